From an optimization exercise on the open Yosys and OpenROAD flow, aimed at a short achievable clock period; shortcuts taken in it are not production practice.
Where RTL was checked, it was by simulation tests only, not by an equivalence proof against the original.
Order is by start time. A run may have started before the one above it ended, and the first run may already hold edits.
The series may have gaps, and a smaller design here may also do less where the tests do not look.
No functional check of the RTL was part of run 1.
Power and IR drop assume default switching activity.

[run.sh]
#!/bin/bash
# synth_recipe.tcl (not shown) runs the flow's synth.tcl, then flattens the netlist and writes it again
# the make line also repeats each setting of config.mk as NAME=value (left out here)
make -C /OpenROAD-flow-scripts/flow DESIGN_CONFIG=/design/flow/config.mk WORK_HOME=/design/flow/orfs CLKGATE_MAP_FILE= SYNTH_SCRIPT=/design/flow/synth_recipe.tcl finish
[config.mk]
export PLATFORM = sky130hd
export DESIGN_NAME = riscv_core
export DESIGN_NICKNAME = riscv_core
export VERILOG_FILES = /design/flow/design.v
export SDC_FILE = /design/flow/constraint.sdc
export NUM_CORES = 8
export LEC_CHECK = 0
export CAP_MARGIN = 20
export CORE_MARGIN = 2
export CORE_UTILIZATION = 32
export SLEW_MARGIN = 20
[constraint.sdc]
create_clock -name core_clock -period 12.5 [get_ports {clock}]
set_input_delay 2.5000 -clock core_clock [delete_from_list [all_inputs] [get_ports {clock}]]
set_output_delay 2.5000 -clock core_clock [all_outputs]
set_load 0.01 [all_outputs]
[design.v]
module signExtend(	input [24:0] instr,
					output [31:0] imm_i,
					output [31:0] imm_s,
					output [31:0] imm_b,
					output [31:0] imm_u,
					output [31:0] imm_j,
					output [31:0] imm_z
					);
assign imm_i = { {20{{instr[24]}}}, instr[24:13]};
assign imm_s = { {20{instr[24]}}, instr[24:18], instr[4:0]};
assign imm_b = { {20{instr[24]}}, instr[0], instr[23:18], instr[4:1], 1'b0};
assign imm_u = { instr[24:5], {12{1'b0}}};
assign imm_j = { {12{instr[24]}}, instr[12:5], instr[13], instr[23:18], instr[17:14], 1'b0};
assign imm_z = { {27{1'b0}}, instr[19:15] };  
endmodule
module SignExtendSelector(	output reg [31:0] out,
							input [31:0] imm_i,
							input [31:0] imm_s,
							input [31:0] imm_b,
							input [31:0] imm_u,
							input [31:0] imm_j,
							input [31:0] imm_z,
							input [6:0] opcode);
always @(*)
begin
	case (opcode)
		7'b0010011:	out = imm_i;
		7'b0000011:	out = imm_i;
		7'b1100111:	out = imm_i;
		7'b1110011:  out = imm_z;
		7'b0100011:		out = imm_s;
		7'b1100011:		out = imm_b;
		7'b1101111:		out = imm_j;
		7'b0010111,
		7'b0110111:	out = imm_u;
		default:		out = 32'b0;
	endcase
end
endmodule
module RegFile (input clock, reset,
				input [4:0] raA, raB, wa,
				input wen,
				input [31:0] wd,
				output [31:0] rdA, rdB);
integer i;
reg [31:0] data[31:0];
always @(posedge clock or negedge reset)
begin
	if (reset == 1'b0) begin
		for (i = 0; i < 32; i = i+1)
			data[i] <= 0;
            data[2] <= 256;
    end
	else begin
		if (wen == 1'b1 && wa != 5'b0)
			data[wa] <=  wd;
	end
end
assign rdA = (wen == 1'b1 && wa == raA && wa != 5'b0) ? wd : data[raA];
assign rdB = (wen == 1'b1 && wa == raB && wa != 5'b0) ? wd : data[raB];
endmodule
module CSRFile (input clock, 
                input reset,
                input [11:0] csrAddr,
                input [11:0] csrWAddr,
                input ren,
                input wen,
                input [31:0] wd,
                output reg [31:0] rd,
                input write_pc,
                input [31:0] PC,
                input [31:0] IDEX_PC,
                input timer_interrupt,
                input software_interrupt,
                input external_interrupt,
                input syscall,
                output reg int_taken,
                output reg trap_in_ID,
                output reg flushPipeline,
                output reg [31:0] trap_vector
);
parameter FLUSH_COUNT = 4'd13;
integer i;
reg [31:0] mstatus;  
reg [31:0] mstatush;  
reg [31:0] misa;     
reg [31:0] mie;      
reg [31:0] mtvec;    
reg [31:0] mscratch; 
reg [31:0] mepc;     
reg [31:0] mcause;   
reg [31:0] mtval;    
wire [31:0] mip;      
assign mip = {16'b0,4'b0,external_interrupt,3'b0,timer_interrupt,3'b0,software_interrupt,3'b0}; 
reg [2:0] enableInterrupts;
reg [3:0] pipeline_flush_count;
always @(posedge clock or negedge reset)
begin
    if(reset == 1'b0)
    begin
        mstatus <= 32'b0;
        mstatush <= 32'b0;
        misa <= 32'h40000100;
        mie <= 32'b0;
        mtvec <= 32'b0;
        mscratch <= 32'b0;
        mepc <= 32'b0;
        mcause <= 32'b0;
        mtval <= 32'b0;
        int_taken <= 1'b0;
        trap_vector <= 32'b0;
        enableInterrupts <= 3'b111;
        flushPipeline <= 1'b0;
        pipeline_flush_count <= FLUSH_COUNT;
        rd <= 32'b0;
        trap_in_ID <= 1'b0;
    end
    else
    begin
        begin  
            if(wen == 1'b1)
            begin
                case(csrWAddr)
                    12'h300: mstatus <= wd;
                    12'h304: mie <= wd;
                    12'h305: mtvec <= {wd[31:2],2'b0};
                    12'h301: mstatush <= wd;
                    12'h340: mscratch <= wd;
                    12'h341: mepc <= wd;
                    12'h342: mcause <= wd;
                    12'h343: mtval <= wd;
                endcase 
            end
            if(csrAddr==csrWAddr)
            begin
                rd <= wd;
            end
            else begin
                if(write_pc)begin
                    case(csrAddr)
                        12'h300: rd <= mstatus;
                        12'h301: rd <= misa;
                        12'h304: rd <= mie;
                        12'h305: rd <= mtvec;
                        12'h301: rd <= mstatush;
                        12'h340: rd <= mscratch;
                        12'h341: rd <= mepc;
                        12'h342: rd <= mcause;
                        12'h343: rd <= mtval;
                        12'h344: rd <= mip;
                        default: rd <= 32'b0;
                    endcase 
                end
            end
        end
        begin  
            if(enableInterrupts <= 3'b110)
            begin
                enableInterrupts <= enableInterrupts + 1;
                if(enableInterrupts == 3'b110)
                begin
                    mstatus[3] <= mstatus[7];
                end
            end
            if(flushPipeline == 1'b1)
            begin
                if(write_pc == 1'b1)
                    pipeline_flush_count <= pipeline_flush_count + 1;
                if(pipeline_flush_count == FLUSH_COUNT)
                begin
                    flushPipeline <= 1'b0;
                    mepc <= IDEX_PC;
                    int_taken <= 1;
                end
            end
            else if(write_pc == 1'b1)
            begin
                int_taken <= 1'b0;
                trap_in_ID <= 1'b0;
                if(syscall == 1'b1) begin
                    if(csrAddr==0)begin
                        mepc <= IDEX_PC;
                        trap_in_ID <= 1'b1;
                        trap_vector <= {mtvec[31:2],2'b0};
                        mcause <= {1'b1,31'd11};
                        mstatus[7] <= mstatus[3];
                        mstatus[3] <= 1'b0;
                    end
                    else if(csrAddr==1)begin
                        mepc <= IDEX_PC;
                        trap_in_ID <= 1'b1;
                        trap_vector <= {mtvec[31:2],2'b0};
                        mcause <= {1'b1,31'd3};
                        mstatus[7] <= mstatus[3];
                        mstatus[3] <= 1'b0;
                    end
                    else if(csrAddr=='h302)begin
                        trap_in_ID <= 1'b1;
                        trap_vector <= mepc;
                        enableInterrupts <= 0;
                    end
                end
                else if(mstatus[3] == 1'b1) begin
                    if(external_interrupt & mie[11]==1'b1 & mip[11] == 1'b1) begin
                        trap_vector <= {mtvec[31:2],2'b0};
                        mcause <= {1'b1,31'd11};
                        mstatus[7] <= mstatus[3];
                        mstatus[3] <= 1'b0;
                        flushPipeline <= 1'b1;
                        pipeline_flush_count <= 0;
                    end
                    else if(timer_interrupt & mie[7]==1'b1 & mip[7] == 1'b1) begin
                        trap_vector <= {mtvec[31:2],2'b0};
                        mcause <= {1'b1,31'd7};
                        mstatus[7] <= mstatus[3];
                        mstatus[3] <= 1'b0;
                        flushPipeline <= 1'b1;
                        pipeline_flush_count <= 0;
                    end
                    else if(software_interrupt & mie[3]==1'b1 & mip[3] == 1'b1) begin
                        trap_vector <= {mtvec[31:2],2'b0};
                        mcause <= {1'b1,31'd3};
                        mstatus[7] <= mstatus[3];
                        mstatus[3] <= 1'b0;
                        flushPipeline <= 1'b1;
                        pipeline_flush_count <= 0;
                    end
                end
            end
        end
    end
end
endmodule
module ALUCPU #(parameter N = 32) (output [N-1:0] out,
								output zero,
								output overflow,
								input signed [N-1:0] inA, inB,
								input [3:0] op);
wire 	[N-1:0] 	out_val;
/*verilator lint_off UNUSED*/
wire 	[N:0]		unsigned_sub;
/*verilator lint_on UNUSED*/
assign unsigned_sub = {({1'b0, inA} - {1'b0, inB})};
assign {overflow, out_val} = (op == 4'b0000) ? (inA + inB) : 
	(op == 4'b0001) 	? 	(inA - inB) :  
	(op == 4'b0010) 	? 	{1'b0, (inA ^ inB)} :
	(op == 4'b0011)  	? 	{1'b0, (inA | inB)} :
	(op == 4'b0100) 	? 	{1'b0, (inA & inB)} :
	(op == 4'b1110) 	? 	{1'b0, ((!inA) & inB)} :
	(op == 4'b0101) 	? 	{1'b0, (inA << inB[4:0])} :
	(op == 4'b0110) 	? 	{1'b0, (inA >> inB[4:0])} :
	(op == 4'b0111) 	? 	{1'b0, {inA >>> inB[4:0]}} :
	(op == 4'b1000) 	? 	{1'b0, ( (inA < inB) ? 32'b1 : 32'b0 )} :
	(op == 4'b1001)	? 	{1'b0, ( ($unsigned(inA) < $unsigned(inB)) ? 32'b1 : 32'b0)} :
	(op == 4'b1010)  	? 	{1'b0, unsigned_sub[32:1]} :  
	(op == 4'b1011)   	? 	{1'b0, inB[31:12], 12'b0}:
	(op == 4'b1100) 	? 	(inA + {inB[31:12], 12'b0}) : 33'b0;
assign zero = (out == 0);
assign out 	= {{(N-32){out_val[31]}}, out_val[31:0]};
endmodule
module control_alu(	output reg [3:0] ALUOp,
					output reg csr_immidiate,
					input [2:0] ALUcntrl,
					input [2:0] funct3,
					input [6:0] funct7);
always @(ALUcntrl or funct3 or funct7)
begin
	csr_immidiate = 0;
	case (ALUcntrl)
		3'b000: begin
			case (funct3)
				3'b000:	ALUOp = (funct7 == 7'h00) ? 4'b0000 : 4'b0001;
				3'b100:		ALUOp = 4'b0010;
				3'b110:			ALUOp = 4'b0011;
				3'b111:		ALUOp = 4'b0100;
				3'b001:		ALUOp = 4'b0101;
				3'b101:		ALUOp = (funct7 == 7'h00) ? 4'b0110 : 4'b0111;
				3'b010:		ALUOp = 4'b1000;
				3'b011:		ALUOp = 4'b1001;
				default:			ALUOp = 4'b0000;
			endcase
		end
		3'b001: begin
			ALUOp  = 4'b0000;
		end
		3'b010: begin
			case (funct3)
				3'b000, 3'b001, 3'b100, 3'b101:	ALUOp = 4'b0001;
				3'b110, 3'b111:							ALUOp = 4'b1010;
				default:											ALUOp = 4'b0001;
			endcase
		end
		3'b011: begin
			ALUOp = 4'b1011;
		end
		3'b100: begin
			ALUOp = 4'b1100;
		end
		3'b101: begin
			case (funct3)
				3'b000:	ALUOp = 4'b0000;
				3'b100:	ALUOp = 4'b0010;
				3'b110:	ALUOp = 4'b0011;
				3'b111:	ALUOp = 4'b0100;
				3'b001:	ALUOp = 4'b0101;
				3'b101:	ALUOp = (funct7 == 7'h00) ? 4'b0110 : 4'b0111;
				3'b010:	ALUOp = 4'b1000;
				3'b011:	ALUOp = 4'b1001;
				default:		ALUOp = 4'b0000;
			endcase
		end
		3'b110: begin
			ALUOp = 4'b0000;
		end
		3'b111:begin
			case (funct3)
				3'b001:
				begin
					csr_immidiate = 0;
					ALUOp = 4'b0000;
				end
				3'b010:
				begin
					csr_immidiate = 0;
					ALUOp = 4'b0011;
				end
				3'b011:
				begin
					csr_immidiate = 0;
					ALUOp = 4'b1110;
				end
				3'b101:
				begin
					csr_immidiate = 1;
					ALUOp = 4'b0000;
				end
				3'b110:
				begin
					csr_immidiate = 1;
					ALUOp = 4'b0011;
				end
				3'b111:
				begin
					csr_immidiate = 1;
					ALUOp = 4'b1110;
				end
				default:
				begin
					csr_immidiate = 0;
					ALUOp = 4'b0000;
				end
			endcase
		end
		default: begin
			ALUOp = 4'b0000;
		end
	endcase
end
endmodule
module control_branch(	output reg branch_taken,
						input [2:0] funct3,
						input Branch,
						input zero,
						input sign);
always @(*)
begin
	if (Branch) begin
		case (funct3)
			3'b000:	branch_taken = zero;
			3'b001:	branch_taken = ~zero;
			3'b100,
			3'b110:	branch_taken = sign;
			3'b101,
			3'b111:	branch_taken = ~sign;
			default:		branch_taken = 1'b0;
		endcase
	end
	else begin
		branch_taken = 1'b0;
	end
end
endmodule
module control_bypass_ex(
    output reg [31:0] bypassOutA,      
    output reg [31:0] bypassOutB,      
    input [4:0] idex_rs1,              
    input [4:0] idex_rs2,              
    input [4:0] idex_rd,               
    input [1:0] idex_reg_type,         
	input [1:0] exmem_reg_type,              
	input [1:0] memwb_reg_type,              
    input [31:0] idex_rdA,             
    input [31:0] idex_rdB,             
    input [31:0] wRegData,             
    input [31:0] EXMEM_ALUOut,         
    input [31:0] csr_data,             
    input [31:0] WB_csr_data,             
    input [31:0] idex_csr_addr,             
    input [31:0] exmem_csr_addr,             
    input [31:0] memwb_csr_addr,             
    input csr_immidiate,               
	input exmem_csr_write_allowed,
	input memwb_csr_write_allowed,
    input [4:0] exmem_rd,              
    input [4:0] memwb_rd,              
    input exmem_regwrite,              
    input memwb_regwrite               
);
reg [1:0] bypassA;  
reg [1:0] bypassB;  
always @(*) begin
	if (exmem_regwrite == 1'b1 && exmem_rd != 5'b0 && exmem_rd == idex_rs1) begin
		bypassA = 2'b10;  
	end
	else if (memwb_regwrite == 1'b1 && memwb_rd != 5'b0 && memwb_rd == idex_rs1) begin
		bypassA = 2'b01;  
	end
	else begin
		bypassA = 2'b00;  
	end
end
always @(*) begin
	case(idex_reg_type)
	2'b00:begin
		if (exmem_regwrite == 1'b1 && exmem_rd == idex_rs2) begin
			bypassB = 2'b10;  
		end
		else if (memwb_regwrite == 1'b1 && memwb_rd == idex_rs2) begin
			bypassB = 2'b01;  
		end
		else begin
			bypassB = 2'b00;  
		end
	end
	2'b01:begin
		if (exmem_regwrite == 1'b1 && exmem_rd != 5'b0 && exmem_csr_addr == idex_csr_addr) begin
			bypassB = 2'b10;  
		end
		else if (memwb_regwrite == 1'b1 && memwb_rd != 5'b0 && memwb_csr_addr == idex_csr_addr) begin
			bypassB = 2'b01;  
		end
		else begin
			bypassB = 2'b00;  
		end
	end
	default:begin
		bypassB = 2'b00;  
	end
	endcase
end
always @(*) begin
	if(csr_immidiate == 1'b1) begin
		bypassOutA = idex_rs1;
	end
	else begin
		case (bypassA)
			2'b00: bypassOutA = idex_rdA;			 
			2'b01: bypassOutA = (idex_reg_type == 2'b01) ?WB_csr_data:wRegData; 
			default: bypassOutA = EXMEM_ALUOut;		 
		endcase
	end
end
always @(*) begin
    case (bypassB)
        2'b00: bypassOutB = (idex_reg_type == 2'b01) ? csr_data : idex_rdB; 	 
        2'b01: bypassOutB = (idex_reg_type == 2'b01) ? WB_csr_data : wRegData; 	 
        default: bypassOutB = EXMEM_ALUOut;                                		 
    endcase
end
endmodule
module control_main(output reg RegDst,
					output reg Branch,
					output reg MemRead,
					output reg MemWrite,
					output reg MemToReg,
					output reg ALUSrc,
					output reg RegWrite,
					output reg Jump,
					output reg JumpJALR,
					output reg inA_is_PC,
					output reg [1:0] reg_type,
					output reg [2:0] ALUcntrl,
					input [6:0] opcode);
always @(*)
begin
	reg_type = 0;  
	case (opcode)
		7'b0110011: begin 
			RegDst		= 1'b1;
			MemRead		= 1'b0;
			MemWrite	= 1'b0;
			MemToReg	= 1'b0;
			ALUSrc		= 1'b0;
			RegWrite	= 1'b1;
			Branch		= 1'b0;
			Jump		= 0;
			JumpJALR	= 0;
			inA_is_PC	= 1'b0;
			ALUcntrl	= 3'b000;
		end
		7'b0010011: begin
			RegDst 		= 1'b1;
			MemRead 	= 1'b0;
			MemWrite 	= 1'b0;
			MemToReg 	= 1'b0;
			ALUSrc 		= 1'b1;
			RegWrite 	= 1'b1;
			Branch 		= 1'b0;
			Jump 		= 0;
			JumpJALR 	= 0;
			inA_is_PC 	= 1'b0;
			ALUcntrl 	= 3'b101;
		end
		7'b0000011: begin 
			RegDst		= 1'b1;
			MemRead		= 1'b1;
			MemWrite	= 1'b0;
			MemToReg	= 1'b1;
			ALUSrc		= 1'b1;
			RegWrite	= 1'b1;
			Branch		= 1'b0;
			Jump		= 0;
			JumpJALR	= 0;
			inA_is_PC	= 1'b0;
			ALUcntrl	= 3'b001;
		end
		7'b1110011: 	begin
			reg_type 	= 2'b01;  
			RegDst		= 1'b1;
			MemRead		= 1'b0;
			MemWrite	= 1'b0;
			MemToReg	= 1'b0;
			ALUSrc		= 1'b0;
			RegWrite	= 1'b1;
			Branch		= 1'b0;
			Jump		= 0;
			JumpJALR	= 0;
			inA_is_PC	= 1'b0;
			ALUcntrl	= 3'b111;
		end
		7'b1100111: begin
			RegDst		= 1'b1;
			MemRead		= 1'b0;
			MemWrite	= 1'b0;
			MemToReg	= 1'b0;
			ALUSrc		= 1'b0;
			RegWrite	= 1'b1;
			Branch		= 1'b0;
			Jump		= 0;
			JumpJALR	= 1;
			inA_is_PC	= 1'b1;
			ALUcntrl	= 3'b110;
		end
		7'b0100011: begin 
			RegDst		= 1'b0;
			MemRead		= 1'b0;
			MemWrite	= 1'b1;
			MemToReg	= 1'b0;
			ALUSrc		= 1'b1;
			RegWrite	= 1'b0;
			Branch		= 1'b0;
			Jump		= 0;
			JumpJALR	= 0;
			inA_is_PC	= 1'b0;
			ALUcntrl	= 3'b001;
		end
		7'b1100011: begin 
			RegDst		= 1'b0;
			MemRead		= 1'b0;
			MemWrite	= 1'b0;
			MemToReg	= 1'b0;
			ALUSrc		= 1'b0;
			RegWrite	= 1'b0;
			Branch		= 1'b1;
			Jump		= 0;
			JumpJALR	= 0;
			inA_is_PC	= 1'b0;
			ALUcntrl	= 3'b010;
		end
		7'b1101111: begin
			RegDst		= 1'b1;
			MemRead		= 1'b0;
			MemWrite	= 1'b0;
			MemToReg	= 1'b0;
			ALUSrc		= 1'b0;
			RegWrite	= 1'b1;
			Branch		= 1'b0;
			Jump		= 1;
			JumpJALR	= 0;
			inA_is_PC	= 1'b1;
			ALUcntrl	= 3'b110;
		end
		7'b0110111: begin
			RegDst		= 1'b1;
			MemRead		= 1'b0;
			MemWrite	= 1'b0;
			MemToReg	= 1'b0;
			ALUSrc		= 1'b1;
			RegWrite	= 1'b1;
			Branch		= 1'b0;
			Jump		= 1'b0;
			JumpJALR	= 0;
			inA_is_PC	= 1'b0;
			ALUcntrl	= 3'b011;
		end
		7'b0010111: begin
			RegDst		= 1'b1;
			MemRead		= 1'b0;
			MemWrite	= 1'b0;
			MemToReg	= 1'b0;
			ALUSrc		= 1'b1;
			RegWrite	= 1'b1;
			Branch		= 1'b0;
			Jump		= 1'b0;
			JumpJALR	= 0;
			inA_is_PC	= 1'b1;
			ALUcntrl	= 3'b100;
		end
		default: begin
			RegDst		= 1'b0;
			MemRead		= 1'b0;
			MemWrite	= 1'b0;
			MemToReg	= 1'b0;
			ALUSrc		= 1'b0;
			RegWrite	= 1'b0;
			Branch		= 0;
			Jump		= 0;
			JumpJALR	= 0;
			inA_is_PC	= 1'b0;
			ALUcntrl	= 3'b000;
		end
	endcase
end  
endmodule
module  control_stall_id(	
	output reg bubble_ifid,
	output reg bubble_idex,
	output reg bubble_exmem,
	output reg bubble_memwb,
	output reg write_ifid,
	output reg write_idex,
	output reg write_exmem,
	output reg write_memwb,
	output reg write_pc,
	output reg instr_en,
	output reg trap_waiting,
	input [4:0] ifid_rs,
	input [4:0] ifid_rt,
	input [4:0] idex_rd,
	input memRead,
	input idex_memWrite,
	input idex_memread,
	input memReady,
	input Jump,
	input IDEX_Branch,
	input EXMEM_Branch,
	input syscall,
	input int_trap,
	input trap_in_ID,
	input flushPipeline,
	input PCSrc);
reg memStalled;
reg suppressTrap;
reg [3:0] state;
always @(*)
begin
	state = 4'b0000;
	bubble_ifid		= 1'b0;
	bubble_idex		= 1'b0;
	bubble_exmem	= 1'b0;
	bubble_memwb	= 1'b0;
	write_pc		= 1'b1;
	write_ifid		= 1'b1;
	write_idex		= 1'b1;
	write_exmem		= 1'b1;
	write_memwb		= 1'b1;
	memStalled		= 1'b0;
	suppressTrap	= 1'b0;
	trap_waiting   	= syscall;
	instr_en 		= 1'b1;
	if(memReady == 1'b0) begin  
		state = 4'd1;
		memStalled		= 1'b1;
		if(memStalled == 1'b0) begin
			write_exmem		= 1'b0;
			write_idex		= 1'b0;
			write_ifid		= 1'b1;
			write_pc		= 1'b0;
		end
		else begin
			write_memwb		= 1'b0;
			write_exmem		= 1'b0;
			write_idex		= 1'b0;
			write_ifid		= 1'b0;
			write_pc		= 1'b0;
			trap_waiting	= 1'b0;
		end
	end
	else if((IDEX_Branch|EXMEM_Branch) && (syscall))begin
		state = 4'd2;
		suppressTrap=1;
		bubble_idex	= 1'b1;
		write_ifid	= 1'b0;
		trap_waiting= 1'b0;
	end
	else if(memRead==1'b1 && idex_memWrite == 1'b1)begin
		state = 4'd3;
		bubble_idex	= 1'b1;
		write_ifid	= 1'b0;
		write_pc	= 1'b0;
		instr_en	= 1'b0;
		trap_waiting= 1'b0;
	end
	else if ((idex_memread == 1'b1) && ((idex_rd==ifid_rs) || (idex_rd==ifid_rt))) begin  
		state = 4'd4;
		bubble_idex	= 1'b1;
		write_ifid	= 1'b0;
		write_pc	= 1'b0;
		instr_en 	= 1'b0;
		trap_waiting= 1'b0;
	end
	else if (Jump == 1'b1||trap_in_ID == 1'b1) begin  
		state = 4'd5;
		bubble_ifid	= 1'b1;
	end
	if(int_trap == 1'b1) begin  
		state = 4'd6;
		bubble_ifid		= 1'b1;
		bubble_idex		= 1'b1;
		bubble_exmem	= 1'b1;
		bubble_memwb	= 1'b1;
		write_pc	= 1'b1;
	end
	else if (PCSrc == 1'b1) begin  
		state = 4'd7;
		bubble_ifid		= 1'b1;
		bubble_idex		= 1'b1;
		bubble_exmem	= 1'b1;
		write_pc	= 1'b1;  
		instr_en = 1'b0;
	end
	if(flushPipeline == 1'b1) begin
		state = 4'd8;
		bubble_ifid		= 1'b1;
	end
end
endmodule
module mem_read_selector(	input [2:0] mem_select,
							input [31:0] DMemOut,
							input [1:0] byte_index,
							output reg [31:0] out);
wire [7:0] byte_sel;
wire [15:0] half;
assign byte_sel = (byte_index == 2'b00) ? DMemOut[7:0] :
				(byte_index == 2'b01) ? DMemOut[15:8] :
				(byte_index == 2'b10) ? DMemOut[23:16] : DMemOut[31:24];
assign half = (byte_index[1] == 1'b0) ? DMemOut[15:0] : DMemOut[31:16];
always @(*)
begin
	case (mem_select)
		3'b000:		out = {{24{byte_sel[7]}}, byte_sel};
		3'b001:		out = {{16{half[15]}}, half};
		3'b100:	out = {{24{1'b0}}, byte_sel};
		3'b101:	out = {{16{1'b0}}, half};
		default:		out = DMemOut;
	endcase
end
endmodule
module mem_write_selector(	input [2:0] mem_select,
							input [31:0] ALUin,
							input [1:0] offset,
							output reg [3:0] byte_select_vector,
							output reg [31:0] out);
always @(*)
begin
	case (mem_select)
		3'b000  : byte_select_vector = 4'b0001 << offset; 
		3'b001  : byte_select_vector = (offset[1] == 1'b1) ? 4'b1100 : 4'b0011;
		default: byte_select_vector = 4'b1111;
	endcase
end
always @(*)
begin
	if (mem_select == 3'b000)
		case (offset)
			2'b00: out = ALUin;
			2'b01: out = ALUin << 8;
			2'b10: out = ALUin << 16;
			2'b11: out = ALUin << 24;
		endcase
	else if (mem_select == 3'b001)
		case (offset)
			2'b00:		out = ALUin;
			2'b10:		out = ALUin << 16;
			default:	out = 32'b0;
		endcase
	else
		out = ALUin;
end
endmodule
module cpu(	input clock,
			input reset,
			output overflow,
			output 	[31:0] PC_out,
			input  	[31:0] instr_in,
			output 	[31:0] data_addr,
			output ren,
			output wen,
			output instr_en,
			output 	[31:0] data_out,
			input 	[31:0] data_in,
			output 	[3:0]  byte_select,
			input software_interrupt,
			input timer_interrupt,
			input external_interrupt,
			output write_pc_out,
			input memReady
			);
reg		[31:0]	IFID_instr;
reg 	[31:0]  PC_IF2;
reg		[31:0]	PC, PC_OLD, IFID_PC, IDEX_PC, EXMEM_PC, MEMWB_PC;
wire	[31:0]	PCplus4, JumpAddress;
reg 	[31:0] PC_new;
wire	[31:0]	instr;
reg		[31:0]	IF2_instr;
reg	[31:0]	IDEX_instr;
reg	[31:0]	EXMEM_instr;
reg	[31:0]	MEMWB_instr;
reg     [31:0]  delayed_instr;
wire			inA_is_PC, branch_taken;
wire	[31:0]	BranchInA;
reg		[31:0]	IDEX_signExtend;
wire	[31:0]	signExtend;
wire	[31:0]	rdA, rdB;
reg		[31:0]	IDEX_rdA, IDEX_rdB;
reg		[2:0]	IDEX_funct3;
reg		[6:0]	IDEX_funct7;
reg		[4:0]	IDEX_instr_rs2, IDEX_instr_rs1, IDEX_instr_rd;
reg				IDEX_RegDst, IDEX_ALUSrc, IDEX_inA_is_PC, IDEX_Jump, IDEX_JumpJALR;
reg 	[1:0] 	IDEX_reg_type;
reg		[2:0]	IDEX_ALUcntrl;
reg				IDEX_MemRead, IDEX_MemWrite;
reg				IDEX_MemToReg, IDEX_RegWrite;
reg 	[2:0]	EXMEM_funct3, MEMWB_funct3;
reg 	[4:0]	EXMEM_RegWriteAddr;
reg 	[31:0]	EXMEM_ALUOut;
reg 	[31:0]	EXMEM_BranchALUOut;
reg 	[1:0] 	EXMEM_reg_type;
reg				EXMEM_Zero, EXMEM_JumpJALR;
wire		[3:0]	byte_select_vector;
reg		[31:0]	EXMEM_MemWriteData;
wire	[31:0]	MemWriteData;
reg				EXMEM_MemRead, EXMEM_MemWrite, EXMEM_RegWrite, EXMEM_MemToReg;
reg		[31:0]	MEMWB_DMemOut;
reg		[4:0]	MEMWB_RegWriteAddr;
reg		[31:0]	MEMWB_ALUOut;
reg				MEMWB_MemToReg, MEMWB_RegWrite;
reg 	[1:0] 	MEMWB_reg_type;
reg 	[31:0] 	ALUInA, ALUInB;
wire 	[31:0] 	bypassOutA, bypassOutB;
wire	[31:0]	ALUOut, BranchALUOut, DMemOut, MemOut;
reg     [31:0]  wRegData;
reg     [31:0]  WB_csr_data;
wire			Zero, RegDst, MemRead, MemWrite, MemToReg, ALUSrc, PCSrc, RegWrite, Jump, JumpJALR;
wire 	[1:0] 	reg_type;  
wire			Branch;
reg				IDEX_Branch, EXMEM_Branch;
wire			bubble_ifid, bubble_idex, bubble_exmem;    
wire			bubble_memwb = 1'b0;  
wire			write_ifid, write_idex, write_exmem, write_memwb, write_pc;   
wire	[6:0]	opcode;
wire	[2:0]	funct3, ALUcntrl; 
wire 	[31:0] 	csr_data;
reg 	[31:0] 	EXMEM_csr_data;
reg 	[31:0] 	MEMWB_csr_data;
wire 	[11:0]	csr_addr;
reg 	[11:0]	IDEX_csr_addr;
reg 	[11:0]	EXMEM_csr_addr;
reg 	[11:0]	MEMWB_csr_addr;
reg 			csr_write_allowed;
reg 			IDEX_csr_write_allowed;
reg 			EXMEM_csr_write_allowed;
reg 			MEMWB_csr_write_allowed;
wire       		csr_immidiate;
reg      		IDEX_csr_immidiate;
reg      		EXMEM_csr_immidiate;
reg      		MEMWB_csr_immidiate;
wire	[6:0]	funct7;
wire	[4:0]	instr_rs1, instr_rs2, instr_rd, RegWriteAddr;
wire	[3:0]	ALUOp;
wire	[1:0]	bypassA, bypassB;
wire	[31:0]	imm_i, imm_s, imm_b, imm_u, imm_j, imm_z;
reg keepDelayInstr;
wire flushPipeline;
wire int_taken;
wire [31:0] trap_vector;
wire syscall, trap_waiting;
wire trap_in_ID;
assign PC_out = PC;
assign instr = instr_in;
assign write_pc_out = write_pc;
assign data_addr = (ren==1'b1)?ALUOut:EXMEM_ALUOut;
assign ren = IDEX_MemRead&(~branch_taken);
assign wen = EXMEM_MemWrite;
assign data_out = MemWriteData;
assign DMemOut = data_in;
assign byte_select = byte_select_vector;
always @(posedge clock or negedge reset)
begin 
	if (reset == 1'b0)
	begin
		PC <= 32'h00000000; 
	end
	else if (write_pc == 1'b1)
	begin
		PC <= PC_new;
	end
	else
	begin
	end
end
reg write_pc_delayed;
reg bubble_ifid_delayed;
always @(posedge clock or negedge reset)
begin
	if(reset == 1'b0)begin
		PC_IF2 <= 32'b0;
		write_pc_delayed <= 1'b0;
		bubble_ifid_delayed <= 1'b0;
		delayed_instr <= 32'b0;
		keepDelayInstr <= 1'b0;
	end
	else begin
		write_pc_delayed <= write_pc;
		if(write_ifid == 1'b1)begin
			if(bubble_ifid == 1'b1)begin
				PC_IF2 <= 32'hffffffff;
			end
			else begin
				PC_IF2 <= PC;
			end
			bubble_ifid_delayed <= bubble_ifid;
			delayed_instr <= 0;
			keepDelayInstr <= 0;
		end
		else begin
			if(bubble_ifid == 1'b1||bubble_ifid_delayed == 1'b1)begin
				PC_IF2 <= 32'hffffffff;
			end
			if(keepDelayInstr ==1'b0) begin
				keepDelayInstr <= 1;
				delayed_instr <= (PCSrc)?32'hffffffff: instr;
			end
		end
	end
end
always@(*)
begin
	if(delayed_instr == 0) begin
		IF2_instr = instr;
	end
	else begin
		if(bubble_ifid_delayed == 1'b1) begin
			IF2_instr = 32'b0;
		end
		else begin
			IF2_instr = delayed_instr;
		end
	end
end
reg [31:0] PCPrevious;
always @(*) begin
	if(int_taken||trap_in_ID)
	begin
		PC_new = trap_vector;
	end
	else if (PCSrc == 1'b0) begin
		if (Jump == 1'b0) begin
			PC_new = PC + ((flushPipeline == 1'b1) ? 32'd0 : 32'd4);
		end
		else begin
			PC_new = JumpAddress;
		end
	end
	else begin
		PC_new = EXMEM_BranchALUOut;
	end
end
assign JumpAddress = IFID_PC + signExtend;
always @(posedge clock or negedge reset)
begin 
	if((reset == 1'b0))
	begin
		IFID_PC			<= 32'b0;
		IFID_instr		<= 32'b0;
	end
	else begin
		if ((bubble_ifid_delayed||bubble_ifid == 1'b1)) begin
			IFID_instr		<= 32'b0;
			IFID_PC			<= 32'hffffffff;
		end 
		else if (write_ifid == 1'b1) begin
			IFID_PC			<= PC_IF2;
			IFID_instr		<= IF2_instr;
		end
	end
end
assign opcode		= IFID_instr[6:0];
assign funct3		= IFID_instr[14:12];
assign funct7		= IFID_instr[31:25];
assign instr_rs1	= IFID_instr[19:15];
assign csr_addr		= IFID_instr[31:20];
assign instr_rs2	= IFID_instr[24:20];
assign instr_rd		= IFID_instr[11:7];
assign syscall		= (IDEX_Jump==1'b0 & 
						IDEX_JumpJALR==1'b0&opcode == 7'b1110011 & funct3==0) ? 1'b1 : 1'b0;
always @(*) begin
	if(reg_type == 2'b01) begin
		if(funct3[1:0] == 2'b00) begin
			csr_write_allowed = 1'b0;
		end
		else if(funct3[1:0] == 2'b01) begin
			csr_write_allowed = 1'b1;
		end
		else begin
			if(instr_rs1 == 32'b0) begin
				csr_write_allowed = 1'b0;
			end
			else begin
				csr_write_allowed = 1'b1;
			end
		end
	end
	else begin
		csr_write_allowed = 1'b0;
	end
end
signExtend signExtendUnit (
	.instr(IFID_instr[31:7]),
	.imm_i(imm_i),
	.imm_s(imm_s),
	.imm_b(imm_b),
	.imm_u(imm_u),
	.imm_j(imm_j),
	.imm_z(imm_z)
);
RegFile cpu_regs (
	.clock(clock),
	.reset(reset),
	.raA(instr_rs1),
	.raB(instr_rs2),
	.wa(MEMWB_RegWriteAddr),
	.wen(MEMWB_RegWrite),
	.wd(wRegData),
	.rdA(rdA),
	.rdB(rdB)
);
SignExtendSelector SignExtendSelector (
	.out(signExtend),
	.imm_i(imm_i),
	.imm_s(imm_s),
	.imm_b(imm_b),
	.imm_u(imm_u),
	.imm_j(imm_j),
	.imm_z(imm_z),
	.opcode(opcode)
);
always @(posedge clock or negedge reset)
begin 
	if ((reset == 1'b0)) begin
		IDEX_inA_is_PC	<= 1'b0;
		IDEX_Jump		<= 1'b0;
		IDEX_JumpJALR	<= 1'b0;
		IDEX_signExtend	<= 32'b0;
		IDEX_instr_rd	<= 5'b0;
		IDEX_instr_rs1	<= 5'b0;
		IDEX_instr_rs2	<= 5'b0;
		IDEX_RegDst		<= 1'b0;
		IDEX_ALUcntrl	<= 3'b0;
		IDEX_ALUSrc		<= 1'b0;
		IDEX_Branch		<= 1'b0;
		IDEX_MemRead	<= 1'b0;
		IDEX_MemWrite	<= 1'b0;
		IDEX_MemToReg	<= 1'b0;
		IDEX_RegWrite	<= 1'b0;
		IDEX_funct3		<= 3'b0;
		IDEX_funct7		<= 7'b0;
		IDEX_PC			<= 32'b0;
		IDEX_rdA		<= 32'b0;
		IDEX_rdB		<= 32'b0;
		IDEX_reg_type	<= 3'b0;
		IDEX_instr		<= 32'b0;
		IDEX_csr_addr	<= 12'b0;
		IDEX_csr_write_allowed <= 1'b0;
	end
	else
	begin
		if ((bubble_idex == 1'b1)) begin
			IDEX_inA_is_PC	<= 1'b0;
			IDEX_Jump		<= 1'b0;
			IDEX_JumpJALR	<= 1'b0;
			IDEX_signExtend	<= 32'b0;
			IDEX_instr_rd	<= 5'b0;
			IDEX_instr_rs1	<= 5'b0;
			IDEX_instr_rs2	<= 5'b0;
			IDEX_RegDst		<= 1'b0;
			IDEX_ALUcntrl	<= 3'b0;
			IDEX_ALUSrc		<= 1'b0;
			IDEX_Branch		<= 1'b0;
			IDEX_MemRead	<= 1'b0;
			IDEX_MemWrite	<= 1'b0;
			IDEX_MemToReg	<= 1'b0;
			IDEX_RegWrite	<= 1'b0;
			IDEX_funct3		<= 3'b0;
			IDEX_funct7		<= 7'b0;
			IDEX_rdA		<= 32'b0;
			IDEX_rdB		<= 32'b0;
			IDEX_reg_type	<= 3'b0;
			IDEX_instr		<= 32'b0;
			IDEX_csr_addr	<= 12'b0;
			IDEX_csr_write_allowed <= 1'b0;
			IDEX_PC			<= 32'hffffffff;
		end
		else if (write_idex == 1'b1) begin
			IDEX_inA_is_PC	<= inA_is_PC;
			IDEX_Jump		<= Jump;
			IDEX_JumpJALR	<= JumpJALR;
			IDEX_signExtend	<= signExtend;
			IDEX_instr_rd	<= instr_rd;
			IDEX_instr_rs1	<= instr_rs1;
			IDEX_instr_rs2	<= instr_rs2;
			IDEX_RegDst		<= RegDst;
			IDEX_ALUcntrl	<= ALUcntrl;
			IDEX_ALUSrc		<= ALUSrc;
			IDEX_Branch		<= Branch;
			IDEX_MemRead	<= MemRead;
			IDEX_MemWrite	<= MemWrite;
			IDEX_MemToReg	<= MemToReg;
			IDEX_RegWrite	<= RegWrite;
			IDEX_funct3		<= funct3;
			IDEX_funct7		<= funct7;
			IDEX_PC			<= IFID_PC;
			IDEX_rdA		<= rdA;
			IDEX_rdB		<= rdB;
			IDEX_reg_type	<= reg_type;
			IDEX_instr		<= IFID_instr;
			IDEX_csr_addr	<= csr_addr;
			IDEX_csr_write_allowed <= csr_write_allowed;
		end
	end
end
reg [31:0] newmepc;
localparam MEPC_IDLE = 32'h0;
localparam MEPC_WAITINGJUMP = 32'h1;
reg mepc_state;
always@(posedge clock or negedge reset)begin
	if(reset==1'b0)begin
		newmepc <= 32'h0;
		mepc_state <= MEPC_IDLE;
	end
	else
	begin
		case(mepc_state)
			MEPC_IDLE:begin
				if(flushPipeline)
				begin
					if(branch_taken||Jump||EXMEM_JumpJALR)
					begin
						newmepc <= PC_new;
					end
					else if(write_pc==1'b0&&IFID_PC!=32'hffffffff)
					begin
						newmepc <= IFID_PC;
					end
					else if(PC_IF2!=32'hffffffff)
					begin
						newmepc <= PC_IF2;
					end
					else
					begin
						newmepc <= PC;
					end
					mepc_state <= MEPC_WAITINGJUMP;
				end
			end
			MEPC_WAITINGJUMP:begin
				if(branch_taken||Jump||EXMEM_JumpJALR)
				begin
					newmepc <= PC_new;
				end
				if(flushPipeline==1'b0)
				begin
					mepc_state <= MEPC_IDLE;
				end
			end
		endcase
	end
end
CSRFile csrFile(
	.clock(clock),
	.reset(reset),
	.wen(MEMWB_csr_write_allowed),
	.ren(reg_type==2'b01),
	.csrAddr(csr_addr),
	.csrWAddr(MEMWB_csr_addr),
	.wd(WB_csr_data),
	.rd(csr_data),
	.write_pc(write_pc),
	.PC(PC),
	.IDEX_PC(newmepc),
	.software_interrupt(software_interrupt),
	.timer_interrupt(timer_interrupt),
	.external_interrupt(external_interrupt),
	.syscall(trap_waiting),
	.int_taken(int_taken),
	.trap_in_ID(trap_in_ID),
	.flushPipeline(flushPipeline),
	.trap_vector(trap_vector)
);
control_main control_main (
	.RegDst(RegDst),
	.reg_type(reg_type),
	.Branch(Branch),
	.MemRead(MemRead),
	.MemWrite(MemWrite),
	.MemToReg(MemToReg),
	.ALUSrc(ALUSrc),
	.RegWrite(RegWrite),
	.Jump(Jump),
	.JumpJALR(JumpJALR),
	.inA_is_PC(inA_is_PC),
	.ALUcntrl(ALUcntrl),
	.opcode(opcode)
);
control_stall_id control_stall_id (
	.bubble_ifid	(bubble_ifid),
	.bubble_idex	(bubble_idex),
	.bubble_exmem	(bubble_exmem),
	.write_ifid		(write_ifid),
	.write_idex		(write_idex),
	.write_exmem	(write_exmem),
	.write_memwb	(write_memwb),
	.write_pc		(write_pc),
	.instr_en		(instr_en),
	.trap_waiting	(trap_waiting),
	.ifid_rs		(instr_rs1),
	.ifid_rt		(instr_rs2),
	.idex_rd		(IDEX_instr_rd),
	.memRead		(MemRead),
	.idex_memWrite	(IDEX_MemWrite),
	.idex_memread	(IDEX_MemRead),
	.Jump			(Jump),
	.IDEX_Branch	(IDEX_Branch),
	.EXMEM_Branch	(EXMEM_Branch),
	.syscall		(syscall),
	.trap_in_ID		(trap_in_ID),
	.int_trap		(int_taken),
	.flushPipeline	(flushPipeline),
	.memReady		(memReady),
	.PCSrc			(PCSrc));
always @(*) begin
    if (IDEX_inA_is_PC == 1'b1) begin
        ALUInA = IDEX_PC;
    end else begin
        ALUInA = bypassOutA;
    end
end
always @(*) begin
    if (IDEX_Jump == 1'b1 || IDEX_JumpJALR == 1'b1) begin
        ALUInB = 32'd4;
    end else if (IDEX_ALUSrc == 1'b0) begin
        ALUInB = bypassOutB;
    end else begin
        ALUInB = IDEX_signExtend;
    end
end
assign BranchInA = (IDEX_JumpJALR == 1'b1) ? bypassOutA : IDEX_PC;
assign BranchALUOut = BranchInA + IDEX_signExtend;
ALUCPU cpu_alu(.out(ALUOut),
			.zero(Zero),	
			.overflow(overflow),
			.inA(ALUInA),
			.inB(ALUInB),
			.op(ALUOp));
assign RegWriteAddr = (IDEX_RegDst==1'b0) ? IDEX_instr_rs2 : IDEX_instr_rd;
always @(posedge clock or negedge reset)
begin
	if ((reset == 1'b0)) begin
		EXMEM_ALUOut		<= 32'b0;
		EXMEM_JumpJALR 		<= 1'b0;
		EXMEM_BranchALUOut	<= 32'b0;
		EXMEM_RegWriteAddr	<= 5'b0;
		EXMEM_MemWriteData	<= 32'b0;
		EXMEM_Zero			<= 1'b0;
		EXMEM_Branch		<= 1'b0;
		EXMEM_MemRead		<= 1'b0;
		EXMEM_MemWrite		<= 1'b0;
		EXMEM_MemToReg		<= 1'b0;
		EXMEM_RegWrite		<= 1'b0;
		EXMEM_funct3		<= 3'b0;
		EXMEM_csr_data		<= 32'b0;
		EXMEM_reg_type		<= 2'b00;
		EXMEM_csr_addr		<= 12'b0;
		EXMEM_csr_write_allowed <= 1'b0;
		EXMEM_PC			<= 32'hffffffff;
		EXMEM_instr			<= 32'b0;
	end 
	else
	begin
		if ((bubble_exmem == 1'b1)) begin
			EXMEM_ALUOut		<= 32'b0;
			EXMEM_JumpJALR 		<= 1'b0;
			EXMEM_BranchALUOut	<= 32'b0;
			EXMEM_RegWriteAddr	<= 5'b0;
			EXMEM_MemWriteData	<= 32'b0;
			EXMEM_Zero			<= 1'b0;
			EXMEM_Branch		<= 1'b0;
			EXMEM_MemRead		<= 1'b0;
			EXMEM_MemWrite		<= 1'b0;
			EXMEM_MemToReg		<= 1'b0;
			EXMEM_RegWrite		<= 1'b0;
			EXMEM_funct3		<= 3'b0;
			EXMEM_csr_data		<= 32'b0;
			EXMEM_reg_type		<= 2'b00;
			EXMEM_csr_addr		<= 12'b0;
			EXMEM_csr_write_allowed <= 1'b0;
			EXMEM_PC			<= 32'hffffffff;
			EXMEM_instr			<= 32'b0;
		end 
		else if (write_exmem == 1'b1) begin
			EXMEM_ALUOut		<= ALUOut;
			EXMEM_JumpJALR		<= IDEX_JumpJALR;
			EXMEM_BranchALUOut	<= BranchALUOut;
			EXMEM_RegWriteAddr	<= RegWriteAddr;
			EXMEM_MemWriteData	<= bypassOutB;
			EXMEM_Zero			<= Zero;
			EXMEM_Branch		<= IDEX_Branch;
			EXMEM_MemRead		<= IDEX_MemRead;
			EXMEM_MemWrite		<= IDEX_MemWrite;
			EXMEM_MemToReg		<= IDEX_MemToReg;
			EXMEM_RegWrite		<= IDEX_RegWrite;
			EXMEM_funct3		<= IDEX_funct3;
			EXMEM_csr_data		<= csr_data;
			EXMEM_reg_type		<= IDEX_reg_type;
			EXMEM_csr_addr		<= IDEX_csr_addr;
			EXMEM_csr_write_allowed <= IDEX_csr_write_allowed;
			EXMEM_PC			<= IDEX_PC;
			EXMEM_instr			<= IDEX_instr;
		end
	end
end
control_alu control_alu(
	.ALUOp(ALUOp), 
	.ALUcntrl(IDEX_ALUcntrl), 
	.csr_immidiate(csr_immidiate),
	.funct3(IDEX_funct3), 
	.funct7(IDEX_funct7)
);
control_bypass_ex control_bypass_ex(
	.bypassOutA(bypassOutA),
	.bypassOutB(bypassOutB),
	.idex_rs1(IDEX_instr_rs1), 
	.idex_rs2(IDEX_instr_rs2),
	.idex_rd(IDEX_instr_rd),
	.idex_reg_type(IDEX_reg_type),
	.exmem_reg_type(EXMEM_reg_type),
	.memwb_reg_type(MEMWB_reg_type),
	.idex_rdA(IDEX_rdA),
	.idex_rdB(IDEX_rdB),
	.wRegData(wRegData),
	.EXMEM_ALUOut(EXMEM_ALUOut),
	.idex_csr_addr(IDEX_csr_addr),
	.exmem_csr_addr(EXMEM_csr_addr),
	.memwb_csr_addr(MEMWB_csr_addr),
	.csr_data(csr_data),
	.WB_csr_data(WB_csr_data),
	.csr_immidiate(csr_immidiate),
	.exmem_csr_write_allowed(EXMEM_csr_write_allowed),
	.memwb_csr_write_allowed(MEMWB_csr_write_allowed),
	.exmem_rd(EXMEM_RegWriteAddr), 
	.memwb_rd(MEMWB_RegWriteAddr),
	.exmem_regwrite(EXMEM_RegWrite), 
	.memwb_regwrite(MEMWB_RegWrite)
);
mem_write_selector mem_write_selector(
	.mem_select(EXMEM_funct3),
	.ALUin(EXMEM_MemWriteData),
	.offset(EXMEM_ALUOut[1:0]),
	.byte_select_vector(byte_select_vector),
	.out(MemWriteData)
);
always @(posedge clock or negedge reset)
begin 
	if (reset == 1'b0) begin
		MEMWB_DMemOut		<= 32'b0;
		MEMWB_ALUOut		<= 32'b0;
		MEMWB_RegWriteAddr	<= 5'b0;
		MEMWB_MemToReg		<= 1'b0;
		MEMWB_RegWrite		<= 1'b0;
		MEMWB_funct3		<= 3'b0;
		MEMWB_csr_data		<= 32'b0;
		MEMWB_reg_type		<= 2'b00;
		MEMWB_csr_addr		<= 12'b0;
		MEMWB_csr_write_allowed <= 1'b0;
		MEMWB_PC			<= 32'b0;
		MEMWB_instr			<= 32'b0;
	end 
	else 
	begin
		if(bubble_memwb == 1'b1) begin
			MEMWB_DMemOut		<= 32'b0;
			MEMWB_ALUOut		<= 32'b0;
			MEMWB_RegWriteAddr	<= 5'b0;
			MEMWB_MemToReg		<= 1'b0;
			MEMWB_RegWrite		<= 1'b0;
			MEMWB_funct3		<= 3'b0;
			MEMWB_csr_data		<= 32'b0;
			MEMWB_reg_type		<= 2'b00;
			MEMWB_csr_addr		<= 12'b0;
			MEMWB_csr_write_allowed <= 1'b0;
			MEMWB_PC			<= 32'hffffffff;
			MEMWB_instr			<= 32'b0;
		end 
		else if (write_memwb == 1'b1) begin
			MEMWB_DMemOut		<= DMemOut;
			MEMWB_ALUOut		<= EXMEM_ALUOut;
			MEMWB_RegWriteAddr	<= EXMEM_RegWriteAddr;
			MEMWB_MemToReg		<= EXMEM_MemToReg;
			MEMWB_RegWrite		<= EXMEM_RegWrite;
			MEMWB_funct3		<= EXMEM_funct3;
			MEMWB_csr_data		<= EXMEM_csr_data;
			MEMWB_reg_type		<= EXMEM_reg_type;
			MEMWB_csr_addr		<= EXMEM_csr_addr;
			MEMWB_csr_write_allowed <= EXMEM_csr_write_allowed;
			MEMWB_PC			<= EXMEM_PC;
			MEMWB_instr			<= EXMEM_instr;
		end
	end
end
control_branch control_branch (
	.branch_taken(branch_taken),
	.funct3(EXMEM_funct3),
	.Branch(EXMEM_Branch),
	.zero(EXMEM_Zero),
	.sign(EXMEM_ALUOut[31])
);
assign PCSrc = (EXMEM_JumpJALR) ? 1'b1 : branch_taken;
mem_read_selector mem_read_selector(
	.mem_select(MEMWB_funct3),
	.DMemOut(MEMWB_DMemOut),
	.byte_index(MEMWB_ALUOut[1:0]),
	.out(MemOut)
);
always @(*) begin
	if (MEMWB_reg_type == 0) begin
		if (MEMWB_MemToReg == 1'b0) begin
			wRegData = MEMWB_ALUOut;
		end else begin
			wRegData = MemOut;
		end
	end else begin
		wRegData = MEMWB_csr_data;
	end
end
always @(*)
begin 
	if (write_memwb == 1'b1) begin
		if (MEMWB_MemToReg == 1'b0) begin
			WB_csr_data = MEMWB_ALUOut;
		end else begin
			WB_csr_data = MemOut;
		end
	end
	else
	begin
		WB_csr_data = 0;
	end
end
endmodule
module riscv_core (
	input         clock,
	input         reset,
	output [31:0] PC_out,
	input  [31:0] instr_in,
	output        instr_en,
	output [31:0] data_addr,
	output        ren,
	output        wen,
	output [31:0] data_out,
	input  [31:0] data_in,
	output [3:0]  byte_select,
	input         memReady,
	input         software_interrupt,
	input         timer_interrupt,
	input         external_interrupt
);
	wire overflow_unused;
	wire write_pc_unused;
	cpu cpu1 (
		.clock(clock),
		.reset(reset),
		.overflow(overflow_unused),
		.PC_out(PC_out),
		.instr_in(instr_in),
		.data_addr(data_addr),
		.ren(ren),
		.wen(wen),
		.instr_en(instr_en),
		.data_out(data_out),
		.data_in(data_in),
		.byte_select(byte_select),
		.software_interrupt(software_interrupt),
		.timer_interrupt(timer_interrupt),
		.external_interrupt(external_interrupt),
		.write_pc_out(write_pc_unused),
		.memReady(memReady)
	);
endmodule
==> results of run 1 <==
==> placed cells by master (no fill, tap or decap), types with 33 or more instances in the layout <==
cell type / instances
dfrtp_1: 1940
nand2_1: 1560
o21ai_0: 1464
nor2_1: 1169
a21oi_1: 816
a22oi_1: 544
buf_4: 450
mux2i_1: 303
a22o_1: 249
nand3_1: 243
nand4_1: 237
a221oi_1: 224
clkbuf_16: 220
mux2_2: 195
clkdlybuf4s50_1: 170
nor3_1: 169
inv_1: 164
ha_1: 164
a211oi_1: 142
xnor2_1: 138
o211ai_1: 123
a222oi_1: 107
xor2_1: 74
o221ai_1: 67
nor2_4: 67
nand2b_1: 66
nor2b_1: 61
a31oi_1: 60
a21o_1: 56
o22ai_1: 55
and3_1: 51
clkbuf_8: 49
clkbuf_1: 46
o21a_1: 44
or3_1: 39
diode_2: 36
o31ai_1: 35
o21ai_1: 33
==> final cells by class <==
cell class / count / area share [%]
antenna: 36 / 0.0721
clock buffer: 315 / 5.08
clock inverter: 84 / 1.02
inverter: 178 / 0.538
multi-input combinational: 9215 / 45.2
sequential: 1957 / 39.2
tap: 4536 / 4.54
timing repair buffer: 638 / 4.37
==> critical path, stage by stage (launching register included) <==
cell and delay (ns):
dfrtp_1 0.65, nand2b_1 0.41, a22oi_1 0.61, a31oi_4 0.14, buf_4 0.28, o2bb2ai_1 0.33, a21oi_2 0.08, a2111oi_2 0.86
o21ai_4 0.13, ha_1 0.35, nor2b_1 0.19, o2111ai_1 0.15, and3_1 0.23, o31a_1 0.35, o21ai_0 0.32, buf_4 0.19
nand2_1 0.06, nor2_1 0.30, a211oi_1 0.22, o41ai_4 0.54, a21oi_1 0.22, a31oi_1 0.40, buf_4 0.21, xnor2_1 0.10
a2111oi_4 0.52, buf_4 0.20, mux2_2 0.14, clkdlybuf4s50_1 0.54
==> report_power, final <==
group / switching [mW] / total [mW] / internal (mW)
clock network: 2.94 / 7.02 / 4.07
registers: 1.53 / 8.72 / 7.20
logic: 8.83 / 12.6 / 3.78
==> layer usage <==
metal | track usage [%] | routed length, um | vias to the layer above
met4 | 24.6 | 55800 | 38
met1 | 42.1 | 223000 | 53817
met2 | 48.5 | 249000 | 8731
li1 | - | - | 45171
met5 | 0.274 | 347 | -
met3 | 11.9 | 80300 | 2629
==> cell usage after synthesis, types with 165 or more instances <==
cell | instances | area share, %
a22oi_1 | 544 | 3.7
a22o_1 | 249 | 2.0
a21oi_1 | 841 | 3.9
clkbuf_1 | 976 | 3.4
nand4_1 | 237 | 1.4
dfrtp_1 | 1950 | 45
nand2_1 | 1584 | 5.5
inv_1 | 165 | 0.57
a221oi_1 | 225 | 1.8
nand3_1 | 253 | 1.2
o21ai_0 | 1467 | 6.7
mux2_2 | 195 | 2.0
nor3_1 | 181 | 0.83
mux2i_1 | 304 | 2.8
nor2_1 | 1258 | 4.3
==> what timing repair did <==
item	in CTS	in global routing
setup endpoints to repair	1	5
endpoints found under the hold margin	0	0
gates resized for setup	3	7
==> worst paths after layout <==
path	start	end	cells after the start
min in group asynchronous	reset	cpu1.cpu_regs.data[23][22]	1
max in group asynchronous	reset	cpu1.EXMEM_MemWriteData[6]	4
setup / recovery	cpu1.MEMWB_ALUOut[0]	data_addr[30]	27
setup reg to reg	cpu1.MEMWB_ALUOut[0]	cpu1.EXMEM_Zero	28
hold reg to reg	cpu1.cpu_regs.data[0][29]	cpu1.cpu_regs.data[0][29]	0
hold / removal	cpu1.cpu_regs.data[0][29]	cpu1.cpu_regs.data[0][29]	0
==> cell families (layout without fill, tap and decap cells) <==
kind of cell / Yosys count / count (layout) / synth area share, %
adders and majority gates: 169 / 169 / 1.97
xor gates and xnor gates: 212 / 212 / 1.70
muxes: 505 / 505 / 4.93
other: 0 / 36 / 0
DFF: 1957 / 1957 / 44.9
and+or+nand+nor: 3924 / 3924 / 15.7
AOI/OAI and AO/OA: 4405 / 4405 / 26.3
buffers and inverters: 1285 / 1215 / 4.54
==> metrics by stage <==
step                setup slack, ns  area [um^2]  hold WS, ns
detailed placement           -0.182       117000        0.389
global placement             -0.546       117000        0.387
floorplan                      1.92       109000        0.352
global route                  0.116       125000        0.410
CTS                          0.0296       125000        0.403
finish                        0.307       125000        0.404
==> key figures, run 1 <==
Outcome
  • Status: no timing/DRC/antenna violations

Routing
  • DRC: 0
  • DR WL/cell: 35.9 um
  • Vias: 110,386
  • Final antenna-violating net count: 0
  • Vias/cell: between 6 and 7
  • Routed WL: slightly above 600 mm
  • DR iter-0 viols: 17,848
  • DRT Pass-1 Iters: 10

Floorplan
  • Row count: about 210
  • Core Area: roughly 0.34 mm^2
  • Die H: roughly 590 um
  • Initial core utilization: 32.1%
  • Die X-Extent: just under 600 um
  • Top Ports: 173
  • Die area: 0.346 mm^2

Yosys
  • Post-synth EDFFs: 0
  • Main synth FF type: dfrtp_1
  • Post-Syn Area per Cell: 8.76 um^2
  • Post-synth ARST share: between 90% and 100%
  • Synth cell types: 107
  • Yosys warns: 15
  • #FFs+latches synth: between 1,500 and 2,000
  • Cells after synthesis: 12,457
  • Seq/Total Area, Yosys: 44.9%
  • Syn Nets: 12,696
  • Synthesized cell area: 0.109 mm^2

STA
  • Max-slew violation count: 0
  • Fin crit share: 97.5%
  • Clk_skew: 0.103 ns
  • Count of final setup violators: 0
  • Fmax: 0.0820 GHz
  • Sum Neg Setup Slack: 0 ns
  • Final hold violations: 0
  • RSZ-0062 raised after global routing: no
  • Relative slew slack: 11.8%
  • Period minus WS final: 12.19 ns
  • Worst-Margin Slew: 1.32 ns

Clock network
  • Clock Tree Buf Depth: 4
  • H-tree levels: 4
  • Clock Sinks: 1,957
  • Post-CTS Hold Fix Bufs: 0
  • CTS tree: done
  • Clock latency at the later pin of the worst-skew pair: 0.97 ns
  • Setup Fix Bufs, Post-CTS: 0
  • Clk root buf: clkbuf_16
  • Clk slew on worst S/H paths: around 0.070 ns
  • CTS Buf Count: 218

GRT
  • Total track usage: about 34%
  • Initial antenna violation count: 52
  • GRT overflow: 0
  • Largest net degree at the start of global routing: 170
  • Vias in the first global route: ~100k
  • First-pass GRT wire length: 837 mm

Power
  • Overall power: 28.4 mW
  • Worst vdd ir: 0.147 mV
  • Power Density: approximately 230 mW/mm^2
  • Pleak: between 50 and 60 nW

Cells and area
  • Utilization after layout: around 37%
  • Footprint of the multi-input gates: 0.0564 mm^2
  • Area grow syn2layout: 14.5%
  • Fillers: ~35,000
  • FF+latch area: 0.0490 mm^2
  • Number of flip-flops under the largest register name: 1,024
  • Largest Register: cpu1.cpu_regs.data
  • Final net count: 12,447
  • Share of layout cells above drive strength 1: between 10% and 20%
  • Non-filler instance count after layout: 16,959

Worst setup path
  • Crit end category: output port
  • CP required: 10.00 ns
  • Internal reg-to-reg setup slack: 3.19 ns
  • CP arrival: 9.69 ns
  • Crit path max fanout: 34
  • Critical Path Start Type: register
  • Setup Crit Path Kind: reg2out

Hold path
  • Worst Hold Class: reg2reg

Placed design
  • Detailed Place HPWL: 410 mm
  • Port Buf Inserts: 172
  • Final Wtd Congestion: between 1 and 1.5
  • Dpl cells: 16,521

Flow run
  • MaxCap Viol Count: 0
==> inputs of run 2 (changes only) <==
--- a/design.v
+++ b/design.v
@@ -75,6 +75,7 @@
                 input external_interrupt,
                 input syscall,
                 output reg int_taken,
+                output int_taken_nx,
                 output reg trap_in_ID,
                 output reg flushPipeline,
                 output reg [31:0] trap_vector
@@ -94,6 +95,8 @@
 assign mip = {16'b0,4'b0,external_interrupt,3'b0,timer_interrupt,3'b0,software_interrupt,3'b0}; 
 reg [2:0] enableInterrupts;
 reg [3:0] pipeline_flush_count;
+assign int_taken_nx = flushPipeline ? ((pipeline_flush_count == FLUSH_COUNT) ? 1'b1 : int_taken)
+                                    : (write_pc ? 1'b0 : int_taken);
 always @(posedge clock or negedge reset)
 begin
     if(reset == 1'b0)
@@ -800,7 +803,6 @@
 endmodule
 module cpu(	input clock,
 			input reset,
-			output overflow,
 			output 	[31:0] PC_out,
 			input  	[31:0] instr_in,
 			output 	[31:0] data_addr,
@@ -813,66 +815,46 @@
 			input software_interrupt,
 			input timer_interrupt,
 			input external_interrupt,
-			output write_pc_out,
 			input memReady
 			);
+wire mr = memReady;
 reg		[31:0]	IFID_instr;
 reg 	[31:0]  PC_IF2;
-reg		[31:0]	PC, PC_OLD, IFID_PC, IDEX_PC, EXMEM_PC, MEMWB_PC;
-wire	[31:0]	PCplus4, JumpAddress;
-reg 	[31:0] PC_new;
+reg		[31:0]	PC, IFID_PC, IDEX_PC;
+wire	[31:0]	JumpAddress;
+reg 	[31:0]  PC_new;
 wire	[31:0]	instr;
 reg		[31:0]	IF2_instr;
-reg	[31:0]	IDEX_instr;
-reg	[31:0]	EXMEM_instr;
-reg	[31:0]	MEMWB_instr;
 reg     [31:0]  delayed_instr;
-wire			inA_is_PC, branch_taken;
-wire	[31:0]	BranchInA;
+wire			inA_is_PC;
 reg		[31:0]	IDEX_signExtend;
 wire	[31:0]	signExtend;
 wire	[31:0]	rdA, rdB;
 reg		[31:0]	IDEX_rdA, IDEX_rdB;
 reg		[2:0]	IDEX_funct3;
-reg		[6:0]	IDEX_funct7;
 reg		[4:0]	IDEX_instr_rs2, IDEX_instr_rs1, IDEX_instr_rd;
 reg				IDEX_RegDst, IDEX_ALUSrc, IDEX_inA_is_PC, IDEX_Jump, IDEX_JumpJALR;
 reg 	[1:0] 	IDEX_reg_type;
-reg		[2:0]	IDEX_ALUcntrl;
 reg				IDEX_MemRead, IDEX_MemWrite;
 reg				IDEX_MemToReg, IDEX_RegWrite;
-reg 	[2:0]	EXMEM_funct3, MEMWB_funct3;
+reg				IDEX_csr_imm;
+reg 	[2:0]	EXMEM_funct3;
 reg 	[4:0]	EXMEM_RegWriteAddr;
 reg 	[31:0]	EXMEM_ALUOut;
 reg 	[31:0]	EXMEM_BranchALUOut;
 reg 	[1:0] 	EXMEM_reg_type;
-reg				EXMEM_Zero, EXMEM_JumpJALR;
-wire		[3:0]	byte_select_vector;
-reg		[31:0]	EXMEM_MemWriteData;
-wire	[31:0]	MemWriteData;
+reg				EXMEM_JumpJALR;
 reg				EXMEM_MemRead, EXMEM_MemWrite, EXMEM_RegWrite, EXMEM_MemToReg;
-reg		[31:0]	MEMWB_DMemOut;
 reg		[4:0]	MEMWB_RegWriteAddr;
-reg		[31:0]	MEMWB_ALUOut;
-reg				MEMWB_MemToReg, MEMWB_RegWrite;
-reg 	[1:0] 	MEMWB_reg_type;
-reg 	[31:0] 	ALUInA, ALUInB;
-wire 	[31:0] 	bypassOutA, bypassOutB;
-wire	[31:0]	ALUOut, BranchALUOut, DMemOut, MemOut;
-reg     [31:0]  wRegData;
-reg     [31:0]  WB_csr_data;
-wire			Zero, RegDst, MemRead, MemWrite, MemToReg, ALUSrc, PCSrc, RegWrite, Jump, JumpJALR;
-wire 	[1:0] 	reg_type;  
+reg				MEMWB_RegWrite;
+wire			RegDst, MemRead, MemWrite, MemToReg, ALUSrc, RegWrite, Jump, JumpJALR;
+wire 	[1:0] 	reg_type;
 wire			Branch;
 reg				IDEX_Branch, EXMEM_Branch;
-wire			bubble_ifid, bubble_idex, bubble_exmem;    
-wire			bubble_memwb = 1'b0;  
-wire			write_ifid, write_idex, write_exmem, write_memwb, write_pc;   
 wire	[6:0]	opcode;
-wire	[2:0]	funct3, ALUcntrl; 
+wire	[2:0]	funct3, ALUcntrl;
 wire 	[31:0] 	csr_data;
 reg 	[31:0] 	EXMEM_csr_data;
-reg 	[31:0] 	MEMWB_csr_data;
 wire 	[11:0]	csr_addr;
 reg 	[11:0]	IDEX_csr_addr;
 reg 	[11:0]	EXMEM_csr_addr;
@@ -881,72 +863,67 @@
 reg 			IDEX_csr_write_allowed;
 reg 			EXMEM_csr_write_allowed;
 reg 			MEMWB_csr_write_allowed;
-wire       		csr_immidiate;
-reg      		IDEX_csr_immidiate;
-reg      		EXMEM_csr_immidiate;
-reg      		MEMWB_csr_immidiate;
 wire	[6:0]	funct7;
 wire	[4:0]	instr_rs1, instr_rs2, instr_rd, RegWriteAddr;
-wire	[3:0]	ALUOp;
-wire	[1:0]	bypassA, bypassB;
 wire	[31:0]	imm_i, imm_s, imm_b, imm_u, imm_j, imm_z;
 reg keepDelayInstr;
 wire flushPipeline;
-wire int_taken;
+wire int_taken, int_taken_nx;
 wire [31:0] trap_vector;
 wire syscall, trap_waiting;
 wire trap_in_ID;
+reg		[31:0]	MEMWB_wRegData;		 
+reg		[31:0]	MEMWB_wbData;		 
+wire	[31:0]	WB_csr_data = mr ? MEMWB_wbData : 32'b0;
+reg		s2_q;		 
+reg		s34_q;		 
+reg		X_q;		 
+reg		brtaken_q;	 
+wire PCSrc = EXMEM_JumpJALR | brtaken_q;
+wire int_trap = int_taken;
+wire stallY = ~s2_q & s34_q;
+wire write_pc		= int_trap | PCSrc | (mr & ~stallY);
+wire write_ifid		= mr & ~s2_q & ~s34_q;
+wire write_idex		= mr;
+wire write_exmem	= mr;
+wire write_memwb	= mr;
+wire bubble_idex	= int_trap | PCSrc | (mr & (s2_q | s34_q));
+wire bubble_exmem	= int_trap | PCSrc;
+wire bubble_ifid	= int_trap | PCSrc | flushPipeline | (mr & ~s2_q & ~s34_q & (Jump | trap_in_ID));
+assign trap_waiting	= mr & syscall & ~s2_q & ~s34_q;
+assign instr_en		= ~(X_q | (mr & stallY));
 assign PC_out = PC;
 assign instr = instr_in;
-assign write_pc_out = write_pc;
-assign data_addr = (ren==1'b1)?ALUOut:EXMEM_ALUOut;
-assign ren = IDEX_MemRead&(~branch_taken);
 assign wen = EXMEM_MemWrite;
-assign data_out = MemWriteData;
-assign DMemOut = data_in;
-assign byte_select = byte_select_vector;
 always @(posedge clock or negedge reset)
-begin 
+begin
 	if (reset == 1'b0)
-	begin
-		PC <= 32'h00000000; 
-	end
+		PC <= 32'h00000000;
 	else if (write_pc == 1'b1)
-	begin
 		PC <= PC_new;
-	end
-	else
-	begin
-	end
 end
-reg write_pc_delayed;
 reg bubble_ifid_delayed;
 always @(posedge clock or negedge reset)
 begin
 	if(reset == 1'b0)begin
 		PC_IF2 <= 32'b0;
-		write_pc_delayed <= 1'b0;
 		bubble_ifid_delayed <= 1'b0;
 		delayed_instr <= 32'b0;
 		keepDelayInstr <= 1'b0;
 	end
 	else begin
-		write_pc_delayed <= write_pc;
 		if(write_ifid == 1'b1)begin
-			if(bubble_ifid == 1'b1)begin
+			if(bubble_ifid == 1'b1)
 				PC_IF2 <= 32'hffffffff;
-			end
-			else begin
+			else
 				PC_IF2 <= PC;
-			end
 			bubble_ifid_delayed <= bubble_ifid;
 			delayed_instr <= 0;
 			keepDelayInstr <= 0;
 		end
 		else begin
-			if(bubble_ifid == 1'b1||bubble_ifid_delayed == 1'b1)begin
+			if(bubble_ifid == 1'b1||bubble_ifid_delayed == 1'b1)
 				PC_IF2 <= 32'hffffffff;
-			end
 			if(keepDelayInstr ==1'b0) begin
 				keepDelayInstr <= 1;
 				delayed_instr <= (PCSrc)?32'hffffffff: instr;
@@ -956,53 +933,41 @@
 end
 always@(*)
 begin
-	if(delayed_instr == 0) begin
+	if(delayed_instr == 0)
 		IF2_instr = instr;
-	end
-	else begin
-		if(bubble_ifid_delayed == 1'b1) begin
-			IF2_instr = 32'b0;
-		end
-		else begin
-			IF2_instr = delayed_instr;
-		end
-	end
+	else if(bubble_ifid_delayed == 1'b1)
+		IF2_instr = 32'b0;
+	else
+		IF2_instr = delayed_instr;
 end
-reg [31:0] PCPrevious;
 always @(*) begin
 	if(int_taken||trap_in_ID)
-	begin
 		PC_new = trap_vector;
-	end
 	else if (PCSrc == 1'b0) begin
-		if (Jump == 1'b0) begin
+		if (Jump == 1'b0)
 			PC_new = PC + ((flushPipeline == 1'b1) ? 32'd0 : 32'd4);
-		end
-		else begin
+		else
 			PC_new = JumpAddress;
-		end
 	end
-	else begin
+	else
 		PC_new = EXMEM_BranchALUOut;
-	end
 end
 assign JumpAddress = IFID_PC + signExtend;
+wire ifid_clear = bubble_ifid_delayed | bubble_ifid;
+wire [31:0] IFID_instr_d = ifid_clear ? 32'b0 : (write_ifid ? IF2_instr : IFID_instr);
 always @(posedge clock or negedge reset)
-begin 
+begin
 	if((reset == 1'b0))
 	begin
 		IFID_PC			<= 32'b0;
 		IFID_instr		<= 32'b0;
 	end
 	else begin
-		if ((bubble_ifid_delayed||bubble_ifid == 1'b1)) begin
-			IFID_instr		<= 32'b0;
+		IFID_instr <= IFID_instr_d;
+		if (ifid_clear)
 			IFID_PC			<= 32'hffffffff;
-		end 
-		else if (write_ifid == 1'b1) begin
+		else if (write_ifid == 1'b1)
 			IFID_PC			<= PC_IF2;
-			IFID_instr		<= IF2_instr;
-		end
 	end
 end
 assign opcode		= IFID_instr[6:0];
@@ -1012,28 +977,19 @@
 assign csr_addr		= IFID_instr[31:20];
 assign instr_rs2	= IFID_instr[24:20];
 assign instr_rd		= IFID_instr[11:7];
-assign syscall		= (IDEX_Jump==1'b0 & 
+assign syscall		= (IDEX_Jump==1'b0 &
 						IDEX_JumpJALR==1'b0&opcode == 7'b1110011 & funct3==0) ? 1'b1 : 1'b0;
 always @(*) begin
 	if(reg_type == 2'b01) begin
-		if(funct3[1:0] == 2'b00) begin
+		if(funct3[1:0] == 2'b00)
 			csr_write_allowed = 1'b0;
-		end
-		else if(funct3[1:0] == 2'b01) begin
+		else if(funct3[1:0] == 2'b01)
 			csr_write_allowed = 1'b1;
-		end
-		else begin
-			if(instr_rs1 == 32'b0) begin
-				csr_write_allowed = 1'b0;
-			end
-			else begin
-				csr_write_allowed = 1'b1;
-			end
-		end
+		else
+			csr_write_allowed = (instr_rs1 != 5'b0);
 	end
-	else begin
+	else
 		csr_write_allowed = 1'b0;
-	end
 end
 signExtend signExtendUnit (
 	.instr(IFID_instr[31:7]),
@@ -1051,7 +1007,7 @@
 	.raB(instr_rs2),
 	.wa(MEMWB_RegWriteAddr),
 	.wen(MEMWB_RegWrite),
-	.wd(wRegData),
+	.wd(MEMWB_wRegData),
 	.rdA(rdA),
 	.rdB(rdB)
 );
@@ -1065,8 +1021,42 @@
 	.imm_z(imm_z),
 	.opcode(opcode)
 );
+localparam NOPS = 13;
+localparam O_ADD = 0, O_SUB = 1, O_XOR = 2, O_OR = 3, O_AND = 4, O_SLL = 5, O_SRL = 6,
+           O_SRA = 7, O_SLT = 8, O_SLTU = 9, O_SUBU = 10, O_LUI = 11, O_CLEAR = 12;
+wire [3:0] ALUOp_id;
+wire csr_imm_id;
+control_alu control_alu(
+	.ALUOp(ALUOp_id),
+	.ALUcntrl(ALUcntrl),
+	.csr_immidiate(csr_imm_id),
+	.funct3(funct3),
+	.funct7(funct7)
+);
+reg [NOPS-1:0] op_id;
+always @(*) begin
+	op_id = 0;
+	case (ALUOp_id)
+		4'b0000:   op_id[O_ADD] = 1'b1;
+		4'b1100: op_id[O_ADD] = 1'b1;
+		4'b0001:   op_id[O_SUB] = 1'b1;
+		4'b0010:   op_id[O_XOR] = 1'b1;
+		4'b0011:    op_id[O_OR] = 1'b1;
+		4'b0100:   op_id[O_AND] = 1'b1;
+		4'b0101:   op_id[O_SLL] = 1'b1;
+		4'b0110:   op_id[O_SRL] = 1'b1;
+		4'b0111:   op_id[O_SRA] = 1'b1;
+		4'b1000:   op_id[O_SLT] = 1'b1;
+		4'b1001:  op_id[O_SLTU] = 1'b1;
+		4'b1010:  op_id[O_SUBU] = 1'b1;
+		4'b1011:   op_id[O_LUI] = 1'b1;
+		4'b1110: op_id[O_CLEAR] = 1'b1;
+		default: op_id = 0;
+	endcase
+end
+reg [NOPS-1:0] IDEX_op;
 always @(posedge clock or negedge reset)
-begin 
+begin
 	if ((reset == 1'b0)) begin
 		IDEX_inA_is_PC	<= 1'b0;
 		IDEX_Jump		<= 1'b0;
@@ -1076,7 +1066,6 @@
 		IDEX_instr_rs1	<= 5'b0;
 		IDEX_instr_rs2	<= 5'b0;
 		IDEX_RegDst		<= 1'b0;
-		IDEX_ALUcntrl	<= 3'b0;
 		IDEX_ALUSrc		<= 1'b0;
 		IDEX_Branch		<= 1'b0;
 		IDEX_MemRead	<= 1'b0;
@@ -1084,14 +1073,14 @@
 		IDEX_MemToReg	<= 1'b0;
 		IDEX_RegWrite	<= 1'b0;
 		IDEX_funct3		<= 3'b0;
-		IDEX_funct7		<= 7'b0;
 		IDEX_PC			<= 32'b0;
 		IDEX_rdA		<= 32'b0;
 		IDEX_rdB		<= 32'b0;
-		IDEX_reg_type	<= 3'b0;
-		IDEX_instr		<= 32'b0;
+		IDEX_reg_type	<= 2'b0;
 		IDEX_csr_addr	<= 12'b0;
 		IDEX_csr_write_allowed <= 1'b0;
+		IDEX_csr_imm	<= 1'b0;
+		IDEX_op			<= 1 << O_ADD;
 	end
 	else
 	begin
@@ -1104,7 +1093,6 @@
 			IDEX_instr_rs1	<= 5'b0;
 			IDEX_instr_rs2	<= 5'b0;
 			IDEX_RegDst		<= 1'b0;
-			IDEX_ALUcntrl	<= 3'b0;
 			IDEX_ALUSrc		<= 1'b0;
 			IDEX_Branch		<= 1'b0;
 			IDEX_MemRead	<= 1'b0;
@@ -1112,13 +1100,13 @@
 			IDEX_MemToReg	<= 1'b0;
 			IDEX_RegWrite	<= 1'b0;
 			IDEX_funct3		<= 3'b0;
-			IDEX_funct7		<= 7'b0;
 			IDEX_rdA		<= 32'b0;
 			IDEX_rdB		<= 32'b0;
-			IDEX_reg_type	<= 3'b0;
-			IDEX_instr		<= 32'b0;
+			IDEX_reg_type	<= 2'b0;
 			IDEX_csr_addr	<= 12'b0;
 			IDEX_csr_write_allowed <= 1'b0;
+			IDEX_csr_imm	<= 1'b0;
+			IDEX_op			<= 1 << O_ADD;
 			IDEX_PC			<= 32'hffffffff;
 		end
 		else if (write_idex == 1'b1) begin
@@ -1130,7 +1118,6 @@
 			IDEX_instr_rs1	<= instr_rs1;
 			IDEX_instr_rs2	<= instr_rs2;
 			IDEX_RegDst		<= RegDst;
-			IDEX_ALUcntrl	<= ALUcntrl;
 			IDEX_ALUSrc		<= ALUSrc;
 			IDEX_Branch		<= Branch;
 			IDEX_MemRead	<= MemRead;
@@ -1138,20 +1125,20 @@
 			IDEX_MemToReg	<= MemToReg;
 			IDEX_RegWrite	<= RegWrite;
 			IDEX_funct3		<= funct3;
-			IDEX_funct7		<= funct7;
 			IDEX_PC			<= IFID_PC;
 			IDEX_rdA		<= rdA;
 			IDEX_rdB		<= rdB;
 			IDEX_reg_type	<= reg_type;
-			IDEX_instr		<= IFID_instr;
 			IDEX_csr_addr	<= csr_addr;
 			IDEX_csr_write_allowed <= csr_write_allowed;
+			IDEX_csr_imm	<= csr_imm_id;
+			IDEX_op			<= op_id;
 		end
 	end
 end
 reg [31:0] newmepc;
-localparam MEPC_IDLE = 32'h0;
-localparam MEPC_WAITINGJUMP = 32'h1;
+localparam MEPC_IDLE = 1'b0;
+localparam MEPC_WAITINGJUMP = 1'b1;
 reg mepc_state;
 always@(posedge clock or negedge reset)begin
 	if(reset==1'b0)begin
@@ -1164,34 +1151,22 @@
 			MEPC_IDLE:begin
 				if(flushPipeline)
 				begin
-					if(branch_taken||Jump||EXMEM_JumpJALR)
-					begin
+					if(brtaken_q||Jump||EXMEM_JumpJALR)
 						newmepc <= PC_new;
-					end
 					else if(write_pc==1'b0&&IFID_PC!=32'hffffffff)
-					begin
 						newmepc <= IFID_PC;
-					end
 					else if(PC_IF2!=32'hffffffff)
-					begin
 						newmepc <= PC_IF2;
-					end
 					else
-					begin
 						newmepc <= PC;
-					end
 					mepc_state <= MEPC_WAITINGJUMP;
 				end
 			end
 			MEPC_WAITINGJUMP:begin
-				if(branch_taken||Jump||EXMEM_JumpJALR)
-				begin
+				if(brtaken_q||Jump||EXMEM_JumpJALR)
 					newmepc <= PC_new;
-				end
 				if(flushPipeline==1'b0)
-				begin
 					mepc_state <= MEPC_IDLE;
-				end
 			end
 		endcase
 	end
@@ -1213,6 +1188,7 @@
 	.external_interrupt(external_interrupt),
 	.syscall(trap_waiting),
 	.int_taken(int_taken),
+	.int_taken_nx(int_taken_nx),
 	.trap_in_ID(trap_in_ID),
 	.flushPipeline(flushPipeline),
 	.trap_vector(trap_vector)
@@ -1232,56 +1208,52 @@
 	.ALUcntrl(ALUcntrl),
 	.opcode(opcode)
 );
-control_stall_id control_stall_id (
-	.bubble_ifid	(bubble_ifid),
-	.bubble_idex	(bubble_idex),
-	.bubble_exmem	(bubble_exmem),
-	.write_ifid		(write_ifid),
-	.write_idex		(write_idex),
-	.write_exmem	(write_exmem),
-	.write_memwb	(write_memwb),
-	.write_pc		(write_pc),
-	.instr_en		(instr_en),
-	.trap_waiting	(trap_waiting),
-	.ifid_rs		(instr_rs1),
-	.ifid_rt		(instr_rs2),
-	.idex_rd		(IDEX_instr_rd),
-	.memRead		(MemRead),
-	.idex_memWrite	(IDEX_MemWrite),
-	.idex_memread	(IDEX_MemRead),
-	.Jump			(Jump),
-	.IDEX_Branch	(IDEX_Branch),
-	.EXMEM_Branch	(EXMEM_Branch),
-	.syscall		(syscall),
-	.trap_in_ID		(trap_in_ID),
-	.int_trap		(int_taken),
-	.flushPipeline	(flushPipeline),
-	.memReady		(memReady),
-	.PCSrc			(PCSrc));
+reg fA_ex, fA_wb;		 
+reg fB_ex, fB_wb;		 
+wire [31:0] wbA = (IDEX_reg_type == 2'b01) ? MEMWB_wbData : MEMWB_wRegData;
+wire [31:0] bypassOutA = IDEX_csr_imm ? {27'b0, IDEX_instr_rs1} :
+                         fA_ex ? EXMEM_ALUOut : fA_wb ? wbA : IDEX_rdA;
+wire [31:0] bypassOutB = fB_ex ? EXMEM_ALUOut : fB_wb ? wbA :
+                         ((IDEX_reg_type == 2'b01) ? csr_data : IDEX_rdB);
+wire [31:0] ALUInA = IDEX_inA_is_PC ? IDEX_PC : bypassOutA;
+wire [31:0] ALUInB = (IDEX_Jump | IDEX_JumpJALR) ? 32'd4 :
+                     (IDEX_ALUSrc == 1'b0) ? bypassOutB : IDEX_signExtend;
+wire [31:0] BranchInA = (IDEX_JumpJALR == 1'b1) ? bypassOutA : IDEX_PC;
+wire [31:0] BranchALUOut = BranchInA + IDEX_signExtend;
+wire [31:0] alu_add = ALUInA + ALUInB;
+wire [31:0] alu_sub = ALUInA - ALUInB;
+wire [32:0] alu_usub = {1'b0, ALUInA} - {1'b0, ALUInB};
+wire signed [31:0] sALUInA = ALUInA;
+wire signed [31:0] sALUInB = ALUInB;
+wire        alu_lt  = sALUInA < sALUInB;
+wire        alu_ltu = ALUInA < ALUInB;
+wire [31:0] alu_sra = sALUInA >>> ALUInB[4:0];
+wire [31:0] ALUOut =
+	({32{IDEX_op[O_ADD]}}   & alu_add) |
+	({32{IDEX_op[O_SUB]}}   & alu_sub) |
+	({32{IDEX_op[O_XOR]}}   & (ALUInA ^ ALUInB)) |
+	({32{IDEX_op[O_OR]}}    & (ALUInA | ALUInB)) |
+	({32{IDEX_op[O_AND]}}   & (ALUInA & ALUInB)) |
+	({32{IDEX_op[O_SLL]}}   & (ALUInA << ALUInB[4:0])) |
+	({32{IDEX_op[O_SRL]}}   & (ALUInA >> ALUInB[4:0])) |
+	({32{IDEX_op[O_SRA]}}   & alu_sra) |
+	({32{IDEX_op[O_SLT]}}   & {31'b0, alu_lt}) |
+	({32{IDEX_op[O_SLTU]}}  & {31'b0, alu_ltu}) |
+	({32{IDEX_op[O_SUBU]}}  & alu_usub[32:1]) |
+	({32{IDEX_op[O_LUI]}}   & {ALUInB[31:12], 12'b0}) |
+	({32{IDEX_op[O_CLEAR]}} & {31'b0, (ALUInA == 32'b0) & ALUInB[0]});
+reg brcond;
 always @(*) begin
-    if (IDEX_inA_is_PC == 1'b1) begin
-        ALUInA = IDEX_PC;
-    end else begin
-        ALUInA = bypassOutA;
-    end
-end
-always @(*) begin
-    if (IDEX_Jump == 1'b1 || IDEX_JumpJALR == 1'b1) begin
-        ALUInB = 32'd4;
-    end else if (IDEX_ALUSrc == 1'b0) begin
-        ALUInB = bypassOutB;
-    end else begin
-        ALUInB = IDEX_signExtend;
-    end
+	case (IDEX_funct3)
+		3'b000:	brcond = (ALUInA == ALUInB);
+		3'b001:	brcond = (ALUInA != ALUInB);
+		3'b100:	brcond = alu_sub[31];
+		3'b101:	brcond = ~alu_sub[31];
+		3'b110:	brcond = alu_usub[32];
+		3'b111:	brcond = ~alu_usub[32];
+		default:		brcond = 1'b0;
+	endcase
 end
-assign BranchInA = (IDEX_JumpJALR == 1'b1) ? bypassOutA : IDEX_PC;
-assign BranchALUOut = BranchInA + IDEX_signExtend;
-ALUCPU cpu_alu(.out(ALUOut),
-			.zero(Zero),	
-			.overflow(overflow),
-			.inA(ALUInA),
-			.inB(ALUInB),
-			.op(ALUOp));
 assign RegWriteAddr = (IDEX_RegDst==1'b0) ? IDEX_instr_rs2 : IDEX_instr_rd;
 always @(posedge clock or negedge reset)
 begin
@@ -1290,8 +1262,6 @@
 		EXMEM_JumpJALR 		<= 1'b0;
 		EXMEM_BranchALUOut	<= 32'b0;
 		EXMEM_RegWriteAddr	<= 5'b0;
-		EXMEM_MemWriteData	<= 32'b0;
-		EXMEM_Zero			<= 1'b0;
 		EXMEM_Branch		<= 1'b0;
 		EXMEM_MemRead		<= 1'b0;
 		EXMEM_MemWrite		<= 1'b0;
@@ -1302,9 +1272,8 @@
 		EXMEM_reg_type		<= 2'b00;
 		EXMEM_csr_addr		<= 12'b0;
 		EXMEM_csr_write_allowed <= 1'b0;
-		EXMEM_PC			<= 32'hffffffff;
-		EXMEM_instr			<= 32'b0;
-	end 
+		brtaken_q			<= 1'b0;
+	end
 	else
 	begin
 		if ((bubble_exmem == 1'b1)) begin
@@ -1312,8 +1281,6 @@
 			EXMEM_JumpJALR 		<= 1'b0;
 			EXMEM_BranchALUOut	<= 32'b0;
 			EXMEM_RegWriteAddr	<= 5'b0;
-			EXMEM_MemWriteData	<= 32'b0;
-			EXMEM_Zero			<= 1'b0;
 			EXMEM_Branch		<= 1'b0;
 			EXMEM_MemRead		<= 1'b0;
 			EXMEM_MemWrite		<= 1'b0;
@@ -1324,16 +1291,13 @@
 			EXMEM_reg_type		<= 2'b00;
 			EXMEM_csr_addr		<= 12'b0;
 			EXMEM_csr_write_allowed <= 1'b0;
-			EXMEM_PC			<= 32'hffffffff;
-			EXMEM_instr			<= 32'b0;
-		end 
+			brtaken_q			<= 1'b0;
+		end
 		else if (write_exmem == 1'b1) begin
 			EXMEM_ALUOut		<= ALUOut;
 			EXMEM_JumpJALR		<= IDEX_JumpJALR;
 			EXMEM_BranchALUOut	<= BranchALUOut;
 			EXMEM_RegWriteAddr	<= RegWriteAddr;
-			EXMEM_MemWriteData	<= bypassOutB;
-			EXMEM_Zero			<= Zero;
 			EXMEM_Branch		<= IDEX_Branch;
 			EXMEM_MemRead		<= IDEX_MemRead;
 			EXMEM_MemWrite		<= IDEX_MemWrite;
@@ -1344,138 +1308,129 @@
 			EXMEM_reg_type		<= IDEX_reg_type;
 			EXMEM_csr_addr		<= IDEX_csr_addr;
 			EXMEM_csr_write_allowed <= IDEX_csr_write_allowed;
-			EXMEM_PC			<= IDEX_PC;
-			EXMEM_instr			<= IDEX_instr;
+			brtaken_q			<= IDEX_Branch & brcond;
 		end
 	end
 end
-control_alu control_alu(
-	.ALUOp(ALUOp), 
-	.ALUcntrl(IDEX_ALUcntrl), 
-	.csr_immidiate(csr_immidiate),
-	.funct3(IDEX_funct3), 
-	.funct7(IDEX_funct7)
-);
-control_bypass_ex control_bypass_ex(
-	.bypassOutA(bypassOutA),
-	.bypassOutB(bypassOutB),
-	.idex_rs1(IDEX_instr_rs1), 
-	.idex_rs2(IDEX_instr_rs2),
-	.idex_rd(IDEX_instr_rd),
-	.idex_reg_type(IDEX_reg_type),
-	.exmem_reg_type(EXMEM_reg_type),
-	.memwb_reg_type(MEMWB_reg_type),
-	.idex_rdA(IDEX_rdA),
-	.idex_rdB(IDEX_rdB),
-	.wRegData(wRegData),
-	.EXMEM_ALUOut(EXMEM_ALUOut),
-	.idex_csr_addr(IDEX_csr_addr),
-	.exmem_csr_addr(EXMEM_csr_addr),
-	.memwb_csr_addr(MEMWB_csr_addr),
-	.csr_data(csr_data),
-	.WB_csr_data(WB_csr_data),
-	.csr_immidiate(csr_immidiate),
-	.exmem_csr_write_allowed(EXMEM_csr_write_allowed),
-	.memwb_csr_write_allowed(MEMWB_csr_write_allowed),
-	.exmem_rd(EXMEM_RegWriteAddr), 
-	.memwb_rd(MEMWB_RegWriteAddr),
-	.exmem_regwrite(EXMEM_RegWrite), 
-	.memwb_regwrite(MEMWB_RegWrite)
-);
+wire [31:0] staddr = bypassOutA + IDEX_signExtend;
+wire [3:0]  bsel_ex;
+wire [31:0] wdata_ex;
 mem_write_selector mem_write_selector(
+	.mem_select(IDEX_funct3),
+	.ALUin(bypassOutB),
+	.offset(staddr[1:0]),
+	.byte_select_vector(bsel_ex),
+	.out(wdata_ex)
+);
+reg [3:0]  bsel_q;
+reg [31:0] wdata_q;
+always @(posedge clock or negedge reset)
+begin
+	if (reset == 1'b0) begin
+		bsel_q  <= 4'b0;
+		wdata_q <= 32'b0;
+	end
+	else if (mr == 1'b1) begin
+		bsel_q  <= bsel_ex;
+		wdata_q <= wdata_ex;
+	end
+end
+assign byte_select = bsel_q;
+assign data_out = wdata_q;
+wire [31:0] MemOut_mem;
+mem_read_selector mem_read_selector(
 	.mem_select(EXMEM_funct3),
-	.ALUin(EXMEM_MemWriteData),
-	.offset(EXMEM_ALUOut[1:0]),
-	.byte_select_vector(byte_select_vector),
-	.out(MemWriteData)
+	.DMemOut(data_in),
+	.byte_index(EXMEM_ALUOut[1:0]),
+	.out(MemOut_mem)
 );
+wire [31:0] wbData_nx = (EXMEM_MemToReg == 1'b0) ? EXMEM_ALUOut : MemOut_mem;
+wire [31:0] wRegData_nx = (EXMEM_reg_type == 2'b00) ? wbData_nx : EXMEM_csr_data;
 always @(posedge clock or negedge reset)
-begin 
+begin
 	if (reset == 1'b0) begin
-		MEMWB_DMemOut		<= 32'b0;
-		MEMWB_ALUOut		<= 32'b0;
 		MEMWB_RegWriteAddr	<= 5'b0;
-		MEMWB_MemToReg		<= 1'b0;
 		MEMWB_RegWrite		<= 1'b0;
-		MEMWB_funct3		<= 3'b0;
-		MEMWB_csr_data		<= 32'b0;
-		MEMWB_reg_type		<= 2'b00;
 		MEMWB_csr_addr		<= 12'b0;
 		MEMWB_csr_write_allowed <= 1'b0;
-		MEMWB_PC			<= 32'b0;
-		MEMWB_instr			<= 32'b0;
-	end 
-	else 
-	begin
-		if(bubble_memwb == 1'b1) begin
-			MEMWB_DMemOut		<= 32'b0;
-			MEMWB_ALUOut		<= 32'b0;
-			MEMWB_RegWriteAddr	<= 5'b0;
-			MEMWB_MemToReg		<= 1'b0;
-			MEMWB_RegWrite		<= 1'b0;
-			MEMWB_funct3		<= 3'b0;
-			MEMWB_csr_data		<= 32'b0;
-			MEMWB_reg_type		<= 2'b00;
-			MEMWB_csr_addr		<= 12'b0;
-			MEMWB_csr_write_allowed <= 1'b0;
-			MEMWB_PC			<= 32'hffffffff;
-			MEMWB_instr			<= 32'b0;
-		end 
-		else if (write_memwb == 1'b1) begin
-			MEMWB_DMemOut		<= DMemOut;
-			MEMWB_ALUOut		<= EXMEM_ALUOut;
-			MEMWB_RegWriteAddr	<= EXMEM_RegWriteAddr;
-			MEMWB_MemToReg		<= EXMEM_MemToReg;
-			MEMWB_RegWrite		<= EXMEM_RegWrite;
-			MEMWB_funct3		<= EXMEM_funct3;
-			MEMWB_csr_data		<= EXMEM_csr_data;
-			MEMWB_reg_type		<= EXMEM_reg_type;
-			MEMWB_csr_addr		<= EXMEM_csr_addr;
-			MEMWB_csr_write_allowed <= EXMEM_csr_write_allowed;
-			MEMWB_PC			<= EXMEM_PC;
-			MEMWB_instr			<= EXMEM_instr;
-		end
+		MEMWB_wRegData		<= 32'b0;
+		MEMWB_wbData		<= 32'b0;
 	end
-end
-control_branch control_branch (
-	.branch_taken(branch_taken),
-	.funct3(EXMEM_funct3),
-	.Branch(EXMEM_Branch),
-	.zero(EXMEM_Zero),
-	.sign(EXMEM_ALUOut[31])
-);
-assign PCSrc = (EXMEM_JumpJALR) ? 1'b1 : branch_taken;
-mem_read_selector mem_read_selector(
-	.mem_select(MEMWB_funct3),
-	.DMemOut(MEMWB_DMemOut),
-	.byte_index(MEMWB_ALUOut[1:0]),
-	.out(MemOut)
-);
-always @(*) begin
-	if (MEMWB_reg_type == 0) begin
-		if (MEMWB_MemToReg == 1'b0) begin
-			wRegData = MEMWB_ALUOut;
-		end else begin
-			wRegData = MemOut;
-		end
-	end else begin
-		wRegData = MEMWB_csr_data;
-	end
-end
-always @(*)
-begin 
-	if (write_memwb == 1'b1) begin
-		if (MEMWB_MemToReg == 1'b0) begin
-			WB_csr_data = MEMWB_ALUOut;
-		end else begin
-			WB_csr_data = MemOut;
-		end
+	else if (write_memwb == 1'b1) begin
+		MEMWB_RegWriteAddr	<= EXMEM_RegWriteAddr;
+		MEMWB_RegWrite		<= EXMEM_RegWrite;
+		MEMWB_csr_addr		<= EXMEM_csr_addr;
+		MEMWB_csr_write_allowed <= EXMEM_csr_write_allowed;
+		MEMWB_wRegData		<= wRegData_nx;
+		MEMWB_wbData		<= wbData_nx;
+	end
+end
+wire [4:0]  IDEX_rs1_d   = bubble_idex ? 5'b0 : (write_idex ? instr_rs1 : IDEX_instr_rs1);
+wire [4:0]  IDEX_rs2_d   = bubble_idex ? 5'b0 : (write_idex ? instr_rs2 : IDEX_instr_rs2);
+wire [4:0]  IDEX_rd_d    = bubble_idex ? 5'b0 : (write_idex ? instr_rd : IDEX_instr_rd);
+wire [11:0] IDEX_csra_d  = bubble_idex ? 12'b0 : (write_idex ? csr_addr : IDEX_csr_addr);
+wire [1:0]  IDEX_rt_d    = bubble_idex ? 2'b0 : (write_idex ? reg_type : IDEX_reg_type);
+wire        IDEX_MemRead_d  = bubble_idex ? 1'b0 : (write_idex ? MemRead : IDEX_MemRead);
+wire        IDEX_MemWrite_d = bubble_idex ? 1'b0 : (write_idex ? MemWrite : IDEX_MemWrite);
+wire        IDEX_Branch_d   = bubble_idex ? 1'b0 : (write_idex ? Branch : IDEX_Branch);
+wire        IDEX_Jump_d     = bubble_idex ? 1'b0 : (write_idex ? Jump : IDEX_Jump);
+wire        IDEX_JumpJALR_d = bubble_idex ? 1'b0 : (write_idex ? JumpJALR : IDEX_JumpJALR);
+wire [4:0]  EXMEM_rd_d   = bubble_exmem ? 5'b0 : (write_exmem ? RegWriteAddr : EXMEM_RegWriteAddr);
+wire        EXMEM_rw_d   = bubble_exmem ? 1'b0 : (write_exmem ? IDEX_RegWrite : EXMEM_RegWrite);
+wire [11:0] EXMEM_csra_d = bubble_exmem ? 12'b0 : (write_exmem ? IDEX_csr_addr : EXMEM_csr_addr);
+wire        EXMEM_Branch_d = bubble_exmem ? 1'b0 : (write_exmem ? IDEX_Branch : EXMEM_Branch);
+wire        EXMEM_JumpJALR_d = bubble_exmem ? 1'b0 : (write_exmem ? IDEX_JumpJALR : EXMEM_JumpJALR);
+wire        brtaken_d    = bubble_exmem ? 1'b0 : (write_exmem ? (IDEX_Branch & brcond) : brtaken_q);
+wire [4:0]  MEMWB_rd_d   = write_memwb ? EXMEM_RegWriteAddr : MEMWB_RegWriteAddr;
+wire        MEMWB_rw_d   = write_memwb ? EXMEM_RegWrite : MEMWB_RegWrite;
+wire [11:0] MEMWB_csra_d = write_memwb ? EXMEM_csr_addr : MEMWB_csr_addr;
+wire fA_ex_d = EXMEM_rw_d & (EXMEM_rd_d != 5'b0) & (EXMEM_rd_d == IDEX_rs1_d);
+wire fA_wb_d = ~fA_ex_d & MEMWB_rw_d & (MEMWB_rd_d != 5'b0) & (MEMWB_rd_d == IDEX_rs1_d);
+wire fB_ex_d = (IDEX_rt_d == 2'b00) ? (EXMEM_rw_d & (EXMEM_rd_d == IDEX_rs2_d)) :
+               (IDEX_rt_d == 2'b01) ? (EXMEM_rw_d & (EXMEM_rd_d != 5'b0) & (EXMEM_csra_d == IDEX_csra_d)) : 1'b0;
+wire fB_wb_d = ~fB_ex_d & ((IDEX_rt_d == 2'b00) ? (MEMWB_rw_d & (MEMWB_rd_d == IDEX_rs2_d)) :
+               (IDEX_rt_d == 2'b01) ? (MEMWB_rw_d & (MEMWB_rd_d != 5'b0) & (MEMWB_csra_d == IDEX_csra_d)) : 1'b0);
+wire [31:0] ifid_nx = IFID_instr_d;
+wire        sys_nx  = ~IDEX_Jump_d & ~IDEX_JumpJALR_d & (ifid_nx[6:0] == 7'b1110011) & (ifid_nx[14:12] == 3'b000);
+wire        s2_d    = (IDEX_Branch_d | EXMEM_Branch_d) & sys_nx;
+wire        s34_d   = ((ifid_nx[6:0] == 7'b0000011) & IDEX_MemWrite_d) |
+                      (IDEX_MemRead_d & ((IDEX_rd_d == ifid_nx[19:15]) | (IDEX_rd_d == ifid_nx[24:20])));
+wire        X_d     = ~int_taken_nx & (EXMEM_JumpJALR_d | brtaken_d);
+wire ldf_ex = IDEX_RegWrite & (RegWriteAddr != 5'b0) & (RegWriteAddr == instr_rs1);
+wire ldf_wb = EXMEM_RegWrite & (EXMEM_RegWriteAddr != 5'b0) & (EXMEM_RegWriteAddr == instr_rs1);
+wire [31:0] ldbase = ldf_ex ? ALUOut : ldf_wb ? wRegData_nx : rdA;
+wire [31:0] ldaddr = ldbase + signExtend;
+wire        ld_enter = MemRead & ~bubble_idex;
+reg [31:0] da_q;
+reg        ren_q;
+always @(posedge clock or negedge reset)
+begin
+	if (reset == 1'b0) begin
+		fA_ex <= 1'b0;
+		fA_wb <= 1'b0;
+		fB_ex <= 1'b0;
+		fB_wb <= 1'b0;
+		s2_q  <= 1'b0;
+		s34_q <= 1'b0;
+		X_q   <= 1'b0;
+		ren_q <= 1'b0;
+		da_q  <= 32'b0;
 	end
-	else
-	begin
-		WB_csr_data = 0;
+	else begin
+		fA_ex <= fA_ex_d;
+		fA_wb <= fA_wb_d;
+		fB_ex <= fB_ex_d;
+		fB_wb <= fB_wb_d;
+		s2_q  <= s2_d;
+		s34_q <= s34_d;
+		X_q   <= X_d;
+		ren_q <= IDEX_MemRead_d & ~brtaken_d;
+		if (mr == 1'b1)
+			da_q <= ld_enter ? ldaddr : staddr;
 	end
 end
+assign ren = ren_q;
+assign data_addr = da_q;
 endmodule
 module riscv_core (
 	input         clock,
@@ -1494,12 +1449,9 @@
 	input         timer_interrupt,
 	input         external_interrupt
 );
-	wire overflow_unused;
-	wire write_pc_unused;
 	cpu cpu1 (
 		.clock(clock),
 		.reset(reset),
-		.overflow(overflow_unused),
 		.PC_out(PC_out),
 		.instr_in(instr_in),
 		.data_addr(data_addr),
@@ -1512,7 +1464,6 @@
 		.software_interrupt(software_interrupt),
 		.timer_interrupt(timer_interrupt),
 		.external_interrupt(external_interrupt),
-		.write_pc_out(write_pc_unused),
 		.memReady(memReady)
 	);
 endmodule
==> run 2 against run 1 <==
Clock power rose by 2%. Register-to-register slack worse by 0.40 ns. Sequential power shrank 4.9%. Still clean. Non-clock buffer count decreased by 74. Final area rose by 3.4%. Cell count fell by 2.6%. Utilization down 0.23 points. Largest cell class unchanged. Hold slack better by 0.00062 ns.
==> key figures, run 2 <==
Cells and area
  • Most common cell after layout, fill and taps aside: dfrtp_1
  • Footprint of the multi-input gates: 0.0600 mm^2
  • Commonest non-fill, non-tap cells in the layout: dfrtp_1 (1,968), mux2_2 (1,050), nor2_1 (952)
  • Final net count: around 12,000
  • Number of flip-flops under the largest register name: 1,024
  • FF+latch area: about 0.050 mm^2
  • Share of layout cells above drive strength 1: between 10% and 20%
  • Area grow syn2layout: 13.5%
  • Largest Register: cpu1.cpu_regs.data
  • Fillers: around 36,000

GRT
  • First-pass GRT wire length: 814 mm
  • Largest net degree at the start of global routing: approximately 180
  • Vias in the first global route: ~100k
  • Total track usage: a little under a third
  • Initial antenna violation count: 37
  • GRT overflow: 0

Yosys
  • Main synth FF type: dfrtp_1
  • #FFs+latches synth: 1,983
  • Synthesized cell area: 0.114 mm^2
  • Share of the synthesized area in the top cell type: 43.4%
  • Synth cell types: 105
  • Most numerous cell in the Yosys netlist: dfrtp_1
  • Post-Syn Area per Cell: 9.59 um^2
  • Cells after synthesis: roughly 12,000
  • Top cell type by total area after synthesis: dfrtp_1
  • Seq/Total Area, Yosys: 43.6%
  • Area contributors post-synth: dfrtp_1 (43%), mux2_2 (10%), a21oi_1 (4.2%), a22oi_1 (3.8%), nor2_1 (3.4%)
  • Yosys warns: 9
  • Syn Nets: 12,168
  • Post-synth ARST share: between 90% and 100%
  • Post-synth EDFFs: 0
  • Top cells by count, synth: dfrtp_1 (1,975), mux2_2 (1,050), nor2_1 (1,030)

STA
  • RSZ-0062 raised after global routing: no
  • Count of final setup violators: 0
  • Max-slew violation count: 0
  • WHS: 0.404 ns
  • Sum Neg Setup Slack: 0 ns
  • Fmax: 0.103 GHz
  • Period minus WS final: 9.71 ns
  • Final hold violations: 0
  • Relative slew slack: 12.5%
  • Clk_skew: 0.170 ns
  • Fin crit share: 77.7%
  • Worst-Margin Slew: ~1.3 ns

Power
  • Sw Share: 44.6%
  • Pleak: around 57 nW
  • Worst vdd ir: 0.133 mV
  • Internal: ~15 mW
  • Clock power frac: between 20% and 30%
  • Comb power frac: 41.1%
  • Power Density: roughly 200 mW/mm^2
  • Sequential share of power: between 30% and 40%
  • Psw: 11.7 mW

Routing
  • DRT Pass-1 Iters: 7
  • Vias/cell: 6.50
  • Vias: 107,451
  • DR WL/cell: 35.7 um
  • Routed WL: between 500 and 600 mm
  • Final antenna-violating net count: 0
  • DR iter-0 viols: around 17,000
  • DRC: 0

Hold path
  • Hold path start: cpu1.cpu_regs.data[0][12]
  • Worst Hold Class: reg2reg

Worst setup path
  • CP required: around 13 ns
  • Setup Crit Path Kind: reg2reg
  • Worst reg2reg path startpoint: cpu1.IDEX_reg_type[1]
  • Most used cell, CP: nor2_1
  • Max incr delay on CP: 0.83 ns
  • R2R depth: 35
  • Crit-path slowest cell: nor2b_4
  • Critical Path Start Type: register
  • Crit. Startpoint: cpu1.IDEX_reg_type[1]
  • Setup crit end: cpu1.da_q[30]
  • Internal reg-to-reg setup slack: around 2.8 ns
  • CP arrival: 10.46 ns
  • Crit path max fanout: 29
  • Crit end category: register
  • RR Endpoint: cpu1.da_q[30]

Placed design
  • Final Wtd Congestion: between 1 and 1.5
  • Detailed Place HPWL: 393 mm
  • Port Buf Inserts: 172

Clock network
  • Setup Fix Bufs, Post-CTS: 0
  • CTS Buf Count: 221
  • Clock latency at the later pin of the worst-skew pair: 1.07 ns
  • Post-CTS sizing: 0
  • H-tree levels: 4
  • Clock Tree Buf Depth: 4
  • Clk slew on worst S/H paths: 0.06 ns
  • Clk root buf: clkbuf_16
  • Post-CTS Hold Fix Bufs: 0
  • Clock Sinks: 1,983
  • CTS tree: done

Floorplan
  • Core Area: 0.353 mm^2
  • Die H: 600 um
  • Top Ports: 173
  • Initial core utilization: 32.2%
  • Row count: ~220
  • Die area: 0.360 mm^2
  • Die X-Extent: 600 um

Outcome
  • Status: no timing/DRC/antenna violations

Flow run
  • MaxCap Viol Count: 0
[run 2: changes by cell type after synthesis, sizes merged, moves of 87 or more]
cell	previous run	this run
o21ai	1506	701
mux2	195	1050
nand2	1585	963
a21oi	846	953
nor2	1259	1030
clkbuf	977	890
[run 2: cell type report]
cell class | count | share of cell area [%]
multi-input combinational | 8578 | 46.5
sequential | 1983 | 38.4
clock buffer | 308 | 4.89
tap | 4730 | 4.58
timing repair buffer | 564 | 3.75
clock inverter | 96 | 1.14
inverter | 243 | 0.707
antenna | 22 | 0.0426
[run 2: layer usage]
layer	up-vias	wire, um	track usage [%]
li1	43413	-	-
met1	53544	218000	39.5
met2	8076	242000	45.4
met3	2388	76300	11.1
met4	30	53400	22.9
met5	-	221	0.147
[run 2: worst min-delay path by stage]
stage	end	slack, ns	cells past startpoint
3_3_place_gp	cpu1.cpu_regs.data[0][18]	0.39	0
4_1_cts	cpu1.cpu_regs.data[0][9]	0.41	0
3_5_place_dp	cpu1.cpu_regs.data[0][9]	0.39	0
6_report	cpu1.cpu_regs.data[0][12]	0.40	0
5_1_grt	cpu1.cpu_regs.data[0][21]	0.42	0
2_1_floorplan	cpu1.mepc_state	0.35	0
[run 2: logic make-up (layout without fill, tap and decap cells)]
family / Yosys count / after routing / share of synthesized area (%)
buffers and inverters: 1305 / 1211 / 4.43
adder cells (fa/ha/maj): 232 / 232 / 2.59
other: 0 / 22 / 0
XOR/XNOR: 268 / 268 / 2.08
AND/OR/NAND/NOR: 3060 / 3060 / 12.2
flip-flops: 1983 / 1983 / 43.6
AO/OA/AOI/OAI: 3699 / 3699 / 21.9
multiplexers: 1319 / 1319 / 13.1
[run 2: worst max-delay path, delay by kind of cell (launching register included)]
kind / cells / cell delay, ns
flip-flops: 1 / 0.40
multiplexers: 2 / 0.90
buffers and inverters: 3 / 0.71
adder cells (fa/ha/maj): 3 / 1.07
AO/OA/AOI/OAI: 14 / 2.97
XOR/XNOR: 2 / 0.35
AND/OR/NAND/NOR: 11 / 3.10
[run 2: power groups by stage]
stage	clock (mW)	sequential [mW]	combinational, mW
2_1_floorplan	0	7.71	6.12
3_3_place_gp	0	8.34	10.3
3_5_place_dp	0	8.34	10.2
4_1_cts	7.14	8.23	10.3
5_1_grt	7.40	8.31	11.2
6_report	7.15	8.29	10.8
[run 2: stage by stage]
stage	utilization [%]	total power [mW]	setup slack, ns	area, um^2	cells
after floorplan	-	13.8	4.71	114000	11866
after global placement	34.3	18.6	3.06	121000	16095
after detailed placement	34.3	18.6	3.02	121000	16095
after CTS	36.5	25.7	2.98	129000	16499
after global routing	36.6	26.9	2.22	129000	16503
final	36.6	26.2	2.79	129000	16524
==> inputs of run 3 (changes only) <==
--- a/design.v
+++ b/design.v
@@ -879,6 +879,7 @@
 reg		s34_q;		 
 reg		X_q;		 
 reg		brtaken_q;	 
+reg		Y_q;		 
 wire PCSrc = EXMEM_JumpJALR | brtaken_q;
 wire int_trap = int_taken;
 wire stallY = ~s2_q & s34_q;
@@ -891,7 +892,7 @@
 wire bubble_exmem	= int_trap | PCSrc;
 wire bubble_ifid	= int_trap | PCSrc | flushPipeline | (mr & ~s2_q & ~s34_q & (Jump | trap_in_ID));
 assign trap_waiting	= mr & syscall & ~s2_q & ~s34_q;
-assign instr_en		= ~(X_q | (mr & stallY));
+assign instr_en		= ~(X_q | (mr & Y_q));
 assign PC_out = PC;
 assign instr = instr_in;
 assign wen = EXMEM_MemWrite;
@@ -1210,14 +1211,23 @@
 );
 reg fA_ex, fA_wb;		 
 reg fB_ex, fB_wb;		 
-wire [31:0] wbA = (IDEX_reg_type == 2'b01) ? MEMWB_wbData : MEMWB_wRegData;
-wire [31:0] bypassOutA = IDEX_csr_imm ? {27'b0, IDEX_instr_rs1} :
-                         fA_ex ? EXMEM_ALUOut : fA_wb ? wbA : IDEX_rdA;
-wire [31:0] bypassOutB = fB_ex ? EXMEM_ALUOut : fB_wb ? wbA :
-                         ((IDEX_reg_type == 2'b01) ? csr_data : IDEX_rdB);
-wire [31:0] ALUInA = IDEX_inA_is_PC ? IDEX_PC : bypassOutA;
-wire [31:0] ALUInB = (IDEX_Jump | IDEX_JumpJALR) ? 32'd4 :
-                     (IDEX_ALUSrc == 1'b0) ? bypassOutB : IDEX_signExtend;
+reg bA_imm, bA_ex, bA_wbc, bA_wbr, bA_rf;			 
+reg aA_pc, aA_imm, aA_ex, aA_wbc, aA_wbr, aA_rf;	 
+reg bB_ex, bB_wbc, bB_wbr, bB_csr, bB_rf;			 
+reg aB_4, aB_imm, aB_ex, aB_wbc, aB_wbr, aB_csr, aB_rf;	 
+wire [31:0] bypassOutA = ({32{bA_imm}} & {27'b0, IDEX_instr_rs1}) | ({32{bA_ex}} & EXMEM_ALUOut) |
+                         ({32{bA_wbc}} & MEMWB_wbData) | ({32{bA_wbr}} & MEMWB_wRegData) |
+                         ({32{bA_rf}} & IDEX_rdA);
+wire [31:0] bypassOutB = ({32{bB_ex}} & EXMEM_ALUOut) | ({32{bB_wbc}} & MEMWB_wbData) |
+                         ({32{bB_wbr}} & MEMWB_wRegData) | ({32{bB_csr}} & csr_data) |
+                         ({32{bB_rf}} & IDEX_rdB);
+wire [31:0] ALUInA = ({32{aA_pc}} & IDEX_PC) | ({32{aA_imm}} & {27'b0, IDEX_instr_rs1}) |
+                     ({32{aA_ex}} & EXMEM_ALUOut) | ({32{aA_wbc}} & MEMWB_wbData) |
+                     ({32{aA_wbr}} & MEMWB_wRegData) | ({32{aA_rf}} & IDEX_rdA);
+wire [31:0] ALUInB = ({32{aB_4}} & 32'd4) | ({32{aB_imm}} & IDEX_signExtend) |
+                     ({32{aB_ex}} & EXMEM_ALUOut) | ({32{aB_wbc}} & MEMWB_wbData) |
+                     ({32{aB_wbr}} & MEMWB_wRegData) | ({32{aB_csr}} & csr_data) |
+                     ({32{aB_rf}} & IDEX_rdB);
 wire [31:0] BranchInA = (IDEX_JumpJALR == 1'b1) ? bypassOutA : IDEX_PC;
 wire [31:0] BranchALUOut = BranchInA + IDEX_signExtend;
 wire [31:0] alu_add = ALUInA + ALUInB;
@@ -1228,20 +1238,25 @@
 wire        alu_lt  = sALUInA < sALUInB;
 wire        alu_ltu = ALUInA < ALUInB;
 wire [31:0] alu_sra = sALUInA >>> ALUInB[4:0];
-wire [31:0] ALUOut =
-	({32{IDEX_op[O_ADD]}}   & alu_add) |
-	({32{IDEX_op[O_SUB]}}   & alu_sub) |
+wire [31:0] alu_log =
 	({32{IDEX_op[O_XOR]}}   & (ALUInA ^ ALUInB)) |
 	({32{IDEX_op[O_OR]}}    & (ALUInA | ALUInB)) |
 	({32{IDEX_op[O_AND]}}   & (ALUInA & ALUInB)) |
-	({32{IDEX_op[O_SLL]}}   & (ALUInA << ALUInB[4:0])) |
-	({32{IDEX_op[O_SRL]}}   & (ALUInA >> ALUInB[4:0])) |
-	({32{IDEX_op[O_SRA]}}   & alu_sra) |
-	({32{IDEX_op[O_SLT]}}   & {31'b0, alu_lt}) |
-	({32{IDEX_op[O_SLTU]}}  & {31'b0, alu_ltu}) |
-	({32{IDEX_op[O_SUBU]}}  & alu_usub[32:1]) |
 	({32{IDEX_op[O_LUI]}}   & {ALUInB[31:12], 12'b0}) |
 	({32{IDEX_op[O_CLEAR]}} & {31'b0, (ALUInA == 32'b0) & ALUInB[0]});
+wire [31:0] alu_sh =
+	({32{IDEX_op[O_SLL]}}   & (ALUInA << ALUInB[4:0])) |
+	({32{IDEX_op[O_SRL]}}   & (ALUInA >> ALUInB[4:0])) |
+	({32{IDEX_op[O_SRA]}}   & alu_sra);
+wire        alu_ltx = (IDEX_op[O_SLT] & alu_lt) | (IDEX_op[O_SLTU] & alu_ltu);
+wire        op_log = IDEX_op[O_XOR] | IDEX_op[O_OR] | IDEX_op[O_AND] | IDEX_op[O_LUI] | IDEX_op[O_CLEAR];
+wire        op_sh  = IDEX_op[O_SLL] | IDEX_op[O_SRL] | IDEX_op[O_SRA];
+wire        op_lt  = IDEX_op[O_SLT] | IDEX_op[O_SLTU];
+wire [31:0] ALUOut =
+	({32{IDEX_op[O_ADD]}}   & alu_add) |
+	({32{IDEX_op[O_SUB]}}   & alu_sub) |
+	alu_log | alu_sh | {31'b0, alu_ltx} |
+	({32{IDEX_op[O_SUBU]}}  & alu_usub[32:1]);
 reg brcond;
 always @(*) begin
 	case (IDEX_funct3)
@@ -1390,6 +1405,22 @@
                (IDEX_rt_d == 2'b01) ? (EXMEM_rw_d & (EXMEM_rd_d != 5'b0) & (EXMEM_csra_d == IDEX_csra_d)) : 1'b0;
 wire fB_wb_d = ~fB_ex_d & ((IDEX_rt_d == 2'b00) ? (MEMWB_rw_d & (MEMWB_rd_d == IDEX_rs2_d)) :
                (IDEX_rt_d == 2'b01) ? (MEMWB_rw_d & (MEMWB_rd_d != 5'b0) & (MEMWB_csra_d == IDEX_csra_d)) : 1'b0);
+wire csrimm_d = bubble_idex ? 1'b0 : (write_idex ? csr_imm_id : IDEX_csr_imm);
+wire inApc_d  = bubble_idex ? 1'b0 : (write_idex ? inA_is_PC : IDEX_inA_is_PC);
+wire alusrc_d = bubble_idex ? 1'b0 : (write_idex ? ALUSrc : IDEX_ALUSrc);
+wire jmp_d    = IDEX_Jump_d | IDEX_JumpJALR_d;
+wire rt01_d   = (IDEX_rt_d == 2'b01);
+wire bA_imm_d = csrimm_d;
+wire bA_ex_d  = ~csrimm_d & fA_ex_d;
+wire bA_wbc_d = ~csrimm_d & fA_wb_d & rt01_d;
+wire bA_wbr_d = ~csrimm_d & fA_wb_d & ~rt01_d;
+wire bA_rf_d  = ~csrimm_d & ~fA_ex_d & ~fA_wb_d;
+wire bB_ex_d  = fB_ex_d;
+wire bB_wbc_d = fB_wb_d & rt01_d;
+wire bB_wbr_d = fB_wb_d & ~rt01_d;
+wire bB_csr_d = ~fB_ex_d & ~fB_wb_d & rt01_d;
+wire bB_rf_d  = ~fB_ex_d & ~fB_wb_d & ~rt01_d;
+wire bBsel_d  = ~jmp_d & ~alusrc_d;
 wire [31:0] ifid_nx = IFID_instr_d;
 wire        sys_nx  = ~IDEX_Jump_d & ~IDEX_JumpJALR_d & (ifid_nx[6:0] == 7'b1110011) & (ifid_nx[14:12] == 3'b000);
 wire        s2_d    = (IDEX_Branch_d | EXMEM_Branch_d) & sys_nx;
@@ -1398,8 +1429,21 @@
 wire        X_d     = ~int_taken_nx & (EXMEM_JumpJALR_d | brtaken_d);
 wire ldf_ex = IDEX_RegWrite & (RegWriteAddr != 5'b0) & (RegWriteAddr == instr_rs1);
 wire ldf_wb = EXMEM_RegWrite & (EXMEM_RegWriteAddr != 5'b0) & (EXMEM_RegWriteAddr == instr_rs1);
-wire [31:0] ldbase = ldf_ex ? ALUOut : ldf_wb ? wRegData_nx : rdA;
-wire [31:0] ldaddr = ldbase + signExtend;
+wire [31:0] ld_csa_s  = ALUInA ^ ALUInB ^ signExtend;
+wire [31:0] ld_csa_c  = (ALUInA & ALUInB) | (ALUInA & signExtend) | (ALUInB & signExtend);
+wire [31:0] ld_csu_s  = ALUInA ^ ~ALUInB ^ signExtend;
+wire [31:0] ld_csu_c  = (ALUInA & ~ALUInB) | (ALUInA & signExtend) | (~ALUInB & signExtend);
+wire [31:0] ld_add    = ld_csa_s + {ld_csa_c[30:0], 1'b0};
+wire [31:0] ld_sub    = ld_csu_s + {ld_csu_c[30:0], 1'b1};
+wire [31:0] ld_log    = alu_log + signExtend;
+wire [31:0] ld_sh     = alu_sh + signExtend;
+wire [31:0] imm_p1    = signExtend + 32'd1;
+wire [31:0] ld_lt     = alu_ltx ? imm_p1 : signExtend;
+wire [31:0] ld_fwd    = ({32{IDEX_op[O_ADD]}} & ld_add) | ({32{IDEX_op[O_SUB]}} & ld_sub) |
+                        ({32{op_log}} & ld_log) | ({32{op_sh}} & ld_sh) | ({32{op_lt}} & ld_lt);
+wire [31:0] ld_wb     = wRegData_nx + signExtend;
+wire [31:0] ld_rf     = rdA + signExtend;
+wire [31:0] ldaddr    = ldf_ex ? ld_fwd : ldf_wb ? ld_wb : ld_rf;
 wire        ld_enter = MemRead & ~bubble_idex;
 reg [31:0] da_q;
 reg        ren_q;
@@ -1410,9 +1454,14 @@
 		fA_wb <= 1'b0;
 		fB_ex <= 1'b0;
 		fB_wb <= 1'b0;
+		bA_imm <= 1'b0; bA_ex <= 1'b0; bA_wbc <= 1'b0; bA_wbr <= 1'b0; bA_rf <= 1'b1;
+		aA_pc <= 1'b0; aA_imm <= 1'b0; aA_ex <= 1'b0; aA_wbc <= 1'b0; aA_wbr <= 1'b0; aA_rf <= 1'b1;
+		bB_ex <= 1'b0; bB_wbc <= 1'b0; bB_wbr <= 1'b0; bB_csr <= 1'b0; bB_rf <= 1'b1;
+		aB_4 <= 1'b0; aB_imm <= 1'b0; aB_ex <= 1'b0; aB_wbc <= 1'b0; aB_wbr <= 1'b0; aB_csr <= 1'b0; aB_rf <= 1'b1;
 		s2_q  <= 1'b0;
 		s34_q <= 1'b0;
 		X_q   <= 1'b0;
+		Y_q   <= 1'b0;
 		ren_q <= 1'b0;
 		da_q  <= 32'b0;
 	end
@@ -1421,9 +1470,19 @@
 		fA_wb <= fA_wb_d;
 		fB_ex <= fB_ex_d;
 		fB_wb <= fB_wb_d;
+		bA_imm <= bA_imm_d; bA_ex <= bA_ex_d; bA_wbc <= bA_wbc_d; bA_wbr <= bA_wbr_d; bA_rf <= bA_rf_d;
+		aA_pc  <= inApc_d;
+		aA_imm <= ~inApc_d & bA_imm_d; aA_ex <= ~inApc_d & bA_ex_d; aA_wbc <= ~inApc_d & bA_wbc_d;
+		aA_wbr <= ~inApc_d & bA_wbr_d; aA_rf <= ~inApc_d & bA_rf_d;
+		bB_ex <= bB_ex_d; bB_wbc <= bB_wbc_d; bB_wbr <= bB_wbr_d; bB_csr <= bB_csr_d; bB_rf <= bB_rf_d;
+		aB_4   <= jmp_d;
+		aB_imm <= ~jmp_d & alusrc_d;
+		aB_ex <= bBsel_d & bB_ex_d; aB_wbc <= bBsel_d & bB_wbc_d; aB_wbr <= bBsel_d & bB_wbr_d;
+		aB_csr <= bBsel_d & bB_csr_d; aB_rf <= bBsel_d & bB_rf_d;
 		s2_q  <= s2_d;
 		s34_q <= s34_d;
 		X_q   <= X_d;
+		Y_q   <= ~s2_d & s34_d;
 		ren_q <= IDEX_MemRead_d & ~brtaken_d;
 		if (mr == 1'b1)
 			da_q <= ld_enter ? ldaddr : staddr;
--- a/config.mk
+++ b/config.mk
@@ -8,4 +8,5 @@
 export CAP_MARGIN = 20
 export CORE_MARGIN = 2
 export CORE_UTILIZATION = 32
+export SETUP_SLACK_MARGIN = 5
 export SLEW_MARGIN = 20
==> run 3 against run 2 <==
Still clean. Setup slack better by 2.2 ns. Via count grew 11%. Flip-flop and latch count rose by 18. Critical path depth decreased by 13. First-iteration DRC count is 10% higher. Hold slack worse by 0.00078 ns. Largest power group unchanged.
==> key figures, run 3 <==
Power
  • Internal: 15.0 mW
  • Pleak: just over 60 nW
  • Psw: 12.9 mW
  • Sequential share of power: 31.4%
  • Comb power frac: a little over two fifths
  • Power Density: 201 mW/mm^2
  • Clock power frac: 25.8%
  • Sw Share: approximately 46%
  • Worst vdd ir: 0.172 mV

STA
  • Clk_skew: 0.144 ns
  • Count of final setup violators: 0
  • Period minus WS final: roughly 7.5 ns
  • Sum Neg Setup Slack: 0 ns
  • Final hold violations: 0
  • RSZ-0062 raised after global routing: yes
  • Max-slew violation count: 0
  • Fmax: 0.133 GHz
  • Final WS setup: 5.00 ns
  • Fin crit share: 60.0%
  • Worst-Margin Slew: 1.39 ns
  • Relative slew slack: 7.19%

Yosys
  • Seq/Total Area, Yosys: between 40% and 50%
  • #FFs+latches synth: 2,001
  • Top cells by count, synth: dfrtp_1 (1,989), nand2_1 (1,235), nor2_1 (1,084)
  • Post-Synth XOR/XNOR Area: 2.73%
  • Compound-Gate Fraction of Synth Area: 22.9%
  • Largest family of logic cells by synthesized area: compound AO/OA/AOI/OAI gates
  • Yosys warns: 9
  • Cells after synthesis: 13,093
  • Main synth FF type: dfrtp_1
  • Post-Syn Area per Cell: 9.37 um^2
  • Area contributors post-synth: dfrtp_1 (41%), mux2_2 (9.8%), nand2_1 (3.8%), o21ai_0 (3.5%), ha_1 (3.5%)
  • Syn Nets: 13,571
  • Share of the synthesized area in the top cell type: 40.6%
  • Most numerous cell in the Yosys netlist: dfrtp_1
  • Post-synth EDFFs: 0
  • Synthesized cell area: 0.123 mm^2
  • Post-synthesis mux area share: 11.6%
  • Adder-cell share of the synthesized area: 4.58%
  • Post-synth ARST share: 100%
  • Synth Area in Simple Gates: 12.7%
  • Synth cell types: roughly 120
  • Top cell type by total area after synthesis: dfrtp_1

Hold path
  • Hold Crit Depth: 0
  • Worst Hold Class: reg2reg
  • Hold path start: cpu1.cpu_regs.data[0][24]

Worst setup path
  • Crit. Startpoint: cpu1.IFID_instr[18]
  • Critical Path Start Type: register
  • R2R depth: 22
  • Internal reg-to-reg setup slack: 5.00 ns
  • Worst reg2reg path startpoint: cpu1.IFID_instr[18]
  • Crit path max fanout: 26
  • CP arrival: 8.33 ns
  • Setup Crit Path Kind: reg2reg
  • Crit end category: register
  • RR Endpoint: cpu1.da_q[25]
  • Setup crit end: cpu1.da_q[25]
  • CP required: 13.33 ns

Placed design
  • Placed cell areas: 0.131 mm^2
  • Port Buf Inserts: 172
  • Pre-CTS WS: 4.04 ns
  • Detailed Place HPWL: approximately 450 mm
  • Final Wtd Congestion: 1.05
  • Dpl cells: about 18,000

Clock network
  • Clk root buf: clkbuf_16
  • Post-CTS Hold Fix Bufs: 0
  • Clock latency at the later pin of the worst-skew pair: 0.98 ns
  • H-tree levels: 4
  • Clk slew on worst S/H paths: roughly 0.070 ns
  • CTS Buf Count: between 200 and 250
  • Clock Tree Buf Depth: 4
  • CTS tree: done
  • Clock Sinks: 2,001

Floorplan
  • Die H: 623 um
  • Die area: between 0.3 and 0.4 mm^2
  • Core Area: 0.382 mm^2
  • Row count: about 230
  • Die X-Extent: 623 um
  • Top Ports: 173
  • Initial core utilization: 32.1%

Routing
  • DR WL/cell: 36.4 um
  • Vias/cell: 6.57
  • Routed WL: roughly 660 mm
  • DR iter-0 viols: between 15,000 and 20,000
  • Vias: between 100k and 150k
  • DRC: 0
  • DRT Pass-1 Iters: 11
  • Final antenna-violating net count: 0

GRT
  • Met1 Use GR: roughly two fifths
  • Layer with the highest usage: met2
  • Initial antenna violation count: 53
  • Largest net degree at the start of global routing: 168
  • Grt met2 use: 46.3%
  • GRT overflow: 0
  • Met3 Usage GRT: 10.6%
  • First-pass GRT wire length: between 900 and 1000 mm
  • Total track usage: 32.6%
  • Vias in the first global route: between 100k and 150k

Cells and area
  • Most common cell after layout, fill and taps aside: dfrtp_1
  • Non-filler instance count after layout: 18,105
  • Commonest non-fill, non-tap cells in the layout: dfrtp_1 (1,982), nand2_1 (1,219), mux2_2 (1,067)
  • Utilization after layout: a little over a third
  • Largest Register: cpu1.cpu_regs.data
  • Area grow syn2layout: 13.3%
  • Share of layout cells above drive strength 1: approximately 17%
  • Final net count: 13,334
  • Design area: ~0.14 mm^2
  • Number of flip-flops under the largest register name: ~1,000

Outcome
  • Status: no timing/DRC/antenna violations

Flow run
  • MaxCap Viol Count: 0
[run 3: final cells by class]
cell class,instances,area (um^2)
clock buffers,317,6430
repair buffers,637,5390
diodes,32,80.1
flip-flops and latches,2001,50100
clock inverters,88,1370
fillers,38722,243000
inverters,383,1450
multi-input cells,9609,67900
well taps,5038,6300
[run 3: layer usage]
layer	wire length (um)	vias to the layer above	share of wire, %
li1	-	48101	-
met1	239000	59000	36
met2	265000	9015	40
met3	82500	2889	13
met4	73100	32	11
met5	473	-	0.072
[run 3: what timing repair did]
action,4_1_cts,5_1_grt
pin swaps,2,3
setup endpoints to repair,29,26
setup buffers,3,10
resized for setup,16,26
[run 3: metrics by stage]
step           total power, mW  hold slack, ns
2_1_floorplan             14.6           0.352
3_3_place_gp              20.1           0.388
3_5_place_dp              20.0           0.388
4_1_cts                   27.2           0.405
5_1_grt                   28.6           0.412
6_report                  27.9           0.404
[run 3: power by group through the flow]
stage                     Combinational [mW]  Clock (mW)  Sequential (mW)
after floorplan                         6.55           0             8.02
after global placement                  11.3           0             8.77
after detailed placement                11.3           0             8.77
after CTS                               11.3        7.20             8.66
after global routing                    12.4        7.46             8.75
final                                   11.9        7.19             8.75
[run 3: how the worst min path moves through the flow]
stage | to
after global routing | cpu1.cpu_regs.data[0][12]
after global placement | cpu1.cpu_regs.data[0][0]
after CTS | cpu1.cpu_regs.data[0][30]
after detailed placement | cpu1.cpu_regs.data[0][30]
after floorplan | cpu1.mepc_state
final | cpu1.cpu_regs.data[0][24]
[run 3: logic make-up after synthesis]
logic type / Yosys count
compound gates: 4048
xor+xnor: 381
fa+ha+maj: 411
buf+inv: 1483
flops: 2001
mux: 1282
simple gates: 3487
[run 3: critical path: stages (launching register included)]
cell and delay (ns):
dfrtp_1 0.38, buf_4 0.38, nand2b_1 0.69, nor2_4 0.29
buf_4 0.41, a221oi_1 0.37, nand3_1 0.15, o32ai_2 0.68
nor2_1 0.09, a21oi_1 0.84, a21oi_1 0.27, ha_1 0.42
a21o_1 0.19, a21oi_1 0.25, inv_1 0.08, a21oi_1 0.22
a21oi_1 0.14, nor4_1 0.43, o31a_1 0.33, o21ai_0 0.18
a31oi_1 0.23, xor2_1 0.11, a311oi_1 0.28
==> inputs of run 4 (changes only) <==
--- a/config.mk
+++ b/config.mk
@@ -7,6 +7,7 @@
 export LEC_CHECK = 0
 export CAP_MARGIN = 20
 export CORE_MARGIN = 2
-export CORE_UTILIZATION = 32
+export CORE_UTILIZATION = 45
+export PLACE_DENSITY = 0.65
 export SETUP_SLACK_MARGIN = 5
 export SLEW_MARGIN = 20
==> run 4 against run 3 <==
Hold slack lost 0.0012 ns. Still clean. Synthesized area unchanged. Highest routed layer unchanged. Routed wire length up 0.72%. Critical endpoint is now cpu1.da_q[30]. Synthesized cell count did not move. Count of clock-buffer cells in the layout up 2. Clock skew fell by 0.039 ns. Combinational power hardly changed. Fmax decreased by 1.7%. Global-route usage grew 14 points.
==> key figures, run 4 <==
Floorplan
  • Row count: 191
  • Die area: 0.277 mm^2
  • Core Area: 0.271 mm^2
  • Die H: 526 um
  • Initial core utilization: a little under half
  • Die X-Extent: roughly 530 um
  • Top Ports: 173

Clock network
  • Clock latency at the later pin of the worst-skew pair: 0.98 ns
  • Clk slew on worst S/H paths: around 0.07 ns
  • Clock Tree Buf Depth: 4
  • CTS Buf Count: approximately 220
  • Clock Sinks: 2,001
  • Clk root buf: clkbuf_16
  • CTS tree: done
  • H-tree levels: 4

Cells and area
  • Number of flip-flops under the largest register name: 1,024
  • Final net count: 13,321
  • Most common cell after layout, fill and taps aside: dfrtp_1
  • Fillers: 24,817
  • Commonest non-fill, non-tap cells in the layout: dfrtp_1 (1,980), nand2_1 (1,220), mux2_2 (1,067)
  • Largest Register: cpu1.cpu_regs.data
  • Share of layout cells above drive strength 1: 16.8%
  • Area grow syn2layout: 11.7%

Yosys
  • Post-synth EDFFs: 0
  • Main synth FF type: dfrtp_1
  • Post-synthesis mux area share: 11.6%
  • Synthesized cell area: 0.123 mm^2
  • Most numerous cell in the Yosys netlist: dfrtp_1
  • Top cells by count, synth: dfrtp_1 (1,989), nand2_1 (1,235), nor2_1 (1,084)
  • Post-Syn Area per Cell: roughly 9.4 um^2
  • Post-Synth XOR/XNOR Area: 2.73%
  • Post-synth ARST share: 100%
  • #FFs+latches synth: 2,001
  • Synth cell types: 118
  • Compound-Gate Fraction of Synth Area: a little under a quarter
  • Adder-cell share of the synthesized area: 4.58%
  • Top cell type by total area after synthesis: dfrtp_1
  • Cells after synthesis: 13,093
  • Share of the synthesized area in the top cell type: 40.6%
  • Largest family of logic cells by synthesized area: compound AO/OA/AOI/OAI gates
  • Syn Nets: 13,571
  • Area contributors post-synth: dfrtp_1 (41%), mux2_2 (9.8%), nand2_1 (3.8%), o21ai_0 (3.5%), ha_1 (3.5%)
  • Yosys warns: 9
  • Synth Area in Simple Gates: 12.7%
  • Seq/Total Area, Yosys: 40.8%

Power
  • Power Density: 202 mW/mm^2
  • Clock power frac: 25.4%
  • Sw Share: a little under half
  • Worst vdd ir: 0.152 mV
  • Sequential share of power: 31.4%
  • Internal: ~15 mW
  • Psw: 12.9 mW
  • Pleak: 61.8 nW
  • Comb power frac: 43.2%

Routing
  • DRT Pass-1 Iters: 12
  • Vias/cell: approximately 7.3
  • DRC: 0
  • DR iter-0 viols: around 21,000
  • Final antenna-violating net count: 0
  • DR WL/cell: 39.9 um
  • Vias: about 120k
  • Routed WL: 664 mm

STA
  • Sum Neg Setup Slack: 0 ns
  • Final hold violations: 0
  • RSZ-0062 raised after global routing: yes
  • Final WS setup: 4.87 ns
  • Count of final setup violators: 0
  • Clk_skew: 0.105 ns
  • Relative slew slack: 14.1%
  • Max-slew violation count: 0
  • Fin crit share: between 60% and 70%
  • Worst-Margin Slew: approximately 1.3 ns
  • Period minus WS final: around 7.6 ns
  • Fmax: 0.131 GHz

GRT
  • Largest net degree at the start of global routing: 176
  • Initial antenna violation count: 58
  • Total track usage: a little under half
  • Vias in the first global route: between 100k and 150k
  • First-pass GRT wire length: 914 mm
  • GRT overflow: 0

Worst setup path
  • Internal reg-to-reg setup slack: around 5 ns
  • CP arrival: about 8.5 ns
  • CP required: 13.32 ns
  • Critical Path Start Type: register
  • Crit end category: register
  • Setup Crit Path Kind: reg2reg
  • Crit path max fanout: 16

Placed design
  • Port Buf Inserts: between 150 and 200
  • Final Wtd Congestion: ~1.1
  • Pre-CTS WS: 3.80 ns
  • Detailed Place HPWL: about 450 mm

Hold path
  • Worst Hold Class: reg2reg

Flow run
  • MaxCap Viol Count: 0

Outcome
  • Status: no timing/DRC/antenna violations
[run 4: cells by family after synthesis]
logic type	Yosys count
DFF	2001
adders and majority gates	411
muxes	1282
buffers and inverters	1483
xor gates and xnor gates	381
and+or+nand+nor	3487
AOI/OAI and AO/OA	4048
[run 4: layout make-up]
type                    instances  area, um^2  area share [%]
multi-input cells            9609       67900            49.6
flip-flops and latches       2001       50100            36.6
clock buffers                 319        6470            4.72
repair buffers                626        5300            3.87
well taps                    3570        4470            3.26
inverters                     383        1460            1.07
clock inverters                92        1200           0.874
diodes                         37        92.6          0.0676
[run 4: final timing paths]
path,depth (start not counted),end,from
worst max-delay path,23,cpu1.da_q[30],cpu1.IFID_instr[15]
worst min-delay path,0,cpu1.cpu_regs.data[0][29],cpu1.cpu_regs.data[0][29]
worst max register to register,23,cpu1.da_q[30],cpu1.IFID_instr[15]
worst min register to register,0,cpu1.cpu_regs.data[0][29],cpu1.cpu_regs.data[0][29]
max in group asynchronous,4,cpu1.csrFile.enableInterrupts[0],reset
min in group asynchronous,1,cpu1.IFID_PC[24],reset
[run 4: power groups by stage]
stage | Sequential (mW) | Clock (mW) | Combinational [mW]
3_3_place_gp | 8.69 | 0 | 11.2
4_1_cts | 8.60 | 7.02 | 11.3
6_report | 8.71 | 7.03 | 12.0
3_5_place_dp | 8.71 | 0 | 11.2
5_1_grt | 8.70 | 7.29 | 12.4
2_1_floorplan | 8.02 | 0 | 6.55
[run 4: critical path: stages (launching register included)]
cell,delay (ns)
dfrtp_4,0.61
inv_1,0.69
nor4_2,0.31
buf_4,0.33
a22o_1,0.21
a221oi_1,0.27
nand4_1,0.20
o32ai_2,0.53
nor2_1,0.17
a21oi_2,0.42
a21oi_1,0.23
ha_1,0.41
a41oi_1,0.19
o21ai_1,0.13
a221oi_2,0.30
a21boi_2,0.29
o211ai_2,0.18
a311o_1,0.43
and2_4,0.21
a311oi_4,0.48
a211oi_1,0.19
or3_1,0.37
o211ai_1,0.14
o221ai_1,0.17
[run 4: metrics by stage]
stage / util, % / cells / power, mW / area (um^2) / hold slack (ns)
4_1_cts: 50.4 / 16581 / 26.9 / 137000 / 0.401
3_5_place_dp: 47.5 / 16167 / 19.9 / 129000 / 0.385
2_1_floorplan: - / 13093 / 14.6 / 123000 / 0.352
3_3_place_gp: 47.5 / 16163 / 19.8 / 129000 / 0.385
6_report: 50.6 / 16637 / 27.7 / 137000 / 0.402
5_1_grt: 50.5 / 16605 / 28.4 / 137000 / 0.411
[run 4: what timing repair did]
item / CTS / global route
hold buffers: 0 / 0
buffers inserted: 3 / 15
gates resized for setup: 26 / 32
setup endpoints to repair: 24 / 27
pin swaps: 1 / 5
[run 4: layer usage]
metal | GRT usage, % | up-vias | part of all wire [%]
met2 | 64.0 | 10763 | 39
met1 | 57.2 | 59891 | 35
met5 | 0.485 | - | 0.081
li1 | - | 48071 | -
met4 | 39.8 | 54 | 11
met3 | 16.7 | 3415 | 14
==> inputs of run 5 (changes only) <==
--- a/design.v
+++ b/design.v
@@ -954,6 +954,28 @@
 		PC_new = EXMEM_BranchALUOut;
 end
 assign JumpAddress = IFID_PC + signExtend;
+signExtend signExtendUnit (
+	.instr(IF2_instr[31:7]),
+	.imm_i(imm_i),
+	.imm_s(imm_s),
+	.imm_b(imm_b),
+	.imm_u(imm_u),
+	.imm_j(imm_j),
+	.imm_z(imm_z)
+);
+wire [31:0] signExtend_if2;
+SignExtendSelector SignExtendSelector (
+	.out(signExtend_if2),
+	.imm_i(imm_i),
+	.imm_s(imm_s),
+	.imm_b(imm_b),
+	.imm_u(imm_u),
+	.imm_j(imm_j),
+	.imm_z(imm_z),
+	.opcode(IF2_instr[6:0])
+);
+reg [31:0] IFID_imm;
+assign signExtend = IFID_imm;
 wire ifid_clear = bubble_ifid_delayed | bubble_ifid;
 wire [31:0] IFID_instr_d = ifid_clear ? 32'b0 : (write_ifid ? IF2_instr : IFID_instr);
 always @(posedge clock or negedge reset)
@@ -962,13 +984,18 @@
 	begin
 		IFID_PC			<= 32'b0;
 		IFID_instr		<= 32'b0;
+		IFID_imm		<= 32'b0;
 	end
 	else begin
 		IFID_instr <= IFID_instr_d;
-		if (ifid_clear)
+		if (ifid_clear) begin
 			IFID_PC			<= 32'hffffffff;
-		else if (write_ifid == 1'b1)
+			IFID_imm		<= 32'b0;
+		end
+		else if (write_ifid == 1'b1) begin
 			IFID_PC			<= PC_IF2;
+			IFID_imm		<= signExtend_if2;
+		end
 	end
 end
 assign opcode		= IFID_instr[6:0];
@@ -992,15 +1019,6 @@
 	else
 		csr_write_allowed = 1'b0;
 end
-signExtend signExtendUnit (
-	.instr(IFID_instr[31:7]),
-	.imm_i(imm_i),
-	.imm_s(imm_s),
-	.imm_b(imm_b),
-	.imm_u(imm_u),
-	.imm_j(imm_j),
-	.imm_z(imm_z)
-);
 RegFile cpu_regs (
 	.clock(clock),
 	.reset(reset),
@@ -1012,16 +1030,6 @@
 	.rdA(rdA),
 	.rdB(rdB)
 );
-SignExtendSelector SignExtendSelector (
-	.out(signExtend),
-	.imm_i(imm_i),
-	.imm_s(imm_s),
-	.imm_b(imm_b),
-	.imm_u(imm_u),
-	.imm_j(imm_j),
-	.imm_z(imm_z),
-	.opcode(opcode)
-);
 localparam NOPS = 13;
 localparam O_ADD = 0, O_SUB = 1, O_XOR = 2, O_OR = 3, O_AND = 4, O_SLL = 5, O_SRL = 6,
            O_SRA = 7, O_SLT = 8, O_SLTU = 9, O_SUBU = 10, O_LUI = 11, O_CLEAR = 12;
==> flow/run.sh (new file) <==
#!/bin/bash
# Layout flow: the standard flow (standard.sh, unchanged synthesis, floorplan,
# placement, CTS and routing) with two changes to how the layout is optimised:
#  - the setup repair steps aim for a larger slack margin, so that repair_timing
#    keeps improving paths that already meet the 12.5 ns clock;
#  - memReady and instr_en, the only input-to-output path, get adjacent pins.
set -euo pipefail
here=$(pwd)
bash standard.sh SETUP_SLACK_MARGIN=7 IO_CONSTRAINTS=$here/flow/io.tcl finish > $here/standard.log 2>&1
==> flow/io.tcl (new file) <==
set_io_pin_constraint -group -order -pin_names {memReady instr_en}
==> standard.sh (new file) <==
#!/bin/bash
# synth_recipe.tcl (not shown) runs the flow's synth.tcl, then flattens the netlist and writes it again
# the make line also repeats each setting of config.mk as NAME=value (left out here)
make -C /OpenROAD-flow-scripts/flow DESIGN_CONFIG=/design/flow/config.mk WORK_HOME=/design/flow/orfs CLKGATE_MAP_FILE= SYNTH_SCRIPT=/design/flow/synth_recipe.tcl "${@:-finish}"
--- a/config.mk
+++ b/config.mk
@@ -7,7 +7,5 @@
 export LEC_CHECK = 0
 export CAP_MARGIN = 20
 export CORE_MARGIN = 2
-export CORE_UTILIZATION = 45
-export PLACE_DENSITY = 0.65
-export SETUP_SLACK_MARGIN = 5
+export CORE_UTILIZATION = 32
 export SLEW_MARGIN = 20
removed: run.sh
==> run 5 against run 4 <==
Via count is 0.20% higher. Hold slack improved by 0.0050 ns. Synthesized area is 0.40% higher. Highest routed layer unchanged. Global-route usage is 13 points lower. Cell count grew 10%. Clock power grew 1%. First-iteration DRC count down 3.3%. Setup slack better by 1.3 ns. Routed wire length up 3.6%.
==> key figures, run 5 <==
Cells and area
  • Final net count: 13,583
  • FF+latch area: between 0.05 and 0.06 mm^2
  • Commonest non-fill, non-tap cells in the layout: dfrtp_1 (1,996), nand2_1 (1,161), mux2_2 (1,048)
  • Area grow syn2layout: 18.0%
  • Fillers: 38,238
  • Number of flip-flops under the largest register name: slightly above 1,000
  • Footprint of the multi-input gates: 0.0698 mm^2
  • Most common cell after layout, fill and taps aside: dfrtp_1
  • Share of layout cells above drive strength 1: 21.1%
  • Largest Register: cpu1.cpu_regs.data

STA
  • Max-slew violation count: 0
  • WHS: between 0.4 and 0.5 ns
  • Relative slew slack: 8.72%
  • RSZ-0062 raised after global routing: yes
  • Fin crit share: 50.4%
  • Period minus WS final: 6.30 ns
  • Final hold violations: 0
  • Count of final setup violators: 0
  • Worst-Margin Slew: approximately 1.4 ns
  • Sum Neg Setup Slack: 0 ns
  • Clk_skew: 0.141 ns
  • Fmax: 0.159 GHz

Worst setup path
  • Crit. Startpoint: cpu1.IFID_instr[16]
  • RR Endpoint: cpu1.da_q[30]
  • Sum of buffers and inverters on the critical path: 3
  • Crit-path leading delay family: compound AO/OA/AOI/OAI gates
  • Critical Path Start Type: register
  • Instance count on the critical path: 26
  • Crit end category: register
  • Worst reg2reg path startpoint: cpu1.IFID_instr[16]
  • Max incr delay on CP: 0.49 ns
  • Internal reg-to-reg setup slack: 6.20 ns
  • R2R depth: 26
  • CP required: 13.37 ns
  • Setup crit end: cpu1.da_q[30]
  • Setup Crit Path Kind: reg2reg
  • Crit path max fanout: 13
  • CP arrival: roughly 7.2 ns
  • Crit-path slowest cell: dfrtp_2

Yosys
  • Main synth FF type: dfrtp_1
  • Cells after synthesis: 12,960
  • Post-synth ARST share: 100%
  • #FFs+latches synth: ~2,000
  • Most numerous cell in the Yosys netlist: dfrtp_1
  • Post-synth EDFFs: 0
  • Share of the synthesized area in the top cell type: 41.0%
  • Top cell type by total area after synthesis: dfrtp_1
  • Post-Syn Area per Cell: 9.51 um^2
  • Synthesized cell area: 0.123 mm^2
  • Syn Nets: 13,459
  • Synth cell types: ~100
  • Seq/Total Area, Yosys: 41.3%
  • Area contributors post-synth: dfrtp_1 (41%), mux2_2 (9.6%), a22oi_1 (3.7%), nand2_1 (3.6%), o21ai_0 (3.6%)
  • Yosys warns: 9
  • Top cells by count, synth: dfrtp_1 (2,021), nand2_1 (1,198), mux2_2 (1,049)

GRT
  • Grt met2 use: 47.2%
  • Initial antenna violation count: 59
  • Met1 Use GR: 40.3%
  • First-pass GRT wire length: 936 mm
  • Met3 Usage GRT: 13.6%
  • Largest net degree at the start of global routing: 167
  • Vias in the first global route: 114,909
  • GRT overflow: 0
  • Total track usage: between 30% and 40%
  • Layer with the highest usage: met2

Floorplan
  • Core Area: 0.383 mm^2
  • Die H: approximately 620 um
  • Die area: 0.390 mm^2
  • Die X-Extent: 624 um
  • Row count: 227
  • Initial core utilization: 32.2%
  • Top Ports: between 150 and 200

Clock network
  • Clock Sinks: 2,033
  • Clock Tree Buf Depth: 4
  • H-tree levels: 4
  • Clock latency at the later pin of the worst-skew pair: 0.99 ns
  • Clk slew on worst S/H paths: 0.07 ns
  • CTS tree: done
  • CTS Buf Count: 224
  • Clk root buf: clkbuf_16

Hold path
  • Hold path start: cpu1.cpu_regs.data[0][25]
  • Hold Crit Depth: 0
  • Worst Hold Class: reg2reg

Routing
  • Routed WL: 689 mm
  • DR iter-0 viols: 20,562
  • DR WL/cell: 37.5 um
  • Vias/cell: about 6.7
  • DRT Pass-1 Iters: 17
  • Vias: 122,437
  • Final antenna-violating net count: 0
  • DRC: 0

Placed design
  • Port Buf Inserts: roughly 170
  • Detailed Place HPWL: around 460 mm
  • Final Wtd Congestion: around 1.0

Power
  • Pleak: 63.9 nW
  • Worst vdd ir: 0.136 mV
  • Power Density: between 150 and 200 mW/mm^2

Flow run
  • MaxCap Viol Count: 0

Outcome
  • Status: no timing/DRC/antenna violations
run 5: cell families after synthesis:
family / share of synthesized area, %
adders and majority gates: 4.80
muxes: 11.8
DFF: 41.3
AOI/OAI and AO/OA: 23.3
and+or+nand+nor: 11.5
xor gates and xnor gates: 2.82
buffers and inverters: 4.48
run 5: where the power goes:
| part | total [mW] | switching, mW | internal, mW |
|---|---|---|---|
| clock | 7.12 | 3.08 | 4.04 |
| combinational | 7.37 | 4.98 | 2.39 |
| sequential | 8.17 | 1.03 | 7.14 |
run 5: repair_timing:
action / in CTS / in global routing
pin swaps: 123 / 68
gates resized for setup: 484 / 246
hold buffers: 0 / 0
setup endpoints to repair: 98 / 42
cloned: 13 / 7
buffers inserted: 242 / 76
run 5: worst min-delay path by stage:
stage / endpoint / slack, ns
floorplan: cpu1.mepc_state / 0.35
global placement: cpu1.cpu_regs.data[0][28] / 0.39
detailed placement: cpu1.cpu_regs.data[0][28] / 0.39
CTS: cpu1.cpu_regs.data[0][28] / 0.40
global route: cpu1.cpu_regs.data[0][25] / 0.42
finish: cpu1.cpu_regs.data[0][25] / 0.41
run 5: layer usage:
metal / routed length [um] / up-vias
met5: 865 / -
li1: - / 48667
met2: 272000 / 10060
met4: 75500 / 61
met3: 96600 / 3366
met1: 244000 / 60283
run 5: final cells by class:
cell class / instances / area share (%)
clock inverter: 109 / 0.920
sequential: 2033 / 35.0
inverter: 388 / 1.04
timing repair buffer: 959 / 6.21
tap: 5038 / 4.34
multi-input combinational: 9478 / 48.0
clock buffer: 305 / 4.39
antenna: 40 / 0.0688
run 5: per-stage QoR:
step | instances | area [um^2] | worst slack (ns) | total power [mW] | util, %
floorplan | 12960 | 123000 | 6.11 | 11.4 | -
global placement | 17551 | 132000 | 4.35 | 14.5 | 34.4
detailed placement | 17554 | 132000 | 4.46 | 14.5 | 34.4
CTS | 18223 | 143000 | 6.38 | 22.0 | 37.5
global route | 18319 | 145000 | 6.09 | 23.2 | 38.0
finish | 18350 | 145000 | 6.20 | 22.7 | 38.0
run 5: worst register-to-register path, delay by kind of cell, from the launching register on:
family,cells,cell delay (ns)
simple gates,7,1.24
mux,2,0.50
xor+xnor,1,0.14
compound gates,12,2.75
buf+inv,3,0.85
flops,1,0.49
fa+ha+maj,1,0.30
==> inputs of run 6 (changes only) <==
--- a/design.v
+++ b/design.v
@@ -39,9 +39,12 @@
 endmodule
 module RegFile (input clock, reset,
 				input [4:0] raA, raB, wa,
+				input [31:0] raA_oh, raB_oh,	 
 				input wen,
 				input [31:0] wd,
-				output [31:0] rdA, rdB);
+				output [31:0] rdA, rdB,
+				output [31:0] rdA_nb,	 
+				output byA);			 
 integer i;
 reg [31:0] data[31:0];
 always @(posedge clock or negedge reset)
@@ -56,8 +59,20 @@
 			data[wa] <=  wd;
 	end
 end
-assign rdA = (wen == 1'b1 && wa == raA && wa != 5'b0) ? wd : data[raA];
-assign rdB = (wen == 1'b1 && wa == raB && wa != 5'b0) ? wd : data[raB];
+reg [31:0] rdA_rf, rdB_rf;
+integer j;
+always @(*) begin
+	rdA_rf = 32'b0;
+	rdB_rf = 32'b0;
+	for (j = 0; j < 32; j = j+1) begin
+		rdA_rf = rdA_rf | ({32{raA_oh[j]}} & data[j]);
+		rdB_rf = rdB_rf | ({32{raB_oh[j]}} & data[j]);
+	end
+end
+assign byA = (wen == 1'b1 && wa == raA && wa != 5'b0);
+assign rdA_nb = rdA_rf;
+assign rdA = byA ? wd : rdA_rf;
+assign rdB = (wen == 1'b1 && wa == raB && wa != 5'b0) ? wd : rdB_rf;
 endmodule
 module CSRFile (input clock, 
                 input reset,
@@ -801,6 +816,15 @@
 		out = ALUin;
 end
 endmodule
+module add_sx12(input [31:0] base, input [31:0] imm, output [31:0] sum);
+	wire [12:0] lo = {1'b0, base[11:0]} + {1'b0, imm[11:0]};
+	wire [19:0] hi_inc = base[31:12] + 20'd1;
+	wire [19:0] hi_dec = base[31:12] - 20'd1;
+	wire up = lo[12] & ~imm[11];
+	wire dn = ~lo[12] & imm[11];
+	assign sum[11:0] = lo[11:0];
+	assign sum[31:12] = up ? hi_inc : dn ? hi_dec : base[31:12];
+endmodule
 module cpu(	input clock,
 			input reset,
 			output 	[31:0] PC_out,
@@ -829,7 +853,8 @@
 wire			inA_is_PC;
 reg		[31:0]	IDEX_signExtend;
 wire	[31:0]	signExtend;
-wire	[31:0]	rdA, rdB;
+wire	[31:0]	rdA, rdB, rdA_nb;
+wire			rf_byA;
 reg		[31:0]	IDEX_rdA, IDEX_rdB;
 reg		[2:0]	IDEX_funct3;
 reg		[4:0]	IDEX_instr_rs2, IDEX_instr_rs1, IDEX_instr_rd;
@@ -976,6 +1001,9 @@
 );
 reg [31:0] IFID_imm;
 assign signExtend = IFID_imm;
+reg [31:0] IFID_rs1_oh, IFID_rs2_oh;
+wire [31:0] rs1_oh_if2 = 32'b1 << IF2_instr[19:15];
+wire [31:0] rs2_oh_if2 = 32'b1 << IF2_instr[24:20];
 wire ifid_clear = bubble_ifid_delayed | bubble_ifid;
 wire [31:0] IFID_instr_d = ifid_clear ? 32'b0 : (write_ifid ? IF2_instr : IFID_instr);
 always @(posedge clock or negedge reset)
@@ -985,16 +1013,22 @@
 		IFID_PC			<= 32'b0;
 		IFID_instr		<= 32'b0;
 		IFID_imm		<= 32'b0;
+		IFID_rs1_oh		<= 32'b1;
+		IFID_rs2_oh		<= 32'b1;
 	end
 	else begin
 		IFID_instr <= IFID_instr_d;
 		if (ifid_clear) begin
 			IFID_PC			<= 32'hffffffff;
 			IFID_imm		<= 32'b0;
+			IFID_rs1_oh		<= 32'b1;
+			IFID_rs2_oh		<= 32'b1;
 		end
 		else if (write_ifid == 1'b1) begin
 			IFID_PC			<= PC_IF2;
 			IFID_imm		<= signExtend_if2;
+			IFID_rs1_oh		<= rs1_oh_if2;
+			IFID_rs2_oh		<= rs2_oh_if2;
 		end
 	end
 end
@@ -1024,11 +1058,15 @@
 	.reset(reset),
 	.raA(instr_rs1),
 	.raB(instr_rs2),
+	.raA_oh(IFID_rs1_oh),
+	.raB_oh(IFID_rs2_oh),
 	.wa(MEMWB_RegWriteAddr),
 	.wen(MEMWB_RegWrite),
 	.wd(MEMWB_wRegData),
 	.rdA(rdA),
-	.rdB(rdB)
+	.rdB(rdB),
+	.rdA_nb(rdA_nb),
+	.byA(rf_byA)
 );
 localparam NOPS = 13;
 localparam O_ADD = 0, O_SUB = 1, O_XOR = 2, O_OR = 3, O_AND = 4, O_SLL = 5, O_SRL = 6,
@@ -1250,16 +1288,16 @@
 	({32{IDEX_op[O_XOR]}}   & (ALUInA ^ ALUInB)) |
 	({32{IDEX_op[O_OR]}}    & (ALUInA | ALUInB)) |
 	({32{IDEX_op[O_AND]}}   & (ALUInA & ALUInB)) |
-	({32{IDEX_op[O_LUI]}}   & {ALUInB[31:12], 12'b0}) |
-	({32{IDEX_op[O_CLEAR]}} & {31'b0, (ALUInA == 32'b0) & ALUInB[0]});
+	({32{IDEX_op[O_LUI]}}   & {ALUInB[31:12], 12'b0});
+wire        alu_clr = (ALUInA == 32'b0) & ALUInB[0];
 wire [31:0] alu_sh =
 	({32{IDEX_op[O_SLL]}}   & (ALUInA << ALUInB[4:0])) |
 	({32{IDEX_op[O_SRL]}}   & (ALUInA >> ALUInB[4:0])) |
 	({32{IDEX_op[O_SRA]}}   & alu_sra);
-wire        alu_ltx = (IDEX_op[O_SLT] & alu_lt) | (IDEX_op[O_SLTU] & alu_ltu);
-wire        op_log = IDEX_op[O_XOR] | IDEX_op[O_OR] | IDEX_op[O_AND] | IDEX_op[O_LUI] | IDEX_op[O_CLEAR];
+wire        alu_ltx = (IDEX_op[O_SLT] & alu_lt) | (IDEX_op[O_SLTU] & alu_ltu) | (IDEX_op[O_CLEAR] & alu_clr);
+wire        op_log = IDEX_op[O_XOR] | IDEX_op[O_OR] | IDEX_op[O_AND] | IDEX_op[O_LUI];
 wire        op_sh  = IDEX_op[O_SLL] | IDEX_op[O_SRL] | IDEX_op[O_SRA];
-wire        op_lt  = IDEX_op[O_SLT] | IDEX_op[O_SLTU];
+wire        op_lt  = IDEX_op[O_SLT] | IDEX_op[O_SLTU] | IDEX_op[O_CLEAR];
 wire [31:0] ALUOut =
 	({32{IDEX_op[O_ADD]}}   & alu_add) |
 	({32{IDEX_op[O_SUB]}}   & alu_sub) |
@@ -1335,7 +1373,8 @@
 		end
 	end
 end
-wire [31:0] staddr = bypassOutA + IDEX_signExtend;
+wire [31:0] staddr;
+add_sx12 add_staddr(.base(bypassOutA), .imm(IDEX_signExtend), .sum(staddr));
 wire [3:0]  bsel_ex;
 wire [31:0] wdata_ex;
 mem_write_selector mem_write_selector(
@@ -1360,15 +1399,56 @@
 end
 assign byte_select = bsel_q;
 assign data_out = wdata_q;
+reg [3:0] mf_b0;		 
+reg       mf_b1lo, mf_b1hi, mf_b1sg;	 
+reg       mf_hw, mf_hsg;	 
+reg [3:0] mf_sg;		 
+reg       wb_m, wb_a, wb_c;	 
+wire ld_lb  = (IDEX_funct3 == 3'b000);
+wire ld_lh  = (IDEX_funct3 == 3'b001);
+wire ld_lbu = (IDEX_funct3 == 3'b100);
+wire ld_lhu = (IDEX_funct3 == 3'b101);
+wire ld_w   = ~(ld_lb | ld_lh | ld_lbu | ld_lhu);
+wire [1:0] ld_off = da_q[1:0];
+always @(posedge clock or negedge reset)
+begin
+	if (reset == 1'b0) begin
+		mf_b0 <= 4'b0; mf_b1lo <= 1'b0; mf_b1hi <= 1'b0; mf_b1sg <= 1'b0;
+		mf_hw <= 1'b0; mf_hsg <= 1'b0; mf_sg <= 4'b0;
+		wb_m <= 1'b0; wb_a <= 1'b1; wb_c <= 1'b0;
+	end
+	else if (bubble_exmem == 1'b1) begin
+		mf_b0 <= 4'b0; mf_b1lo <= 1'b0; mf_b1hi <= 1'b0; mf_b1sg <= 1'b0;
+		mf_hw <= 1'b0; mf_hsg <= 1'b0; mf_sg <= 4'b0;
+		wb_m <= 1'b0; wb_a <= 1'b1; wb_c <= 1'b0;
+	end
+	else if (write_exmem == 1'b1) begin
+		mf_b0[0] <= ld_w | ((ld_lb | ld_lbu) & (ld_off == 2'd0)) | ((ld_lh | ld_lhu) & ~ld_off[1]);
+		mf_b0[1] <= (ld_lb | ld_lbu) & (ld_off == 2'd1);
+		mf_b0[2] <= ((ld_lb | ld_lbu) & (ld_off == 2'd2)) | ((ld_lh | ld_lhu) & ld_off[1]);
+		mf_b0[3] <= (ld_lb | ld_lbu) & (ld_off == 2'd3);
+		mf_b1lo  <= ld_w | ((ld_lh | ld_lhu) & ~ld_off[1]);
+		mf_b1hi  <= (ld_lh | ld_lhu) & ld_off[1];
+		mf_b1sg  <= ld_lb;
+		mf_hw    <= ld_w;
+		mf_hsg   <= ld_lb | ld_lh;
+		mf_sg[0] <= ld_lb & (ld_off == 2'd0);
+		mf_sg[1] <= (ld_lb & (ld_off == 2'd1)) | (ld_lh & ~ld_off[1]);
+		mf_sg[2] <= ld_lb & (ld_off == 2'd2);
+		mf_sg[3] <= (ld_lb & (ld_off == 2'd3)) | (ld_lh & ld_off[1]);
+		wb_m <= (IDEX_reg_type == 2'b00) & IDEX_MemToReg;
+		wb_a <= (IDEX_reg_type == 2'b00) & ~IDEX_MemToReg;
+		wb_c <= (IDEX_reg_type != 2'b00);
+	end
+end
+wire ld_sgn = (mf_sg[0] & data_in[7]) | (mf_sg[1] & data_in[15]) | (mf_sg[2] & data_in[23]) | (mf_sg[3] & data_in[31]);
 wire [31:0] MemOut_mem;
-mem_read_selector mem_read_selector(
-	.mem_select(EXMEM_funct3),
-	.DMemOut(data_in),
-	.byte_index(EXMEM_ALUOut[1:0]),
-	.out(MemOut_mem)
-);
+assign MemOut_mem[7:0] = ({8{mf_b0[0]}} & data_in[7:0]) | ({8{mf_b0[1]}} & data_in[15:8]) |
+                         ({8{mf_b0[2]}} & data_in[23:16]) | ({8{mf_b0[3]}} & data_in[31:24]);
+assign MemOut_mem[15:8] = ({8{mf_b1lo}} & data_in[15:8]) | ({8{mf_b1hi}} & data_in[31:24]) | {8{mf_b1sg & ld_sgn}};
+assign MemOut_mem[31:16] = ({16{mf_hw}} & data_in[31:16]) | {16{mf_hsg & ld_sgn}};
 wire [31:0] wbData_nx = (EXMEM_MemToReg == 1'b0) ? EXMEM_ALUOut : MemOut_mem;
-wire [31:0] wRegData_nx = (EXMEM_reg_type == 2'b00) ? wbData_nx : EXMEM_csr_data;
+wire [31:0] wRegData_nx = ({32{wb_m}} & MemOut_mem) | ({32{wb_a}} & EXMEM_ALUOut) | ({32{wb_c}} & EXMEM_csr_data);
 always @(posedge clock or negedge reset)
 begin
 	if (reset == 1'b0) begin
@@ -1443,16 +1523,26 @@
 wire [31:0] ld_csu_c  = (ALUInA & ~ALUInB) | (ALUInA & signExtend) | (~ALUInB & signExtend);
 wire [31:0] ld_add    = ld_csa_s + {ld_csa_c[30:0], 1'b0};
 wire [31:0] ld_sub    = ld_csu_s + {ld_csu_c[30:0], 1'b1};
-wire [31:0] ld_log    = alu_log + signExtend;
-wire [31:0] ld_sh     = alu_sh + signExtend;
+wire [31:0] ld_log, ld_sh;
+add_sx12 add_ld_log(.base(alu_log), .imm(signExtend), .sum(ld_log));
+add_sx12 add_ld_sh(.base(alu_sh), .imm(signExtend), .sum(ld_sh));
 wire [31:0] imm_p1    = signExtend + 32'd1;
 wire [31:0] ld_lt     = alu_ltx ? imm_p1 : signExtend;
-wire [31:0] ld_fwd    = ({32{IDEX_op[O_ADD]}} & ld_add) | ({32{IDEX_op[O_SUB]}} & ld_sub) |
-                        ({32{op_log}} & ld_log) | ({32{op_sh}} & ld_sh) | ({32{op_lt}} & ld_lt);
-wire [31:0] ld_wb     = wRegData_nx + signExtend;
-wire [31:0] ld_rf     = rdA + signExtend;
-wire [31:0] ldaddr    = ldf_ex ? ld_fwd : ldf_wb ? ld_wb : ld_rf;
-wire        ld_enter = MemRead & ~bubble_idex;
+wire [31:0] ld_wbm, ld_wbr, ld_rfw, ld_rfr;
+add_sx12 add_ld_wbm(.base(MemOut_mem), .imm(signExtend), .sum(ld_wbm));
+add_sx12 add_ld_wbr(.base(({32{wb_a}} & EXMEM_ALUOut) | ({32{wb_c}} & EXMEM_csr_data)), .imm(signExtend), .sum(ld_wbr));
+add_sx12 add_ld_rfw(.base(MEMWB_wRegData), .imm(signExtend), .sum(ld_rfw));
+add_sx12 add_ld_rfr(.base(rdA_nb), .imm(signExtend), .sum(ld_rfr));
+wire        ld_enter  = MemRead & ~(int_trap | PCSrc | s2_q | s34_q);
+wire        ldsel_x   = ld_enter & ldf_ex;
+wire        ldsel_w   = ld_enter & ~ldf_ex & ldf_wb;
+wire        ldsel_r   = ld_enter & ~ldf_ex & ~ldf_wb;
+wire [31:0] da_d =
+	({32{ldsel_x & IDEX_op[O_ADD]}} & ld_add) | ({32{ldsel_x & IDEX_op[O_SUB]}} & ld_sub) |
+	({32{ldsel_x & op_log}} & ld_log) | ({32{ldsel_x & op_sh}} & ld_sh) | ({32{ldsel_x & op_lt}} & ld_lt) |
+	({32{ldsel_w & wb_m}} & ld_wbm) | ({32{ldsel_w & ~wb_m}} & ld_wbr) |
+	({32{ldsel_r & rf_byA}} & ld_rfw) | ({32{ldsel_r & ~rf_byA}} & ld_rfr) |
+	({32{~ld_enter}} & staddr);
 reg [31:0] da_q;
 reg        ren_q;
 always @(posedge clock or negedge reset)
@@ -1493,7 +1583,7 @@
 		Y_q   <= ~s2_d & s34_d;
 		ren_q <= IDEX_MemRead_d & ~brtaken_d;
 		if (mr == 1'b1)
-			da_q <= ld_enter ? ldaddr : staddr;
+			da_q <= da_d;
 	end
 end
 assign ren = ren_q;
==> flow/run.sh (replaced) <==
#!/bin/bash
# Layout flow: the standard flow (standard.sh) with these changes to how the
# layout is optimised; synthesis is the standard one, run first on its own.
#  - the setup repair steps aim for a larger slack margin, so that repair_timing
#    keeps improving paths that already meet the 12.5 ns clock;
#  - memReady and instr_en, the only input-to-output path, get adjacent pins;
#  - ports are buffered with buf_4 and the delay cells are not used, so that
#    the resizer does not put slow delay buffers on the port paths.
set -euo pipefail
here=$(pwd)
bash standard.sh synth > "$here/synth.log" 2>&1
export DONT_USE_CELLS="sky130_fd_sc_hd__dlygate4sd1_1 sky130_fd_sc_hd__dlygate4sd2_1 sky130_fd_sc_hd__dlygate4sd3_1 sky130_fd_sc_hd__clkdlybuf4s15_1 sky130_fd_sc_hd__clkdlybuf4s15_2 sky130_fd_sc_hd__clkdlybuf4s18_1 sky130_fd_sc_hd__clkdlybuf4s18_2 sky130_fd_sc_hd__clkdlybuf4s25_1 sky130_fd_sc_hd__clkdlybuf4s25_2 sky130_fd_sc_hd__clkdlybuf4s50_1 sky130_fd_sc_hd__clkdlybuf4s50_2 sky130_fd_sc_hd__dlymetal6s2s_1 sky130_fd_sc_hd__dlymetal6s4s_1 sky130_fd_sc_hd__dlymetal6s6s_1"
bash standard.sh SETUP_SLACK_MARGIN=7.3 IO_CONSTRAINTS="$here/flow/io.tcl" \
  "BUFFER_PORTS_ARGS=-buffer_cell sky130_fd_sc_hd__buf_4" finish > "$here/layout.log" 2>&1
==> run 6 against run 5 <==
Still clean. Register-to-register slack improved by 0.32 ns. Via count grew 4.6%. Synthesized cell count increased by 4.3%. Fmax up 5.4%. Global-route usage grew 0.79 points. Clock skew fell by 0.053 ns. Clock power increased by 8.6%. Routed wire length grew 5.9%. Synthesized area grew 3.7%. Critical path type unchanged. Critical endpoint is now cpu1.da_q[28]. Largest cell class unchanged.
==> key figures, run 6 <==
Routing
  • DRC: 0
  • DRT Pass-1 Iters: 14
  • Final antenna-violating net count: 0
  • DR WL/cell: 37.9 um
  • DR iter-0 viols: roughly 21,000
  • Vias/cell: 6.67
  • Vias: 128,103
  • Routed WL: roughly 730 mm

Floorplan
  • Top Ports: 173
  • Row count: 232
  • Die H: 636 um
  • Initial core utilization: 32.1%
  • Die X-Extent: 636 um
  • Die area: between 0.4 and 0.5 mm^2
  • Core Area: between 0.3 and 0.4 mm^2

Cells and area
  • Share of layout cells above drive strength 1: 23.4%
  • Most common cell after layout, fill and taps aside: dfrtp_1
  • Commonest non-fill, non-tap cells in the layout: dfrtp_1 (2,009), nand2_1 (1,137), mux2_2 (1,029)
  • Final net count: 14,190
  • Largest Register: cpu1.cpu_regs.data
  • Fillers: 39,761
  • Number of flip-flops under the largest register name: 1,024
  • Utilization after layout: 38.3%
  • Area grow syn2layout: 19.5%

Yosys
  • #FFs+latches synth: between 2,000 and 2,500
  • Main synth FF type: dfrtp_1
  • Synth cell types: 102
  • Compound-Gate Fraction of Synth Area: between 20% and 30%
  • Top cell type by total area after synthesis: dfrtp_1
  • Synthesized cell area: roughly 0.13 mm^2
  • Area contributors post-synth: dfrtp_1 (41%), mux2_2 (9.1%), a22oi_1 (6.0%), o21ai_0 (3.5%), nand2_1 (3.5%)
  • Synth Area in Simple Gates: 12.2%
  • Largest family of logic cells by synthesized area: compound AO/OA/AOI/OAI gates
  • Post-synth EDFFs: 0
  • Post-Syn Area per Cell: ~9.5 um^2
  • Post-Synth XOR/XNOR Area: 3.31%
  • Top cells by count, synth: dfrtp_1 (2,093), nand2_1 (1,181), mux2_2 (1,032)
  • Syn Nets: 13,988
  • Yosys warns: 8
  • Adder-cell share of the synthesized area: 4.35%
  • Post-synth ARST share: 100%
  • Most numerous cell in the Yosys netlist: dfrtp_1
  • Cells after synthesis: 13,519
  • Post-synthesis mux area share: between 10% and 20%
  • Share of the synthesized area in the top cell type: 41.0%
  • Seq/Total Area, Yosys: between 40% and 50%

GRT
  • GRT overflow: 0
  • Vias in the first global route: between 100k and 150k
  • Total track usage: 34.6%
  • Largest net degree at the start of global routing: 169
  • Initial antenna violation count: 43
  • First-pass GRT wire length: 992 mm

Placed design
  • Final Wtd Congestion: 1.08
  • Port Buf Inserts: 172
  • Pre-CTS WS: roughly 4.6 ns
  • Detailed Place HPWL: 485 mm

Outcome
  • Status: no timing/DRC/antenna violations

Clock network
  • Clk root buf: clkbuf_16
  • Post-CTS Hold Fix Bufs: 0
  • Clock latency at the later pin of the worst-skew pair: between 1 and 1.5 ns
  • H-tree levels: 4
  • Clock Sinks: 2,108
  • CTS tree: done
  • Clk slew on worst S/H paths: roughly 0.060 ns
  • CTS Buf Count: 240
  • Clock Tree Buf Depth: 4

Power
  • Power Density: 129 mW/mm^2
  • Worst vdd ir: 0.129 mV
  • Pleak: roughly 66 nW
  • Overall power: 19.8 mW

STA
  • Period minus WS final: 5.98 ns
  • Fmax: 0.167 GHz
  • Sum Neg Setup Slack: 0 ns
  • Fin crit share: 47.8%
  • Count of final setup violators: 0
  • WHS: 0.404 ns
  • Final WS setup: 6.52 ns
  • Worst-Margin Slew: 1.30 ns
  • Max-slew violation count: 0
  • Relative slew slack: 13.0%
  • RSZ-0062 raised after global routing: yes
  • Clk_skew: between 0.08 and 0.09 ns
  • Final hold violations: 0

Worst setup path
  • Crit path max fanout: 23
  • Critical Path Start Type: register
  • Crit end category: register
  • CP required: 13.34 ns
  • CP arrival: 6.82 ns
  • Setup Crit Path Kind: reg2reg

Hold path
  • Worst Hold Class: reg2reg

Flow run
  • MaxCap Viol Count: 0
run 6: cell types whose count changed in the layout (fill, tap and decap cells not counted), moves of 46 or more:
cell | before | now
a222oi_1 | 194 | 71
a221oi_1 | 333 | 273
o21ai_1 | 85 | 35
a22oi_1 | 597 | 987
buf_4 | 633 | 863
xnor2_1 | 262 | 308
nor3_1 | 102 | 197
clkdlybuf4s50_1 | 149 | 0
nand4_1 | 232 | 279
a21o_1 | 129 | 83
ha_1 | 336 | 274
run 6: worst paths after layout:
path	depth (start not counted)	endpoint	slack [ns]	start
setup / recovery	18	cpu1.da_q[28]	6.52	cpu1.wb_a
hold / removal	0	cpu1.cpu_regs.data[0][15]	0.40	cpu1.cpu_regs.data[0][15]
setup reg to reg	18	cpu1.da_q[28]	6.52	cpu1.wb_a
hold reg to reg	0	cpu1.cpu_regs.data[0][15]	0.40	cpu1.cpu_regs.data[0][15]
max in group asynchronous	4	cpu1.cpu_regs.data[8][4]	8.07	reset
min in group asynchronous	1	cpu1.IDEX_op[2]	1.39	reset
run 6: cell families after synthesis:
family | count (synthesis)
muxes | 1317
buffers and inverters | 1516
xor gates and xnor gates | 483
AOI/OAI and AO/OA | 4276
adders and majority gates | 399
and+or+nand+nor | 3420
DFF | 2108
run 6: layout make-up:
type | count | area [um^2] | share of cell area (%)
Antenna cell | 31 | 77.6 | 0.0508
Timing Repair inverter | 3 | 53.8 | 0.0352
Timing Repair Buffer | 1044 | 9690 | 6.34
Clock inverter | 100 | 1360 | 0.890
Inverter | 425 | 1700 | 1.11
Tap cell | 5265 | 6590 | 4.31
Clock buffer | 343 | 7040 | 4.61
Multi-Input combinational cell | 9899 | 73300 | 48.0
Sequential cell | 2108 | 52900 | 34.7
run 6: timing repair:
action	4_1_cts	5_1_grt
resized for setup	759	191
cloned	23	2
endpoints found under the setup margin	164	116
pin swaps	209	75
buffers inserted	329	60
run 6: critical path, stage by stage, from the launching register on:
cell and delay (ns):
dfstp_4 0.69, buf_12 0.23, a22o_1 0.26, ha_1 0.23, inv_1 0.07, fa_1 0.40, nand2b_1 0.23, a21oi_4 0.22
o31ai_1 0.13, a21oi_1 0.27, o21a_2 0.19, nand2_1 0.15, or2_2 0.42, o32ai_2 0.30, xnor2_1 0.19, a222oi_1 0.68
o211ai_1 0.43, a2111o_1 0.39, o32a_1 0.29
run 6: metrics by stage:
| step | cell area [um^2] | cells |
|---|---|---|
| final | 153000 | 19218 |
| after global routing | 153000 | 19197 |
| after CTS | 151000 | 19120 |
| after detailed placement | 136000 | 18325 |
| after global placement | 136000 | 18324 |
| after floorplan | 128000 | 13519 |
run 6: layer usage:
layer	track usage [%]	vias to the layer above	part of all wire [%]
li1	-	50772	-
met1	41.1	63260	35
met2	48.4	10580	40
met3	12.9	3463	14
met4	31.2	28	12
met5	0.343	-	0.037
run 6: power breakdown:
| part | leakage (nW) | total [mW] | internal, mW | switching, mW |
|---|---|---|---|---|
| sequential | 27.1 | 8.17 | 7.31 | 0.854 |
| combinational | 34.7 | 3.88 | 1.11 | 2.77 |
| clock | 4.15 | 7.73 | 4.47 | 3.26 |
| total | 66.0 | 19.8 | 12.9 | 6.89 |
==> inputs of run 7 (changes only) <==
--- a/design.v
+++ b/design.v
@@ -40,6 +40,8 @@
 module RegFile (input clock, reset,
 				input [4:0] raA, raB, wa,
 				input [31:0] raA_oh, raB_oh,	 
+				input [31:0] raC_oh,			 
+				output [31:0] rdC,
 				input wen,
 				input [31:0] wd,
 				output [31:0] rdA, rdB,
@@ -59,18 +61,21 @@
 			data[wa] <=  wd;
 	end
 end
-reg [31:0] rdA_rf, rdB_rf;
+reg [31:0] rdA_rf, rdB_rf, rdC_rf;
 integer j;
 always @(*) begin
 	rdA_rf = 32'b0;
 	rdB_rf = 32'b0;
+	rdC_rf = 32'b0;
 	for (j = 0; j < 32; j = j+1) begin
 		rdA_rf = rdA_rf | ({32{raA_oh[j]}} & data[j]);
 		rdB_rf = rdB_rf | ({32{raB_oh[j]}} & data[j]);
+		rdC_rf = rdC_rf | ({32{raC_oh[j]}} & data[j]);
 	end
 end
 assign byA = (wen == 1'b1 && wa == raA && wa != 5'b0);
 assign rdA_nb = rdA_rf;
+assign rdC = rdC_rf;
 assign rdA = byA ? wd : rdA_rf;
 assign rdB = (wen == 1'b1 && wa == raB && wa != 5'b0) ? wd : rdB_rf;
 endmodule
@@ -1002,6 +1007,11 @@
 reg [31:0] IFID_imm;
 assign signExtend = IFID_imm;
 reg [31:0] IFID_rs1_oh, IFID_rs2_oh;
+reg [31:0] IFID_rs1val;
+wire [31:0] rs1v_rf_if2;
+wire rf_wr_if2 = MEMWB_RegWrite & (MEMWB_RegWriteAddr != 5'b0) & (MEMWB_RegWriteAddr == IF2_instr[19:15]);
+wire [31:0] rs1v_if2 = rf_wr_if2 ? MEMWB_wRegData : rs1v_rf_if2;
+wire [31:0] rdA_f = rf_byA ? MEMWB_wRegData : IFID_rs1val;	 
 wire [31:0] rs1_oh_if2 = 32'b1 << IF2_instr[19:15];
 wire [31:0] rs2_oh_if2 = 32'b1 << IF2_instr[24:20];
 wire ifid_clear = bubble_ifid_delayed | bubble_ifid;
@@ -1013,23 +1023,28 @@
 		IFID_PC			<= 32'b0;
 		IFID_instr		<= 32'b0;
 		IFID_imm		<= 32'b0;
-		IFID_rs1_oh		<= 32'b1;
-		IFID_rs2_oh		<= 32'b1;
+		IFID_rs1_oh		<= 32'b0;
+		IFID_rs2_oh		<= 32'b0;
+		IFID_rs1val		<= 32'b0;
 	end
 	else begin
 		IFID_instr <= IFID_instr_d;
 		if (ifid_clear) begin
 			IFID_PC			<= 32'hffffffff;
 			IFID_imm		<= 32'b0;
-			IFID_rs1_oh		<= 32'b1;
-			IFID_rs2_oh		<= 32'b1;
+			IFID_rs1_oh		<= 32'b0;
+			IFID_rs2_oh		<= 32'b0;
+			IFID_rs1val		<= 32'b0;
 		end
 		else if (write_ifid == 1'b1) begin
 			IFID_PC			<= PC_IF2;
 			IFID_imm		<= signExtend_if2;
 			IFID_rs1_oh		<= rs1_oh_if2;
 			IFID_rs2_oh		<= rs2_oh_if2;
+			IFID_rs1val		<= rs1v_if2;
 		end
+		else if (rf_byA)
+			IFID_rs1val		<= MEMWB_wRegData;
 	end
 end
 assign opcode		= IFID_instr[6:0];
@@ -1060,6 +1075,8 @@
 	.raB(instr_rs2),
 	.raA_oh(IFID_rs1_oh),
 	.raB_oh(IFID_rs2_oh),
+	.raC_oh(rs1_oh_if2),
+	.rdC(rs1v_rf_if2),
 	.wa(MEMWB_RegWriteAddr),
 	.wen(MEMWB_RegWrite),
 	.wd(MEMWB_wRegData),
@@ -1128,6 +1145,9 @@
 		IDEX_csr_write_allowed <= 1'b0;
 		IDEX_csr_imm	<= 1'b0;
 		IDEX_op			<= 1 << O_ADD;
+		IDEX_opA		<= 32'b0;
+		IDEX_opA2		<= 32'b0;
+		IDEX_opB		<= 32'b0;
 	end
 	else
 	begin
@@ -1154,6 +1174,9 @@
 			IDEX_csr_write_allowed <= 1'b0;
 			IDEX_csr_imm	<= 1'b0;
 			IDEX_op			<= 1 << O_ADD;
+			IDEX_opA		<= 32'b0;
+			IDEX_opA2		<= 32'b0;
+			IDEX_opB		<= 32'b0;
 			IDEX_PC			<= 32'hffffffff;
 		end
 		else if (write_idex == 1'b1) begin
@@ -1173,13 +1196,16 @@
 			IDEX_RegWrite	<= RegWrite;
 			IDEX_funct3		<= funct3;
 			IDEX_PC			<= IFID_PC;
-			IDEX_rdA		<= rdA;
+			IDEX_rdA		<= rdA_f;
 			IDEX_rdB		<= rdB;
 			IDEX_reg_type	<= reg_type;
 			IDEX_csr_addr	<= csr_addr;
 			IDEX_csr_write_allowed <= csr_write_allowed;
 			IDEX_csr_imm	<= csr_imm_id;
 			IDEX_op			<= op_id;
+			IDEX_opA		<= inA_is_PC ? IFID_PC : csr_imm_id ? {27'b0, instr_rs1} : rdA_f;
+			IDEX_opA2		<= csr_imm_id ? {27'b0, instr_rs1} : rdA_f;
+			IDEX_opB		<= (Jump | JumpJALR) ? 32'd4 : ALUSrc ? signExtend : rdB;
 		end
 	end
 end
@@ -1257,23 +1283,20 @@
 );
 reg fA_ex, fA_wb;		 
 reg fB_ex, fB_wb;		 
-reg bA_imm, bA_ex, bA_wbc, bA_wbr, bA_rf;			 
-reg aA_pc, aA_imm, aA_ex, aA_wbc, aA_wbr, aA_rf;	 
-reg bB_ex, bB_wbc, bB_wbr, bB_csr, bB_rf;			 
-reg aB_4, aB_imm, aB_ex, aB_wbc, aB_wbr, aB_csr, aB_rf;	 
-wire [31:0] bypassOutA = ({32{bA_imm}} & {27'b0, IDEX_instr_rs1}) | ({32{bA_ex}} & EXMEM_ALUOut) |
-                         ({32{bA_wbc}} & MEMWB_wbData) | ({32{bA_wbr}} & MEMWB_wRegData) |
-                         ({32{bA_rf}} & IDEX_rdA);
-wire [31:0] bypassOutB = ({32{bB_ex}} & EXMEM_ALUOut) | ({32{bB_wbc}} & MEMWB_wbData) |
-                         ({32{bB_wbr}} & MEMWB_wRegData) | ({32{bB_csr}} & csr_data) |
-                         ({32{bB_rf}} & IDEX_rdB);
-wire [31:0] ALUInA = ({32{aA_pc}} & IDEX_PC) | ({32{aA_imm}} & {27'b0, IDEX_instr_rs1}) |
-                     ({32{aA_ex}} & EXMEM_ALUOut) | ({32{aA_wbc}} & MEMWB_wbData) |
-                     ({32{aA_wbr}} & MEMWB_wRegData) | ({32{aA_rf}} & IDEX_rdA);
-wire [31:0] ALUInB = ({32{aB_4}} & 32'd4) | ({32{aB_imm}} & IDEX_signExtend) |
-                     ({32{aB_ex}} & EXMEM_ALUOut) | ({32{aB_wbc}} & MEMWB_wbData) |
-                     ({32{aB_wbr}} & MEMWB_wRegData) | ({32{aB_csr}} & csr_data) |
-                     ({32{aB_rf}} & IDEX_rdB);
+reg bA_op, bA_ex, bA_wb;				 
+reg aA_op, aA_ex, aA_wb;				 
+reg bB_rf, bB_ex, bB_wb, bB_csr;		 
+reg aB_op, aB_ex, aB_wb, aB_csr;		 
+reg [31:0] IDEX_opA;	 
+reg [31:0] IDEX_opA2;	 
+reg [31:0] IDEX_opB;	 
+reg [31:0] wbX;			 
+wire [31:0] bypassOutA = ({32{bA_op}} & IDEX_opA2) | ({32{bA_ex}} & EXMEM_ALUOut) | ({32{bA_wb}} & wbX);
+wire [31:0] bypassOutB = ({32{bB_rf}} & IDEX_rdB) | ({32{bB_ex}} & EXMEM_ALUOut) | ({32{bB_wb}} & wbX) |
+                         ({32{bB_csr}} & csr_data);
+wire [31:0] ALUInA = ({32{aA_op}} & IDEX_opA) | ({32{aA_ex}} & EXMEM_ALUOut) | ({32{aA_wb}} & wbX);
+wire [31:0] ALUInB = ({32{aB_op}} & IDEX_opB) | ({32{aB_ex}} & EXMEM_ALUOut) | ({32{aB_wb}} & wbX) |
+                     ({32{aB_csr}} & csr_data);
 wire [31:0] BranchInA = (IDEX_JumpJALR == 1'b1) ? bypassOutA : IDEX_PC;
 wire [31:0] BranchALUOut = BranchInA + IDEX_signExtend;
 wire [31:0] alu_add = ALUInA + ALUInB;
@@ -1498,14 +1521,11 @@
 wire alusrc_d = bubble_idex ? 1'b0 : (write_idex ? ALUSrc : IDEX_ALUSrc);
 wire jmp_d    = IDEX_Jump_d | IDEX_JumpJALR_d;
 wire rt01_d   = (IDEX_rt_d == 2'b01);
-wire bA_imm_d = csrimm_d;
+wire bA_op_d  = csrimm_d | (~fA_ex_d & ~fA_wb_d);
 wire bA_ex_d  = ~csrimm_d & fA_ex_d;
-wire bA_wbc_d = ~csrimm_d & fA_wb_d & rt01_d;
-wire bA_wbr_d = ~csrimm_d & fA_wb_d & ~rt01_d;
-wire bA_rf_d  = ~csrimm_d & ~fA_ex_d & ~fA_wb_d;
+wire bA_wb_d  = ~csrimm_d & fA_wb_d;
 wire bB_ex_d  = fB_ex_d;
-wire bB_wbc_d = fB_wb_d & rt01_d;
-wire bB_wbr_d = fB_wb_d & ~rt01_d;
+wire bB_wb_d  = fB_wb_d;
 wire bB_csr_d = ~fB_ex_d & ~fB_wb_d & rt01_d;
 wire bB_rf_d  = ~fB_ex_d & ~fB_wb_d & ~rt01_d;
 wire bBsel_d  = ~jmp_d & ~alusrc_d;
@@ -1532,19 +1552,22 @@
 add_sx12 add_ld_wbm(.base(MemOut_mem), .imm(signExtend), .sum(ld_wbm));
 add_sx12 add_ld_wbr(.base(({32{wb_a}} & EXMEM_ALUOut) | ({32{wb_c}} & EXMEM_csr_data)), .imm(signExtend), .sum(ld_wbr));
 add_sx12 add_ld_rfw(.base(MEMWB_wRegData), .imm(signExtend), .sum(ld_rfw));
-add_sx12 add_ld_rfr(.base(rdA_nb), .imm(signExtend), .sum(ld_rfr));
+add_sx12 add_ld_rfr(.base(IFID_rs1val), .imm(signExtend), .sum(ld_rfr));
 wire        ld_enter  = MemRead & ~(int_trap | PCSrc | s2_q | s34_q);
 wire        ldsel_x   = ld_enter & ldf_ex;
 wire        ldsel_w   = ld_enter & ~ldf_ex & ldf_wb;
 wire        ldsel_r   = ld_enter & ~ldf_ex & ~ldf_wb;
-wire [31:0] da_d =
-	({32{ldsel_x & IDEX_op[O_ADD]}} & ld_add) | ({32{ldsel_x & IDEX_op[O_SUB]}} & ld_sub) |
-	({32{ldsel_x & op_log}} & ld_log) | ({32{ldsel_x & op_sh}} & ld_sh) | ({32{ldsel_x & op_lt}} & ld_lt) |
+wire [31:0] da_add_d = {32{ldsel_x & IDEX_op[O_ADD]}} & ld_add;
+wire [31:0] da_sub_d = {32{ldsel_x & IDEX_op[O_SUB]}} & ld_sub;
+wire [31:0] da_log_d = {32{ldsel_x & op_log}} & ld_log;
+wire [31:0] da_sh_d  = {32{ldsel_x & op_sh}} & ld_sh;
+wire [31:0] da_oth_d =
+	({32{ldsel_x & op_lt}} & ld_lt) |
 	({32{ldsel_w & wb_m}} & ld_wbm) | ({32{ldsel_w & ~wb_m}} & ld_wbr) |
 	({32{ldsel_r & rf_byA}} & ld_rfw) | ({32{ldsel_r & ~rf_byA}} & ld_rfr) |
 	({32{~ld_enter}} & staddr);
-reg [31:0] da_q;
-reg        ren_q;
+reg [31:0] da_add_q, da_sub_q, da_log_q, da_sh_q, da_oth_q;
+wire [31:0] da_q = da_add_q | da_sub_q | da_log_q | da_sh_q | da_oth_q;
 always @(posedge clock or negedge reset)
 begin
 	if (reset == 1'b0) begin
@@ -1552,41 +1575,46 @@
 		fA_wb <= 1'b0;
 		fB_ex <= 1'b0;
 		fB_wb <= 1'b0;
-		bA_imm <= 1'b0; bA_ex <= 1'b0; bA_wbc <= 1'b0; bA_wbr <= 1'b0; bA_rf <= 1'b1;
-		aA_pc <= 1'b0; aA_imm <= 1'b0; aA_ex <= 1'b0; aA_wbc <= 1'b0; aA_wbr <= 1'b0; aA_rf <= 1'b1;
-		bB_ex <= 1'b0; bB_wbc <= 1'b0; bB_wbr <= 1'b0; bB_csr <= 1'b0; bB_rf <= 1'b1;
-		aB_4 <= 1'b0; aB_imm <= 1'b0; aB_ex <= 1'b0; aB_wbc <= 1'b0; aB_wbr <= 1'b0; aB_csr <= 1'b0; aB_rf <= 1'b1;
+		bA_op <= 1'b0; bA_ex <= 1'b0; bA_wb <= 1'b0;
+		aA_op <= 1'b0; aA_ex <= 1'b0; aA_wb <= 1'b0;
+		bB_rf <= 1'b0; bB_ex <= 1'b0; bB_wb <= 1'b0; bB_csr <= 1'b0;
+		aB_op <= 1'b0; aB_ex <= 1'b0; aB_wb <= 1'b0; aB_csr <= 1'b0;
+		wbX <= 32'b0;
 		s2_q  <= 1'b0;
 		s34_q <= 1'b0;
 		X_q   <= 1'b0;
 		Y_q   <= 1'b0;
-		ren_q <= 1'b0;
-		da_q  <= 32'b0;
+		da_add_q <= 32'b0;
+		da_sub_q <= 32'b0;
+		da_log_q <= 32'b0;
+		da_sh_q  <= 32'b0;
+		da_oth_q <= 32'b0;
 	end
 	else begin
 		fA_ex <= fA_ex_d;
 		fA_wb <= fA_wb_d;
 		fB_ex <= fB_ex_d;
 		fB_wb <= fB_wb_d;
-		bA_imm <= bA_imm_d; bA_ex <= bA_ex_d; bA_wbc <= bA_wbc_d; bA_wbr <= bA_wbr_d; bA_rf <= bA_rf_d;
-		aA_pc  <= inApc_d;
-		aA_imm <= ~inApc_d & bA_imm_d; aA_ex <= ~inApc_d & bA_ex_d; aA_wbc <= ~inApc_d & bA_wbc_d;
-		aA_wbr <= ~inApc_d & bA_wbr_d; aA_rf <= ~inApc_d & bA_rf_d;
-		bB_ex <= bB_ex_d; bB_wbc <= bB_wbc_d; bB_wbr <= bB_wbr_d; bB_csr <= bB_csr_d; bB_rf <= bB_rf_d;
-		aB_4   <= jmp_d;
-		aB_imm <= ~jmp_d & alusrc_d;
-		aB_ex <= bBsel_d & bB_ex_d; aB_wbc <= bBsel_d & bB_wbc_d; aB_wbr <= bBsel_d & bB_wbr_d;
-		aB_csr <= bBsel_d & bB_csr_d; aB_rf <= bBsel_d & bB_rf_d;
+		bA_op <= bA_op_d; bA_ex <= bA_ex_d; bA_wb <= bA_wb_d;
+		aA_op <= inApc_d | bA_op_d; aA_ex <= ~inApc_d & bA_ex_d; aA_wb <= ~inApc_d & bA_wb_d;
+		bB_rf <= bB_rf_d; bB_ex <= bB_ex_d; bB_wb <= bB_wb_d; bB_csr <= bB_csr_d;
+		aB_op <= ~bBsel_d | bB_rf_d; aB_ex <= bBsel_d & bB_ex_d; aB_wb <= bBsel_d & bB_wb_d;
+		aB_csr <= bBsel_d & bB_csr_d;
+		wbX <= rt01_d ? (write_memwb ? wbData_nx : MEMWB_wbData) : (write_memwb ? wRegData_nx : MEMWB_wRegData);
 		s2_q  <= s2_d;
 		s34_q <= s34_d;
 		X_q   <= X_d;
 		Y_q   <= ~s2_d & s34_d;
-		ren_q <= IDEX_MemRead_d & ~brtaken_d;
-		if (mr == 1'b1)
-			da_q <= da_d;
+		if (mr == 1'b1) begin
+			da_add_q <= da_add_d;
+			da_sub_q <= da_sub_d;
+			da_log_q <= da_log_d;
+			da_sh_q  <= da_sh_d;
+			da_oth_q <= da_oth_d;
+		end
 	end
 end
-assign ren = ren_q;
+assign ren = IDEX_MemRead & ~brtaken_q;
 assign data_addr = da_q;
 endmodule
 module riscv_core (
==> run 7 against run 6 <==
Highest routed layer unchanged. Die area is 6.0% higher. Setup slack better by 0.073 ns. Largest power group unchanged. Fmax is 1.2% higher. Count of clock-buffer cells in the layout is 41 higher. Register-to-register slack better by 0.07 ns. Largest cell class unchanged. Synthesized area is 6.1% higher. Via count is 4.1% higher. Synthesized cell count is 4.9% higher. Combinational power is 100% higher. Non-clock buffer count is 108 lower. Still clean. Cell count is 5.0% higher.
==> key figures, run 7 <==
Outcome
  • Status: no timing/DRC/antenna violations

Clock network
  • Clk root buf: clkbuf_16
  • H-tree levels: 5
  • CTS Buf Count: approximately 280
  • Clock latency at the later pin of the worst-skew pair: 1.02 ns
  • CTS tree: done
  • Clk slew on worst S/H paths: 0.06 ns
  • Post-CTS Hold Fix Bufs: 0
  • Clock Sinks: 2,324
  • Clock Tree Buf Depth: 4

Yosys
  • Most numerous cell in the Yosys netlist: dfrtp_1
  • Synth cell types: 97
  • Top cell type by total area after synthesis: dfrtp_1
  • Syn Nets: 14,649
  • Cells after synthesis: 14,180
  • Post-synth EDFFs: 0
  • Main synth FF type: dfrtp_1
  • Area contributors post-synth: dfrtp_1 (43%), mux2_2 (8.3%), a22oi_1 (3.7%), o21ai_0 (3.4%), nand2_1 (3.4%)
  • Yosys warns: 8
  • Post-Syn Area per Cell: roughly 9.6 um^2
  • Synthesized cell area: between 0.1 and 0.15 mm^2
  • Post-synth ARST share: 100%
  • #FFs+latches synth: 2,324
  • Seq/Total Area, Yosys: 42.9%
  • Share of the synthesized area in the top cell type: 42.7%
  • Top cells by count, synth: dfrtp_1 (2,315), nand2_1 (1,224), nor2_1 (1,134)

Power
  • Pleak: 69.5 nW
  • Power Density: between 150 and 200 mW/mm^2
  • Comb power frac: about 30%
  • Clock power frac: approximately a third
  • Internal: 15.6 mW
  • Psw: 10.6 mW
  • Worst vdd ir: 0.165 mV
  • Sw Share: 40.5%
  • Sequential share of power: between 30% and 40%

STA
  • Worst-Margin Slew: 1.35 ns
  • Sum Neg Setup Slack: 0 ns
  • Period minus WS final: between 5 and 6 ns
  • Fmax: 0.169 GHz
  • Relative slew slack: roughly a tenth
  • Final WS setup: 6.59 ns
  • Fin crit share: 47.3%
  • Max-slew violation count: 0
  • Clk_skew: 0.0778 ns
  • RSZ-0062 raised after global routing: yes
  • Count of final setup violators: 0
  • Final hold violations: 0

Routing
  • Vias: 133,357
  • Routed WL: 744 mm
  • DRC: 0
  • Metal2 WL: 301 mm
  • Vias/cell: 6.61
  • Max layer used: met5
  • DR WL/cell: 36.9 um
  • DR iter-0 viols: 21,289
  • DRT Pass-1 Iters: 10
  • Wire length on met1: around 260 mm
  • Met3 wire length: 104 mm
  • Final antenna-violating net count: 0

Cells and area
  • Largest Register: cpu1.cpu_regs.data
  • Footprint of the multi-input gates: 0.0743 mm^2
  • FF+latch area: between 0.05 and 0.06 mm^2
  • Most common cell after layout, fill and taps aside: dfrtp_1
  • Commonest non-fill, non-tap cells in the layout: dfrtp_1 (2,263), nand2_1 (1,185), nor2_1 (1,068)
  • Non-filler instance count after layout: 20,172
  • Final net count: roughly 15,000
  • Area grow syn2layout: 17.2%
  • Number of flip-flops under the largest register name: 1,024
  • Share of layout cells above drive strength 1: between 20% and 30%
  • Fillers: 42,532
  • Utilization after layout: 37.6%

Worst setup path
  • R2R depth: 22
  • Worst reg2reg path startpoint: cpu1.aA_ex
  • RR Endpoint: cpu1.da_sh_q[30]
  • CP arrival: approximately 6.8 ns
  • CP required: 13.37 ns
  • Internal reg-to-reg setup slack: 6.59 ns
  • Crit end category: register
  • Critical Path Start Type: register
  • Crit path max fanout: 8
  • Setup Crit Path Kind: reg2reg

GRT
  • Total track usage: 33.4%
  • Initial antenna violation count: 65
  • GRT overflow: 0
  • Largest net degree at the start of global routing: 181
  • First-pass GRT wire length: between 1000 and 1500 mm
  • Vias in the first global route: 124,742

Floorplan
  • Row count: 239
  • Die H: around 650 um
  • Top Ports: ~170
  • Die X-Extent: 655 um
  • Die area: 0.429 mm^2
  • Core Area: approximately 0.42 mm^2
  • Initial core utilization: approximately 32%

Flow run
  • MaxCap Viol Count: 0

Hold path
  • Hold path start: cpu1.cpu_regs.data[0][16]
  • Worst Hold Class: reg2reg
  • Min-Delay Endpoint: cpu1.cpu_regs.data[0][16]
  • Hold Crit Depth: 0

Placed design
  • Dpl cells: about 19,000
  • Detailed Place HPWL: ~490 mm
  • Final Wtd Congestion: 1.10
  • Port Buf Inserts: between 150 and 200
  • Pre-CTS WS: 5.64 ns
==> run 7: changes by cell type after synthesis, sizes merged, moves of 101 or more <==
cell    before   now
clkbuf     924  1025
a21oi      715   826
dfrtp     2093  2315
a222oi      71   182
nor2       970  1134
a22o       259   416
a22oi     1031   667
==> run 7: cell type report <==
| class | instances | share of cell area (%) |
|---|---|---|
| clock buffers | 384 | 5.00 |
| well taps | 5663 | 4.46 |
| clock inverters | 110 | 0.888 |
| multi-input cells | 10286 | 46.7 |
| repair buffers | 936 | 5.17 |
| flip-flops and latches | 2324 | 36.7 |
| inverters | 418 | 1.01 |
| diodes | 51 | 0.0803 |
==> run 7: worst max-delay path, stage by stage, from the launching register on <==
cell and delay [ns]:
dfrtp_2 0.47, buf_6 0.15, buf_16 0.14, a222oi_1 0.49
buf_4 0.32, o21ai_4 0.09, and2_4 0.17, a222oi_1 0.49
o22ai_1 0.21, o21bai_4 0.22, o22a_4 0.26, ha_4 0.29
nor2b_1 0.13, o21a_1 0.17, o21ai_2 0.08, a21o_1 0.24
o211a_4 0.31, or3_4 0.39, or3_1 0.32, o31a_1 0.36
a2111oi_4 0.23, xnor2_1 0.16, o2bb2ai_1 0.08
==> run 7: stage by stage <==
step	cell area, um^2	hold slack (ns)	power, mW
final	159000	0.404	26.2
after CTS	157000	0.404	25.6
after global placement	144000	0.387	16.7
after global routing	159000	0.413	26.7
after floorplan	136000	0.389	13.0
after detailed placement	145000	0.390	16.7
==> run 7: metal layers <==
metal  global-route usage, %  vias up
met5                   0.464        -
met4                    27.9       40
met3                    13.4     3495
met2                    47.4    10688
met1                    39.4    66125
li1                        -    53009
==> run 7: power groups by stage <==
stage	sequential (mW)	clock (mW)	combinational (mW)
6_report	9.79	8.65	7.77
5_1_grt	9.75	8.95	8.00
4_1_cts	9.65	8.65	7.26
3_5_place_dp	9.77	0	6.95
3_3_place_gp	9.77	0	6.91
2_1_floorplan	8.91	0	4.05
==> run 7: how the worst max path moves through the flow <==
stage                     slack [ns]  cells after the start               end        from
after floorplan                 6.21                      9          instr_en    memReady
after global placement          5.53                     20  cpu1.da_sh_q[29]  cpu1.aB_wb
after detailed placement        5.64                     25  cpu1.da_sh_q[30]  cpu1.aB_wb
after CTS                       6.86                     26  cpu1.da_sh_q[30]  cpu1.aA_ex
after global routing            6.62                     23  cpu1.da_sh_q[30]  cpu1.aA_ex
final                           6.59                     22  cpu1.da_sh_q[30]  cpu1.aA_ex
==> run 7: what timing repair did <==
action / 4_1_cts / 5_1_grt
gates resized for setup: 325 / 188
endpoints found under the hold margin: 0 / 0
cloned: 25 / 1
pin swaps: 97 / 143
endpoints found under the setup margin: 269 / 108
buffers inserted: 160 / 72
==> run 7: kinds of logic after synthesis <==
kind of cell,count (synthesis),share of synthesized area (%)
AO/OA/AOI/OAI,4462,22.8
AND/OR/NAND/NOR,3720,12.5
flip-flops,2324,42.9
buffers and inverters,1574,4.40
multiplexers,1228,10.3
XOR/XNOR,473,3.06
adder cells (fa/ha/maj),399,4.10
==> inputs of run 8 (changes only) <==
--- a/design.v
+++ b/design.v
@@ -87,6 +87,7 @@
                 input wen,
                 input [31:0] wd,
                 output reg [31:0] rd,
+                output reg [31:0] rd_nx,	 
                 input write_pc,
                 input [31:0] PC,
                 input [31:0] IDEX_PC,
@@ -117,6 +118,26 @@
 reg [3:0] pipeline_flush_count;
 assign int_taken_nx = flushPipeline ? ((pipeline_flush_count == FLUSH_COUNT) ? 1'b1 : int_taken)
                                     : (write_pc ? 1'b0 : int_taken);
+always @(*)
+begin
+    if(csrAddr==csrWAddr)
+        rd_nx = wd;
+    else if(write_pc)
+        case(csrAddr)
+            12'h300: rd_nx = mstatus;
+            12'h301: rd_nx = misa;
+            12'h304: rd_nx = mie;
+            12'h305: rd_nx = mtvec;
+            12'h340: rd_nx = mscratch;
+            12'h341: rd_nx = mepc;
+            12'h342: rd_nx = mcause;
+            12'h343: rd_nx = mtval;
+            12'h344: rd_nx = mip;
+            default: rd_nx = 32'b0;
+        endcase
+    else
+        rd_nx = rd;
+end
 always @(posedge clock or negedge reset)
 begin
     if(reset == 1'b0)
@@ -821,15 +842,6 @@
 		out = ALUin;
 end
 endmodule
-module add_sx12(input [31:0] base, input [31:0] imm, output [31:0] sum);
-	wire [12:0] lo = {1'b0, base[11:0]} + {1'b0, imm[11:0]};
-	wire [19:0] hi_inc = base[31:12] + 20'd1;
-	wire [19:0] hi_dec = base[31:12] - 20'd1;
-	wire up = lo[12] & ~imm[11];
-	wire dn = ~lo[12] & imm[11];
-	assign sum[11:0] = lo[11:0];
-	assign sum[31:12] = up ? hi_inc : dn ? hi_dec : base[31:12];
-endmodule
 module cpu(	input clock,
 			input reset,
 			output 	[31:0] PC_out,
@@ -860,7 +872,7 @@
 wire	[31:0]	signExtend;
 wire	[31:0]	rdA, rdB, rdA_nb;
 wire			rf_byA;
-reg		[31:0]	IDEX_rdA, IDEX_rdB;
+reg		[31:0]	IDEX_rdB;
 reg		[2:0]	IDEX_funct3;
 reg		[4:0]	IDEX_instr_rs2, IDEX_instr_rs1, IDEX_instr_rd;
 reg				IDEX_RegDst, IDEX_ALUSrc, IDEX_inA_is_PC, IDEX_Jump, IDEX_JumpJALR;
@@ -883,7 +895,7 @@
 reg				IDEX_Branch, EXMEM_Branch;
 wire	[6:0]	opcode;
 wire	[2:0]	funct3, ALUcntrl;
-wire 	[31:0] 	csr_data;
+wire 	[31:0] 	csr_data, csr_data_nx;
 reg 	[31:0] 	EXMEM_csr_data;
 wire 	[11:0]	csr_addr;
 reg 	[11:0]	IDEX_csr_addr;
@@ -1138,7 +1150,6 @@
 		IDEX_RegWrite	<= 1'b0;
 		IDEX_funct3		<= 3'b0;
 		IDEX_PC			<= 32'b0;
-		IDEX_rdA		<= 32'b0;
 		IDEX_rdB		<= 32'b0;
 		IDEX_reg_type	<= 2'b0;
 		IDEX_csr_addr	<= 12'b0;
@@ -1167,7 +1178,6 @@
 			IDEX_MemToReg	<= 1'b0;
 			IDEX_RegWrite	<= 1'b0;
 			IDEX_funct3		<= 3'b0;
-			IDEX_rdA		<= 32'b0;
 			IDEX_rdB		<= 32'b0;
 			IDEX_reg_type	<= 2'b0;
 			IDEX_csr_addr	<= 12'b0;
@@ -1196,16 +1206,15 @@
 			IDEX_RegWrite	<= RegWrite;
 			IDEX_funct3		<= funct3;
 			IDEX_PC			<= IFID_PC;
-			IDEX_rdA		<= rdA_f;
 			IDEX_rdB		<= rdB;
 			IDEX_reg_type	<= reg_type;
 			IDEX_csr_addr	<= csr_addr;
 			IDEX_csr_write_allowed <= csr_write_allowed;
 			IDEX_csr_imm	<= csr_imm_id;
 			IDEX_op			<= op_id;
-			IDEX_opA		<= inA_is_PC ? IFID_PC : csr_imm_id ? {27'b0, instr_rs1} : rdA_f;
-			IDEX_opA2		<= csr_imm_id ? {27'b0, instr_rs1} : rdA_f;
-			IDEX_opB		<= (Jump | JumpJALR) ? 32'd4 : ALUSrc ? signExtend : rdB;
+			IDEX_opA		<= opA_new;
+			IDEX_opA2		<= opA2_new;
+			IDEX_opB		<= opB_new;
 		end
 	end
 end
@@ -1253,6 +1262,7 @@
 	.csrWAddr(MEMWB_csr_addr),
 	.wd(WB_csr_data),
 	.rd(csr_data),
+	.rd_nx(csr_data_nx),
 	.write_pc(write_pc),
 	.PC(PC),
 	.IDEX_PC(newmepc),
@@ -1281,22 +1291,11 @@
 	.ALUcntrl(ALUcntrl),
 	.opcode(opcode)
 );
-reg fA_ex, fA_wb;		 
-reg fB_ex, fB_wb;		 
-reg bA_op, bA_ex, bA_wb;				 
-reg aA_op, aA_ex, aA_wb;				 
-reg bB_rf, bB_ex, bB_wb, bB_csr;		 
-reg aB_op, aB_ex, aB_wb, aB_csr;		 
 reg [31:0] IDEX_opA;	 
 reg [31:0] IDEX_opA2;	 
 reg [31:0] IDEX_opB;	 
 reg [31:0] wbX;			 
-wire [31:0] bypassOutA = ({32{bA_op}} & IDEX_opA2) | ({32{bA_ex}} & EXMEM_ALUOut) | ({32{bA_wb}} & wbX);
-wire [31:0] bypassOutB = ({32{bB_rf}} & IDEX_rdB) | ({32{bB_ex}} & EXMEM_ALUOut) | ({32{bB_wb}} & wbX) |
-                         ({32{bB_csr}} & csr_data);
-wire [31:0] ALUInA = ({32{aA_op}} & IDEX_opA) | ({32{aA_ex}} & EXMEM_ALUOut) | ({32{aA_wb}} & wbX);
-wire [31:0] ALUInB = ({32{aB_op}} & IDEX_opB) | ({32{aB_ex}} & EXMEM_ALUOut) | ({32{aB_wb}} & wbX) |
-                     ({32{aB_csr}} & csr_data);
+reg [31:0] bypassOutA, bypassOutB, ALUInA, ALUInB;
 wire [31:0] BranchInA = (IDEX_JumpJALR == 1'b1) ? bypassOutA : IDEX_PC;
 wire [31:0] BranchALUOut = BranchInA + IDEX_signExtend;
 wire [31:0] alu_add = ALUInA + ALUInB;
@@ -1397,7 +1396,7 @@
 	end
 end
 wire [31:0] staddr;
-add_sx12 add_staddr(.base(bypassOutA), .imm(IDEX_signExtend), .sum(staddr));
+assign staddr = bypassOutA + IDEX_signExtend;
 wire [3:0]  bsel_ex;
 wire [31:0] wdata_ex;
 mem_write_selector mem_write_selector(
@@ -1529,6 +1528,22 @@
 wire bB_csr_d = ~fB_ex_d & ~fB_wb_d & rt01_d;
 wire bB_rf_d  = ~fB_ex_d & ~fB_wb_d & ~rt01_d;
 wire bBsel_d  = ~jmp_d & ~alusrc_d;
+wire aA_op_d  = inApc_d | bA_op_d;
+wire aA_ex_d  = ~inApc_d & bA_ex_d;
+wire aA_wb_d  = ~inApc_d & bA_wb_d;
+wire aB_op_d  = ~bBsel_d | bB_rf_d;
+wire aB_ex_d  = bBsel_d & bB_ex_d;
+wire aB_wb_d  = bBsel_d & bB_wb_d;
+wire aB_csr_d = bBsel_d & bB_csr_d;
+wire [31:0] opA_new  = inA_is_PC ? IFID_PC : csr_imm_id ? {27'b0, instr_rs1} : rdA_f;
+wire [31:0] opA2_new = csr_imm_id ? {27'b0, instr_rs1} : rdA_f;
+wire [31:0] opB_new  = (Jump | JumpJALR) ? 32'd4 : ALUSrc ? signExtend : rdB;
+wire [31:0] IDEX_opA_d  = bubble_idex ? 32'b0 : (write_idex ? opA_new : IDEX_opA);
+wire [31:0] IDEX_opA2_d = bubble_idex ? 32'b0 : (write_idex ? opA2_new : IDEX_opA2);
+wire [31:0] IDEX_opB_d  = bubble_idex ? 32'b0 : (write_idex ? opB_new : IDEX_opB);
+wire [31:0] IDEX_rdB_d  = bubble_idex ? 32'b0 : (write_idex ? rdB : IDEX_rdB);
+wire [31:0] EXMEM_ALUOut_d = bubble_exmem ? 32'b0 : (write_exmem ? ALUOut : EXMEM_ALUOut);
+wire [31:0] wbX_d = rt01_d ? (write_memwb ? wbData_nx : MEMWB_wbData) : (write_memwb ? wRegData_nx : MEMWB_wRegData);
 wire [31:0] ifid_nx = IFID_instr_d;
 wire        sys_nx  = ~IDEX_Jump_d & ~IDEX_JumpJALR_d & (ifid_nx[6:0] == 7'b1110011) & (ifid_nx[14:12] == 3'b000);
 wire        s2_d    = (IDEX_Branch_d | EXMEM_Branch_d) & sys_nx;
@@ -1544,15 +1559,15 @@
 wire [31:0] ld_add    = ld_csa_s + {ld_csa_c[30:0], 1'b0};
 wire [31:0] ld_sub    = ld_csu_s + {ld_csu_c[30:0], 1'b1};
 wire [31:0] ld_log, ld_sh;
-add_sx12 add_ld_log(.base(alu_log), .imm(signExtend), .sum(ld_log));
-add_sx12 add_ld_sh(.base(alu_sh), .imm(signExtend), .sum(ld_sh));
+assign ld_log = alu_log + signExtend;
+assign ld_sh = alu_sh + signExtend;
 wire [31:0] imm_p1    = signExtend + 32'd1;
 wire [31:0] ld_lt     = alu_ltx ? imm_p1 : signExtend;
 wire [31:0] ld_wbm, ld_wbr, ld_rfw, ld_rfr;
-add_sx12 add_ld_wbm(.base(MemOut_mem), .imm(signExtend), .sum(ld_wbm));
-add_sx12 add_ld_wbr(.base(({32{wb_a}} & EXMEM_ALUOut) | ({32{wb_c}} & EXMEM_csr_data)), .imm(signExtend), .sum(ld_wbr));
-add_sx12 add_ld_rfw(.base(MEMWB_wRegData), .imm(signExtend), .sum(ld_rfw));
-add_sx12 add_ld_rfr(.base(IFID_rs1val), .imm(signExtend), .sum(ld_rfr));
+assign ld_wbm = MemOut_mem + signExtend;
+assign ld_wbr = (({32{wb_a}} & EXMEM_ALUOut) | ({32{wb_c}} & EXMEM_csr_data)) + signExtend;
+assign ld_rfw = MEMWB_wRegData + signExtend;
+assign ld_rfr = IFID_rs1val + signExtend;
 wire        ld_enter  = MemRead & ~(int_trap | PCSrc | s2_q | s34_q);
 wire        ldsel_x   = ld_enter & ldf_ex;
 wire        ldsel_w   = ld_enter & ~ldf_ex & ldf_wb;
@@ -1571,14 +1586,10 @@
 always @(posedge clock or negedge reset)
 begin
 	if (reset == 1'b0) begin
-		fA_ex <= 1'b0;
-		fA_wb <= 1'b0;
-		fB_ex <= 1'b0;
-		fB_wb <= 1'b0;
-		bA_op <= 1'b0; bA_ex <= 1'b0; bA_wb <= 1'b0;
-		aA_op <= 1'b0; aA_ex <= 1'b0; aA_wb <= 1'b0;
-		bB_rf <= 1'b0; bB_ex <= 1'b0; bB_wb <= 1'b0; bB_csr <= 1'b0;
-		aB_op <= 1'b0; aB_ex <= 1'b0; aB_wb <= 1'b0; aB_csr <= 1'b0;
+		bypassOutA <= 32'b0;
+		bypassOutB <= 32'b0;
+		ALUInA <= 32'b0;
+		ALUInB <= 32'b0;
 		wbX <= 32'b0;
 		s2_q  <= 1'b0;
 		s34_q <= 1'b0;
@@ -1591,16 +1602,13 @@
 		da_oth_q <= 32'b0;
 	end
 	else begin
-		fA_ex <= fA_ex_d;
-		fA_wb <= fA_wb_d;
-		fB_ex <= fB_ex_d;
-		fB_wb <= fB_wb_d;
-		bA_op <= bA_op_d; bA_ex <= bA_ex_d; bA_wb <= bA_wb_d;
-		aA_op <= inApc_d | bA_op_d; aA_ex <= ~inApc_d & bA_ex_d; aA_wb <= ~inApc_d & bA_wb_d;
-		bB_rf <= bB_rf_d; bB_ex <= bB_ex_d; bB_wb <= bB_wb_d; bB_csr <= bB_csr_d;
-		aB_op <= ~bBsel_d | bB_rf_d; aB_ex <= bBsel_d & bB_ex_d; aB_wb <= bBsel_d & bB_wb_d;
-		aB_csr <= bBsel_d & bB_csr_d;
-		wbX <= rt01_d ? (write_memwb ? wbData_nx : MEMWB_wbData) : (write_memwb ? wRegData_nx : MEMWB_wRegData);
+		bypassOutA <= ({32{bA_op_d}} & IDEX_opA2_d) | ({32{bA_ex_d}} & EXMEM_ALUOut_d) | ({32{bA_wb_d}} & wbX_d);
+		bypassOutB <= ({32{bB_rf_d}} & IDEX_rdB_d) | ({32{bB_ex_d}} & EXMEM_ALUOut_d) | ({32{bB_wb_d}} & wbX_d) |
+		              ({32{bB_csr_d}} & csr_data_nx);
+		ALUInA <= ({32{aA_op_d}} & IDEX_opA_d) | ({32{aA_ex_d}} & EXMEM_ALUOut_d) | ({32{aA_wb_d}} & wbX_d);
+		ALUInB <= ({32{aB_op_d}} & IDEX_opB_d) | ({32{aB_ex_d}} & EXMEM_ALUOut_d) | ({32{aB_wb_d}} & wbX_d) |
+		          ({32{aB_csr_d}} & csr_data_nx);
+		wbX <= wbX_d;
 		s2_q  <= s2_d;
 		s34_q <= s34_d;
 		X_q   <= X_d;
--- a/flow/run.sh
+++ b/flow/run.sh
@@ -5,10 +5,14 @@
 #    keeps improving paths that already meet the 12.5 ns clock;
 #  - memReady and instr_en, the only input-to-output path, get adjacent pins;
 #  - ports are buffered with buf_4 and the delay cells are not used, so that
-#    the resizer does not put slow delay buffers on the port paths.
+#    the resizer does not put slow delay buffers on the port paths;
+#  - after global routing, the gate that drives instr_en's output buffer gets
+#    its own memReady input buffer, placed with it next to the two pins
+#    (flow/post_grt.tcl, flow/eco_io.tcl).
 set -euo pipefail
 here=$(pwd)
 bash standard.sh synth > "$here/synth.log" 2>&1
 export DONT_USE_CELLS="sky130_fd_sc_hd__dlygate4sd1_1 sky130_fd_sc_hd__dlygate4sd2_1 sky130_fd_sc_hd__dlygate4sd3_1 sky130_fd_sc_hd__clkdlybuf4s15_1 sky130_fd_sc_hd__clkdlybuf4s15_2 sky130_fd_sc_hd__clkdlybuf4s18_1 sky130_fd_sc_hd__clkdlybuf4s18_2 sky130_fd_sc_hd__clkdlybuf4s25_1 sky130_fd_sc_hd__clkdlybuf4s25_2 sky130_fd_sc_hd__clkdlybuf4s50_1 sky130_fd_sc_hd__clkdlybuf4s50_2 sky130_fd_sc_hd__dlymetal6s2s_1 sky130_fd_sc_hd__dlymetal6s4s_1 sky130_fd_sc_hd__dlymetal6s6s_1"
 bash standard.sh SETUP_SLACK_MARGIN=7.3 IO_CONSTRAINTS="$here/flow/io.tcl" \
-  "BUFFER_PORTS_ARGS=-buffer_cell sky130_fd_sc_hd__buf_4" finish > "$here/layout.log" 2>&1
+  "BUFFER_PORTS_ARGS=-buffer_cell sky130_fd_sc_hd__buf_4" \
+  POST_GLOBAL_ROUTE_TCL="$here/flow/post_grt.tcl" finish > "$here/layout.log" 2>&1
==> flow/eco_io.tcl (new file) <==
# ECO on the only input-to-output path, memReady -> instr_en: give the gate
# that drives instr_en's output buffer its own memReady buffer, next to the
# pins, so that the path is port, buffer, gate, buffer, port.
proc eco_io_driver_iterm {net} {
  foreach it [$net getITerms] {
    if {[$it isOutputSignal]} { return $it }
  }
  return ""
}
proc eco_io_from_port {net port} {
  # follows buffers back from net; 1 if they lead to the input port
  for {set i 0} {$i < 20} {incr i} {
    foreach bt [$net getBTerms] { if {[$bt getName] eq $port} { return 1 } }
    set drv [eco_io_driver_iterm $net]
    if {$drv eq ""} { return 0 }
    set inst [$drv getInst]
    set master [[$inst getMaster] getName]
    if {![regexp {__(buf|bufbuf|clkbuf)_} $master]} { return 0 }
    set nxt ""
    foreach it [$inst getITerms] {
      if {[$it isInputSignal] && [$it getNet] ne "NULL"} { set nxt [$it getNet] }
    }
    if {$nxt eq ""} { return 0 }
    set net $nxt
  }
  return 0
}
proc eco_io {in_port out_port {inbuf sky130_fd_sc_hd__buf_4} {gsize 2} {outbuf sky130_fd_sc_hd__buf_4}} {
  set block [ord::get_db_block]
  set onet [[$block findBTerm $out_port] getNet]
  set obuf [[eco_io_driver_iterm $onet] getInst]
  set obuf_in ""
  foreach it [$obuf getITerms] { if {[$it isInputSignal]} { set obuf_in $it } }
  set gnet [$obuf_in getNet]
  set gate [[eco_io_driver_iterm $gnet] getInst]
  set gpin ""
  foreach it [$gate getITerms] {
    if {[$it isInputSignal] && [$it getNet] ne "NULL" && [eco_io_from_port [$it getNet] $in_port]} { set gpin $it }
  }
  if {$gpin eq ""} { puts "ECO-IO: no path found"; return }
  puts "ECO-IO: output buffer [$obuf getName] ([[$obuf getMaster] getName]), gate [$gate getName] ([[$gate getMaster] getName]) pin [[$gpin getMTerm] getName]"
  set pnet [[$block findBTerm $in_port] getNet]
  # new buffer on the port net driving only the gate's pin
  set bufm [[ord::get_db] findMaster $inbuf]
  set newbuf [odb::dbInst_create $block $bufm eco_io_inbuf]
  set newnet [odb::dbNet_create $block eco_io_net]
  $gpin disconnect
  $gpin connect $newnet
  foreach it [$newbuf getITerms] {
    set mt [[$it getMTerm] getName]
    if {$mt eq "A"} { $it connect $pnet }
    if {$mt eq "X"} { $it connect $newnet }
  }
  # sizes
  set gm [[$gate getMaster] getName]
  regsub {_[0-9]+$} $gm "_$gsize" gm2
  set m2 [[ord::get_db] findMaster $gm2]
  if {$m2 ne "NULL"} { $gate swapMaster $m2 }
  set om [[ord::get_db] findMaster $outbuf]
  $obuf swapMaster $om
  # place next to the pins, inside the core
  set pb [[lindex [[$block findBTerm $in_port] getBPins] 0] getBBox]
  set ob [[lindex [[$block findBTerm $out_port] getBPins] 0] getBBox]
  set core [$block getCoreArea]
  set px [expr {([$pb xMin] + [$ob xMin]) / 2}]
  set py [expr {([$pb yMin] + [$ob yMin]) / 2}]
  set x [expr {max([$core xMin], min([$core xMax] - 20000, $px))}]
  set y [expr {max([$core yMin], min([$core yMax] - 20000, $py))}]
  foreach inst [list $newbuf $gate $obuf] {
    $inst setLocation $x $y
    $inst setPlacementStatus PLACED
  }
  puts "ECO-IO: placed near ($x, $y)"
}
==> flow/post_grt.tcl (new file) <==
# POST_GLOBAL_ROUTE hook: ECO on the memReady -> instr_en path, then the
# changed nets are routed again and the route guides rewritten.
source [file join [file dirname [info script]] eco_io.tcl]
global_route -start_incremental
eco_io memReady instr_en sky130_fd_sc_hd__buf_2 2 sky130_fd_sc_hd__buf_4
detailed_placement
check_placement -verbose
global_route -end_incremental
estimate_parasitics -global_routing
report_checks -to instr_en -fields {fanout cap slew}
write_guides $::env(RESULTS_DIR)/route.guide
==> run 8 against run 7 <==
Still clean. Sequential power down 2.8%. Sequential share of layout area up 0.48 points. Clock power down 2%. Fmax up 9.4%. Register-to-register slack better by 0.51 ns.
==> key figures, run 8 <==
Outcome
  • Status: no timing/DRC/antenna violations

Yosys
  • Cells after synthesis: 14,496
  • Seq/Total Area, Yosys: 42.5%
  • Syn Nets: 15,084
  • Area contributors post-synth: dfrtp_1 (42%), mux2_2 (8.7%), ha_1 (3.9%), nand2_1 (3.2%), a21oi_1 (3.2%)
  • Top cell type by total area after synthesis: dfrtp_1
  • Adder-cell share of the synthesized area: 4.97%
  • Main synth FF type: dfrtp_1
  • Largest family of logic cells by synthesized area: compound AO/OA/AOI/OAI gates
  • Top cells by count, synth: dfrtp_1 (2,397), nand2_1 (1,224), nor2_1 (1,112)
  • Post-synthesis mux area share: 11.7%
  • Post-Syn Area per Cell: 9.77 um^2
  • Synth Area in Simple Gates: a little under an eighth
  • Post-Synth XOR/XNOR Area: 2.90%
  • Synthesized cell area: between 0.1 and 0.15 mm^2
  • Share of the synthesized area in the top cell type: 42.4%
  • #FFs+latches synth: 2,406
  • Most numerous cell in the Yosys netlist: dfrtp_1
  • Yosys warns: 8
  • Post-synth EDFFs: 0
  • Post-synth ARST share: 100%
  • Compound-Gate Fraction of Synth Area: a little over a fifth
  • Synth cell types: 114

Worst setup path
  • Setup Crit Path Kind: reg2reg
  • Crit end category: register
  • Worst reg2reg path startpoint: cpu1.ALUInB[0]
  • CP arrival: 6.30 ns
  • Internal reg-to-reg setup slack: a little over 7 ns
  • CP required: 13.40 ns
  • Critical Path Start Type: register
  • R2R depth: 25
  • Crit path max fanout: 8
  • RR Endpoint: cpu1.da_sh_q[29]

Routing
  • Vias/cell: 6.55
  • Vias: 134,827
  • DRC: 0
  • Routed WL: about 750 mm
  • Final antenna-violating net count: 0
  • DR WL/cell: 36.6 um
  • DRT Pass-1 Iters: 11
  • DR iter-0 viols: 21,885

GRT
  • Initial antenna violation count: 73
  • Total track usage: 32.3%
  • Largest net degree at the start of global routing: 169
  • GRT overflow: 0
  • First-pass GRT wire length: 1020 mm
  • Vias in the first global route: approximately 120k

Clock network
  • Clock latency at the later pin of the worst-skew pair: slightly above 1 ns
  • Post-CTS sizing: ~190
  • H-tree levels: 5
  • Clk root buf: clkbuf_16
  • Clk slew on worst S/H paths: 0.06 ns
  • CTS tree: done
  • Setup Fix Bufs, Post-CTS: 68
  • CTS Buf Count: 277
  • Clock Sinks: 2,406
  • Post-CTS Hold Fix Bufs: 0
  • Clock Tree Buf Depth: 4

Floorplan
  • Die area: 0.448 mm^2
  • Row count: 244
  • Top Ports: around 170
  • Die H: 669 um
  • Core Area: 0.441 mm^2
  • Die X-Extent: 669 um
  • Initial core utilization: about 32%

STA
  • Clk_skew: 0.0942 ns
  • Fmax: 0.185 GHz
  • Final hold violations: 0
  • Sum Neg Setup Slack: 0 ns
  • Count of final setup violators: 0
  • Period minus WS final: about 5.4 ns
  • Fin crit share: between 40% and 50%
  • Worst-Margin Slew: 1.40 ns
  • Final WS setup: 7.10 ns
  • Relative slew slack: roughly 6%
  • Max-slew violation count: 0

Cells and area
  • Largest Register: cpu1.cpu_regs.data
  • Number of flip-flops under the largest register name: 1,024
  • Final net count: 14,989
  • Area grow syn2layout: 14.7%
  • Most common cell after layout, fill and taps aside: dfrtp_1
  • Fillers: 44,384
  • FF+latch area: 0.0603 mm^2
  • Share of layout cells above drive strength 1: 19.3%
  • Footprint of the multi-input gates: 0.0773 mm^2
  • Commonest non-fill, non-tap cells in the layout: dfrtp_1 (2,341), nand2_1 (1,196), mux2_2 (1,088)

Placed design
  • Pre-CTS WS: 4.29 ns
  • Final Wtd Congestion: 1.05
  • Port Buf Inserts: between 150 and 200
  • Detailed Place HPWL: 506 mm

Hold path
  • Worst Hold Class: reg2reg
  • Min-Delay Endpoint: cpu1.cpu_regs.data[0][26]
  • Hold Crit Depth: 0
  • Hold path start: cpu1.cpu_regs.data[0][26]

Power
  • Power Density: roughly 150 mW/mm^2
  • Pleak: just over 70 nW
  • Worst vdd ir: around 0.13 mV

Flow run
  • MaxCap Viol Count: 0
## run 8: cell types whose count changed after synthesis, sizes merged, moves of 72 or more
cell | previous run | this run
buf | 130 | 281
a221o | 12 | 89
dfrtp | 2315 | 2397
a222oi | 182 | 103
mux2 | 1005 | 1090
a21o | 111 | 189
mux2i | 194 | 307
nand3 | 257 | 185
a21oi | 826 | 913
ha | 324 | 443
clkbuf | 1025 | 837
## run 8: worst max-delay path, stage by stage, from the launching register on
cell and delay (ns):
dfrtp_4 0.56, buf_12 0.16, buf_16 0.14, buf_6 0.13, mux4_2 0.42, mux2_4 0.29, nand2_1 0.07, nand2_1 0.06
o21ai_1 0.18, a21oi_1 0.10, a21oi_2 0.13, buf_6 0.15, inv_2 0.05, ha_4 0.22, a211oi_4 0.31, nor2_4 0.09
o2111ai_4 0.32, a2bb2oi_4 0.29, o211ai_1 0.13, buf_4 0.17, a2111oi_4 0.38, nor3_2 0.11, or3_1 0.38, a21oi_2 0.17
xnor2_1 0.08, a22o_1 0.18
## run 8: kinds of logic after synthesis
| logic type | after synthesis |
|---|---|
| multiplexers | 1454 |
| adder cells (fa/ha/maj) | 518 |
| flip-flops | 2406 |
| AO/OA/AOI/OAI | 4479 |
| XOR/XNOR | 468 |
| AND/OR/NAND/NOR | 3596 |
| buffers and inverters | 1575 |
## run 8: stage by stage
step	total power [mW]	instance area, um^2	cells	util (%)	hold WS (ns)
6_report	25.1	162000	20573	36.8	0.403
4_1_cts	24.6	161000	20468	36.5	0.405
3_5_place_dp	16.2	150000	19898	34.1	0.392
3_3_place_gp	16.2	150000	19897	34.1	0.388
2_1_floorplan	12.9	142000	14496	-	0.352
## run 8: layout make-up
class	instances	area share (%)
tap	5904	4.55
inverter	457	1.08
antenna	57	0.0878
sequential	2406	37.1
timing repair buffer	738	3.96
clock buffer	394	4.95
multi-input combinational	10520	47.6
buffer	1	0.00308
clock inverter	96	0.658
## run 8: worst max path at each step
| stage | slack [ns] | depth (start not counted) | end | start |
|---|---|---|---|---|
| 2_1_floorplan | 5.77 | 13 | instr_en | memReady |
| 3_3_place_gp | 4.38 | 16 | cpu1.ALUInB[18] | memReady |
| 3_5_place_dp | 4.29 | 15 | cpu1.ALUInB[24] | memReady |
| 4_1_cts | 7.06 | 3 | instr_en | memReady |
| 6_report | 7.10 | 25 | cpu1.da_sh_q[29] | cpu1.ALUInB[0] |
## run 8: per-layer routing
| layer | GRT usage, % | vias up | wire length, um |
|---|---|---|---|
| li1 | - | 53772 | - |
| met1 | 39.9 | 67227 | 274000 |
| met2 | 44.9 | 10634 | 300000 |
| met3 | 12.8 | 3146 | 106000 |
| met4 | 24.2 | 48 | 72200 |
| met5 | 0.0859 | - | 768 |
## run 8: report_power, final
group	internal [mW]	switching, mW	total [mW]	leakage (nW)
combinational	2.06	5.00	7.06	36.7
clock	4.83	3.67	8.50	4.50
sequential	8.43	1.09	9.52	31.3
total	15.3	9.76	25.1	72.5
==> inputs of run 9 (changes only) <==
--- a/config.mk
+++ b/config.mk
@@ -5,7 +5,7 @@
 export SDC_FILE = /design/flow/constraint.sdc
 export NUM_CORES = 8
 export LEC_CHECK = 0
-export CAP_MARGIN = 20
+export CAP_MARGIN = 30
 export CORE_MARGIN = 2
 export CORE_UTILIZATION = 32
-export SLEW_MARGIN = 20
+export SLEW_MARGIN = 30
==> run 9 against run 8 <==
Largest power group unchanged. Critical path type unchanged. Clock power grew 2%. Largest cell class unchanged. Register-to-register slack better by 0.02 ns. Final area grew 0.50%.
==> key figures, run 9 <==
Worst setup path
  • Worst reg2reg path startpoint: cpu1.ALUInB[0]
  • Max incr delay on CP: 0.53 ns
  • Internal reg-to-reg setup slack: 7.12 ns
  • Crit-path slowest cell: a22oi_1
  • Crit. Startpoint: cpu1.ALUInB[0]
  • Setup crit end: cpu1.da_sh_q[30]
  • CP arrival: approximately 6.3 ns
  • Crit path max fanout: 6
  • Critical path, cell by cell: buf_12, buf_16, buf_4, mux4_2, nor2_1, a21oi_1, a211o_1, nand2_1, a22oi_1, ha_1, a21oi_1, a31oi_1, nor2_1, a311oi_4, buf_6, o41ai_4, o21ai_2, or4_4, a31oi_4, xnor2_1, a22o_1
  • CP required: 13.39 ns
  • Critical Path Start Type: register
  • R2R depth: 21
  • Setup Crit Path Kind: reg2reg
  • RR Endpoint: cpu1.da_sh_q[30]
  • Crit end category: register

Routing
  • Max layer used: met5
  • Routed WL: 754 mm
  • DR iter-0 viols: 21,761
  • Vias/cell: approximately 6.5
  • Metal2 WL: 299 mm
  • Wire length on met1: between 200 and 300 mm
  • DR WL/cell: between 30 and 40 um
  • Met3 wire length: 106 mm
  • Final antenna-violating net count: 0
  • DRT Pass-1 Iters: 11
  • Vias: 134,770
  • DRC: 0

Cells and area
  • Fillers: about 44,000
  • Number of flip-flops under the largest register name: approximately 1,000
  • FF+latch area: approximately 0.06 mm^2
  • Most common cell after layout, fill and taps aside: dfrtp_1
  • Non-filler instance count after layout: just over 20,000
  • Final net count: about 15,000
  • Share of layout cells above drive strength 1: between 10% and 20%
  • Area grow syn2layout: 15.3%
  • Commonest non-fill, non-tap cells in the layout: dfrtp_1 (2,340), nand2_1 (1,194), mux2_2 (1,088)
  • Largest Register: cpu1.cpu_regs.data
  • Footprint of the multi-input gates: 0.0775 mm^2

Yosys
  • Area contributors post-synth: dfrtp_1 (42%), mux2_2 (8.7%), ha_1 (3.9%), nand2_1 (3.2%), a21oi_1 (3.2%)
  • Post-Syn Area per Cell: slightly below 10 um^2
  • Post-synth ARST share: 100%
  • Post-synth EDFFs: 0
  • Top cell type by total area after synthesis: dfrtp_1
  • Syn Nets: 15,084
  • Top cells by count, synth: dfrtp_1 (2,397), nand2_1 (1,224), nor2_1 (1,112)
  • #FFs+latches synth: about 2,400
  • Synth cell types: 114
  • Most numerous cell in the Yosys netlist: dfrtp_1
  • Yosys warns: 8
  • Seq/Total Area, Yosys: 42.5%
  • Cells after synthesis: roughly 14,000
  • Synthesized cell area: 0.142 mm^2
  • Main synth FF type: dfrtp_1
  • Share of the synthesized area in the top cell type: 42.4%

Floorplan
  • Die H: 669 um
  • Die X-Extent: 669 um
  • Row count: roughly 240
  • Die area: between 0.4 and 0.5 mm^2
  • Top Ports: 173
  • Core Area: 0.441 mm^2
  • Initial core utilization: 32.1%

Clock network
  • Clock latency at the later pin of the worst-skew pair: between 1 and 1.5 ns
  • Post-CTS sizing: ~140
  • Clk root buf: clkbuf_16
  • Setup Fix Bufs, Post-CTS: 44
  • CTS tree: done
  • Clk slew on worst S/H paths: 0.06 ns
  • Post-CTS Hold Fix Bufs: 0
  • CTS Buf Count: between 200 and 300
  • Clock Sinks: about 2,400
  • H-tree levels: 5
  • Clock Tree Buf Depth: 4

Placed design
  • Pre-CTS WS: 4.32 ns
  • Port Buf Inserts: 172
  • Dpl cells: ~20,000
  • Final Wtd Congestion: 1.05
  • Detailed Place HPWL: 507 mm

STA
  • Max-slew violation count: 0
  • Fmax: 0.186 GHz
  • Period minus WS final: approximately 5.4 ns
  • Clk_skew: 0.0791 ns
  • Sum Neg Setup Slack: 0 ns
  • Count of final setup violators: 0
  • Fin crit share: 43.0%
  • Final hold violations: 0
  • Worst-Margin Slew: 1.26 ns
  • Relative slew slack: about 15%
  • Final WS setup: about 7.1 ns

Flow run
  • MaxCap Viol Count: 0

GRT
  • Total track usage: 32.3%
  • Largest net degree at the start of global routing: about 170
  • GRT overflow: 0
  • Vias in the first global route: 124,135
  • Initial antenna violation count: 77
  • First-pass GRT wire length: about 1000 mm

Power
  • Worst vdd ir: 0.115 mV
  • Pleak: 72.8 nW
  • Comb power frac: 28.1%
  • Clock power frac: 34.2%
  • Psw: 9.78 mW
  • Internal: 15.5 mW
  • Sequential share of power: 37.7%
  • Power Density: 155 mW/mm^2
  • Sw Share: 38.7%

Outcome
  • Status: no timing/DRC/antenna violations

Hold path
  • Worst Hold Class: reg2reg
## run 9: worst min-delay path by stage
stage | cells after the start | endpoint | slack, ns | from
6_report | 0 | cpu1.cpu_regs.data[0][30] | 0.40 | cpu1.cpu_regs.data[0][30]
2_1_floorplan | 0 | cpu1.mepc_state | 0.35 | cpu1.csrFile.flushPipeline
3_5_place_dp | 0 | cpu1.cpu_regs.data[0][30] | 0.39 | cpu1.cpu_regs.data[0][30]
3_3_place_gp | 0 | cpu1.cpu_regs.data[0][15] | 0.39 | cpu1.cpu_regs.data[0][15]
4_1_cts | 0 | cpu1.cpu_regs.data[0][26] | 0.40 | cpu1.cpu_regs.data[0][26]
## run 9: area by class of cell
type,count,area share (%)
multi-input combinational,10522,47.5
sequential,2406,36.9
clock buffer,400,5.05
tap,5904,4.53
timing repair buffer,765,4.17
inverter,457,1.07
clock inverter,83,0.670
antenna,53,0.0813
buffer,1,0.00307
## run 9: per-layer routing
| layer | global-route usage [%] | vias up |
|---|---|---|
| met4 | 25.1 | 48 |
| met3 | 12.4 | 3059 |
| met5 | 0.247 | - |
| li1 | - | 53858 |
| met1 | 40.1 | 67134 |
| met2 | 44.5 | 10671 |
## run 9: power by group through the flow
stage	logic (mW)	registers [mW]	clock network, mW
final	7.09	9.53	8.63
after CTS	6.69	9.46	8.63
after detailed placement	6.60	9.58	0
after global placement	6.58	9.59	0
after floorplan	3.94	8.97	0
## run 9: cell families (layout without fill, tap and decap cells)
family | after synthesis | count (layout) | synth area share [%]
AO/OA/AOI/OAI | 4479 | 4479 | 21.9
XOR/XNOR | 468 | 468 | 2.90
adder cells (fa/ha/maj) | 518 | 518 | 4.97
buffers and inverters | 1575 | 1706 | 4.37
flip-flops | 2406 | 2406 | 42.5
multiplexers | 1454 | 1454 | 11.7
other | 0 | 53 | 0
AND/OR/NAND/NOR | 3596 | 3603 | 11.6
## run 9: stage by stage
step / hold WS [ns] / util [%] / cell area [um^2] / power [mW]
finish: 0.403 / 37.0 / 163000 / 25.3
CTS: 0.404 / 36.5 / 161000 / 24.8
detailed placement: 0.391 / 34.1 / 151000 / 16.2
global placement: 0.388 / 34.1 / 150000 / 16.2
floorplan: 0.352 / - / 142000 / 12.9
## run 9: worst max-delay path: cells and delay by family (launching register included)
kind,cells,cell delay [ns]
buf+inv,4,0.61
flops,1,0.49
compound gates,10,2.43
xor+xnor,1,0.08
mux,1,0.41
simple gates,4,0.77
fa+ha+maj,1,0.43
==> inputs of run 10 (changes only) <==
--- a/design.v
+++ b/design.v
@@ -42,6 +42,8 @@
 				input [31:0] raA_oh, raB_oh,	 
 				input [31:0] raC_oh,			 
 				output [31:0] rdC,
+				input [31:0] raD_oh,			 
+				output [31:0] rdD,
 				input wen,
 				input [31:0] wd,
 				output [31:0] rdA, rdB,
@@ -61,21 +63,24 @@
 			data[wa] <=  wd;
 	end
 end
-reg [31:0] rdA_rf, rdB_rf, rdC_rf;
+reg [31:0] rdA_rf, rdB_rf, rdC_rf, rdD_rf;
 integer j;
 always @(*) begin
 	rdA_rf = 32'b0;
 	rdB_rf = 32'b0;
 	rdC_rf = 32'b0;
+	rdD_rf = 32'b0;
 	for (j = 0; j < 32; j = j+1) begin
 		rdA_rf = rdA_rf | ({32{raA_oh[j]}} & data[j]);
 		rdB_rf = rdB_rf | ({32{raB_oh[j]}} & data[j]);
 		rdC_rf = rdC_rf | ({32{raC_oh[j]}} & data[j]);
+		rdD_rf = rdD_rf | ({32{raD_oh[j]}} & data[j]);
 	end
 end
 assign byA = (wen == 1'b1 && wa == raA && wa != 5'b0);
 assign rdA_nb = rdA_rf;
 assign rdC = rdC_rf;
+assign rdD = rdD_rf;
 assign rdA = byA ? wd : rdA_rf;
 assign rdB = (wen == 1'b1 && wa == raB && wa != 5'b0) ? wd : rdB_rf;
 endmodule
@@ -1020,9 +1025,15 @@
 assign signExtend = IFID_imm;
 reg [31:0] IFID_rs1_oh, IFID_rs2_oh;
 reg [31:0] IFID_rs1val;
-wire [31:0] rs1v_rf_if2;
-wire rf_wr_if2 = MEMWB_RegWrite & (MEMWB_RegWriteAddr != 5'b0) & (MEMWB_RegWriteAddr == IF2_instr[19:15]);
-wire [31:0] rs1v_if2 = rf_wr_if2 ? MEMWB_wRegData : rs1v_rf_if2;
+wire        if2_sel_in = (delayed_instr == 32'b0);
+wire [4:0]  rs1_in = instr[19:15];
+wire [4:0]  rs1_dl = bubble_ifid_delayed ? 5'b0 : delayed_instr[19:15];
+wire [31:0] rs1v_rf_in, rs1v_rf_dl;
+wire        rf_wr_in = MEMWB_RegWrite & (MEMWB_RegWriteAddr != 5'b0) & (MEMWB_RegWriteAddr == rs1_in);
+wire        rf_wr_dl = MEMWB_RegWrite & (MEMWB_RegWriteAddr != 5'b0) & (MEMWB_RegWriteAddr == rs1_dl);
+wire [31:0] rs1v_in = rf_wr_in ? MEMWB_wRegData : rs1v_rf_in;
+wire [31:0] rs1v_dl = rf_wr_dl ? MEMWB_wRegData : rs1v_rf_dl;
+wire [31:0] rs1v_if2 = if2_sel_in ? rs1v_in : rs1v_dl;
 wire [31:0] rdA_f = rf_byA ? MEMWB_wRegData : IFID_rs1val;	 
 wire [31:0] rs1_oh_if2 = 32'b1 << IF2_instr[19:15];
 wire [31:0] rs2_oh_if2 = 32'b1 << IF2_instr[24:20];
@@ -1087,8 +1098,10 @@
 	.raB(instr_rs2),
 	.raA_oh(IFID_rs1_oh),
 	.raB_oh(IFID_rs2_oh),
-	.raC_oh(rs1_oh_if2),
-	.rdC(rs1v_rf_if2),
+	.raC_oh(32'b1 << rs1_in),
+	.rdC(rs1v_rf_in),
+	.raD_oh(32'b1 << rs1_dl),
+	.rdD(rs1v_rf_dl),
 	.wa(MEMWB_RegWriteAddr),
 	.wen(MEMWB_RegWrite),
 	.wd(MEMWB_wRegData),
@@ -1305,7 +1318,10 @@
 wire signed [31:0] sALUInB = ALUInB;
 wire        alu_lt  = sALUInA < sALUInB;
 wire        alu_ltu = ALUInA < ALUInB;
-wire [31:0] alu_sra = sALUInA >>> ALUInB[4:0];
+reg  [31:0] shA;
+reg  [4:0]  shamt;
+wire signed [31:0] sshA = shA;
+wire [31:0] alu_sra = sshA >>> shamt;
 wire [31:0] alu_log =
 	({32{IDEX_op[O_XOR]}}   & (ALUInA ^ ALUInB)) |
 	({32{IDEX_op[O_OR]}}    & (ALUInA | ALUInB)) |
@@ -1313,8 +1329,8 @@
 	({32{IDEX_op[O_LUI]}}   & {ALUInB[31:12], 12'b0});
 wire        alu_clr = (ALUInA == 32'b0) & ALUInB[0];
 wire [31:0] alu_sh =
-	({32{IDEX_op[O_SLL]}}   & (ALUInA << ALUInB[4:0])) |
-	({32{IDEX_op[O_SRL]}}   & (ALUInA >> ALUInB[4:0])) |
+	({32{IDEX_op[O_SLL]}}   & (shA << shamt)) |
+	({32{IDEX_op[O_SRL]}}   & (shA >> shamt)) |
 	({32{IDEX_op[O_SRA]}}   & alu_sra);
 wire        alu_ltx = (IDEX_op[O_SLT] & alu_lt) | (IDEX_op[O_SLTU] & alu_ltu) | (IDEX_op[O_CLEAR] & alu_clr);
 wire        op_log = IDEX_op[O_XOR] | IDEX_op[O_OR] | IDEX_op[O_AND] | IDEX_op[O_LUI];
@@ -1325,15 +1341,17 @@
 	({32{IDEX_op[O_SUB]}}   & alu_sub) |
 	alu_log | alu_sh | {31'b0, alu_ltx} |
 	({32{IDEX_op[O_SUBU]}}  & alu_usub[32:1]);
+wire [31:0] br_sub  = bypassOutA - bypassOutB;
+wire [32:0] br_usub = {1'b0, bypassOutA} - {1'b0, bypassOutB};
 reg brcond;
 always @(*) begin
 	case (IDEX_funct3)
-		3'b000:	brcond = (ALUInA == ALUInB);
-		3'b001:	brcond = (ALUInA != ALUInB);
-		3'b100:	brcond = alu_sub[31];
-		3'b101:	brcond = ~alu_sub[31];
-		3'b110:	brcond = alu_usub[32];
-		3'b111:	brcond = ~alu_usub[32];
+		3'b000:	brcond = (bypassOutA == bypassOutB);
+		3'b001:	brcond = (bypassOutA != bypassOutB);
+		3'b100:	brcond = br_sub[31];
+		3'b101:	brcond = ~br_sub[31];
+		3'b110:	brcond = br_usub[32];
+		3'b111:	brcond = ~br_usub[32];
 		default:		brcond = 1'b0;
 	endcase
 end
@@ -1543,7 +1561,12 @@
 wire [31:0] IDEX_opB_d  = bubble_idex ? 32'b0 : (write_idex ? opB_new : IDEX_opB);
 wire [31:0] IDEX_rdB_d  = bubble_idex ? 32'b0 : (write_idex ? rdB : IDEX_rdB);
 wire [31:0] EXMEM_ALUOut_d = bubble_exmem ? 32'b0 : (write_exmem ? ALUOut : EXMEM_ALUOut);
+wire [NOPS-1:0] IDEX_op_d = bubble_idex ? (1 << O_ADD) : (write_idex ? op_id : IDEX_op);
+wire        op_sh_d = IDEX_op_d[O_SLL] | IDEX_op_d[O_SRL] | IDEX_op_d[O_SRA];
 wire [31:0] wbX_d = rt01_d ? (write_memwb ? wbData_nx : MEMWB_wbData) : (write_memwb ? wRegData_nx : MEMWB_wRegData);
+wire [31:0] ALUInA_d = ({32{aA_op_d}} & IDEX_opA_d) | ({32{aA_ex_d}} & EXMEM_ALUOut_d) | ({32{aA_wb_d}} & wbX_d);
+wire [31:0] ALUInB_d = ({32{aB_op_d}} & IDEX_opB_d) | ({32{aB_ex_d}} & EXMEM_ALUOut_d) | ({32{aB_wb_d}} & wbX_d) |
+                       ({32{aB_csr_d}} & csr_data_nx);
 wire [31:0] ifid_nx = IFID_instr_d;
 wire        sys_nx  = ~IDEX_Jump_d & ~IDEX_JumpJALR_d & (ifid_nx[6:0] == 7'b1110011) & (ifid_nx[14:12] == 3'b000);
 wire        s2_d    = (IDEX_Branch_d | EXMEM_Branch_d) & sys_nx;
@@ -1572,17 +1595,15 @@
 wire        ldsel_x   = ld_enter & ldf_ex;
 wire        ldsel_w   = ld_enter & ~ldf_ex & ldf_wb;
 wire        ldsel_r   = ld_enter & ~ldf_ex & ~ldf_wb;
-wire [31:0] da_add_d = {32{ldsel_x & IDEX_op[O_ADD]}} & ld_add;
-wire [31:0] da_sub_d = {32{ldsel_x & IDEX_op[O_SUB]}} & ld_sub;
-wire [31:0] da_log_d = {32{ldsel_x & op_log}} & ld_log;
 wire [31:0] da_sh_d  = {32{ldsel_x & op_sh}} & ld_sh;
 wire [31:0] da_oth_d =
-	({32{ldsel_x & op_lt}} & ld_lt) |
+	({32{ldsel_x & IDEX_op[O_ADD]}} & ld_add) | ({32{ldsel_x & IDEX_op[O_SUB]}} & ld_sub) |
+	({32{ldsel_x & op_log}} & ld_log) | ({32{ldsel_x & op_lt}} & ld_lt) |
 	({32{ldsel_w & wb_m}} & ld_wbm) | ({32{ldsel_w & ~wb_m}} & ld_wbr) |
 	({32{ldsel_r & rf_byA}} & ld_rfw) | ({32{ldsel_r & ~rf_byA}} & ld_rfr) |
 	({32{~ld_enter}} & staddr);
-reg [31:0] da_add_q, da_sub_q, da_log_q, da_sh_q, da_oth_q;
-wire [31:0] da_q = da_add_q | da_sub_q | da_log_q | da_sh_q | da_oth_q;
+reg [31:0] da_sh_q, da_oth_q;
+wire [31:0] da_q = da_sh_q | da_oth_q;
 always @(posedge clock or negedge reset)
 begin
 	if (reset == 1'b0) begin
@@ -1590,14 +1611,13 @@
 		bypassOutB <= 32'b0;
 		ALUInA <= 32'b0;
 		ALUInB <= 32'b0;
+		shA <= 32'b0;
+		shamt <= 5'b0;
 		wbX <= 32'b0;
 		s2_q  <= 1'b0;
 		s34_q <= 1'b0;
 		X_q   <= 1'b0;
 		Y_q   <= 1'b0;
-		da_add_q <= 32'b0;
-		da_sub_q <= 32'b0;
-		da_log_q <= 32'b0;
 		da_sh_q  <= 32'b0;
 		da_oth_q <= 32'b0;
 	end
@@ -1605,18 +1625,16 @@
 		bypassOutA <= ({32{bA_op_d}} & IDEX_opA2_d) | ({32{bA_ex_d}} & EXMEM_ALUOut_d) | ({32{bA_wb_d}} & wbX_d);
 		bypassOutB <= ({32{bB_rf_d}} & IDEX_rdB_d) | ({32{bB_ex_d}} & EXMEM_ALUOut_d) | ({32{bB_wb_d}} & wbX_d) |
 		              ({32{bB_csr_d}} & csr_data_nx);
-		ALUInA <= ({32{aA_op_d}} & IDEX_opA_d) | ({32{aA_ex_d}} & EXMEM_ALUOut_d) | ({32{aA_wb_d}} & wbX_d);
-		ALUInB <= ({32{aB_op_d}} & IDEX_opB_d) | ({32{aB_ex_d}} & EXMEM_ALUOut_d) | ({32{aB_wb_d}} & wbX_d) |
-		          ({32{aB_csr_d}} & csr_data_nx);
+		ALUInA <= ALUInA_d;
+		ALUInB <= ALUInB_d;
+		shA <= {32{op_sh_d}} & ALUInA_d;
+		shamt <= {5{op_sh_d}} & ALUInB_d[4:0];
 		wbX <= wbX_d;
 		s2_q  <= s2_d;
 		s34_q <= s34_d;
 		X_q   <= X_d;
 		Y_q   <= ~s2_d & s34_d;
 		if (mr == 1'b1) begin
-			da_add_q <= da_add_d;
-			da_sub_q <= da_sub_d;
-			da_log_q <= da_log_d;
 			da_sh_q  <= da_sh_d;
 			da_oth_q <= da_oth_d;
 		end
--- a/flow/run.sh
+++ b/flow/run.sh
@@ -6,8 +6,9 @@
 #  - memReady and instr_en, the only input-to-output path, get adjacent pins;
 #  - ports are buffered with buf_4 and the delay cells are not used, so that
 #    the resizer does not put slow delay buffers on the port paths;
-#  - after global routing, the gate that drives instr_en's output buffer gets
-#    its own memReady input buffer, placed with it next to the two pins
+#  - after global routing, two more setup repair passes on global-route
+#    parasitics, then the gate that drives instr_en's output buffer gets its
+#    own memReady input buffer, placed with it next to the two pins
 #    (flow/post_grt.tcl, flow/eco_io.tcl).
 set -euo pipefail
 here=$(pwd)
==> flow/post_grt.tcl (replaced) <==
# POST_GLOBAL_ROUTE hook: more setup repair passes on global-route parasitics,
# then the ECO on the memReady -> instr_en path; changed nets are routed again
# and the route guides rewritten.
source [file join [file dirname [info script]] eco_io.tcl]
for {set pass 0} {$pass < 2} {incr pass} {
  estimate_parasitics -global_routing
  repair_timing -setup -setup_margin 7.5 -repair_tns 100 -skip_last_gasp
  global_route -start_incremental
  detailed_placement
  global_route -end_incremental
}
global_route -start_incremental
eco_io memReady instr_en sky130_fd_sc_hd__buf_2 2 sky130_fd_sc_hd__buf_4
detailed_placement
check_placement -verbose
global_route -end_incremental
estimate_parasitics -global_routing
report_worst_slack
write_guides $::env(RESULTS_DIR)/route.guide
==> run 10 against run 9 <==
Now fails the layout checks on antenna rules. Cell count increased by 5.5%. Critical path depth decreased by 3. Utilization increased by 0.53 points. Highest routed layer unchanged. Synthesized cell count increased by 6.1%.
==> key figures, run 10 <==
GRT
  • First-pass GRT wire length: 1210 mm
  • Vias in the first global route: between 100k and 150k
  • Total track usage: between 30% and 40%
  • Largest net degree at the start of global routing: 176
  • Initial antenna violation count: around 100
  • GRT overflow: 0

Floorplan
  • Row count: between 200 and 250
  • Die X-Extent: just under 700 um
  • Top Ports: 173
  • Die H: around 700 um
  • Initial core utilization: 32.1%
  • Die area: 0.463 mm^2
  • Core Area: 0.456 mm^2

Cells and area
  • Design area: 0.171 mm^2
  • Largest Register: cpu1.cpu_regs.data
  • Number of flip-flops under the largest register name: slightly above 1,000
  • Footprint of the multi-input gates: 0.0845 mm^2
  • Commonest non-fill, non-tap cells in the layout: dfrtp_1 (2,258), nand2_1 (1,132), nor2_1 (1,099)
  • Most common cell after layout, fill and taps aside: dfrtp_1
  • FF+latch area: a little under 0.06 mm^2
  • Utilization after layout: 37.5%
  • Final net count: 16,027
  • Share of layout cells above drive strength 1: a little over a fifth
  • Area grow syn2layout: 16.9%
  • Fillers: 45,731
  • Non-filler instance count after layout: 21,727

Yosys
  • Yosys warns: 8
  • Top cells by count, synth: dfrtp_1 (2,338), nor2_1 (1,204), nand2_1 (1,161)
  • Most numerous cell in the Yosys netlist: dfrtp_1
  • Area contributors post-synth: dfrtp_1 (40%), mux2_2 (8.3%), a22oi_1 (5.5%), ha_1 (4.1%), a21oi_1 (3.3%)
  • Main synth FF type: dfrtp_1
  • Cells after synthesis: 15,379
  • Synth cell types: roughly 110
  • Post-synth ARST share: 100%
  • Syn Nets: about 16,000
  • Post-Syn Area per Cell: 9.52 um^2
  • Seq/Total Area, Yosys: 40.1%
  • Share of the synthesized area in the top cell type: 40.0%
  • #FFs+latches synth: 2,347
  • Top cell type by total area after synthesis: dfrtp_1
  • Synthesized cell area: 0.146 mm^2
  • Post-synth EDFFs: 0

Worst setup path
  • Crit end category: register
  • Critical Path Start Type: input port
  • Internal reg-to-reg setup slack: between 7 and 8 ns
  • Worst reg2reg path startpoint: cpu1.IFID_imm[9]
  • Crit path max fanout: 8
  • Crit. Startpoint: data_in[23]
  • Setup Crit Path Kind: in2reg
  • CP required: 13.35 ns
  • CP arrival: 6.27 ns

Routing
  • Vias: 150,848
  • DRC: 0
  • Final antenna-violating net count: 1
  • DR iter-0 viols: about 25,000
  • Vias/cell: 6.94
  • DRT Pass-1 Iters: 16
  • DR WL/cell: 42.2 um
  • Routed WL: a little over 900 mm

Placed design
  • Placed cell areas: 0.156 mm^2
  • Final Wtd Congestion: 1.08
  • Port Buf Inserts: 172
  • Dpl cells: 20,889
  • Detailed Place HPWL: 624 mm

Clock network
  • H-tree levels: 5
  • Clock latency at the later pin of the worst-skew pair: 1.01 ns
  • CTS tree: done
  • Clk slew on worst S/H paths: 0.06 ns
  • Clock Tree Buf Depth: 4
  • Clock Sinks: ~2,300
  • CTS Buf Count: 278
  • Clk root buf: clkbuf_16
  • Post-CTS sizing: 188
  • Post-CTS Hold Fix Bufs: 0
  • Setup Fix Bufs, Post-CTS: 66

STA
  • Max-slew violation count: 0
  • Final hold violations: 0
  • Clk_skew: 0.0940 ns
  • WHS: 0.436 ns
  • Worst-Margin Slew: 1.25 ns
  • Fmax: 0.185 GHz
  • Count of final setup violators: 0
  • Fin crit share: 43.3%
  • Sum Neg Setup Slack: 0 ns
  • Relative slew slack: around 17%
  • Period minus WS final: approximately 5.4 ns

Outcome
  • Status: failed layout checks
  • Failed Checks: antenna rules

Hold path
  • Worst Hold Class: reg2reg
  • Hold path start: cpu1.cpu_regs.data[0][22]

Power
  • Power Density: 149 mW/mm^2
  • Worst vdd ir: 0.113 mV
  • Pleak: roughly 75 nW

Flow run
  • MaxCap Viol Count: 0
## run 10: path summary, 6_finish.rpt
path	to	depth (start not counted)
max in group asynchronous	cpu1.cpu_regs.data[28][27]	5
min in group asynchronous	cpu1.cpu_regs.data[12][3]	1
worst max-delay path	cpu1.da_oth_q[24]	18
worst min-delay path	cpu1.cpu_regs.data[0][22]	0
worst max register to register	cpu1.da_oth_q[31]	16
worst min register to register	cpu1.cpu_regs.data[0][22]	0
## run 10: layer usage
layer	vias up	global-route usage, %	wire, um
met5	-	2.55	1760
met4	88	32.3	104000
met3	4635	16.5	128000
met2	13290	51.9	359000
met1	74834	44.7	324000
li1	58001	-	-
## run 10: power by group
| part | switching [mW] | leakage (nW) | internal (mW) | total [mW] |
|---|---|---|---|---|
| Clock | 3.72 | 4.60 | 5.01 | 8.73 |
| Combinational | 5.17 | 40.4 | 1.99 | 7.17 |
| Sequential | 1.24 | 30.4 | 8.30 | 9.54 |
| Total | 10.1 | 75.4 | 15.3 | 25.4 |
## run 10: cells by family after synthesis
family | Yosys count | share of synthesized area [%]
DFF | 2347 | 40.1
and+or+nand+nor | 3834 | 12.1
muxes | 1473 | 11.5
buffers and inverters | 1674 | 4.46
adders and majority gates | 549 | 5.08
AOI/OAI and AO/OA | 5042 | 23.9
xor gates and xnor gates | 460 | 2.75
## run 10: layout make-up
| type | count | area share (%) |
|---|---|---|
| Inverter | 467 | 1.07 |
| Clock inverter | 109 | 0.838 |
| Clock buffer | 382 | 4.63 |
| Timing Repair inverter | 1 | 0.00293 |
| Timing Repair Buffer | 946 | 5.13 |
| Sequential cell | 2347 | 34.4 |
| Antenna cell | 108 | 0.158 |
| Tap cell | 6000 | 4.39 |
| Buffer | 1 | 0.00293 |
| Multi-Input combinational cell | 11366 | 49.4 |
## run 10: worst max-delay path, cell delays in order
cell,delay (ns)
buf_12,0.12
a22oi_2,0.17
nand2_2,0.09
and2_4,0.20
a221o_2,0.37
ha_4,0.26
buf_4,0.14
o21ai_1,0.08
a21oi_1,0.09
a221o_1,0.33
or3b_4,0.40
o21ai_4,0.19
o21bai_4,0.08
a21oi_2,0.15
mux2i_1,0.10
a221oi_2,0.45
o221ai_1,0.20
o32a_1,0.31
## run 10: metrics by stage
step           power, mW  worst slack [ns]
2_1_floorplan       12.5              5.75
3_3_place_gp        16.2              4.90
3_5_place_dp        16.2              4.95
4_1_cts             24.9              7.07
6_report            25.4              7.08
==> inputs of run 11 (changes only) <==
--- a/design.v
+++ b/design.v
@@ -93,6 +93,8 @@
                 input [31:0] wd,
                 output reg [31:0] rd,
                 output reg [31:0] rd_nx,	 
+                output reg [31:0] rd_case,	 
+                output flush_done,			 
                 input write_pc,
                 input [31:0] PC,
                 input [31:0] IDEX_PC,
@@ -123,6 +125,22 @@
 reg [3:0] pipeline_flush_count;
 assign int_taken_nx = flushPipeline ? ((pipeline_flush_count == FLUSH_COUNT) ? 1'b1 : int_taken)
                                     : (write_pc ? 1'b0 : int_taken);
+assign flush_done = (pipeline_flush_count == FLUSH_COUNT);
+always @(*)
+begin
+    case(csrAddr)
+        12'h300: rd_case = mstatus;
+        12'h301: rd_case = misa;
+        12'h304: rd_case = mie;
+        12'h305: rd_case = mtvec;
+        12'h340: rd_case = mscratch;
+        12'h341: rd_case = mepc;
+        12'h342: rd_case = mcause;
+        12'h343: rd_case = mtval;
+        12'h344: rd_case = mip;
+        default: rd_case = 32'b0;
+    endcase
+end
 always @(*)
 begin
     if(csrAddr==csrWAddr)
@@ -900,7 +918,8 @@
 reg				IDEX_Branch, EXMEM_Branch;
 wire	[6:0]	opcode;
 wire	[2:0]	funct3, ALUcntrl;
-wire 	[31:0] 	csr_data, csr_data_nx;
+wire 	[31:0] 	csr_data, csr_data_nx, csr_rd_case;
+wire			csr_flush_done;
 reg 	[31:0] 	EXMEM_csr_data;
 wire 	[11:0]	csr_addr;
 reg 	[11:0]	IDEX_csr_addr;
@@ -1143,6 +1162,9 @@
 		default: op_id = 0;
 	endcase
 end
+wire [31:0] opA_new  = inA_is_PC ? IFID_PC : csr_imm_id ? {27'b0, instr_rs1} : rdA_f;
+wire [31:0] opA2_new = csr_imm_id ? {27'b0, instr_rs1} : rdA_f;
+wire [31:0] opB_new  = (Jump | JumpJALR) ? 32'd4 : ALUSrc ? signExtend : rdB;
 reg [NOPS-1:0] IDEX_op;
 always @(posedge clock or negedge reset)
 begin
@@ -1276,6 +1298,8 @@
 	.wd(WB_csr_data),
 	.rd(csr_data),
 	.rd_nx(csr_data_nx),
+	.rd_case(csr_rd_case),
+	.flush_done(csr_flush_done),
 	.write_pc(write_pc),
 	.PC(PC),
 	.IDEX_PC(newmepc),
@@ -1443,6 +1467,7 @@
 reg       mf_b1lo, mf_b1hi, mf_b1sg;	 
 reg       mf_hw, mf_hsg;	 
 reg [3:0] mf_sg;		 
+reg       mf_w, mf_h, mf_b;	 
 reg       wb_m, wb_a, wb_c;	 
 wire ld_lb  = (IDEX_funct3 == 3'b000);
 wire ld_lh  = (IDEX_funct3 == 3'b001);
@@ -1455,14 +1480,19 @@
 	if (reset == 1'b0) begin
 		mf_b0 <= 4'b0; mf_b1lo <= 1'b0; mf_b1hi <= 1'b0; mf_b1sg <= 1'b0;
 		mf_hw <= 1'b0; mf_hsg <= 1'b0; mf_sg <= 4'b0;
+		mf_w <= 1'b0; mf_h <= 1'b0; mf_b <= 1'b0;
 		wb_m <= 1'b0; wb_a <= 1'b1; wb_c <= 1'b0;
 	end
 	else if (bubble_exmem == 1'b1) begin
 		mf_b0 <= 4'b0; mf_b1lo <= 1'b0; mf_b1hi <= 1'b0; mf_b1sg <= 1'b0;
 		mf_hw <= 1'b0; mf_hsg <= 1'b0; mf_sg <= 4'b0;
+		mf_w <= 1'b0; mf_h <= 1'b0; mf_b <= 1'b0;
 		wb_m <= 1'b0; wb_a <= 1'b1; wb_c <= 1'b0;
 	end
 	else if (write_exmem == 1'b1) begin
+		mf_w <= ld_w;
+		mf_h <= ld_lh | ld_lhu;
+		mf_b <= ld_lb | ld_lbu;
 		mf_b0[0] <= ld_w | ((ld_lb | ld_lbu) & (ld_off == 2'd0)) | ((ld_lh | ld_lhu) & ~ld_off[1]);
 		mf_b0[1] <= (ld_lb | ld_lbu) & (ld_off == 2'd1);
 		mf_b0[2] <= ((ld_lb | ld_lbu) & (ld_off == 2'd2)) | ((ld_lh | ld_lhu) & ld_off[1]);
@@ -1508,71 +1538,64 @@
 		MEMWB_wbData		<= wbData_nx;
 	end
 end
-wire [4:0]  IDEX_rs1_d   = bubble_idex ? 5'b0 : (write_idex ? instr_rs1 : IDEX_instr_rs1);
-wire [4:0]  IDEX_rs2_d   = bubble_idex ? 5'b0 : (write_idex ? instr_rs2 : IDEX_instr_rs2);
-wire [4:0]  IDEX_rd_d    = bubble_idex ? 5'b0 : (write_idex ? instr_rd : IDEX_instr_rd);
-wire [11:0] IDEX_csra_d  = bubble_idex ? 12'b0 : (write_idex ? csr_addr : IDEX_csr_addr);
-wire [1:0]  IDEX_rt_d    = bubble_idex ? 2'b0 : (write_idex ? reg_type : IDEX_reg_type);
-wire        IDEX_MemRead_d  = bubble_idex ? 1'b0 : (write_idex ? MemRead : IDEX_MemRead);
-wire        IDEX_MemWrite_d = bubble_idex ? 1'b0 : (write_idex ? MemWrite : IDEX_MemWrite);
-wire        IDEX_Branch_d   = bubble_idex ? 1'b0 : (write_idex ? Branch : IDEX_Branch);
-wire        IDEX_Jump_d     = bubble_idex ? 1'b0 : (write_idex ? Jump : IDEX_Jump);
-wire        IDEX_JumpJALR_d = bubble_idex ? 1'b0 : (write_idex ? JumpJALR : IDEX_JumpJALR);
-wire [4:0]  EXMEM_rd_d   = bubble_exmem ? 5'b0 : (write_exmem ? RegWriteAddr : EXMEM_RegWriteAddr);
-wire        EXMEM_rw_d   = bubble_exmem ? 1'b0 : (write_exmem ? IDEX_RegWrite : EXMEM_RegWrite);
-wire [11:0] EXMEM_csra_d = bubble_exmem ? 12'b0 : (write_exmem ? IDEX_csr_addr : EXMEM_csr_addr);
-wire        EXMEM_Branch_d = bubble_exmem ? 1'b0 : (write_exmem ? IDEX_Branch : EXMEM_Branch);
-wire        EXMEM_JumpJALR_d = bubble_exmem ? 1'b0 : (write_exmem ? IDEX_JumpJALR : EXMEM_JumpJALR);
-wire        brtaken_d    = bubble_exmem ? 1'b0 : (write_exmem ? (IDEX_Branch & brcond) : brtaken_q);
-wire [4:0]  MEMWB_rd_d   = write_memwb ? EXMEM_RegWriteAddr : MEMWB_RegWriteAddr;
-wire        MEMWB_rw_d   = write_memwb ? EXMEM_RegWrite : MEMWB_RegWrite;
-wire [11:0] MEMWB_csra_d = write_memwb ? EXMEM_csr_addr : MEMWB_csr_addr;
-wire fA_ex_d = EXMEM_rw_d & (EXMEM_rd_d != 5'b0) & (EXMEM_rd_d == IDEX_rs1_d);
-wire fA_wb_d = ~fA_ex_d & MEMWB_rw_d & (MEMWB_rd_d != 5'b0) & (MEMWB_rd_d == IDEX_rs1_d);
-wire fB_ex_d = (IDEX_rt_d == 2'b00) ? (EXMEM_rw_d & (EXMEM_rd_d == IDEX_rs2_d)) :
-               (IDEX_rt_d == 2'b01) ? (EXMEM_rw_d & (EXMEM_rd_d != 5'b0) & (EXMEM_csra_d == IDEX_csra_d)) : 1'b0;
-wire fB_wb_d = ~fB_ex_d & ((IDEX_rt_d == 2'b00) ? (MEMWB_rw_d & (MEMWB_rd_d == IDEX_rs2_d)) :
-               (IDEX_rt_d == 2'b01) ? (MEMWB_rw_d & (MEMWB_rd_d != 5'b0) & (MEMWB_csra_d == IDEX_csra_d)) : 1'b0);
-wire csrimm_d = bubble_idex ? 1'b0 : (write_idex ? csr_imm_id : IDEX_csr_imm);
-wire inApc_d  = bubble_idex ? 1'b0 : (write_idex ? inA_is_PC : IDEX_inA_is_PC);
-wire alusrc_d = bubble_idex ? 1'b0 : (write_idex ? ALUSrc : IDEX_ALUSrc);
-wire jmp_d    = IDEX_Jump_d | IDEX_JumpJALR_d;
-wire rt01_d   = (IDEX_rt_d == 2'b01);
-wire bA_op_d  = csrimm_d | (~fA_ex_d & ~fA_wb_d);
-wire bA_ex_d  = ~csrimm_d & fA_ex_d;
-wire bA_wb_d  = ~csrimm_d & fA_wb_d;
-wire bB_ex_d  = fB_ex_d;
-wire bB_wb_d  = fB_wb_d;
-wire bB_csr_d = ~fB_ex_d & ~fB_wb_d & rt01_d;
-wire bB_rf_d  = ~fB_ex_d & ~fB_wb_d & ~rt01_d;
-wire bBsel_d  = ~jmp_d & ~alusrc_d;
-wire aA_op_d  = inApc_d | bA_op_d;
-wire aA_ex_d  = ~inApc_d & bA_ex_d;
-wire aA_wb_d  = ~inApc_d & bA_wb_d;
-wire aB_op_d  = ~bBsel_d | bB_rf_d;
-wire aB_ex_d  = bBsel_d & bB_ex_d;
-wire aB_wb_d  = bBsel_d & bB_wb_d;
-wire aB_csr_d = bBsel_d & bB_csr_d;
-wire [31:0] opA_new  = inA_is_PC ? IFID_PC : csr_imm_id ? {27'b0, instr_rs1} : rdA_f;
-wire [31:0] opA2_new = csr_imm_id ? {27'b0, instr_rs1} : rdA_f;
-wire [31:0] opB_new  = (Jump | JumpJALR) ? 32'd4 : ALUSrc ? signExtend : rdB;
-wire [31:0] IDEX_opA_d  = bubble_idex ? 32'b0 : (write_idex ? opA_new : IDEX_opA);
-wire [31:0] IDEX_opA2_d = bubble_idex ? 32'b0 : (write_idex ? opA2_new : IDEX_opA2);
-wire [31:0] IDEX_opB_d  = bubble_idex ? 32'b0 : (write_idex ? opB_new : IDEX_opB);
-wire [31:0] IDEX_rdB_d  = bubble_idex ? 32'b0 : (write_idex ? rdB : IDEX_rdB);
-wire [31:0] EXMEM_ALUOut_d = bubble_exmem ? 32'b0 : (write_exmem ? ALUOut : EXMEM_ALUOut);
-wire [NOPS-1:0] IDEX_op_d = bubble_idex ? (1 << O_ADD) : (write_idex ? op_id : IDEX_op);
-wire        op_sh_d = IDEX_op_d[O_SLL] | IDEX_op_d[O_SRL] | IDEX_op_d[O_SRA];
-wire [31:0] wbX_d = rt01_d ? (write_memwb ? wbData_nx : MEMWB_wbData) : (write_memwb ? wRegData_nx : MEMWB_wRegData);
-wire [31:0] ALUInA_d = ({32{aA_op_d}} & IDEX_opA_d) | ({32{aA_ex_d}} & EXMEM_ALUOut_d) | ({32{aA_wb_d}} & wbX_d);
-wire [31:0] ALUInB_d = ({32{aB_op_d}} & IDEX_opB_d) | ({32{aB_ex_d}} & EXMEM_ALUOut_d) | ({32{aB_wb_d}} & wbX_d) |
-                       ({32{aB_csr_d}} & csr_data_nx);
-wire [31:0] ifid_nx = IFID_instr_d;
-wire        sys_nx  = ~IDEX_Jump_d & ~IDEX_JumpJALR_d & (ifid_nx[6:0] == 7'b1110011) & (ifid_nx[14:12] == 3'b000);
-wire        s2_d    = (IDEX_Branch_d | EXMEM_Branch_d) & sys_nx;
-wire        s34_d   = ((ifid_nx[6:0] == 7'b0000011) & IDEX_MemWrite_d) |
-                      (IDEX_MemRead_d & ((IDEX_rd_d == ifid_nx[19:15]) | (IDEX_rd_d == ifid_nx[24:20])));
-wire        X_d     = ~int_taken_nx & (EXMEM_JumpJALR_d | brtaken_d);
+wire [31:0] bypassOutA_d1, bypassOutB_d1, ALUInA_d1, ALUInB_d1, shA_d1, wbX_d1;
+wire [31:0] bypassOutA_d0, bypassOutB_d0, ALUInA_d0, ALUInB_d0, shA_d0, wbX_d0;
+wire [4:0]  shamt_d1, shamt_d0;
+wire        s2_d1, s34_d1, X_d1, s2_d0, s34_d0, X_d0;
+cpu_nx nx1 (.m(1'b1),
+	.IF2_instr(IF2_instr), .IFID_instr(IFID_instr), .IFID_PC(IFID_PC),
+	.int_trap(int_trap), .PCSrc(PCSrc), .s2_q(s2_q), .s34_q(s34_q), .stallY(stallY),
+	.flushPipeline(flushPipeline), .trap_in_ID(trap_in_ID), .bubble_ifid_delayed(bubble_ifid_delayed),
+	.Jump(Jump), .JumpJALR(JumpJALR), .Branch(Branch), .MemRead(MemRead), .MemWrite(MemWrite),
+	.reg_type(reg_type), .inA_is_PC(inA_is_PC), .ALUSrc(ALUSrc), .csr_imm_id(csr_imm_id), .op_id(op_id),
+	.rdA_f(rdA_f), .rdB(rdB), .signExtend(signExtend),
+	.IDEX_instr_rs1(IDEX_instr_rs1), .IDEX_instr_rs2(IDEX_instr_rs2), .IDEX_instr_rd(IDEX_instr_rd),
+	.IDEX_csr_addr(IDEX_csr_addr), .IDEX_reg_type(IDEX_reg_type), .IDEX_MemRead(IDEX_MemRead),
+	.IDEX_MemWrite(IDEX_MemWrite), .IDEX_Branch(IDEX_Branch), .IDEX_Jump(IDEX_Jump),
+	.IDEX_JumpJALR(IDEX_JumpJALR), .IDEX_csr_imm(IDEX_csr_imm), .IDEX_inA_is_PC(IDEX_inA_is_PC),
+	.IDEX_ALUSrc(IDEX_ALUSrc), .IDEX_opA(IDEX_opA), .IDEX_opA2(IDEX_opA2), .IDEX_opB(IDEX_opB),
+	.IDEX_rdB(IDEX_rdB), .IDEX_op(IDEX_op), .IDEX_RegWrite(IDEX_RegWrite), .RegWriteAddr(RegWriteAddr),
+	.brcond(brcond), .ALUOut(ALUOut),
+	.EXMEM_RegWriteAddr(EXMEM_RegWriteAddr), .EXMEM_RegWrite(EXMEM_RegWrite), .EXMEM_csr_addr(EXMEM_csr_addr),
+	.EXMEM_Branch(EXMEM_Branch), .EXMEM_JumpJALR(EXMEM_JumpJALR), .brtaken_q(brtaken_q), .EXMEM_ALUOut(EXMEM_ALUOut),
+	.MEMWB_RegWriteAddr(MEMWB_RegWriteAddr), .MEMWB_RegWrite(MEMWB_RegWrite), .MEMWB_csr_addr(MEMWB_csr_addr),
+	.MEMWB_wbData(MEMWB_wbData), .MEMWB_wRegData(MEMWB_wRegData), .wbData_nx(wbData_nx), .wRegData_nx(wRegData_nx),
+	.csr_eq(csr_addr == MEMWB_csr_addr), .csr_rd_case(csr_rd_case), .csr_data(csr_data),
+	.csr_flush_done(csr_flush_done), .int_taken(int_taken),
+	.bypassOutA_d(bypassOutA_d1), .bypassOutB_d(bypassOutB_d1), .ALUInA_d(ALUInA_d1), .ALUInB_d(ALUInB_d1),
+	.shA_d(shA_d1), .shamt_d(shamt_d1), .wbX_d(wbX_d1), .s2_d(s2_d1), .s34_d(s34_d1), .X_d(X_d1));
+cpu_nx nx0 (.m(1'b0),
+	.IF2_instr(IF2_instr), .IFID_instr(IFID_instr), .IFID_PC(IFID_PC),
+	.int_trap(int_trap), .PCSrc(PCSrc), .s2_q(s2_q), .s34_q(s34_q), .stallY(stallY),
+	.flushPipeline(flushPipeline), .trap_in_ID(trap_in_ID), .bubble_ifid_delayed(bubble_ifid_delayed),
+	.Jump(Jump), .JumpJALR(JumpJALR), .Branch(Branch), .MemRead(MemRead), .MemWrite(MemWrite),
+	.reg_type(reg_type), .inA_is_PC(inA_is_PC), .ALUSrc(ALUSrc), .csr_imm_id(csr_imm_id), .op_id(op_id),
+	.rdA_f(rdA_f), .rdB(rdB), .signExtend(signExtend),
+	.IDEX_instr_rs1(IDEX_instr_rs1), .IDEX_instr_rs2(IDEX_instr_rs2), .IDEX_instr_rd(IDEX_instr_rd),
+	.IDEX_csr_addr(IDEX_csr_addr), .IDEX_reg_type(IDEX_reg_type), .IDEX_MemRead(IDEX_MemRead),
+	.IDEX_MemWrite(IDEX_MemWrite), .IDEX_Branch(IDEX_Branch), .IDEX_Jump(IDEX_Jump),
+	.IDEX_JumpJALR(IDEX_JumpJALR), .IDEX_csr_imm(IDEX_csr_imm), .IDEX_inA_is_PC(IDEX_inA_is_PC),
+	.IDEX_ALUSrc(IDEX_ALUSrc), .IDEX_opA(IDEX_opA), .IDEX_opA2(IDEX_opA2), .IDEX_opB(IDEX_opB),
+	.IDEX_rdB(IDEX_rdB), .IDEX_op(IDEX_op), .IDEX_RegWrite(IDEX_RegWrite), .RegWriteAddr(RegWriteAddr),
+	.brcond(brcond), .ALUOut(ALUOut),
+	.EXMEM_RegWriteAddr(EXMEM_RegWriteAddr), .EXMEM_RegWrite(EXMEM_RegWrite), .EXMEM_csr_addr(EXMEM_csr_addr),
+	.EXMEM_Branch(EXMEM_Branch), .EXMEM_JumpJALR(EXMEM_JumpJALR), .brtaken_q(brtaken_q), .EXMEM_ALUOut(EXMEM_ALUOut),
+	.MEMWB_RegWriteAddr(MEMWB_RegWriteAddr), .MEMWB_RegWrite(MEMWB_RegWrite), .MEMWB_csr_addr(MEMWB_csr_addr),
+	.MEMWB_wbData(MEMWB_wbData), .MEMWB_wRegData(MEMWB_wRegData), .wbData_nx(wbData_nx), .wRegData_nx(wRegData_nx),
+	.csr_eq(csr_addr == MEMWB_csr_addr), .csr_rd_case(csr_rd_case), .csr_data(csr_data),
+	.csr_flush_done(csr_flush_done), .int_taken(int_taken),
+	.bypassOutA_d(bypassOutA_d0), .bypassOutB_d(bypassOutB_d0), .ALUInA_d(ALUInA_d0), .ALUInB_d(ALUInB_d0),
+	.shA_d(shA_d0), .shamt_d(shamt_d0), .wbX_d(wbX_d0), .s2_d(s2_d0), .s34_d(s34_d0), .X_d(X_d0));
+wire [31:0] bypassOutA_d = mr ? bypassOutA_d1 : bypassOutA_d0;
+wire [31:0] bypassOutB_d = mr ? bypassOutB_d1 : bypassOutB_d0;
+wire [31:0] ALUInA_d = mr ? ALUInA_d1 : ALUInA_d0;
+wire [31:0] ALUInB_d = mr ? ALUInB_d1 : ALUInB_d0;
+wire [31:0] shA_d = mr ? shA_d1 : shA_d0;
+wire [4:0]  shamt_d = mr ? shamt_d1 : shamt_d0;
+wire [31:0] wbX_d = mr ? wbX_d1 : wbX_d0;
+wire        s2_d = mr ? s2_d1 : s2_d0;
+wire        s34_d = mr ? s34_d1 : s34_d0;
+wire        X_d = mr ? X_d1 : X_d0;
 wire ldf_ex = IDEX_RegWrite & (RegWriteAddr != 5'b0) & (RegWriteAddr == instr_rs1);
 wire ldf_wb = EXMEM_RegWrite & (EXMEM_RegWriteAddr != 5'b0) & (EXMEM_RegWriteAddr == instr_rs1);
 wire [31:0] ld_csa_s  = ALUInA ^ ALUInB ^ signExtend;
@@ -1587,7 +1610,17 @@
 wire [31:0] imm_p1    = signExtend + 32'd1;
 wire [31:0] ld_lt     = alu_ltx ? imm_p1 : signExtend;
 wire [31:0] ld_wbm, ld_wbr, ld_rfw, ld_rfr;
-assign ld_wbm = MemOut_mem + signExtend;
+wire [31:0] ld_wbm_w = data_in + signExtend;
+wire [7:0]  ld_h_b1 = ({8{mf_b1lo}} & data_in[15:8]) | ({8{mf_b1hi}} & data_in[31:24]);
+wire [16:0] ld_h_lo = {1'b0, ld_h_b1, MemOut_mem[7:0]} + {1'b0, signExtend[15:0]};
+wire [15:0] imm_h_p1 = signExtend[31:16] + 16'd1;
+wire [15:0] imm_h_m1 = signExtend[31:16] - 16'd1;
+wire [15:0] ld_h_hi = (ld_h_lo[16] & ~ld_sgn) ? imm_h_p1 : (~ld_h_lo[16] & ld_sgn) ? imm_h_m1 : signExtend[31:16];
+wire [8:0]  ld_b_lo = {1'b0, MemOut_mem[7:0]} + {1'b0, signExtend[7:0]};
+wire [23:0] imm_b_p1 = signExtend[31:8] + 24'd1;
+wire [23:0] imm_b_m1 = signExtend[31:8] - 24'd1;
+wire [23:0] ld_b_hi = (ld_b_lo[8] & ~ld_sgn) ? imm_b_p1 : (~ld_b_lo[8] & ld_sgn) ? imm_b_m1 : signExtend[31:8];
+assign ld_wbm = ({32{mf_w}} & ld_wbm_w) | ({32{mf_h}} & {ld_h_hi, ld_h_lo[15:0]}) | ({32{mf_b}} & {ld_b_hi, ld_b_lo[7:0]});
 assign ld_wbr = (({32{wb_a}} & EXMEM_ALUOut) | ({32{wb_c}} & EXMEM_csr_data)) + signExtend;
 assign ld_rfw = MEMWB_wRegData + signExtend;
 assign ld_rfr = IFID_rs1val + signExtend;
@@ -1622,13 +1655,12 @@
 		da_oth_q <= 32'b0;
 	end
 	else begin
-		bypassOutA <= ({32{bA_op_d}} & IDEX_opA2_d) | ({32{bA_ex_d}} & EXMEM_ALUOut_d) | ({32{bA_wb_d}} & wbX_d);
-		bypassOutB <= ({32{bB_rf_d}} & IDEX_rdB_d) | ({32{bB_ex_d}} & EXMEM_ALUOut_d) | ({32{bB_wb_d}} & wbX_d) |
-		              ({32{bB_csr_d}} & csr_data_nx);
+		bypassOutA <= bypassOutA_d;
+		bypassOutB <= bypassOutB_d;
 		ALUInA <= ALUInA_d;
 		ALUInB <= ALUInB_d;
-		shA <= {32{op_sh_d}} & ALUInA_d;
-		shamt <= {5{op_sh_d}} & ALUInB_d[4:0];
+		shA <= shA_d;
+		shamt <= shamt_d;
 		wbX <= wbX_d;
 		s2_q  <= s2_d;
 		s34_q <= s34_d;
@@ -1643,6 +1675,130 @@
 assign ren = IDEX_MemRead & ~brtaken_q;
 assign data_addr = da_q;
 endmodule
+module cpu_nx #(parameter NOPS = 13, O_ADD = 0, O_SLL = 5, O_SRL = 6, O_SRA = 7) (
+	input m,
+	input [31:0] IF2_instr, IFID_instr, IFID_PC,
+	input int_trap, PCSrc, s2_q, s34_q, stallY, flushPipeline, trap_in_ID, bubble_ifid_delayed,
+	input Jump, JumpJALR, Branch, MemRead, MemWrite,
+	input [1:0] reg_type,
+	input inA_is_PC, ALUSrc, csr_imm_id,
+	input [NOPS-1:0] op_id,
+	input [31:0] rdA_f, rdB, signExtend,
+	input [4:0] IDEX_instr_rs1, IDEX_instr_rs2, IDEX_instr_rd,
+	input [11:0] IDEX_csr_addr,
+	input [1:0] IDEX_reg_type,
+	input IDEX_MemRead, IDEX_MemWrite, IDEX_Branch, IDEX_Jump, IDEX_JumpJALR, IDEX_csr_imm, IDEX_inA_is_PC, IDEX_ALUSrc,
+	input [31:0] IDEX_opA, IDEX_opA2, IDEX_opB, IDEX_rdB,
+	input [NOPS-1:0] IDEX_op,
+	input IDEX_RegWrite,
+	input [4:0] RegWriteAddr,
+	input brcond,
+	input [31:0] ALUOut,
+	input [4:0] EXMEM_RegWriteAddr,
+	input EXMEM_RegWrite,
+	input [11:0] EXMEM_csr_addr,
+	input EXMEM_Branch, EXMEM_JumpJALR, brtaken_q,
+	input [31:0] EXMEM_ALUOut,
+	input [4:0] MEMWB_RegWriteAddr,
+	input MEMWB_RegWrite,
+	input [11:0] MEMWB_csr_addr,
+	input [31:0] MEMWB_wbData, MEMWB_wRegData, wbData_nx, wRegData_nx,
+	input csr_eq,
+	input [31:0] csr_rd_case, csr_data,
+	input csr_flush_done, int_taken,
+	output [31:0] bypassOutA_d, bypassOutB_d, ALUInA_d, ALUInB_d, shA_d,
+	output [4:0] shamt_d,
+	output [31:0] wbX_d,
+	output s2_d, s34_d, X_d
+);
+wire [4:0]  instr_rs1 = IFID_instr[19:15];
+wire [4:0]  instr_rs2 = IFID_instr[24:20];
+wire [4:0]  instr_rd  = IFID_instr[11:7];
+wire [11:0] csr_addr  = IFID_instr[31:20];
+wire write_pc		= int_trap | PCSrc | (m & ~stallY);
+wire write_ifid		= m & ~s2_q & ~s34_q;
+wire write_idex		= m;
+wire write_exmem	= m;
+wire write_memwb	= m;
+wire bubble_idex	= int_trap | PCSrc | (m & (s2_q | s34_q));
+wire bubble_exmem	= int_trap | PCSrc;
+wire bubble_ifid	= int_trap | PCSrc | flushPipeline | (m & ~s2_q & ~s34_q & (Jump | trap_in_ID));
+wire ifid_clear		= bubble_ifid_delayed | bubble_ifid;
+wire [31:0] IFID_instr_d = ifid_clear ? 32'b0 : (write_ifid ? IF2_instr : IFID_instr);
+wire [31:0] wd = m ? MEMWB_wbData : 32'b0;
+wire [31:0] csr_data_nx = csr_eq ? wd : (write_pc ? csr_rd_case : csr_data);
+wire int_taken_nx = flushPipeline ? (csr_flush_done ? 1'b1 : int_taken) : (write_pc ? 1'b0 : int_taken);
+wire [4:0]  IDEX_rs1_d   = bubble_idex ? 5'b0 : (write_idex ? instr_rs1 : IDEX_instr_rs1);
+wire [4:0]  IDEX_rs2_d   = bubble_idex ? 5'b0 : (write_idex ? instr_rs2 : IDEX_instr_rs2);
+wire [4:0]  IDEX_rd_d    = bubble_idex ? 5'b0 : (write_idex ? instr_rd : IDEX_instr_rd);
+wire [11:0] IDEX_csra_d  = bubble_idex ? 12'b0 : (write_idex ? csr_addr : IDEX_csr_addr);
+wire [1:0]  IDEX_rt_d    = bubble_idex ? 2'b0 : (write_idex ? reg_type : IDEX_reg_type);
+wire        IDEX_MemRead_d  = bubble_idex ? 1'b0 : (write_idex ? MemRead : IDEX_MemRead);
+wire        IDEX_MemWrite_d = bubble_idex ? 1'b0 : (write_idex ? MemWrite : IDEX_MemWrite);
+wire        IDEX_Branch_d   = bubble_idex ? 1'b0 : (write_idex ? Branch : IDEX_Branch);
+wire        IDEX_Jump_d     = bubble_idex ? 1'b0 : (write_idex ? Jump : IDEX_Jump);
+wire        IDEX_JumpJALR_d = bubble_idex ? 1'b0 : (write_idex ? JumpJALR : IDEX_JumpJALR);
+wire [4:0]  EXMEM_rd_d   = bubble_exmem ? 5'b0 : (write_exmem ? RegWriteAddr : EXMEM_RegWriteAddr);
+wire        EXMEM_rw_d   = bubble_exmem ? 1'b0 : (write_exmem ? IDEX_RegWrite : EXMEM_RegWrite);
+wire [11:0] EXMEM_csra_d = bubble_exmem ? 12'b0 : (write_exmem ? IDEX_csr_addr : EXMEM_csr_addr);
+wire        EXMEM_Branch_d = bubble_exmem ? 1'b0 : (write_exmem ? IDEX_Branch : EXMEM_Branch);
+wire        EXMEM_JumpJALR_d = bubble_exmem ? 1'b0 : (write_exmem ? IDEX_JumpJALR : EXMEM_JumpJALR);
+wire        brtaken_d    = bubble_exmem ? 1'b0 : (write_exmem ? (IDEX_Branch & brcond) : brtaken_q);
+wire [4:0]  MEMWB_rd_d   = write_memwb ? EXMEM_RegWriteAddr : MEMWB_RegWriteAddr;
+wire        MEMWB_rw_d   = write_memwb ? EXMEM_RegWrite : MEMWB_RegWrite;
+wire [11:0] MEMWB_csra_d = write_memwb ? EXMEM_csr_addr : MEMWB_csr_addr;
+wire fA_ex_d = EXMEM_rw_d & (EXMEM_rd_d != 5'b0) & (EXMEM_rd_d == IDEX_rs1_d);
+wire fA_wb_d = ~fA_ex_d & MEMWB_rw_d & (MEMWB_rd_d != 5'b0) & (MEMWB_rd_d == IDEX_rs1_d);
+wire fB_ex_d = (IDEX_rt_d == 2'b00) ? (EXMEM_rw_d & (EXMEM_rd_d == IDEX_rs2_d)) :
+               (IDEX_rt_d == 2'b01) ? (EXMEM_rw_d & (EXMEM_rd_d != 5'b0) & (EXMEM_csra_d == IDEX_csra_d)) : 1'b0;
+wire fB_wb_d = ~fB_ex_d & ((IDEX_rt_d == 2'b00) ? (MEMWB_rw_d & (MEMWB_rd_d == IDEX_rs2_d)) :
+               (IDEX_rt_d == 2'b01) ? (MEMWB_rw_d & (MEMWB_rd_d != 5'b0) & (MEMWB_csra_d == IDEX_csra_d)) : 1'b0);
+wire csrimm_d = bubble_idex ? 1'b0 : (write_idex ? csr_imm_id : IDEX_csr_imm);
+wire inApc_d  = bubble_idex ? 1'b0 : (write_idex ? inA_is_PC : IDEX_inA_is_PC);
+wire alusrc_d = bubble_idex ? 1'b0 : (write_idex ? ALUSrc : IDEX_ALUSrc);
+wire jmp_d    = IDEX_Jump_d | IDEX_JumpJALR_d;
+wire rt01_d   = (IDEX_rt_d == 2'b01);
+wire bA_op_d  = csrimm_d | (~fA_ex_d & ~fA_wb_d);
+wire bA_ex_d  = ~csrimm_d & fA_ex_d;
+wire bA_wb_d  = ~csrimm_d & fA_wb_d;
+wire bB_ex_d  = fB_ex_d;
+wire bB_wb_d  = fB_wb_d;
+wire bB_csr_d = ~fB_ex_d & ~fB_wb_d & rt01_d;
+wire bB_rf_d  = ~fB_ex_d & ~fB_wb_d & ~rt01_d;
+wire bBsel_d  = ~jmp_d & ~alusrc_d;
+wire aA_op_d  = inApc_d | bA_op_d;
+wire aA_ex_d  = ~inApc_d & bA_ex_d;
+wire aA_wb_d  = ~inApc_d & bA_wb_d;
+wire aB_op_d  = ~bBsel_d | bB_rf_d;
+wire aB_ex_d  = bBsel_d & bB_ex_d;
+wire aB_wb_d  = bBsel_d & bB_wb_d;
+wire aB_csr_d = bBsel_d & bB_csr_d;
+wire [31:0] opA_new  = inA_is_PC ? IFID_PC : csr_imm_id ? {27'b0, instr_rs1} : rdA_f;
+wire [31:0] opA2_new = csr_imm_id ? {27'b0, instr_rs1} : rdA_f;
+wire [31:0] opB_new  = (Jump | JumpJALR) ? 32'd4 : ALUSrc ? signExtend : rdB;
+wire [31:0] IDEX_opA_d  = bubble_idex ? 32'b0 : (write_idex ? opA_new : IDEX_opA);
+wire [31:0] IDEX_opA2_d = bubble_idex ? 32'b0 : (write_idex ? opA2_new : IDEX_opA2);
+wire [31:0] IDEX_opB_d  = bubble_idex ? 32'b0 : (write_idex ? opB_new : IDEX_opB);
+wire [31:0] IDEX_rdB_d  = bubble_idex ? 32'b0 : (write_idex ? rdB : IDEX_rdB);
+wire [31:0] EXMEM_ALUOut_d = bubble_exmem ? 32'b0 : (write_exmem ? ALUOut : EXMEM_ALUOut);
+wire [NOPS-1:0] IDEX_op_d = bubble_idex ? (1 << O_ADD) : (write_idex ? op_id : IDEX_op);
+wire        op_sh_d = IDEX_op_d[O_SLL] | IDEX_op_d[O_SRL] | IDEX_op_d[O_SRA];
+assign wbX_d = rt01_d ? (write_memwb ? wbData_nx : MEMWB_wbData) : (write_memwb ? wRegData_nx : MEMWB_wRegData);
+assign ALUInA_d = ({32{aA_op_d}} & IDEX_opA_d) | ({32{aA_ex_d}} & EXMEM_ALUOut_d) | ({32{aA_wb_d}} & wbX_d);
+assign ALUInB_d = ({32{aB_op_d}} & IDEX_opB_d) | ({32{aB_ex_d}} & EXMEM_ALUOut_d) | ({32{aB_wb_d}} & wbX_d) |
+                       ({32{aB_csr_d}} & csr_data_nx);
+wire [31:0] ifid_nx = IFID_instr_d;
+wire        sys_nx  = ~IDEX_Jump_d & ~IDEX_JumpJALR_d & (ifid_nx[6:0] == 7'b1110011) & (ifid_nx[14:12] == 3'b000);
+assign s2_d = (IDEX_Branch_d | EXMEM_Branch_d) & sys_nx;
+assign s34_d = ((ifid_nx[6:0] == 7'b0000011) & IDEX_MemWrite_d) |
+                      (IDEX_MemRead_d & ((IDEX_rd_d == ifid_nx[19:15]) | (IDEX_rd_d == ifid_nx[24:20])));
+assign X_d = ~int_taken_nx & (EXMEM_JumpJALR_d | brtaken_d);
+assign bypassOutA_d = ({32{bA_op_d}} & IDEX_opA2_d) | ({32{bA_ex_d}} & EXMEM_ALUOut_d) | ({32{bA_wb_d}} & wbX_d);
+assign bypassOutB_d = ({32{bB_rf_d}} & IDEX_rdB_d) | ({32{bB_ex_d}} & EXMEM_ALUOut_d) | ({32{bB_wb_d}} & wbX_d) |
+                      ({32{bB_csr_d}} & csr_data_nx);
+assign shA_d = {32{op_sh_d}} & ALUInA_d;
+assign shamt_d = {5{op_sh_d}} & ALUInB_d[4:0];
+endmodule
 module riscv_core (
 	input         clock,
 	input         reset,
--- a/flow/run.sh
+++ b/flow/run.sh
@@ -9,11 +9,12 @@
 #  - after global routing, two more setup repair passes on global-route
 #    parasitics, then the gate that drives instr_en's output buffer gets its
 #    own memReady input buffer, placed with it next to the two pins
-#    (flow/post_grt.tcl, flow/eco_io.tcl).
+#    (flow/post_grt.tcl, flow/eco_io.tcl);
+#  - up to 12 rounds of antenna repair after detailed routing (5 by default).
 set -euo pipefail
 here=$(pwd)
 bash standard.sh synth > "$here/synth.log" 2>&1
 export DONT_USE_CELLS="sky130_fd_sc_hd__dlygate4sd1_1 sky130_fd_sc_hd__dlygate4sd2_1 sky130_fd_sc_hd__dlygate4sd3_1 sky130_fd_sc_hd__clkdlybuf4s15_1 sky130_fd_sc_hd__clkdlybuf4s15_2 sky130_fd_sc_hd__clkdlybuf4s18_1 sky130_fd_sc_hd__clkdlybuf4s18_2 sky130_fd_sc_hd__clkdlybuf4s25_1 sky130_fd_sc_hd__clkdlybuf4s25_2 sky130_fd_sc_hd__clkdlybuf4s50_1 sky130_fd_sc_hd__clkdlybuf4s50_2 sky130_fd_sc_hd__dlymetal6s2s_1 sky130_fd_sc_hd__dlymetal6s4s_1 sky130_fd_sc_hd__dlymetal6s6s_1"
 bash standard.sh SETUP_SLACK_MARGIN=7.3 IO_CONSTRAINTS="$here/flow/io.tcl" \
   "BUFFER_PORTS_ARGS=-buffer_cell sky130_fd_sc_hd__buf_4" \
-  POST_GLOBAL_ROUTE_TCL="$here/flow/post_grt.tcl" finish > "$here/layout.log" 2>&1
+  POST_GLOBAL_ROUTE_TCL="$here/flow/post_grt.tcl" MAX_REPAIR_ANTENNAS_ITER_DRT=12 finish > "$here/layout.log" 2>&1
--- a/config.mk
+++ b/config.mk
@@ -7,5 +7,5 @@
 export LEC_CHECK = 0
 export CAP_MARGIN = 30
 export CORE_MARGIN = 2
-export CORE_UTILIZATION = 32
+export CORE_UTILIZATION = 40
 export SLEW_MARGIN = 30
==> run 11 against run 10 <==
Largest power group unchanged. Highest routed layer unchanged. Synthesized area increased by 5.8%. Sequential power decreased by 2%. Die area decreased by 15%. Via count increased by 11%. Now clean on timing, DRC and antenna.
==> key figures, run 11 <==
Outcome
  • Status: no timing/DRC/antenna violations

STA
  • Fin crit share: 42.7%
  • Max-slew violation count: 0
  • Clk_skew: 0.101 ns
  • Worst-Margin Slew: roughly 1.3 ns
  • Relative slew slack: 11.3%
  • Sum Neg Setup Slack: 0 ns
  • Final hold violations: 0
  • WHS: ~0.43 ns
  • Fmax: 0.187 GHz
  • Count of final setup violators: 0
  • Period minus WS final: 5.34 ns

Routing
  • Vias: 167,925
  • DRT Pass-1 Iters: 22
  • DR WL/cell: around 44 um
  • DR iter-0 viols: between 30,000 and 40,000
  • Routed WL: between 900 and 1000 mm
  • DRC: 0
  • Vias/cell: 7.54
  • Final antenna-violating net count: 0

Power
  • Overall power: 25.9 mW
  • Power Density: between 100 and 150 mW/mm^2
  • Pleak: about 76 nW
  • Worst vdd ir: 0.134 mV

Clock network
  • Setup Fix Bufs, Post-CTS: 21
  • Clk root buf: clkbuf_16
  • Clock Sinks: 2,342
  • Clock Tree Buf Depth: 4
  • CTS Buf Count: 283
  • Clk slew on worst S/H paths: approximately 0.06 ns
  • Post-CTS sizing: 100
  • Post-CTS Hold Fix Bufs: 0
  • CTS tree: done
  • H-tree levels: 5
  • Clock latency at the later pin of the worst-skew pair: around 1.0 ns

Worst setup path
  • Instance count on the critical path: 3
  • Worst reg2reg path startpoint: cpu1.brtaken_q
  • Max incr delay on CP: about 0.14 ns
  • CP required: 10.00 ns
  • CP arrival: between 2 and 3 ns
  • Critical Path Start Type: input port
  • Setup crit end: instr_en
  • Crit path max fanout: 4
  • RR Endpoint: cpu1.shamt[1]
  • Critical path, cell by cell: buf_2, a21oi_2, buf_4
  • R2R depth: 14
  • Sum of buffers and inverters on the critical path: 2
  • Crit-path slowest cell: buf_4
  • Internal reg-to-reg setup slack: 7.24 ns
  • Crit-path leading delay family: buffers and inverters
  • Crit. Startpoint: memReady
  • Crit end category: output port
  • Setup Crit Path Kind: in2out

GRT
  • GRT overflow: 0
  • Vias in the first global route: between 100k and 150k
  • First-pass GRT wire length: between 1000 and 1500 mm
  • Largest net degree at the start of global routing: 154
  • Initial antenna violation count: 145
  • Total track usage: 48.5%

Cells and area
  • Final net count: 17,324
  • FF+latch area: around 0.059 mm^2
  • Number of flip-flops under the largest register name: 1,024
  • Footprint of the multi-input gates: 0.0921 mm^2
  • Fillers: 37,259
  • Area grow syn2layout: 14.3%
  • Largest Register: cpu1.cpu_regs.data
  • Most common cell after layout, fill and taps aside: dfrtp_1
  • Commonest non-fill, non-tap cells in the layout: dfrtp_1 (2,258), nand2_1 (1,466), nor2_1 (1,251)
  • Share of layout cells above drive strength 1: 19.1%

Yosys
  • Cells after synthesis: 16,868
  • Post-synth EDFFs: 0
  • Post-Syn Area per Cell: between 9 and 10 um^2
  • Top cell type by total area after synthesis: dfrtp_1
  • Synth cell types: roughly 110
  • Most numerous cell in the Yosys netlist: dfrtp_1
  • Main synth FF type: dfrtp_1
  • Share of the synthesized area in the top cell type: 37.7%
  • Top cells by count, synth: dfrtp_1 (2,333), nand2_1 (1,498), nor2_1 (1,361)
  • Yosys warns: 8
  • Post-synth ARST share: 100%
  • Area contributors post-synth: dfrtp_1 (38%), mux2_2 (8.0%), a22oi_1 (4.1%), ha_1 (4.0%), nand2_1 (3.6%)
  • Syn Nets: 17,508
  • Synthesized cell area: 0.155 mm^2
  • #FFs+latches synth: between 2,000 and 2,500
  • Seq/Total Area, Yosys: 37.9%

Floorplan
  • Die X-Extent: 626 um
  • Initial core utilization: 40.2%
  • Row count: 228
  • Die H: 626 um
  • Top Ports: 173
  • Core Area: 0.385 mm^2
  • Die area: 0.392 mm^2

Placed design
  • Detailed Place HPWL: approximately 670 mm
  • Port Buf Inserts: 172
  • Final Wtd Congestion: ~1.1

Flow run
  • MaxCap Viol Count: 0

Hold path
  • Worst Hold Class: reg2reg
==> run 11: changes by cell type in the layout (fill, tap and decap cells not counted), moves of 74 or more <==
cell	change
o21ai_0	+191
nand2_1	+334
a21oi_1	+129
a22o_1	+122
a22oi_1	-221
o22ai_1	+74
a221oi_1	+86
a211oi_1	+80
diode_2	+86
nor2_1	+152
==> run 11: worst min path at each step <==
stage                                          from                         to  slack, ns  cells after the start
after detailed placement  cpu1.cpu_regs.data[0][31]  cpu1.cpu_regs.data[0][31]       0.41                      0
after CTS                 cpu1.cpu_regs.data[0][31]  cpu1.cpu_regs.data[0][31]       0.43                      0
final                     cpu1.cpu_regs.data[0][31]  cpu1.cpu_regs.data[0][31]       0.43                      0
after floorplan                    cpu1.IDEX_opA[6]           cpu1.IDEX_opA[6]       0.43                      2
after global placement     cpu1.cpu_regs.data[0][4]   cpu1.cpu_regs.data[0][4]       0.42                      0
==> run 11: metrics by stage <==
step	setup WS, ns	instances	area (um^2)	utilization, %
final	7.16	22269	177000	45.9
after floorplan	6.66	16868	155000	-
after global placement	5.64	21450	163000	42.4
after detailed placement	5.67	21459	164000	42.5
after CTS	7.01	21985	174000	45.2
==> run 11: report_power, final <==
group | internal, mW | leakage, nW | switching (mW) | total [mW]
registers | 8.21 | 30.4 | 1.18 | 9.39
logic | 2.10 | 41.2 | 5.55 | 7.65
clock network | 5.12 | 4.66 | 3.75 | 8.87
==> run 11: kinds of logic after synthesis <==
family | count (synthesis) | share of synthesized area [%]
flops | 2342 | 37.9
xor+xnor | 516 | 2.92
mux | 1448 | 10.8
compound gates | 5728 | 25.8
simple gates | 4441 | 13.1
buf+inv | 1823 | 4.54
fa+ha+maj | 570 | 4.98
==> run 11: final cells by class <==
| type | instances | area share [%] |
|---|---|---|
| Antenna cell | 194 | 0.274 |
| Buffer | 1 | 0.00283 |
| Clock buffer | 394 | 4.56 |
| Clock inverter | 107 | 0.857 |
| Inverter | 423 | 0.911 |
| Multi-Input combinational cell | 12706 | 52.1 |
| Sequential cell | 2342 | 33.2 |
| Tap cell | 5175 | 3.66 |
| Timing Repair Buffer | 927 | 4.50 |
==> run 11: routing by layer <==
metal  vias to the layer above  track usage [%]  share of wire (%)
met5                         -             3.05               0.21
met4                        68             43.7                 12
met3                      5878             25.2                 15
met2                     16607             64.0                 38
met1                     81878             56.2                 34
li1                      63494                -                  -
==> inputs of run 12 (changes only) <==
--- a/config.mk
+++ b/config.mk
@@ -7,5 +7,5 @@
 export LEC_CHECK = 0
 export CAP_MARGIN = 30
 export CORE_MARGIN = 2
-export CORE_UTILIZATION = 40
+export CORE_UTILIZATION = 32
 export SLEW_MARGIN = 30
==> run 12 against run 11 <==
Clock skew fell by 0.048 ns. Utilization down 8.5 points. Via count fell by 0.29%. Count of clock-buffer cells in the layout is 17 higher. First-iteration DRC count fell by 9.9%. Clock power is 5.1% higher. Setup slack got worse by 0.0091 ns. Synthesized area unchanged. Synthesized cell count did not move. Sequential power is essentially flat. Final area increased by 1.9%. Sequential share of layout area shrank 0.61 points. Highest routed layer unchanged.
==> key figures, run 12 <==
Worst setup path
  • Critical path, cell by cell: buf_2, a21oi_2, buf_4
  • CP required: 10.00 ns
  • Critical Path Start Type: input port
  • Crit-path slowest cell: buf_4
  • Crit end category: output port
  • CP arrival: 2.85 ns
  • Internal reg-to-reg setup slack: 7.24 ns
  • Setup Crit Path Kind: in2out
  • Max incr delay on CP: 0.14 ns
  • Crit path max fanout: 4
  • Worst reg2reg path startpoint: cpu1.EXMEM_JumpJALR
  • R2R depth: 12
  • RR Endpoint: cpu1.ALUInB[0]

Routing
  • DRT Pass-1 Iters: 14
  • Vias/cell: a little over 7
  • Vias: 167,446
  • DR iter-0 viols: 29,245
  • DR WL/cell: 44.0 um
  • DRC: 0
  • Routed WL: 1040 mm
  • Final antenna-violating net count: 0

Cells and area
  • Largest Register: cpu1.cpu_regs.data
  • Final net count: 17,429
  • Most common cell after layout, fill and taps aside: dfrtp_1
  • Commonest non-fill, non-tap cells in the layout: dfrtp_1 (2,249), nand2_1 (1,460), nor2_1 (1,255)
  • FF+latch area: 0.0587 mm^2
  • Number of flip-flops under the largest register name: 1,024
  • Fillers: 48,804
  • Footprint of the multi-input gates: 0.0927 mm^2
  • Share of layout cells above drive strength 1: 20.3%
  • Area grow syn2layout: 16.5%

Yosys
  • Area contributors post-synth: dfrtp_1 (38%), mux2_2 (8.0%), a22oi_1 (4.1%), ha_1 (4.0%), nand2_1 (3.6%)
  • Top cells by count, synth: dfrtp_1 (2,333), nand2_1 (1,498), nor2_1 (1,361)
  • Cells after synthesis: 16,868
  • Post-synth EDFFs: 0
  • Post-Syn Area per Cell: between 9 and 10 um^2
  • #FFs+latches synth: 2,342
  • Top cell type by total area after synthesis: dfrtp_1
  • Share of the synthesized area in the top cell type: 37.7%
  • Syn Nets: ~18,000
  • Synth cell types: 113
  • Yosys warns: 8
  • Main synth FF type: dfrtp_1
  • Synthesized cell area: between 0.15 and 0.2 mm^2
  • Seq/Total Area, Yosys: 37.9%
  • Most numerous cell in the Yosys netlist: dfrtp_1
  • Post-synth ARST share: 100%

Floorplan
  • Die X-Extent: 700 um
  • Die area: 0.489 mm^2
  • Top Ports: 173
  • Row count: between 200 and 300
  • Die H: 700 um
  • Initial core utilization: about a third
  • Core Area: 0.482 mm^2

GRT
  • Initial antenna violation count: 165
  • Total track usage: 40.6%
  • Largest net degree at the start of global routing: 155
  • Vias in the first global route: 150,133
  • GRT overflow: 0
  • First-pass GRT wire length: 1370 mm

Flow run
  • MaxCap Viol Count: 0

STA
  • Fin crit share: 42.8%
  • Final hold violations: 0
  • Sum Neg Setup Slack: 0 ns
  • Max-slew violation count: 0
  • Worst-Margin Slew: 1.29 ns
  • Period minus WS final: 5.35 ns
  • Clk_skew: 0.0531 ns
  • Count of final setup violators: 0
  • Relative slew slack: between 10% and 20%
  • Fmax: 0.187 GHz

Clock network
  • CTS Buf Count: 290
  • Clk root buf: clkbuf_16
  • Post-CTS Hold Fix Bufs: 0
  • Clk slew on worst S/H paths: roughly 0.06 ns
  • Clock Sinks: 2,342
  • Setup Fix Bufs, Post-CTS: 28
  • CTS tree: done
  • Post-CTS sizing: 122
  • H-tree levels: 5
  • Clock Tree Buf Depth: 4
  • Clock latency at the later pin of the worst-skew pair: 1.03 ns

Power
  • Overall power: 26.5 mW
  • Power Density: 147 mW/mm^2
  • Pleak: 77.1 nW
  • Worst vdd ir: 0.111 mV

Hold path
  • Worst Hold Class: reg2reg
  • Min-Delay Endpoint: cpu1.cpu_regs.data[0][16]
  • Hold Crit Depth: 0
  • Hold path start: cpu1.cpu_regs.data[0][16]

Placed design
  • Port Buf Inserts: 172
  • Detailed Place HPWL: 717 mm
  • Final Wtd Congestion: between 1 and 1.5

Outcome
  • Status: no timing/DRC/antenna violations
run 12: cell counts after synthesis:
Identical to the previous run, type by type.
run 12: worst max-delay path by stage:
stage	from	endpoint	slack, ns
2_1_floorplan	memReady	instr_en	6.66
3_3_place_gp	data_in[27]	cpu1.da_oth_q[31]	5.58
3_5_place_dp	memReady	cpu1.IFID_rs2_oh[15]	5.72
4_1_cts	memReady	instr_en	6.85
6_report	memReady	instr_en	7.15
run 12: layout make-up:
cell class	count	area share, %
sequential	2342	32.6
multi-input combinational	12710	51.4
tap	6425	4.46
buffer	1	0.00277
clock inverter	121	0.938
inverter	423	0.906
timing repair buffer	1021	4.76
clock buffer	411	4.71
antenna	169	0.234
run 12: where the power goes:
group | total, mW | switching, mW | internal [mW]
Combinational | 7.82 | 5.70 | 2.12
Clock | 9.32 | 3.93 | 5.40
Sequential | 9.39 | 1.17 | 8.21
Total | 26.5 | 10.8 | 15.7
run 12: routing by layer:
metal	vias to the layer above	track usage [%]	wire length, um
met4	75	35.7	115000
met2	15272	54.9	405000
li1	63711	-	-
met5	-	2.67	1620
met3	5170	18.5	149000
met1	83218	47.8	369000
run 12: per-stage QoR:
stage	setup WS (ns)	instances	hold slack, ns	utilization (%)	cell area (um^2)
after global placement	5.58	22735	0.415	34.3	165000
after floorplan	6.66	16868	0.427	-	155000
final	7.15	23623	0.432	37.4	180000
after CTS	6.85	23319	0.431	36.7	177000
after detailed placement	5.72	22754	0.415	34.4	166000
run 12: critical path: cells and delay by family:
family	cells	cell delay [ns]
AOI/OAI and AO/OA	1	0.10
buffers and inverters	2	0.24
run 12: kinds of logic after synthesis:
kind of cell	share of synthesized area [%]
compound gates	25.8
flops	37.9
buf+inv	4.54
simple gates	13.1
mux	10.8
fa+ha+maj	4.98
xor+xnor	2.92

==> what the ideal ports hide <==
No port has a modelled driver above. Below, the same layouts with a new extraction and two added sets of constraints. Step 1 sets driving cells, clkbuf_16 on the clock port and buf_2 on the other inputs (assumed; they add their load-dependent delay and slew). Step 2, shift: input delay + t, output delay - t, t = (earliest + latest rising clock arrival at the registers) / 2. This alone moves slack from input paths to output paths. Slacks: ideal / step 1 / step 2; pairs: ideal / step 1.
| run | shift t [ns] | slack for setup (ns) | worst hold slack (ns) |
|---|---|---|---|
| run 1 | 1.036 | 0.307 / 0.204 / 0.290 | 0.404 / 0.404 / 0.404 |
| run 2 | 1.071 | 2.791 / 2.791 / 2.791 | 0.404 / 0.404 / 0.404 |
| run 3 | 1.005 | 5.004 / 5.004 / 4.320 | 0.404 / 0.404 / 0.404 |
| run 4 | 1.052 | 4.873 / 4.873 / 4.320 | 0.402 / 0.402 / 0.402 |
| run 5 | 1.023 | 6.198 / 6.198 / 5.277 | 0.408 / 0.408 / 0.408 |
| run 6 | 1.079 | 6.519 / 6.481 / 5.401 | 0.404 / 0.404 / 0.404 |
| run 7 | 1.085 | 6.592 / 6.592 / 6.163 | 0.404 / 0.404 / 0.404 |
| run 8 | 1.086 | 7.100 / 6.964 / 6.157 | 0.403 / 0.403 / 0.403 |
| run 9 | 1.081 | 7.123 / 6.962 / 5.953 | 0.403 / 0.403 / 0.403 |
| run 10 | 1.081 | 7.082 / 6.879 / 6.029 | 0.436 / 0.436 / 0.436 |
| run 11 | 1.110 | 7.160 / 7.030 / 6.086 | 0.431 / 0.431 / 0.431 |
| run 12 | 1.129 | 7.150 / 6.826 / 6.034 | 0.432 / 0.432 / 0.432 |
The setup slack of run 9, which loses most, moves by -0.161 ns with the drivers and by -1.170 ns with both steps.
